Source: an optimization exercise on an open RTL-to-GDS flow (aim: small area and a short achievable clock period). Production flows keep margins and buffers that such runs may drop.
Where RTL was checked, it was by simulation tests only, not by an equivalence proof against the original.
The runs stand in the order in which they began. Some may have run side by side, so a run need not build on the results above it, and the first need not be the original design.
The series may have gaps, and a smaller design here may also do less where the tests do not look.
Function not checked in runs 1 to 10, 13 to 15, 19, 20, 22, 24 and 31: the RTL went through the layout flow alone.
Power and IR drop assume default switching activity.

<file path="flow/run.sh">
#!/bin/bash
# synth_recipe.tcl (not shown) runs the flow's synth.tcl, then flattens the netlist and writes it again
# the make line also repeats each setting of config.mk as NAME=value (left out here)
make -C /OpenROAD-flow-scripts/flow DESIGN_CONFIG=/design/flow/config.mk WORK_HOME=/design/flow/orfs CLKGATE_MAP_FILE= SYNTH_SCRIPT=/design/flow/synth_recipe.tcl finish
</file>
<file path="flow/config.mk">
export PLATFORM = sky130hd
export DESIGN_NAME = cim_mac_tree
export DESIGN_NICKNAME = cim_mac_tree
export VERILOG_FILES = /design/flow/design.v
export SDC_FILE = /design/flow/constraint.sdc
export NUM_CORES = 4
export LEC_CHECK = 0
export CAP_MARGIN = 20
export CORE_MARGIN = 2
export CORE_UTILIZATION = 40
export SLEW_MARGIN = 20
</file>
<file path="flow/constraint.sdc">
create_clock -name core_clock -period 8.0 [get_ports {clk}]
set_input_delay 1.6000 -clock core_clock [delete_from_list [all_inputs] [get_ports {clk}]]
set_output_delay 1.6000 -clock core_clock [all_outputs]
set_load 0.01 [all_outputs]
</file>
<file path="flow/design.v">
module adder_1bit ( 
    input  a,
    input  b,
    input  cin,
    output sum,
    output cout
);
    assign sum  = a ^ b ^ cin;
    assign cout = (a & b) | (b & cin) | (a & cin);
endmodule
module adder_8bit (
    input  [7:0] a,
    input  [7:0] b,
    output [8:0] sum
);
    wire c1, c2, c3, c4, c5, c6, c7;
    adder_1bit fa0 (.a(a[0]), .b(b[0]), .cin(1'b0),   .sum(sum[0]), .cout(c1));
    adder_1bit fa1 (.a(a[1]), .b(b[1]), .cin(c1),     .sum(sum[1]), .cout(c2));
    adder_1bit fa2 (.a(a[2]), .b(b[2]), .cin(c2),     .sum(sum[2]), .cout(c3));
    adder_1bit fa3 (.a(a[3]), .b(b[3]), .cin(c3),     .sum(sum[3]), .cout(c4));
    adder_1bit fa4 (.a(a[4]), .b(b[4]), .cin(c4),     .sum(sum[4]), .cout(c5));
    adder_1bit fa5 (.a(a[5]), .b(b[5]), .cin(c5),     .sum(sum[5]), .cout(c6));
    adder_1bit fa6 (.a(a[6]), .b(b[6]), .cin(c6),     .sum(sum[6]), .cout(c7));
    adder_1bit fa7 (.a(a[7]), .b(b[7]), .cin(c7),     .sum(sum[7]), .cout(sum[8]));
endmodule
module adder_9bit (
    input  [8:0] a,
    input  [8:0] b,
    output [9:0] sum
);
    wire c1, c2, c3, c4, c5, c6, c7, c8;
    adder_1bit fa0 (.a(a[0]), .b(b[0]), .cin(1'b0),   .sum(sum[0]), .cout(c1));
    adder_1bit fa1 (.a(a[1]), .b(b[1]), .cin(c1),     .sum(sum[1]), .cout(c2));
    adder_1bit fa2 (.a(a[2]), .b(b[2]), .cin(c2),     .sum(sum[2]), .cout(c3));
    adder_1bit fa3 (.a(a[3]), .b(b[3]), .cin(c3),     .sum(sum[3]), .cout(c4));
    adder_1bit fa4 (.a(a[4]), .b(b[4]), .cin(c4),     .sum(sum[4]), .cout(c5));
    adder_1bit fa5 (.a(a[5]), .b(b[5]), .cin(c5),     .sum(sum[5]), .cout(c6));
    adder_1bit fa6 (.a(a[6]), .b(b[6]), .cin(c6),     .sum(sum[6]), .cout(c7));
    adder_1bit fa7 (.a(a[7]), .b(b[7]), .cin(c7),     .sum(sum[7]), .cout(c8));
    adder_1bit fa8 (.a(a[8]), .b(b[8]), .cin(c8),     .sum(sum[8]), .cout(sum[9]));
endmodule
module adder_10bit ( 
	input  [9:0] a,
    input  [9:0] b,
    output [10:0] sum
);
    wire c1, c2, c3, c4, c5, c6, c7, c8, c9;
    adder_1bit fa0 (.a(a[0]), .b(b[0]), .cin(1'b0),   .sum(sum[0]), .cout(c1));
    adder_1bit fa1 (.a(a[1]), .b(b[1]), .cin(c1),     .sum(sum[1]), .cout(c2));
    adder_1bit fa2 (.a(a[2]), .b(b[2]), .cin(c2),     .sum(sum[2]), .cout(c3));
    adder_1bit fa3 (.a(a[3]), .b(b[3]), .cin(c3),     .sum(sum[3]), .cout(c4));
    adder_1bit fa4 (.a(a[4]), .b(b[4]), .cin(c4),     .sum(sum[4]), .cout(c5));
    adder_1bit fa5 (.a(a[5]), .b(b[5]), .cin(c5),     .sum(sum[5]), .cout(c6));
    adder_1bit fa6 (.a(a[6]), .b(b[6]), .cin(c6),     .sum(sum[6]), .cout(c7));
    adder_1bit fa7 (.a(a[7]), .b(b[7]), .cin(c7),     .sum(sum[7]), .cout(c8));
    adder_1bit fa8 (.a(a[8]), .b(b[8]), .cin(c8),     .sum(sum[8]), .cout(c9));
    adder_1bit fa9 (.a(a[9]), .b(b[9]), .cin(c9),     .sum(sum[9]), .cout(sum[10]));
endmodule
module adder_11bit (
    input  [10:0] a,
    input  [10:0] b,
    output [11:0] sum
);
    wire c1, c2, c3, c4, c5, c6, c7, c8, c9, c10;
    adder_1bit fa0  (.a(a[0]),  .b(b[0]),  .cin(1'b0),   .sum(sum[0]),  .cout(c1));
    adder_1bit fa1  (.a(a[1]),  .b(b[1]),  .cin(c1),     .sum(sum[1]),  .cout(c2));
    adder_1bit fa2  (.a(a[2]),  .b(b[2]),  .cin(c2),     .sum(sum[2]),  .cout(c3));
    adder_1bit fa3  (.a(a[3]),  .b(b[3]),  .cin(c3),     .sum(sum[3]),  .cout(c4));
    adder_1bit fa4  (.a(a[4]),  .b(b[4]),  .cin(c4),     .sum(sum[4]),  .cout(c5));
    adder_1bit fa5  (.a(a[5]),  .b(b[5]),  .cin(c5),     .sum(sum[5]),  .cout(c6));
    adder_1bit fa6  (.a(a[6]),  .b(b[6]),  .cin(c6),     .sum(sum[6]),  .cout(c7));
    adder_1bit fa7  (.a(a[7]),  .b(b[7]),  .cin(c7),     .sum(sum[7]),  .cout(c8));
    adder_1bit fa8  (.a(a[8]),  .b(b[8]),  .cin(c8),     .sum(sum[8]),  .cout(c9));
    adder_1bit fa9  (.a(a[9]),  .b(b[9]),  .cin(c9),     .sum(sum[9]),  .cout(c10));
    adder_1bit fa10 (.a(a[10]), .b(b[10]), .cin(c10),    .sum(sum[10]), .cout(sum[11]));
endmodule
module array_adder_tree (
    input             clk,
    input             rst_n,
    input      [7:0]  bank0, bank1, bank2, bank3,
                      bank4, bank5, bank6, bank7,
                      bank8, bank9, bank10, bank11,
                      bank12, bank13, bank14, bank15,
    output reg [11:0] sum
);
    wire [8:0] s1_0, s1_1, s1_2, s1_3, s1_4, s1_5, s1_6, s1_7;
    adder_8bit l1_0 (.a(bank0),  .b(bank1),  .sum(s1_0));
    adder_8bit l1_1 (.a(bank2),  .b(bank3),  .sum(s1_1));
    adder_8bit l1_2 (.a(bank4),  .b(bank5),  .sum(s1_2));
    adder_8bit l1_3 (.a(bank6),  .b(bank7),  .sum(s1_3));
    adder_8bit l1_4 (.a(bank8),  .b(bank9),  .sum(s1_4));
    adder_8bit l1_5 (.a(bank10), .b(bank11), .sum(s1_5));
    adder_8bit l1_6 (.a(bank12), .b(bank13), .sum(s1_6));
    adder_8bit l1_7 (.a(bank14), .b(bank15), .sum(s1_7));
    wire [9:0] s2_0, s2_1, s2_2, s2_3;
    adder_9bit l2_0 (.a(s1_0), .b(s1_1), .sum(s2_0));
    adder_9bit l2_1 (.a(s1_2), .b(s1_3), .sum(s2_1));
    adder_9bit l2_2 (.a(s1_4), .b(s1_5), .sum(s2_2));
    adder_9bit l2_3 (.a(s1_6), .b(s1_7), .sum(s2_3));
    wire [10:0] s3_0, s3_1;
    adder_10bit l3_0 (.a(s2_0), .b(s2_1), .sum(s3_0));
    adder_10bit l3_1 (.a(s2_2), .b(s2_3), .sum(s3_1));
    wire [11:0] s4;
    adder_11bit l4_0 (.a(s3_0), .b(s3_1), .sum(s4));
    always @(posedge clk or negedge rst_n) begin
        if (!rst_n) begin
            sum <= 12'd0;
        end else begin
            sum <= s4;
        end
    end
endmodule
module sync_to_negedge (
    input             clk_inv,
    input             rst_n,
    input             mac_en,
    input      [7:0]  col_mux,
    input      [15:0] data_in,
    input      [7:0]  bank0,  bank1,  bank2,  bank3,
                      bank4,  bank5,  bank6,  bank7,
                      bank8,  bank9,  bank10, bank11,
                      bank12, bank13, bank14, bank15,
    output reg        mac_en_neg,
    output reg [15:0] data_in_neg,
    output reg [7:0]  col_mux_neg,
    output reg [7:0]  bank0_neg,  bank1_neg,  bank2_neg,  bank3_neg,
                      bank4_neg,  bank5_neg,  bank6_neg,  bank7_neg,
                      bank8_neg,  bank9_neg,  bank10_neg, bank11_neg,
                      bank12_neg, bank13_neg, bank14_neg, bank15_neg
);
    always @(posedge clk_inv or negedge rst_n) begin
        if (!rst_n) begin
            mac_en_neg  <= 1'b1;
            data_in_neg <= 16'b0000_0000_0000_0000;
            col_mux_neg <= 8'b0000_0000;
            bank0_neg   <= 8'b0000_0000;
            bank1_neg   <= 8'b0000_0000;
            bank2_neg   <= 8'b0000_0000;
            bank3_neg   <= 8'b0000_0000;
            bank4_neg   <= 8'b0000_0000;
            bank5_neg   <= 8'b0000_0000;
            bank6_neg   <= 8'b0000_0000;
            bank7_neg   <= 8'b0000_0000;
            bank8_neg   <= 8'b0000_0000;
            bank9_neg   <= 8'b0000_0000;
            bank10_neg  <= 8'b0000_0000;
            bank11_neg  <= 8'b0000_0000;
            bank12_neg  <= 8'b0000_0000;
            bank13_neg  <= 8'b0000_0000;
            bank14_neg  <= 8'b0000_0000;
            bank15_neg  <= 8'b0000_0000;
        end
        else begin
            mac_en_neg  <= mac_en;
            data_in_neg <= data_in;
            col_mux_neg <= col_mux;
            bank0_neg   <= bank0;
            bank1_neg   <= bank1;
            bank2_neg   <= bank2;
            bank3_neg   <= bank3;
            bank4_neg   <= bank4;
            bank5_neg   <= bank5;
            bank6_neg   <= bank6;
            bank7_neg   <= bank7;
            bank8_neg   <= bank8;
            bank9_neg   <= bank9;
            bank10_neg  <= bank10;
            bank11_neg  <= bank11;
            bank12_neg  <= bank12;
            bank13_neg  <= bank13;
            bank14_neg  <= bank14;
            bank15_neg  <= bank15;
        end
    end
endmodule
module array_logic ( 
    input         clk_inv,
    input         rst_n,
    input         mac_en,
    input  [7:0]  col_mux,
    input  [15:0] data_in,
    input  [7:0]  bank0,  bank1,  bank2,  bank3,
                  bank4,  bank5,  bank6,  bank7,
                  bank8,  bank9,  bank10, bank11,
                  bank12, bank13, bank14, bank15,
    output [7:0]  add0,  add1,  add2,  add3,
                  add4,  add5,  add6,  add7,
                  add8,  add9,  add10, add11,
                  add12, add13, add14, add15
);	
    wire        mac_en_neg;
    wire [7:0]  col_mux_neg;
    wire [15:0] data_in_neg;
    wire [7:0]  bank0_neg;
    wire [7:0]  bank1_neg;
    wire [7:0]  bank2_neg;
    wire [7:0]  bank3_neg;
    wire [7:0]  bank4_neg;
    wire [7:0]  bank5_neg;
    wire [7:0]  bank6_neg;
    wire [7:0]  bank7_neg;
    wire [7:0]  bank8_neg;
    wire [7:0]  bank9_neg;
    wire [7:0]  bank10_neg;
    wire [7:0]  bank11_neg;
    wire [7:0]  bank12_neg;
    wire [7:0]  bank13_neg;
    wire [7:0]  bank14_neg;
    wire [7:0]  bank15_neg;
    sync_to_negedge u_sync (
    .clk_inv       (clk_inv),          
    .rst_n         (rst_n),            
    .mac_en        (mac_en),           
    .col_mux       (col_mux),          
    .data_in       (data_in),         
    .bank0         (bank0),
    .bank1         (bank1),
    .bank2         (bank2),
    .bank3         (bank3),
    .bank4         (bank4),
    .bank5         (bank5),
    .bank6         (bank6),
    .bank7         (bank7),
    .bank8         (bank8),
    .bank9         (bank9),
    .bank10        (bank10),
    .bank11        (bank11),
    .bank12        (bank12),
    .bank13        (bank13),
    .bank14        (bank14),
    .bank15        (bank15),
    .mac_en_neg    (mac_en_neg),       
    .col_mux_neg   (col_mux_neg),      
    .data_in_neg   (data_in_neg),      
    .bank0_neg     (bank0_neg),
    .bank1_neg     (bank1_neg),
    .bank2_neg     (bank2_neg),
    .bank3_neg     (bank3_neg),
    .bank4_neg     (bank4_neg),
    .bank5_neg     (bank5_neg),
    .bank6_neg     (bank6_neg),
    .bank7_neg     (bank7_neg),
    .bank8_neg     (bank8_neg),
    .bank9_neg     (bank9_neg),
    .bank10_neg    (bank10_neg),
    .bank11_neg    (bank11_neg),
    .bank12_neg    (bank12_neg),
    .bank13_neg    (bank13_neg),
    .bank14_neg    (bank14_neg),
    .bank15_neg    (bank15_neg)
);
    wire [15:0] match;
    assign match[0]  = |(bank0_neg  & col_mux_neg);
    assign match[1]  = |(bank1_neg  & col_mux_neg);
    assign match[2]  = |(bank2_neg  & col_mux_neg);
    assign match[3]  = |(bank3_neg  & col_mux_neg);
    assign match[4]  = |(bank4_neg  & col_mux_neg);
    assign match[5]  = |(bank5_neg  & col_mux_neg);
    assign match[6]  = |(bank6_neg  & col_mux_neg);
    assign match[7]  = |(bank7_neg  & col_mux_neg);
    assign match[8]  = |(bank8_neg  & col_mux_neg);
    assign match[9]  = |(bank9_neg  & col_mux_neg);
    assign match[10] = |(bank10_neg & col_mux_neg);
    assign match[11] = |(bank11_neg & col_mux_neg);
    assign match[12] = |(bank12_neg & col_mux_neg);
    assign match[13] = |(bank13_neg & col_mux_neg);
    assign match[14] = |(bank14_neg & col_mux_neg);
    assign match[15] = |(bank15_neg & col_mux_neg);
    assign add0  = mac_en_neg ? (bank0_neg  & {8{data_in_neg[0]}})  : {7'd0,{match[0]}};
    assign add1  = mac_en_neg ? (bank1_neg  & {8{data_in_neg[1]}})  : {7'd0,{match[1]}};
    assign add2  = mac_en_neg ? (bank2_neg  & {8{data_in_neg[2]}})  : {7'd0,{match[2]}};
    assign add3  = mac_en_neg ? (bank3_neg  & {8{data_in_neg[3]}})  : {7'd0,{match[3]}};
    assign add4  = mac_en_neg ? (bank4_neg  & {8{data_in_neg[4]}})  : {7'd0,{match[4]}};
    assign add5  = mac_en_neg ? (bank5_neg  & {8{data_in_neg[5]}})  : {7'd0,{match[5]}};
    assign add6  = mac_en_neg ? (bank6_neg  & {8{data_in_neg[6]}})  : {7'd0,{match[6]}};
    assign add7  = mac_en_neg ? (bank7_neg  & {8{data_in_neg[7]}})  : {7'd0,{match[7]}};
    assign add8  = mac_en_neg ? (bank8_neg  & {8{data_in_neg[8]}})  : {7'd0,{match[8]}};
    assign add9  = mac_en_neg ? (bank9_neg  & {8{data_in_neg[9]}})  : {7'd0,{match[9]}};
    assign add10 = mac_en_neg ? (bank10_neg & {8{data_in_neg[10]}}) : {7'd0,{match[10]}};
    assign add11 = mac_en_neg ? (bank11_neg & {8{data_in_neg[11]}}) : {7'd0,{match[11]}};
    assign add12 = mac_en_neg ? (bank12_neg & {8{data_in_neg[12]}}) : {7'd0,{match[12]}};
    assign add13 = mac_en_neg ? (bank13_neg & {8{data_in_neg[13]}}) : {7'd0,{match[13]}};
    assign add14 = mac_en_neg ? (bank14_neg & {8{data_in_neg[14]}}) : {7'd0,{match[14]}};
    assign add15 = mac_en_neg ? (bank15_neg & {8{data_in_neg[15]}}) : {7'd0,{match[15]}};
endmodule
module cim_mac_tree (
    input         clk,
    input         rst_n,
    input         mac_en,
    input  [7:0]  col_mux,
    input  [15:0] data_in,
    input  [7:0]  bank0,  bank1,  bank2,  bank3,
                  bank4,  bank5,  bank6,  bank7,
                  bank8,  bank9,  bank10, bank11,
                  bank12, bank13, bank14, bank15,
    output [11:0] sum
);
    wire [7:0] add0,  add1,  add2,  add3,
               add4,  add5,  add6,  add7,
               add8,  add9,  add10, add11,
               add12, add13, add14, add15;
    array_logic u_logic (
        .clk_inv (clk),
        .rst_n   (rst_n),
        .mac_en  (mac_en),
        .col_mux (col_mux),
        .data_in (data_in),
        .bank0 (bank0),   .bank1 (bank1),   .bank2 (bank2),   .bank3 (bank3),
        .bank4 (bank4),   .bank5 (bank5),   .bank6 (bank6),   .bank7 (bank7),
        .bank8 (bank8),   .bank9 (bank9),   .bank10(bank10),  .bank11(bank11),
        .bank12(bank12),  .bank13(bank13),  .bank14(bank14),  .bank15(bank15),
        .add0 (add0),   .add1 (add1),   .add2 (add2),   .add3 (add3),
        .add4 (add4),   .add5 (add5),   .add6 (add6),   .add7 (add7),
        .add8 (add8),   .add9 (add9),   .add10(add10),  .add11(add11),
        .add12(add12),  .add13(add13),  .add14(add14),  .add15(add15)
    );
    array_adder_tree u_tree (
        .clk   (clk),
        .rst_n (rst_n),
        .bank0 (add0),   .bank1 (add1),   .bank2 (add2),   .bank3 (add3),
        .bank4 (add4),   .bank5 (add5),   .bank6 (add6),   .bank7 (add7),
        .bank8 (add8),   .bank9 (add9),   .bank10(add10),  .bank11(add11),
        .bank12(add12),  .bank13(add13),  .bank14(add14),  .bank15(add15),
        .sum   (sum)
    );
endmodule
</file>
==> notes.md, run 1 <==
- Run status: timing/DRC/antenna clean
- Num Clock Sinks: 165
- Post-synthesis sequential area ratio: 48.7%
- The worst path uses 95.5% of the clock period.
* Wire length reported by the detailed router: 20,800 microns
* Total clock buffers created by CTS: 17
- Synth Area per Inst: 13.4 sq um
- Tracing the worst setup path back leads to its startpoint at u_logic.u_sync.col_mux_neg[6]$_DFF_PN0_.
- Capturing instance or port of the critical path: u_tree.sum[10]$_DFF_PN0_
- Setup Crit Path Kind: register to register
* Post-synthesis cell type count: 19
* Maximum fanout encountered on the critical timing path: 16
- Max_cap viols: 0
- Power density over the cells: 262 nW/um^2
- Global routing used 19.7% of the available tracks.
* Clock insertion delay at the later pin of the skew report: 420 ps
- Across all register-to-register paths, the minimum setup slack is 360 ps.
* Crit Reg-Reg Startpoint: u_logic.u_sync.col_mux_neg[6]$_DFF_PN0_
- Hold timing on the final database bottoms out at a slack of 1100 ps.
- Data arrives at the worst endpoint at 7940 ps.
- Cells with a size suffix above 1 make up 4.69% of the layout.
- Global-route wire length before repair: 32,300 microns
- The finished layout holds 1,085 standard cells, fillers aside.
* Initial antenna violation count: 0
- The cell area that synthesis handed to floorplanning was 8480 sq um.
* Initial Util: 40.6%
- Post-CTS Resized: 0
- Detailed router's first-iteration violation count: 455
- Port buffering added 166 buffers.
- Based on the critical path, the design can be clocked at up to 131 MHz.
* Clock tree from TritonCTS: yes
- Leaving out fill and tap cells, the most frequent cell in the layout is sky130_fd_sc_hd__clkdlybuf4s50_1.
- Number of setup buffers added after CTS: 0
- Cts hold-fix bufs: 0
- Reported leakage power: 4.94 nW
- Count of mapped cells out of synthesis: 635
- The number of global-route vias before repair was 5,968.
- Number of top-level pins: 167
* Reg clk slew, reported paths: 70 ps
- Entering global routing, the biggest net connects 86 pins.
- Synthesized Nets: 921
* Worst rel slew slack: 34.9%
- Vert. Die Dim: 150 microns
- Synth Register Bits: 165
* Final critical-path required period: 7640 ps
- The net count of the finished layout is 1,083.
- For this run, the detailed router's first-pass iteration total came to 5.
- WL per Instance: 19.2 microns
* Post-place instance area: 10,300 sq um
* Worst setup SP type: register
- At the placement stage, the worst setup path has a slack of 353 ps.
- In the routed layout, each cell is associated on average with a via count of 5.00.
- Total congestion overflow after global routing: 0
- After legalization and detailed placement, the total HPWL measured 16,400 microns.
* Core footprint: 20,900 sq um
- The number of failing hold endpoints at the final stage came to 0.
- Sum of negative setup slack: 0 ps
* Transition time at the pin with the least slew margin: 972 ps
- Terminus of the critical flop-to-flop path: u_tree.sum[10]$_DFF_PN0_
* Overall power after layout: 2.87 mW
- At the worst endpoint, the required time is 8300 ps.
- The clock arrives with 9.15 ps of skew.
* ANT cells: 0
* Unrepaired setup endpoints after global routing: no
- Once detail routing completed, the nets flagged for antenna violations numbered 0.
* Routability congestion estimate from global placement: 0.851
* Max IR drop VDD: 0.000171 V
* Post-Route Utilization: 52.3%
- Total number of vias: 5,428
* Final setup margin: 356 ps
- Number of max-slew violations in the final report: 0
* Cell chosen for the clock root: sky130_fd_sc_hd__clkbuf_16
- Counting along the longest clock path gives a buffer depth of 2.
- Relative area change from synthesis to final layout: 28.8%
- HP Class: register to register
* Number of placed cells counting well taps: 1,053
- The Yosys step of the flow raised 2 warnings.
- The floorplan step set the die width to 150 microns.
- Final setup fails: 0
- Most frequent cells in the layout: sky130_fd_sc_hd__clkdlybuf4s50_1 (165), sky130_fd_sc_hd__dfrtp_1 (164), sky130_fd_sc_hd__fa_1 (116)
- Number of rows in the core area: 53
* Category of the worst setup path capture point: register
* Final Cell Area: 10,900 sq um
- Depth of the worst register-to-register path: 21
* # DRC: 0
- Maximum level of the CTS H-tree: 4
- Die Outline Area: 22,400 sq um
## state kept, by name (all words and copies together), names as in the netlist
name,count
u_logic.u_sync.data_in_neg,16
u_tree.sum,12
u_logic.u_sync.bank0_neg,8
u_logic.u_sync.bank10_neg,8
u_logic.u_sync.bank11_neg,8
u_logic.u_sync.bank12_neg,8
u_logic.u_sync.bank13_neg,8
u_logic.u_sync.bank14_neg,8
u_logic.u_sync.bank15_neg,8
u_logic.u_sync.bank1_neg,8
u_logic.u_sync.bank2_neg,8
u_logic.u_sync.bank3_neg,8
u_logic.u_sync.bank4_neg,8
u_logic.u_sync.bank5_neg,8
u_logic.u_sync.bank6_neg,8
u_logic.u_sync.bank7_neg,8
u_logic.u_sync.bank8_neg,8
u_logic.u_sync.bank9_neg,8
u_logic.u_sync.col_mux_neg,8
u_logic.u_sync.mac_en_neg,1
## Yosys cell counts
master	instances	share of area, %
sky130_fd_sc_hd__a222oi_1	16	1.9
sky130_fd_sc_hd__inv_1	87	3.8
sky130_fd_sc_hd__clkbuf_1	2	0.089
sky130_fd_sc_hd__buf_4	6	0.53
sky130_fd_sc_hd__buf_2	4	0.24
sky130_fd_sc_hd__buf_6	8	1.1
sky130_fd_sc_hd__and2_1	16	1.2
sky130_fd_sc_hd__fa_1	116	27
sky130_fd_sc_hd__dfrtp_1	164	48
sky130_fd_sc_hd__dfstp_2	1	0.31
sky130_fd_sc_hd__o21ai_1	15	0.88
sky130_fd_sc_hd__clkbuf_2	6	0.35
sky130_fd_sc_hd__clkbuf_8	1	0.16
sky130_fd_sc_hd__ha_1	15	2.2
sky130_fd_sc_hd__a22oi_1	32	2.8
sky130_fd_sc_hd__and3_1	64	4.7
sky130_fd_sc_hd__o21ai_0	17	1.0
sky130_fd_sc_hd__nor2b_2	1	0.10
sky130_fd_sc_hd__nand2_1	64	2.8
## report_power, final
part	internal (mW)	total, mW	switching [mW]
Clock	0.505	0.851	0.347
Sequential	0.924	0.976	0.0519
Combinational	0.487	1.04	0.553
Total	1.92	2.87	0.952
## worst max-delay path, cell delays in order (launching register included)
cell and delay, ps:
sky130_fd_sc_hd__dfrtp_1 960, sky130_fd_sc_hd__a222oi_1 270, sky130_fd_sc_hd__and3_1 210, sky130_fd_sc_hd__o21ai_0 180, sky130_fd_sc_hd__ha_1 180, sky130_fd_sc_hd__inv_1 50, sky130_fd_sc_hd__fa_1 380, sky130_fd_sc_hd__fa_1 400
sky130_fd_sc_hd__fa_1 390, sky130_fd_sc_hd__fa_1 410, sky130_fd_sc_hd__fa_1 390, sky130_fd_sc_hd__fa_1 420, sky130_fd_sc_hd__fa_1 500, sky130_fd_sc_hd__fa_1 520, sky130_fd_sc_hd__inv_1 50, sky130_fd_sc_hd__fa_1 430
sky130_fd_sc_hd__fa_1 400, sky130_fd_sc_hd__fa_1 490, sky130_fd_sc_hd__inv_1 50, sky130_fd_sc_hd__fa_1 380, sky130_fd_sc_hd__inv_1 70, sky130_fd_sc_hd__fa_1 400
## per-layer routing
metal  GRT usage [%]  share of wire (%)  vias to the layer above
met3            4.09                7.1                       41
li1                -                  -                     2376
met2            31.0                 48                      289
met4            6.19                1.8                        0
met1            27.7                 43                     2722
met5               0                  0                        -
## cells by family (layout without fill, tap and decap cells)
| family | Yosys count | count (layout) | share of synthesized area [%] |
|---|---|---|---|
| fa+ha+maj | 131 | 131 | 29.6 |
| simple gates | 145 | 145 | 8.83 |
| compound gates | 80 | 80 | 6.61 |
| buf+inv | 114 | 289 | 6.28 |
| flops | 165 | 165 | 48.7 |
## layout make-up
cell class / count / area [sq um]
clock buffers: 19 / 443
clock inverters: 13 / 170
fillers: 1805 / 9960
inverters: 87 / 327
multi-input cells: 356 / 3820
flip-flops and latches: 165 / 4130
well taps: 275 / 344
repair buffers: 170 / 1700
## how the worst min path moves through the flow
stage                                                      start                      end  cells past startpoint  slack (ps)
final                      u_logic.u_sync.bank3_neg[0]$_DFF_PN0_  u_tree.sum[0]$_DFF_PN0_                      6        1100
after global routing      u_logic.u_sync.bank15_neg[0]$_DFF_PN0_  u_tree.sum[0]$_DFF_PN0_                      6        1160
after CTS                 u_logic.u_sync.bank14_neg[0]$_DFF_PN0_  u_tree.sum[0]$_DFF_PN0_                      6        1110
after detailed placement   u_logic.u_sync.bank3_neg[0]$_DFF_PN0_  u_tree.sum[0]$_DFF_PN0_                      6        1080
after global placement    u_logic.u_sync.bank15_neg[0]$_DFF_PN0_  u_tree.sum[0]$_DFF_PN0_                      6        1090
after floorplan           u_logic.u_sync.bank15_neg[0]$_DFF_PN0_  u_tree.sum[0]$_DFF_PN0_                      6         900
==> run 2, diff against run 1 <==
==> flow/design.v (replaced) <==
module adder_1bit ( 
    input  a,
    input  b,
    input  cin,
    output sum,
    output cout
);
    assign sum  = a ^ b ^ cin;
    assign cout = (a & b) | (b & cin) | (a & cin);
endmodule
module cim_mac_tree (
    input         clk,
    input         rst_n,
    input         mac_en,
    input  [7:0]  col_mux,
    input  [15:0] data_in,
    input  [7:0]  bank0,  bank1,  bank2,  bank3,
                  bank4,  bank5,  bank6,  bank7,
                  bank8,  bank9,  bank10, bank11,
                  bank12, bank13, bank14, bank15,
    output reg [11:0] sum
);
    wire [15:0] en = data_in & {16{mac_en}};
    wire g0_0 = mac_en ? (bank0[0] & data_in[0]) : |(bank0 & col_mux);
    wire g0_1 = bank0[1] & en[0];
    wire g0_2 = bank0[2] & en[0];
    wire g0_3 = bank0[3] & en[0];
    wire g0_4 = bank0[4] & en[0];
    wire g0_5 = bank0[5] & en[0];
    wire g0_6 = bank0[6] & en[0];
    wire g0_7 = bank0[7] & en[0];
    wire g1_0 = mac_en ? (bank1[0] & data_in[1]) : |(bank1 & col_mux);
    wire g1_1 = bank1[1] & en[1];
    wire g1_2 = bank1[2] & en[1];
    wire g1_3 = bank1[3] & en[1];
    wire g1_4 = bank1[4] & en[1];
    wire g1_5 = bank1[5] & en[1];
    wire g1_6 = bank1[6] & en[1];
    wire g1_7 = bank1[7] & en[1];
    wire g2_0 = mac_en ? (bank2[0] & data_in[2]) : |(bank2 & col_mux);
    wire g2_1 = bank2[1] & en[2];
    wire g2_2 = bank2[2] & en[2];
    wire g2_3 = bank2[3] & en[2];
    wire g2_4 = bank2[4] & en[2];
    wire g2_5 = bank2[5] & en[2];
    wire g2_6 = bank2[6] & en[2];
    wire g2_7 = bank2[7] & en[2];
    wire g3_0 = mac_en ? (bank3[0] & data_in[3]) : |(bank3 & col_mux);
    wire g3_1 = bank3[1] & en[3];
    wire g3_2 = bank3[2] & en[3];
    wire g3_3 = bank3[3] & en[3];
    wire g3_4 = bank3[4] & en[3];
    wire g3_5 = bank3[5] & en[3];
    wire g3_6 = bank3[6] & en[3];
    wire g3_7 = bank3[7] & en[3];
    wire g4_0 = mac_en ? (bank4[0] & data_in[4]) : |(bank4 & col_mux);
    wire g4_1 = bank4[1] & en[4];
    wire g4_2 = bank4[2] & en[4];
    wire g4_3 = bank4[3] & en[4];
    wire g4_4 = bank4[4] & en[4];
    wire g4_5 = bank4[5] & en[4];
    wire g4_6 = bank4[6] & en[4];
    wire g4_7 = bank4[7] & en[4];
    wire g5_0 = mac_en ? (bank5[0] & data_in[5]) : |(bank5 & col_mux);
    wire g5_1 = bank5[1] & en[5];
    wire g5_2 = bank5[2] & en[5];
    wire g5_3 = bank5[3] & en[5];
    wire g5_4 = bank5[4] & en[5];
    wire g5_5 = bank5[5] & en[5];
    wire g5_6 = bank5[6] & en[5];
    wire g5_7 = bank5[7] & en[5];
    wire g6_0 = mac_en ? (bank6[0] & data_in[6]) : |(bank6 & col_mux);
    wire g6_1 = bank6[1] & en[6];
    wire g6_2 = bank6[2] & en[6];
    wire g6_3 = bank6[3] & en[6];
    wire g6_4 = bank6[4] & en[6];
    wire g6_5 = bank6[5] & en[6];
    wire g6_6 = bank6[6] & en[6];
    wire g6_7 = bank6[7] & en[6];
    wire g7_0 = mac_en ? (bank7[0] & data_in[7]) : |(bank7 & col_mux);
    wire g7_1 = bank7[1] & en[7];
    wire g7_2 = bank7[2] & en[7];
    wire g7_3 = bank7[3] & en[7];
    wire g7_4 = bank7[4] & en[7];
    wire g7_5 = bank7[5] & en[7];
    wire g7_6 = bank7[6] & en[7];
    wire g7_7 = bank7[7] & en[7];
    wire g8_0 = mac_en ? (bank8[0] & data_in[8]) : |(bank8 & col_mux);
    wire g8_1 = bank8[1] & en[8];
    wire g8_2 = bank8[2] & en[8];
    wire g8_3 = bank8[3] & en[8];
    wire g8_4 = bank8[4] & en[8];
    wire g8_5 = bank8[5] & en[8];
    wire g8_6 = bank8[6] & en[8];
    wire g8_7 = bank8[7] & en[8];
    wire g9_0 = mac_en ? (bank9[0] & data_in[9]) : |(bank9 & col_mux);
    wire g9_1 = bank9[1] & en[9];
    wire g9_2 = bank9[2] & en[9];
    wire g9_3 = bank9[3] & en[9];
    wire g9_4 = bank9[4] & en[9];
    wire g9_5 = bank9[5] & en[9];
    wire g9_6 = bank9[6] & en[9];
    wire g9_7 = bank9[7] & en[9];
    wire g10_0 = mac_en ? (bank10[0] & data_in[10]) : |(bank10 & col_mux);
    wire g10_1 = bank10[1] & en[10];
    wire g10_2 = bank10[2] & en[10];
    wire g10_3 = bank10[3] & en[10];
    wire g10_4 = bank10[4] & en[10];
    wire g10_5 = bank10[5] & en[10];
    wire g10_6 = bank10[6] & en[10];
    wire g10_7 = bank10[7] & en[10];
    wire g11_0 = mac_en ? (bank11[0] & data_in[11]) : |(bank11 & col_mux);
    wire g11_1 = bank11[1] & en[11];
    wire g11_2 = bank11[2] & en[11];
    wire g11_3 = bank11[3] & en[11];
    wire g11_4 = bank11[4] & en[11];
    wire g11_5 = bank11[5] & en[11];
    wire g11_6 = bank11[6] & en[11];
    wire g11_7 = bank11[7] & en[11];
    wire g12_0 = mac_en ? (bank12[0] & data_in[12]) : |(bank12 & col_mux);
    wire g12_1 = bank12[1] & en[12];
    wire g12_2 = bank12[2] & en[12];
    wire g12_3 = bank12[3] & en[12];
    wire g12_4 = bank12[4] & en[12];
    wire g12_5 = bank12[5] & en[12];
    wire g12_6 = bank12[6] & en[12];
    wire g12_7 = bank12[7] & en[12];
    wire g13_0 = mac_en ? (bank13[0] & data_in[13]) : |(bank13 & col_mux);
    wire g13_1 = bank13[1] & en[13];
    wire g13_2 = bank13[2] & en[13];
    wire g13_3 = bank13[3] & en[13];
    wire g13_4 = bank13[4] & en[13];
    wire g13_5 = bank13[5] & en[13];
    wire g13_6 = bank13[6] & en[13];
    wire g13_7 = bank13[7] & en[13];
    wire g14_0 = mac_en ? (bank14[0] & data_in[14]) : |(bank14 & col_mux);
    wire g14_1 = bank14[1] & en[14];
    wire g14_2 = bank14[2] & en[14];
    wire g14_3 = bank14[3] & en[14];
    wire g14_4 = bank14[4] & en[14];
    wire g14_5 = bank14[5] & en[14];
    wire g14_6 = bank14[6] & en[14];
    wire g14_7 = bank14[7] & en[14];
    wire g15_0 = mac_en ? (bank15[0] & data_in[15]) : |(bank15 & col_mux);
    wire g15_1 = bank15[1] & en[15];
    wire g15_2 = bank15[2] & en[15];
    wire g15_3 = bank15[3] & en[15];
    wire g15_4 = bank15[4] & en[15];
    wire g15_5 = bank15[5] & en[15];
    wire g15_6 = bank15[6] & en[15];
    wire g15_7 = bank15[7] & en[15];
    wire s1, c2;
    wire s3, c4;
    wire s5, c6;
    wire s7, c8;
    wire s9, c10;
    wire s11, c12;
    wire s13, c14;
    wire s15, c16;
    wire s17, c18;
    wire s19, c20;
    wire s21, c22;
    wire s23, c24;
    wire s25, c26;
    wire s27, c28;
    wire s29, c30;
    wire s31, c32;
    wire s33, c34;
    wire s35, c36;
    wire s37, c38;
    wire s39, c40;
    wire s41, c42;
    wire s43, c44;
    wire s45, c46;
    wire s47, c48;
    wire s49, c50;
    wire s51, c52;
    wire s53, c54;
    wire s55, c56;
    wire s57, c58;
    wire s59, c60;
    wire s61, c62;
    wire s63, c64;
    wire s65, c66;
    wire s67, c68;
    wire s69, c70;
    wire s71, c72;
    wire s73, c74;
    wire s75, c76;
    wire s77, c78;
    wire s79, c80;
    wire s81, c82;
    wire s83, c84;
    wire s85, c86;
    wire s87, c88;
    wire s89, c90;
    wire s91, c92;
    wire s93, c94;
    wire s95, c96;
    wire s97, c98;
    wire s99, c100;
    wire s101, c102;
    wire s103, c104;
    wire s105, c106;
    wire s107, c108;
    wire s109, c110;
    wire s111, c112;
    wire s113, c114;
    wire s115, c116;
    wire s117, c118;
    wire s119, c120;
    wire s121, c122;
    wire s123, c124;
    wire s125, c126;
    wire s127, c128;
    wire s129, c130;
    wire s131, c132;
    wire s133, c134;
    wire s135, c136;
    wire s137, c138;
    wire s139, c140;
    wire s141, c142;
    wire s143, c144;
    wire s145, c146;
    wire s147, c148;
    wire s149, c150;
    wire s151, c152;
    wire s153, c154;
    wire s155, c156;
    wire s157, c158;
    wire s159, c160;
    wire s161, c162;
    wire s163, c164;
    wire s165, c166;
    wire s167, c168;
    wire s169, c170;
    wire s171, c172;
    wire s173, c174;
    wire s175, c176;
    wire s177, c178;
    wire s179, c180;
    wire s181, c182;
    wire s183, c184;
    wire s185, c186;
    wire s187, c188;
    wire s189, c190;
    wire s191, c192;
    wire s193, c194;
    wire s195, c196;
    wire s197, c198;
    wire s199, c200;
    wire s201, c202;
    wire s203, c204;
    wire s205, c206;
    wire s207, c208;
    wire s209, c210;
    wire s211, c212;
    wire s213, c214;
    wire s215, c216;
    wire s217, c218;
    adder_1bit u_s1 (.a(g0_0), .b(g1_0), .cin(g2_0), .sum(s1), .cout(c2));
    adder_1bit u_s3 (.a(g3_0), .b(g4_0), .cin(g5_0), .sum(s3), .cout(c4));
    adder_1bit u_s5 (.a(g6_0), .b(g7_0), .cin(g8_0), .sum(s5), .cout(c6));
    adder_1bit u_s7 (.a(g9_0), .b(g10_0), .cin(g11_0), .sum(s7), .cout(c8));
    adder_1bit u_s9 (.a(g12_0), .b(g13_0), .cin(g14_0), .sum(s9), .cout(c10));
    adder_1bit u_s11 (.a(g0_1), .b(g1_1), .cin(g2_1), .sum(s11), .cout(c12));
    adder_1bit u_s13 (.a(g3_1), .b(g4_1), .cin(g5_1), .sum(s13), .cout(c14));
    adder_1bit u_s15 (.a(g6_1), .b(g7_1), .cin(g8_1), .sum(s15), .cout(c16));
    adder_1bit u_s17 (.a(g9_1), .b(g10_1), .cin(g11_1), .sum(s17), .cout(c18));
    adder_1bit u_s19 (.a(g12_1), .b(g13_1), .cin(g14_1), .sum(s19), .cout(c20));
    adder_1bit u_s21 (.a(g15_1), .b(s11), .cin(s13), .sum(s21), .cout(c22));
    adder_1bit u_s23 (.a(s15), .b(s17), .cin(s19), .sum(s23), .cout(c24));
    adder_1bit u_s25 (.a(g0_2), .b(g1_2), .cin(g2_2), .sum(s25), .cout(c26));
    adder_1bit u_s27 (.a(g3_2), .b(g4_2), .cin(g5_2), .sum(s27), .cout(c28));
    adder_1bit u_s29 (.a(g6_2), .b(g7_2), .cin(g8_2), .sum(s29), .cout(c30));
    adder_1bit u_s31 (.a(g9_2), .b(g10_2), .cin(g11_2), .sum(s31), .cout(c32));
    adder_1bit u_s33 (.a(g12_2), .b(g13_2), .cin(g14_2), .sum(s33), .cout(c34));
    adder_1bit u_s35 (.a(g15_2), .b(c12), .cin(c14), .sum(s35), .cout(c36));
    adder_1bit u_s37 (.a(c16), .b(c18), .cin(c20), .sum(s37), .cout(c38));
    adder_1bit u_s39 (.a(s25), .b(s27), .cin(s29), .sum(s39), .cout(c40));
    adder_1bit u_s41 (.a(g0_3), .b(g1_3), .cin(g2_3), .sum(s41), .cout(c42));
    adder_1bit u_s43 (.a(g3_3), .b(g4_3), .cin(g5_3), .sum(s43), .cout(c44));
    adder_1bit u_s45 (.a(g6_3), .b(g7_3), .cin(g8_3), .sum(s45), .cout(c46));
    adder_1bit u_s47 (.a(g9_3), .b(g10_3), .cin(g11_3), .sum(s47), .cout(c48));
    adder_1bit u_s49 (.a(g12_3), .b(g13_3), .cin(g14_3), .sum(s49), .cout(c50));
    adder_1bit u_s51 (.a(g15_3), .b(c26), .cin(c28), .sum(s51), .cout(c52));
    adder_1bit u_s53 (.a(c30), .b(c32), .cin(c34), .sum(s53), .cout(c54));
    adder_1bit u_s55 (.a(s41), .b(s43), .cin(s45), .sum(s55), .cout(c56));
    adder_1bit u_s57 (.a(g0_4), .b(g1_4), .cin(g2_4), .sum(s57), .cout(c58));
    adder_1bit u_s59 (.a(g3_4), .b(g4_4), .cin(g5_4), .sum(s59), .cout(c60));
    adder_1bit u_s61 (.a(g6_4), .b(g7_4), .cin(g8_4), .sum(s61), .cout(c62));
    adder_1bit u_s63 (.a(g9_4), .b(g10_4), .cin(g11_4), .sum(s63), .cout(c64));
    adder_1bit u_s65 (.a(g12_4), .b(g13_4), .cin(g14_4), .sum(s65), .cout(c66));
    adder_1bit u_s67 (.a(g15_4), .b(c42), .cin(c44), .sum(s67), .cout(c68));
    adder_1bit u_s69 (.a(c46), .b(c48), .cin(c50), .sum(s69), .cout(c70));
    adder_1bit u_s71 (.a(s57), .b(s59), .cin(s61), .sum(s71), .cout(c72));
    adder_1bit u_s73 (.a(g0_5), .b(g1_5), .cin(g2_5), .sum(s73), .cout(c74));
    adder_1bit u_s75 (.a(g3_5), .b(g4_5), .cin(g5_5), .sum(s75), .cout(c76));
    adder_1bit u_s77 (.a(g6_5), .b(g7_5), .cin(g8_5), .sum(s77), .cout(c78));
    adder_1bit u_s79 (.a(g9_5), .b(g10_5), .cin(g11_5), .sum(s79), .cout(c80));
    adder_1bit u_s81 (.a(g12_5), .b(g13_5), .cin(g14_5), .sum(s81), .cout(c82));
    adder_1bit u_s83 (.a(g15_5), .b(c58), .cin(c60), .sum(s83), .cout(c84));
    adder_1bit u_s85 (.a(c62), .b(c64), .cin(c66), .sum(s85), .cout(c86));
    adder_1bit u_s87 (.a(s73), .b(s75), .cin(s77), .sum(s87), .cout(c88));
    adder_1bit u_s89 (.a(g0_6), .b(g1_6), .cin(g2_6), .sum(s89), .cout(c90));
    adder_1bit u_s91 (.a(g3_6), .b(g4_6), .cin(g5_6), .sum(s91), .cout(c92));
    adder_1bit u_s93 (.a(g6_6), .b(g7_6), .cin(g8_6), .sum(s93), .cout(c94));
    adder_1bit u_s95 (.a(g9_6), .b(g10_6), .cin(g11_6), .sum(s95), .cout(c96));
    adder_1bit u_s97 (.a(g12_6), .b(g13_6), .cin(g14_6), .sum(s97), .cout(c98));
    adder_1bit u_s99 (.a(g15_6), .b(c74), .cin(c76), .sum(s99), .cout(c100));
    adder_1bit u_s101 (.a(c78), .b(c80), .cin(c82), .sum(s101), .cout(c102));
    adder_1bit u_s103 (.a(s89), .b(s91), .cin(s93), .sum(s103), .cout(c104));
    adder_1bit u_s105 (.a(g0_7), .b(g1_7), .cin(g2_7), .sum(s105), .cout(c106));
    adder_1bit u_s107 (.a(g3_7), .b(g4_7), .cin(g5_7), .sum(s107), .cout(c108));
    adder_1bit u_s109 (.a(g6_7), .b(g7_7), .cin(g8_7), .sum(s109), .cout(c110));
    adder_1bit u_s111 (.a(g9_7), .b(g10_7), .cin(g11_7), .sum(s111), .cout(c112));
    adder_1bit u_s113 (.a(g12_7), .b(g13_7), .cin(g14_7), .sum(s113), .cout(c114));
    adder_1bit u_s115 (.a(g15_7), .b(c90), .cin(c92), .sum(s115), .cout(c116));
    adder_1bit u_s117 (.a(c94), .b(c96), .cin(c98), .sum(s117), .cout(c118));
    adder_1bit u_s119 (.a(s105), .b(s107), .cin(s109), .sum(s119), .cout(c120));
    adder_1bit u_s121 (.a(c106), .b(c108), .cin(c110), .sum(s121), .cout(c122));
    reg [66:0] r1;
    wire [66:0] d1 = {c122, s121, c120, c118, c116, c114, c112, s119, s117, s115, c104, c102, c100, s113, s111, s103, s101, s99, c88, c86, c84, s97, s95, s87, s85, s83, c72, c70, c68, s81, s79, s71, s69, s67, c56, c54, c52, s65, s63, s55, s53, s51, c40, c38, c36, s49, s47, s39, s37, s35, c24, c22, s33, s31, s23, s21, c10, c8, c6, c4, c2, s9, s7, s5, s3, s1, g15_0};
    adder_1bit u_s123 (.a(r1[0]), .b(r1[1]), .cin(r1[2]), .sum(s123), .cout(c124));
    adder_1bit u_s125 (.a(r1[3]), .b(r1[4]), .cin(r1[5]), .sum(s125), .cout(c126));
    adder_1bit u_s127 (.a(r1[6]), .b(r1[7]), .cin(r1[8]), .sum(s127), .cout(c128));
    adder_1bit u_s129 (.a(r1[9]), .b(r1[10]), .cin(r1[11]), .sum(s129), .cout(c130));
    adder_1bit u_s131 (.a(r1[12]), .b(c124), .cin(c126), .sum(s131), .cout(c132));
    adder_1bit u_s133 (.a(s127), .b(s129), .cin(s131), .sum(s133), .cout(c134));
    adder_1bit u_s135 (.a(r1[13]), .b(r1[14]), .cin(r1[15]), .sum(s135), .cout(c136));
    adder_1bit u_s137 (.a(r1[16]), .b(r1[17]), .cin(r1[18]), .sum(s137), .cout(c138));
    adder_1bit u_s139 (.a(r1[19]), .b(c128), .cin(c130), .sum(s139), .cout(c140));
    adder_1bit u_s141 (.a(s135), .b(s137), .cin(c132), .sum(s141), .cout(c142));
    adder_1bit u_s143 (.a(s139), .b(c134), .cin(s141), .sum(s143), .cout(c144));
    adder_1bit u_s145 (.a(r1[20]), .b(r1[21]), .cin(r1[22]), .sum(s145), .cout(c146));
    adder_1bit u_s147 (.a(r1[23]), .b(r1[24]), .cin(r1[25]), .sum(s147), .cout(c148));
    adder_1bit u_s149 (.a(r1[26]), .b(r1[27]), .cin(c136), .sum(s149), .cout(c150));
    adder_1bit u_s151 (.a(c138), .b(s145), .cin(s147), .sum(s151), .cout(c152));
    adder_1bit u_s153 (.a(c140), .b(s149), .cin(s151), .sum(s153), .cout(c154));
    adder_1bit u_s155 (.a(c142), .b(s153), .cin(c144), .sum(s155), .cout(c156));
    adder_1bit u_s157 (.a(r1[28]), .b(r1[29]), .cin(r1[30]), .sum(s157), .cout(c158));
    adder_1bit u_s159 (.a(r1[31]), .b(r1[32]), .cin(r1[33]), .sum(s159), .cout(c160));
    adder_1bit u_s161 (.a(r1[34]), .b(r1[35]), .cin(c146), .sum(s161), .cout(c162));
    adder_1bit u_s163 (.a(c148), .b(s157), .cin(s159), .sum(s163), .cout(c164));
    adder_1bit u_s165 (.a(c150), .b(c152), .cin(s161), .sum(s165), .cout(c166));
    adder_1bit u_s167 (.a(s163), .b(c154), .cin(s165), .sum(s167), .cout(c168));
    adder_1bit u_s169 (.a(r1[36]), .b(r1[37]), .cin(r1[38]), .sum(s169), .cout(c170));
    adder_1bit u_s171 (.a(r1[39]), .b(r1[40]), .cin(r1[41]), .sum(s171), .cout(c172));
    adder_1bit u_s173 (.a(r1[42]), .b(r1[43]), .cin(c158), .sum(s173), .cout(c174));
    adder_1bit u_s175 (.a(c160), .b(s169), .cin(s171), .sum(s175), .cout(c176));
    adder_1bit u_s177 (.a(c162), .b(c164), .cin(s173), .sum(s177), .cout(c178));
    adder_1bit u_s179 (.a(s175), .b(c166), .cin(s177), .sum(s179), .cout(c180));
    adder_1bit u_s181 (.a(r1[44]), .b(r1[45]), .cin(r1[46]), .sum(s181), .cout(c182));
    adder_1bit u_s183 (.a(r1[47]), .b(r1[48]), .cin(r1[49]), .sum(s183), .cout(c184));
    adder_1bit u_s185 (.a(r1[50]), .b(r1[51]), .cin(c170), .sum(s185), .cout(c186));
    adder_1bit u_s187 (.a(c172), .b(s181), .cin(s183), .sum(s187), .cout(c188));
    adder_1bit u_s189 (.a(c174), .b(c176), .cin(s185), .sum(s189), .cout(c190));
    adder_1bit u_s191 (.a(s187), .b(c178), .cin(s189), .sum(s191), .cout(c192));
    adder_1bit u_s193 (.a(r1[52]), .b(r1[53]), .cin(r1[54]), .sum(s193), .cout(c194));
    adder_1bit u_s195 (.a(r1[55]), .b(r1[56]), .cin(r1[57]), .sum(s195), .cout(c196));
    adder_1bit u_s197 (.a(r1[58]), .b(r1[59]), .cin(c182), .sum(s197), .cout(c198));
    adder_1bit u_s199 (.a(c184), .b(s193), .cin(s195), .sum(s199), .cout(c200));
    adder_1bit u_s201 (.a(c186), .b(c188), .cin(s197), .sum(s201), .cout(c202));
    adder_1bit u_s203 (.a(s199), .b(c190), .cin(s201), .sum(s203), .cout(c204));
    adder_1bit u_s205 (.a(r1[60]), .b(r1[61]), .cin(r1[62]), .sum(s205), .cout(c206));
    adder_1bit u_s207 (.a(r1[63]), .b(r1[64]), .cin(r1[65]), .sum(s207), .cout(c208));
    adder_1bit u_s209 (.a(c194), .b(c196), .cin(s205), .sum(s209), .cout(c210));
    adder_1bit u_s211 (.a(s207), .b(c198), .cin(c200), .sum(s211), .cout(c212));
    adder_1bit u_s213 (.a(s209), .b(c202), .cin(s211), .sum(s213), .cout(c214));
    adder_1bit u_s215 (.a(r1[66]), .b(c206), .cin(c208), .sum(s215), .cout(c216));
    adder_1bit u_s217 (.a(c210), .b(s215), .cin(c212), .sum(s217), .cout(c218));
    wire [11:0] rowA = {1'b0, c216, c214, c204, c192, c180, c168, s167, s155, s143, s133, s123};
    wire [11:0] rowB = {1'b0, c218, s217, s213, s203, s191, s179, c156, 1'b0, 1'b0, 1'b0, s125};
    wire [11:0] tot = rowA + rowB;
    always @(posedge clk or negedge rst_n) begin
        if (!rst_n) begin
            r1  <= 67'd0;
            sum <= 12'd0;
        end else begin
            r1  <= d1;
            sum <= tot;
        end
    end
endmodule
==> notes.md, run 2 <==
- Run status: timing/DRC/antenna clean
- Initial antenna violation count: 0
- Fillcell total: 1,441
* Largest delay contributor family on the critical path: adder cells
- Wire length reported by the detailed router: 24,300 microns
- Number of global-route vias before repair: 6,000
- Most frequent cell on the critical path: sky130_fd_sc_hd__fa_1
- Die width: 132 microns
* Sequential Power Share: 23.0%
* Largest net degree at the start of global routing: 80
- Dominant combinational cell family by area after synthesis: adder cells
- For the pin with the worst max-slew slack, the measured transition is 885 ps.
- The library cell used most frequently in the layout, excluding fill and tap cells, is sky130_fd_sc_hd__clkdlybuf4s50_1.
- Post-detailed-placement half-perimeter wirelength: 20,300 microns
- After clock tree synthesis, the setup repair step added 0 buffers.
- Largest register FFs: 67
- Register bank with the most flops: r1
- Post-CTS Resized: 0
- Detailed router's first-iteration violation count: 462
- Via/cell ratio: 5.60
- Initial Util: 41.2%
- The worst register-to-register path has a setup slack of 3780 ps.
- For this run, the number of Yosys warnings is 1.
- The worst setup path is launched from a register.
* Synthesized-area fraction occupied by ao, oa, aoi and oai cells: 13.5%
- Delay of the slowest cell on the worst path: 510 ps
* Post-synthesis sequential area ratio: 30.1%
- Area share of xor/xnor cells in the synthesized design: 0.801%
- Share of the clock period used by the worst path after layout: 52.7%
- Data on the critical path is required at its endpoint by 8250 ps.
* Largest area contributor in the synthesized netlist: sky130_fd_sc_hd__fa_1
- Share of total power in combinational logic: 57.6%
- Post-synth EDFFs: 0
* Sum of negative setup slack: 0 ps
- In the final design database the tool counted 1,010 nets.
- For this design the top-level I/O count stands at 167.
* Final count of hold timing violations: 0
- Most numerous cell in the Yosys netlist: sky130_fd_sc_hd__fa_1
* Maximum fanout encountered on the critical timing path: 4
* Reported leakage power: 4.08 nW
- Power density over the cells: 264 nW/um^2
- Setup violations remaining at the end of the flow were counted as 0.
* WL per Instance: 25.4 microns
- Clock skew on the completed layout was measured at 7.75 ps.
- The number of antenna diodes in the final layout is 0.
- Cts hold-fix bufs: 0
- Crit path max-delay cell type: sky130_fd_sc_hd__fa_1
- Total clock buffers created by CTS: 9
- Together, buffers and inverters on the worst path number 0.
- Critical path data arrival time: 4460 ps
- Yosys attributes the largest share of cell area to sky130_fd_sc_hd__fa_1 (33%), sky130_fd_sc_hd__dfrtp_1 (30%), sky130_fd_sc_hd__a22oi_1 (7.1%).
* Relative area change from synthesis to final layout: 31.4%
- Clock tree from TritonCTS: yes
* Count of mapped cells out of synthesis: 589
- The number of different library cells used by synthesis comes to 45.
* Sw frac: 40.8%
- The count of nets left with antenna violations once routing finished came out at 0.
- The floorplan step defined a die boundary enclosing 17,500 sq um.
- Total number of vias: 5,366
* Synth Area per Inst: 11.1 sq um
- Final critical-path required period: 4220 ps
- In the layout the commonest cells are sky130_fd_sc_hd__clkdlybuf4s50_1 (164), sky130_fd_sc_hd__fa_1 (109), sky130_fd_sc_hd__inv_1 (97).
- Adder and majority cell fraction of the synthesized area: 35.0%
* Global-route wire length before repair: 36,200 microns
- STA classifies the critical path endpoint as a register.
* Share of cell area taken by muxes after synthesis: 0.305%
- Number of rows in the core area: 46
- Fmax: 237 MHz
- In the final layout, flip-flops and latches occupy 1980 sq um.
- Cell-internal power: 1.35 mW
* Share of synthesized cell area in and, or, nand and nor gates: 11.8%
- Vert. Die Dim: 132 microns
- Buffers from clock root to sink, at most: 2
- At the later pin of the worst-skew pair, clock insertion delay measures 350 ps.
* Num Clock Sinks: 79
- The worst setup path is of the register to register kind.
- Of all flip-flops after synthesis, the portion carrying an async set or reset was 100%.
- Most used standard cells in the synthesized netlist: sky130_fd_sc_hd__fa_1 (109), sky130_fd_sc_hd__inv_1 (97), sky130_fd_sc_hd__dfrtp_1 (79)
- In the final layout, the registers with the most flip-flops are r1: 67 flops, sum: 12 flops.
- In this run the power spent charging and discharging nets is 0.928 mW.
- The completed layout was analyzed and its total power is 2.27 mW.
- The worst-case IR drop observed on VDD is 0.000190 V.
- Summing all multi-input logic gate instances after layout gives 4030 sq um.
- The synthesized design devotes to its leading area cell type 33.2% of total area.
- For this run, the leading register cell type out of synthesis is sky130_fd_sc_hd__dfrtp_1.
- Setup repair after global routing left no endpoint under its margin.
- Synth Register Bits: 79
- Traced cell by cell, the critical path runs through fa_1 -> fa_1 -> fa_1 -> fa_1 -> fa_1 -> ha_1 -> nand4_1 -> a21oi_2 -> or4_1 -> o311ai_1.
* HP Class: register to register
- Cell chosen for the clock root: sky130_fd_sc_hd__clkbuf_16
* Routability congestion estimate from global placement: 1.02
- Share of final-layout standard cells stronger than drive strength 1: 5.12%
- Share of total power in the clock network: 19.4%
- # DRC: 0
- Number of iterations in the first detailed-routing pass: 5
* Max_cap viols: 0
- Total of buffers placed on input and output ports: 166
* Gr usage total: 28.6%
- After clock tree synthesis, the clock-pin slew on the worst setup and hold paths is 60 ps.
- The core region is 15,900 sq um.
- Mapped Area: 6560 sq um
- In this run the number of H-tree levels came out at 3.
- The count of final max-slew check failures is 0.
- Total congestion overflow after global routing: 0
- Counting every net in the synthesized netlist gives 862.
- Worst rel slew slack: 40.8%
[run 2: logic make-up after synthesis]
| group | count (synthesis) |
|---|---|
| compound gates | 112 |
| xor+xnor | 6 |
| fa+ha+maj | 118 |
| buf+inv | 128 |
| flops | 79 |
| mux | 2 |
| simple gates | 144 |
[run 2: through the flow]
step	cell area, sq um	hold slack, ps	setup slack, ps	instances	util, %
2_1_floorplan	6560	609	4290	589	-
3_3_place_gp	8300	660	3820	942	52.1
3_5_place_dp	8300	672	3790	942	52.1
4_1_cts	8620	687	3750	958	54.1
5_1_grt	8620	722	3640	958	54.1
6_report	8620	687	3780	958	54.1
[run 2: worst paths after layout]
path | to | start | cells past startpoint
max | sum[8]$_DFF_PN0_ | r1[1]$_DFF_PN0_ | 10
min in group asynchronous | sum[7]$_DFF_PN0_ | rst_n | 1
min reg2reg | sum[0]$_DFF_PN0_ | r1[4]$_DFF_PN0_ | 2
max reg2reg | sum[8]$_DFF_PN0_ | r1[1]$_DFF_PN0_ | 10
min | sum[0]$_DFF_PN0_ | r1[4]$_DFF_PN0_ | 2
max in group asynchronous | r1[0]$_DFF_PN0_ | rst_n | 1
[run 2: routing by layer]
metal / part of all wire [%] / routed length (microns) / vias up / track usage [%]
li1: - / - / 2290 / -
met1: 40 / 9760 / 2684 / 36.4
met2: 49 / 11800 / 335 / 48.2
met3: 7.4 / 1800 / 57 / 5.23
met4: 3.9 / 952 / 0 / 12.1
met5: 0 / 0 / - / 0
[run 2: worst reg2reg max path: stages (launching register included)]
cell and delay, ps:
sky130_fd_sc_hd__dfrtp_1 420, sky130_fd_sc_hd__fa_1 510, sky130_fd_sc_hd__fa_1 490, sky130_fd_sc_hd__fa_1 460, sky130_fd_sc_hd__fa_1 440, sky130_fd_sc_hd__fa_1 480
sky130_fd_sc_hd__ha_1 400, sky130_fd_sc_hd__nand4_1 250, sky130_fd_sc_hd__a21oi_2 130, sky130_fd_sc_hd__or4_1 420, sky130_fd_sc_hd__o311ai_1 110
[run 2: area by class of cell]
cell class / count / share of cell area, %
inverters: 98 / 4.27
clock buffers: 11 / 2.93
well taps: 216 / 3.13
clock inverters: 5 / 0.740
flip-flops and latches: 79 / 22.9
multi-input cells: 382 / 46.7
repair buffers: 167 / 19.3
[run 2: power groups by stage]
stage	Clock [mW]	Combinational, mW	Sequential (mW)
after floorplan	0	0.889	0.532
after global placement	0	1.29	0.530
after detailed placement	0	1.32	0.532
after CTS	0.447	1.33	0.524
after global routing	0.469	1.48	0.529
final	0.441	1.31	0.523
==> run 3, diff against run 2 <==
==> flow/design.v (replaced) <==
module adder_1bit ( 
    input  a,
    input  b,
    input  cin,
    output sum,
    output cout
);
    assign sum  = a ^ b ^ cin;
    assign cout = (a & b) | (b & cin) | (a & cin);
endmodule
module cim_mac_tree (
    input         clk,
    input         rst_n,
    input         mac_en,
    input  [7:0]  col_mux,
    input  [15:0] data_in,
    input  [7:0]  bank0,  bank1,  bank2,  bank3,
                  bank4,  bank5,  bank6,  bank7,
                  bank8,  bank9,  bank10, bank11,
                  bank12, bank13, bank14, bank15,
    output reg [11:0] sum
);
    wire [15:0] en = data_in & {16{mac_en}};
    wire g0_0 = mac_en ? (bank0[0] & data_in[0]) : |(bank0 & col_mux);
    wire g0_1 = bank0[1] & en[0];
    wire g0_2 = bank0[2] & en[0];
    wire g0_3 = bank0[3] & en[0];
    wire g0_4 = bank0[4] & en[0];
    wire g0_5 = bank0[5] & en[0];
    wire g0_6 = bank0[6] & en[0];
    wire g0_7 = bank0[7] & en[0];
    wire g1_0 = mac_en ? (bank1[0] & data_in[1]) : |(bank1 & col_mux);
    wire g1_1 = bank1[1] & en[1];
    wire g1_2 = bank1[2] & en[1];
    wire g1_3 = bank1[3] & en[1];
    wire g1_4 = bank1[4] & en[1];
    wire g1_5 = bank1[5] & en[1];
    wire g1_6 = bank1[6] & en[1];
    wire g1_7 = bank1[7] & en[1];
    wire g2_0 = mac_en ? (bank2[0] & data_in[2]) : |(bank2 & col_mux);
    wire g2_1 = bank2[1] & en[2];
    wire g2_2 = bank2[2] & en[2];
    wire g2_3 = bank2[3] & en[2];
    wire g2_4 = bank2[4] & en[2];
    wire g2_5 = bank2[5] & en[2];
    wire g2_6 = bank2[6] & en[2];
    wire g2_7 = bank2[7] & en[2];
    wire g3_0 = mac_en ? (bank3[0] & data_in[3]) : |(bank3 & col_mux);
    wire g3_1 = bank3[1] & en[3];
    wire g3_2 = bank3[2] & en[3];
    wire g3_3 = bank3[3] & en[3];
    wire g3_4 = bank3[4] & en[3];
    wire g3_5 = bank3[5] & en[3];
    wire g3_6 = bank3[6] & en[3];
    wire g3_7 = bank3[7] & en[3];
    wire g4_0 = mac_en ? (bank4[0] & data_in[4]) : |(bank4 & col_mux);
    wire g4_1 = bank4[1] & en[4];
    wire g4_2 = bank4[2] & en[4];
    wire g4_3 = bank4[3] & en[4];
    wire g4_4 = bank4[4] & en[4];
    wire g4_5 = bank4[5] & en[4];
    wire g4_6 = bank4[6] & en[4];
    wire g4_7 = bank4[7] & en[4];
    wire g5_0 = mac_en ? (bank5[0] & data_in[5]) : |(bank5 & col_mux);
    wire g5_1 = bank5[1] & en[5];
    wire g5_2 = bank5[2] & en[5];
    wire g5_3 = bank5[3] & en[5];
    wire g5_4 = bank5[4] & en[5];
    wire g5_5 = bank5[5] & en[5];
    wire g5_6 = bank5[6] & en[5];
    wire g5_7 = bank5[7] & en[5];
    wire g6_0 = mac_en ? (bank6[0] & data_in[6]) : |(bank6 & col_mux);
    wire g6_1 = bank6[1] & en[6];
    wire g6_2 = bank6[2] & en[6];
    wire g6_3 = bank6[3] & en[6];
    wire g6_4 = bank6[4] & en[6];
    wire g6_5 = bank6[5] & en[6];
    wire g6_6 = bank6[6] & en[6];
    wire g6_7 = bank6[7] & en[6];
    wire g7_0 = mac_en ? (bank7[0] & data_in[7]) : |(bank7 & col_mux);
    wire g7_1 = bank7[1] & en[7];
    wire g7_2 = bank7[2] & en[7];
    wire g7_3 = bank7[3] & en[7];
    wire g7_4 = bank7[4] & en[7];
    wire g7_5 = bank7[5] & en[7];
    wire g7_6 = bank7[6] & en[7];
    wire g7_7 = bank7[7] & en[7];
    wire g8_0 = mac_en ? (bank8[0] & data_in[8]) : |(bank8 & col_mux);
    wire g8_1 = bank8[1] & en[8];
    wire g8_2 = bank8[2] & en[8];
    wire g8_3 = bank8[3] & en[8];
    wire g8_4 = bank8[4] & en[8];
    wire g8_5 = bank8[5] & en[8];
    wire g8_6 = bank8[6] & en[8];
    wire g8_7 = bank8[7] & en[8];
    wire g9_0 = mac_en ? (bank9[0] & data_in[9]) : |(bank9 & col_mux);
    wire g9_1 = bank9[1] & en[9];
    wire g9_2 = bank9[2] & en[9];
    wire g9_3 = bank9[3] & en[9];
    wire g9_4 = bank9[4] & en[9];
    wire g9_5 = bank9[5] & en[9];
    wire g9_6 = bank9[6] & en[9];
    wire g9_7 = bank9[7] & en[9];
    wire g10_0 = mac_en ? (bank10[0] & data_in[10]) : |(bank10 & col_mux);
    wire g10_1 = bank10[1] & en[10];
    wire g10_2 = bank10[2] & en[10];
    wire g10_3 = bank10[3] & en[10];
    wire g10_4 = bank10[4] & en[10];
    wire g10_5 = bank10[5] & en[10];
    wire g10_6 = bank10[6] & en[10];
    wire g10_7 = bank10[7] & en[10];
    wire g11_0 = mac_en ? (bank11[0] & data_in[11]) : |(bank11 & col_mux);
    wire g11_1 = bank11[1] & en[11];
    wire g11_2 = bank11[2] & en[11];
    wire g11_3 = bank11[3] & en[11];
    wire g11_4 = bank11[4] & en[11];
    wire g11_5 = bank11[5] & en[11];
    wire g11_6 = bank11[6] & en[11];
    wire g11_7 = bank11[7] & en[11];
    wire g12_0 = mac_en ? (bank12[0] & data_in[12]) : |(bank12 & col_mux);
    wire g12_1 = bank12[1] & en[12];
    wire g12_2 = bank12[2] & en[12];
    wire g12_3 = bank12[3] & en[12];
    wire g12_4 = bank12[4] & en[12];
    wire g12_5 = bank12[5] & en[12];
    wire g12_6 = bank12[6] & en[12];
    wire g12_7 = bank12[7] & en[12];
    wire g13_0 = mac_en ? (bank13[0] & data_in[13]) : |(bank13 & col_mux);
    wire g13_1 = bank13[1] & en[13];
    wire g13_2 = bank13[2] & en[13];
    wire g13_3 = bank13[3] & en[13];
    wire g13_4 = bank13[4] & en[13];
    wire g13_5 = bank13[5] & en[13];
    wire g13_6 = bank13[6] & en[13];
    wire g13_7 = bank13[7] & en[13];
    wire g14_0 = mac_en ? (bank14[0] & data_in[14]) : |(bank14 & col_mux);
    wire g14_1 = bank14[1] & en[14];
    wire g14_2 = bank14[2] & en[14];
    wire g14_3 = bank14[3] & en[14];
    wire g14_4 = bank14[4] & en[14];
    wire g14_5 = bank14[5] & en[14];
    wire g14_6 = bank14[6] & en[14];
    wire g14_7 = bank14[7] & en[14];
    wire g15_0 = mac_en ? (bank15[0] & data_in[15]) : |(bank15 & col_mux);
    wire g15_1 = bank15[1] & en[15];
    wire g15_2 = bank15[2] & en[15];
    wire g15_3 = bank15[3] & en[15];
    wire g15_4 = bank15[4] & en[15];
    wire g15_5 = bank15[5] & en[15];
    wire g15_6 = bank15[6] & en[15];
    wire g15_7 = bank15[7] & en[15];
    wire s1, c2;
    wire s3, c4;
    wire s5, c6;
    wire s7, c8;
    wire s9, c10;
    wire s11, c12;
    wire s13, c14;
    wire s15, c16;
    wire s17, c18;
    wire s19, c20;
    wire s21, c22;
    wire s23, c24;
    wire s25, c26;
    wire s27, c28;
    wire s29, c30;
    wire s31, c32;
    wire s33, c34;
    wire s35, c36;
    wire s37, c38;
    wire s39, c40;
    wire s41, c42;
    wire s43, c44;
    wire s45, c46;
    wire s47, c48;
    wire s49, c50;
    wire s51, c52;
    wire s53, c54;
    wire s55, c56;
    wire s57, c58;
    wire s59, c60;
    wire s61, c62;
    wire s63, c64;
    wire s65, c66;
    wire s67, c68;
    wire s69, c70;
    wire s71, c72;
    wire s73, c74;
    wire s75, c76;
    wire s77, c78;
    wire s79, c80;
    wire s81, c82;
    wire s83, c84;
    wire s85, c86;
    wire s87, c88;
    wire s89, c90;
    wire s91, c92;
    wire s93, c94;
    wire s95, c96;
    wire s97, c98;
    wire s99, c100;
    wire s101, c102;
    wire s103, c104;
    wire s105, c106;
    wire s107, c108;
    wire s109, c110;
    wire s111, c112;
    wire s113, c114;
    wire s115, c116;
    wire s117, c118;
    wire s119, c120;
    wire s121, c122;
    wire s123, c124;
    wire s125, c126;
    wire s127, c128;
    wire s129, c130;
    wire s131, c132;
    wire s133, c134;
    wire s135, c136;
    wire s137, c138;
    wire s139, c140;
    wire s141, c142;
    wire s143, c144;
    wire s145, c146;
    wire s147, c148;
    wire s149, c150;
    wire s151, c152;
    wire s153, c154;
    wire s155, c156;
    wire s157, c158;
    wire s159, c160;
    wire s161, c162;
    wire s163, c164;
    wire s165, c166;
    wire s167, c168;
    wire s169, c170;
    wire s171, c172;
    wire s173, c174;
    wire s175, c176;
    wire s177, c178;
    wire s179, c180;
    wire s181, c182;
    wire s183, c184;
    wire s185, c186;
    wire s187, c188;
    wire s189, c190;
    wire s191, c192;
    wire s193, c194;
    wire s195, c196;
    wire s197, c198;
    wire s199, c200;
    wire s201, c202;
    wire s203, c204;
    wire s205, c206;
    wire s207, c208;
    wire s209, c210;
    wire s211, c212;
    wire s213, c214;
    wire s215, c216;
    wire s217, c218;
    adder_1bit u_s1 (.a(g0_0), .b(g1_0), .cin(g2_0), .sum(s1), .cout(c2));
    adder_1bit u_s3 (.a(g3_0), .b(g4_0), .cin(g5_0), .sum(s3), .cout(c4));
    adder_1bit u_s5 (.a(g6_0), .b(g7_0), .cin(g8_0), .sum(s5), .cout(c6));
    adder_1bit u_s7 (.a(g9_0), .b(g10_0), .cin(g11_0), .sum(s7), .cout(c8));
    adder_1bit u_s9 (.a(g12_0), .b(g13_0), .cin(g14_0), .sum(s9), .cout(c10));
    adder_1bit u_s11 (.a(g15_0), .b(s1), .cin(s3), .sum(s11), .cout(c12));
    adder_1bit u_s13 (.a(s5), .b(s7), .cin(s9), .sum(s13), .cout(c14));
    adder_1bit u_s15 (.a(g0_1), .b(g1_1), .cin(g2_1), .sum(s15), .cout(c16));
    adder_1bit u_s17 (.a(g3_1), .b(g4_1), .cin(g5_1), .sum(s17), .cout(c18));
    adder_1bit u_s19 (.a(g6_1), .b(g7_1), .cin(g8_1), .sum(s19), .cout(c20));
    adder_1bit u_s21 (.a(g9_1), .b(g10_1), .cin(g11_1), .sum(s21), .cout(c22));
    adder_1bit u_s23 (.a(g12_1), .b(g13_1), .cin(g14_1), .sum(s23), .cout(c24));
    adder_1bit u_s25 (.a(g15_1), .b(s15), .cin(s17), .sum(s25), .cout(c26));
    adder_1bit u_s27 (.a(s19), .b(s21), .cin(s23), .sum(s27), .cout(c28));
    adder_1bit u_s29 (.a(c2), .b(c4), .cin(c6), .sum(s29), .cout(c30));
    adder_1bit u_s31 (.a(c8), .b(c10), .cin(s25), .sum(s31), .cout(c32));
    adder_1bit u_s33 (.a(g0_2), .b(g1_2), .cin(g2_2), .sum(s33), .cout(c34));
    adder_1bit u_s35 (.a(g3_2), .b(g4_2), .cin(g5_2), .sum(s35), .cout(c36));
    adder_1bit u_s37 (.a(g6_2), .b(g7_2), .cin(g8_2), .sum(s37), .cout(c38));
    adder_1bit u_s39 (.a(g9_2), .b(g10_2), .cin(g11_2), .sum(s39), .cout(c40));
    adder_1bit u_s41 (.a(g12_2), .b(g13_2), .cin(g14_2), .sum(s41), .cout(c42));
    adder_1bit u_s43 (.a(g15_2), .b(c16), .cin(c18), .sum(s43), .cout(c44));
    adder_1bit u_s45 (.a(c20), .b(c22), .cin(c24), .sum(s45), .cout(c46));
    adder_1bit u_s47 (.a(s33), .b(s35), .cin(s37), .sum(s47), .cout(c48));
    adder_1bit u_s49 (.a(s39), .b(s41), .cin(c26), .sum(s49), .cout(c50));
    adder_1bit u_s51 (.a(c28), .b(s43), .cin(s45), .sum(s51), .cout(c52));
    adder_1bit u_s53 (.a(g0_3), .b(g1_3), .cin(g2_3), .sum(s53), .cout(c54));
    adder_1bit u_s55 (.a(g3_3), .b(g4_3), .cin(g5_3), .sum(s55), .cout(c56));
    adder_1bit u_s57 (.a(g6_3), .b(g7_3), .cin(g8_3), .sum(s57), .cout(c58));
    adder_1bit u_s59 (.a(g9_3), .b(g10_3), .cin(g11_3), .sum(s59), .cout(c60));
    adder_1bit u_s61 (.a(g12_3), .b(g13_3), .cin(g14_3), .sum(s61), .cout(c62));
    adder_1bit u_s63 (.a(g15_3), .b(c34), .cin(c36), .sum(s63), .cout(c64));
    adder_1bit u_s65 (.a(c38), .b(c40), .cin(c42), .sum(s65), .cout(c66));
    adder_1bit u_s67 (.a(s53), .b(s55), .cin(s57), .sum(s67), .cout(c68));
    adder_1bit u_s69 (.a(s59), .b(s61), .cin(c44), .sum(s69), .cout(c70));
    adder_1bit u_s71 (.a(c46), .b(c48), .cin(s63), .sum(s71), .cout(c72));
    adder_1bit u_s73 (.a(g0_4), .b(g1_4), .cin(g2_4), .sum(s73), .cout(c74));
    adder_1bit u_s75 (.a(g3_4), .b(g4_4), .cin(g5_4), .sum(s75), .cout(c76));
    adder_1bit u_s77 (.a(g6_4), .b(g7_4), .cin(g8_4), .sum(s77), .cout(c78));
    adder_1bit u_s79 (.a(g9_4), .b(g10_4), .cin(g11_4), .sum(s79), .cout(c80));
    adder_1bit u_s81 (.a(g12_4), .b(g13_4), .cin(g14_4), .sum(s81), .cout(c82));
    adder_1bit u_s83 (.a(g15_4), .b(c54), .cin(c56), .sum(s83), .cout(c84));
    adder_1bit u_s85 (.a(c58), .b(c60), .cin(c62), .sum(s85), .cout(c86));
    adder_1bit u_s87 (.a(s73), .b(s75), .cin(s77), .sum(s87), .cout(c88));
    adder_1bit u_s89 (.a(s79), .b(s81), .cin(c64), .sum(s89), .cout(c90));
    adder_1bit u_s91 (.a(c66), .b(c68), .cin(s83), .sum(s91), .cout(c92));
    adder_1bit u_s93 (.a(g0_5), .b(g1_5), .cin(g2_5), .sum(s93), .cout(c94));
    adder_1bit u_s95 (.a(g3_5), .b(g4_5), .cin(g5_5), .sum(s95), .cout(c96));
    adder_1bit u_s97 (.a(g6_5), .b(g7_5), .cin(g8_5), .sum(s97), .cout(c98));
    adder_1bit u_s99 (.a(g9_5), .b(g10_5), .cin(g11_5), .sum(s99), .cout(c100));
    adder_1bit u_s101 (.a(g12_5), .b(g13_5), .cin(g14_5), .sum(s101), .cout(c102));
    adder_1bit u_s103 (.a(g15_5), .b(c74), .cin(c76), .sum(s103), .cout(c104));
    adder_1bit u_s105 (.a(c78), .b(c80), .cin(c82), .sum(s105), .cout(c106));
    adder_1bit u_s107 (.a(s93), .b(s95), .cin(s97), .sum(s107), .cout(c108));
    adder_1bit u_s109 (.a(s99), .b(s101), .cin(c84), .sum(s109), .cout(c110));
    adder_1bit u_s111 (.a(c86), .b(c88), .cin(s103), .sum(s111), .cout(c112));
    adder_1bit u_s113 (.a(g0_6), .b(g1_6), .cin(g2_6), .sum(s113), .cout(c114));
    adder_1bit u_s115 (.a(g3_6), .b(g4_6), .cin(g5_6), .sum(s115), .cout(c116));
    adder_1bit u_s117 (.a(g6_6), .b(g7_6), .cin(g8_6), .sum(s117), .cout(c118));
    adder_1bit u_s119 (.a(g9_6), .b(g10_6), .cin(g11_6), .sum(s119), .cout(c120));
    adder_1bit u_s121 (.a(g12_6), .b(g13_6), .cin(g14_6), .sum(s121), .cout(c122));
    adder_1bit u_s123 (.a(g15_6), .b(c94), .cin(c96), .sum(s123), .cout(c124));
    adder_1bit u_s125 (.a(c98), .b(c100), .cin(c102), .sum(s125), .cout(c126));
    adder_1bit u_s127 (.a(s113), .b(s115), .cin(s117), .sum(s127), .cout(c128));
    adder_1bit u_s129 (.a(s119), .b(s121), .cin(c104), .sum(s129), .cout(c130));
    adder_1bit u_s131 (.a(c106), .b(c108), .cin(s123), .sum(s131), .cout(c132));
    adder_1bit u_s133 (.a(g0_7), .b(g1_7), .cin(g2_7), .sum(s133), .cout(c134));
    adder_1bit u_s135 (.a(g3_7), .b(g4_7), .cin(g5_7), .sum(s135), .cout(c136));
    adder_1bit u_s137 (.a(g6_7), .b(g7_7), .cin(g8_7), .sum(s137), .cout(c138));
    adder_1bit u_s139 (.a(g9_7), .b(g10_7), .cin(g11_7), .sum(s139), .cout(c140));
    adder_1bit u_s141 (.a(g12_7), .b(g13_7), .cin(g14_7), .sum(s141), .cout(c142));
    adder_1bit u_s143 (.a(g15_7), .b(c114), .cin(c116), .sum(s143), .cout(c144));
    adder_1bit u_s145 (.a(c118), .b(c120), .cin(c122), .sum(s145), .cout(c146));
    adder_1bit u_s147 (.a(s133), .b(s135), .cin(s137), .sum(s147), .cout(c148));
    adder_1bit u_s149 (.a(s139), .b(s141), .cin(c124), .sum(s149), .cout(c150));
    adder_1bit u_s151 (.a(c126), .b(c128), .cin(s143), .sum(s151), .cout(c152));
    adder_1bit u_s153 (.a(c134), .b(c136), .cin(c138), .sum(s153), .cout(c154));
    adder_1bit u_s155 (.a(c140), .b(c142), .cin(c144), .sum(s155), .cout(c156));
    adder_1bit u_s157 (.a(c146), .b(c148), .cin(s153), .sum(s157), .cout(c158));
    reg [48:0] r1;
    wire [48:0] d1 = {c158, c156, c154, s157, s155, c152, c150, s151, s149, c132, c130, s147, s145, s131, s129, c112, c110, s127, s125, s111, s109, c92, c90, s107, s105, s91, s89, c72, c70, s87, s85, s71, s69, c52, c50, s67, s65, s51, s49, c32, c30, s47, s31, s29, c14, c12, s27, s13, s11};
    adder_1bit u_s159 (.a(r1[2]), .b(r1[3]), .cin(r1[4]), .sum(s159), .cout(c160));
    adder_1bit u_s161 (.a(r1[5]), .b(r1[6]), .cin(s159), .sum(s161), .cout(c162));
    adder_1bit u_s163 (.a(r1[7]), .b(r1[8]), .cin(r1[9]), .sum(s163), .cout(c164));
    adder_1bit u_s165 (.a(r1[10]), .b(r1[11]), .cin(c160), .sum(s165), .cout(c166));
    adder_1bit u_s167 (.a(s163), .b(c162), .cin(s165), .sum(s167), .cout(c168));
    adder_1bit u_s169 (.a(r1[12]), .b(r1[13]), .cin(r1[14]), .sum(s169), .cout(c170));
    adder_1bit u_s171 (.a(r1[15]), .b(r1[16]), .cin(r1[17]), .sum(s171), .cout(c172));
    adder_1bit u_s173 (.a(c164), .b(s169), .cin(s171), .sum(s173), .cout(c174));
    adder_1bit u_s175 (.a(c166), .b(s173), .cin(c168), .sum(s175), .cout(c176));
    adder_1bit u_s177 (.a(r1[18]), .b(r1[19]), .cin(r1[20]), .sum(s177), .cout(c178));
    adder_1bit u_s179 (.a(r1[21]), .b(r1[22]), .cin(r1[23]), .sum(s179), .cout(c180));
    adder_1bit u_s181 (.a(c170), .b(c172), .cin(s177), .sum(s181), .cout(c182));
    adder_1bit u_s183 (.a(s179), .b(c174), .cin(s181), .sum(s183), .cout(c184));
    adder_1bit u_s185 (.a(r1[24]), .b(r1[25]), .cin(r1[26]), .sum(s185), .cout(c186));
    adder_1bit u_s187 (.a(r1[27]), .b(r1[28]), .cin(r1[29]), .sum(s187), .cout(c188));
    adder_1bit u_s189 (.a(c178), .b(c180), .cin(s185), .sum(s189), .cout(c190));
    adder_1bit u_s191 (.a(s187), .b(c182), .cin(s189), .sum(s191), .cout(c192));
    adder_1bit u_s193 (.a(r1[30]), .b(r1[31]), .cin(r1[32]), .sum(s193), .cout(c194));
    adder_1bit u_s195 (.a(r1[33]), .b(r1[34]), .cin(r1[35]), .sum(s195), .cout(c196));
    adder_1bit u_s197 (.a(c186), .b(c188), .cin(s193), .sum(s197), .cout(c198));
    adder_1bit u_s199 (.a(s195), .b(c190), .cin(s197), .sum(s199), .cout(c200));
    adder_1bit u_s201 (.a(r1[36]), .b(r1[37]), .cin(r1[38]), .sum(s201), .cout(c202));
    adder_1bit u_s203 (.a(r1[39]), .b(r1[40]), .cin(r1[41]), .sum(s203), .cout(c204));
    adder_1bit u_s205 (.a(c194), .b(c196), .cin(s201), .sum(s205), .cout(c206));
    adder_1bit u_s207 (.a(s203), .b(c198), .cin(s205), .sum(s207), .cout(c208));
    adder_1bit u_s209 (.a(r1[42]), .b(r1[43]), .cin(r1[44]), .sum(s209), .cout(c210));
    adder_1bit u_s211 (.a(r1[45]), .b(c202), .cin(c204), .sum(s211), .cout(c212));
    adder_1bit u_s213 (.a(s209), .b(c206), .cin(s211), .sum(s213), .cout(c214));
    adder_1bit u_s215 (.a(r1[46]), .b(r1[47]), .cin(r1[48]), .sum(s215), .cout(c216));
    adder_1bit u_s217 (.a(c210), .b(s215), .cin(c212), .sum(s217), .cout(c218));
    wire [11:0] rowA = {1'b0, c216, c214, c208, c200, c192, c184, s183, s175, s167, s161, r1[0]};
    wire [11:0] rowB = {1'b0, c218, s217, s213, s207, s199, s191, c176, 1'b0, 1'b0, 1'b0, r1[1]};
    wire [11:0] tot = rowA + rowB;
    always @(posedge clk or negedge rst_n) begin
        if (!rst_n) begin
            r1  <= 49'd0;
            sum <= 12'd0;
        end else begin
            r1  <= d1;
            sum <= tot;
        end
    end
endmodule
==> notes.md, run 3 <==
- Yosys mapped a number of flops with a built-in enable equal to 0.
* Count of cells along the worst hold path: 1
- Relative to the synthesized area, the layout overhead comes to 34.8%.
- Worst Hold Path EP: sum[0]$_DFF_PN0_
- The die covers 15,900 sq um.
* Delay of the slowest cell on the worst path: 640 ps
* Via/cell ratio: 5.69
- For this design, the sink count on the clock tree is 61.
* Transition time at the pin with the least slew margin: 909 ps
- Max IR drop VDD: 0.000245 V
- The routed design uses 9840 microns of met2 wire.
* Core footprint: 14,500 sq um
- The H-tree was split into 3 levels.
- The setup path with the least slack is of type input pin to register.
- The worst pin sits at a relative slew slack of 39.2%.
- Cell chosen for the clock root: sky130_fd_sc_hd__clkbuf_16
- Clock-pin slew was measured on the worst setup and hold paths at 50 ps.
- Maximum fanout encountered on the critical timing path: 86
- Nets: 969
* Total of warnings raised by yosys: 1
* Required arrival time at the worst endpoint: 8210 ps
- The number of failing hold endpoints at the final stage came to 0.
- Clock tree from TritonCTS: yes
- The synthesized netlist contains 36 unique library cells.
* Mapped Area: 5960 sq um
* Max_cap viols: 0
* HP Class: register to register
- The worst path in the final design needs a cycle of 4290 ps, including I/O delays and setup.
* Number of top-level pins: 167
- Number of placed cells counting well taps: 869
- Top routing layer in use: met4
- Total congestion overflow after global routing: 0
- Chain of cells forming the critical path: buf_2 -> buf_4 -> and3_1 -> fa_1 -> fa_1 -> fa_1
- Biggest area contributors in the synthesized netlist: sky130_fd_sc_hd__fa_1 (37%), sky130_fd_sc_hd__dfrtp_1 (26%), sky130_fd_sc_hd__and3_1 (8.7%)
- Setup total negative slack on the finished layout was measured at 0 ps.
- Worst Clk Skew: 5.00 ps
* Startpoint of the most critical hold path: r1[0]$_DFF_PN0_
- After the flow finishes, the layout carries non-filler instances totaling 885.
- Number of rows in the core area: 44
* Crit Reg-Reg Startpoint: r1[4]$_DFF_PN0_
- The number of global-route vias before repair is 5,553.
- Pre-CTS setup slack: 3390 ps
- In this run the critical register-to-register path is captured at sum[11]$_DFF_PN0_.
- Post-detailed-placement half-perimeter wirelength: 17,200 microns
- Synth Area per Inst: 10.8 sq um
- The largest registers in the layout are r1: 49 flops, sum: 12 flops.
- Gr usage total: 26.9%
- The run finished with no timing, DRC or antenna violations.
- Buffers from clock root to sink, at most: 2
* Largest register FFs: 49
* Die width: 126 microns
* Initial Util: 41.0%
* Total clock buffers created by CTS: 9
* Routed Antenna Nets: 0
- Based on the critical path, the design can be clocked at up to 233 MHz.
* Largest net degree at the start of global routing: 87
* Leading cell type in the layout, fill and taps excluded: sky130_fd_sc_hd__clkdlybuf4s50_1
- Met3 WL: 1520 microns
* Power density over the cells: 260 nW/um^2
- Most frequent cell on the critical path: sky130_fd_sc_hd__fa_1
- Setup slack on the critical path of the routed design comes to 3710 ps.
* Category of the worst setup path capture point: register
- Setup crit start: mac_en
- Reported leakage power: 3.87 nW
- Depth of the worst register-to-register path: 9
- Final setup fails: 0
* Post-CTS Resized: 0
- Share of the clock period used by the worst path after layout: 53.6%
* Share of the synthesized area in the top cell type: 36.6%
- Synthesized Nets: 823
- Worst setup SP type: input pin
- By instance count, the leading cell after synthesis is sky130_fd_sc_hd__fa_1.
- Unrepaired setup endpoints after global routing: no
- The first routing iteration left 330 violations.
- Number of max-slew violations in the final report: 0
* Most frequent cells in the layout: sky130_fd_sc_hd__clkdlybuf4s50_1 (164), sky130_fd_sc_hd__fa_1 (109), sky130_fd_sc_hd__inv_1 (85)
- Post-route met1 wirelength: 8410 microns
- Minimum setup slack among reg-to-reg paths: 4290 ps
* Count of mapped cells out of synthesis: 550
* Synth Register Bits: 61
- Number of setup buffers added after CTS: 0
- For the worst setup path, the data arrival time is 4490 ps.
- By count the netlist is led by sky130_fd_sc_hd__fa_1 (109), sky130_fd_sc_hd__inv_1 (85), sky130_fd_sc_hd__and3_1 (83).
- In the final routed layout, each cell accounts on average for 23.0 microns.
* Share of synthesized registers carrying an async set or reset: 100%
- 0 antenna diodes ended up in the layout.
* Total number of vias: 5,039
* Routability congestion estimate from global placement: 0.966
- Largest area contributor in the synthesized netlist: sky130_fd_sc_hd__fa_1
* Total of buffers placed on input and output ports: 166
* Vert. Die Dim: 126 microns
- Synth Flop Type: sky130_fd_sc_hd__dfrtp_1
* Crit path max-delay cell type: sky130_fd_sc_hd__buf_4
- Initial antenna violation count: 0
- Of the synthesized area, sequential elements account for 25.6%.
- The pre-antenna-repair detailed-routing pass consisted of 5 iterations.
- Cts hold-fix bufs: 0
- # DRC: 0
* Register bank with the most flops: r1
- The final layout contains routed wiring with a total length of 20,400 microns.
- The first global-routing pass estimated 31,800 microns of wire.
- Of the cells placed in the final design, the portion with a size suffix greater than 1 is 3.57%.
- The later pin in the worst-skew pair is clocked with a latency of 330 ps.
## run 3: layout make-up
class,instances,area [sq um]
Clock buffer,11,233
Clock inverter,5,75.1
Fill cell,1286,6510
Inverter,85,319
Multi-Input combinational cell,371,3980
Sequential cell,61,1530
Tap cell,184,230
Timing Repair Buffer,168,1670
## run 3: stage by stage
| step | utilization, % | cell area, sq um | total power, mW | hold WS (ps) |
|---|---|---|---|---|
| floorplan | - | 5960 | 1.29 | 443 |
| global placement | 53.1 | 7720 | 1.66 | 533 |
| detailed placement | 53.1 | 7720 | 1.70 | 529 |
| CTS | 55.2 | 8030 | 2.11 | 540 |
| global route | 55.2 | 8030 | 2.27 | 573 |
| finish | 55.2 | 8030 | 2.09 | 521 |
## run 3: kinds of logic after synthesis
| kind of cell | share of synthesized area, % |
|---|---|
| adders and majority gates | 38.5 |
| AOI/OAI and AO/OA | 14.2 |
| and+or+nand+nor | 12.8 |
| muxes | 0.189 |
| DFF | 25.6 |
| xor gates and xnor gates | 1.03 |
| buffers and inverters | 7.61 |
## run 3: metal layers
layer / global-route usage (%) / up-vias
li1: - / 2180
met1: 36.4 / 2506
met2: 44.4 / 312
met3: 4.42 / 41
met4: 9.18 / 0
met5: 0 / -
## run 3: worst max-delay path by stage
stage	slack, ps	depth (start not counted)	endpoint
after floorplan	4160	8	r1[17]$_DFF_PN0_
after global placement	3430	7	r1[4]$_DFF_PN0_
after detailed placement	3390	6	r1[6]$_DFF_PN0_
after CTS	3750	6	r1[6]$_DFF_PN0_
after global routing	3570	7	r1[45]$_DFF_PN0_
final	3710	6	r1[6]$_DFF_PN0_
## run 3: power breakdown
| group | leakage, nW | internal (mW) | switching (mW) |
|---|---|---|---|
| Combinational | 2.95 | 0.589 | 0.654 |
| Clock | 0.153 | 0.271 | 0.136 |
| Sequential | 0.768 | 0.404 | 0.0323 |
| Total | 3.87 | 1.26 | 0.822 |
## run 3: worst max-delay path, delay by kind of cell
family                     cells  cell delay, ps
adders and majority gates      3            1440
buffers and inverters          2            1150
and+or+nand+nor                1             290
## Run 4: large edit since run 3, in outline
flow/design.v: 384 -> 386 lines; modules unchanged: 1
  cim_mac_tree: edited, 374 -> 376 lines, shown in part
==> module cim_mac_tree as of run 4, first 28 of 376 lines <==
module cim_mac_tree (
    input         clk,
    input         rst_n,
    input         mac_en,
    input  [7:0]  col_mux,
    input  [15:0] data_in,
    input  [7:0]  bank0,  bank1,  bank2,  bank3,
                  bank4,  bank5,  bank6,  bank7,
                  bank8,  bank9,  bank10, bank11,
                  bank12, bank13, bank14, bank15,
    output reg [11:0] sum
);
    wire [15:0] en  = data_in & {16{mac_en}};
    wire [7:0]  col = col_mux & {8{~mac_en}};
    wire g0_0 = ~((bank0[0] & en[0]) | (|(bank0 & col)));
    wire g0_1 = ~(bank0[1] & en[0]);
    wire g0_2 = ~(bank0[2] & en[0]);
    wire g0_3 = ~(bank0[3] & en[0]);
    wire g0_4 = ~(bank0[4] & en[0]);
    wire g0_5 = ~(bank0[5] & en[0]);
    wire g0_6 = ~(bank0[6] & en[0]);
    wire g0_7 = ~(bank0[7] & en[0]);
    wire g1_0 = ~((bank1[0] & en[1]) | (|(bank1 & col)));
    wire g1_1 = ~(bank1[1] & en[1]);
    wire g1_2 = ~(bank1[2] & en[1]);
    wire g1_3 = ~(bank1[3] & en[1]);
    wire g1_4 = ~(bank1[4] & en[1]);
    wire g1_5 = ~(bank1[5] & en[1]);
--- a/flow/config.mk
+++ b/flow/config.mk
@@ -9,3 +9,4 @@
 export CORE_MARGIN = 2
 export CORE_UTILIZATION = 40
 export SLEW_MARGIN = 20
+export SYNTH_HIERARCHICAL = 1
==> notes.md, run 4 <==
- The run finished with no timing, DRC or antenna violations.
- Setup Crit Path Kind: input pin to register
* Number of rows in the core area: 42
* Routability congestion estimate from global placement: 0.941
- Setup repair after global routing left no endpoint under its margin.
- Power spread over the standard cell area amounts to 285 nW/um^2.
- Entering global routing, the biggest net connects 48 pins.
* Mapped Area: 5330 sq um
- Most frequent cells in the layout: sky130_fd_sc_hd__clkdlybuf4s50_1 (166), sky130_fd_sc_hd__nand2_1 (147), sky130_fd_sc_hd__fa_1 (109)
- Sequential cells were found to cover 24.2% of the synthesized design area.
- CP Buf/Inv Count: 1
- Clock insertion delay at the later pin of the skew report: 330 ps
* # DRC: 0
* Area of the multi-input gates: 3890 sq um
* Detailed router's first-iteration violation count: 464
- For this run, asynchronously set or reset flops after synthesis account for 21.3%.
* Post-detailed-placement half-perimeter wirelength: 17,800 microns
* Category of the worst setup path capture point: register
* Total of warnings raised by yosys: 7
- Chain of cells forming the critical path: clkdlybuf4s50_1 -> a222oi_1 -> a31oi_1 -> a21oi_1 -> fa_1 -> fa_1 -> fa_1
- Die Outline Area: 14,300 sq um
* Final critical-path required period: 4810 ps
- Maximum fanout encountered on the critical timing path: 16
- Clock tree from TritonCTS: yes
- Share of the clock period used by the worst path after layout: 60.1%
- Overall power after layout: 2.11 mW
- Wire length reported by the detailed router: 20,400 microns
* Share of the synthesized area in the top cell type: 41.0%
- Most used standard cells in the synthesized netlist: sky130_fd_sc_hd__nand2_1 (147), sky130_fd_sc_hd__fa_1 (109), sky130_fd_sc_hd__dfxtp_1 (48)
* Largest area contributor in the synthesized netlist: sky130_fd_sc_hd__fa_1
- Max IR drop VDD: 0.000185 V
* Synthesized Nets: 786
* Most numerous cell in the Yosys netlist: sky130_fd_sc_hd__nand2_1
* Final setup fails: 0
- The most numerous cell type found on the critical path is sky130_fd_sc_hd__fa_1.
* Largest register FFs: 48
* Post-synth EDFFs: 0
- Total number of vias: 4,630
* Total congestion overflow after global routing: 0
* HP Class: register to register
- Share of final-layout standard cells stronger than drive strength 1: 3.63%
* Routed Antenna Nets: 0
* Delay of the slowest cell on the worst path: 820 ps
- Leaving out fill and tap cells, the most frequent cell in the layout is sky130_fd_sc_hd__clkdlybuf4s50_1.
* Fmax: 208 MHz
- After detailed routing, the average wire length per cell comes to 24.4 microns.
- Reported leakage power: 2.52 nW
- Relative area change from synthesis to final layout: 38.6%
- The core region is 13,100 sq um.
* Sum of negative setup slack: 0 ps
- The count of final max-slew check failures is 0.
* Fin Hold WS: 617 ps
- Total of buffers placed on input and output ports: 166
- After clock tree synthesis, the setup repair step added 0 buffers.
- After detailed routing, the number of vias per cell comes to 5.53.
* Number of iterations in the first detailed-routing pass: 8
- The number of failing hold endpoints at the final stage is 0.
- Num Clock Sinks: 61
- Once the clock tree was built, the resizer swapped 0 gates to a different size.
- Synth Area per Inst: 10.4 sq um
- Gr usage total: 29.4%
* Initial antenna violation count: 0
* Fillcell total: 1,145
* Number of top-level pins: 167
- The worst pin sits at a relative slew slack of 49.7%.
- Required arrival time at the worst endpoint: 8200 ps
- Nets: 929
- Register bank with the most flops: r1
- The slowest stage of the critical path is the sky130_fd_sc_hd__a222oi_1 cell.
- Biggest area contributors in the synthesized netlist: sky130_fd_sc_hd__fa_1 (41%), sky130_fd_sc_hd__dfxtp_1 (18%), sky130_fd_sc_hd__nand2_1 (10%)
- Among cell families on the critical path, the largest total delay comes from adder cells.
- Vert. Die Dim: 119 microns
* Worst Clk Skew: 4.41 ps
- Buffers inserted to repair hold after CTS numbered 0.
* Cell chosen for the clock root: sky130_fd_sc_hd__clkbuf_16
* Post-Route Utilization: 56.2%
- Counting flops and latches in the post-synthesis netlist gives 61.
* ANT cells: 0
* Sequential Area: 1290 sq um
- Data arrives at the worst endpoint at 5020 ps.
- After synthesis, the netlist uses 35 different library cells.
- Reg clk slew, reported paths: 50 ps
- The most used flip-flop cell after synthesis is sky130_fd_sc_hd__dfxtp_1.
- At the pin with the least slew margin, the transition time is 752 ps.
- Maximum level of the CTS H-tree: 3
- Measured along the x axis, the die boundary spans 119 microns.
* Global-route wire length before repair: 30,300 microns
- Registers with the most flip-flops: r1: 48 flops, sum: 12 flops, first: 1 flops
- Max_cap viols: 0
- Buffers from clock root to sink, at most: 2
- STA classifies the critical path startpoint as an input pin.
- Synthesis produced a netlist whose cell count is 513.
- Buffers inserted during clock tree synthesis total 9.
- Initial Util: 40.5%
- The number of global-route vias before repair is 5,208.
[run 4: cell types whose count changed in the layout (fill, tap and decap cells not counted), sizes merged, moves of 12 or more]
cell,before,now
a41oi,16,0
a222oi,1,16
a22oi,62,32
and3,84,0
a21oi,8,21
inv,85,6
dfrtp,61,12
nand3,14,1
dfxtp,0,48
and2,4,16
nand2,20,147
[run 4: layer usage]
layer	vias up	wire, microns	part of all wire, %	track usage (%)
li1	2017	-	-	-
met1	2316	8020	39	36.7
met2	257	10200	50	50.7
met3	40	1550	7.6	6.13
met4	0	638	3.1	10.5
met5	-	0	0	0
[run 4: per-stage QoR]
step           instance area (sq um)  setup slack [ps]  cells
4_1_cts                         7380              3260    837
3_3_place_gp                    7080              2950    821
6_report                        7380              3190    837
3_5_place_dp                    7080              2910    821
5_1_grt                         7380              3130    837
2_1_floorplan                   5330              3980    513
[run 4: final cells by class]
cell class,instances,area share (%)
multi-input combinational,413,52.7
clock buffer,9,3.05
sequential,61,17.4
timing repair buffer,167,22.6
inverter,4,0.203
tap,176,2.98
clock inverter,7,1.00
[run 4: modules after synthesis, one instance, submodules excluded]
module        times used  cell area, sq um  cells
cim_mac_tree           1              3140    404
adder_1bit           109              20.0      1
[run 4: cell families after synthesis]
family                     synth area share (%)
and+or+nand+nor                            14.8
muxes                                     0.681
adders and majority gates                  43.1
AOI/OAI and AO/OA                          13.6
other                                    0.0704
DFF                                        24.2
buffers and inverters                      2.75
xor gates and xnor gates                  0.823
[run 4: power breakdown]
| group | switching [mW] | internal, mW | total [mW] |
|---|---|---|---|
| combinational | 0.681 | 0.616 | 1.30 |
| clock | 0.141 | 0.242 | 0.382 |
| sequential | 0.0368 | 0.391 | 0.428 |
[run 4: path summary, 6_finish.rpt]
check | slack (ps) | endpoint | start | depth (start not counted)
max in group asynchronous | 5970 | sum[1]$_DFF_PN0_ | rst_n | 1
setup / recovery | 3190 | r1[4]$_DFF_P_ | col_mux[4] | 7
hold reg to reg | 620 | sum[6]$_DFF_PN0_ | first$_DFF_PN1_ | 1
hold / removal | 620 | sum[6]$_DFF_PN0_ | first$_DFF_PN1_ | 1
min in group asynchronous | 1640 | sum[8]$_DFF_PN0_ | rst_n | 1
setup reg to reg | 4690 | sum[8]$_DFF_PN0_ | r1[23]$_DFF_P_ | 8
==> run 5, diff against run 4 <==
==> flow/flow/run.sh (new file) <==
#!/bin/bash
# The standard layout (standard.sh, unchanged synthesis), with the
# port buffers made of the smallest buffer instead of the default choice.
set -o pipefail
export BUFFER_PORTS_ARGS="-buffer_cell sky130_fd_sc_hd__buf_1"
bash standard.sh finish > standard_flow.log 2>&1
==> flow/standard.sh (new file) <==
#!/bin/bash
# synth_recipe.tcl (not shown) runs the flow's synth.tcl, then flattens the netlist and writes it again
# the make line also repeats each setting of config.mk as NAME=value (left out here)
make -C /OpenROAD-flow-scripts/flow DESIGN_CONFIG=/design/flow/config.mk WORK_HOME=/design/flow/orfs CLKGATE_MAP_FILE= SYNTH_SCRIPT=/design/flow/synth_recipe.tcl "${@:-finish}"
removed: flow/run.sh
==> notes.md, run 5 <==
- The run finished with no timing, DRC or antenna violations.
- Post-synthesis cell type count: 35
- The tree built by TritonCTS fans out to 61 sinks.
- STA classifies the critical path startpoint as an input pin.
- Total of buffers placed on input and output ports: 166
* Largest net degree at the start of global routing: 48
- Of all nets on the critical path, the largest fanout is 16.
- The count of nets left with antenna violations once routing finished came out at 0.
* Final setup margin: 3700 ps
* Fin Hold WS: 598 ps
- Yosys instantiated no cell more often than sky130_fd_sc_hd__nand2_1.
- The internal power of the cells totals 1.22 mW.
- The number of setup buffers added after CTS is 0.
- The first TritonRoute pass finished after 5 iterations.
* Core footprint: 13,100 sq um
- Reg clk slew, reported paths: 50 ps
* Number of global-route vias before repair: 5,114
- Wire length reported by the detailed router: 20,300 microns
- Routability congestion estimate from global placement: 1.04
- Post-synth EDFFs: 0
* Total congestion overflow after global routing: 0
* Synth Register Bits: 61
- Summed over all failing endpoints, the final setup total negative slack is 0 ps.
* Clock insertion delay at the later pin of the skew report: 320 ps
- In this run the vertical extent of the chip is 119 microns.
* HP Class: register to register
* Sequential Power Share: 20.7%
- Of the total power, combinational logic draws 58.9%.
* Post-CTS Resized: 0
- Hold repair after CTS inserted 0 buffers.
- Synth Flop Type: sky130_fd_sc_hd__dfxtp_1
- Max IR drop VDD: 0.000191 V
- The biggest area contributor in the post-synthesis netlist is sky130_fd_sc_hd__fa_1.
* Detailed router's first-iteration violation count: 341
- Measured against its own limit, the worst slew margin works out to 39.6%.
- Setup repair after global routing left no endpoint under its margin.
- Number of max-slew violations in the final report: 0
- The number of failing hold endpoints at the final stage came to 0.
- Cell chosen for the clock root: sky130_fd_sc_hd__clkbuf_16
- Largest register FFs: 48
- Summing over every cut layer, the via total after detailed routing is 4,622.
* Max_cap viols: 0
- The share of total power dissipated in the clock network is 20.4%.
- For this design the static power due to leakage is 2.09 nW.
- Transition time at the pin with the least slew margin: 906 ps
* Die Outline Area: 14,300 sq um
* Count of mapped cells out of synthesis: 513
* Pre-CTS setup slack: 3420 ps
* Via/cell ratio: 5.52
* ANT cells: 0
- After synthesis, the cell types taking the most area are sky130_fd_sc_hd__fa_1 (41%), sky130_fd_sc_hd__dfxtp_1 (18%), sky130_fd_sc_hd__nand2_1 (10%).
- For this run, the total global-route usage over all layers was measured as 29.1%.
- Summed over all nets, the half-perimeter wirelength after detailed placement is 17,700 microns.
* Global-route wire length before repair: 29,800 microns
- For this run, the share of the core covered by cells in the final layout is 48.5%.
- Post-synthesis sequential area ratio: 24.2%
- # DRC: 0
- Leaving out fill and tap cells, the most frequent cell in the layout is sky130_fd_sc_hd__buf_1.
- Summing every instance area after synthesis gives 5330 sq um.
* WL per Instance: 24.2 microns
* Initial Util: 40.5%
- At the worst endpoint, the required time is 8190 ps.
* Final setup fails: 0
* Power density over the cells: 322 nW/um^2
- Synthesized Nets: 786
- In this run the count of I/O pins placed on the die edge is 167.
* Fmax: 233 MHz
* Maximum level of the CTS H-tree: 3
- Total clock buffers created by CTS: 9
- In this run the mean area of a mapped cell was 10.4 sq um.
- Of the total power, the share spent switching nets is 40.6%.
- Clock tree from TritonCTS: yes
- After floorplanning, the core was divided into 42 placement rows.
- Final critical-path required period: 4300 ps
- Worst Clk Skew: 7.74 ps
- In the synthesized netlist, the cells that appear most often are sky130_fd_sc_hd__nand2_1 (147), sky130_fd_sc_hd__fa_1 (109), sky130_fd_sc_hd__dfxtp_1 (48).
- The top cell type by area accounts for 41.0% of the synthesized area.
* Setup Crit Path Kind: input pin to register
- STA classifies the critical path endpoint as a register.
- Share of the clock period used by the worst path after layout: 53.7%
- Buffers from clock root to sink, at most: 2
* Share of final-layout standard cells stronger than drive strength 1: 3.33%
- Registers with the most flip-flops: r1: 48 flops, sum: 12 flops, first: 1 flops
- Relative to the synthesized area, the layout overhead comes to 19.7%.
- Critical path data arrival time: 4480 ps
- Of all flip-flops after synthesis, the portion carrying an async set or reset was 21.3%.
- Total of warnings raised by yosys: 7
- Die width: 119 microns
* Nets: 929
* Initial antenna violation count: 0
* Reported net switching power: 0.834 mW
* Register bank with the most flops: r1
- Most frequent cells in the layout: sky130_fd_sc_hd__buf_1 (166), sky130_fd_sc_hd__nand2_1 (147), sky130_fd_sc_hd__fa_1 (109)
## run 5: Yosys stat by module, one instance, submodules excluded
module        flops+latches  cell area (sq um)  copies in the design
adder_1bit                0               20.0                   109
cim_mac_tree             61               3140                     1
## run 5: logic make-up (layout without fill, tap and decap cells)
family	Yosys count	after routing	synth area share (%)
AND/OR/NAND/NOR	187	187	14.8
multiplexers	3	3	0.681
flip-flops	61	61	24.2
AO/OA/AOI/OAI	99	99	13.6
adder cells (fa/ha/maj)	118	118	43.1
buffers and inverters	39	187	2.75
other	1	1	0.0704
XOR/XNOR	5	5	0.823
## run 5: final cells by class
cell class / instances / area, sq um
clock buffers: 13 / 260
clock inverters: 3 / 67.6
fillers: 1250 / 6770
inverters: 4 / 15.0
multi-input cells: 413 / 3890
flip-flops and latches: 61 / 1290
well taps: 176 / 220
repair buffers: 167 / 631
## run 5: power groups by stage
stage,Combinational [mW],Clock (mW),Sequential [mW]
after floorplan,0.899,0,0.436
after global placement,1.17,0,0.432
after detailed placement,1.20,0,0.433
after CTS,1.22,0.428,0.427
after global routing,1.35,0.441,0.434
final,1.21,0.419,0.426
## run 5: path summary, 6_finish.rpt
check	end	depth (start not counted)	slack, ps	from
max	r1[4]$_DFF_P_	7	3700	col_mux[4]
min	sum[0]$_DFF_PN0_	3	600	r1[1]$_DFF_P_
max reg2reg	sum[8]$_DFF_PN0_	8	4680	r1[18]$_DFF_P_
min reg2reg	sum[0]$_DFF_PN0_	3	600	r1[1]$_DFF_P_
max in group asynchronous	sum[3]$_DFF_PN0_	1	6260	rst_n
min in group asynchronous	sum[10]$_DFF_PN0_	1	1300	rst_n
## run 5: critical path, stage by stage
cell	delay, ps
sky130_fd_sc_hd__buf_1	660
sky130_fd_sc_hd__a222oi_1	340
sky130_fd_sc_hd__a31oi_1	300
sky130_fd_sc_hd__a21oi_1	100
sky130_fd_sc_hd__fa_1	570
sky130_fd_sc_hd__fa_1	460
sky130_fd_sc_hd__fa_1	440
## run 5: per-stage QoR
step,area (sq um),cells,total power [mW]
after floorplan,5330,513,1.34
after global placement,6040,821,1.60
after detailed placement,6040,821,1.64
after CTS,6370,837,2.07
after global routing,6370,837,2.22
final,6370,837,2.05
## run 5: routing by layer
metal	vias to the layer above	track usage [%]	wire (microns)
li1	2015	-	-
met1	2351	37.4	8480
met2	233	51.7	10300
met3	23	4.17	1110
met4	0	7.28	407
met5	-	0	0
==> run 6, diff against run 5 <==
--- a/flow/config.mk
+++ b/flow/config.mk
@@ -8,5 +8,6 @@
 export CAP_MARGIN = 20
 export CORE_MARGIN = 2
 export CORE_UTILIZATION = 40
+export SETUP_SLACK_MARGIN = 4.5
 export SLEW_MARGIN = 20
 export SYNTH_HIERARCHICAL = 1
==> notes.md, run 6 <==
- In this run, the clock network consumes 18.9% of the power.
* Required arrival time at the worst endpoint: 8200 ps
- Cell-internal power: 1.23 mW
- Max_cap viols: 0
- The count of final max-slew check failures is 0.
* Nets: 948
* Setup Crit Path Kind: input pin to register
- The min-delay analysis places its worst path in the category register to register.
- ANT cells: 0
* Critical path data arrival time: 4040 ps
* Sw frac: 41.2%
- In the final routed layout, each cell accounts on average for 24.2 microns.
* Number of rows in the core area: 42
- Largest area contributor in the synthesized netlist: sky130_fd_sc_hd__fa_1
- In this run, CTS created clock tree buffers numbering 9.
* Routability congestion estimate from global placement: 0.958
- Cell chosen for the clock root: sky130_fd_sc_hd__clkbuf_16
* Detailed router's first-iteration violation count: 389
- In this run the power spent charging and discharging nets is 0.862 mW.
- The total area inside the core boundary comes to 13,100 sq um.
- After layout, the worst path uses 48.1% of the clock period.
- The run finished with no timing, DRC or antenna violations.
* Maximum level of the CTS H-tree: 3
- Die width: 119 microns
* Number of top-level pins: 167
* Synthesized Nets: 786
* Global-route wire length before repair: 30,500 microns
- Largest register FFs: 48
- Clock tree from TritonCTS: yes
- r1 holds more flip-flops than any other register.
- Mapped Area: 5330 sq um
- Gr usage total: 29.6%
- In the final layout, the multi-input gates occupy 4090 sq um.
- Transition time at the pin with the least slew margin: 688 ps
- Largest net degree at the start of global routing: 24
* Sum of negative setup slack: 0 ps
- The largest registers in the layout are r1: 48 flops, sum: 12 flops, first: 1 flops.
* Synth Register Bits: 61
- Final setup fails: 0
* Total number of vias: 4,781
- Maximum fanout encountered on the critical timing path: 16
- In this run the static leakage power is 2.36 nW.
- Number of global-route vias before repair: 5,322
* Synth Flop Type: sky130_fd_sc_hd__dfxtp_1
- Total power for the finished layout comes to 2.09 mW.
* Die Outline Area: 14,300 sq um
- Fmax: 260 MHz
* Sequential Area: 1290 sq um
* Most used standard cells in the synthesized netlist: sky130_fd_sc_hd__nand2_1 (147), sky130_fd_sc_hd__fa_1 (109), sky130_fd_sc_hd__dfxtp_1 (48)
- For this configuration, the core starts out at a cell density of 40.5%.
- The later pin in the worst-skew pair is clocked with a latency of 330 ps.
- For this design the ratio of total power to cell area is 302 nW/um^2.
- Via/cell ratio: 5.59
- Yosys mapped a number of flops with a built-in enable equal to 0.
- Combinational cells account for 60.7% of the total power.
- Reg clk slew, reported paths: 50 ps
* Share of final-layout standard cells stronger than drive strength 1: 17.2%
- Sequential elements use 24.2% of the synthesized area.
* Post-detailed-placement half-perimeter wirelength: 17,500 microns
- Leading cell type in the layout, fill and taps excluded: sky130_fd_sc_hd__buf_1
- Biggest area contributors in the synthesized netlist: sky130_fd_sc_hd__fa_1 (41%), sky130_fd_sc_hd__dfxtp_1 (18%), sky130_fd_sc_hd__nand2_1 (10%)
* Total of buffers placed on input and output ports: 166
* Worst Clk Skew: 9.68 ps
* Total of warnings raised by yosys: 7
* Relative area change from synthesis to final layout: 30.1%
- After detailed routing, the number of remaining DRC violations is 0.
- Routed Antenna Nets: 0
* Buffers from clock root to sink, at most: 2
- Synth Area per Inst: 10.4 sq um
- Unrepaired setup endpoints after global routing: yes
- Total congestion overflow after global routing: 0
- Most frequent cells in the layout: sky130_fd_sc_hd__buf_1 (158), sky130_fd_sc_hd__nand2_1 (134), sky130_fd_sc_hd__fa_1 (72)
- Fillcell total: 1,224
- Fin Hold WS: 607 ps
- The worst setup path is launched from an input pin.
- Counting cells, the worst reg-to-reg path comes to 8.
* Max IR drop VDD: 0.000232 V
- Sequential cells burn 20.4% of the power.
* Cts hold-fix bufs: 0
- Synthesis produced a netlist whose cell count is 513.
- In this run the vertical extent of the chip is 119 microns.
- Final critical-path required period: 3850 ps
- Share of synthesized registers carrying an async set or reset: 21.3%
- In the post-synthesis netlist, the cell with the most instances is sky130_fd_sc_hd__nand2_1.
* Wire length reported by the detailed router: 20,700 microns
* Post-synthesis cell type count: 35
- STA classifies the critical path endpoint as a register.
- The tree built by TritonCTS fans out to 61 sinks.
* Worst rel slew slack: 54.1%
- The number of failing hold endpoints at the final stage was 0.
- Initial antenna violation count: 1
- The first detailed-routing pass took 6 iterations.
* Count of cells along the worst hold path: 3
- In this run the biggest area consumer among cell types represents 41.0% of the synthesized area.
run 6: cell families (layout without fill, tap and decap cells):
kind of cell	after synthesis	count (layout)	synth area share [%]
simple gates	187	187	14.8
flops	61	61	24.2
xor+xnor	5	5	0.823
buf+inv	39	206	2.75
other cells	1	1	0.0704
compound gates	99	99	13.6
fa+ha+maj	118	118	43.1
mux	3	3	0.681
run 6: critical path, cell delays in order:
cell and delay (ps):
sky130_fd_sc_hd__buf_12 130, sky130_fd_sc_hd__a222oi_1 600, sky130_fd_sc_hd__a31oi_1 170, sky130_fd_sc_hd__a21oi_1 210
sky130_fd_sc_hd__fa_1 480, sky130_fd_sc_hd__fa_2 390, sky130_fd_sc_hd__fa_1 460
run 6: layout make-up:
type                    count  area share (%)
multi-input cells         413            59.0
clock buffers              15            4.48
repair buffers            186            14.4
flip-flops and latches     61            18.6
clock inverters             1           0.126
inverters                   4           0.217
well taps                 176            3.18
run 6: final timing paths:
check / start / endpoint / slack, ps
min in group asynchronous: rst_n / sum[6]$_DFF_PN0_ / 1290
max in group asynchronous: rst_n / sum[2]$_DFF_PN0_ / 6270
setup reg to reg: r1[17]$_DFF_P_ / sum[8]$_DFF_PN0_ / 4720
setup / recovery: col_mux[2] / r1[4]$_DFF_P_ / 4150
hold / removal: r1[1]$_DFF_P_ / sum[0]$_DFF_PN0_ / 610
hold reg to reg: r1[1]$_DFF_P_ / sum[0]$_DFF_PN0_ / 610
run 6: timing repair:
action | 4_1_cts | 5_1_grt
setup buffers | 11 | 4
pin swaps | 20 | 7
cloned | 3 | 1
setup endpoints to repair | 37 | 11
gates resized for setup | 48 | 7
run 6: routing by layer:
metal	vias up	GRT usage [%]	wire (microns)
li1	2056	-	-
met1	2395	36.5	8100
met2	278	52.3	10300
met3	50	4.41	1410
met4	2	12.0	829
met5	-	0	11
run 6: per-module statistics from Yosys (local to each module, per instance):
| module | times used | cells | area [sq um] |
|---|---|---|---|
| cim_mac_tree | 1 | 404 | 3140 |
| adder_1bit | 109 | 1 | 20.0 |
run 6: through the flow:
step                      setup WS [ps]  util [%]  area [sq um]  instances
after floorplan                    4220         -          5610        513
after global routing               4130      52.7          6930        856
after global placement             3510      47.2          6200        821
after CTS                          4240      52.1          6840        851
after detailed placement           3470      47.2          6200        821
final                              4150      52.7          6930        856
run 6: power by group through the flow:
stage / logic, mW / clock network [mW] / registers (mW)
global route: 1.41 / 0.414 / 0.434
global placement: 1.18 / 0 / 0.431
detailed placement: 1.23 / 0 / 0.433
finish: 1.27 / 0.394 / 0.427
floorplan: 0.915 / 0 / 0.436
CTS: 1.26 / 0.399 / 0.428
==> run 7: too many edits to list; what changed since run 6 <==
flow/design.v: 386 -> 386 lines; modules unchanged: 1
  cim_mac_tree: edited, 376 -> 376 lines, shown in part
==> module cim_mac_tree as of run 7, first 27 of 376 lines <==
module cim_mac_tree (
    input         clk,
    input         rst_n,
    input         mac_en,
    input  [7:0]  col_mux,
    input  [15:0] data_in,
    input  [7:0]  bank0,  bank1,  bank2,  bank3,
                  bank4,  bank5,  bank6,  bank7,
                  bank8,  bank9,  bank10, bank11,
                  bank12, bank13, bank14, bank15,
    output reg [11:0] sum
);
    wire [15:0] en  = data_in & {16{mac_en}};
    wire [7:0]  col = col_mux & {8{~mac_en}};
    wire g0_0 = ~((bank0[0] & en[0]) | (|(bank0 & col)));
    wire g0_1 = ~(bank0[1] & en[0]);
    wire g0_2 = ~(bank0[2] & en[0]);
    wire g0_3 = ~(bank0[3] & en[0]);
    wire g0_4 = ~(bank0[4] & en[0]);
    wire g0_5 = ~(bank0[5] & en[0]);
    wire g0_6 = ~(bank0[6] & en[0]);
    wire g0_7 = ~(bank0[7] & en[0]);
    wire g1_0 = ~((bank1[0] & en[1]) | (|(bank1 & col)));
    wire g1_1 = ~(bank1[1] & en[1]);
    wire g1_2 = ~(bank1[2] & en[1]);
    wire g1_3 = ~(bank1[3] & en[1]);
    wire g1_4 = ~(bank1[4] & en[1]);
--- a/flow/config.mk
+++ b/flow/config.mk
@@ -8,6 +8,5 @@
 export CAP_MARGIN = 20
 export CORE_MARGIN = 2
 export CORE_UTILIZATION = 40
-export SETUP_SLACK_MARGIN = 4.5
 export SLEW_MARGIN = 20
 export SYNTH_HIERARCHICAL = 1
==> notes.md, run 7 <==
* Number of top-level pins: 167
- Number of rows in the core area: 43
* Share of the synthesized area in the top cell type: 38.2%
* Category of the worst setup path capture point: register
- Total congestion overflow after global routing: 0
- The number of antenna diodes in the final layout is 0.
- The critical path contains buffers and inverters numbering 0 combined.
- The synthesized design contains 0 enable-type register cells.
* Most used standard cells in the synthesized netlist: sky130_fd_sc_hd__nand2_1 (147), sky130_fd_sc_hd__fa_1 (109), sky130_fd_sc_hd__dfxtp_1 (67)
- Sw frac: 41.1%
- In this run the power spent charging and discharging nets is 0.874 mW.
* Clock tree from TritonCTS: yes
- Global-route wire length before repair: 29,700 microns
* Total number of vias: 4,669
- Once detailed placement completed, the half-perimeter wirelength came to 17,700 microns.
- Post-synthesis cell type count: 35
* Num Clock Sinks: 80
- Fmax: 261 MHz
- Final cell count without fillers: 860
* Depth of the worst register-to-register path: 9
- The die covers 15,200 sq um.
- After detailed routing, the average wire length per cell comes to 23.9 microns.
* Largest area contributor in the synthesized netlist: sky130_fd_sc_hd__fa_1
- Counting tap cells, the placed design contains a total of 844 instances.
- The analysis attributes to cell leakage a power of 2.23 nW.
- Mapped Area: 5710 sq um
* Area share of xor/xnor cells in the synthesized design: 0.768%
- Power density over the cells: 317 nW/um^2
* Delay of the slowest cell on the worst path: 550 ps
- Combinational cells account for 56.8% of the total power.
- Crit path max-delay cell type: sky130_fd_sc_hd__or4b_4
- Adder and majority cell fraction of the synthesized area: 40.2%
- Terminus of the critical flop-to-flop path: sum[9]$_DFF_PN0_
* Count of mapped cells out of synthesis: 532
* Count of cells along the worst hold path: 1
* Initial antenna violation count: 2
* Synth Flop Type: sky130_fd_sc_hd__dfxtp_1
- Dominant combinational cell family by area after synthesis: adder cells
- HP Class: register to register
* Share of cell area taken by muxes after synthesis: 0.636%
- Sequential Power Share: 24.4%
* Chain of cells forming the critical path: fa_1 -> fa_1 -> fa_1 -> fa_1 -> fa_1 -> or4b_4 -> a21oi_4 -> o31a_4 -> mux2_4
* Max IR drop VDD: 0.000197 V
- After the last flow step, the layout net total stands at 948.
* Largest net degree at the start of global routing: 48
* Synthesized-area fraction occupied by ao, oa, aoi and oai cells: 12.7%
- The initial utilization of the core area, before any placement, comes to 41.1%.
* Most numerous cell in the Yosys netlist: sky130_fd_sc_hd__nand2_1
- Final count of hold timing violations: 0
- Using the TritonRoute via totals, the vias-per-cell ratio works out to 5.43.
* Wire length reported by the detailed router: 20,600 microns
* Minimum setup slack among reg-to-reg paths: 4160 ps
- Number of setup buffers added after CTS: 0
- Broken down by cell family, the worst path's largest delay share belongs to adder cells.
* Gr usage total: 28.2%
* Post-synthesis sequential area ratio: 29.2%
- Of the total power, the clock network draws 18.8%.
- Transition time at the pin with the least slew margin: 998 ps
* Cts hold-fix bufs: 0
- Cell-internal power: 1.25 mW
- The worst setup path is launched from a register.
* Maximum level of the CTS H-tree: 3
- Total of buffers placed on input and output ports: 166
* Share of the clock period used by the worst path after layout: 48.0%
- For this run, design rule violations remaining after detail routing come to 0.
* Detailed router's first-iteration violation count: 314
- TritonCTS created 9 clock buffers.
* Number of global-route vias before repair: 5,199
- For this run, the number of Yosys warnings is 7.
- On the final layout, the worst clock skew is 7.71 ps.
- Unrepaired setup endpoints after global routing: no
* Registers with the most flip-flops: r1: 67 flops, sum: 12 flops, first: 1 flops
* Largest register FFs: 67
* Die width: 123 microns
- Pre-CTS setup slack: 4150 ps
- The synthesized netlist devotes 13.9% of its cell area to simple gates.
* Number of max-slew violations in the final report: 0
- Max-cap violations in this run came to 0.
- The total area inside the core boundary comes to 13,900 sq um.
- Register bank with the most flops: r1
- In the synthesized netlist the async set-or-reset flop fraction comes to 16.3%.
* Most frequent cells in the layout: sky130_fd_sc_hd__buf_1 (166), sky130_fd_sc_hd__nand2_1 (147), sky130_fd_sc_hd__fa_1 (109)
* Maximum fanout encountered on the critical timing path: 4
- Biggest area contributors in the synthesized netlist: sky130_fd_sc_hd__fa_1 (38%), sky130_fd_sc_hd__dfxtp_1 (24%), sky130_fd_sc_hd__nand2_1 (9.7%)
* Routability congestion estimate from global placement: 1.02
- Measured against its own limit, the worst slew margin works out to 33.5%.
* Reg clk slew, reported paths: 60 ps
* Run status: timing/DRC/antenna clean
- Synthesized Nets: 805
- Post-CTS Resized: 0
- Leading cell type in the layout, fill and taps excluded: sky130_fd_sc_hd__buf_1
- For hold timing, the worst endpoint is sum[4]$_DFF_PN0_.
* Sum of negative setup slack: 0 ps
- Synth Register Bits: 80
- The count of nets left with antenna violations once routing finished came out at 0.
* Cell chosen for the clock root: sky130_fd_sc_hd__clkbuf_16
* Most frequent cell on the critical path: sky130_fd_sc_hd__fa_1
- Counting along the longest clock path gives a buffer depth of 2.
- Share of final-layout standard cells stronger than drive strength 1: 3.53%
- Clock latency on the worst-skew pair, taken at its later pin, is 350 ps.
* Startpoint of the most critical hold path: first$_DFF_PN1_
- Number of iterations in the first detailed-routing pass: 8
- The worst register-to-register path begins at r1[2]$_DFF_P_.
- The worst path meets setup with 4160 ps of slack.
- Setup Crit Path Kind: register to register
* Synth Area per Inst: 10.7 sq um
* Final critical-path required period: 3840 ps
* Required arrival time at the worst endpoint: 8230 ps
- At the worst endpoint, the arrival time is 4070 ps.
* Vert. Die Dim: 123 microns
* Relative area change from synthesis to final layout: 17.7%
- Final setup fails: 0
[run 7: cell count changes after synthesis]
cell,delta
sky130_fd_sc_hd__dfxtp_1,+19
[run 7: area by class of cell]
| type | count | area [sq um] |
|---|---|---|
| tap | 180 | 225 |
| timing repair buffer | 167 | 631 |
| sequential | 80 | 1670 |
| inverter | 4 | 15.0 |
| clock buffer | 10 | 239 |
| multi-input combinational | 413 | 3890 |
| fill | 1365 | 7160 |
| clock inverter | 6 | 48.8 |
[run 7: kinds of logic (layout without fill, tap and decap cells)]
kind of cell,after synthesis,count (layout)
simple gates,187,187
fa+ha+maj,118,118
compound gates,99,99
flops,80,80
buf+inv,39,187
xor+xnor,5,5
mux,3,3
other cells,1,1
[run 7: how the worst max path moves through the flow]
stage	startpoint	endpoint	cells after the start	slack [ps]
6_report	r1[2]$_DFF_P_	sum[9]$_DFF_PN0_	9	4160
5_1_grt	r1[0]$_DFF_P_	sum[8]$_DFF_PN0_	10	3940
3_5_place_dp	r1[0]$_DFF_P_	sum[9]$_DFF_PN0_	9	4150
3_3_place_gp	r1[2]$_DFF_P_	sum[8]$_DFF_PN0_	9	4190
2_1_floorplan	r1[0]$_DFF_P_	sum[9]$_DFF_PN0_	9	4280
4_1_cts	r1[0]$_DFF_P_	sum[8]$_DFF_PN0_	10	4130
[run 7: routing by layer]
layer  routed length (microns)  track usage (%)  vias up
met2                     10100             47.9      256
li1                          -                -     2074
met3                      1510             6.60       53
met5                        13                0        -
met1                      8090             34.1     2284
met4                       920             12.6        2
[run 7: metrics by stage]
step / utilization, % / cell area (sq um) / hold WS (ps) / power (mW)
global route: 48.4 / 6720 / 638 / 2.33
CTS: 48.4 / 6720 / 617 / 2.15
global placement: 46.3 / 6430 / 593 / 1.72
floorplan: - / 5710 / 628 / 1.46
finish: 48.4 / 6720 / 611 / 2.13
detailed placement: 46.3 / 6430 / 600 / 1.75
[run 7: per-module statistics from Yosys (local to each module, per instance)]
module | cells inside | cell area, sq um
cim_mac_tree | 423 | 3520
adder_1bit | 1 | 20.0
[run 7: power groups by stage]
| stage | clock network [mW] | logic, mW | registers [mW] |
|---|---|---|---|
| after floorplan | 0 | 0.937 | 0.524 |
| after global placement | 0 | 1.19 | 0.528 |
| after global routing | 0.427 | 1.38 | 0.526 |
| after CTS | 0.407 | 1.22 | 0.520 |
| final | 0.399 | 1.21 | 0.519 |
| after detailed placement | 0 | 1.22 | 0.529 |
==> run 8, diff against run 7 <==
--- a/flow/config.mk
+++ b/flow/config.mk
@@ -8,5 +8,6 @@
 export CAP_MARGIN = 20
 export CORE_MARGIN = 2
 export CORE_UTILIZATION = 40
+export SETUP_SLACK_MARGIN = 4.5
 export SLEW_MARGIN = 20
 export SYNTH_HIERARCHICAL = 1
==> notes.md, run 8 <==
* Post-synth EDFFs: 0
* Met2 wire length: 9770 microns
- Reg clk slew, reported paths: 70 ps
- Critical path data arrival time: 3840 ps
- The die covers 15,200 sq um.
* Required arrival time at the worst endpoint: 8230 ps
- The floorplan has 43 rows.
- Traced cell by cell, the critical path runs through fa_2 -> fa_2 -> fa_1 -> fa_2 -> fa_2 -> or4b_4 -> a21oi_4 -> o31a_4 -> mux2_4.
* Number of global-route vias before repair: 5,050
- The worst setup path is captured at a register.
* Power density over the cells: 380 nW/um^2
* Max IR drop VDD: 0.000258 V
- Fillcell total: 1,321
* Final cell count without fillers: 867
* Final setup margin: 4380 ps
* Cts hold-fix bufs: 0
- OpenSTA, run right after detailed placement, puts the worst setup slack at 4190 ps.
* Global-route wire length before repair: 29,200 microns
* Clock tree from TritonCTS: yes
- Ranked by flip-flop count, first place goes to r1.
- Fmax: 276 MHz
- Maximum fanout encountered on the critical timing path: 4
* Final count of hold timing violations: 0
* Count of mapped cells out of synthesis: 532
- Number of top-level pins: 167
- Reported leakage power: 2.28 nW
* Buffers from clock root to sink, at most: 2
- The final layout contains routed wiring with a total length of 20,100 microns.
* Crit path max-delay cell type: sky130_fd_sc_hd__or4b_4
* Clock insertion delay at the later pin of the skew report: 340 ps
- Input and output buffers added on the ports amount to 166.
- Largest delay contributor family on the critical path: adder cells
- In the final timing run, aggregate negative setup slack is 0 ps.
- For this run, the register share of the synthesized area comes to 29.2%.
- Overall power after layout: 2.62 mW
* Largest net degree at the start of global routing: 48
- Share of the synthesized area in the top cell type: 38.2%
- In the final layout, the registers with the most flip-flops are r1: 67 flops, sum: 12 flops, first: 1 flops.
* Minimum setup slack among reg-to-reg paths: 4380 ps
- For this run, asynchronously set or reset flops after synthesis account for 16.3%.
* Initial antenna violation count: 3
* Post-Route Utilization: 49.7%
- Total congestion overflow after global routing: 0
- Worst setup SP type: register
- WL per Instance: 23.2 microns
* Number of placed cells counting well taps: 844
* Num Clock Sinks: 80
- Yosys mapped the design onto 35 distinct sky130hd cell types.
- Worst rel slew slack: 39.7%
- Synth Flop Type: sky130_fd_sc_hd__dfxtp_1
- Core footprint: 13,900 sq um
- The synthesized design contains 80 register bits.
- Most used standard cells in the synthesized netlist: sky130_fd_sc_hd__nand2_1 (147), sky130_fd_sc_hd__fa_1 (109), sky130_fd_sc_hd__dfxtp_1 (67)
- The run finished with no timing, DRC or antenna violations.
- Leaving out fill and tap cells, the most frequent cell in the layout is sky130_fd_sc_hd__buf_1.
- At the pin with the least slew margin, the transition time is 905 ps.
* Cell chosen for the clock root: sky130_fd_sc_hd__clkbuf_16
* Number of iterations in the first detailed-routing pass: 7
* Relative area change from synthesis to final layout: 20.9%
- In the layout the commonest cells are sky130_fd_sc_hd__buf_1 (166), sky130_fd_sc_hd__nand2_1 (146), sky130_fd_sc_hd__fa_1 (99).
- The register with the most flip-flops in the layout has 67 of them.
- Delay of the slowest cell on the worst path: 550 ps
- After detailed routing, the number of remaining DRC violations is 0.
- Once the floorplan was initialized, standard cells occupied 41.1% of the core.
- Max_cap viols: 0
- Vert. Die Dim: 123 microns
- Share of final-layout standard cells stronger than drive strength 1: 7.14%
- Detailed placement finished with a half-perimeter wire length of 17,400 microns.
* Die width: 123 microns
- Share of the clock period used by the worst path after layout: 45.2%
* Routed Antenna Nets: 0
- Most frequent cell on the critical path: sky130_fd_sc_hd__fa_2
- Routability congestion estimate from global placement: 1.06
- The tightest min-delay check is of the register to register type.
* Setup Crit Path Kind: register to register
- Top routing layer in use: met5
* Number of max-slew violations in the final report: 0
* Synth Area per Inst: 10.7 sq um
- Across every metal layer, demand over resource in global routing totals 26.8%.
- In this run, CTS created clock tree buffers numbering 9.
- For the final database, setup skew stands at 7.78 ps.
- Among all cell types in the netlist, the one instantiated most often is sky130_fd_sc_hd__nand2_1.
* Detailed router's first-iteration violation count: 361
* Final critical-path required period: 3620 ps
- Sorting the synthesized cells by area gives the leading types as sky130_fd_sc_hd__fa_1 (38%), sky130_fd_sc_hd__dfxtp_1 (24%), sky130_fd_sc_hd__nand2_1 (9.7%).
- Post-route met1 wirelength: 8140 microns
- The clock tree synthesis step divided the H-tree into 3 levels.
* Total number of vias: 4,755
* Mapped Area: 5710 sq um
- The biggest area contributor in the post-synthesis netlist is sky130_fd_sc_hd__fa_1.
- Together, buffers and inverters on the worst path number 0.
- During synthesis, Yosys emitted a total of 7 warnings.
- Final setup fails: 0
- Synthesized Nets: 805
- Unrepaired setup endpoints after global routing: yes
- Via/cell ratio: 5.48
- At the end of the flow, the number of nets in the layout was 954.
- Met3 WL: 1590 microns
==> run 8: cell types whose count changed in the layout (fill, tap and decap cells not counted), moves of 2 or more <==
cell,delta
sky130_fd_sc_hd__inv_8,+3
sky130_fd_sc_hd__ha_1,-3
sky130_fd_sc_hd__dfxtp_2,+2
sky130_fd_sc_hd__ha_4,+3
sky130_fd_sc_hd__buf_4,+5
sky130_fd_sc_hd__fa_2,+10
sky130_fd_sc_hd__dfxtp_1,-2
sky130_fd_sc_hd__fa_1,-10
==> run 8: path summary, 6_finish.rpt <==
| check | cells after the start | endpoint | from |
|---|---|---|---|
| setup reg to reg | 9 | sum[9]$_DFF_PN0_ | r1[0]$_DFF_P_ |
| hold reg to reg | 1 | sum[2]$_DFF_PN0_ | first$_DFF_PN1_ |
| hold / removal | 1 | sum[2]$_DFF_PN0_ | first$_DFF_PN1_ |
| max in group asynchronous | 1 | sum[0]$_DFF_PN0_ | rst_n |
| min in group asynchronous | 1 | sum[8]$_DFF_PN0_ | rst_n |
| setup / recovery | 9 | sum[9]$_DFF_PN0_ | r1[0]$_DFF_P_ |
==> run 8: per-stage QoR <==
| stage | cell area (sq um) | hold slack (ps) |
|---|---|---|
| after floorplan | 5720 | 628 |
| after detailed placement | 6440 | 609 |
| after global routing | 6890 | 648 |
| after global placement | 6440 | 597 |
| final | 6900 | 619 |
| after CTS | 6830 | 622 |
==> run 8: layout make-up <==
cell class	instances	area (sq um)	share of cell area, %
Antenna cell	1	2.50	0.0363
Clock buffer	9	225	3.27
Clock inverter	7	76.3	1.11
Inverter	4	15.0	0.218
Multi-Input combinational cell	413	4000	58.0
Sequential cell	80	1670	24.2
Tap cell	180	225	3.27
Timing Repair Buffer	173	679	9.85
==> run 8: Yosys stat by module (local to each module, per instance) <==
module / area, sq um / cells / copies in the design / flip-flops and latches
cim_mac_tree: 3520 / 423 / 1 / 80
adder_1bit: 20.0 / 1 / 109 / 0
==> run 8: where the power goes <==
part	switching, mW	internal (mW)	leakage [nW]
logic	0.827	0.861	1.40
clock network	0.190	0.223	0.150
registers	0.0427	0.478	0.724
total	1.06	1.56	2.28
==> run 8: what timing repair did <==
action	CTS	global route
buffers inserted	2	4
pin swaps	4	3
gates cloned	0	0
gates resized for setup	15	8
setup endpoints to repair	5	6
==> run 8: kinds of logic (layout without fill, tap and decap cells) <==
logic type,count (synthesis),after routing,synth area share [%]
muxes,3,3,0.636
DFF,80,80,29.2
other,1,2,0.0657
AOI/OAI and AO/OA,99,99,12.7
adders and majority gates,118,118,40.2
and+or+nand+nor,187,187,13.9
xor gates and xnor gates,5,5,0.768
buffers and inverters,39,193,2.57
==> run 8: metal layers <==
layer,global-route usage (%),up-vias
met1,34.3,2361
li1,-,2088
met3,6.37,36
met5,0,-
met4,8.03,4
met2,45.2,266
==> run 8: worst register-to-register path, stage by stage, from the launching register on <==
cell and delay, ps:
sky130_fd_sc_hd__dfxtp_2 330, sky130_fd_sc_hd__fa_2 390, sky130_fd_sc_hd__fa_2 380, sky130_fd_sc_hd__fa_1 460, sky130_fd_sc_hd__fa_2 360, sky130_fd_sc_hd__fa_2 440, sky130_fd_sc_hd__or4b_4 550, sky130_fd_sc_hd__a21oi_4 170
sky130_fd_sc_hd__o31a_4 160, sky130_fd_sc_hd__mux2_4 290
==> run 9, diff against run 8 <==
==> flow/design.v (replaced) <==
module adder_1bit ( 
    input  a,
    input  b,
    input  cin,
    output sum,
    output cout
);
    assign sum  = a ^ b ^ cin;
    assign cout = (a & b) | (b & cin) | (a & cin);
endmodule
module cim_mac_tree (
    input         clk,
    input         rst_n,
    input         mac_en,
    input  [7:0]  col_mux,
    input  [15:0] data_in,
    input  [7:0]  bank0,  bank1,  bank2,  bank3,
                  bank4,  bank5,  bank6,  bank7,
                  bank8,  bank9,  bank10, bank11,
                  bank12, bank13, bank14, bank15,
    output reg [11:0] sum
);
    wire [15:0] en  = data_in & {16{mac_en}};
    wire [7:0]  col = col_mux & {8{~mac_en}};
    wire g0_0 = ~((bank0[0] & en[0]) | (|(bank0 & col)));
    wire g0_1 = ~(bank0[1] & en[0]);
    wire g0_2 = ~(bank0[2] & en[0]);
    wire g0_3 = ~(bank0[3] & en[0]);
    wire g0_4 = ~(bank0[4] & en[0]);
    wire g0_5 = ~(bank0[5] & en[0]);
    wire g0_6 = ~(bank0[6] & en[0]);
    wire g0_7 = ~(bank0[7] & en[0]);
    wire g1_0 = ~((bank1[0] & en[1]) | (|(bank1 & col)));
    wire g1_1 = ~(bank1[1] & en[1]);
    wire g1_2 = ~(bank1[2] & en[1]);
    wire g1_3 = ~(bank1[3] & en[1]);
    wire g1_4 = ~(bank1[4] & en[1]);
    wire g1_5 = ~(bank1[5] & en[1]);
    wire g1_6 = ~(bank1[6] & en[1]);
    wire g1_7 = ~(bank1[7] & en[1]);
    wire g2_0 = ~((bank2[0] & en[2]) | (|(bank2 & col)));
    wire g2_1 = ~(bank2[1] & en[2]);
    wire g2_2 = ~(bank2[2] & en[2]);
    wire g2_3 = ~(bank2[3] & en[2]);
    wire g2_4 = ~(bank2[4] & en[2]);
    wire g2_5 = ~(bank2[5] & en[2]);
    wire g2_6 = ~(bank2[6] & en[2]);
    wire g2_7 = ~(bank2[7] & en[2]);
    wire g3_0 = ~((bank3[0] & en[3]) | (|(bank3 & col)));
    wire g3_1 = ~(bank3[1] & en[3]);
    wire g3_2 = ~(bank3[2] & en[3]);
    wire g3_3 = ~(bank3[3] & en[3]);
    wire g3_4 = ~(bank3[4] & en[3]);
    wire g3_5 = ~(bank3[5] & en[3]);
    wire g3_6 = ~(bank3[6] & en[3]);
    wire g3_7 = ~(bank3[7] & en[3]);
    wire g4_0 = ~((bank4[0] & en[4]) | (|(bank4 & col)));
    wire g4_1 = ~(bank4[1] & en[4]);
    wire g4_2 = ~(bank4[2] & en[4]);
    wire g4_3 = ~(bank4[3] & en[4]);
    wire g4_4 = ~(bank4[4] & en[4]);
    wire g4_5 = ~(bank4[5] & en[4]);
    wire g4_6 = ~(bank4[6] & en[4]);
    wire g4_7 = ~(bank4[7] & en[4]);
    wire g5_0 = ~((bank5[0] & en[5]) | (|(bank5 & col)));
    wire g5_1 = ~(bank5[1] & en[5]);
    wire g5_2 = ~(bank5[2] & en[5]);
    wire g5_3 = ~(bank5[3] & en[5]);
    wire g5_4 = ~(bank5[4] & en[5]);
    wire g5_5 = ~(bank5[5] & en[5]);
    wire g5_6 = ~(bank5[6] & en[5]);
    wire g5_7 = ~(bank5[7] & en[5]);
    wire g6_0 = ~((bank6[0] & en[6]) | (|(bank6 & col)));
    wire g6_1 = ~(bank6[1] & en[6]);
    wire g6_2 = ~(bank6[2] & en[6]);
    wire g6_3 = ~(bank6[3] & en[6]);
    wire g6_4 = ~(bank6[4] & en[6]);
    wire g6_5 = ~(bank6[5] & en[6]);
    wire g6_6 = ~(bank6[6] & en[6]);
    wire g6_7 = ~(bank6[7] & en[6]);
    wire g7_0 = ~((bank7[0] & en[7]) | (|(bank7 & col)));
    wire g7_1 = ~(bank7[1] & en[7]);
    wire g7_2 = ~(bank7[2] & en[7]);
    wire g7_3 = ~(bank7[3] & en[7]);
    wire g7_4 = ~(bank7[4] & en[7]);
    wire g7_5 = ~(bank7[5] & en[7]);
    wire g7_6 = ~(bank7[6] & en[7]);
    wire g7_7 = ~(bank7[7] & en[7]);
    wire g8_0 = ~((bank8[0] & en[8]) | (|(bank8 & col)));
    wire g8_1 = ~(bank8[1] & en[8]);
    wire g8_2 = ~(bank8[2] & en[8]);
    wire g8_3 = ~(bank8[3] & en[8]);
    wire g8_4 = ~(bank8[4] & en[8]);
    wire g8_5 = ~(bank8[5] & en[8]);
    wire g8_6 = ~(bank8[6] & en[8]);
    wire g8_7 = ~(bank8[7] & en[8]);
    wire g9_0 = ~((bank9[0] & en[9]) | (|(bank9 & col)));
    wire g9_1 = ~(bank9[1] & en[9]);
    wire g9_2 = ~(bank9[2] & en[9]);
    wire g9_3 = ~(bank9[3] & en[9]);
    wire g9_4 = ~(bank9[4] & en[9]);
    wire g9_5 = ~(bank9[5] & en[9]);
    wire g9_6 = ~(bank9[6] & en[9]);
    wire g9_7 = ~(bank9[7] & en[9]);
    wire g10_0 = ~((bank10[0] & en[10]) | (|(bank10 & col)));
    wire g10_1 = ~(bank10[1] & en[10]);
    wire g10_2 = ~(bank10[2] & en[10]);
    wire g10_3 = ~(bank10[3] & en[10]);
    wire g10_4 = ~(bank10[4] & en[10]);
    wire g10_5 = ~(bank10[5] & en[10]);
    wire g10_6 = ~(bank10[6] & en[10]);
    wire g10_7 = ~(bank10[7] & en[10]);
    wire g11_0 = ~((bank11[0] & en[11]) | (|(bank11 & col)));
    wire g11_1 = ~(bank11[1] & en[11]);
    wire g11_2 = ~(bank11[2] & en[11]);
    wire g11_3 = ~(bank11[3] & en[11]);
    wire g11_4 = ~(bank11[4] & en[11]);
    wire g11_5 = ~(bank11[5] & en[11]);
    wire g11_6 = ~(bank11[6] & en[11]);
    wire g11_7 = ~(bank11[7] & en[11]);
    wire g12_0 = ~((bank12[0] & en[12]) | (|(bank12 & col)));
    wire g12_1 = ~(bank12[1] & en[12]);
    wire g12_2 = ~(bank12[2] & en[12]);
    wire g12_3 = ~(bank12[3] & en[12]);
    wire g12_4 = ~(bank12[4] & en[12]);
    wire g12_5 = ~(bank12[5] & en[12]);
    wire g12_6 = ~(bank12[6] & en[12]);
    wire g12_7 = ~(bank12[7] & en[12]);
    wire g13_0 = ~((bank13[0] & en[13]) | (|(bank13 & col)));
    wire g13_1 = ~(bank13[1] & en[13]);
    wire g13_2 = ~(bank13[2] & en[13]);
    wire g13_3 = ~(bank13[3] & en[13]);
    wire g13_4 = ~(bank13[4] & en[13]);
    wire g13_5 = ~(bank13[5] & en[13]);
    wire g13_6 = ~(bank13[6] & en[13]);
    wire g13_7 = ~(bank13[7] & en[13]);
    wire g14_0 = ~((bank14[0] & en[14]) | (|(bank14 & col)));
    wire g14_1 = ~(bank14[1] & en[14]);
    wire g14_2 = ~(bank14[2] & en[14]);
    wire g14_3 = ~(bank14[3] & en[14]);
    wire g14_4 = ~(bank14[4] & en[14]);
    wire g14_5 = ~(bank14[5] & en[14]);
    wire g14_6 = ~(bank14[6] & en[14]);
    wire g14_7 = ~(bank14[7] & en[14]);
    wire g15_0 = ~((bank15[0] & en[15]) | (|(bank15 & col)));
    wire g15_1 = ~(bank15[1] & en[15]);
    wire g15_2 = ~(bank15[2] & en[15]);
    wire g15_3 = ~(bank15[3] & en[15]);
    wire g15_4 = ~(bank15[4] & en[15]);
    wire g15_5 = ~(bank15[5] & en[15]);
    wire g15_6 = ~(bank15[6] & en[15]);
    wire g15_7 = ~(bank15[7] & en[15]);
    wire s1, c2;
    wire s3, c4;
    wire s5, c6;
    wire s7, c8;
    wire s9, c10;
    wire s11, c12;
    wire s13, c14;
    wire s15, c16;
    wire s17, c18;
    wire s19, c20;
    wire s21, c22;
    wire s23, c24;
    wire s25, c26;
    wire s27, c28;
    wire s29, c30;
    wire s31, c32;
    wire s33, c34;
    wire s35, c36;
    wire s37, c38;
    wire s39, c40;
    wire s41, c42;
    wire s43, c44;
    wire s45, c46;
    wire s47, c48;
    wire s49, c50;
    wire s51, c52;
    wire s53, c54;
    wire s55, c56;
    wire s57, c58;
    wire s59, c60;
    wire s61, c62;
    wire s63, c64;
    wire s65, c66;
    wire s67, c68;
    wire s69, c70;
    wire s71, c72;
    wire s73, c74;
    wire s75, c76;
    wire s77, c78;
    wire s79, c80;
    wire s81, c82;
    wire s83, c84;
    wire s85, c86;
    wire s87, c88;
    wire s89, c90;
    wire s91, c92;
    wire s93, c94;
    wire s95, c96;
    wire s97, c98;
    wire s99, c100;
    wire s101, c102;
    wire s103, c104;
    wire s105, c106;
    wire s107, c108;
    wire s109, c110;
    wire s111, c112;
    wire s113, c114;
    wire s115, c116;
    wire s117, c118;
    wire s119, c120;
    wire s121, c122;
    wire s123, c124;
    wire s125, c126;
    wire s127, c128;
    wire s129, c130;
    wire s131, c132;
    wire s133, c134;
    wire s135, c136;
    wire s137, c138;
    wire s139, c140;
    wire s141, c142;
    wire s143, c144;
    wire s145, c146;
    wire s147, c148;
    wire s149, c150;
    wire s151, c152;
    wire s153, c154;
    wire s155, c156;
    wire s157, c158;
    wire s159, c160;
    wire s161, c162;
    wire s163, c164;
    wire s165, c166;
    wire s167, c168;
    wire s169, c170;
    wire s171, c172;
    wire s173, c174;
    wire s175, c176;
    wire s177, c178;
    wire s179, c180;
    wire s181, c182;
    wire s183, c184;
    wire s185, c186;
    wire s187, c188;
    wire s189, c190;
    wire s191, c192;
    wire s193, c194;
    wire s195, c196;
    wire s197, c198;
    wire s199, c200;
    wire s201, c202;
    wire s203, c204;
    wire s205, c206;
    wire s207, c208;
    wire s209, c210;
    wire s211, c212;
    wire s213, c214;
    wire s215, c216;
    wire s217, c218;
    wire s219, c220;
    adder_1bit u_s1 (.a(g0_0), .b(g1_0), .cin(g2_0), .sum(s1), .cout(c2));
    adder_1bit u_s3 (.a(g3_0), .b(g4_0), .cin(g5_0), .sum(s3), .cout(c4));
    adder_1bit u_s5 (.a(g6_0), .b(g7_0), .cin(g8_0), .sum(s5), .cout(c6));
    adder_1bit u_s7 (.a(g9_0), .b(g10_0), .cin(g11_0), .sum(s7), .cout(c8));
    adder_1bit u_s9 (.a(g12_0), .b(g13_0), .cin(g14_0), .sum(s9), .cout(c10));
    adder_1bit u_s11 (.a(g15_0), .b(s1), .cin(s3), .sum(s11), .cout(c12));
    adder_1bit u_s13 (.a(s5), .b(s7), .cin(s9), .sum(s13), .cout(c14));
    adder_1bit u_s15 (.a(g0_1), .b(g1_1), .cin(g2_1), .sum(s15), .cout(c16));
    adder_1bit u_s17 (.a(g3_1), .b(g4_1), .cin(g5_1), .sum(s17), .cout(c18));
    adder_1bit u_s19 (.a(g6_1), .b(g7_1), .cin(g8_1), .sum(s19), .cout(c20));
    adder_1bit u_s21 (.a(g9_1), .b(g10_1), .cin(g11_1), .sum(s21), .cout(c22));
    adder_1bit u_s23 (.a(g12_1), .b(g13_1), .cin(g14_1), .sum(s23), .cout(c24));
    adder_1bit u_s25 (.a(g15_1), .b(s15), .cin(s17), .sum(s25), .cout(c26));
    adder_1bit u_s27 (.a(s19), .b(s21), .cin(s23), .sum(s27), .cout(c28));
    adder_1bit u_s29 (.a(s25), .b(s27), .cin(c2), .sum(s29), .cout(c30));
    adder_1bit u_s31 (.a(c4), .b(c6), .cin(c8), .sum(s31), .cout(c32));
    adder_1bit u_s33 (.a(g0_2), .b(g1_2), .cin(g2_2), .sum(s33), .cout(c34));
    adder_1bit u_s35 (.a(g3_2), .b(g4_2), .cin(g5_2), .sum(s35), .cout(c36));
    adder_1bit u_s37 (.a(g6_2), .b(g7_2), .cin(g8_2), .sum(s37), .cout(c38));
    adder_1bit u_s39 (.a(g9_2), .b(g10_2), .cin(g11_2), .sum(s39), .cout(c40));
    adder_1bit u_s41 (.a(g12_2), .b(g13_2), .cin(g14_2), .sum(s41), .cout(c42));
    adder_1bit u_s43 (.a(g15_2), .b(c16), .cin(c18), .sum(s43), .cout(c44));
    adder_1bit u_s45 (.a(c20), .b(c22), .cin(c24), .sum(s45), .cout(c46));
    adder_1bit u_s47 (.a(s33), .b(s35), .cin(s37), .sum(s47), .cout(c48));
    adder_1bit u_s49 (.a(s39), .b(s41), .cin(c26), .sum(s49), .cout(c50));
    adder_1bit u_s51 (.a(c28), .b(s43), .cin(s45), .sum(s51), .cout(c52));
    adder_1bit u_s53 (.a(g0_3), .b(g1_3), .cin(g2_3), .sum(s53), .cout(c54));
    adder_1bit u_s55 (.a(g3_3), .b(g4_3), .cin(g5_3), .sum(s55), .cout(c56));
    adder_1bit u_s57 (.a(g6_3), .b(g7_3), .cin(g8_3), .sum(s57), .cout(c58));
    adder_1bit u_s59 (.a(g9_3), .b(g10_3), .cin(g11_3), .sum(s59), .cout(c60));
    adder_1bit u_s61 (.a(g12_3), .b(g13_3), .cin(g14_3), .sum(s61), .cout(c62));
    adder_1bit u_s63 (.a(g15_3), .b(c34), .cin(c36), .sum(s63), .cout(c64));
    adder_1bit u_s65 (.a(c38), .b(c40), .cin(c42), .sum(s65), .cout(c66));
    adder_1bit u_s67 (.a(s53), .b(s55), .cin(s57), .sum(s67), .cout(c68));
    adder_1bit u_s69 (.a(s59), .b(s61), .cin(c44), .sum(s69), .cout(c70));
    adder_1bit u_s71 (.a(c46), .b(c48), .cin(s63), .sum(s71), .cout(c72));
    adder_1bit u_s73 (.a(g0_4), .b(g1_4), .cin(g2_4), .sum(s73), .cout(c74));
    adder_1bit u_s75 (.a(g3_4), .b(g4_4), .cin(g5_4), .sum(s75), .cout(c76));
    adder_1bit u_s77 (.a(g6_4), .b(g7_4), .cin(g8_4), .sum(s77), .cout(c78));
    adder_1bit u_s79 (.a(g9_4), .b(g10_4), .cin(g11_4), .sum(s79), .cout(c80));
    adder_1bit u_s81 (.a(g12_4), .b(g13_4), .cin(g14_4), .sum(s81), .cout(c82));
    adder_1bit u_s83 (.a(g15_4), .b(c54), .cin(c56), .sum(s83), .cout(c84));
    adder_1bit u_s85 (.a(c58), .b(c60), .cin(c62), .sum(s85), .cout(c86));
    adder_1bit u_s87 (.a(s73), .b(s75), .cin(s77), .sum(s87), .cout(c88));
    adder_1bit u_s89 (.a(s79), .b(s81), .cin(c64), .sum(s89), .cout(c90));
    adder_1bit u_s91 (.a(c66), .b(c68), .cin(s83), .sum(s91), .cout(c92));
    adder_1bit u_s93 (.a(g0_5), .b(g1_5), .cin(g2_5), .sum(s93), .cout(c94));
    adder_1bit u_s95 (.a(g3_5), .b(g4_5), .cin(g5_5), .sum(s95), .cout(c96));
    adder_1bit u_s97 (.a(g6_5), .b(g7_5), .cin(g8_5), .sum(s97), .cout(c98));
    adder_1bit u_s99 (.a(g9_5), .b(g10_5), .cin(g11_5), .sum(s99), .cout(c100));
    adder_1bit u_s101 (.a(g12_5), .b(g13_5), .cin(g14_5), .sum(s101), .cout(c102));
    adder_1bit u_s103 (.a(g15_5), .b(c74), .cin(c76), .sum(s103), .cout(c104));
    adder_1bit u_s105 (.a(c78), .b(c80), .cin(c82), .sum(s105), .cout(c106));
    adder_1bit u_s107 (.a(s93), .b(s95), .cin(s97), .sum(s107), .cout(c108));
    adder_1bit u_s109 (.a(s99), .b(s101), .cin(c84), .sum(s109), .cout(c110));
    adder_1bit u_s111 (.a(c86), .b(c88), .cin(s103), .sum(s111), .cout(c112));
    adder_1bit u_s113 (.a(g0_6), .b(g1_6), .cin(g2_6), .sum(s113), .cout(c114));
    adder_1bit u_s115 (.a(g3_6), .b(g4_6), .cin(g5_6), .sum(s115), .cout(c116));
    adder_1bit u_s117 (.a(g6_6), .b(g7_6), .cin(g8_6), .sum(s117), .cout(c118));
    adder_1bit u_s119 (.a(g9_6), .b(g10_6), .cin(g11_6), .sum(s119), .cout(c120));
    adder_1bit u_s121 (.a(g12_6), .b(g13_6), .cin(g14_6), .sum(s121), .cout(c122));
    adder_1bit u_s123 (.a(g15_6), .b(c94), .cin(c96), .sum(s123), .cout(c124));
    adder_1bit u_s125 (.a(c98), .b(c100), .cin(c102), .sum(s125), .cout(c126));
    adder_1bit u_s127 (.a(s113), .b(s115), .cin(s117), .sum(s127), .cout(c128));
    adder_1bit u_s129 (.a(s119), .b(s121), .cin(c104), .sum(s129), .cout(c130));
    adder_1bit u_s131 (.a(c106), .b(c108), .cin(s123), .sum(s131), .cout(c132));
    adder_1bit u_s133 (.a(g0_7), .b(g1_7), .cin(g2_7), .sum(s133), .cout(c134));
    adder_1bit u_s135 (.a(g3_7), .b(g4_7), .cin(g5_7), .sum(s135), .cout(c136));
    adder_1bit u_s137 (.a(g6_7), .b(g7_7), .cin(g8_7), .sum(s137), .cout(c138));
    adder_1bit u_s139 (.a(g9_7), .b(g10_7), .cin(g11_7), .sum(s139), .cout(c140));
    adder_1bit u_s141 (.a(g12_7), .b(g13_7), .cin(g14_7), .sum(s141), .cout(c142));
    adder_1bit u_s143 (.a(g15_7), .b(c114), .cin(c116), .sum(s143), .cout(c144));
    adder_1bit u_s145 (.a(c118), .b(c120), .cin(c122), .sum(s145), .cout(c146));
    adder_1bit u_s147 (.a(s133), .b(s135), .cin(s137), .sum(s147), .cout(c148));
    adder_1bit u_s149 (.a(s139), .b(s141), .cin(c124), .sum(s149), .cout(c150));
    adder_1bit u_s151 (.a(c126), .b(c128), .cin(s143), .sum(s151), .cout(c152));
    adder_1bit u_s153 (.a(c134), .b(c136), .cin(c138), .sum(s153), .cout(c154));
    adder_1bit u_s155 (.a(c140), .b(c142), .cin(c144), .sum(s155), .cout(c156));
    adder_1bit u_s157 (.a(c146), .b(c148), .cin(s153), .sum(s157), .cout(c158));
    reg  [48:0] r1;
    wire [48:0] d1 = {c158, c156, c154, s157, s155, c152, c150, s151, s149, c132, c130, s147, s145, s131, s129, c112, c110, s127, s125, s111, s109, c92, c90, s107, s105, s91, s89, c72, c70, s87, s85, s71, s69, c52, c50, s67, s65, c32, c30, s51, s49, s47, s31, s29, c14, c12, c10, s13, s11};
    assign s159 = ~(r1[2] ^ r1[3]);
    assign c160 = r1[2] | r1[3];
    adder_1bit u_s161 (.a(r1[7]), .b(r1[8]), .cin(r1[9]), .sum(s161), .cout(c162));
    adder_1bit u_s163 (.a(r1[12]), .b(r1[13]), .cin(r1[14]), .sum(s163), .cout(c164));
    assign s165 = ~(r1[15] ^ r1[16]);
    assign c166 = r1[15] | r1[16];
    adder_1bit u_s167 (.a(r1[18]), .b(r1[19]), .cin(r1[20]), .sum(s167), .cout(c168));
    adder_1bit u_s169 (.a(r1[21]), .b(r1[22]), .cin(r1[23]), .sum(s169), .cout(c170));
    adder_1bit u_s171 (.a(r1[24]), .b(r1[25]), .cin(r1[26]), .sum(s171), .cout(c172));
    adder_1bit u_s173 (.a(r1[27]), .b(r1[28]), .cin(r1[29]), .sum(s173), .cout(c174));
    adder_1bit u_s175 (.a(r1[30]), .b(r1[31]), .cin(r1[32]), .sum(s175), .cout(c176));
    adder_1bit u_s177 (.a(r1[33]), .b(r1[34]), .cin(r1[35]), .sum(s177), .cout(c178));
    adder_1bit u_s179 (.a(r1[36]), .b(r1[37]), .cin(r1[38]), .sum(s179), .cout(c180));
    adder_1bit u_s181 (.a(r1[39]), .b(r1[40]), .cin(r1[41]), .sum(s181), .cout(c182));
    adder_1bit u_s183 (.a(r1[42]), .b(r1[43]), .cin(r1[44]), .sum(s183), .cout(c184));
    assign s185 = ~(r1[4] ^ r1[5]);
    assign c186 = r1[4] | r1[5];
    adder_1bit u_s187 (.a(r1[10]), .b(r1[11]), .cin(c160), .sum(s187), .cout(c188));
    adder_1bit u_s189 (.a(r1[17]), .b(c162), .cin(s163), .sum(s189), .cout(c190));
    adder_1bit u_s191 (.a(c164), .b(c166), .cin(s167), .sum(s191), .cout(c192));
    adder_1bit u_s193 (.a(c168), .b(c170), .cin(s171), .sum(s193), .cout(c194));
    adder_1bit u_s195 (.a(c172), .b(c174), .cin(s175), .sum(s195), .cout(c196));
    adder_1bit u_s197 (.a(c176), .b(c178), .cin(s179), .sum(s197), .cout(c198));
    adder_1bit u_s199 (.a(r1[45]), .b(c180), .cin(c182), .sum(s199), .cout(c200));
    adder_1bit u_s201 (.a(r1[46]), .b(r1[47]), .cin(r1[48]), .sum(s201), .cout(c202));
    assign s203 = ~(r1[6] ^ s159);
    assign c204 = r1[6] | s159;
    adder_1bit u_s205 (.a(s161), .b(c186), .cin(s187), .sum(s205), .cout(c206));
    adder_1bit u_s207 (.a(s165), .b(c188), .cin(s189), .sum(s207), .cout(c208));
    adder_1bit u_s209 (.a(s169), .b(c190), .cin(s191), .sum(s209), .cout(c210));
    adder_1bit u_s211 (.a(s173), .b(c192), .cin(s193), .sum(s211), .cout(c212));
    adder_1bit u_s213 (.a(s177), .b(c194), .cin(s195), .sum(s213), .cout(c214));
    adder_1bit u_s215 (.a(s181), .b(c196), .cin(s197), .sum(s215), .cout(c216));
    adder_1bit u_s217 (.a(s183), .b(c198), .cin(s199), .sum(s217), .cout(c218));
    adder_1bit u_s219 (.a(c184), .b(s201), .cin(c200), .sum(s219), .cout(c220));
    wire [11:0] rowA = {1'b1, c202, c218, c216, c214, c212, c210, c208, c206, c204, s185, r1[0]};
    wire [11:0] rowB = {1'b1, c220, s219, s217, s215, s213, s211, s209, s207, s205, s203, r1[1]};
    wire [11:0] tot = ~(rowA + rowB + 12'd1);
    reg first;
    always @(posedge clk or negedge rst_n) begin
        if (!rst_n) first <= 1'b1;
        else        first <= 1'b0;
    end
    always @(posedge clk) r1 <= d1;
    always @(posedge clk or negedge rst_n) begin
        if (!rst_n) sum <= 12'd0;
        else        sum <= first ? 12'd0 : tot;
    end
endmodule
==> notes.md, run 9 <==
- The worst setup path is launched from an input pin.
- Traced cell by cell, the critical path runs through buf_12 -> buf_16 -> and2_4 -> nand2_4 -> fa_1 -> fa_2 -> fa_1.
- Data on the critical path arrives at its endpoint at 3690 ps.
* Total clock buffers created by CTS: 9
- Clock tree from TritonCTS: yes
* Register bank with the most flops: r1
- The commonest cells after synthesis are sky130_fd_sc_hd__nand2_1 (115), sky130_fd_sc_hd__fa_1 (107), sky130_fd_sc_hd__dfxtp_1 (49).
* Clock insertion delay at the later pin of the skew report: 330 ps
- Share of final-layout standard cells stronger than drive strength 1: 18.0%
* Post-route met1 wirelength: 8130 microns
- Counting instances, the worst hold path has a depth of 1.
- Worst rel slew slack: 56.5%
* Vert. Die Dim: 120 microns
- Routability congestion estimate from global placement: 1.07
* Initial Util: 40.8%
* Crit path max-delay cell type: sky130_fd_sc_hd__fa_2
- The worst register-to-register path begins at r1[24]$_DFF_P_.
- Yosys mapped the design onto 37 distinct sky130hd cell types.
* Most numerous cell in the Yosys netlist: sky130_fd_sc_hd__nand2_1
- In the post-route analysis, the smallest setup slack over all paths is 4500 ps.
* Share of synthesized registers carrying an async set or reset: 21.0%
- Leaving out fill and tap cells, the most frequent cell in the layout is sky130_fd_sc_hd__buf_1.
* Minimum setup slack among reg-to-reg paths: 4520 ps
* Synth Register Bits: 62
* Pre-CTS setup slack: 3490 ps
- Fin Hold WS: 594 ps
- Sequential cells were found to cover 24.4% of the synthesized design area.
- Most frequent cells in the layout: sky130_fd_sc_hd__buf_1 (165), sky130_fd_sc_hd__nand2_1 (106), sky130_fd_sc_hd__fa_1 (83)
* Worst Hold Path EP: sum[8]$_DFF_PN0_
* Number of rows in the core area: 42
- Once detail routing completed, the nets flagged for antenna violations numbered 0.
- Relative area change from synthesis to final layout: 32.5%
- Counting flops with a built-in enable in the synthesized netlist gives 0.
* Wire length reported by the detailed router: 20,000 microns
- Final critical-path required period: 3500 ps
* Share of the synthesized area in the top cell type: 40.0%
* Share of the clock period used by the worst path after layout: 43.8%
- Initial antenna violation count: 0
- The count of final max-slew check failures was 0.
- Of all nets on the critical path, the largest fanout is 6.
* Fillcell total: 1,243
- Sequential Area: 1310 sq um
* Gr usage total: 28.7%
* Total congestion overflow after global routing: 0
* Count of mapped cells out of synthesis: 503
- The tool flagged a number of max-cap violations equal to 0.
- The worst setup path is captured at a register.
- The HPWL after detailed placement is 16,800 microns.
- In this run the power density over the cells is 313 nW/um^2.
- Setup violations remaining at the end of the flow were counted as 0.
* Overall power after layout: 2.22 mW
- For this run, design rule violations remaining after detail routing come to 0.
* Largest area contributor in the synthesized netlist: sky130_fd_sc_hd__fa_1
- Reported leakage power: 2.48 nW
- The endpoint identified for the worst register-to-register timing path is sum[10]$_DFF_PN0_.
* Maximum level of the CTS H-tree: 3
- The largest registers in the layout are r1: 49 flops, sum: 12 flops, first: 1 flops.
* Unrepaired setup endpoints after global routing: yes
- For the worst setup path, the data required time is 8190 ps.
* Number of top-level pins: 167
- The tightest min-delay check is of the register to register type.
* Number of global-route vias before repair: 5,198
- Core footprint: 13,100 sq um
- Detailed router's first-iteration violation count: 300
* Setup Crit Path Kind: input pin to register
- Global-route wire length before repair: 29,600 microns
* Sum of negative setup slack: 0 ps
- Yosys printed 7 warnings.
* Depth of the worst register-to-register path: 9
* Cts hold-fix bufs: 0
* Worst Clk Skew: 9.11 ps
* Die width: 120 microns
- Once layout is complete, the utilization of the core stands at 54.0%.
* Buffers from clock root to sink, at most: 2
* Synth Flop Type: sky130_fd_sc_hd__dfxtp_1
- Dividing the detail-routed via count by the number of cells gives 5.43.
* Die Outline Area: 14,300 sq um
- The largest single stage delay on the critical path is 630 ps.
- The pre-antenna-repair detailed-routing pass consisted of 7 iterations.
- The routed design uses 10,000 microns of met2 wire.
- The number of nets handed over by synthesis was 780.
- Largest register FFs: 49
- In this run the cell area of the synthesized design comes to 5360 sq um.
- Run status: timing/DRC/antenna clean
- The worst-case IR drop observed on VDD is 0.000181 V.
- For this design, the sink count on the clock tree is 62.
* Total of buffers placed on input and output ports: 166
- At the pin with the least slew margin, the transition time is 653 ps.
- The final layout contains 959 nets.
- The number of failing hold endpoints at the final stage came to 0.
- Sorting the synthesized cells by area gives the leading types as sky130_fd_sc_hd__fa_1 (40%), sky130_fd_sc_hd__dfxtp_1 (18%), sky130_fd_sc_hd__nand2_1 (8.1%).
* Met3 WL: 1200 microns
- Startpoint of the most critical hold path: first$_DFF_PN1_
- Based on the critical path, the design can be clocked at up to 286 MHz.
- A synthesized cell averages 10.6 sq um.
* Top routing layer in use: met4
- Largest net degree at the start of global routing: 17
- Area of the multi-input gates: 4130 sq um
- Total number of vias: 4,688
* Cell chosen for the clock root: sky130_fd_sc_hd__clkbuf_16
- In the final routed layout, each cell accounts on average for 23.2 microns.
* Reg clk slew, reported paths: 60 ps
- ANT cells: 0
- Most frequent cell on the critical path: sky130_fd_sc_hd__fa_1
[run 9: cell count changes in the layout (fill, tap and decap cells not counted), sizes merged, moves of 6 or more]
cell / before / now
nand2: 147 / 115
buf: 173 / 201
a22oi: 32 / 6
dfxtp: 67 / 49
a21oi: 21 / 5
a22o: 0 / 16
a31oi: 18 / 3
a221oi: 0 / 14
and3: 0 / 14
o21ai: 5 / 18
nor2b: 4 / 13
inv: 10 / 17
ha: 9 / 15
[run 9: kinds of logic after synthesis]
family	count (synthesis)	synth area share, %
AO/OA/AOI/OAI	87	12.5
buffers and inverters	51	3.81
XOR/XNOR	6	0.981
flip-flops	62	24.4
AND/OR/NAND/NOR	172	14.2
other	1	0.0700
adder cells (fa/ha/maj)	122	43.5
multiplexers	2	0.491
[run 9: area by class of cell]
cell class | count | share of cell area (%)
Inverter | 17 | 0.900
Timing Repair Buffer | 201 | 15.0
Tap cell | 176 | 3.10
Multi-Input combinational cell | 391 | 58.3
Sequential cell | 62 | 18.4
Clock buffer | 11 | 3.42
Clock inverter | 5 | 0.829
[run 9: critical path: cells and delay by family]
family / cells / cell delay [ps]
simple gates: 2 / 260
fa+ha+maj: 3 / 1570
buf+inv: 2 / 250
[run 9: power by group]
group | internal (mW) | total [mW] | switching [mW]
registers | 0.398 | 0.432 | 0.0343
logic | 0.658 | 1.40 | 0.744
clock network | 0.249 | 0.384 | 0.135
[run 9: worst max-delay path by stage]
stage              startpoint  slack [ps]           endpoint  cells after the start
2_1_floorplan          mac_en        4390      r1[5]$_DFF_P_                      7
3_3_place_gp           mac_en        3500      r1[1]$_DFF_P_                      8
3_5_place_dp           mac_en        3490      r1[1]$_DFF_P_                      8
4_1_cts        r1[12]$_DFF_P_        4500  sum[10]$_DFF_PN0_                      9
5_1_grt        r1[18]$_DFF_P_        4430   sum[9]$_DFF_PN0_                      9
6_report               mac_en        4500      r1[5]$_DFF_P_                      7
[run 9: stage by stage]
step                      cell area (sq um)  std cells
final                                  7090        863
after global routing                   7090        863
after CTS                              6980        856
after detailed placement               6180        814
after global placement                 6180        814
after floorplan                        5620        503
[run 9: what timing repair did]
action                                  4_1_cts  5_1_grt
pin swaps                                    17       19
buffers inserted                             22        7
endpoints found under the setup margin       38       11
resized for setup                            56       11
gates cloned                                  4        0
[run 9: per-module statistics from Yosys, one instance, submodules excluded]
module	cells inside	area, sq um	flops+latches
adder_1bit	1	20.0	0
cim_mac_tree	397	3230	62
[run 9: routing by layer]
layer,global-route usage (%),up-vias
met5,0,-
met1,35.9,2328
met4,9.04,0
met2,51.8,263
met3,3.66,47
li1,-,2050
==> run 10, diff against run 9 <==
--- a/flow/config.mk
+++ b/flow/config.mk
@@ -7,7 +7,8 @@
 export LEC_CHECK = 0
 export CAP_MARGIN = 20
 export CORE_MARGIN = 2
-export CORE_UTILIZATION = 40
+export CORE_UTILIZATION = 60
+export CTS_BUF_LIST = sky130_fd_sc_hd__clkbuf_4 sky130_fd_sc_hd__clkbuf_8
 export SETUP_SLACK_MARGIN = 4.5
 export SLEW_MARGIN = 20
 export SYNTH_HIERARCHICAL = 1
==> notes.md, run 10 <==
* Gr usage total: 40.4%
- Clock insertion delay at the later pin of the skew report: 340 ps
- The initial antenna violation count is 1.
- The library cell used most frequently in the layout, excluding fill and tap cells, is sky130_fd_sc_hd__buf_1.
* Total congestion overflow after global routing: 0
* Cts hold-fix bufs: 0
- Num Clock Sinks: 62
- In the post-synthesis netlist, the cell with the most instances is sky130_fd_sc_hd__nand2_1.
* Share of final-layout standard cells stronger than drive strength 1: 12.3%
- Wire length reported by the detailed router: 19,300 microns
* Buffers from clock root to sink, at most: 2
- Largest area contributor in the synthesized netlist: sky130_fd_sc_hd__fa_1
- In this run the count of I/O pins placed on the die edge is 167.
* Routability congestion estimate from global placement: 1.06
- Detailed router's first-iteration violation count: 480
- # DRC: 0
- Counting every net in the synthesized netlist gives 780.
* Max IR drop VDD: 0.000391 V
- The wire-length estimate of the detail-placed layout is 15,800 microns.
- Largest register FFs: 49
- Power density over the cells: 346 nW/um^2
* Sequential Area: 1310 sq um
- Most used standard cells in the synthesized netlist: sky130_fd_sc_hd__nand2_1 (115), sky130_fd_sc_hd__fa_1 (107), sky130_fd_sc_hd__dfxtp_1 (49)
- Among all flip-flop cells after synthesis, the most frequent one is sky130_fd_sc_hd__dfxtp_1.
- Final critical-path required period: 3570 ps
- Unrepaired setup endpoints after global routing: yes
- Worst setup SP type: register
- Leaving out fill and tap cells, the most frequent cells in the layout are sky130_fd_sc_hd__buf_1 (165), sky130_fd_sc_hd__nand2_1 (107), sky130_fd_sc_hd__fa_1 (88).
- Compared with the post-synthesis result, the final layout area differs by 19.4%.
* Vert. Die Dim: 98.5 microns
* Maximum level of the CTS H-tree: 3
* Register bank with the most flops: r1
- For the final database, setup skew stands at 8.41 ps.
* Fin Hold WS: 624 ps
- Static timing analysis puts the maximum clock frequency at 280 MHz.
* Total number of vias: 4,860
- Buffers inserted during clock tree synthesis total 9.
- Share of the clock period used by the worst path after layout: 44.6%
- Dividing the detail-routed wire length by the instance count gives 25.4 microns.
- The first global-routing pass estimated 29,000 microns of wire.
- Entering global routing, the biggest net connects 25 pins.
* Biggest area contributors in the synthesized netlist: sky130_fd_sc_hd__fa_1 (40%), sky130_fd_sc_hd__dfxtp_1 (18%), sky130_fd_sc_hd__nand2_1 (8.1%)
* Final count of hold timing violations: 0
* Sum of negative setup slack: 0 ps
* Run status: timing/DRC/antenna clean
- Initial Util: 61.7%
- Headroom to the max-slew limit came out at 57.4%.
- Number of iterations in the first detailed-routing pass: 7
- At the pin with the least slew margin, the transition time is 639 ps.
- In this run the static leakage power is 2.17 nW.
- The setup path with the least slack is of type register to register.
- Final cell count without fillers: 761
- The count of final max-slew check failures is 0.
- Post-synthesis sequential area ratio: 24.4%
- The tool flagged a number of max-cap violations equal to 0.
- Setup violations remaining at the end of the flow were counted as 0.
- Reg clk slew, reported paths: 70 ps
- Via/cell ratio: 6.39
- Summing all multi-input logic gate instances after layout gives 4060 sq um.
- Of the post-synthesis cell area, the dominant cell type holds 40.0%.
- Routed Antenna Nets: 0
- Clock tree from TritonCTS: yes
* Die Outline Area: 9700 sq um
* Synth Area per Inst: 10.6 sq um
- Fillcell total: 616
- Row generation in the floorplan step produced 34 rows.
- After synthesis, the netlist uses 37 different library cells.
- In this run, synthesis produced a sequential element count of 62.
- STA puts the critical path data arrival time at 3800 ps.
- Counting flops with a built-in enable in the synthesized netlist gives 0.
- For this run, the number of Yosys warnings is 7.
- Counting tap cells, the placed design contains a total of 744 instances.
* Count of mapped cells out of synthesis: 503
- The number of global-route vias before repair was 5,413.
- Share of synthesized registers carrying an async set or reset: 21.0%
* ANT cells: 0
- The largest registers in the layout are r1: 49 flops, sum: 12 flops, first: 1 flops.
- The worst setup path is captured at a register.
- The tightest min-delay check is of the register to register type.
- Required arrival time at the worst endpoint: 8230 ps
* Maximum fanout encountered on the critical timing path: 5
- Summing every instance area after synthesis gives 5360 sq um.
- Input and output buffers added on the ports amount to 166.
* Die width: 98.5 microns
- Cell chosen for the clock root: sky130_fd_sc_hd__clkbuf_8
- Nets: 925
* Core footprint: 8680 sq um
## run 10: cell counts after synthesis
Identical to the previous run, type by type.
## run 10: worst max-delay path, stage by stage, from the launching register on
cell and delay [ps]:
sky130_fd_sc_hd__dfxtp_1 320, sky130_fd_sc_hd__fa_1 560, sky130_fd_sc_hd__fa_1 430, sky130_fd_sc_hd__fa_1 550, sky130_fd_sc_hd__ha_2 350, sky130_fd_sc_hd__and3_1 250
sky130_fd_sc_hd__a221oi_4 340, sky130_fd_sc_hd__o21ai_2 140, sky130_fd_sc_hd__a31oi_2 160, sky130_fd_sc_hd__mux2_2 350
## run 10: worst paths after layout
path	start	end	slack [ps]	cells after the start
max	r1[24]$_DFF_P_	sum[10]$_DFF_PN0_	4430	9
min	first$_DFF_PN1_	sum[8]$_DFF_PN0_	620	1
max reg2reg	r1[24]$_DFF_P_	sum[10]$_DFF_PN0_	4430	9
min reg2reg	first$_DFF_PN1_	sum[8]$_DFF_PN0_	620	1
max in group asynchronous	rst_n	sum[11]$_DFF_PN0_	6340	1
min in group asynchronous	rst_n	sum[0]$_DFF_PN0_	1250	1
## run 10: kinds of logic (layout without fill, tap and decap cells)
kind of cell             count (synthesis)  count (layout)  share of synthesized area [%]
AO/OA/AOI/OAI                           87              87                           12.5
XOR/XNOR                                 6               6                          0.981
adder cells (fa/ha/maj)                122             122                           43.5
buffers and inverters                   51             201                           3.81
flip-flops                              62              62                           24.4
multiplexers                             2               2                          0.491
other                                    1               1                         0.0700
AND/OR/NAND/NOR                        172             172                           14.2
## run 10: cell type report
cell class	count	share of cell area (%)
Sequential cell	62	20.4
Tap cell	108	2.11
Timing Repair Buffer	168	10.2
Multi-Input combinational cell	390	63.5
Inverter	17	0.998
Clock buffer	9	1.94
Clock inverter	7	0.763
## run 10: through the flow
| step | worst slack [ps] | instance area, sq um | total power, mW | util (%) |
|---|---|---|---|---|
| after floorplan | 4390 | 5620 | 1.37 | - |
| after global placement | 3230 | 6080 | 1.61 | 70.0 |
| after detailed placement | 3210 | 6080 | 1.72 | 70.1 |
| after CTS | 4510 | 6360 | 2.06 | 73.3 |
| after global routing | 4360 | 6400 | 2.35 | 73.7 |
| final | 4430 | 6400 | 2.21 | 73.7 |
## run 10: layer usage
metal | vias up | part of all wire [%] | track usage [%] | wire length (microns)
met3 | 111 | 9.4 | 8.09 | 1820
li1 | 1982 | - | - | -
met1 | 2324 | 34 | 47.5 | 6630
met2 | 443 | 50 | 70.0 | 9610
met4 | 0 | 6.4 | 22.0 | 1240
met5 | - | 0 | 0 | 0
## run 10: what timing repair did
item,4_1_cts,5_1_grt
pin swaps,2,6
setup endpoints to repair,51,10
resized for setup,41,8
cloned,0,0
setup buffers,0,1
## run 10: report_power, final
| part | internal, mW | switching, mW | leakage [nW] |
|---|---|---|---|
| sequential | 0.397 | 0.0392 | 0.575 |
| clock | 0.113 | 0.129 | 0.0894 |
| combinational | 0.671 | 0.862 | 1.51 |
| total | 1.18 | 1.03 | 2.17 |
## run 10: Yosys stat by module, one instance, submodules excluded
module | flip-flops and latches | cells inside | cell area [sq um] | copies in the design
adder_1bit | 0 | 1 | 20.0 | 106
cim_mac_tree | 62 | 397 | 3230 | 1
==> run 11, diff against run 10 <==
--- a/flow/design.v
+++ b/flow/design.v
@@ -259,7 +259,6 @@
     wire s213, c214;
     wire s215, c216;
     wire s217, c218;
-    wire s219, c220;
     adder_1bit u_s1 (.a(g0_0), .b(g1_0), .cin(g2_0), .sum(s1), .cout(c2));
     adder_1bit u_s3 (.a(g3_0), .b(g4_0), .cin(g5_0), .sum(s3), .cout(c4));
     adder_1bit u_s5 (.a(g6_0), .b(g7_0), .cin(g8_0), .sum(s5), .cout(c6));
@@ -341,43 +340,38 @@
     adder_1bit u_s157 (.a(c146), .b(c148), .cin(s153), .sum(s157), .cout(c158));
     reg  [48:0] r1;
     wire [48:0] d1 = {c158, c156, c154, s157, s155, c152, c150, s151, s149, c132, c130, s147, s145, s131, s129, c112, c110, s127, s125, s111, s109, c92, c90, s107, s105, s91, s89, c72, c70, s87, s85, s71, s69, c52, c50, s67, s65, c32, c30, s51, s49, s47, s31, s29, c14, c12, c10, s13, s11};
-    assign s159 = ~(r1[2] ^ r1[3]);
-    assign c160 = r1[2] | r1[3];
-    adder_1bit u_s161 (.a(r1[7]), .b(r1[8]), .cin(r1[9]), .sum(s161), .cout(c162));
-    adder_1bit u_s163 (.a(r1[12]), .b(r1[13]), .cin(r1[14]), .sum(s163), .cout(c164));
-    assign s165 = ~(r1[15] ^ r1[16]);
-    assign c166 = r1[15] | r1[16];
-    adder_1bit u_s167 (.a(r1[18]), .b(r1[19]), .cin(r1[20]), .sum(s167), .cout(c168));
-    adder_1bit u_s169 (.a(r1[21]), .b(r1[22]), .cin(r1[23]), .sum(s169), .cout(c170));
-    adder_1bit u_s171 (.a(r1[24]), .b(r1[25]), .cin(r1[26]), .sum(s171), .cout(c172));
-    adder_1bit u_s173 (.a(r1[27]), .b(r1[28]), .cin(r1[29]), .sum(s173), .cout(c174));
-    adder_1bit u_s175 (.a(r1[30]), .b(r1[31]), .cin(r1[32]), .sum(s175), .cout(c176));
-    adder_1bit u_s177 (.a(r1[33]), .b(r1[34]), .cin(r1[35]), .sum(s177), .cout(c178));
-    adder_1bit u_s179 (.a(r1[36]), .b(r1[37]), .cin(r1[38]), .sum(s179), .cout(c180));
-    adder_1bit u_s181 (.a(r1[39]), .b(r1[40]), .cin(r1[41]), .sum(s181), .cout(c182));
-    adder_1bit u_s183 (.a(r1[42]), .b(r1[43]), .cin(r1[44]), .sum(s183), .cout(c184));
-    assign s185 = ~(r1[4] ^ r1[5]);
-    assign c186 = r1[4] | r1[5];
-    adder_1bit u_s187 (.a(r1[10]), .b(r1[11]), .cin(c160), .sum(s187), .cout(c188));
-    adder_1bit u_s189 (.a(r1[17]), .b(c162), .cin(s163), .sum(s189), .cout(c190));
-    adder_1bit u_s191 (.a(c164), .b(c166), .cin(s167), .sum(s191), .cout(c192));
-    adder_1bit u_s193 (.a(c168), .b(c170), .cin(s171), .sum(s193), .cout(c194));
-    adder_1bit u_s195 (.a(c172), .b(c174), .cin(s175), .sum(s195), .cout(c196));
-    adder_1bit u_s197 (.a(c176), .b(c178), .cin(s179), .sum(s197), .cout(c198));
-    adder_1bit u_s199 (.a(r1[45]), .b(c180), .cin(c182), .sum(s199), .cout(c200));
-    adder_1bit u_s201 (.a(r1[46]), .b(r1[47]), .cin(r1[48]), .sum(s201), .cout(c202));
-    assign s203 = ~(r1[6] ^ s159);
-    assign c204 = r1[6] | s159;
-    adder_1bit u_s205 (.a(s161), .b(c186), .cin(s187), .sum(s205), .cout(c206));
-    adder_1bit u_s207 (.a(s165), .b(c188), .cin(s189), .sum(s207), .cout(c208));
-    adder_1bit u_s209 (.a(s169), .b(c190), .cin(s191), .sum(s209), .cout(c210));
-    adder_1bit u_s211 (.a(s173), .b(c192), .cin(s193), .sum(s211), .cout(c212));
-    adder_1bit u_s213 (.a(s177), .b(c194), .cin(s195), .sum(s213), .cout(c214));
-    adder_1bit u_s215 (.a(s181), .b(c196), .cin(s197), .sum(s215), .cout(c216));
-    adder_1bit u_s217 (.a(s183), .b(c198), .cin(s199), .sum(s217), .cout(c218));
-    adder_1bit u_s219 (.a(c184), .b(s201), .cin(c200), .sum(s219), .cout(c220));
-    wire [11:0] rowA = {1'b1, c202, c218, c216, c214, c212, c210, c208, c206, c204, s185, r1[0]};
-    wire [11:0] rowB = {1'b1, c220, s219, s217, s215, s213, s211, s209, s207, s205, s203, r1[1]};
+    adder_1bit u_s159 (.a(r1[2]), .b(r1[3]), .cin(r1[4]), .sum(s159), .cout(c160));
+    adder_1bit u_s161 (.a(r1[5]), .b(r1[6]), .cin(s159), .sum(s161), .cout(c162));
+    adder_1bit u_s163 (.a(r1[7]), .b(r1[8]), .cin(r1[9]), .sum(s163), .cout(c164));
+    adder_1bit u_s165 (.a(r1[10]), .b(r1[11]), .cin(c160), .sum(s165), .cout(c166));
+    adder_1bit u_s167 (.a(s163), .b(c162), .cin(s165), .sum(s167), .cout(c168));
+    adder_1bit u_s169 (.a(r1[12]), .b(r1[13]), .cin(r1[14]), .sum(s169), .cout(c170));
+    adder_1bit u_s171 (.a(r1[15]), .b(r1[16]), .cin(r1[17]), .sum(s171), .cout(c172));
+    adder_1bit u_s173 (.a(c164), .b(s169), .cin(s171), .sum(s173), .cout(c174));
+    adder_1bit u_s175 (.a(c166), .b(s173), .cin(c168), .sum(s175), .cout(c176));
+    adder_1bit u_s177 (.a(r1[18]), .b(r1[19]), .cin(r1[20]), .sum(s177), .cout(c178));
+    adder_1bit u_s179 (.a(r1[21]), .b(r1[22]), .cin(r1[23]), .sum(s179), .cout(c180));
+    adder_1bit u_s181 (.a(c170), .b(c172), .cin(s177), .sum(s181), .cout(c182));
+    adder_1bit u_s183 (.a(s179), .b(c174), .cin(s181), .sum(s183), .cout(c184));
+    adder_1bit u_s185 (.a(r1[24]), .b(r1[25]), .cin(r1[26]), .sum(s185), .cout(c186));
+    adder_1bit u_s187 (.a(r1[27]), .b(r1[28]), .cin(r1[29]), .sum(s187), .cout(c188));
+    adder_1bit u_s189 (.a(c178), .b(c180), .cin(s185), .sum(s189), .cout(c190));
+    adder_1bit u_s191 (.a(s187), .b(c182), .cin(s189), .sum(s191), .cout(c192));
+    adder_1bit u_s193 (.a(r1[30]), .b(r1[31]), .cin(r1[32]), .sum(s193), .cout(c194));
+    adder_1bit u_s195 (.a(r1[33]), .b(r1[34]), .cin(r1[35]), .sum(s195), .cout(c196));
+    adder_1bit u_s197 (.a(c186), .b(c188), .cin(s193), .sum(s197), .cout(c198));
+    adder_1bit u_s199 (.a(s195), .b(c190), .cin(s197), .sum(s199), .cout(c200));
+    adder_1bit u_s201 (.a(r1[36]), .b(r1[37]), .cin(r1[38]), .sum(s201), .cout(c202));
+    adder_1bit u_s203 (.a(r1[39]), .b(r1[40]), .cin(r1[41]), .sum(s203), .cout(c204));
+    adder_1bit u_s205 (.a(c194), .b(c196), .cin(s201), .sum(s205), .cout(c206));
+    adder_1bit u_s207 (.a(s203), .b(c198), .cin(s205), .sum(s207), .cout(c208));
+    adder_1bit u_s209 (.a(r1[42]), .b(r1[43]), .cin(r1[44]), .sum(s209), .cout(c210));
+    adder_1bit u_s211 (.a(r1[45]), .b(c202), .cin(c204), .sum(s211), .cout(c212));
+    adder_1bit u_s213 (.a(s209), .b(c206), .cin(s211), .sum(s213), .cout(c214));
+    adder_1bit u_s215 (.a(r1[46]), .b(r1[47]), .cin(r1[48]), .sum(s215), .cout(c216));
+    adder_1bit u_s217 (.a(c210), .b(s215), .cin(c212), .sum(s217), .cout(c218));
+    wire [11:0] rowA = {1'b1, c216, c214, c208, c200, c192, c184, s183, s175, s167, s161, r1[0]};
+    wire [11:0] rowB = {1'b1, c218, s217, s213, s207, s199, s191, c176, 1'b1, 1'b1, 1'b1, r1[1]};
     wire [11:0] tot = ~(rowA + rowB + 12'd1);
     reg first;
     always @(posedge clk or negedge rst_n) begin
--- a/flow/config.mk
+++ b/flow/config.mk
@@ -7,8 +7,7 @@
 export LEC_CHECK = 0
 export CAP_MARGIN = 20
 export CORE_MARGIN = 2
-export CORE_UTILIZATION = 60
-export CTS_BUF_LIST = sky130_fd_sc_hd__clkbuf_4 sky130_fd_sc_hd__clkbuf_8
+export CORE_UTILIZATION = 40
 export SETUP_SLACK_MARGIN = 4.5
 export SLEW_MARGIN = 20
 export SYNTH_HIERARCHICAL = 1
==> notes.md, run 11 <==
- Once layout is complete, the cells apart from fillers number 855.
- At the pin with the least slew margin, the transition time is 736 ps.
- Measured on the finished design, the core utilization comes to 51.8%.
- The final layout contains 946 nets.
- Registers with the most flip-flops: r1: 49 flops, sum: 12 flops, first: 1 flops
- Required arrival time at the worst endpoint: 8200 ps
- Counting the fill cells in the layout gives 1,256.
- Number of rows in the core area: 42
- Total of warnings raised by yosys: 7
- The number of global-route vias before repair came to 5,158.
- Summing the sequential cell areas from Yosys gives 24.5% of the chip area.
- Vert. Die Dim: 120 microns
- After clock tree synthesis, the clock-pin slew on the worst setup and hold paths is 50 ps.
- Final Cell Area: 6800 sq um
* Worst Clk Skew: 9.67 ps
- The worst setup path is of the input pin to register kind.
* Fin Hold WS: 618 ps
* Area of the multi-input gates: 4030 sq um
* Total number of vias: 4,806
- Register bank with the most flops: r1
* Final critical-path required period: 3480 ps
* Synth Register Bits: 62
* Post-place instance area: 6150 sq um
- By count the netlist is led by sky130_fd_sc_hd__nand2_1 (147), sky130_fd_sc_hd__fa_1 (109), sky130_fd_sc_hd__dfxtp_1 (49).
- The worst setup path is launched from an input pin.
- After detailed placement, the design holds a cell count of 822.
- Initial antenna violation count: 2
- Of the available clock period, the critical path in the final layout requires 43.5%.
* Mapped Area: 5350 sq um
- Setup violations remaining at the end of the flow were counted as 0.
- In this run, distinct cell masters in the synthesized netlist total 35.
- Share of synthesized registers carrying an async set or reset: 21.0%
- Share of total power in the clock network: 17.3%
- Global-route wire length before repair: 30,600 microns
* Max IR drop VDD: 0.000192 V
- Setup repair after global routing could not meet its margin everywhere.
* Post-synth EDFFs: 0
- STA classifies the critical path endpoint as a register.
* Synthesized Nets: 787
* Gr usage total: 29.6%
- Biggest area contributors in the synthesized netlist: sky130_fd_sc_hd__fa_1 (41%), sky130_fd_sc_hd__dfxtp_1 (18%), sky130_fd_sc_hd__nand2_1 (10%)
- The root buffer cell chosen for the clock tree is sky130_fd_sc_hd__clkbuf_16.
- Critical path data arrival time: 3680 ps
- Net switching is 41.5% of the power.
- For this configuration, the core starts out at a cell density of 40.7%.
- Derived from the worst setup path, the maximum achievable clock frequency is 287 MHz.
* Worst rel slew slack: 51.0%
- Cell-internal power: 1.29 mW
* Reported leakage power: 2.29 nW
- Routability congestion estimate from global placement: 1.03
- Max_cap viols: 0
* Overall power after layout: 2.20 mW
- Dividing total power by cell area gives a power density of 324 nW/um^2.
* # DRC: 0
- Leading cell type in the layout, fill and taps excluded: sky130_fd_sc_hd__buf_1
- Share of total power in combinational logic: 62.9%
- In this run the worst path has a maximum fanout of 16.
- For this design, the sink count on the clock tree is 62.
* Share of the synthesized area in the top cell type: 40.8%
* Synth Area per Inst: 10.4 sq um
- Clock insertion delay at the later pin of the skew report: 330 ps
- Largest register FFs: 49
- TritonCTS created 9 clock buffers.
- After detailed routing, the number of vias per cell comes to 5.62.
- In this run the horizontal extent of the chip is 120 microns.
- Run status: timing/DRC/antenna clean
- During placement, the flow inserted port buffers numbering 166.
- Adding up every negative setup slack in the final design gives 0 ps.
* Count of mapped cells out of synthesis: 514
- Registers take 1310 sq um.
- Core footprint: 13,100 sq um
* Most frequent cells in the layout: sky130_fd_sc_hd__buf_1 (158), sky130_fd_sc_hd__nand2_1 (137), sky130_fd_sc_hd__fa_1 (86)
- The count of final max-slew check failures is 0.
* Die Outline Area: 14,300 sq um
- Relative to the synthesized area, the layout overhead comes to 27.3%.
- Clock tree from TritonCTS: yes
* Number of iterations in the first detailed-routing pass: 6
- For this block, the initial DRC count from the detailed router was 470.
- HP Class: register to register
- Final setup margin: 4520 ps
* Largest area contributor in the synthesized netlist: sky130_fd_sc_hd__fa_1
- For this run, the leading register cell type out of synthesis is sky130_fd_sc_hd__dfxtp_1.
* WL per Instance: 24.4 microns
* Wire length reported by the detailed router: 20,900 microns
- Total congestion overflow after global routing: 0
- The HPWL after detailed placement is 17,700 microns.
- In this run the power spent charging and discharging nets is 0.913 mW.
* Sequential Power Share: 19.8%
- Most numerous cell in the Yosys netlist: sky130_fd_sc_hd__nand2_1
- The number of failing hold endpoints at the final stage came to 0.
* Share of final-layout standard cells stronger than drive strength 1: 14.7%
- Largest net degree at the start of global routing: 24
- During I/O placement, the number of pins put on the boundary was 167.
- In this run the deepest clock path goes through 2 buffers.
- Prior to clock tree synthesis, the placed netlist has a worst setup slack of 3750 ps.
- Maximum level of the CTS H-tree: 3
* Routed Antenna Nets: 0
## run 11: kinds of logic (layout without fill, tap and decap cells)
family	count (synthesis)	count (layout)	share of synthesized area, %
fa+ha+maj	118	118	42.9
compound gates	99	99	13.5
buf+inv	39	203	2.74
flops	62	62	24.5
xor+xnor	5	5	0.819
simple gates	187	187	14.8
mux	3	3	0.679
other cells	1	2	0.0702
## run 11: final timing paths
path,start,cells past startpoint,slack (ps),to
max in group asynchronous,rst_n,1,6220,sum[1]$_DFF_PN0_
min in group asynchronous,rst_n,1,1310,sum[5]$_DFF_PN0_
max,col_mux[2],6,4520,r1[1]$_DFF_P_
min,first$_DFF_PN1_,1,620,sum[5]$_DFF_PN0_
max reg2reg,r1[3]$_DFF_P_,8,4530,sum[9]$_DFF_PN0_
min reg2reg,first$_DFF_PN1_,1,620,sum[5]$_DFF_PN0_
## run 11: critical path: stages
cell	delay [ps]
sky130_fd_sc_hd__buf_2	240
sky130_fd_sc_hd__a222oi_1	430
sky130_fd_sc_hd__a31oi_1	210
sky130_fd_sc_hd__a21oi_1	220
sky130_fd_sc_hd__fa_1	470
sky130_fd_sc_hd__fa_1	480
## run 11: power by group through the flow
stage | Sequential, mW | Combinational [mW] | Clock, mW
final | 0.436 | 1.38 | 0.381
after global routing | 0.442 | 1.52 | 0.402
after floorplan | 0.441 | 0.925 | 0
after detailed placement | 0.442 | 1.23 | 0
after CTS | 0.436 | 1.30 | 0.387
after global placement | 0.442 | 1.18 | 0
## run 11: modules after synthesis (local to each module, per instance)
module,flip-flops and latches,cells
cim_mac_tree,62,405
adder_1bit,0,1
## run 11: cell type report
type / instances / area share (%)
Clock buffer: 14 / 4.19
Timing Repair Buffer: 183 / 13.6
Tap cell: 176 / 3.24
Sequential cell: 62 / 19.2
Inverter: 4 / 0.221
Multi-Input combinational cell: 413 / 59.3
Antenna cell: 1 / 0.0368
Clock inverter: 2 / 0.184
## run 11: timing repair
action                     CTS  global route
pin swaps                   10            19
hold buffers                 0             0
setup endpoints to repair   38            12
gates resized for setup     56            16
cloned                       2             1
buffers inserted             2            11
## run 11: metal layers
| layer | vias up | wire length (microns) | GRT usage, % |
|---|---|---|---|
| li1 | 2058 | - | - |
| met1 | 2391 | 8120 | 37.4 |
| met2 | 304 | 10200 | 50.9 |
| met3 | 51 | 1640 | 4.85 |
| met4 | 2 | 902 | 11.8 |
| met5 | - | 12 | 0 |
==> run 12, diff against run 11 <==
--- a/flow/config.mk
+++ b/flow/config.mk
@@ -7,7 +7,8 @@
 export LEC_CHECK = 0
 export CAP_MARGIN = 20
 export CORE_MARGIN = 2
-export CORE_UTILIZATION = 40
+export CORE_UTILIZATION = 65
+export CTS_BUF_LIST = sky130_fd_sc_hd__clkbuf_4
 export SETUP_SLACK_MARGIN = 4.5
 export SLEW_MARGIN = 20
 export SYNTH_HIERARCHICAL = 1
==> notes.md, run 12 <==
- The run finished with no timing, DRC or antenna violations.
* Number of iterations in the first detailed-routing pass: 9
- Counting the fill cells in the layout gives 481.
* Buffers from clock root to sink, at most: 2
- Relative area change from synthesis to final layout: 19.6%
* Routed Antenna Nets: 0
- Largest net degree at the start of global routing: 25
- Routability congestion estimate from global placement: 0.995
- Number of max-slew violations in the final report: 0
- Via/cell ratio: 7.01
- Most frequent cells in the layout: sky130_fd_sc_hd__buf_1 (158), sky130_fd_sc_hd__nand2_1 (137), sky130_fd_sc_hd__fa_1 (84)
* Total number of vias: 5,414
- Post-detailed-placement half-perimeter wirelength: 16,800 microns
- TritonCTS built the clock tree.
- In this run, distinct cell masters in the synthesized netlist total 35.
* Max_cap viols: 0
* Worst Clk Skew: 10.3 ps
* Most frequent cell on the critical path: sky130_fd_sc_hd__fa_1
- Registers with the most flip-flops: r1: 49 flops, sum: 12 flops, first: 1 flops
* Die Outline Area: 8960 sq um
- The number of failing hold endpoints at the final stage was 0.
* Global-route wire length before repair: 31,000 microns
* Count of mapped cells out of synthesis: 514
- Number of top-level pins: 167
- Timing would allow up to 267 MHz.
- Depth of the worst register-to-register path: 8
- Required arrival time at the worst endpoint: 8290 ps
- After synthesis the netlist holds a flip-flop and latch count of 62.
- The count of buffers added on input and output ports is 166.
- Final setup margin: 4260 ps
- CP Buf/Inv Count: 1
- Largest register FFs: 49
- Worst rel slew slack: 46.3%
- Power spread over the standard cell area amounts to 356 nW/um^2.
- Of the available clock period, the critical path in the final layout requires 46.8%.
- The total overflow left after global routing is 0.
- In the post-synthesis netlist, the biggest area contributors are sky130_fd_sc_hd__fa_1 (41%), sky130_fd_sc_hd__dfxtp_1 (18%), sky130_fd_sc_hd__nand2_1 (10%).
- Setup repair after global routing could not meet its margin everywhere.
- Synth Flop Type: sky130_fd_sc_hd__dfxtp_1
- Of all cell types, the one taking the most synthesized area is sky130_fd_sc_hd__fa_1.
- Initial Util: 66.0%
- In this design, the stage delay of the slowest critical-path cell is 670 ps.
- For this run, the number of Yosys warnings is 7.
- Crit path max-delay cell type: sky130_fd_sc_hd__a22oi_1
- In this run the standard cell core region covers 8090 sq um.
- Initial antenna violation count: 1
- More flip-flops sit in one register than any other, and that register is r1.
- In the synthesized netlist the async set-or-reset flop fraction comes to 21.0%.
- Transition time at the pin with the least slew margin: 806 ps
- For this run, the register share of the synthesized area comes to 24.5%.
* WL per Instance: 29.8 microns
- Cell chosen for the clock root: sky130_fd_sc_hd__clkbuf_4
* Wire length reported by the detailed router: 23,000 microns
* Number of rows in the core area: 33
- Capturing instance or port of the critical path: r1[1]$_DFF_P_
* Terminus of the critical flop-to-flop path: sum[9]$_DFF_PN0_
* Category of the worst setup path capture point: register
- Share of final-layout standard cells stronger than drive strength 1: 13.7%
- CTS saw 62 sinks.
- The detailed router finished its first iteration with 986 violations.
* Pre-CTS setup slack: 3750 ps
- Along the worst path, the maximum fanout reaches 16.
- At the later pin of the worst-skew pair, clock insertion delay measures 410 ps.
* Critical path data arrival time: 4030 ps
* Leading cell type in the layout, fill and taps excluded: sky130_fd_sc_hd__buf_1
- Counting I/O delays and the setup requirement, the final critical path takes 3740 ps.
- The kind of cell with the highest combined delay along the critical path is compound AO/OA/AOI/OAI gates.
- HP Class: register to register
- Reported leakage power: 2.13 nW
- The synthesized design devotes to its leading area cell type 40.8% of total area.
- Max IR drop VDD: 0.000249 V
- Reg clk slew, reported paths: 110 ps
- Total clock buffers created by CTS: 9
- Measured along the y axis, the die boundary spans 94.7 microns.
* Number of global-route vias before repair: 5,611
- Setup violations remaining at the end of the flow were counted as 0.
- Most numerous cell in the Yosys netlist: sky130_fd_sc_hd__nand2_1
* Crit Reg-Reg Startpoint: r1[2]$_DFF_P_
- After detailed routing, the number of remaining DRC violations is 0.
- The number of nets handed over by synthesis was 787.
- Nets: 934
- In this run the worst setup path begins at col_mux[3].
* Chain of cells forming the critical path: clkdlybuf4s15_2 -> a22oi_1 -> a31oi_1 -> a21oi_1 -> fa_1 -> fa_1
- In the final timing run, aggregate negative setup slack is 0 ps.
- Maximum level of the CTS H-tree: 3
- Startpoint of the most critical hold path: r1[1]$_DFF_P_
* Most used standard cells in the synthesized netlist: sky130_fd_sc_hd__nand2_1 (147), sky130_fd_sc_hd__fa_1 (109), sky130_fd_sc_hd__dfxtp_1 (49)
- Die width: 94.7 microns
- The worst setup path is launched from an input pin.
* Minimum setup slack among reg-to-reg paths: 4500 ps
- Gr usage total: 49.6%
- Levels on crit path: 6
- The critical path in this run is classified as input pin to register.
- Synth Area per Inst: 10.4 sq um
- Summing every instance area after synthesis gives 5350 sq um.
- Post-synth EDFFs: 0
run 12: cells by family after synthesis:
group	after synthesis	synth area share [%]
adders and majority gates	118	42.9
DFF	62	24.5
AOI/OAI and AO/OA	99	13.5
buffers and inverters	39	2.74
muxes	3	0.679
and+or+nand+nor	187	14.8
other	1	0.0702
xor gates and xnor gates	5	0.819
run 12: area by class of cell:
cell class              count  area, sq um  share of cell area, %
diodes                      1         2.50                 0.0392
repair buffers            171          758                   11.9
multi-input cells         413         4040                   63.3
clock inverters             7         65.1                   1.02
inverters                   4         15.0                  0.235
flip-flops and latches     62         1310                   20.5
clock buffers               9         67.6                   1.06
well taps                 105          131                   2.06
run 12: what timing repair did:
item / CTS / global route
setup endpoints to repair: 35 / 22
pin swaps: 3 / 12
buffers inserted: 0 / 2
hold buffers: 0 / 0
cloned: 1 / 1
resized for setup: 31 / 29
run 12: layer usage:
| metal | GRT usage [%] | part of all wire [%] |
|---|---|---|
| met5 | 1.19 | 0.16 |
| met4 | 36.8 | 10 |
| met3 | 18.3 | 15 |
| met2 | 77.8 | 45 |
| met1 | 55.2 | 30 |
run 12: through the flow:
stage	cell area [sq um]	hold slack, ps	instances	power (mW)	utilization (%)
finish	6390	612	772	2.28	79.0
global placement	6060	567	751	1.58	74.9
floorplan	5510	559	514	1.37	-
CTS	6280	619	768	2.04	77.6
detailed placement	6060	593	751	1.74	74.9
global route	6390	649	772	2.39	79.0
run 12: worst min path at each step:
stage,cells past startpoint,to
floorplan,3,sum[0]$_DFF_PN0_
global placement,3,sum[0]$_DFF_PN0_
detailed placement,3,sum[0]$_DFF_PN0_
CTS,3,sum[0]$_DFF_PN0_
global route,3,sum[0]$_DFF_PN0_
finish,3,sum[0]$_DFF_PN0_
run 12: power breakdown:
| part | internal [mW] | switching (mW) |
|---|---|---|
| Combinational | 0.660 | 0.958 |
| Sequential | 0.396 | 0.0446 |
| Clock | 0.0931 | 0.126 |
| Total | 1.15 | 1.13 |
run 12: worst reg2reg max path, stage by stage, from the launching register on:
cell	delay, ps
sky130_fd_sc_hd__dfxtp_1	340
sky130_fd_sc_hd__fa_2	410
sky130_fd_sc_hd__fa_1	460
sky130_fd_sc_hd__fa_2	370
sky130_fd_sc_hd__fa_2	500
sky130_fd_sc_hd__or4b_4	610
sky130_fd_sc_hd__a21oi_4	220
sky130_fd_sc_hd__o31a_4	180
sky130_fd_sc_hd__mux2_4	310
run 12: modules after synthesis, one instance, submodules excluded:
module | times used | area (sq um)
adder_1bit | 109 | 20.0
cim_mac_tree | 1 | 3160
==> run 13, diff against run 12 <==
==> flow/design.v: back to that of run 9 <==
--- a/flow/config.mk
+++ b/flow/config.mk
@@ -7,8 +7,8 @@
 export LEC_CHECK = 0
 export CAP_MARGIN = 20
 export CORE_MARGIN = 2
-export CORE_UTILIZATION = 65
-export CTS_BUF_LIST = sky130_fd_sc_hd__clkbuf_4
-export SETUP_SLACK_MARGIN = 4.5
+export CORE_UTILIZATION = 60
+export CTS_BUF_LIST = sky130_fd_sc_hd__clkbuf_4 sky130_fd_sc_hd__clkbuf_8
+export SETUP_SLACK_MARGIN = 4.8
 export SLEW_MARGIN = 20
 export SYNTH_HIERARCHICAL = 1
==> notes.md, run 13 <==
- For the worst setup path, the data required time is 8240 ps.
- Total congestion overflow after global routing: 0
- Before antenna repair, the detailed router went through 9 iterations.
* Post-synth EDFFs: 0
- The number of failing hold endpoints at the final stage came to 0.
- Core footprint: 8680 sq um
- The count of final max-slew check failures was 0.
* Setup crit start: r1[24]$_DFF_P_
- Summed over all instances, the cell type with the most area after synthesis is sky130_fd_sc_hd__fa_1.
- Yosys mapped the design onto 37 distinct sky130hd cell types.
* Reported leakage power: 2.63 nW
- The cell family contributing the most delay on the critical path is adder cells.
- Setup repair after global routing could not meet its margin everywhere.
- Detailed router's first-iteration violation count: 551
- Synthesized Nets: 780
- IR analysis of the VDD net gives a maximum drop of 0.000354 V.
- After synthesis the netlist holds a flip-flop and latch count of 62.
- The critical path runs through a total of 9 cells.
- The worst register-to-register path begins at r1[24]$_DFF_P_.
- Die Outline Area: 9700 sq um
* Post-detailed-placement half-perimeter wirelength: 16,300 microns
- Initial antenna violation count: 0
* Total of buffers placed on input and output ports: 166
- Synth Flop Type: sky130_fd_sc_hd__dfxtp_1
* Routability congestion estimate from global placement: 1.10
* Most frequent cells in the layout: sky130_fd_sc_hd__buf_1 (163), sky130_fd_sc_hd__nand2_1 (78), sky130_fd_sc_hd__fa_2 (58)
- Max-cap violations in this run came to 0.
- Relative area change from synthesis to final layout: 37.4%
- Cts hold-fix bufs: 0
- Die width: 98.5 microns
- r1 holds more flip-flops than any other register.
- Counting instances, the worst hold path has a depth of 1.
- The die is 98.5 microns tall.
* Num Clock Sinks: 62
- Via/cell ratio: 6.58
- The path class of the tightest hold or removal check is register to register.
- Overall power after layout: 2.68 mW
* Clock tree from TritonCTS: yes
- Power density over the cells: 364 nW/um^2
- Measured in cells, the most critical reg-to-reg path has a length of 9.
* Minimum setup slack among reg-to-reg paths: 4540 ps
- Once detail routing completed, the nets flagged for antenna violations numbered 0.
- In this design, the stage delay of the slowest critical-path cell is 600 ps.
- During I/O placement, the number of pins put on the boundary was 167.
* Final setup fails: 0
- Final critical-path required period: 3460 ps
* Setup Crit Path Kind: register to register
- The largest registers in the layout are r1: 49 flops, sum: 12 flops, first: 1 flops.
- In the post-synthesis netlist, the biggest area contributors are sky130_fd_sc_hd__fa_1 (40%), sky130_fd_sc_hd__dfxtp_1 (18%), sky130_fd_sc_hd__nand2_1 (8.1%).
* Chain of cells forming the critical path: fa_1 -> fa_1 -> fa_1 -> ha_4 -> and3_1 -> a221oi_4 -> o21ai_2 -> a31oi_1 -> mux2_2
- In the final timing run, aggregate negative setup slack is 0 ps.
- Counting both buffers and inverters, the worst setup path holds a total of 0.
- For this design, the slowest cell found on the critical path is sky130_fd_sc_hd__fa_1.
- For this run, the total global-route usage over all layers was measured as 43.8%.
- Share of final-layout standard cells stronger than drive strength 1: 30.4%
* Global-route wire length before repair: 31,000 microns
- Critical path data arrival time: 3690 ps
* Worst setup SP type: register
- For this run, the register share of the synthesized area comes to 24.4%.
- By instance count, the cell type seen most on the critical path is sky130_fd_sc_hd__fa_1.
- Ranked by instance count, the synthesized netlist is headed by sky130_fd_sc_hd__nand2_1 (115), sky130_fd_sc_hd__fa_1 (107), sky130_fd_sc_hd__dfxtp_1 (49).
* WL per Instance: 27.6 microns
- Most numerous cell in the Yosys netlist: sky130_fd_sc_hd__nand2_1
- The endpoint identified for the worst register-to-register timing path is sum[10]$_DFF_PN0_.
- Fmax: 289 MHz
- After technology mapping, the gate count stands at 503.
* # DRC: 0
- Summed over all layers, the routed wires come to 22,100 microns.
* Clock insertion delay at the later pin of the skew report: 350 ps
- Maximum fanout encountered on the critical timing path: 5
- Clock skew on the completed layout was measured at 10.2 ps.
- The number of clock buffers added by TritonCTS is 9.
- The register with the most flip-flops in the layout has 49 of them.
* Number of global-route vias before repair: 5,601
- After synthesis, the largest area contributor takes up 40.0% of total cell area.
- Nets: 963
- In this run the number of H-tree levels came out at 3.
- Worst rel slew slack: 54.0%
* Capturing instance or port of the critical path: sum[10]$_DFF_PN0_
- Share of synthesized registers carrying an async set or reset: 21.0%
- Largest net degree at the start of global routing: 17
* Transition time at the pin with the least slew margin: 690 ps
* Reg clk slew, reported paths: 80 ps
- Leaving out fill and tap cells, the most frequent cell in the layout is sky130_fd_sc_hd__buf_1.
* ANT cells: 0
- Number of rows in the core area: 34
- Run status: timing/DRC/antenna clean
* Total number of vias: 5,255
- After synthesis, the mean cell area works out to 10.6 sq um.
* Category of the worst setup path capture point: register
- In this run the cell area of the synthesized design comes to 5360 sq um.
- For this run, the number of Yosys warnings is 7.
* Share of the clock period used by the worst path after layout: 43.2%
* Buffers from clock root to sink, at most: 2
* Cell chosen for the clock root: sky130_fd_sc_hd__clkbuf_8
* Initial Util: 61.7%
## run 13: cell count changes after synthesis, moves of 14 or more
cell and change:
sky130_fd_sc_hd__a31oi_1 -15, sky130_fd_sc_hd__a22o_1 +16, sky130_fd_sc_hd__a21oi_1 -15, sky130_fd_sc_hd__nand2_1 -32
sky130_fd_sc_hd__and3_1 +14, sky130_fd_sc_hd__a22oi_1 -26
## run 13: area by class of cell
type	count	area, sq um
multi-input combinational	391	4470
tap	108	135
fill	447	1320
clock buffer	11	151
sequential	62	1310
timing repair buffer	205	1160
clock inverter	5	63.8
inverter	17	63.8
## run 13: cells by family (layout without fill, tap and decap cells)
group / after synthesis / after routing / synth area share (%)
AO/OA/AOI/OAI: 87 / 87 / 12.5
XOR/XNOR: 6 / 6 / 0.981
other: 1 / 1 / 0.0700
buffers and inverters: 51 / 238 / 3.81
multiplexers: 2 / 2 / 0.491
AND/OR/NAND/NOR: 172 / 173 / 14.2
flip-flops: 62 / 62 / 24.4
adder cells (fa/ha/maj): 122 / 122 / 43.5
## run 13: modules after synthesis (local to each module, per instance)
module        cells inside  flops+latches  cell area [sq um]  copies in the design
cim_mac_tree           397             62               3230                     1
adder_1bit               1              0               20.0                   106
## run 13: worst min-delay path by stage
stage	endpoint	slack, ps	startpoint
after floorplan	sum[0]$_DFF_PN0_	560	r1[1]$_DFF_P_
after global placement	sum[5]$_DFF_PN0_	580	first$_DFF_PN1_
after detailed placement	sum[8]$_DFF_PN0_	590	first$_DFF_PN1_
after CTS	sum[0]$_DFF_PN0_	610	r1[1]$_DFF_P_
after global routing	sum[8]$_DFF_PN0_	670	first$_DFF_PN1_
final	sum[8]$_DFF_PN0_	640	first$_DFF_PN1_
## run 13: stage by stage
stage / setup slack (ps) / instance area [sq um] / instances / hold WS (ps) / util, %
detailed placement: 3250 / 6220 / 743 / 591 / 71.6
global placement: 3230 / 6210 / 743 / 577 / 71.6
floorplan: 4390 / 5780 / 503 / 559 / -
CTS: 4590 / 7150 / 793 / 609 / 82.4
global route: 4490 / 7360 / 799 / 666 / 84.8
finish: 4540 / 7360 / 799 / 640 / 84.8
## run 13: where the power goes
| part | internal, mW | switching [mW] |
|---|---|---|
| Sequential | 0.398 | 0.0429 |
| Combinational | 0.908 | 1.02 |
| Clock | 0.164 | 0.139 |
| Total | 1.47 | 1.21 |
## run 13: layer usage
layer	wire (microns)	share of wire [%]	GRT usage (%)
met1	7060	32	50.7
met2	10700	49	74.5
met3	2650	12	12.3
met4	1630	7.4	22.4
met5	0	0	0
## run 13: what timing repair did
action	CTS	global route
setup endpoints to repair	53	26
gates cloned	4	1
buffers inserted	30	5
hold endpoints to repair	0	0
resized for setup	97	38
pin swaps	51	40
--- run 14: outline of the changes from run 13 ---
flow/design.v: 392 -> 400 lines; modules unchanged: 1
  cim_mac_tree: edited, 382 -> 390 lines, shown in part
==> module cim_mac_tree as of run 14, first 24 of 390 lines <==
module cim_mac_tree (
    input         clk,
    input         rst_n,
    input         mac_en,
    input  [7:0]  col_mux,
    input  [15:0] data_in,
    input  [7:0]  bank0,  bank1,  bank2,  bank3,
                  bank4,  bank5,  bank6,  bank7,
                  bank8,  bank9,  bank10, bank11,
                  bank12, bank13, bank14, bank15,
    output [11:0] sum
);
    wire [15:0] en  = data_in & {16{mac_en}};
    wire [7:0]  col = col_mux & {8{~mac_en}};
    wire g0_0 = ~((bank0[0] & en[0]) | (|(bank0 & col)));
    wire g0_1 = ~(bank0[1] & en[0]);
    wire g0_2 = ~(bank0[2] & en[0]);
    wire g0_3 = ~(bank0[3] & en[0]);
    wire g0_4 = ~(bank0[4] & en[0]);
    wire g0_5 = ~(bank0[5] & en[0]);
    wire g0_6 = ~(bank0[6] & en[0]);
    wire g0_7 = ~(bank0[7] & en[0]);
    wire g1_0 = ~((bank1[0] & en[1]) | (|(bank1 & col)));
    wire g1_1 = ~(bank1[1] & en[1]);
--- a/flow/config.mk
+++ b/flow/config.mk
@@ -7,7 +7,7 @@
 export LEC_CHECK = 0
 export CAP_MARGIN = 20
 export CORE_MARGIN = 2
-export CORE_UTILIZATION = 60
+export CORE_UTILIZATION = 55
 export CTS_BUF_LIST = sky130_fd_sc_hd__clkbuf_4 sky130_fd_sc_hd__clkbuf_8
 export SETUP_SLACK_MARGIN = 4.8
 export SLEW_MARGIN = 20
==> notes.md, run 14 <==
- The run finished with no timing, DRC or antenna violations.
* Sequential Area: 1710 sq um
* Most numerous cell in the Yosys netlist: sky130_fd_sc_hd__nand2_1
- Row generation in the floorplan step produced 38 rows.
- Cell chosen for the clock root: sky130_fd_sc_hd__clkbuf_8
* Sum of negative setup slack: 0 ps
- In this run the critical register-to-register path is captured at s2[11]$_DFF_PN0_.
- Depth of the worst register-to-register path: 10
- Setup repair after global routing could not meet its margin everywhere.
- Across the routed clock network, the largest skew measured is 14.7 ps.
- Share of the synthesized area in the top cell type: 35.9%
* Count of mapped cells out of synthesis: 570
- Summing all multi-input logic gate instances after layout gives 4150 sq um.
- Gr usage total: 38.1%
- Overall power consumption after layout is estimated at 2.24 mW.
- Fin Hold WS: 665 ps
* Most frequent cells in the layout: sky130_fd_sc_hd__buf_1 (158), sky130_fd_sc_hd__nand2_1 (117), sky130_fd_sc_hd__fa_1 (92)
* Total congestion overflow after global routing: 0
- Leaving out filler cells and counting taps, the final layout contains 855.
- Category of the worst setup path capture point: register
* Setup Crit Path Kind: register to register
* Relative area change from synthesis to final layout: 17.2%
- # DRC: 0
- Num Clock Sinks: 81
- Registers with the most flip-flops: r1: 67 flops, s2: 13 flops, first: 1 flops
- The critical path starts at r1[36]$_DFF_P_.
* Number of global-route vias before repair: 5,685
* Cell-internal power: 1.30 mW
* Mapped Area: 6030 sq um
- Synth Area per Inst: 10.6 sq um
- Counting along the longest clock path gives a buffer depth of 2.
- Of all nets on the critical path, the largest fanout is 2.
- Sequential elements use 28.1% of the synthesized area.
- Worst rel slew slack: 45.5%
* Capturing instance or port of the critical path: s2[11]$_DFF_PN0_
- Number of placed cells counting well taps: 836
- Synthesis produced a netlist with a net count of 851.
- The floorplan step defined a die boundary enclosing 11,800 sq um.
- For the pin with the worst max-slew slack, the measured transition is 817 ps.
- Largest net degree at the start of global routing: 39
- In this run, synthesis inferred 0 flip-flops with an integrated enable.
- Share of final-layout standard cells stronger than drive strength 1: 12.5%
- Register bank with the most flops: r1
* Number of max-slew violations in the final report: 0
- Vert. Die Dim: 109 microns
* Biggest area contributors in the synthesized netlist: sky130_fd_sc_hd__fa_1 (36%), sky130_fd_sc_hd__dfxtp_1 (22%), sky130_fd_sc_hd__nand2_1 (7.6%)
- The worst register-to-register path begins at r1[36]$_DFF_P_.
- Sequential Power Share: 23.6%
- Reported net switching power: 0.943 mW
- After detailed routing, the average wire length per cell comes to 26.6 microns.
* Clock tree from TritonCTS: yes
- Share of total power in the clock network: 15.5%
* Nets: 990
- Clock-pin slew was measured on the worst setup and hold paths at 100 ps.
- Power density over the cells: 317 nW/um^2
* Synth Register Bits: 81
- The initial antenna violation count came to 2.
- Max IR drop VDD: 0.000372 V
* Final count of hold timing violations: 0
- Wires add up to 22,700 microns.
- After filler insertion, the fill cell instance count of the layout stands at 816.
- Setup violations remaining at the end of the flow were counted as 0.
* Most used standard cells in the synthesized netlist: sky130_fd_sc_hd__nand2_1 (122), sky130_fd_sc_hd__fa_1 (108), sky130_fd_sc_hd__dfxtp_1 (67)
- Largest register FFs: 67
- Final critical-path required period: 3490 ps
- Reported leakage power: 2.51 nW
- Number of top-level pins: 167
- Routability congestion estimate from global placement: 0.996
* Number of iterations in the first detailed-routing pass: 6
- During placement, the flow inserted port buffers numbering 166.
* Largest area contributor in the synthesized netlist: sky130_fd_sc_hd__fa_1
* HP Class: register to register
* Share of the clock period used by the worst path after layout: 43.6%
* Maximum level of the CTS H-tree: 3
- Initial Util: 56.1%
* Share of synthesized registers carrying an async set or reset: 17.3%
* Post-synthesis cell type count: 44
- The clock reaches the later pin of the worst-skew pair after 350 ps.
* Synth Flop Type: sky130_fd_sc_hd__dfxtp_1
* Minimum setup slack among reg-to-reg paths: 4510 ps
- Global-route wire length before repair: 31,500 microns
- Leaving out fill and tap cells, the most frequent cell in the layout is sky130_fd_sc_hd__buf_1.
- Max_cap viols: 0
* Via/cell ratio: 6.22
- Die width: 109 microns
- Routed Antenna Nets: 0
* Total clock buffers created by CTS: 9
- Summed over all nets, the half-perimeter wirelength after detailed placement is 18,200 microns.
- Required arrival time at the worst endpoint: 8240 ps
* Core footprint: 10,700 sq um
- Data on the critical path arrives at its endpoint at 3730 ps.
* Share of total power in combinational logic: 60.9%
* Sw frac: 42.0%
* Cts hold-fix bufs: 0
* Total number of vias: 5,316
- Detailed router's first-iteration violation count: 530
- Fmax: 287 MHz
- STA classifies the critical path startpoint as a register.
* Total of warnings raised by yosys: 7
run 14: cell type report:
| type | instances | share of cell area [%] |
|---|---|---|
| diodes | 1 | 0.0354 |
| repair buffers | 169 | 9.39 |
| multi-input cells | 410 | 58.7 |
| clock inverters | 7 | 1.51 |
| clock buffers | 9 | 1.75 |
| well taps | 140 | 2.48 |
| flip-flops and latches | 81 | 24.1 |
| inverters | 38 | 2.02 |
run 14: logic make-up after synthesis:
| kind of cell | Yosys count | synth area share (%) |
|---|---|---|
| other | 1 | 0.0622 |
| adder cells (fa/ha/maj) | 126 | 39.6 |
| AO/OA/AOI/OAI | 105 | 12.8 |
| multiplexers | 1 | 0.187 |
| AND/OR/NAND/NOR | 172 | 12.7 |
| XOR/XNOR | 5 | 0.727 |
| flip-flops | 81 | 28.1 |
| buffers and inverters | 79 | 5.90 |
run 14: worst min path at each step:
| stage | from | end | slack (ps) | cells after the start |
|---|---|---|---|---|
| 6_report | first$_DFF_PN1_ | s2[1]$_DFF_PN0_ | 660 | 1 |
| 5_1_grt | first$_DFF_PN1_ | s2[1]$_DFF_PN0_ | 690 | 1 |
| 3_3_place_gp | first$_DFF_PN1_ | s2[9]$_DFF_PN0_ | 610 | 1 |
| 3_5_place_dp | first$_DFF_PN1_ | s2[7]$_DFF_PN0_ | 640 | 1 |
| 4_1_cts | first$_DFF_PN1_ | s2[7]$_DFF_PN0_ | 670 | 1 |
| 2_1_floorplan | first$_DFF_PN1_ | s2[0]$_DFF_PN0_ | 590 | 2 |
run 14: timing repair:
action / 4_1_cts / 5_1_grt
pin swaps: 10 / 6
endpoints found under the hold margin: 0 / 0
buffers inserted: 1 / 1
resized for setup: 33 / 37
endpoints found under the setup margin: 48 / 40
run 14: critical path: stages (launching register included):
cell and delay (ps):
sky130_fd_sc_hd__dfxtp_2 340, sky130_fd_sc_hd__fa_2 390, sky130_fd_sc_hd__fa_1 530, sky130_fd_sc_hd__fa_1 430, sky130_fd_sc_hd__fa_1 490, sky130_fd_sc_hd__inv_1 50, sky130_fd_sc_hd__ha_2 180, sky130_fd_sc_hd__fa_2 340
sky130_fd_sc_hd__a21o_1 170, sky130_fd_sc_hd__a21oi_2 150, sky130_fd_sc_hd__mux2_4 310
run 14: power by group through the flow:
stage	registers, mW	logic [mW]	clock network [mW]
3_3_place_gp	0.529	1.00	0
6_report	0.529	1.37	0.347
3_5_place_dp	0.532	1.09	0
2_1_floorplan	0.514	0.815	0
5_1_grt	0.535	1.48	0.365
4_1_cts	0.525	1.21	0.348
run 14: Yosys stat by module (local to each module, per instance):
module / cell area, sq um / flip-flops and latches / times used / cells
cim_mac_tree: 3900 / 81 / 1 / 464
adder_1bit: 20.0 / 0 / 106 / 1
run 14: metal layers:
layer / share of wire [%] / up-vias / global-route usage [%]
met4: 7.2 / 0 / 24.1
met2: 48 / 481 / 63.1
met5: 0 / - / 0
met1: 34 / 2538 / 44.1
met3: 11 / 127 / 9.98
li1: - / 2170 / -
run 14: through the flow:
| step | area, sq um | utilization, % | worst slack (ps) |
|---|---|---|---|
| global route | 7060 | 65.7 | 4450 |
| detailed placement | 6650 | 61.8 | 4230 |
| floorplan | 6080 | - | 4550 |
| global placement | 6650 | 61.8 | 4230 |
| finish | 7060 | 65.7 | 4510 |
| CTS | 6990 | 65.0 | 4480 |
==> run 15: too many edits to list; what changed since run 14 <==
flow/design.v: 400 -> 399 lines; modules unchanged: 1
  cim_mac_tree: edited, 390 -> 389 lines, shown in part
==> module cim_mac_tree as of run 15, first 22 of 389 lines <==
module cim_mac_tree (
    input         clk,
    input         rst_n,
    input         mac_en,
    input  [7:0]  col_mux,
    input  [15:0] data_in,
    input  [7:0]  bank0,  bank1,  bank2,  bank3,
                  bank4,  bank5,  bank6,  bank7,
                  bank8,  bank9,  bank10, bank11,
                  bank12, bank13, bank14, bank15,
    output [11:0] sum
);
    wire [15:0] en  = data_in & {16{mac_en}};
    wire [7:0]  col = col_mux & {8{~mac_en}};
    wire g0_0 = ~((bank0[0] & en[0]) | (|(bank0 & col)));
    wire g0_1 = ~(bank0[1] & en[0]);
    wire g0_2 = ~(bank0[2] & en[0]);
    wire g0_3 = ~(bank0[3] & en[0]);
    wire g0_4 = ~(bank0[4] & en[0]);
    wire g0_5 = ~(bank0[5] & en[0]);
    wire g0_6 = ~(bank0[6] & en[0]);
    wire g0_7 = ~(bank0[7] & en[0]);
--- a/flow/config.mk
+++ b/flow/config.mk
@@ -7,8 +7,8 @@
 export LEC_CHECK = 0
 export CAP_MARGIN = 20
 export CORE_MARGIN = 2
-export CORE_UTILIZATION = 55
+export CORE_UTILIZATION = 60
 export CTS_BUF_LIST = sky130_fd_sc_hd__clkbuf_4 sky130_fd_sc_hd__clkbuf_8
-export SETUP_SLACK_MARGIN = 4.8
+export SETUP_SLACK_MARGIN = 4.5
 export SLEW_MARGIN = 20
 export SYNTH_HIERARCHICAL = 1
==> notes.md, run 15 <==
* Initial antenna violation count: 0
* Nets: 960
- The core region is 9110 sq um.
- Summing all multi-input logic gate instances after layout gives 4190 sq um.
* Fmax: 288 MHz
- Between clock sinks in the finished design, the worst skew comes to 17.6 ps.
- Buffers from clock root to sink, at most: 2
- Setup Crit Path Kind: input pin to register
- After layout, the design draws a total of 2.26 mW.
* Share of final-layout standard cells stronger than drive strength 1: 13.1%
- Number of setup buffers added after CTS: 0
- The worst path needs 3470 ps of the cycle, external delays included.
* Via/cell ratio: 6.16
* Required arrival time at the worst endpoint: 8210 ps
- The sequential cells in the finished layout cover a total of 1270 sq um.
- Initial Util: 61.1%
- Worst setup SP type: input pin
* Synthesized Nets: 813
- By area the synthesized netlist is led by sky130_fd_sc_hd__fa_1 (38%), sky130_fd_sc_hd__dfxtp_1 (22%), sky130_fd_sc_hd__nand2_1 (8.1%).
* Gr usage total: 40.4%
- After detailed routing, the total wire length is 19,400 microns.
- Cell chosen for the clock root: sky130_fd_sc_hd__clkbuf_8
- The number of hold buffers added after CTS was 0.
* Detailed router's first-iteration violation count: 419
- Power density over the cells: 343 nW/um^2
* Reg clk slew, reported paths: 80 ps
- Register bank with the most flops: r1
* Run status: timing/DRC/antenna clean
- After routing the design area is 6590 sq um.
- The count of final max-slew check failures came to 0.
- Total clock buffers created by CTS: 9
* Leading cell type in the layout, fill and taps excluded: sky130_fd_sc_hd__buf_1
- Total of warnings raised by yosys: 7
- Of all nets on the critical path, the largest fanout is 24.
- Total number of vias: 4,921
* Top routing layer in use: met4
- Largest register FFs: 49
- After detailed routing, the wire length on met1 is 6680 microns.
- The internal power of the cells totals 1.23 mW.
- Measured along the x axis, the die boundary spans 100 microns.
- The average instance in the mapped netlist occupies 10.4 sq um.
* ANT cells: 0
* Pre-CTS setup slack: 3440 ps
* Number of iterations in the first detailed-routing pass: 7
* Num Clock Sinks: 63
- Maximum level of the CTS H-tree: 3
- After filler insertion, the fill cell instance count of the layout stands at 644.
- Share of total power in the clock network: 15.7%
- WL per Instance: 24.3 microns
- Combinational logic burns 63.9% of the power.
- From synthesis to final layout, the design area changed by 18.4%.
- The count of buffers added on input and output ports is 166.
* # DRC: 0
- Sequential Power Share: 20.4%
- Post-synth EDFFs: 0
- Post-synthesis cell type count: 41
* Reported leakage power: 2.19 nW
* Vert. Die Dim: 100 microns
- Pin placement for this block handled 167 I/O pins.
- In this run the remaining antenna-violating nets after routing total 0.
- For this design the total switching power over the nets is 1.04 mW.
* Share of the synthesized area in the top cell type: 38.5%
- Max_cap viols: 0
- Post-detailed-placement half-perimeter wirelength: 16,200 microns
- The most common cell in the synthesized netlist is sky130_fd_sc_hd__nand2_1.
* Category of the worst setup path capture point: register
- Die Outline Area: 10,100 sq um
- Global routing finished with a remaining overflow of 0.
* Clock tree from TritonCTS: yes
* Sw frac: 45.8%
- Share of synthesized registers carrying an async set or reset: 3.17%
- The critical path goes through buf_6 -> and2_2 -> nand2_1 -> fa_1 -> fa_1 -> fa_1.
- The largest individual stage delay along the critical path comes from the cell sky130_fd_sc_hd__fa_1.
- Mapped Area: 5570 sq um
- Delay of the slowest cell on the worst path: 570 ps
- Number of global-route vias before repair: 5,577
- IR analysis of the VDD net gives a maximum drop of 0.000360 V.
- Unrepaired setup endpoints after global routing: yes
- At the worst endpoint, the arrival time is 3670 ps.
* Final setup fails: 0
- The synthesized design contains 63 register bits.
- Global-route wire length before repair: 29,400 microns
- Share of the clock period used by the worst path after layout: 43.3%
* Most used standard cells in the synthesized netlist: sky130_fd_sc_hd__nand2_1 (120), sky130_fd_sc_hd__fa_1 (107), sky130_fd_sc_hd__dfxtp_1 (61)
* HP Class: register to register
- Synth Flop Type: sky130_fd_sc_hd__dfxtp_1
- In this design, the critical path's most frequently occurring cell is sky130_fd_sc_hd__fa_1.
- Fin Hold WS: 441 ps
- Clock insertion delay at the later pin of the skew report: 360 ps
- Post-synthesis sequential area ratio: 22.8%
- Largest area contributor in the synthesized netlist: sky130_fd_sc_hd__fa_1
- Sum of negative setup slack: 0 ps
- Most frequent cells in the layout: sky130_fd_sc_hd__buf_1 (165), sky130_fd_sc_hd__nand2_1 (112), sky130_fd_sc_hd__fa_1 (88)
- Entering global routing, the biggest net connects 25 pins.
- Row generation in the floorplan step produced 35 rows.
* Met2 wire length: 9820 microns
- Count of mapped cells out of synthesis: 536
* Met3 WL: 1840 microns
- Across all setup checks in the final design, the least slack found is 4530 ps.
* Routability congestion estimate from global placement: 1.05
* Final count of hold timing violations: 0
* Registers with the most flip-flops: r1: 49 flops, s2: 12 flops
- After detailed placement, the total cell area comes to 6260 sq um.
run 15: changes by cell type in the layout (fill, tap and decap cells not counted), sizes merged, moves of 5 or more:
| cell | delta |
|---|---|
| a211oi | +10 |
| a21oi | -11 |
| a222oi | -5 |
| a22o | +13 |
| a22oi | -18 |
| a41oi | -9 |
| and2 | +11 |
| buf | +9 |
| clkbuf | -7 |
| dfrtp | -12 |
| dfxtp | -6 |
| inv | -20 |
| nand3 | +14 |
| o21ai | +15 |
run 15: per-stage QoR:
step	cells	utilization [%]
after floorplan	536	-
after global placement	783	68.7
after detailed placement	783	68.8
after CTS	799	72.0
after global routing	799	72.4
final	799	72.4
run 15: area by class of cell:
class / count / area share [%]
tap: 111 / 2.11
timing repair buffer: 171 / 10.1
multi-input combinational: 419 / 63.6
clock buffer: 9 / 1.88
clock inverter: 7 / 1.90
sequential: 63 / 19.3
inverter: 19 / 1.08
run 15: worst paths after layout:
kind | start | to | slack, ps | depth (start not counted)
max | mac_en | r1[9]$_DFF_P_ | 4530 | 6
min | first$_DFF_PN1_ | valid$_DFF_PN0_ | 440 | 1
max reg2reg | r1[24]$_DFF_P_ | s2[9]$_DFF_P_ | 4690 | 9
min reg2reg | first$_DFF_PN1_ | valid$_DFF_PN0_ | 440 | 1
max in group asynchronous | rst_n | first$_DFF_PN1_ | 6780 | 1
min in group asynchronous | rst_n | valid$_DFF_PN0_ | 1010 | 1
run 15: layer usage:
layer | up-vias | global-route usage, %
li1 | 2079 | -
met1 | 2386 | 44.5
met2 | 378 | 72.3
met3 | 78 | 9.19
met4 | 0 | 21.5
met5 | - | 0
run 15: kinds of logic after synthesis:
logic type	after synthesis	share of synthesized area, %
AO/OA/AOI/OAI	100	14.2
XOR/XNOR	6	0.944
adder cells (fa/ha/maj)	122	41.8
buffers and inverters	54	4.63
flip-flops	63	22.8
multiplexers	1	0.180
other	1	0.0673
AND/OR/NAND/NOR	189	15.3
run 15: critical path: cells and delay by family:
family / cells / cell delay [ps]
adder cells (fa/ha/maj): 3 / 1470
buffers and inverters: 1 / 200
AND/OR/NAND/NOR: 2 / 400
run 15: Yosys stat by module (local to each module, per instance):
module | times used | cell area (sq um) | cells
cim_mac_tree | 1 | 3450 | 430
adder_1bit | 106 | 20.0 | 1
run 15: timing repair:
item / in CTS / in global routing
resized for setup: 21 / 13
endpoints found under the setup margin: 47 / 11
gates cloned: 0 / 0
run 15: power groups by stage:
| stage | Clock, mW | Sequential, mW | Combinational (mW) |
|---|---|---|---|
| 3_5_place_dp | 0 | 0.467 | 1.37 |
| 4_1_cts | 0.358 | 0.461 | 1.40 |
| 6_report | 0.356 | 0.462 | 1.45 |
| 5_1_grt | 0.368 | 0.467 | 1.57 |
| 3_3_place_gp | 0 | 0.463 | 1.26 |
| 2_1_floorplan | 0 | 0.451 | 1.03 |
==> run 16, diff against run 15 <==
--- a/flow/design.v
+++ b/flow/design.v
@@ -259,7 +259,6 @@
     wire s213, c214;
     wire s215, c216;
     wire s217, c218;
-    wire s219, c220;
     adder_1bit u_s1 (.a(g0_0), .b(g1_0), .cin(g2_0), .sum(s1), .cout(c2));
     adder_1bit u_s3 (.a(g3_0), .b(g4_0), .cin(g5_0), .sum(s3), .cout(c4));
     adder_1bit u_s5 (.a(g6_0), .b(g7_0), .cin(g8_0), .sum(s5), .cout(c6));
@@ -341,43 +340,38 @@
     adder_1bit u_s157 (.a(c146), .b(c148), .cin(s153), .sum(s157), .cout(c158));
     reg  [48:0] r1;
     wire [48:0] d1 = {c158, c156, c154, s157, s155, c152, c150, s151, s149, c132, c130, s147, s145, s131, s129, c112, c110, s127, s125, s111, s109, c92, c90, s107, s105, s91, s89, c72, c70, s87, s85, s71, s69, c52, c50, s67, s65, c32, c30, s51, s49, s47, s31, s29, c14, c12, c10, s13, s11};
-    assign s159 = ~(r1[2] ^ r1[3]);
-    assign c160 = r1[2] | r1[3];
-    adder_1bit u_s161 (.a(r1[7]), .b(r1[8]), .cin(r1[9]), .sum(s161), .cout(c162));
-    adder_1bit u_s163 (.a(r1[12]), .b(r1[13]), .cin(r1[14]), .sum(s163), .cout(c164));
-    assign s165 = ~(r1[15] ^ r1[16]);
-    assign c166 = r1[15] | r1[16];
-    adder_1bit u_s167 (.a(r1[18]), .b(r1[19]), .cin(r1[20]), .sum(s167), .cout(c168));
-    adder_1bit u_s169 (.a(r1[21]), .b(r1[22]), .cin(r1[23]), .sum(s169), .cout(c170));
-    adder_1bit u_s171 (.a(r1[24]), .b(r1[25]), .cin(r1[26]), .sum(s171), .cout(c172));
-    adder_1bit u_s173 (.a(r1[27]), .b(r1[28]), .cin(r1[29]), .sum(s173), .cout(c174));
-    adder_1bit u_s175 (.a(r1[30]), .b(r1[31]), .cin(r1[32]), .sum(s175), .cout(c176));
-    adder_1bit u_s177 (.a(r1[33]), .b(r1[34]), .cin(r1[35]), .sum(s177), .cout(c178));
-    adder_1bit u_s179 (.a(r1[36]), .b(r1[37]), .cin(r1[38]), .sum(s179), .cout(c180));
-    adder_1bit u_s181 (.a(r1[39]), .b(r1[40]), .cin(r1[41]), .sum(s181), .cout(c182));
-    adder_1bit u_s183 (.a(r1[42]), .b(r1[43]), .cin(r1[44]), .sum(s183), .cout(c184));
-    assign s185 = ~(r1[4] ^ r1[5]);
-    assign c186 = r1[4] | r1[5];
-    adder_1bit u_s187 (.a(r1[10]), .b(r1[11]), .cin(c160), .sum(s187), .cout(c188));
-    adder_1bit u_s189 (.a(r1[17]), .b(c162), .cin(s163), .sum(s189), .cout(c190));
-    adder_1bit u_s191 (.a(c164), .b(c166), .cin(s167), .sum(s191), .cout(c192));
-    adder_1bit u_s193 (.a(c168), .b(c170), .cin(s171), .sum(s193), .cout(c194));
-    adder_1bit u_s195 (.a(c172), .b(c174), .cin(s175), .sum(s195), .cout(c196));
-    adder_1bit u_s197 (.a(c176), .b(c178), .cin(s179), .sum(s197), .cout(c198));
-    adder_1bit u_s199 (.a(r1[45]), .b(c180), .cin(c182), .sum(s199), .cout(c200));
-    adder_1bit u_s201 (.a(r1[46]), .b(r1[47]), .cin(r1[48]), .sum(s201), .cout(c202));
-    assign s203 = ~(r1[6] ^ s159);
-    assign c204 = r1[6] | s159;
-    adder_1bit u_s205 (.a(s161), .b(c186), .cin(s187), .sum(s205), .cout(c206));
-    adder_1bit u_s207 (.a(s165), .b(c188), .cin(s189), .sum(s207), .cout(c208));
-    adder_1bit u_s209 (.a(s169), .b(c190), .cin(s191), .sum(s209), .cout(c210));
-    adder_1bit u_s211 (.a(s173), .b(c192), .cin(s193), .sum(s211), .cout(c212));
-    adder_1bit u_s213 (.a(s177), .b(c194), .cin(s195), .sum(s213), .cout(c214));
-    adder_1bit u_s215 (.a(s181), .b(c196), .cin(s197), .sum(s215), .cout(c216));
-    adder_1bit u_s217 (.a(s183), .b(c198), .cin(s199), .sum(s217), .cout(c218));
-    adder_1bit u_s219 (.a(c184), .b(s201), .cin(c200), .sum(s219), .cout(c220));
-    wire [11:0] rowA = {1'b1, c202, c218, c216, c214, c212, c210, c208, c206, c204, s185, r1[0]};
-    wire [11:0] rowB = {1'b1, c220, s219, s217, s215, s213, s211, s209, s207, s205, s203, r1[1]};
+    adder_1bit u_s159 (.a(r1[2]), .b(r1[3]), .cin(r1[4]), .sum(s159), .cout(c160));
+    adder_1bit u_s161 (.a(r1[5]), .b(r1[6]), .cin(s159), .sum(s161), .cout(c162));
+    adder_1bit u_s163 (.a(r1[7]), .b(r1[8]), .cin(r1[9]), .sum(s163), .cout(c164));
+    adder_1bit u_s165 (.a(r1[10]), .b(r1[11]), .cin(c160), .sum(s165), .cout(c166));
+    adder_1bit u_s167 (.a(s163), .b(c162), .cin(s165), .sum(s167), .cout(c168));
+    adder_1bit u_s169 (.a(r1[12]), .b(r1[13]), .cin(r1[14]), .sum(s169), .cout(c170));
+    adder_1bit u_s171 (.a(r1[15]), .b(r1[16]), .cin(r1[17]), .sum(s171), .cout(c172));
+    adder_1bit u_s173 (.a(c164), .b(s169), .cin(s171), .sum(s173), .cout(c174));
+    adder_1bit u_s175 (.a(c166), .b(s173), .cin(c168), .sum(s175), .cout(c176));
+    adder_1bit u_s177 (.a(r1[18]), .b(r1[19]), .cin(r1[20]), .sum(s177), .cout(c178));
+    adder_1bit u_s179 (.a(r1[21]), .b(r1[22]), .cin(r1[23]), .sum(s179), .cout(c180));
+    adder_1bit u_s181 (.a(c170), .b(c172), .cin(s177), .sum(s181), .cout(c182));
+    adder_1bit u_s183 (.a(s179), .b(c174), .cin(s181), .sum(s183), .cout(c184));
+    adder_1bit u_s185 (.a(r1[24]), .b(r1[25]), .cin(r1[26]), .sum(s185), .cout(c186));
+    adder_1bit u_s187 (.a(r1[27]), .b(r1[28]), .cin(r1[29]), .sum(s187), .cout(c188));
+    adder_1bit u_s189 (.a(c178), .b(c180), .cin(s185), .sum(s189), .cout(c190));
+    adder_1bit u_s191 (.a(s187), .b(c182), .cin(s189), .sum(s191), .cout(c192));
+    adder_1bit u_s193 (.a(r1[30]), .b(r1[31]), .cin(r1[32]), .sum(s193), .cout(c194));
+    adder_1bit u_s195 (.a(r1[33]), .b(r1[34]), .cin(r1[35]), .sum(s195), .cout(c196));
+    adder_1bit u_s197 (.a(c186), .b(c188), .cin(s193), .sum(s197), .cout(c198));
+    adder_1bit u_s199 (.a(s195), .b(c190), .cin(s197), .sum(s199), .cout(c200));
+    adder_1bit u_s201 (.a(r1[36]), .b(r1[37]), .cin(r1[38]), .sum(s201), .cout(c202));
+    adder_1bit u_s203 (.a(r1[39]), .b(r1[40]), .cin(r1[41]), .sum(s203), .cout(c204));
+    adder_1bit u_s205 (.a(c194), .b(c196), .cin(s201), .sum(s205), .cout(c206));
+    adder_1bit u_s207 (.a(s203), .b(c198), .cin(s205), .sum(s207), .cout(c208));
+    adder_1bit u_s209 (.a(r1[42]), .b(r1[43]), .cin(r1[44]), .sum(s209), .cout(c210));
+    adder_1bit u_s211 (.a(r1[45]), .b(c202), .cin(c204), .sum(s211), .cout(c212));
+    adder_1bit u_s213 (.a(s209), .b(c206), .cin(s211), .sum(s213), .cout(c214));
+    adder_1bit u_s215 (.a(r1[46]), .b(r1[47]), .cin(r1[48]), .sum(s215), .cout(c216));
+    adder_1bit u_s217 (.a(c210), .b(s215), .cin(c212), .sum(s217), .cout(c218));
+    wire [11:0] rowA = {1'b1, c216, c214, c208, c200, c192, c184, s183, s175, s167, s161, r1[0]};
+    wire [11:0] rowB = {1'b1, c218, s217, s213, s207, s199, s191, c176, 1'b1, 1'b1, 1'b1, r1[1]};
     wire [11:0] tot = ~(rowA + rowB + 12'd1);
     reg  [11:0] s2;
     wire [11:0] s2sum = s2;
==> notes.md, run 16 <==
- Vert. Die Dim: 98.1 microns
* Largest register FFs: 49
* Largest area contributor in the synthesized netlist: sky130_fd_sc_hd__fa_1
* Chain of cells forming the critical path: fa_1 -> fa_2 -> fa_1 -> fa_2 -> or4b_4 -> a22oi_1 -> a21oi_1 -> xnor2_1
- Buffers from clock root to sink, at most: 2
* Transition time at the pin with the least slew margin: 517 ps
* Total clock buffers created by CTS: 9
- The tool flagged a number of max-cap violations equal to 0.
* Global-route wire length before repair: 28,100 microns
- Global routing finished with a remaining overflow of 0.
* # DRC: 0
* Worst Clk Skew: 8.54 ps
- The top cell types in the final layout, fill and taps aside, are sky130_fd_sc_hd__buf_1 (165), sky130_fd_sc_hd__nand2_1 (102), sky130_fd_sc_hd__fa_1 (81).
- The worst setup path is launched from a register.
- Power density over the cells: 335 nW/um^2
- Routed Antenna Nets: 0
- Minimum setup slack among reg-to-reg paths: 4540 ps
* Number of placed cells counting well taps: 747
- In the routed layout, each cell is associated on average with a via count of 6.28.
* Most numerous cell in the Yosys netlist: sky130_fd_sc_hd__nand2_1
- Routability congestion estimate from global placement: 1.04
- The core region is 8640 sq um.
* Fmax: 289 MHz
- Global routing used 39.8% of the available tracks across all layers.
* Depth of the worst register-to-register path: 8
* Startpoint of the most critical hold path: first$_DFF_PN1_
- Leading cell type in the layout, fill and taps excluded: sky130_fd_sc_hd__buf_1
* Number of iterations in the first detailed-routing pass: 5
* Cell chosen for the clock root: sky130_fd_sc_hd__clkbuf_8
- Mapped Area: 5320 sq um
* Final critical-path required period: 3460 ps
- Terminus of the critical flop-to-flop path: s2[9]$_DFF_P_
- Synth Area per Inst: 10.6 sq um
- The analysis attributes to cell leakage a power of 2.04 nW.
* Delay of the slowest cell on the worst path: 570 ps
* Number of setup buffers added after CTS: 0
- The count of final max-slew check failures was 0.
- Yosys printed 7 warnings.
- The die is 98.1 microns wide.
* Die Outline Area: 9630 sq um
* Largest net degree at the start of global routing: 25
- Dividing the detail-routed wire length by the instance count gives 24.5 microns.
- Relative area change from synthesis to final layout: 20.9%
- Crit Reg-Reg Startpoint: r1[4]$_DFF_P_
- Category of the worst setup path capture point: register
- Final count of hold timing violations: 0
- The flow ran to the end and the layout has no timing, DRC or antenna violations.
* Initial Util: 61.5%
- The initial antenna violation count is 1.
- The critical path in this run is classified as register to register.
* Count of cells along the worst hold path: 1
- For the worst-skew pair, the clock arrives at the later sink with an insertion delay of 340 ps.
- The number of global-route vias before repair was 5,367.
- Clock tree from TritonCTS: yes
* Max IR drop VDD: 0.000298 V
- After legalization and detailed placement, the total HPWL measured 15,800 microns.
- Share of synthesized registers carrying an async set or reset: 3.17%
* Maximum fanout encountered on the critical timing path: 3
- In this run the number of H-tree levels came out at 3.
- HP Class: register to register
- Unrepaired setup endpoints after global routing: yes
* Share of final-layout standard cells stronger than drive strength 1: 15.6%
- Worst rel slew slack: 65.5%
* Synth Flop Type: sky130_fd_sc_hd__dfxtp_1
* Total of buffers placed on input and output ports: 166
- Critical path data arrival time: 3690 ps
* Biggest area contributors in the synthesized netlist: sky130_fd_sc_hd__fa_1 (41%), sky130_fd_sc_hd__dfxtp_1 (23%), sky130_fd_sc_hd__nand2_1 (8.1%)
* Total number of vias: 4,788
* Post-synthesis sequential area ratio: 23.9%
- Detailed router's first-iteration violation count: 398
- Share of the synthesized area in the top cell type: 41.1%
- After synthesis the netlist holds a flip-flop and latch count of 63.
- The register with the most flip-flops in the final layout is r1.
- Nets: 923
- Count of mapped cells out of synthesis: 503
- The path with the worst hold slack has its endpoint at valid$_DFF_PN0_.
- When the netlist entered floorplanning its net count stood at 776.
* ANT cells: 0
- Required arrival time at the worst endpoint: 8230 ps
- Final cell count without fillers: 763
* Most used standard cells in the synthesized netlist: sky130_fd_sc_hd__nand2_1 (115), sky130_fd_sc_hd__fa_1 (109), sky130_fd_sc_hd__dfxtp_1 (61)
- For this design, the slowest cell found on the critical path is sky130_fd_sc_hd__or4b_4.
- Wire length reported by the detailed router: 18,700 microns
- After synthesis, the netlist uses 40 different library cells.
- After layout, the worst path uses 43.3% of the clock period.
- Post-synth EDFFs: 0
- The floorplan has 34 rows.
* Final setup fails: 0
- Reg clk slew, reported paths: 70 ps
* Registers with the most flip-flops: r1: 49 flops, s2: 12 flops
- After routing, the total negative slack on setup checks comes to 0 ps.
- CTS saw 63 sinks.
- For this design the top-level I/O count stands at 167.
run 16: where the power goes:
group          leakage (nW)  switching, mW  internal (mW)
logic                  1.42          0.806          0.623
clock network        0.0887          0.131          0.124
registers             0.531         0.0460          0.421
total                  2.04          0.983           1.17
run 16: area by class of cell:
| class | count | area [sq um] |
|---|---|---|
| multi-input combinational | 401 | 4150 |
| sequential | 63 | 1270 |
| tap | 108 | 135 |
| fill | 625 | 2210 |
| clock inverter | 5 | 33.8 |
| inverter | 5 | 18.8 |
| timing repair buffer | 170 | 669 |
| clock buffer | 11 | 145 |
run 16: Yosys stat by module, one instance, submodules excluded:
module	cell area, sq um	cells inside
adder_1bit	20.0	1
cim_mac_tree	3130	394
run 16: worst max-delay path, delay by kind of cell (launching register included):
kind	cells	cell delay, ps
xor+xnor	1	140
fa+ha+maj	4	1880
flops	1	350
simple gates	1	570
compound gates	2	420
run 16: through the flow:
| step | hold WS, ps | power (mW) | area, sq um | setup WS (ps) | util (%) |
|---|---|---|---|---|---|
| 5_1_grt | 459 | 2.26 | 6430 | 4500 | 74.4 |
| 3_3_place_gp | 412 | 1.59 | 6120 | 3300 | 70.9 |
| 2_1_floorplan | 405 | 1.36 | 5590 | 4300 | - |
| 4_1_cts | 437 | 2.04 | 6370 | 4510 | 73.7 |
| 6_report | 437 | 2.15 | 6430 | 4540 | 74.4 |
| 3_5_place_dp | 419 | 1.71 | 6130 | 3500 | 70.9 |
run 16: cell families (layout without fill, tap and decap cells):
family	count (synthesis)	in the layout	share of synthesized area, %
adders and majority gates	118	118	43.2
muxes	2	2	0.377
xor gates and xnor gates	8	8	1.32
other	1	1	0.0706
and+or+nand+nor	177	177	15.3
AOI/OAI and AO/OA	95	95	12.9
DFF	63	63	23.9
buffers and inverters	39	191	2.90
run 16: how the worst max path moves through the flow:
stage	startpoint	to	depth (start not counted)
2_1_floorplan	mac_en	r1[5]$_DFF_P_	8
3_3_place_gp	mac_en	r1[1]$_DFF_P_	6
3_5_place_dp	mac_en	r1[0]$_DFF_P_	7
4_1_cts	r1[2]$_DFF_P_	s2[10]$_DFF_P_	8
5_1_grt	r1[4]$_DFF_P_	s2[10]$_DFF_P_	8
6_report	r1[4]$_DFF_P_	s2[9]$_DFF_P_	8
run 16: what timing repair did:
action,4_1_cts,5_1_grt
pin swaps,0,5
hold buffers,0,0
resized for setup,28,15
setup endpoints to repair,50,14
run 16: layer usage:
metal  GRT usage (%)  wire [microns]  vias to the layer above
met2            70.2            9290                      371
met1            44.7            6430                     2339
met4            19.6            1120                        2
met5               0              13                        -
li1                -               -                     1980
met3            10.5            1830                       96
==> run 17, diff against run 16 <==
--- a/flow/config.mk
+++ b/flow/config.mk
@@ -9,6 +9,6 @@
 export CORE_MARGIN = 2
 export CORE_UTILIZATION = 60
 export CTS_BUF_LIST = sky130_fd_sc_hd__clkbuf_4 sky130_fd_sc_hd__clkbuf_8
-export SETUP_SLACK_MARGIN = 4.5
+export SETUP_SLACK_MARGIN = 4.3
 export SLEW_MARGIN = 20
 export SYNTH_HIERARCHICAL = 1
==> notes.md, run 17 <==
- Terminus of the critical flop-to-flop path: s2[10]$_DFF_P_
- Share of the synthesized area in the top cell type: 41.1%
* Nets: 922
- In this run the count of I/O pins placed on the die edge is 167.
* Final critical-path required period: 3640 ps
* Total of warnings raised by yosys: 7
- Counting flops with a built-in enable in the synthesized netlist gives 0.
* Registers with the most flip-flops: r1: 49 flops, s2: 12 flops
- Worst Hold Path EP: valid$_DFF_PN0_
* Number of max-slew violations in the final report: 0
- Count of mapped cells out of synthesis: 503
- The slowest stage of the critical path belongs to the cell sky130_fd_sc_hd__fa_1.
* Category of the worst setup path capture point: register
- Max_cap viols: 0
* Sum of negative setup slack: 0 ps
- In the final layout, the multi-input gates occupy 3960 sq um.
* Final count of hold timing violations: 0
- Synthesis inferred 63 register bits.
- Counting instances, the worst hold path has a depth of 1.
* Startpoint of the most critical hold path: first$_DFF_PN1_
- Row generation in the floorplan step produced 34 rows.
* Post-place instance area: 5980 sq um
- Largest net degree at the start of global routing: 25
- Required arrival time at the worst endpoint: 8240 ps
- After synthesis, the cell types taking the most area are sky130_fd_sc_hd__fa_1 (41%), sky130_fd_sc_hd__dfxtp_1 (23%), sky130_fd_sc_hd__nand2_1 (8.1%).
* Global-route wire length before repair: 27,000 microns
- For the worst-skew pair, the clock arrives at the later sink with an insertion delay of 370 ps.
- Reg clk slew, reported paths: 80 ps
- Critical path data arrival time: 3880 ps
- After global routing the overflow that remains totals 0.
- Dividing the detail-routed wire length by the instance count gives 23.6 microns.
- Delay of the slowest cell on the worst path: 580 ps
- Clock tree from TritonCTS: yes
- Buffers inserted to repair hold after CTS numbered 0.
* Initial antenna violation count: 1
- Post-synthesis sequential area ratio: 23.9%
- Counting every sink on the clock net gives 63.
- Largest delay contributor family on the critical path: adder cells
* # DRC: 0
* Routed Antenna Nets: 0
* Minimum setup slack among reg-to-reg paths: 4500 ps
- Fillcell total: 650
- CP Buf/Inv Count: 1
- The run finished with no timing, DRC or antenna violations.
* Depth of the worst register-to-register path: 8
* Chain of cells forming the critical path: buf_4 -> and2_1 -> nand2_1 -> fa_1 -> fa_1 -> fa_1
* Largest register FFs: 49
- Fmax: 275 MHz
- In this run, distinct cell masters in the synthesized netlist total 40.
- For this block, the routed nets add up to 18,000 microns of wire.
- On the final layout, the worst clock skew is 13.1 ps.
* Total of buffers placed on input and output ports: 166
* Most numerous cell in the Yosys netlist: sky130_fd_sc_hd__nand2_1
- Die Outline Area: 9630 sq um
- Largest area contributor in the synthesized netlist: sky130_fd_sc_hd__fa_1
* Setup Crit Path Kind: input pin to register
- From synthesis to final layout, the design area changed by 17.5%.
- Die width: 98.1 microns
- For this run, the total global-route usage over all layers was measured as 38.5%.
- In this run the standard cell core region covers 8640 sq um.
* Most frequent cells in the layout: sky130_fd_sc_hd__buf_1 (165), sky130_fd_sc_hd__nand2_1 (112), sky130_fd_sc_hd__fa_1 (109)
- Synth Area per Inst: 10.6 sq um
- Via/cell ratio: 6.16
* Post-detailed-placement half-perimeter wirelength: 15,200 microns
- For this configuration, the core starts out at a cell density of 61.5%.
- Routability congestion estimate from global placement: 1.07
- Unrepaired setup endpoints after global routing: no
- Number of global-route vias before repair: 5,226
- Number of setup buffers added after CTS: 0
- Reported leakage power: 2.01 nW
- Number of iterations in the first detailed-routing pass: 5
* Power density over the cells: 325 nW/um^2
- ANT cells: 0
- Leading cell type in the layout, fill and taps excluded: sky130_fd_sc_hd__buf_1
- The post-route netlist has 7.03% of its cells at a drive strength greater than 1.
- Crit Reg-Reg Startpoint: r1[3]$_DFF_P_
- Worst setup SP type: input pin
- With fillers left out, the area of the finished cells amounts to 6240 sq um.
- Buffers inserted during clock tree synthesis total 9.
- Sequential Area: 1270 sq um
- The final critical path takes up 45.5% of the cycle.
- Ranked by flip-flop count, first place goes to r1.
- VDD sags by at most 0.000212 V.
- Counting instances in the post-synthesis netlist gives the leading cell types as sky130_fd_sc_hd__nand2_1 (115), sky130_fd_sc_hd__fa_1 (109), sky130_fd_sc_hd__dfxtp_1 (61).
- When the netlist entered floorplanning its net count stood at 776.
* Most frequent cell on the critical path: sky130_fd_sc_hd__fa_1
* Vert. Die Dim: 98.1 microns
- Total number of vias: 4,694
- Synth Flop Type: sky130_fd_sc_hd__dfxtp_1
- Along the worst path, the maximum fanout reaches 24.
- Detailed router's first-iteration violation count: 433
* Final setup fails: 0
- Mapped Area: 5320 sq um
- Clock tree synthesis selected as its root buffer the cell sky130_fd_sc_hd__clkbuf_8.
- In this run the worst hold path is classified as register to register.
- Counting flops with an async set or reset pin after synthesis yields a share of 3.17%.
- The longest clock path from root to sink contains 2 buffers.
- Maximum level of the CTS H-tree: 3
run 17: cell counts after synthesis:
No cell type changed its count.
run 17: worst register-to-register path, delay by kind of cell (launching register included):
family          cells  cell delay (ps)
flops               1              420
compound gates      3              700
simple gates        1              460
fa+ha+maj           4             1840
run 17: metal layers:
metal,track usage (%),share of wire (%)
met1,44.0,35
met2,66.3,50
met3,11.2,10
met4,18.6,5.3
met5,0,0.056
run 17: power breakdown:
part           switching (mW)  internal, mW
clock network           0.142         0.157
logic                   0.711         0.555
registers              0.0433         0.421
run 17: timing repair:
item | CTS | global route
endpoints found under the setup margin | 36 | 21
pin swaps | 0 | 0
resized for setup | 12 | 11
run 17: cells by family after synthesis:
family	synth area share, %
other	0.0706
XOR/XNOR	1.32
AO/OA/AOI/OAI	12.9
flip-flops	23.9
AND/OR/NAND/NOR	15.3
adder cells (fa/ha/maj)	43.2
multiplexers	0.377
buffers and inverters	2.90
run 17: per-module statistics from Yosys (local to each module, per instance):
module,copies in the design,cell area (sq um),cells inside,flops+latches
cim_mac_tree,1,3130,394,63
adder_1bit,109,20.0,1,0
run 17: area by class of cell:
type,instances,area share [%]
tap,108,2.16
sequential,63,20.4
clock inverter,6,1.16
clock buffer,10,2.20
timing repair buffer,169,10.4
multi-input combinational,401,63.4
inverter,5,0.301
run 17: worst max path at each step:
stage | from | to | cells after the start
after global routing | mac_en | r1[1]$_DFF_P_ | 8
final | mac_en | r1[5]$_DFF_P_ | 6
after floorplan | mac_en | r1[5]$_DFF_P_ | 8
after CTS | mac_en | r1[1]$_DFF_P_ | 7
after global placement | mac_en | r1[1]$_DFF_P_ | 6
after detailed placement | mac_en | r1[5]$_DFF_P_ | 6
run 17: metrics by stage:
step	hold slack (ps)	setup WS [ps]	instances	power [mW]	utilization, %
floorplan	405	4300	503	1.36	-
global placement	413	3460	746	1.58	69.2
detailed placement	421	3520	746	1.69	69.3
CTS	441	4290	762	2.01	71.9
global route	451	4320	762	2.15	72.3
finish	436	4360	762	2.03	72.3
==> run 18, diff against run 17 <==
--- a/flow/config.mk
+++ b/flow/config.mk
@@ -9,6 +9,6 @@
 export CORE_MARGIN = 2
 export CORE_UTILIZATION = 60
 export CTS_BUF_LIST = sky130_fd_sc_hd__clkbuf_4 sky130_fd_sc_hd__clkbuf_8
-export SETUP_SLACK_MARGIN = 4.3
+export SETUP_SLACK_MARGIN = 4.7
 export SLEW_MARGIN = 20
 export SYNTH_HIERARCHICAL = 1
==> notes.md, run 18 <==
- The total overflow left after global routing is 0.
* Synth Area per Inst: 10.6 sq um
* Relative area change from synthesis to final layout: 33.2%
- For this run, design rule violations remaining after detail routing come to 0.
* Total of buffers placed on input and output ports: 166
- Fin Hold WS: 433 ps
- Required arrival time at the worst endpoint: 8210 ps
* Number of iterations in the first detailed-routing pass: 5
- Overall power after layout: 2.20 mW
* Reg clk slew, reported paths: 80 ps
- For this design the ratio of total power to cell area is 310 nW/um^2.
- The cell sitting at the root of the clock tree is a sky130_fd_sc_hd__clkbuf_8.
- The first global-routing pass estimated 29,600 microns of wire.
- Along the worst path, the maximum fanout reaches 8.
- HP Class: register to register
- Entering global routing, the biggest net connects 17 pins.
- Setup violations remaining at the end of the flow were counted as 0.
- Final Cell Area: 7080 sq um
- Clock insertion delay at the later pin of the skew report: 340 ps
* Die width: 98.1 microns
- Post-detailed-placement half-perimeter wirelength: 15,600 microns
- Unrepaired setup endpoints after global routing: yes
* Pre-CTS setup slack: 3500 ps
- Count of mapped cells out of synthesis: 503
- Largest area contributor in the synthesized netlist: sky130_fd_sc_hd__fa_1
- Number of global-route vias before repair: 5,568
* Max IR drop VDD: 0.000273 V
- TritonCTS built the clock tree.
- Setup Crit Path Kind: input pin to register
- Worst setup SP type: input pin
* Number of rows in the core area: 34
* Routability congestion estimate from global placement: 1.03
- Number of placed cells counting well taps: 749
- Static timing analysis puts the maximum clock frequency at 294 MHz.
* Synth Flop Type: sky130_fd_sc_hd__dfxtp_1
- For this configuration, the core starts out at a cell density of 61.5%.
- Post-synthesis cell type count: 40
* Critical path data arrival time: 3610 ps
- The initial antenna violation count came to 1.
- Category of the worst setup path capture point: register
- Share of synthesized registers carrying an async set or reset: 3.17%
- Post-synthesis sequential area ratio: 23.9%
- The analysis attributes to cell leakage a power of 2.36 nW.
- The number of clock buffers added by TritonCTS is 9.
- Buffers from clock root to sink, at most: 2
* Wire length reported by the detailed router: 20,800 microns
- Register bank with the most flops: r1
- Registers with the most flip-flops: r1: 49 flops, s2: 12 flops
* Post-place instance area: 6180 sq um
- Most used standard cells in the synthesized netlist: sky130_fd_sc_hd__nand2_1 (115), sky130_fd_sc_hd__fa_1 (109), sky130_fd_sc_hd__dfxtp_1 (61)
- For this run, the number of Yosys warnings is 7.
* Via/cell ratio: 6.49
- The worst path uses 42.5% of the clock period.
- Worst Clk Skew: 12.3 ps
- Num Clock Sinks: 63
- Number of max-slew violations in the final report: 0
- The core region is 8640 sq um.
* Die Outline Area: 9630 sq um
- Share of the synthesized area in the top cell type: 41.1%
- The startpoint identified for the worst hold timing path is first$_DFF_PN1_.
- Final setup margin: 4600 ps
- The detailed router finished its first iteration with 543 violations.
- Final count of hold timing violations: 0
* Synth Register Bits: 63
- Cts hold-fix bufs: 0
- The synthesized netlist occupies a cell area of 5320 sq um.
- Setup total negative slack on the finished layout was measured at 0 ps.
- Share of final-layout standard cells stronger than drive strength 1: 26.3%
* Post-Route Utilization: 82.0%
* Gr usage total: 42.0%
- Max_cap viols: 0
- Most numerous cell in the Yosys netlist: sky130_fd_sc_hd__nand2_1
- The detail route stage leaves a number of antenna-violating nets equal to 0.
- In the post-synthesis netlist, the biggest area contributors are sky130_fd_sc_hd__fa_1 (41%), sky130_fd_sc_hd__dfxtp_1 (23%), sky130_fd_sc_hd__nand2_1 (8.1%).
- The top cell types in the final layout, fill and taps aside, are sky130_fd_sc_hd__buf_1 (165), sky130_fd_sc_hd__nand2_1 (92), sky130_fd_sc_hd__fa_1 (67).
- During I/O placement, the number of pins put on the boundary was 167.
- The startpoint identified for the worst register-to-register timing path is r1[4]$_DFF_P_.
* Total number of vias: 5,212
* WL per Instance: 26.0 microns
- The repair_antennas step left the layout with diodes totalling 0.
- Largest register FFs: 49
* Nets: 963
- The synthesized design contains 0 enable-type register cells.
- For this run, the number of standard cells in the final layout without fillers is 803.
- From bottom edge to top edge, the die measures 98.1 microns.
- Fillcell total: 519
- Final critical-path required period: 3400 ps
- The library cell used most frequently in the layout, excluding fill and tap cells, is sky130_fd_sc_hd__buf_1.
- Maximum level of the CTS H-tree: 3
* Setup crit start: col_mux[2]
* Synthesized Nets: 776
- The run finished with no timing, DRC or antenna violations.
## run 18: cell count changes in the layout (fill, tap and decap cells not counted), sizes merged
cell | before | now
nor2b | 9 | 11
clkbuf | 10 | 13
bufinv | 1 | 0
buf | 169 | 206
clkinv | 0 | 3
clkinvlp | 1 | 2
inv | 9 | 5
## run 18: report_power, final
part / internal (mW) / switching [mW] / total [mW]
combinational: 0.681 / 0.800 / 1.48
sequential: 0.422 / 0.0452 / 0.467
clock: 0.124 / 0.126 / 0.250
total: 1.23 / 0.971 / 2.20
## run 18: Yosys stat by module, one instance, submodules excluded
module | flip-flops and latches | copies in the design | cell area [sq um] | cells inside
cim_mac_tree | 63 | 1 | 3130 | 394
adder_1bit | 0 | 109 | 20.0 | 1
## run 18: final timing paths
| path | endpoint | slack [ps] | cells past startpoint |
|---|---|---|---|
| min in group asynchronous | valid$_DFF_PN0_ | 1030 | 1 |
| max reg2reg | s2[7]$_DFF_P_ | 4690 | 8 |
| max | r1[1]$_DFF_P_ | 4600 | 7 |
| max in group asynchronous | first$_DFF_PN1_ | 6760 | 1 |
| min reg2reg | valid$_DFF_PN0_ | 430 | 1 |
| min | valid$_DFF_PN0_ | 430 | 1 |
## run 18: cell families after synthesis
kind of cell | Yosys count | share of synthesized area (%)
adders and majority gates | 118 | 43.2
buffers and inverters | 39 | 2.90
AOI/OAI and AO/OA | 95 | 12.9
muxes | 2 | 0.377
DFF | 63 | 23.9
xor gates and xnor gates | 8 | 1.32
other | 1 | 0.0706
and+or+nand+nor | 177 | 15.3
## run 18: critical path, cell delays in order
cell and delay (ps):
sky130_fd_sc_hd__buf_1 160, sky130_fd_sc_hd__nor2b_2 460, sky130_fd_sc_hd__a22oi_1 190, sky130_fd_sc_hd__nand3_1 150
sky130_fd_sc_hd__a211oi_2 60, sky130_fd_sc_hd__fa_1 580, sky130_fd_sc_hd__fa_1 410
## run 18: what timing repair did
action                                  4_1_cts  5_1_grt
buffers inserted                             16       14
pin swaps                                    24       55
gates cloned                                  1        7
endpoints found under the setup margin       52       17
resized for setup                            53       45
## run 18: layout make-up
type	instances	area [sq um]	share of cell area, %
timing repair buffer	208	1150	16.2
clock buffer	11	145	2.05
clock inverter	5	33.8	0.477
tap	108	135	1.91
inverter	5	18.8	0.265
sequential	63	1270	18.0
multi-input combinational	403	4330	61.1
## run 18: routing by layer
metal  GRT usage, %  vias up  part of all wire [%]
met5              0        -                 0.038
met4           24.3        2                   7.6
met3           10.2      159                    12
met2           73.8      512                    49
met1           46.2     2471                    32
li1               -     2068                     -
--- run 19: outline of the changes from run 18 ---
flow/design.v: 393 -> 393 lines; modules unchanged: 1
  cim_mac_tree: edited, 383 -> 383 lines, shown in part
==> module cim_mac_tree as of run 19, first 24 of 383 lines <==
module cim_mac_tree (
    input         clk,
    input         rst_n,
    input         mac_en,
    input  [7:0]  col_mux,
    input  [15:0] data_in,
    input  [7:0]  bank0,  bank1,  bank2,  bank3,
                  bank4,  bank5,  bank6,  bank7,
                  bank8,  bank9,  bank10, bank11,
                  bank12, bank13, bank14, bank15,
    output [11:0] sum
);
    wire [15:0] en  = data_in & {16{mac_en}};
    wire [7:0]  col = col_mux & {8{~mac_en}};
    wire g0_0 = ~((bank0[0] & en[0]) | (|(bank0 & col)));
    wire g0_1 = ~(bank0[1] & en[0]);
    wire g0_2 = ~(bank0[2] & en[0]);
    wire g0_3 = ~(bank0[3] & en[0]);
    wire g0_4 = ~(bank0[4] & en[0]);
    wire g0_5 = ~(bank0[5] & en[0]);
    wire g0_6 = ~(bank0[6] & en[0]);
    wire g0_7 = ~(bank0[7] & en[0]);
    wire g1_0 = ~((bank1[0] & en[1]) | (|(bank1 & col)));
    wire g1_1 = ~(bank1[1] & en[1]);
--- a/flow/config.mk
+++ b/flow/config.mk
@@ -9,6 +9,6 @@
 export CORE_MARGIN = 2
 export CORE_UTILIZATION = 60
 export CTS_BUF_LIST = sky130_fd_sc_hd__clkbuf_4 sky130_fd_sc_hd__clkbuf_8
-export SETUP_SLACK_MARGIN = 4.7
+export SETUP_SLACK_MARGIN = 4.6
 export SLEW_MARGIN = 20
 export SYNTH_HIERARCHICAL = 1
==> notes.md, run 19 <==
- Routed Antenna Nets: 0
* Critical path data arrival time: 3850 ps
* Reported net switching power: 1.19 mW
* Share of total power in combinational logic: 69.8%
- The startpoint identified for the worst register-to-register timing path is r1[2]$_DFF_P_.
- Final cell count without fillers: 775
- Maximum fanout encountered on the critical timing path: 3
- Leading cell type in the layout, fill and taps excluded: sky130_fd_sc_hd__buf_1
* CP Buf/Inv Count: 0
- Maximum level of the CTS H-tree: 3
* Delay of the slowest cell on the worst path: 490 ps
- Among all flip-flop cells after synthesis, the most frequent one is sky130_fd_sc_hd__dfxtp_1.
- Clock tree from TritonCTS: yes
- In the global route stage, overall resource usage came out at 42.4%.
* Register bank with the most flops: r1
- At the worst endpoint, the required time is 8240 ps.
- Transition time at the pin with the least slew margin: 782 ps
- Counting distinct cell types in the post-synthesis netlist gives 40.
* Unrepaired setup endpoints after global routing: yes
* Sequential Area: 1350 sq um
- Post-synthesis sequential area ratio: 25.1%
- The number of antenna diodes in the final layout is 0.
- Routability-driven placement finished with a final weighted congestion of 1.03.
- Via/cell ratio: 6.59
- Counting stages on the worst path, the most repeated cell is sky130_fd_sc_hd__fa_2.
* Setup Crit Path Kind: register to register
- Buffers from clock root to sink, at most: 2
* Max_cap viols: 0
- For this design the ratio of total power to cell area is 389 nW/um^2.
- In this run the clock root is driven by a sky130_fd_sc_hd__clkbuf_8.
* Mapped Area: 5400 sq um
- Most used standard cells in the synthesized netlist: sky130_fd_sc_hd__nand2_1 (115), sky130_fd_sc_hd__fa_1 (109), sky130_fd_sc_hd__dfxtp_1 (65)
- Worst Clk Skew: 12.3 ps
- In this run the tightest slew margin relative to its limit is 47.6%.
- Depth of the worst register-to-register path: 9
- Once placement finished, the instance area stood at 6260 sq um.
* Crit path max-delay cell type: sky130_fd_sc_hd__fa_1
- HP Class: register to register
- Net switching is 46.2% of the power.
- In the post-synthesis netlist, the cell with the most instances is sky130_fd_sc_hd__nand2_1.
- Cts hold-fix bufs: 0
* Fmax: 277 MHz
* Cell-internal power: 1.38 mW
- Once layout is complete, the utilization of the core stands at 75.7%.
- STA classifies the critical path startpoint as a register.
- Biggest area contributors in the synthesized netlist: sky130_fd_sc_hd__fa_1 (40%), sky130_fd_sc_hd__dfxtp_1 (24%), sky130_fd_sc_hd__nand2_1 (8.0%)
* Num Clock Sinks: 67
* Share of final-layout standard cells stronger than drive strength 1: 17.8%
* Levels on crit path: 9
- Initial Util: 61.9%
- Fillcell total: 549
* Most frequent cells in the layout: sky130_fd_sc_hd__buf_1 (165), sky130_fd_sc_hd__nand2_1 (93), sky130_fd_sc_hd__fa_1 (70)
- Registers with the most flip-flops: r1: 53 flops, s2: 12 flops
- Synthesis handed over a netlist of 507 instances.
- Share of the synthesized area in the top cell type: 40.4%
- In the final routed layout, each cell accounts on average for 26.8 microns.
- Terminus of the critical flop-to-flop path: s2[10]$_DFF_P_
* Number of placed cells counting well taps: 753
- Global routing used 69.3% of the available met2 tracks.
- Setup crit start: r1[2]$_DFF_P_
- Reported leakage power: 2.14 nW
* Vert. Die Dim: 98.8 microns
- Run status: timing/DRC/antenna clean
* Fin Hold WS: 443 ps
- Total of buffers placed on input and output ports: 166
- Die Outline Area: 9770 sq um
* Largest area contributor in the synthesized netlist: sky130_fd_sc_hd__fa_1
- The multi-input combinational cells in the finished layout cover a total of 4170 sq um.
- Setup violations remaining at the end of the flow were counted as 0.
- Detailed router's first-iteration violation count: 622
* Chain of cells forming the critical path: fa_2 -> fa_1 -> fa_2 -> fa_2 -> fa_2 -> or3b_4 -> a31oi_4 -> o41ai_1 -> a311oi_1
- In the routed design, unresolved DRC markers number 0.
* Total number of vias: 5,108
- Core footprint: 8720 sq um
- Largest register FFs: 53
- Number of rows in the core area: 34
* Reg clk slew, reported paths: 80 ps
- Global-route wire length before repair: 29,900 microns
* Largest delay contributor family on the critical path: adder cells
* Met3 track demand over resource: 12.7%
- Largest net degree at the start of global routing: 25
- Sequential Power Share: 18.9%
- Capturing instance or port of the critical path: s2[10]$_DFF_P_
- In this run, CTS created clock tree buffers numbering 9.
- The layer flagged by global routing as most heavily used is met2.
- Relative area change from synthesis to final layout: 22.3%
* Final Cell Area: 6600 sq um
- The clock network is responsible for 11.3% of the overall power.
- In this run, synthesis inferred 0 flip-flops with an integrated enable.
* Total of warnings raised by yosys: 7
- Number of max-slew violations in the final report: 0
- Total congestion overflow after global routing: 0
* Nets: 935
- The number of nets handed over by synthesis was 780.
- The initial antenna violation count is 1.
- Number of iterations in the first detailed-routing pass: 6
- Number of global-route vias before repair: 5,507
- For met1 alone, demand over resource in global routing was 50.0%.
* Share of the clock period used by the worst path after layout: 45.1%
* Synth Area per Inst: 10.6 sq um
- Detailed placement ended at an HPWL of 15,700 microns.
* Synth Register Bits: 67
- VDD sags by at most 0.000474 V.
- Counting flops with an async set or reset pin after synthesis yields a share of 2.99%.
- For this block, the routed nets add up to 20,800 microns of wire.
* Minimum setup slack among reg-to-reg paths: 4390 ps
* Number of top-level pins: 167
* Final count of hold timing violations: 0
- Measured along the x axis, the die boundary spans 98.8 microns.
- Sum of negative setup slack: 0 ps
* Clock insertion delay at the later pin of the skew report: 360 ps
* Category of the worst setup path capture point: register
* Final critical-path required period: 3610 ps
==> run 19: worst min path at each step <==
stage / startpoint / endpoint / slack, ps / depth (start not counted)
5_1_grt: first$_DFF_PN1_ / valid$_DFF_PN0_ / 450 / 1
4_1_cts: first$_DFF_PN1_ / valid$_DFF_PN0_ / 440 / 1
3_5_place_dp: first$_DFF_PN1_ / valid$_DFF_PN0_ / 420 / 1
3_3_place_gp: first$_DFF_PN1_ / valid$_DFF_PN0_ / 410 / 1
2_1_floorplan: first$_DFF_PN1_ / valid$_DFF_PN0_ / 410 / 1
6_report: first$_DFF_PN1_ / valid$_DFF_PN0_ / 440 / 1
==> run 19: layer usage <==
metal  share of wire, %  wire length [microns]
met5                  0                      0
met3                 12                   2490
met4                7.6                   1580
met1                 33                   6920
met2                 47                   9810
==> run 19: Yosys stat by module, one instance, submodules excluded <==
module	cell area [sq um]	times used
cim_mac_tree	3210	1
adder_1bit	20.0	109
==> run 19: repair_timing <==
item	4_1_cts	5_1_grt
endpoints found under the hold margin	0	0
buffers inserted	3	3
pin swaps	7	3
gates resized for setup	26	11
endpoints found under the setup margin	55	18
==> run 19: cells by family (layout without fill, tap and decap cells) <==
kind of cell | after synthesis | count (layout) | synth area share [%]
simple gates | 177 | 177 | 15.1
other cells | 1 | 1 | 0.0695
flops | 67 | 67 | 25.1
compound gates | 95 | 95 | 12.7
fa+ha+maj | 118 | 118 | 42.5
mux | 2 | 2 | 0.371
buf+inv | 39 | 199 | 2.85
xor+xnor | 8 | 8 | 1.30
==> run 19: layout make-up <==
cell class | instances | share of cell area [%]
clock buffers | 9 | 1.88
flip-flops and latches | 67 | 20.5
well taps | 108 | 2.05
inverters | 5 | 0.284
repair buffers | 178 | 10.9
clock inverters | 7 | 1.18
multi-input cells | 401 | 63.2
==> run 19: through the flow <==
step	power (mW)	worst slack [ps]
3_3_place_gp	1.66	3690
2_1_floorplan	1.43	4400
4_1_cts	2.28	4450
6_report	2.57	4390
5_1_grt	2.67	4340
3_5_place_dp	1.79	3590
==> run 19: power by group through the flow <==
stage	Clock (mW)	Combinational [mW]	Sequential (mW)
after global placement	0	1.18	0.483
final	0.290	1.79	0.486
after CTS	0.287	1.51	0.482
after detailed placement	0	1.30	0.488
after floorplan	0	0.955	0.474
after global routing	0.301	1.88	0.491
==> run 19: worst register-to-register path, cell delays in order, from the launching register on <==
cell,delay [ps]
sky130_fd_sc_hd__dfxtp_1,350
sky130_fd_sc_hd__fa_2,390
sky130_fd_sc_hd__fa_1,500
sky130_fd_sc_hd__fa_2,360
sky130_fd_sc_hd__fa_2,350
sky130_fd_sc_hd__fa_2,450
sky130_fd_sc_hd__or3b_4,460
sky130_fd_sc_hd__a31oi_4,200
sky130_fd_sc_hd__o41ai_1,120
sky130_fd_sc_hd__a311oi_1,320
==> run 20, diff against run 19 <==
--- a/flow/design.v
+++ b/flow/design.v
@@ -259,6 +259,8 @@
     wire s213, c214;
     wire s215, c216;
     wire s217, c218;
+    wire s219, c220;
+    wire s221, c222;
     adder_1bit u_s1 (.a(g0_0), .b(g1_0), .cin(g2_0), .sum(s1), .cout(c2));
     adder_1bit u_s3 (.a(g3_0), .b(g4_0), .cin(g5_0), .sum(s3), .cout(c4));
     adder_1bit u_s5 (.a(g6_0), .b(g7_0), .cin(g8_0), .sum(s5), .cout(c6));
@@ -279,102 +281,112 @@
     adder_1bit u_s35 (.a(g15_2), .b(c12), .cin(c14), .sum(s35), .cout(c36));
     adder_1bit u_s37 (.a(c16), .b(c18), .cin(c20), .sum(s37), .cout(c38));
     adder_1bit u_s39 (.a(s25), .b(s27), .cin(s29), .sum(s39), .cout(c40));
-    adder_1bit u_s41 (.a(s31), .b(s33), .cin(c22), .sum(s41), .cout(c42));
-    adder_1bit u_s43 (.a(c24), .b(s35), .cin(s37), .sum(s43), .cout(c44));
-    adder_1bit u_s45 (.a(g0_3), .b(g1_3), .cin(g2_3), .sum(s45), .cout(c46));
-    adder_1bit u_s47 (.a(g3_3), .b(g4_3), .cin(g5_3), .sum(s47), .cout(c48));
-    adder_1bit u_s49 (.a(g6_3), .b(g7_3), .cin(g8_3), .sum(s49), .cout(c50));
-    adder_1bit u_s51 (.a(g9_3), .b(g10_3), .cin(g11_3), .sum(s51), .cout(c52));
-    adder_1bit u_s53 (.a(g12_3), .b(g13_3), .cin(g14_3), .sum(s53), .cout(c54));
-    adder_1bit u_s55 (.a(g15_3), .b(c26), .cin(c28), .sum(s55), .cout(c56));
-    adder_1bit u_s57 (.a(c30), .b(c32), .cin(c34), .sum(s57), .cout(c58));
-    adder_1bit u_s59 (.a(s45), .b(s47), .cin(s49), .sum(s59), .cout(c60));
-    adder_1bit u_s61 (.a(s51), .b(s53), .cin(c36), .sum(s61), .cout(c62));
-    adder_1bit u_s63 (.a(c38), .b(c40), .cin(s55), .sum(s63), .cout(c64));
-    adder_1bit u_s65 (.a(g0_4), .b(g1_4), .cin(g2_4), .sum(s65), .cout(c66));
-    adder_1bit u_s67 (.a(g3_4), .b(g4_4), .cin(g5_4), .sum(s67), .cout(c68));
-    adder_1bit u_s69 (.a(g6_4), .b(g7_4), .cin(g8_4), .sum(s69), .cout(c70));
-    adder_1bit u_s71 (.a(g9_4), .b(g10_4), .cin(g11_4), .sum(s71), .cout(c72));
-    adder_1bit u_s73 (.a(g12_4), .b(g13_4), .cin(g14_4), .sum(s73), .cout(c74));
-    adder_1bit u_s75 (.a(g15_4), .b(c46), .cin(c48), .sum(s75), .cout(c76));
-    adder_1bit u_s77 (.a(c50), .b(c52), .cin(c54), .sum(s77), .cout(c78));
-    adder_1bit u_s79 (.a(s65), .b(s67), .cin(s69), .sum(s79), .cout(c80));
-    adder_1bit u_s81 (.a(s71), .b(s73), .cin(c56), .sum(s81), .cout(c82));
-    adder_1bit u_s83 (.a(c58), .b(c60), .cin(s75), .sum(s83), .cout(c84));
-    adder_1bit u_s85 (.a(g0_5), .b(g1_5), .cin(g2_5), .sum(s85), .cout(c86));
-    adder_1bit u_s87 (.a(g3_5), .b(g4_5), .cin(g5_5), .sum(s87), .cout(c88));
-    adder_1bit u_s89 (.a(g6_5), .b(g7_5), .cin(g8_5), .sum(s89), .cout(c90));
-    adder_1bit u_s91 (.a(g9_5), .b(g10_5), .cin(g11_5), .sum(s91), .cout(c92));
-    adder_1bit u_s93 (.a(g12_5), .b(g13_5), .cin(g14_5), .sum(s93), .cout(c94));
-    adder_1bit u_s95 (.a(g15_5), .b(c66), .cin(c68), .sum(s95), .cout(c96));
-    adder_1bit u_s97 (.a(c70), .b(c72), .cin(c74), .sum(s97), .cout(c98));
-    adder_1bit u_s99 (.a(s85), .b(s87), .cin(s89), .sum(s99), .cout(c100));
-    adder_1bit u_s101 (.a(s91), .b(s93), .cin(c76), .sum(s101), .cout(c102));
-    adder_1bit u_s103 (.a(c78), .b(c80), .cin(s95), .sum(s103), .cout(c104));
-    adder_1bit u_s105 (.a(g0_6), .b(g1_6), .cin(g2_6), .sum(s105), .cout(c106));
-    adder_1bit u_s107 (.a(g3_6), .b(g4_6), .cin(g5_6), .sum(s107), .cout(c108));
-    adder_1bit u_s109 (.a(g6_6), .b(g7_6), .cin(g8_6), .sum(s109), .cout(c110));
-    adder_1bit u_s111 (.a(g9_6), .b(g10_6), .cin(g11_6), .sum(s111), .cout(c112));
-    adder_1bit u_s113 (.a(g12_6), .b(g13_6), .cin(g14_6), .sum(s113), .cout(c114));
-    adder_1bit u_s115 (.a(g15_6), .b(c86), .cin(c88), .sum(s115), .cout(c116));
-    adder_1bit u_s117 (.a(c90), .b(c92), .cin(c94), .sum(s117), .cout(c118));
+    adder_1bit u_s41 (.a(g0_3), .b(g1_3), .cin(g2_3), .sum(s41), .cout(c42));
+    adder_1bit u_s43 (.a(g3_3), .b(g4_3), .cin(g5_3), .sum(s43), .cout(c44));
+    adder_1bit u_s45 (.a(g6_3), .b(g7_3), .cin(g8_3), .sum(s45), .cout(c46));
+    adder_1bit u_s47 (.a(g9_3), .b(g10_3), .cin(g11_3), .sum(s47), .cout(c48));
+    adder_1bit u_s49 (.a(g12_3), .b(g13_3), .cin(g14_3), .sum(s49), .cout(c50));
+    adder_1bit u_s51 (.a(g15_3), .b(c26), .cin(c28), .sum(s51), .cout(c52));
+    adder_1bit u_s53 (.a(c30), .b(c32), .cin(c34), .sum(s53), .cout(c54));
+    adder_1bit u_s55 (.a(s41), .b(s43), .cin(s45), .sum(s55), .cout(c56));
+    adder_1bit u_s57 (.a(g0_4), .b(g1_4), .cin(g2_4), .sum(s57), .cout(c58));
+    adder_1bit u_s59 (.a(g3_4), .b(g4_4), .cin(g5_4), .sum(s59), .cout(c60));
+    adder_1bit u_s61 (.a(g6_4), .b(g7_4), .cin(g8_4), .sum(s61), .cout(c62));
+    adder_1bit u_s63 (.a(g9_4), .b(g10_4), .cin(g11_4), .sum(s63), .cout(c64));
+    adder_1bit u_s65 (.a(g12_4), .b(g13_4), .cin(g14_4), .sum(s65), .cout(c66));
+    adder_1bit u_s67 (.a(g15_4), .b(c42), .cin(c44), .sum(s67), .cout(c68));
+    adder_1bit u_s69 (.a(c46), .b(c48), .cin(c50), .sum(s69), .cout(c70));
+    adder_1bit u_s71 (.a(s57), .b(s59), .cin(s61), .sum(s71), .cout(c72));
+    adder_1bit u_s73 (.a(g0_5), .b(g1_5), .cin(g2_5), .sum(s73), .cout(c74));
+    adder_1bit u_s75 (.a(g3_5), .b(g4_5), .cin(g5_5), .sum(s75), .cout(c76));
+    adder_1bit u_s77 (.a(g6_5), .b(g7_5), .cin(g8_5), .sum(s77), .cout(c78));
+    adder_1bit u_s79 (.a(g9_5), .b(g10_5), .cin(g11_5), .sum(s79), .cout(c80));
+    adder_1bit u_s81 (.a(g12_5), .b(g13_5), .cin(g14_5), .sum(s81), .cout(c82));
+    adder_1bit u_s83 (.a(g15_5), .b(c58), .cin(c60), .sum(s83), .cout(c84));
+    adder_1bit u_s85 (.a(c62), .b(c64), .cin(c66), .sum(s85), .cout(c86));
+    adder_1bit u_s87 (.a(s73), .b(s75), .cin(s77), .sum(s87), .cout(c88));
+    adder_1bit u_s89 (.a(g0_6), .b(g1_6), .cin(g2_6), .sum(s89), .cout(c90));
+    adder_1bit u_s91 (.a(g3_6), .b(g4_6), .cin(g5_6), .sum(s91), .cout(c92));
+    adder_1bit u_s93 (.a(g6_6), .b(g7_6), .cin(g8_6), .sum(s93), .cout(c94));
+    adder_1bit u_s95 (.a(g9_6), .b(g10_6), .cin(g11_6), .sum(s95), .cout(c96));
+    adder_1bit u_s97 (.a(g12_6), .b(g13_6), .cin(g14_6), .sum(s97), .cout(c98));
+    adder_1bit u_s99 (.a(g15_6), .b(c74), .cin(c76), .sum(s99), .cout(c100));
+    adder_1bit u_s101 (.a(c78), .b(c80), .cin(c82), .sum(s101), .cout(c102));
+    adder_1bit u_s103 (.a(s89), .b(s91), .cin(s93), .sum(s103), .cout(c104));
+    adder_1bit u_s105 (.a(g0_7), .b(g1_7), .cin(g2_7), .sum(s105), .cout(c106));
+    adder_1bit u_s107 (.a(g3_7), .b(g4_7), .cin(g5_7), .sum(s107), .cout(c108));
+    adder_1bit u_s109 (.a(g6_7), .b(g7_7), .cin(g8_7), .sum(s109), .cout(c110));
+    adder_1bit u_s111 (.a(g9_7), .b(g10_7), .cin(g11_7), .sum(s111), .cout(c112));
+    adder_1bit u_s113 (.a(g12_7), .b(g13_7), .cin(g14_7), .sum(s113), .cout(c114));
+    adder_1bit u_s115 (.a(g15_7), .b(c90), .cin(c92), .sum(s115), .cout(c116));
+    adder_1bit u_s117 (.a(c94), .b(c96), .cin(c98), .sum(s117), .cout(c118));
     adder_1bit u_s119 (.a(s105), .b(s107), .cin(s109), .sum(s119), .cout(c120));
-    adder_1bit u_s121 (.a(s111), .b(s113), .cin(c96), .sum(s121), .cout(c122));
-    adder_1bit u_s123 (.a(c98), .b(c100), .cin(s115), .sum(s123), .cout(c124));
-    adder_1bit u_s125 (.a(g0_7), .b(g1_7), .cin(g2_7), .sum(s125), .cout(c126));
-    adder_1bit u_s127 (.a(g3_7), .b(g4_7), .cin(g5_7), .sum(s127), .cout(c128));
-    adder_1bit u_s129 (.a(g6_7), .b(g7_7), .cin(g8_7), .sum(s129), .cout(c130));
-    adder_1bit u_s131 (.a(g9_7), .b(g10_7), .cin(g11_7), .sum(s131), .cout(c132));
-    adder_1bit u_s133 (.a(g12_7), .b(g13_7), .cin(g14_7), .sum(s133), .cout(c134));
-    adder_1bit u_s135 (.a(g15_7), .b(c106), .cin(c108), .sum(s135), .cout(c136));
-    adder_1bit u_s137 (.a(c110), .b(c112), .cin(c114), .sum(s137), .cout(c138));
-    adder_1bit u_s139 (.a(s125), .b(s127), .cin(s129), .sum(s139), .cout(c140));
-    adder_1bit u_s141 (.a(s131), .b(s133), .cin(c116), .sum(s141), .cout(c142));
-    adder_1bit u_s143 (.a(c118), .b(c120), .cin(s135), .sum(s143), .cout(c144));
-    adder_1bit u_s145 (.a(c126), .b(c128), .cin(c130), .sum(s145), .cout(c146));
-    adder_1bit u_s147 (.a(c132), .b(c134), .cin(c136), .sum(s147), .cout(c148));
-    adder_1bit u_s149 (.a(c138), .b(c140), .cin(s145), .sum(s149), .cout(c150));
-    reg  [52:0] r1;
-    wire [52:0] d1 = {c150, c148, c146, s149, s147, c144, c142, s143, s141, c124, c122, s139, s137, s123, s121, c104, c102, s119, s117, s103, s101, c84, c82, s99, s97, s83, s81, c64, c62, s79, s77, s63, s61, c44, c42, s59, s57, s43, s41, s39, c10, c8, c6, c4, c2, s23, s21, s9, s7, s5, s3, s1, g15_0};
-    adder_1bit u_s151 (.a(r1[0]), .b(r1[1]), .cin(r1[2]), .sum(s151), .cout(c152));
-    adder_1bit u_s153 (.a(r1[3]), .b(r1[4]), .cin(r1[5]), .sum(s153), .cout(c154));
-    adder_1bit u_s155 (.a(r1[6]), .b(r1[7]), .cin(r1[8]), .sum(s155), .cout(c156));
-    adder_1bit u_s157 (.a(r1[9]), .b(r1[10]), .cin(r1[11]), .sum(s157), .cout(c158));
-    adder_1bit u_s159 (.a(r1[12]), .b(c152), .cin(c154), .sum(s159), .cout(c160));
-    adder_1bit u_s161 (.a(s155), .b(s157), .cin(s159), .sum(s161), .cout(c162));
-    adder_1bit u_s163 (.a(r1[13]), .b(r1[14]), .cin(r1[15]), .sum(s163), .cout(c164));
-    adder_1bit u_s165 (.a(c156), .b(c158), .cin(s163), .sum(s165), .cout(c166));
-    adder_1bit u_s167 (.a(c160), .b(s165), .cin(c162), .sum(s167), .cout(c168));
-    adder_1bit u_s169 (.a(r1[16]), .b(r1[17]), .cin(r1[18]), .sum(s169), .cout(c170));
-    adder_1bit u_s171 (.a(r1[19]), .b(r1[20]), .cin(r1[21]), .sum(s171), .cout(c172));
-    adder_1bit u_s173 (.a(c164), .b(s169), .cin(s171), .sum(s173), .cout(c174));
-    adder_1bit u_s175 (.a(c166), .b(s173), .cin(c168), .sum(s175), .cout(c176));
-    adder_1bit u_s177 (.a(r1[22]), .b(r1[23]), .cin(r1[24]), .sum(s177), .cout(c178));
-    adder_1bit u_s179 (.a(r1[25]), .b(r1[26]), .cin(r1[27]), .sum(s179), .cout(c180));
-    adder_1bit u_s181 (.a(c170), .b(c172), .cin(s177), .sum(s181), .cout(c182));
-    adder_1bit u_s183 (.a(s179), .b(c174), .cin(s181), .sum(s183), .cout(c184));
-    adder_1bit u_s185 (.a(r1[28]), .b(r1[29]), .cin(r1[30]), .sum(s185), .cout(c186));
-    adder_1bit u_s187 (.a(r1[31]), .b(r1[32]), .cin(r1[33]), .sum(s187), .cout(c188));
-    adder_1bit u_s189 (.a(c178), .b(c180), .cin(s185), .sum(s189), .cout(c190));
-    adder_1bit u_s191 (.a(s187), .b(c182), .cin(s189), .sum(s191), .cout(c192));
-    adder_1bit u_s193 (.a(r1[34]), .b(r1[35]), .cin(r1[36]), .sum(s193), .cout(c194));
-    adder_1bit u_s195 (.a(r1[37]), .b(r1[38]), .cin(r1[39]), .sum(s195), .cout(c196));
-    adder_1bit u_s197 (.a(c186), .b(c188), .cin(s193), .sum(s197), .cout(c198));
-    adder_1bit u_s199 (.a(s195), .b(c190), .cin(s197), .sum(s199), .cout(c200));
-    adder_1bit u_s201 (.a(r1[40]), .b(r1[41]), .cin(r1[42]), .sum(s201), .cout(c202));
-    adder_1bit u_s203 (.a(r1[43]), .b(r1[44]), .cin(r1[45]), .sum(s203), .cout(c204));
-    adder_1bit u_s205 (.a(c194), .b(c196), .cin(s201), .sum(s205), .cout(c206));
-    adder_1bit u_s207 (.a(s203), .b(c198), .cin(s205), .sum(s207), .cout(c208));
-    adder_1bit u_s209 (.a(r1[46]), .b(r1[47]), .cin(r1[48]), .sum(s209), .cout(c210));
-    adder_1bit u_s211 (.a(r1[49]), .b(c202), .cin(c204), .sum(s211), .cout(c212));
-    adder_1bit u_s213 (.a(s209), .b(c206), .cin(s211), .sum(s213), .cout(c214));
-    adder_1bit u_s215 (.a(r1[50]), .b(r1[51]), .cin(r1[52]), .sum(s215), .cout(c216));
-    adder_1bit u_s217 (.a(c210), .b(s215), .cin(c212), .sum(s217), .cout(c218));
-    wire [11:0] rowA = {1'b1, c216, c214, c208, c200, c192, c184, s183, s175, s167, s161, s151};
-    wire [11:0] rowB = {1'b1, c218, s217, s213, s207, s199, s191, c176, 1'b1, 1'b1, 1'b1, s153};
-    wire [11:0] tot = ~(rowA + rowB + 12'd1);
-    reg  [11:0] s2;
-    wire [11:0] s2sum = s2;
+    adder_1bit u_s121 (.a(c106), .b(c108), .cin(c110), .sum(s121), .cout(c122));
+    reg  [66:0] r1;
+    wire [66:0] d1 = {c122, s121, c120, c118, c116, c114, c112, s119, s117, s115, c104, c102, c100, s113, s111, s103, s101, s99, c88, c86, c84, s97, s95, s87, s85, s83, c72, c70, c68, s81, s79, s71, s69, s67, c56, c54, c52, s65, s63, s55, s53, s51, c40, c38, c36, s49, s47, s39, s37, s35, c24, c22, s33, s31, c10, c8, c6, c4, c2, s23, s21, s9, s7, s5, s3, s1, g15_0};
+    assign s123 = ~(r1[6] ^ r1[7]);
+    assign c124 = r1[6] | r1[7];
+    adder_1bit u_s125 (.a(r1[13]), .b(r1[14]), .cin(r1[15]), .sum(s125), .cout(c126));
+    adder_1bit u_s127 (.a(r1[20]), .b(r1[21]), .cin(r1[22]), .sum(s127), .cout(c128));
+    assign s129 = ~(r1[23] ^ r1[24]);
+    assign c130 = r1[23] | r1[24];
+    adder_1bit u_s131 (.a(r1[28]), .b(r1[29]), .cin(r1[30]), .sum(s131), .cout(c132));
+    adder_1bit u_s133 (.a(r1[31]), .b(r1[32]), .cin(r1[33]), .sum(s133), .cout(c134));
+    adder_1bit u_s135 (.a(r1[36]), .b(r1[37]), .cin(r1[38]), .sum(s135), .cout(c136));
+    adder_1bit u_s137 (.a(r1[39]), .b(r1[40]), .cin(r1[41]), .sum(s137), .cout(c138));
+    adder_1bit u_s139 (.a(r1[44]), .b(r1[45]), .cin(r1[46]), .sum(s139), .cout(c140));
+    adder_1bit u_s141 (.a(r1[47]), .b(r1[48]), .cin(r1[49]), .sum(s141), .cout(c142));
+    adder_1bit u_s143 (.a(r1[52]), .b(r1[53]), .cin(r1[54]), .sum(s143), .cout(c144));
+    adder_1bit u_s145 (.a(r1[55]), .b(r1[56]), .cin(r1[57]), .sum(s145), .cout(c146));
+    adder_1bit u_s147 (.a(r1[60]), .b(r1[61]), .cin(r1[62]), .sum(s147), .cout(c148));
+    adder_1bit u_s149 (.a(r1[0]), .b(r1[1]), .cin(r1[2]), .sum(s149), .cout(c150));
+    adder_1bit u_s151 (.a(r1[8]), .b(r1[9]), .cin(r1[10]), .sum(s151), .cout(c152));
+    assign s153 = ~(r1[11] ^ r1[12]);
+    assign c154 = r1[11] | r1[12];
+    adder_1bit u_s155 (.a(r1[16]), .b(r1[17]), .cin(r1[18]), .sum(s155), .cout(c156));
+    adder_1bit u_s157 (.a(r1[19]), .b(c124), .cin(s125), .sum(s157), .cout(c158));
+    adder_1bit u_s159 (.a(r1[25]), .b(r1[26]), .cin(r1[27]), .sum(s159), .cout(c160));
+    adder_1bit u_s161 (.a(c126), .b(s127), .cin(s129), .sum(s161), .cout(c162));
+    adder_1bit u_s163 (.a(r1[34]), .b(r1[35]), .cin(c128), .sum(s163), .cout(c164));
+    adder_1bit u_s165 (.a(c130), .b(s131), .cin(s133), .sum(s165), .cout(c166));
+    adder_1bit u_s167 (.a(r1[42]), .b(r1[43]), .cin(c132), .sum(s167), .cout(c168));
+    adder_1bit u_s169 (.a(c134), .b(s135), .cin(s137), .sum(s169), .cout(c170));
+    adder_1bit u_s171 (.a(r1[50]), .b(r1[51]), .cin(c136), .sum(s171), .cout(c172));
+    adder_1bit u_s173 (.a(c138), .b(s139), .cin(s141), .sum(s173), .cout(c174));
+    adder_1bit u_s175 (.a(r1[58]), .b(r1[59]), .cin(c140), .sum(s175), .cout(c176));
+    adder_1bit u_s177 (.a(c142), .b(s143), .cin(s145), .sum(s177), .cout(c178));
+    adder_1bit u_s179 (.a(r1[63]), .b(r1[64]), .cin(r1[65]), .sum(s179), .cout(c180));
+    adder_1bit u_s181 (.a(c144), .b(c146), .cin(s147), .sum(s181), .cout(c182));
+    assign s183 = ~(r1[3] ^ r1[4]);
+    assign c184 = r1[3] | r1[4];
+    adder_1bit u_s185 (.a(s123), .b(c150), .cin(s151), .sum(s185), .cout(c186));
+    adder_1bit u_s187 (.a(c152), .b(c154), .cin(s155), .sum(s187), .cout(c188));
+    adder_1bit u_s189 (.a(c156), .b(s159), .cin(c158), .sum(s189), .cout(c190));
+    adder_1bit u_s191 (.a(c160), .b(c162), .cin(s163), .sum(s191), .cout(c192));
+    adder_1bit u_s193 (.a(c164), .b(c166), .cin(s167), .sum(s193), .cout(c194));
+    adder_1bit u_s195 (.a(c168), .b(c170), .cin(s171), .sum(s195), .cout(c196));
+    adder_1bit u_s197 (.a(c172), .b(c174), .cin(s175), .sum(s197), .cout(c198));
+    adder_1bit u_s199 (.a(s179), .b(c176), .cin(c178), .sum(s199), .cout(c200));
+    adder_1bit u_s201 (.a(r1[66]), .b(c148), .cin(c180), .sum(s201), .cout(c202));
+    assign s203 = ~(r1[5] ^ s149);
+    assign c204 = r1[5] | s149;
+    adder_1bit u_s205 (.a(s153), .b(c184), .cin(s185), .sum(s205), .cout(c206));
+    adder_1bit u_s207 (.a(s157), .b(c186), .cin(s187), .sum(s207), .cout(c208));
+    adder_1bit u_s209 (.a(s161), .b(c188), .cin(s189), .sum(s209), .cout(c210));
+    adder_1bit u_s211 (.a(s165), .b(c190), .cin(s191), .sum(s211), .cout(c212));
+    adder_1bit u_s213 (.a(s169), .b(c192), .cin(s193), .sum(s213), .cout(c214));
+    adder_1bit u_s215 (.a(s173), .b(c194), .cin(s195), .sum(s215), .cout(c216));
+    adder_1bit u_s217 (.a(s177), .b(c196), .cin(s197), .sum(s217), .cout(c218));
+    adder_1bit u_s219 (.a(s181), .b(c198), .cin(s199), .sum(s219), .cout(c220));
+    adder_1bit u_s221 (.a(c182), .b(s201), .cin(c200), .sum(s221), .cout(c222));
+    wire [11:0] rowA = {1'b1, c202, c220, c218, c216, c214, c212, c210, c208, c206, c204, s183};
+    wire [11:0] rowB = {1'b1, c222, s221, s219, s217, s215, s213, s211, s209, s207, s205, s203};
+    wire [11:0] xa = ~rowA, xb = ~rowB;
+    wire [6:0] lo = xa[5:0] + xb[5:0];
+    wire [5:0] hi = xa[11:6] + xb[11:6];
+    wire [12:0] tot = {hi, lo};
+    reg  [12:0] s2;    
+    wire [11:0] s2sum = {s2[12:7] + s2[6], s2[5:0]};
     reg first, valid;
     always @(posedge clk or negedge rst_n) begin
         if (!rst_n) begin
--- a/flow/config.mk
+++ b/flow/config.mk
@@ -9,6 +9,6 @@
 export CORE_MARGIN = 2
 export CORE_UTILIZATION = 60
 export CTS_BUF_LIST = sky130_fd_sc_hd__clkbuf_4 sky130_fd_sc_hd__clkbuf_8
-export SETUP_SLACK_MARGIN = 4.6
+export SETUP_SLACK_MARGIN = 4.7
 export SLEW_MARGIN = 20
 export SYNTH_HIERARCHICAL = 1
==> notes.md, run 20 <==
* Largest delay contributor family on the critical path: adder cells
- CP Buf/Inv Count: 1
- In this run the remaining antenna-violating nets after routing total 0.
* Reported net switching power: 1.06 mW
- Global-route wire length before repair: 32,000 microns
- Fmax: 292 MHz
- The number of different library cells used by synthesis comes to 29.
- Post-Route Utilization: 71.9%
- Clock tree synthesis selected as its root buffer the cell sky130_fd_sc_hd__clkbuf_8.
- The synthesized design contains 82 register bits.
- The floorplan has 36 rows.
- Total congestion overflow after global routing: 0
- The synthesized netlist devotes 13.0% of its cell area to compound gates.
- The number of global-route vias before repair is 5,680.
- The critical path is of the register to register type.
* Critical path data arrival time: 3680 ps
* Number of max-slew violations in the final report: 0
- After detailed placement, the total cell area comes to 6530 sq um.
- Total of buffers placed on input and output ports: 166
- Setup repair after global routing could not meet its margin everywhere.
- The detailed router finished its first iteration with 699 violations.
- The worst register-to-register path begins at r1[20]$_DFF_P_.
- Share of total power in combinational logic: 60.9%
- Leading cell type in the layout, fill and taps excluded: sky130_fd_sc_hd__buf_1
* Mapped Area: 5920 sq um
- Sum of negative setup slack: 0 ps
* Num Clock Sinks: 82
- Post-synth EDFFs: 0
* Share of total power in the clock network: 14.9%
- The initial antenna violation count came to 2.
- The critical path starts at r1[20]$_DFF_P_.
- The register with the most flip-flops in the layout has 67 of them.
- Ranked by total cell area, the synthesized netlist is headed by sky130_fd_sc_hd__fa_1 (37%), sky130_fd_sc_hd__dfxtp_1 (27%), sky130_fd_sc_hd__nand2_1 (7.8%).
- Final setup margin: 4580 ps
- Registers with the most flip-flops: r1: 67 flops, s2: 13 flops
- Counting the fill cells in the layout gives 647.
- In the routed layout, each cell is associated on average with a via count of 6.55.
* Sw frac: 44.8%
* Largest area contributor in the synthesized netlist: sky130_fd_sc_hd__fa_1
- Measured against the total synthesized area, the mux share comes to 0%.
- Entering global routing, the biggest net connects 39 pins.
* Count of mapped cells out of synthesis: 563
- In the final design database the tool counted 991 nets.
* Reported leakage power: 2.45 nW
- The number of placed instances, taps included, is 828.
* Maximum fanout encountered on the critical timing path: 3
- Delay of the slowest cell on the worst path: 600 ps
- Total number of vias: 5,557
* Buffers from clock root to sink, at most: 2
- STA puts the critical path data required time at 8260 ps.
- Register bank with the most flops: r1
- Reg clk slew, reported paths: 90 ps
* Number of top-level pins: 167
- Clock tree from TritonCTS: yes
* Gr usage total: 43.5%
- Vert. Die Dim: 103 microns
- Adder and majority cell fraction of the synthesized area: 40.4%
- HP Class: register to register
- Initial Util: 61.1%
* Met3 WL: 3020 microns
- For this run, the detailed router's first-pass iteration total came to 10.
- After Yosys synthesis, and, or, nand and nor cells account for 11.7% of the synthesized area.
- After layout, the worst path uses 42.8% of the clock period.
* Final setup fails: 0
- Chain of cells forming the critical path: fa_1 -> fa_2 -> fa_2 -> fa_1 -> inv_1 -> ha_1 -> o21ai_2 -> nor2_1 -> o21ai_0 -> nand2b_1
- After the flow finishes, the layout carries non-filler instances totaling 849.
- Wires add up to 24,500 microns.
- The share of the Yosys chip area taken by registers is 27.9%.
* Met2 wire length: 11,400 microns
* Share of the synthesized area in the top cell type: 36.5%
- Post-detailed-placement half-perimeter wirelength: 17,800 microns
* Pre-CTS setup slack: 4250 ps
- Counting I/O delays and the setup requirement, the final critical path takes 3420 ps.
- The startpoint identified for the worst hold timing path is first$_DFF_PN1_.
- Final Cell Area: 6960 sq um
- Sequential Power Share: 24.3%
* Run status: timing/DRC/antenna clean
- Routed signal wires occupy layers up through met4.
- The number of failing hold endpoints at the final stage came to 0.
* Maximum level of the CTS H-tree: 3
- Routability congestion estimate from global placement: 1.01
- Cts hold-fix bufs: 0
* Transition time at the pin with the least slew margin: 1030 ps
- In the final routed layout, each cell accounts on average for 28.9 microns.
- Overall power after layout: 2.36 mW
* Share of final-layout standard cells stronger than drive strength 1: 10.3%
* Worst setup SP type: register
* Most used standard cells in the synthesized netlist: sky130_fd_sc_hd__nand2_1 (123), sky130_fd_sc_hd__fa_1 (108), sky130_fd_sc_hd__dfxtp_1 (80)
* Worst Clk Skew: 11.0 ps
- Most frequent cells in the layout: sky130_fd_sc_hd__buf_1 (163), sky130_fd_sc_hd__nand2_1 (123), sky130_fd_sc_hd__fa_1 (94)
* Synth Flop Type: sky130_fd_sc_hd__dfxtp_1
* Crit path max-delay cell type: sky130_fd_sc_hd__fa_2
* Synthesized Nets: 844
- After synthesis, the largest family of logic cells by area is adder cells.
- From left edge to right edge, the die measures 103 microns.
- The later pin in the worst-skew pair is clocked with a latency of 380 ps.
* Power density over the cells: 339 nW/um^2
* Cell-internal power: 1.30 mW
- The die covers 10,700 sq um.
- After synthesis, the mean cell area works out to 10.5 sq um.
* Core footprint: 9680 sq um
- From synthesis to final layout, the design area changed by 17.7%.
- Most numerous cell in the Yosys netlist: sky130_fd_sc_hd__nand2_1
- Share of synthesized registers carrying an async set or reset: 2.44%
- In this run, CTS created clock tree buffers numbering 9.
- STA classifies the critical path endpoint as a register.
- During synthesis, Yosys emitted a total of 7 warnings.
- Area share of xor/xnor cells in the synthesized design: 1.33%
* Post-route met1 wirelength: 8110 microns
* Worst rel slew slack: 31.4%
* Max_cap viols: 0
* # DRC: 0
* Max IR drop VDD: 0.000334 V
- Hold is met by 446 ps.
-- run 20: per-module statistics from Yosys, one instance, submodules excluded --
module | copies in the design | area [sq um] | cells
cim_mac_tree | 1 | 3790 | 457
adder_1bit | 106 | 20.0 | 1
-- run 20: cells by family after synthesis --
family	after synthesis
buffers and inverters	75
other	1
adder cells (fa/ha/maj)	126
XOR/XNOR	9
flip-flops	82
AND/OR/NAND/NOR	162
AO/OA/AOI/OAI	108
-- run 20: layout make-up --
type                       count  area [sq um]  share of cell area (%)
clock buffer                  11           139                    1.99
timing repair buffer         171           672                    9.65
inverter                      40           150                    2.16
antenna                        1          2.50                  0.0359
multi-input combinational    406          4080                    58.6
clock inverter                 5          87.6                    1.26
sequential                    82          1660                    23.9
tap                          133           166                    2.39
-- run 20: timing repair --
item / in CTS / in global routing
resized for setup: 21 / 43
pin swaps: 9 / 24
setup endpoints to repair: 15 / 27
setup buffers: 2 / 2
-- run 20: path summary, 6_finish.rpt --
check / cells after the start / slack [ps] / end
setup / recovery: 10 / 4580 / s2[6]$_DFF_P_
hold / removal: 1 / 450 / valid$_DFF_PN0_
setup reg to reg: 10 / 4580 / s2[6]$_DFF_P_
hold reg to reg: 1 / 450 / valid$_DFF_PN0_
max in group asynchronous: 1 / 6790 / first$_DFF_PN1_
min in group asynchronous: 1 / 1000 / valid$_DFF_PN0_
-- run 20: worst register-to-register path, delay by kind of cell, from the launching register on --
family                   cells  cell delay (ps)
AO/OA/AOI/OAI                2              370
adder cells (fa/ha/maj)      5             2380
buffers and inverters        1               50
AND/OR/NAND/NOR              2              190
flip-flops                   1              330
-- run 20: power by group through the flow --
stage | Combinational (mW) | Clock (mW) | Sequential (mW)
4_1_cts | 1.11 | 0.344 | 0.552
6_report | 1.44 | 0.350 | 0.572
5_1_grt | 1.56 | 0.364 | 0.573
3_3_place_gp | 0.935 | 0 | 0.555
3_5_place_dp | 1.03 | 0 | 0.559
2_1_floorplan | 0.737 | 0 | 0.540
-- run 20: routing by layer --
layer,global-route usage [%],up-vias
met5,0,-
met4,28.2,0
met3,12.6,189
met2,72.3,575
met1,49.2,2643
li1,-,2150
==> run 21, diff against run 20 <==
==> flow/design.v: back to that of run 16 <==
==> flow/flow/run.sh (replaced) <==
#!/bin/bash
# The standard layout (standard.sh, unchanged synthesis), with the
# port buffers made of the smallest buffer instead of the default choice,
# and ORFS's power recovery (downsizing of non-critical cells) after global
# routing.
set -o pipefail
export BUFFER_PORTS_ARGS="-buffer_cell sky130_fd_sc_hd__buf_1"
export RECOVER_POWER=100
bash standard.sh finish > standard_flow.log 2>&1
--- a/flow/config.mk
+++ b/flow/config.mk
@@ -9,6 +9,6 @@
 export CORE_MARGIN = 2
 export CORE_UTILIZATION = 60
 export CTS_BUF_LIST = sky130_fd_sc_hd__clkbuf_4 sky130_fd_sc_hd__clkbuf_8
-export SETUP_SLACK_MARGIN = 4.7
+export SETUP_SLACK_MARGIN = 4.5
 export SLEW_MARGIN = 20
 export SYNTH_HIERARCHICAL = 1
==> notes.md, run 21 <==
- Pre-CTS setup slack: 3500 ps
- # DRC: 0
- Setup crit start: mac_en
* Post-route met1 wirelength: 6510 microns
- In the synthesized netlist the async set-or-reset flop fraction comes to 3.17%.
- Counting the fill cells in the layout gives 641.
* Largest area contributor in the synthesized netlist: sky130_fd_sc_hd__fa_1
- WL per Instance: 24.6 microns
- Total clock buffers created by CTS: 9
* Buffers from clock root to sink, at most: 2
* Transition time at the pin with the least slew margin: 1500 ps
* Max IR drop VDD: 0.000267 V
- Number of max-slew violations in the final report: 17
* Global-route wire length before repair: 28,100 microns
- The net count of the finished layout is 923.
- The congestion estimate from routability-driven global placement came to 1.04.
- The initial utilization of the core area, before any placement, comes to 61.5%.
- Most used standard cells in the synthesized netlist: sky130_fd_sc_hd__nand2_1 (115), sky130_fd_sc_hd__fa_1 (109), sky130_fd_sc_hd__dfxtp_1 (61)
- Register bank with the most flops: r1
- Yosys printed 7 warnings.
- Max_cap viols: 1
- Num Clock Sinks: 63
- The number of antenna diodes in the final layout is 0.
- Using the TritonRoute via totals, the vias-per-cell ratio works out to 6.22.
- Clock tree from TritonCTS: yes
- The number of global-route vias before repair is 5,367.
* HP Class: register to register
- Global routing finished with a remaining overflow of 0.
- Startpoint of the most critical hold path: first$_DFF_PN1_
- Cts hold-fix bufs: 0
- Largest net degree at the start of global routing: 25
- Synthesized Nets: 776
- STA puts the critical path data required time at 8210 ps.
* Reg clk slew, reported paths: 70 ps
- Reported net switching power: 0.923 mW
- Summed over all cells, the static leakage comes to 2.01 nW.
- The cell count after synthesis came out at 503.
- The worst setup path is launched from an input pin.
* Final critical-path required period: 4770 ps
- Number of iterations in the first detailed-routing pass: 7
* Delay of the slowest cell on the worst path: 1300 ps
* Detailed router's first-iteration violation count: 320
* Final count of hold timing violations: 0
- Worst Clk Skew: 8.49 ps
- Number of rows in the core area: 34
- Among all flip-flop cells after synthesis, the most frequent one is sky130_fd_sc_hd__dfxtp_1.
* Sum of negative setup slack: 0 ps
* Post-detailed-placement half-perimeter wirelength: 15,800 microns
- The library cell used most frequently in the layout, excluding fill and tap cells, is sky130_fd_sc_hd__buf_1.
* Most frequent cells in the layout: sky130_fd_sc_hd__buf_1 (165), sky130_fd_sc_hd__nand2_1 (102), sky130_fd_sc_hd__fa_1 (92)
* Chain of cells forming the critical path: clkbuf_1 -> nor2b_1 -> a22oi_1 -> and4_1 -> fa_1 -> fa_1
* Share of final-layout standard cells stronger than drive strength 1: 12.5%
- Biggest area contributors in the synthesized netlist: sky130_fd_sc_hd__fa_1 (41%), sky130_fd_sc_hd__dfxtp_1 (23%), sky130_fd_sc_hd__nand2_1 (8.1%)
* Maximum fanout encountered on the critical timing path: 24
- Relative area change from synthesis to final layout: 19.1%
* Most frequent cell on the critical path: sky130_fd_sc_hd__fa_1
- Synth Area per Inst: 10.6 sq um
* Run status: failed layout checks
- Post-synthesis sequential area ratio: 23.9%
* Power density over the cells: 320 nW/um^2
* Count of cells along the worst hold path: 1
- Net switching is 45.6% of the power.
- Dividing the final minimum period by the clock period gives 59.6%.
- The register with the most flip-flops in the layout has 49 of them.
* Share of total power in the clock network: 12.4%
- Buffers placed on the I/O ports in this run total 166.
- In this run the post-CTS setup repair buffer count came out at 0.
* Die width: 98.1 microns
- The initial antenna violation count came to 1.
* Top routing layer in use: met5
* Unrepaired setup endpoints after global routing: yes
- The tree is rooted in a sky130_fd_sc_hd__clkbuf_8.
- Final setup fails: 0
- Vert. Die Dim: 98.1 microns
* Wire length reported by the detailed router: 18,800 microns
- Number of top-level pins: 167
- Share of total power in combinational logic: 64.5%
* Fmax: 210 MHz
* Core footprint: 8640 sq um
- In the detailed route, the total length drawn on met2 is 9240 microns.
- Synthesis inferred 63 register bits.
- Clock insertion delay at the later pin of the skew report: 330 ps
* Mapped Area: 5320 sq um
- Yosys mapped a number of flops with a built-in enable equal to 0.
- For this design, the slowest cell found on the critical path is sky130_fd_sc_hd__nor2b_1.
- Met3 WL: 1830 microns
* Gr usage total: 39.8%
- Setup slack closes at 3230 ps.
- Setup Crit Path Kind: input pin to register
- The H-tree was split into 3 levels.
- In the final layout, the registers with the most flip-flops are r1: 49 flops, s2: 12 flops.
* Layout check failures: max-capacitance violations, max-slew violations
* Die Outline Area: 9630 sq um
* Sequential Power Share: 23.1%
* Share of the synthesized area in the top cell type: 41.1%
- After synthesis, the netlist uses 40 different library cells.
- Crit Reg-Reg Startpoint: r1[4]$_DFF_P_
- Headroom to the max-slew limit came out at -0.463%.
- Most numerous cell in the Yosys netlist: sky130_fd_sc_hd__nand2_1
- The worst register-to-register path has a depth of 8.
* Routed Antenna Nets: 0
- STA puts the critical path data arrival time at 4980 ps.
* Total number of vias: 4,746
- The internal portion of the total power is 1.10 mW.
* Category of the worst setup path capture point: register
run 21: cell count changes after synthesis, moves of 9 or more:
cell | before | now
sky130_fd_sc_hd__a21oi_1 | 19 | 6
sky130_fd_sc_hd__a41oi_1 | 10 | 0
sky130_fd_sc_hd__a211oi_1 | 5 | 14
sky130_fd_sc_hd__a22oi_1 | 52 | 33
sky130_fd_sc_hd__clkbuf_1 | 13 | 30
sky130_fd_sc_hd__o21ai_0 | 5 | 16
sky130_fd_sc_hd__a22o_1 | 0 | 14
sky130_fd_sc_hd__inv_1 | 40 | 5
sky130_fd_sc_hd__ha_1 | 18 | 9
sky130_fd_sc_hd__nand3_1 | 2 | 15
sky130_fd_sc_hd__dfxtp_1 | 80 | 61
sky130_fd_sc_hd__buf_2 | 14 | 2
run 21: power groups by stage:
stage	Combinational [mW]	Clock, mW	Sequential, mW
after floorplan	0.911	0	0.453
after global placement	1.13	0	0.464
after detailed placement	1.24	0	0.472
after CTS	1.32	0.253	0.465
after global routing	1.40	0.268	0.473
final	1.31	0.251	0.468
run 21: final cells by class:
cell class	instances	area [sq um]	area share, %
Sequential cell	63	1270	20.1
Clock inverter	5	33.8	0.534
Multi-Input combinational cell	401	4070	64.3
Timing Repair Buffer	170	653	10.3
Tap cell	108	135	2.14
Clock buffer	11	145	2.29
Inverter	5	18.8	0.297
run 21: cell families (layout without fill, tap and decap cells):
kind of cell	after synthesis	in the layout	synth area share (%)
buffers and inverters	39	191	2.90
xor gates and xnor gates	8	8	1.32
AOI/OAI and AO/OA	95	95	12.9
other	1	1	0.0706
muxes	2	2	0.377
DFF	63	63	23.9
adders and majority gates	118	118	43.2
and+or+nand+nor	177	177	15.3
run 21: modules after synthesis (local to each module, per instance):
module        copies in the design  flip-flops and latches
adder_1bit                     109                       0
cim_mac_tree                     1                      63
run 21: timing repair:
item,CTS,global route
setup endpoints to repair,50,14
gates resized for setup,28,15
pin swaps,0,5
run 21: metal layers:
metal,global-route usage [%],vias up
met4,19.6,2
met1,44.7,2313
li1,-,1978
met3,10.5,90
met5,0,-
met2,70.2,363
run 21: worst paths after layout:
check	end	slack, ps
setup reg to reg	s2[11]$_DFF_P_	4200
hold / removal	valid$_DFF_PN0_	440
min in group asynchronous	valid$_DFF_PN0_	1030
setup / recovery	r1[1]$_DFF_P_	3230
hold reg to reg	valid$_DFF_PN0_	440
max in group asynchronous	first$_DFF_PN1_	6760
run 21: critical path: cells and delay by family:
kind / cells / cell delay, ps
compound gates: 1 / 290
buf+inv: 1 / 440
simple gates: 2 / 1630
fa+ha+maj: 2 / 1000
run 21: stage by stage:
| step | util (%) | std cells | instance area, sq um | power [mW] | hold WS (ps) |
|---|---|---|---|---|---|
| 6_report | 73.3 | 763 | 6330 | 2.03 | 437 |
| 3_5_place_dp | 70.9 | 747 | 6130 | 1.71 | 419 |
| 3_3_place_gp | 70.9 | 747 | 6120 | 1.59 | 412 |
| 4_1_cts | 73.7 | 763 | 6370 | 2.04 | 437 |
| 2_1_floorplan | - | 503 | 5590 | 1.36 | 405 |
| 5_1_grt | 73.3 | 763 | 6330 | 2.14 | 459 |
==> run 22, diff against run 21 <==
--- a/flow/design.v
+++ b/flow/design.v
@@ -259,6 +259,7 @@
     wire s213, c214;
     wire s215, c216;
     wire s217, c218;
+    wire s219, c220;
     adder_1bit u_s1 (.a(g0_0), .b(g1_0), .cin(g2_0), .sum(s1), .cout(c2));
     adder_1bit u_s3 (.a(g3_0), .b(g4_0), .cin(g5_0), .sum(s3), .cout(c4));
     adder_1bit u_s5 (.a(g6_0), .b(g7_0), .cin(g8_0), .sum(s5), .cout(c6));
@@ -340,41 +341,49 @@
     adder_1bit u_s157 (.a(c146), .b(c148), .cin(s153), .sum(s157), .cout(c158));
     reg  [48:0] r1;
     wire [48:0] d1 = {c158, c156, c154, s157, s155, c152, c150, s151, s149, c132, c130, s147, s145, s131, s129, c112, c110, s127, s125, s111, s109, c92, c90, s107, s105, s91, s89, c72, c70, s87, s85, s71, s69, c52, c50, s67, s65, c32, c30, s51, s49, s47, s31, s29, c14, c12, c10, s13, s11};
-    adder_1bit u_s159 (.a(r1[2]), .b(r1[3]), .cin(r1[4]), .sum(s159), .cout(c160));
-    adder_1bit u_s161 (.a(r1[5]), .b(r1[6]), .cin(s159), .sum(s161), .cout(c162));
-    adder_1bit u_s163 (.a(r1[7]), .b(r1[8]), .cin(r1[9]), .sum(s163), .cout(c164));
-    adder_1bit u_s165 (.a(r1[10]), .b(r1[11]), .cin(c160), .sum(s165), .cout(c166));
-    adder_1bit u_s167 (.a(s163), .b(c162), .cin(s165), .sum(s167), .cout(c168));
-    adder_1bit u_s169 (.a(r1[12]), .b(r1[13]), .cin(r1[14]), .sum(s169), .cout(c170));
-    adder_1bit u_s171 (.a(r1[15]), .b(r1[16]), .cin(r1[17]), .sum(s171), .cout(c172));
-    adder_1bit u_s173 (.a(c164), .b(s169), .cin(s171), .sum(s173), .cout(c174));
-    adder_1bit u_s175 (.a(c166), .b(s173), .cin(c168), .sum(s175), .cout(c176));
-    adder_1bit u_s177 (.a(r1[18]), .b(r1[19]), .cin(r1[20]), .sum(s177), .cout(c178));
-    adder_1bit u_s179 (.a(r1[21]), .b(r1[22]), .cin(r1[23]), .sum(s179), .cout(c180));
-    adder_1bit u_s181 (.a(c170), .b(c172), .cin(s177), .sum(s181), .cout(c182));
-    adder_1bit u_s183 (.a(s179), .b(c174), .cin(s181), .sum(s183), .cout(c184));
-    adder_1bit u_s185 (.a(r1[24]), .b(r1[25]), .cin(r1[26]), .sum(s185), .cout(c186));
-    adder_1bit u_s187 (.a(r1[27]), .b(r1[28]), .cin(r1[29]), .sum(s187), .cout(c188));
-    adder_1bit u_s189 (.a(c178), .b(c180), .cin(s185), .sum(s189), .cout(c190));
-    adder_1bit u_s191 (.a(s187), .b(c182), .cin(s189), .sum(s191), .cout(c192));
-    adder_1bit u_s193 (.a(r1[30]), .b(r1[31]), .cin(r1[32]), .sum(s193), .cout(c194));
-    adder_1bit u_s195 (.a(r1[33]), .b(r1[34]), .cin(r1[35]), .sum(s195), .cout(c196));
-    adder_1bit u_s197 (.a(c186), .b(c188), .cin(s193), .sum(s197), .cout(c198));
-    adder_1bit u_s199 (.a(s195), .b(c190), .cin(s197), .sum(s199), .cout(c200));
-    adder_1bit u_s201 (.a(r1[36]), .b(r1[37]), .cin(r1[38]), .sum(s201), .cout(c202));
-    adder_1bit u_s203 (.a(r1[39]), .b(r1[40]), .cin(r1[41]), .sum(s203), .cout(c204));
-    adder_1bit u_s205 (.a(c194), .b(c196), .cin(s201), .sum(s205), .cout(c206));
-    adder_1bit u_s207 (.a(s203), .b(c198), .cin(s205), .sum(s207), .cout(c208));
-    adder_1bit u_s209 (.a(r1[42]), .b(r1[43]), .cin(r1[44]), .sum(s209), .cout(c210));
-    adder_1bit u_s211 (.a(r1[45]), .b(c202), .cin(c204), .sum(s211), .cout(c212));
-    adder_1bit u_s213 (.a(s209), .b(c206), .cin(s211), .sum(s213), .cout(c214));
-    adder_1bit u_s215 (.a(r1[46]), .b(r1[47]), .cin(r1[48]), .sum(s215), .cout(c216));
-    adder_1bit u_s217 (.a(c210), .b(s215), .cin(c212), .sum(s217), .cout(c218));
-    wire [11:0] rowA = {1'b1, c216, c214, c208, c200, c192, c184, s183, s175, s167, s161, r1[0]};
-    wire [11:0] rowB = {1'b1, c218, s217, s213, s207, s199, s191, c176, 1'b1, 1'b1, 1'b1, r1[1]};
-    wire [11:0] tot = ~(rowA + rowB + 12'd1);
-    reg  [11:0] s2;
-    wire [11:0] s2sum = s2;
+    assign s159 = ~(r1[2] ^ r1[3]);
+    assign c160 = r1[2] | r1[3];
+    adder_1bit u_s161 (.a(r1[7]), .b(r1[8]), .cin(r1[9]), .sum(s161), .cout(c162));
+    adder_1bit u_s163 (.a(r1[12]), .b(r1[13]), .cin(r1[14]), .sum(s163), .cout(c164));
+    assign s165 = ~(r1[15] ^ r1[16]);
+    assign c166 = r1[15] | r1[16];
+    adder_1bit u_s167 (.a(r1[18]), .b(r1[19]), .cin(r1[20]), .sum(s167), .cout(c168));
+    adder_1bit u_s169 (.a(r1[21]), .b(r1[22]), .cin(r1[23]), .sum(s169), .cout(c170));
+    adder_1bit u_s171 (.a(r1[24]), .b(r1[25]), .cin(r1[26]), .sum(s171), .cout(c172));
+    adder_1bit u_s173 (.a(r1[27]), .b(r1[28]), .cin(r1[29]), .sum(s173), .cout(c174));
+    adder_1bit u_s175 (.a(r1[30]), .b(r1[31]), .cin(r1[32]), .sum(s175), .cout(c176));
+    adder_1bit u_s177 (.a(r1[33]), .b(r1[34]), .cin(r1[35]), .sum(s177), .cout(c178));
+    adder_1bit u_s179 (.a(r1[36]), .b(r1[37]), .cin(r1[38]), .sum(s179), .cout(c180));
+    adder_1bit u_s181 (.a(r1[39]), .b(r1[40]), .cin(r1[41]), .sum(s181), .cout(c182));
+    adder_1bit u_s183 (.a(r1[42]), .b(r1[43]), .cin(r1[44]), .sum(s183), .cout(c184));
+    assign s185 = ~(r1[4] ^ r1[5]);
+    assign c186 = r1[4] | r1[5];
+    adder_1bit u_s187 (.a(r1[10]), .b(r1[11]), .cin(c160), .sum(s187), .cout(c188));
+    adder_1bit u_s189 (.a(r1[17]), .b(c162), .cin(s163), .sum(s189), .cout(c190));
+    adder_1bit u_s191 (.a(c164), .b(c166), .cin(s167), .sum(s191), .cout(c192));
+    adder_1bit u_s193 (.a(c168), .b(c170), .cin(s171), .sum(s193), .cout(c194));
+    adder_1bit u_s195 (.a(c172), .b(c174), .cin(s175), .sum(s195), .cout(c196));
+    adder_1bit u_s197 (.a(c176), .b(c178), .cin(s179), .sum(s197), .cout(c198));
+    adder_1bit u_s199 (.a(r1[45]), .b(c180), .cin(c182), .sum(s199), .cout(c200));
+    adder_1bit u_s201 (.a(r1[46]), .b(r1[47]), .cin(r1[48]), .sum(s201), .cout(c202));
+    assign s203 = ~(r1[6] ^ s159);
+    assign c204 = r1[6] | s159;
+    adder_1bit u_s205 (.a(s161), .b(c186), .cin(s187), .sum(s205), .cout(c206));
+    adder_1bit u_s207 (.a(s165), .b(c188), .cin(s189), .sum(s207), .cout(c208));
+    adder_1bit u_s209 (.a(s169), .b(c190), .cin(s191), .sum(s209), .cout(c210));
+    adder_1bit u_s211 (.a(s173), .b(c192), .cin(s193), .sum(s211), .cout(c212));
+    adder_1bit u_s213 (.a(s177), .b(c194), .cin(s195), .sum(s213), .cout(c214));
+    adder_1bit u_s215 (.a(s181), .b(c196), .cin(s197), .sum(s215), .cout(c216));
+    adder_1bit u_s217 (.a(s183), .b(c198), .cin(s199), .sum(s217), .cout(c218));
+    adder_1bit u_s219 (.a(c184), .b(s201), .cin(c200), .sum(s219), .cout(c220));
+    wire [11:0] rowA = {1'b1, c202, c218, c216, c214, c212, c210, c208, c206, c204, s185, r1[0]};
+    wire [11:0] rowB = {1'b1, c220, s219, s217, s215, s213, s211, s209, s207, s205, s203, r1[1]};
+    wire [11:0] xa = ~rowA, xb = ~rowB;
+    wire [6:0] lo = xa[5:0] + xb[5:0];
+    wire [5:0] hi = xa[11:6] + xb[11:6];
+    wire [12:0] tot = {hi, lo};
+    reg  [12:0] s2;    
+    wire [11:0] s2sum = {s2[12:7] + s2[6], s2[5:0]};
     reg first, valid;
     always @(posedge clk or negedge rst_n) begin
         if (!rst_n) begin
==> flow/flow/run.sh (replaced) <==
#!/bin/bash
# The standard layout (standard.sh, unchanged synthesis), with the
# port buffers made of the smallest buffer instead of the default choice.
set -o pipefail
export BUFFER_PORTS_ARGS="-buffer_cell sky130_fd_sc_hd__buf_1"
bash standard.sh finish > standard_flow.log 2>&1
--- a/flow/config.mk
+++ b/flow/config.mk
@@ -7,8 +7,8 @@
 export LEC_CHECK = 0
 export CAP_MARGIN = 20
 export CORE_MARGIN = 2
-export CORE_UTILIZATION = 60
+export CORE_UTILIZATION = 50
 export CTS_BUF_LIST = sky130_fd_sc_hd__clkbuf_4 sky130_fd_sc_hd__clkbuf_8
-export SETUP_SLACK_MARGIN = 4.5
+export SETUP_SLACK_MARGIN = 4.6
 export SLEW_MARGIN = 20
 export SYNTH_HIERARCHICAL = 1
==> notes.md, run 22 <==
- Die width: 109 microns
- Summing all non-filler instances in the final layout gives an area of 6900 sq um.
* Cell chosen for the clock root: sky130_fd_sc_hd__clkbuf_8
- Maximum fanout encountered on the critical timing path: 16
* Unrepaired setup endpoints after global routing: yes
- For this design the ratio of total power to cell area is 271 nW/um^2.
* Met2 wire length: 9730 microns
* Max_cap viols: 0
* Final cell count without fillers: 843
- After synthesis, the share of flip-flops with an asynchronous set or reset is 3.13%.
- Reg clk slew, reported paths: 80 ps
- Max IR drop VDD: 0.000476 V
* Total clock buffers created by CTS: 9
- After Yosys synthesis, full adders, half adders and majority gates account for 43.0% of the synthesized area.
- Maximum level of the CTS H-tree: 3
- Via/cell ratio: 5.84
- Largest delay contributor family on the critical path: compound AO/OA/AOI/OAI gates
* Vert. Die Dim: 109 microns
* Gr usage total: 35.1%
- Registers with the most flip-flops: r1: 49 flops, s2: 13 flops
* Fin Hold WS: 425 ps
* Worst setup SP type: input pin
- Chain of cells forming the critical path: buf_6 -> a222oi_1 -> a31oi_1 -> a21oi_2 -> fa_1 -> fa_1
- The number of buffers and inverters on the critical path is 1.
- Global-route wire length before repair: 29,100 microns
- Summing internal, switching and leakage power gives 1.87 mW.
* Critical path data arrival time: 3650 ps
- Num Clock Sinks: 64
- The core region is 10,800 sq um.
- The die covers 11,900 sq um.
- Crit path max-delay cell type: sky130_fd_sc_hd__a222oi_1
- In this run the remaining antenna-violating nets after routing total 0.
* Fillcell total: 927
- Largest net degree at the start of global routing: 20
- Top routing layer in use: met4
- Initial antenna violation count: 0
- Leading cell type in the layout, fill and taps excluded: sky130_fd_sc_hd__buf_1
* Number of rows in the core area: 38
- Synthesis produced a netlist whose cell count is 538.
- Post-place instance area: 6300 sq um
- Pre-CTS setup slack: 3690 ps
* Number of placed cells counting well taps: 810
* Most frequent cells in the layout: sky130_fd_sc_hd__buf_1 (156), sky130_fd_sc_hd__nand2_1 (109), sky130_fd_sc_hd__fa_1 (70)
- Most used standard cells in the synthesized netlist: sky130_fd_sc_hd__nand2_1 (123), sky130_fd_sc_hd__fa_1 (108), sky130_fd_sc_hd__dfxtp_1 (62)
* Most numerous cell in the Yosys netlist: sky130_fd_sc_hd__nand2_1
- The synthesized design devotes to its leading area cell type 39.1% of total area.
- Routability congestion estimate from global placement: 1.07
- Among all flip-flop cells after synthesis, the most frequent one is sky130_fd_sc_hd__dfxtp_1.
- By area, the combinational part of the netlist is dominated by adder cells.
- In this run, synthesis produced a sequential element count of 64.
* Post-synthesis sequential area ratio: 23.4%
* Most frequent cell on the critical path: sky130_fd_sc_hd__fa_1
* Biggest area contributors in the synthesized netlist: sky130_fd_sc_hd__fa_1 (39%), sky130_fd_sc_hd__dfxtp_1 (22%), sky130_fd_sc_hd__nand2_1 (8.4%)
* # DRC: 0
- After layout, the worst path uses 42.8% of the clock period.
- TritonCTS built the clock tree.
* Category of the worst setup path capture point: register
- Sum of negative setup slack: 0 ps
- Yosys mapped the design onto 34 distinct sky130hd cell types.
- After layout, the worst setup slack is 4570 ps.
- Post-synth EDFFs: 0
- During synthesis, Yosys emitted a total of 7 warnings.
* Largest register FFs: 49
- Setup violations remaining at the end of the flow were counted as 0.
- Post-Route Utilization: 63.9%
- Detailed router's first-iteration violation count: 437
* Share of final-layout standard cells stronger than drive strength 1: 17.1%
* Wire length reported by the detailed router: 20,300 microns
- Number of iterations in the first detailed-routing pass: 5
- Required arrival time at the worst endpoint: 8230 ps
- Register bank with the most flops: r1
- Total of buffers placed on input and output ports: 166
* Worst rel slew slack: 56.8%
- Share of cell area taken by muxes after synthesis: 0%
- Summing the areas of all xor and xnor instances in the mapped netlist gives 1.43% of the synthesized area.
- Initial Util: 51.2%
- Total number of vias: 4,923
- Clock insertion delay at the later pin of the skew report: 350 ps
- Mapped Area: 5530 sq um
- Nets: 978
- Final count of hold timing violations: 0
- The min-delay analysis places its worst path in the category register to register.
- Buffers from clock root to sink, at most: 2
- For the pin with the worst max-slew slack, the measured transition is 647 ps.
* Number of top-level pins: 167
- The count of final max-slew check failures was 0.
* Largest area contributor in the synthesized netlist: sky130_fd_sc_hd__fa_1
* Run status: timing/DRC/antenna clean
- After global routing the overflow that remains totals 0.
- Post-route met1 wirelength: 7570 microns
- After layout, the minimum clock period comes to 3430 ps.
* Synthesized-area fraction occupied by ao, oa, aoi and oai cells: 14.7%
- Between clock sinks in the finished design, the worst skew comes to 9.18 ps.
- WL per Instance: 24.1 microns
* Delay of the slowest cell on the worst path: 620 ps
- Synth Area per Inst: 10.3 sq um
- The analysis attributes to cell leakage a power of 2.48 nW.
- The critical path is of the input pin to register type.
- Fmax: 292 MHz
- Relative area change from synthesis to final layout: 24.8%
- Summing the areas of all and, or, nand and nor instances in the mapped netlist gives 12.4% of the synthesized area.
* Synthesized Nets: 818
- Post-detailed-placement half-perimeter wirelength: 16,600 microns
- The routed design uses 1850 microns of met3 wire.
- Number of global-route vias before repair: 5,299
* ANT cells: 0
[run 22: report_power, final]
group	leakage, nW	internal [mW]	switching (mW)	total (mW)
combinational	1.83	0.500	0.583	1.08
sequential	0.539	0.422	0.0444	0.466
clock	0.110	0.178	0.138	0.317
[run 22: path summary, 6_finish.rpt]
kind / startpoint / end / slack (ps) / cells past startpoint
worst max-delay path: col_mux[4] / r1[0]$_DFF_P_ / 4570 / 6
worst min-delay path: first$_DFF_PN1_ / valid$_DFF_PN0_ / 420 / 1
worst max register to register: r1[24]$_DFF_P_ / s2[11]$_DFF_P_ / 4920 / 9
worst min register to register: first$_DFF_PN1_ / valid$_DFF_PN0_ / 420 / 1
max in group asynchronous: rst_n / first$_DFF_PN1_ / 6770 / 1
min in group asynchronous: rst_n / valid$_DFF_PN0_ / 1010 / 1
[run 22: modules after synthesis (local to each module, per instance)]
| module | flops+latches | cells | times used |
|---|---|---|---|
| adder_1bit | 0 | 1 | 106 |
| cim_mac_tree | 64 | 432 | 1 |
[run 22: timing repair]
action	in CTS	in global routing
buffers inserted	6	7
gates cloned	2	2
endpoints found under the hold margin	0	0
gates resized for setup	70	20
hold buffers	0	0
pin swaps	8	11
endpoints found under the setup margin	46	10
[run 22: layout make-up]
| class | count | area, sq um | share of cell area (%) |
|---|---|---|---|
| Tap cell | 140 | 175 | 2.54 |
| Sequential cell | 64 | 1290 | 18.7 |
| Clock buffer | 9 | 124 | 1.80 |
| Clock inverter | 7 | 103 | 1.49 |
| Inverter | 31 | 116 | 1.69 |
| Multi-Input combinational cell | 408 | 4170 | 60.4 |
| Timing Repair Buffer | 184 | 921 | 13.3 |
[run 22: per-layer routing]
| metal | vias to the layer above | GRT usage [%] |
|---|---|---|
| met3 | 75 | 6.46 |
| li1 | 2116 | - |
| met2 | 358 | 59.8 |
| met1 | 2374 | 42.2 |
| met5 | - | 0 |
| met4 | 0 | 18.2 |
[run 22: cell families after synthesis]
| kind of cell | Yosys count |
|---|---|
| buffers and inverters | 66 |
| AOI/OAI and AO/OA | 113 |
| other | 1 |
| xor gates and xnor gates | 9 |
| adders and majority gates | 125 |
| and+or+nand+nor | 160 |
| DFF | 64 |
==> run 23, diff against run 22 <==
==> flow/design.v: back to that of run 16 <==
--- a/flow/config.mk
+++ b/flow/config.mk
@@ -9,6 +9,6 @@
 export CORE_MARGIN = 2
 export CORE_UTILIZATION = 50
 export CTS_BUF_LIST = sky130_fd_sc_hd__clkbuf_4 sky130_fd_sc_hd__clkbuf_8
-export SETUP_SLACK_MARGIN = 4.6
+export SETUP_SLACK_MARGIN = 4.5
 export SLEW_MARGIN = 20
 export SYNTH_HIERARCHICAL = 1
==> notes.md, run 23 <==
- Number of rows in the core area: 37
- Startpoint of the most critical hold path: first$_DFF_PN1_
* Share of total power in combinational logic: 64.7%
- The tool flagged a number of max-cap violations equal to 0.
- The critical path goes through buf_8 -> and2_2 -> nand2_1 -> fa_1 -> fa_2 -> fa_1.
- Largest register FFs: 49
- sky130_fd_sc_hd__fa_1 takes more of the synthesized area than any other cell.
- Unrepaired setup endpoints after global routing: yes
* Count of cells along the worst hold path: 1
- Synth Register Bits: 63
- Wire length reported by the detailed router: 18,700 microns
- Final critical-path required period: 3460 ps
* WL per Instance: 23.5 microns
- Largest net degree at the start of global routing: 25
- The floorplan step set the die height to 107 microns.
- The critical path is of the input pin to register type.
- Measured along the x axis, the die boundary spans 107 microns.
- Number of iterations in the first detailed-routing pass: 6
* Post-synthesis sequential area ratio: 23.9%
- Total clock buffers created by CTS: 9
- Detailed router's first-iteration violation count: 325
* Gr usage total: 34.3%
* Minimum setup slack among reg-to-reg paths: 4630 ps
- Among all flip-flop cells after synthesis, the most frequent one is sky130_fd_sc_hd__dfxtp_1.
- In this design, the stage delay of the slowest critical-path cell is 600 ps.
- Fmax: 289 MHz
- Share of total power in the clock network: 12.6%
* Most frequent cells in the layout: sky130_fd_sc_hd__buf_1 (165), sky130_fd_sc_hd__nand2_1 (102), sky130_fd_sc_hd__fa_1 (84)
* Number of max-slew violations in the final report: 0
* Mapped Area: 5320 sq um
- The floorplan step defined a die boundary enclosing 11,500 sq um.
- Leading cell type in the layout, fill and taps excluded: sky130_fd_sc_hd__buf_1
- Category of the worst setup path capture point: register
* Terminus of the critical flop-to-flop path: s2[11]$_DFF_P_
* Max IR drop VDD: 0.000391 V
- The tree is rooted in a sky130_fd_sc_hd__clkbuf_8.
- In this run the count of I/O pins placed on the die edge is 167.
- Initial Util: 51.5%
- 0 antenna diodes ended up in the layout.
- At the worst endpoint, the required time is 8210 ps.
- Once placement finished, the instance area stood at 6170 sq um.
- Maximum level of the CTS H-tree: 3
- Registers with the most flip-flops: r1: 49 flops, s2: 12 flops
* Critical path data arrival time: 3670 ps
- Final setup fails: 0
- Post-detailed-placement half-perimeter wirelength: 16,100 microns
- Total congestion overflow after global routing: 0
* Core footprint: 10,300 sq um
- Maximum fanout encountered on the critical timing path: 24
- Ranked by total cell area, the synthesized netlist is headed by sky130_fd_sc_hd__fa_1 (41%), sky130_fd_sc_hd__dfxtp_1 (23%), sky130_fd_sc_hd__nand2_1 (8.1%).
- Worst setup SP type: input pin
- Post-synthesis cell type count: 40
- Number of global-route vias before repair: 5,043
- Power density over the cells: 312 nW/um^2
- Depth of the worst register-to-register path: 8
- Reported net switching power: 0.884 mW
- The run finished with no timing, DRC or antenna violations.
- After clock tree synthesis, the clock-pin slew on the worst setup and hold paths is 80 ps.
* Cts hold-fix bufs: 0
- TritonCTS built the clock tree.
- Share of the synthesized area in the top cell type: 41.1%
- Sum of negative setup slack: 0 ps
- Total number of vias: 4,626
* Share of the clock period used by the worst path after layout: 43.3%
- Via/cell ratio: 5.83
* Post-synth EDFFs: 0
- The initial antenna violation count came to 1.
* Buffers from clock root to sink, at most: 2
* Overall power after layout: 2.01 mW
- By instance count, the leading cell after synthesis is sky130_fd_sc_hd__nand2_1.
* Register bank with the most flops: r1
- Most used standard cells in the synthesized netlist: sky130_fd_sc_hd__nand2_1 (115), sky130_fd_sc_hd__fa_1 (109), sky130_fd_sc_hd__dfxtp_1 (61)
- HP Class: register to register
- Worst Clk Skew: 11.5 ps
- Synthesized Nets: 776
- Cells with a size suffix above 1 make up 14.9% of the layout.
- At the end of the flow the core is filled with cells to 62.5%.
- Summed over all cells, the static leakage comes to 2.05 nW.
- The congestion estimate from routability-driven global placement came to 1.03.
- Most frequent cell on the critical path: sky130_fd_sc_hd__fa_1
- Averaged over all synthesized cells, the footprint is 10.6 sq um.
- The first global-routing pass estimated 28,000 microns of wire.
- Num Clock Sinks: 63
- For this run, the post-layout net count is 926.
* Cell-internal power: 1.13 mW
- Crit path max-delay cell type: sky130_fd_sc_hd__fa_2
- Final count of hold timing violations: 0
* Share of synthesized registers carrying an async set or reset: 3.17%
- Yosys printed 7 warnings.
- Final Cell Area: 6450 sq um
- The count of buffers added on input and output ports is 166.
- Routed Antenna Nets: 0
* # DRC: 0
- Crit Reg-Reg Startpoint: r1[2]$_DFF_P_
- Sw frac: 44.0%
- Clock insertion delay at the later pin of the skew report: 340 ps
* Relative area change from synthesis to final layout: 21.4%
- Worst Hold Path EP: valid$_DFF_PN0_
- Sequential Power Share: 22.7%
* Count of mapped cells out of synthesis: 503
==> run 23: routing by layer <==
metal | vias up | share of wire [%] | track usage (%)
met4 | 2 | 4.9 | 14.7
met5 | - | 0.059 | 0
met2 | 294 | 49 | 59.2
met3 | 61 | 7.6 | 6.08
li1 | 1987 | - | -
met1 | 2282 | 39 | 42.1
==> run 23: layout make-up <==
type / count / area (sq um)
flip-flops and latches: 63 / 1270
clock buffers: 10 / 138
fillers: 875 / 3870
well taps: 136 / 170
inverters: 5 / 18.8
clock inverters: 6 / 43.8
repair buffers: 173 / 687
multi-input cells: 401 / 4120
==> run 23: repair_timing <==
action	4_1_cts	5_1_grt
pin swaps	0	2
resized for setup	18	20
cloned	0	0
setup buffers	0	1
setup endpoints to repair	47	18
==> run 23: per-stage QoR <==
stage | instances | hold WS [ps] | setup slack (ps)
floorplan | 503 | 405 | 4300
global placement | 777 | 412 | 3540
detailed placement | 777 | 415 | 3490
CTS | 793 | 435 | 4470
global route | 794 | 453 | 4450
finish | 794 | 433 | 4540
==> run 23: cells by family after synthesis <==
kind of cell	share of synthesized area (%)
simple gates	15.3
fa+ha+maj	43.2
compound gates	12.9
flops	23.9
buf+inv	2.90
xor+xnor	1.32
mux	0.377
other cells	0.0706
==> run 23: critical path: cells and delay by family <==
kind	cells	cell delay (ps)
adder cells (fa/ha/maj)	3	1510
buffers and inverters	1	170
AND/OR/NAND/NOR	2	370
==> run 23: worst max-delay path by stage <==
stage,start,end,slack [ps],cells past startpoint
6_report,mac_en,r1[9]$_DFF_P_,4540,6
5_1_grt,mac_en,r1[1]$_DFF_P_,4450,8
3_5_place_dp,mac_en,r1[1]$_DFF_P_,3490,7
4_1_cts,mac_en,r1[1]$_DFF_P_,4470,7
3_3_place_gp,mac_en,r1[1]$_DFF_P_,3540,7
2_1_floorplan,mac_en,r1[5]$_DFF_P_,4300,8
==> run 23: modules after synthesis, one instance, submodules excluded <==
module / cells inside / cell area, sq um
cim_mac_tree: 394 / 3130
adder_1bit: 1 / 20.0
==> run 23: power groups by stage <==
| stage | Sequential (mW) | Clock, mW | Combinational (mW) |
|---|---|---|---|
| 2_1_floorplan | 0.453 | 0 | 0.911 |
| 3_3_place_gp | 0.463 | 0 | 1.15 |
| 3_5_place_dp | 0.465 | 0 | 1.22 |
| 4_1_cts | 0.458 | 0.259 | 1.23 |
| 5_1_grt | 0.466 | 0.271 | 1.44 |
| 6_report | 0.457 | 0.253 | 1.30 |
==> run 24, diff against run 23 <==
--- a/flow/design.v
+++ b/flow/design.v
@@ -271,107 +271,107 @@
     adder_1bit u_s19 (.a(g6_1), .b(g7_1), .cin(g8_1), .sum(s19), .cout(c20));
     adder_1bit u_s21 (.a(g9_1), .b(g10_1), .cin(g11_1), .sum(s21), .cout(c22));
     adder_1bit u_s23 (.a(g12_1), .b(g13_1), .cin(g14_1), .sum(s23), .cout(c24));
-    adder_1bit u_s25 (.a(g15_1), .b(s15), .cin(s17), .sum(s25), .cout(c26));
-    adder_1bit u_s27 (.a(s19), .b(s21), .cin(s23), .sum(s27), .cout(c28));
-    adder_1bit u_s29 (.a(s25), .b(s27), .cin(c2), .sum(s29), .cout(c30));
-    adder_1bit u_s31 (.a(c4), .b(c6), .cin(c8), .sum(s31), .cout(c32));
-    adder_1bit u_s33 (.a(g0_2), .b(g1_2), .cin(g2_2), .sum(s33), .cout(c34));
-    adder_1bit u_s35 (.a(g3_2), .b(g4_2), .cin(g5_2), .sum(s35), .cout(c36));
-    adder_1bit u_s37 (.a(g6_2), .b(g7_2), .cin(g8_2), .sum(s37), .cout(c38));
-    adder_1bit u_s39 (.a(g9_2), .b(g10_2), .cin(g11_2), .sum(s39), .cout(c40));
-    adder_1bit u_s41 (.a(g12_2), .b(g13_2), .cin(g14_2), .sum(s41), .cout(c42));
-    adder_1bit u_s43 (.a(g15_2), .b(c16), .cin(c18), .sum(s43), .cout(c44));
-    adder_1bit u_s45 (.a(c20), .b(c22), .cin(c24), .sum(s45), .cout(c46));
-    adder_1bit u_s47 (.a(s33), .b(s35), .cin(s37), .sum(s47), .cout(c48));
-    adder_1bit u_s49 (.a(s39), .b(s41), .cin(c26), .sum(s49), .cout(c50));
-    adder_1bit u_s51 (.a(c28), .b(s43), .cin(s45), .sum(s51), .cout(c52));
-    adder_1bit u_s53 (.a(g0_3), .b(g1_3), .cin(g2_3), .sum(s53), .cout(c54));
-    adder_1bit u_s55 (.a(g3_3), .b(g4_3), .cin(g5_3), .sum(s55), .cout(c56));
-    adder_1bit u_s57 (.a(g6_3), .b(g7_3), .cin(g8_3), .sum(s57), .cout(c58));
-    adder_1bit u_s59 (.a(g9_3), .b(g10_3), .cin(g11_3), .sum(s59), .cout(c60));
-    adder_1bit u_s61 (.a(g12_3), .b(g13_3), .cin(g14_3), .sum(s61), .cout(c62));
-    adder_1bit u_s63 (.a(g15_3), .b(c34), .cin(c36), .sum(s63), .cout(c64));
-    adder_1bit u_s65 (.a(c38), .b(c40), .cin(c42), .sum(s65), .cout(c66));
-    adder_1bit u_s67 (.a(s53), .b(s55), .cin(s57), .sum(s67), .cout(c68));
-    adder_1bit u_s69 (.a(s59), .b(s61), .cin(c44), .sum(s69), .cout(c70));
-    adder_1bit u_s71 (.a(c46), .b(c48), .cin(s63), .sum(s71), .cout(c72));
-    adder_1bit u_s73 (.a(g0_4), .b(g1_4), .cin(g2_4), .sum(s73), .cout(c74));
-    adder_1bit u_s75 (.a(g3_4), .b(g4_4), .cin(g5_4), .sum(s75), .cout(c76));
-    adder_1bit u_s77 (.a(g6_4), .b(g7_4), .cin(g8_4), .sum(s77), .cout(c78));
-    adder_1bit u_s79 (.a(g9_4), .b(g10_4), .cin(g11_4), .sum(s79), .cout(c80));
-    adder_1bit u_s81 (.a(g12_4), .b(g13_4), .cin(g14_4), .sum(s81), .cout(c82));
-    adder_1bit u_s83 (.a(g15_4), .b(c54), .cin(c56), .sum(s83), .cout(c84));
-    adder_1bit u_s85 (.a(c58), .b(c60), .cin(c62), .sum(s85), .cout(c86));
-    adder_1bit u_s87 (.a(s73), .b(s75), .cin(s77), .sum(s87), .cout(c88));
-    adder_1bit u_s89 (.a(s79), .b(s81), .cin(c64), .sum(s89), .cout(c90));
-    adder_1bit u_s91 (.a(c66), .b(c68), .cin(s83), .sum(s91), .cout(c92));
-    adder_1bit u_s93 (.a(g0_5), .b(g1_5), .cin(g2_5), .sum(s93), .cout(c94));
-    adder_1bit u_s95 (.a(g3_5), .b(g4_5), .cin(g5_5), .sum(s95), .cout(c96));
-    adder_1bit u_s97 (.a(g6_5), .b(g7_5), .cin(g8_5), .sum(s97), .cout(c98));
-    adder_1bit u_s99 (.a(g9_5), .b(g10_5), .cin(g11_5), .sum(s99), .cout(c100));
-    adder_1bit u_s101 (.a(g12_5), .b(g13_5), .cin(g14_5), .sum(s101), .cout(c102));
-    adder_1bit u_s103 (.a(g15_5), .b(c74), .cin(c76), .sum(s103), .cout(c104));
-    adder_1bit u_s105 (.a(c78), .b(c80), .cin(c82), .sum(s105), .cout(c106));
-    adder_1bit u_s107 (.a(s93), .b(s95), .cin(s97), .sum(s107), .cout(c108));
-    adder_1bit u_s109 (.a(s99), .b(s101), .cin(c84), .sum(s109), .cout(c110));
-    adder_1bit u_s111 (.a(c86), .b(c88), .cin(s103), .sum(s111), .cout(c112));
-    adder_1bit u_s113 (.a(g0_6), .b(g1_6), .cin(g2_6), .sum(s113), .cout(c114));
-    adder_1bit u_s115 (.a(g3_6), .b(g4_6), .cin(g5_6), .sum(s115), .cout(c116));
-    adder_1bit u_s117 (.a(g6_6), .b(g7_6), .cin(g8_6), .sum(s117), .cout(c118));
-    adder_1bit u_s119 (.a(g9_6), .b(g10_6), .cin(g11_6), .sum(s119), .cout(c120));
-    adder_1bit u_s121 (.a(g12_6), .b(g13_6), .cin(g14_6), .sum(s121), .cout(c122));
-    adder_1bit u_s123 (.a(g15_6), .b(c94), .cin(c96), .sum(s123), .cout(c124));
-    adder_1bit u_s125 (.a(c98), .b(c100), .cin(c102), .sum(s125), .cout(c126));
-    adder_1bit u_s127 (.a(s113), .b(s115), .cin(s117), .sum(s127), .cout(c128));
-    adder_1bit u_s129 (.a(s119), .b(s121), .cin(c104), .sum(s129), .cout(c130));
-    adder_1bit u_s131 (.a(c106), .b(c108), .cin(s123), .sum(s131), .cout(c132));
-    adder_1bit u_s133 (.a(g0_7), .b(g1_7), .cin(g2_7), .sum(s133), .cout(c134));
-    adder_1bit u_s135 (.a(g3_7), .b(g4_7), .cin(g5_7), .sum(s135), .cout(c136));
-    adder_1bit u_s137 (.a(g6_7), .b(g7_7), .cin(g8_7), .sum(s137), .cout(c138));
-    adder_1bit u_s139 (.a(g9_7), .b(g10_7), .cin(g11_7), .sum(s139), .cout(c140));
-    adder_1bit u_s141 (.a(g12_7), .b(g13_7), .cin(g14_7), .sum(s141), .cout(c142));
-    adder_1bit u_s143 (.a(g15_7), .b(c114), .cin(c116), .sum(s143), .cout(c144));
-    adder_1bit u_s145 (.a(c118), .b(c120), .cin(c122), .sum(s145), .cout(c146));
-    adder_1bit u_s147 (.a(s133), .b(s135), .cin(s137), .sum(s147), .cout(c148));
-    adder_1bit u_s149 (.a(s139), .b(s141), .cin(c124), .sum(s149), .cout(c150));
-    adder_1bit u_s151 (.a(c126), .b(c128), .cin(s143), .sum(s151), .cout(c152));
-    adder_1bit u_s153 (.a(c134), .b(c136), .cin(c138), .sum(s153), .cout(c154));
-    adder_1bit u_s155 (.a(c140), .b(c142), .cin(c144), .sum(s155), .cout(c156));
-    adder_1bit u_s157 (.a(c146), .b(c148), .cin(s153), .sum(s157), .cout(c158));
-    reg  [48:0] r1;
-    wire [48:0] d1 = {c158, c156, c154, s157, s155, c152, c150, s151, s149, c132, c130, s147, s145, s131, s129, c112, c110, s127, s125, s111, s109, c92, c90, s107, s105, s91, s89, c72, c70, s87, s85, s71, s69, c52, c50, s67, s65, c32, c30, s51, s49, s47, s31, s29, c14, c12, c10, s13, s11};
-    adder_1bit u_s159 (.a(r1[2]), .b(r1[3]), .cin(r1[4]), .sum(s159), .cout(c160));
-    adder_1bit u_s161 (.a(r1[5]), .b(r1[6]), .cin(s159), .sum(s161), .cout(c162));
-    adder_1bit u_s163 (.a(r1[7]), .b(r1[8]), .cin(r1[9]), .sum(s163), .cout(c164));
-    adder_1bit u_s165 (.a(r1[10]), .b(r1[11]), .cin(c160), .sum(s165), .cout(c166));
-    adder_1bit u_s167 (.a(s163), .b(c162), .cin(s165), .sum(s167), .cout(c168));
-    adder_1bit u_s169 (.a(r1[12]), .b(r1[13]), .cin(r1[14]), .sum(s169), .cout(c170));
-    adder_1bit u_s171 (.a(r1[15]), .b(r1[16]), .cin(r1[17]), .sum(s171), .cout(c172));
-    adder_1bit u_s173 (.a(c164), .b(s169), .cin(s171), .sum(s173), .cout(c174));
-    adder_1bit u_s175 (.a(c166), .b(s173), .cin(c168), .sum(s175), .cout(c176));
-    adder_1bit u_s177 (.a(r1[18]), .b(r1[19]), .cin(r1[20]), .sum(s177), .cout(c178));
-    adder_1bit u_s179 (.a(r1[21]), .b(r1[22]), .cin(r1[23]), .sum(s179), .cout(c180));
+    adder_1bit u_s25 (.a(g15_1), .b(c2), .cin(c4), .sum(s25), .cout(c26));
+    adder_1bit u_s27 (.a(c6), .b(c8), .cin(c10), .sum(s27), .cout(c28));
+    adder_1bit u_s29 (.a(s15), .b(s17), .cin(s19), .sum(s29), .cout(c30));
+    adder_1bit u_s31 (.a(s21), .b(s23), .cin(c12), .sum(s31), .cout(c32));
+    adder_1bit u_s33 (.a(c14), .b(s25), .cin(s27), .sum(s33), .cout(c34));
+    adder_1bit u_s35 (.a(g0_2), .b(g1_2), .cin(g2_2), .sum(s35), .cout(c36));
+    adder_1bit u_s37 (.a(g3_2), .b(g4_2), .cin(g5_2), .sum(s37), .cout(c38));
+    adder_1bit u_s39 (.a(g6_2), .b(g7_2), .cin(g8_2), .sum(s39), .cout(c40));
+    adder_1bit u_s41 (.a(g9_2), .b(g10_2), .cin(g11_2), .sum(s41), .cout(c42));
+    adder_1bit u_s43 (.a(g12_2), .b(g13_2), .cin(g14_2), .sum(s43), .cout(c44));
+    adder_1bit u_s45 (.a(g15_2), .b(c16), .cin(c18), .sum(s45), .cout(c46));
+    adder_1bit u_s47 (.a(c20), .b(c22), .cin(c24), .sum(s47), .cout(c48));
+    adder_1bit u_s49 (.a(s35), .b(s37), .cin(s39), .sum(s49), .cout(c50));
+    adder_1bit u_s51 (.a(s41), .b(s43), .cin(c26), .sum(s51), .cout(c52));
+    adder_1bit u_s53 (.a(c28), .b(c30), .cin(s45), .sum(s53), .cout(c54));
+    adder_1bit u_s55 (.a(g0_3), .b(g1_3), .cin(g2_3), .sum(s55), .cout(c56));
+    adder_1bit u_s57 (.a(g3_3), .b(g4_3), .cin(g5_3), .sum(s57), .cout(c58));
+    adder_1bit u_s59 (.a(g6_3), .b(g7_3), .cin(g8_3), .sum(s59), .cout(c60));
+    adder_1bit u_s61 (.a(g9_3), .b(g10_3), .cin(g11_3), .sum(s61), .cout(c62));
+    adder_1bit u_s63 (.a(g12_3), .b(g13_3), .cin(g14_3), .sum(s63), .cout(c64));
+    adder_1bit u_s65 (.a(g15_3), .b(c36), .cin(c38), .sum(s65), .cout(c66));
+    adder_1bit u_s67 (.a(c40), .b(c42), .cin(c44), .sum(s67), .cout(c68));
+    adder_1bit u_s69 (.a(s55), .b(s57), .cin(s59), .sum(s69), .cout(c70));
+    adder_1bit u_s71 (.a(s61), .b(s63), .cin(c46), .sum(s71), .cout(c72));
+    adder_1bit u_s73 (.a(c48), .b(c50), .cin(s65), .sum(s73), .cout(c74));
+    adder_1bit u_s75 (.a(g0_4), .b(g1_4), .cin(g2_4), .sum(s75), .cout(c76));
+    adder_1bit u_s77 (.a(g3_4), .b(g4_4), .cin(g5_4), .sum(s77), .cout(c78));
+    adder_1bit u_s79 (.a(g6_4), .b(g7_4), .cin(g8_4), .sum(s79), .cout(c80));
+    adder_1bit u_s81 (.a(g9_4), .b(g10_4), .cin(g11_4), .sum(s81), .cout(c82));
+    adder_1bit u_s83 (.a(g12_4), .b(g13_4), .cin(g14_4), .sum(s83), .cout(c84));
+    adder_1bit u_s85 (.a(g15_4), .b(c56), .cin(c58), .sum(s85), .cout(c86));
+    adder_1bit u_s87 (.a(c60), .b(c62), .cin(c64), .sum(s87), .cout(c88));
+    adder_1bit u_s89 (.a(s75), .b(s77), .cin(s79), .sum(s89), .cout(c90));
+    adder_1bit u_s91 (.a(s81), .b(s83), .cin(c66), .sum(s91), .cout(c92));
+    adder_1bit u_s93 (.a(c68), .b(c70), .cin(s85), .sum(s93), .cout(c94));
+    adder_1bit u_s95 (.a(g0_5), .b(g1_5), .cin(g2_5), .sum(s95), .cout(c96));
+    adder_1bit u_s97 (.a(g3_5), .b(g4_5), .cin(g5_5), .sum(s97), .cout(c98));
+    adder_1bit u_s99 (.a(g6_5), .b(g7_5), .cin(g8_5), .sum(s99), .cout(c100));
+    adder_1bit u_s101 (.a(g9_5), .b(g10_5), .cin(g11_5), .sum(s101), .cout(c102));
+    adder_1bit u_s103 (.a(g12_5), .b(g13_5), .cin(g14_5), .sum(s103), .cout(c104));
+    adder_1bit u_s105 (.a(g15_5), .b(c76), .cin(c78), .sum(s105), .cout(c106));
+    adder_1bit u_s107 (.a(c80), .b(c82), .cin(c84), .sum(s107), .cout(c108));
+    adder_1bit u_s109 (.a(s95), .b(s97), .cin(s99), .sum(s109), .cout(c110));
+    adder_1bit u_s111 (.a(s101), .b(s103), .cin(c86), .sum(s111), .cout(c112));
+    adder_1bit u_s113 (.a(c88), .b(c90), .cin(s105), .sum(s113), .cout(c114));
+    adder_1bit u_s115 (.a(g0_6), .b(g1_6), .cin(g2_6), .sum(s115), .cout(c116));
+    adder_1bit u_s117 (.a(g3_6), .b(g4_6), .cin(g5_6), .sum(s117), .cout(c118));
+    adder_1bit u_s119 (.a(g6_6), .b(g7_6), .cin(g8_6), .sum(s119), .cout(c120));
+    adder_1bit u_s121 (.a(g9_6), .b(g10_6), .cin(g11_6), .sum(s121), .cout(c122));
+    adder_1bit u_s123 (.a(g12_6), .b(g13_6), .cin(g14_6), .sum(s123), .cout(c124));
+    adder_1bit u_s125 (.a(g15_6), .b(c96), .cin(c98), .sum(s125), .cout(c126));
+    adder_1bit u_s127 (.a(c100), .b(c102), .cin(c104), .sum(s127), .cout(c128));
+    adder_1bit u_s129 (.a(s115), .b(s117), .cin(s119), .sum(s129), .cout(c130));
+    adder_1bit u_s131 (.a(s121), .b(s123), .cin(c106), .sum(s131), .cout(c132));
+    adder_1bit u_s133 (.a(c108), .b(c110), .cin(s125), .sum(s133), .cout(c134));
+    adder_1bit u_s135 (.a(g0_7), .b(g1_7), .cin(g2_7), .sum(s135), .cout(c136));
+    adder_1bit u_s137 (.a(g3_7), .b(g4_7), .cin(g5_7), .sum(s137), .cout(c138));
+    adder_1bit u_s139 (.a(g6_7), .b(g7_7), .cin(g8_7), .sum(s139), .cout(c140));
+    adder_1bit u_s141 (.a(g9_7), .b(g10_7), .cin(g11_7), .sum(s141), .cout(c142));
+    adder_1bit u_s143 (.a(g12_7), .b(g13_7), .cin(g14_7), .sum(s143), .cout(c144));
+    adder_1bit u_s145 (.a(g15_7), .b(c116), .cin(c118), .sum(s145), .cout(c146));
+    adder_1bit u_s147 (.a(c120), .b(c122), .cin(c124), .sum(s147), .cout(c148));
+    adder_1bit u_s149 (.a(s135), .b(s137), .cin(s139), .sum(s149), .cout(c150));
+    adder_1bit u_s151 (.a(s141), .b(s143), .cin(c126), .sum(s151), .cout(c152));
+    adder_1bit u_s153 (.a(c128), .b(c130), .cin(s145), .sum(s153), .cout(c154));
+    adder_1bit u_s155 (.a(c136), .b(c138), .cin(c140), .sum(s155), .cout(c156));
+    adder_1bit u_s157 (.a(c142), .b(c144), .cin(c146), .sum(s157), .cout(c158));
+    adder_1bit u_s159 (.a(c148), .b(c150), .cin(s155), .sum(s159), .cout(c160));
+    reg  [47:0] r1;
+    wire [47:0] d1 = {c160, c158, c156, s159, s157, c154, c152, s153, s151, c134, c132, s149, s147, s133, s131, c114, c112, s129, s127, s113, s111, c94, c92, s109, s107, s93, s91, c74, c72, s89, s87, s73, s71, c54, c52, s69, s67, s53, s51, c34, c32, s49, s47, s33, s31, s29, s13, s11};
+    adder_1bit u_s161 (.a(r1[2]), .b(r1[3]), .cin(r1[4]), .sum(s161), .cout(c162));
+    adder_1bit u_s163 (.a(r1[5]), .b(r1[6]), .cin(r1[7]), .sum(s163), .cout(c164));
+    adder_1bit u_s165 (.a(r1[8]), .b(r1[9]), .cin(r1[10]), .sum(s165), .cout(c166));
+    adder_1bit u_s167 (.a(c162), .b(s163), .cin(s165), .sum(s167), .cout(c168));
+    adder_1bit u_s169 (.a(r1[11]), .b(r1[12]), .cin(r1[13]), .sum(s169), .cout(c170));
+    adder_1bit u_s171 (.a(r1[14]), .b(r1[15]), .cin(r1[16]), .sum(s171), .cout(c172));
+    adder_1bit u_s173 (.a(c164), .b(c166), .cin(s169), .sum(s173), .cout(c174));
+    adder_1bit u_s175 (.a(s171), .b(c168), .cin(s173), .sum(s175), .cout(c176));
+    adder_1bit u_s177 (.a(r1[17]), .b(r1[18]), .cin(r1[19]), .sum(s177), .cout(c178));
+    adder_1bit u_s179 (.a(r1[20]), .b(r1[21]), .cin(r1[22]), .sum(s179), .cout(c180));
     adder_1bit u_s181 (.a(c170), .b(c172), .cin(s177), .sum(s181), .cout(c182));
     adder_1bit u_s183 (.a(s179), .b(c174), .cin(s181), .sum(s183), .cout(c184));
-    adder_1bit u_s185 (.a(r1[24]), .b(r1[25]), .cin(r1[26]), .sum(s185), .cout(c186));
-    adder_1bit u_s187 (.a(r1[27]), .b(r1[28]), .cin(r1[29]), .sum(s187), .cout(c188));
+    adder_1bit u_s185 (.a(r1[23]), .b(r1[24]), .cin(r1[25]), .sum(s185), .cout(c186));
+    adder_1bit u_s187 (.a(r1[26]), .b(r1[27]), .cin(r1[28]), .sum(s187), .cout(c188));
     adder_1bit u_s189 (.a(c178), .b(c180), .cin(s185), .sum(s189), .cout(c190));
     adder_1bit u_s191 (.a(s187), .b(c182), .cin(s189), .sum(s191), .cout(c192));
-    adder_1bit u_s193 (.a(r1[30]), .b(r1[31]), .cin(r1[32]), .sum(s193), .cout(c194));
-    adder_1bit u_s195 (.a(r1[33]), .b(r1[34]), .cin(r1[35]), .sum(s195), .cout(c196));
+    adder_1bit u_s193 (.a(r1[29]), .b(r1[30]), .cin(r1[31]), .sum(s193), .cout(c194));
+    adder_1bit u_s195 (.a(r1[32]), .b(r1[33]), .cin(r1[34]), .sum(s195), .cout(c196));
     adder_1bit u_s197 (.a(c186), .b(c188), .cin(s193), .sum(s197), .cout(c198));
     adder_1bit u_s199 (.a(s195), .b(c190), .cin(s197), .sum(s199), .cout(c200));
-    adder_1bit u_s201 (.a(r1[36]), .b(r1[37]), .cin(r1[38]), .sum(s201), .cout(c202));
-    adder_1bit u_s203 (.a(r1[39]), .b(r1[40]), .cin(r1[41]), .sum(s203), .cout(c204));
+    adder_1bit u_s201 (.a(r1[35]), .b(r1[36]), .cin(r1[37]), .sum(s201), .cout(c202));
+    adder_1bit u_s203 (.a(r1[38]), .b(r1[39]), .cin(r1[40]), .sum(s203), .cout(c204));
     adder_1bit u_s205 (.a(c194), .b(c196), .cin(s201), .sum(s205), .cout(c206));
     adder_1bit u_s207 (.a(s203), .b(c198), .cin(s205), .sum(s207), .cout(c208));
-    adder_1bit u_s209 (.a(r1[42]), .b(r1[43]), .cin(r1[44]), .sum(s209), .cout(c210));
-    adder_1bit u_s211 (.a(r1[45]), .b(c202), .cin(c204), .sum(s211), .cout(c212));
+    adder_1bit u_s209 (.a(r1[41]), .b(r1[42]), .cin(r1[43]), .sum(s209), .cout(c210));
+    adder_1bit u_s211 (.a(r1[44]), .b(c202), .cin(c204), .sum(s211), .cout(c212));
     adder_1bit u_s213 (.a(s209), .b(c206), .cin(s211), .sum(s213), .cout(c214));
-    adder_1bit u_s215 (.a(r1[46]), .b(r1[47]), .cin(r1[48]), .sum(s215), .cout(c216));
+    adder_1bit u_s215 (.a(r1[45]), .b(r1[46]), .cin(r1[47]), .sum(s215), .cout(c216));
     adder_1bit u_s217 (.a(c210), .b(s215), .cin(c212), .sum(s217), .cout(c218));
-    wire [11:0] rowA = {1'b1, c216, c214, c208, c200, c192, c184, s183, s175, s167, s161, r1[0]};
-    wire [11:0] rowB = {1'b1, c218, s217, s213, s207, s199, s191, c176, 1'b1, 1'b1, 1'b1, r1[1]};
+    wire [11:0] rowA = {1'b1, c216, c214, c208, c200, c192, c184, c176, s175, s167, s161, r1[0]};
+    wire [11:0] rowB = {1'b1, c218, s217, s213, s207, s199, s191, s183, 1'b1, 1'b1, 1'b1, r1[1]};
     wire [11:0] tot = ~(rowA + rowB + 12'd1);
     reg  [11:0] s2;
     wire [11:0] s2sum = s2;
--- a/flow/config.mk
+++ b/flow/config.mk
@@ -7,7 +7,7 @@
 export LEC_CHECK = 0
 export CAP_MARGIN = 20
 export CORE_MARGIN = 2
-export CORE_UTILIZATION = 50
+export CORE_UTILIZATION = 60
 export CTS_BUF_LIST = sky130_fd_sc_hd__clkbuf_4 sky130_fd_sc_hd__clkbuf_8
 export SETUP_SLACK_MARGIN = 4.5
 export SLEW_MARGIN = 20
==> notes.md, run 24 <==
* Die Outline Area: 9590 sq um
* ANT cells: 0
- The flow ran to the end and the layout has no timing, DRC or antenna violations.
- In this run the register-to-register setup slack is 4900 ps.
- Counting flops with a built-in enable in the synthesized netlist gives 0.
* Clock tree from TritonCTS: yes
- Worst Clk Skew: 15.3 ps
- In this design, the critical path's most frequently occurring cell is sky130_fd_sc_hd__fa_2.
- In this run the static leakage power is 2.19 nW.
- A synthesized cell averages 10.5 sq um.
- The tightest hold path in the finished design has a slack of 436 ps.
* Die width: 97.9 microns
* Register bank with the most flops: r1
- The net count of the finished layout is 936.
- Net switching is 42.9% of the power.
- Cell-internal power: 1.22 mW
- WL per Instance: 24.8 microns
- Clock insertion delay at the later pin of the skew report: 350 ps
* Cell chosen for the clock root: sky130_fd_sc_hd__clkbuf_8
- Via/cell ratio: 6.31
- IR analysis of the VDD net gives a maximum drop of 0.000221 V.
* Most used standard cells in the synthesized netlist: sky130_fd_sc_hd__nand2_1 (115), sky130_fd_sc_hd__fa_1 (109), sky130_fd_sc_hd__dfxtp_1 (60)
- Fmax: 270 MHz
* Final cell count without fillers: 776
- In the routed design, unresolved DRC markers number 0.
- Measured on the finished design, the core utilization comes to 78.3%.
- HP Class: register to register
- Share of final-layout standard cells stronger than drive strength 1: 20.5%
- Count of mapped cells out of synthesis: 502
- The tree built by TritonCTS fans out to 62 sinks.
- Data on the critical path is required at its endpoint by 8220 ps.
* Number of global-route vias before repair: 5,527
- In the synthesized netlist the async set-or-reset flop fraction comes to 3.23%.
- The largest registers in the layout are r1: 48 flops, s2: 12 flops.
- Reg clk slew, reported paths: 80 ps
* Setup Crit Path Kind: input pin to register
- Initial antenna violation count: 0
- Largest delay contributor family on the critical path: adder cells
- Share of total power in the clock network: 15.9%
- In this run, synthesis produced a sequential element count of 62.
- Worst Hold Path EP: valid$_DFF_PN0_
- Depth of the worst register-to-register path: 8
- The signal on the critical path passes through buf_1 -> nor2b_4 -> buf_8 -> a22oi_2 -> nand3_1 -> a211oi_2 -> fa_2 -> fa_2 -> fa_1.
* Maximum fanout encountered on the critical timing path: 8
* Critical path data arrival time: 3930 ps
- Routability congestion estimate from global placement: 0.960
- Leading cell type in the layout, fill and taps excluded: sky130_fd_sc_hd__buf_1
- Total number of vias: 4,898
- Wire length reported by the detailed router: 19,200 microns
- Delay of the slowest cell on the worst path: 490 ps
- For this run the aggregate overflow at the end of global routing stands at 0.
- Summing every instance area after synthesis gives 5300 sq um.
* Total of buffers placed on input and output ports: 166
* Detailed router's first-iteration violation count: 442
- The final critical path takes up 46.4% of the cycle.
- Unrepaired setup endpoints after global routing: yes
- Post-place instance area: 6110 sq um
* Reported net switching power: 0.920 mW
- Levels on crit path: 9
- Detailed placement finished with a half-perimeter wire length of 15,300 microns.
* Share of total power in combinational logic: 62.8%
- Crit Reg-Reg Startpoint: r1[29]$_DFF_P_
- The first global-routing pass estimated 29,400 microns of wire.
- Total clock buffers created by CTS: 9
- Initial Util: 61.3%
- STA classifies the critical path startpoint as an input pin.
- The count of final max-slew check failures was 0.
- From bottom edge to top edge, the die measures 97.9 microns.
- After routing, the total negative slack on setup checks comes to 0 ps.
- Number of rows in the core area: 34
- Routed Antenna Nets: 0
- Gr usage total: 41.8%
- The worst setup path is captured at a register.
- Buffers from clock root to sink, at most: 2
- Among all stages on the critical path, the largest delay is contributed by sky130_fd_sc_hd__fa_2.
- Sequential Power Share: 21.3%
* Maximum level of the CTS H-tree: 3
- Setup violations remaining at the end of the flow were counted as 0.
- Largest net degree at the start of global routing: 17
* Startpoint of the most critical hold path: first$_DFF_PN1_
* Number of top-level pins: 167
* Final critical-path required period: 3710 ps
- The synthesized netlist contains 40 unique library cells.
* Number of placed cells counting well taps: 747
- Power spread over the standard cell area amounts to 317 nW/um^2.
- The number of failing hold endpoints at the final stage is 0.
* Total of warnings raised by yosys: 7
- Most numerous cell in the Yosys netlist: sky130_fd_sc_hd__nand2_1
- Among all flip-flop cells after synthesis, the most frequent one is sky130_fd_sc_hd__dfxtp_1.
* Synthesized Nets: 775
- Core footprint: 8640 sq um
- Max-cap violations in this run came to 0.
- The synthesized design devotes to its leading area cell type 41.2% of total area.
- Counting instances, the worst hold path has a depth of 1.
- Terminus of the critical flop-to-flop path: s2[11]$_DFF_P_
* Post-synthesis sequential area ratio: 23.7%
- Cts hold-fix bufs: 0
- Counting both buffers and inverters, the worst setup path holds a total of 2.
* Relative area change from synthesis to final layout: 27.7%
- Biggest area contributors in the synthesized netlist: sky130_fd_sc_hd__fa_1 (41%), sky130_fd_sc_hd__dfxtp_1 (23%), sky130_fd_sc_hd__nand2_1 (8.2%)
* Largest area contributor in the synthesized netlist: sky130_fd_sc_hd__fa_1
* Largest register FFs: 48
- The top cell types in the final layout, fill and taps aside, are sky130_fd_sc_hd__buf_1 (165), sky130_fd_sc_hd__nand2_1 (102), sky130_fd_sc_hd__fa_1 (75).
* Number of iterations in the first detailed-routing pass: 7
- Final Cell Area: 6760 sq um
==> run 24: worst max-delay path by stage <==
stage                          start       endpoint  slack (ps)
final                     col_mux[5]  r1[3]$_DFF_P_        4290
after global routing      col_mux[5]  r1[4]$_DFF_P_        4280
after CTS                 col_mux[5]  r1[3]$_DFF_P_        4370
after detailed placement      mac_en  r1[4]$_DFF_P_        3090
after global placement        mac_en  r1[4]$_DFF_P_        3160
after floorplan               mac_en  r1[4]$_DFF_P_        4100
==> run 24: kinds of logic (layout without fill, tap and decap cells) <==
group,Yosys count,in the layout,synth area share (%)
AO/OA/AOI/OAI,95,95,13.0
XOR/XNOR,8,8,1.32
adder cells (fa/ha/maj),118,118,43.3
buffers and inverters,39,205,2.91
flip-flops,62,62,23.7
multiplexers,2,2,0.378
other,1,1,0.0708
AND/OR/NAND/NOR,177,177,15.4
==> run 24: modules after synthesis, one instance, submodules excluded <==
module | flip-flops and latches | cell area [sq um]
adder_1bit | 0 | 20.0
cim_mac_tree | 62 | 3110
==> run 24: through the flow <==
stage	power (mW)	setup slack (ps)
after floorplan	1.39	4100
after global placement	1.63	3160
after detailed placement	1.75	3090
after CTS	2.11	4370
after global routing	2.26	4280
final	2.14	4290
==> run 24: area by class of cell <==
type / count / area, sq um
Clock buffer: 10 / 131
Clock inverter: 6 / 109
Fill cell: 602 / 1880
Inverter: 5 / 18.8
Multi-Input combinational cell: 401 / 4240
Sequential cell: 62 / 1250
Tap cell: 108 / 135
Timing Repair Buffer: 184 / 878
==> run 24: power groups by stage <==
stage / clock network [mW] / registers (mW) / logic, mW
finish: 0.340 / 0.457 / 1.34
floorplan: 0 / 0.450 / 0.940
detailed placement: 0 / 0.464 / 1.28
CTS: 0.342 / 0.457 / 1.31
global route: 0.356 / 0.464 / 1.44
global placement: 0 / 0.460 / 1.17
==> run 24: timing repair <==
| action | in CTS | in global routing |
|---|---|---|
| gates resized for setup | 69 | 14 |
| buffers inserted | 9 | 0 |
| setup endpoints to repair | 46 | 7 |
| pin swaps | 31 | 15 |
| gates cloned | 4 | 0 |
==> run 24: per-layer routing <==
| layer | wire (microns) | track usage, % |
|---|---|---|
| met1 | 6350 | 46.6 |
| met2 | 9220 | 69.8 |
| met3 | 2200 | 12.2 |
| met4 | 1470 | 27.7 |
| met5 | 0 | 0 |
==> run 25, diff against run 24 <==
==> flow/design.v: back to that of run 16 <==
--- a/flow/config.mk
+++ b/flow/config.mk
@@ -7,8 +7,8 @@
 export LEC_CHECK = 0
 export CAP_MARGIN = 20
 export CORE_MARGIN = 2
-export CORE_UTILIZATION = 60
+export CORE_UTILIZATION = 55
 export CTS_BUF_LIST = sky130_fd_sc_hd__clkbuf_4 sky130_fd_sc_hd__clkbuf_8
-export SETUP_SLACK_MARGIN = 4.5
+export SETUP_SLACK_MARGIN = 4.55
 export SLEW_MARGIN = 20
 export SYNTH_HIERARCHICAL = 1
==> notes.md, run 25 <==
* Run status: timing/DRC/antenna clean
- Die width: 102 microns
- Total clock buffers created by CTS: 9
- The worst setup path is launched from a register.
* Crit path max-delay cell type: sky130_fd_sc_hd__or4b_4
- Routability congestion estimate from global placement: 1.07
- Summing internal, switching and leakage power gives 2.08 mW.
- Fillcell total: 724
- Num Clock Sinks: 63
- The H-tree was split into 3 levels.
- Synthesized Nets: 776
- Post-synthesis sequential area ratio: 23.9%
* Die Outline Area: 10,500 sq um
- Critical path data arrival time: 3730 ps
- Most frequent cell on the critical path: sky130_fd_sc_hd__fa_1
* Final setup fails: 0
- Sum of negative setup slack: 0 ps
- In the final layout, the registers with the most flip-flops are r1: 49 flops, s2: 12 flops.
- Total of warnings raised by yosys: 7
- Chain of cells forming the critical path: fa_1 -> fa_2 -> fa_1 -> fa_1 -> or4b_4 -> a221oi_4 -> o21ai_1 -> a21oi_1
* Largest area contributor in the synthesized netlist: sky130_fd_sc_hd__fa_1
- The critical path is of the register to register type.
- The longest clock path from root to sink contains 2 buffers.
- The first global-routing pass estimated 29,100 microns of wire.
- At the later pin of the worst-skew pair, clock insertion delay measures 350 ps.
- Of the cells placed in the final design, the portion with a size suffix greater than 1 is 16.4%.
- Cell chosen for the clock root: sky130_fd_sc_hd__clkbuf_8
* Vert. Die Dim: 102 microns
- Power spread over the standard cell area amounts to 322 nW/um^2.
- Once the floorplan was initialized, standard cells occupied 57.0% of the core.
- Ranked by instance count, the synthesized netlist is headed by sky130_fd_sc_hd__nand2_1 (115), sky130_fd_sc_hd__fa_1 (109), sky130_fd_sc_hd__dfxtp_1 (61).
- The register with the most flip-flops in the final layout is r1.
- STA classifies the critical path endpoint as a register.
* Core footprint: 9330 sq um
- Once detailed placement completed, the half-perimeter wirelength came to 16,300 microns.
- The detail route stage leaves a number of antenna-violating nets equal to 0.
- In this run the cell area of the synthesized design comes to 5320 sq um.
- The total overflow left after global routing is 0.
- Required arrival time at the worst endpoint: 8280 ps
* Synth Register Bits: 63
- Of the available clock period, the critical path in the final layout requires 43.1%.
* Number of rows in the core area: 35
* Via/cell ratio: 6.18
- After detailed routing, the average wire length per cell comes to 25.0 microns.
- CP Buf/Inv Count: 0
- Gr usage total: 39.6%
- Max IR drop VDD: 0.000338 V
- Synth Flop Type: sky130_fd_sc_hd__dfxtp_1
- On the worst path, the slowest cell contributes a delay of 570 ps.
* Clock tree from TritonCTS: yes
- ANT cells: 0
* Number of top-level pins: 167
* Area of the multi-input gates: 4150 sq um
* Relative area change from synthesis to final layout: 21.8%
- The number of failing hold endpoints at the final stage came to 0.
* Largest net degree at the start of global routing: 25
* Sequential Area: 1270 sq um
- The first TritonRoute pass finished after 5 iterations.
- # DRC: 0
- Max_cap viols: 0
- Wire length reported by the detailed router: 19,700 microns
- Fmax: 290 MHz
- HP Class: register to register
- Across the routed clock network, the largest skew measured is 12.6 ps.
- Total number of vias: 4,854
- Most numerous cell in the Yosys netlist: sky130_fd_sc_hd__nand2_1
* Most frequent cells in the layout: sky130_fd_sc_hd__buf_1 (165), sky130_fd_sc_hd__nand2_1 (102), sky130_fd_sc_hd__fa_1 (77)
- Reported leakage power: 2.04 nW
- Hold is met by 438 ps.
- Nets: 925
* Leading cell type in the layout, fill and taps excluded: sky130_fd_sc_hd__buf_1
- Ranked by total cell area, the synthesized netlist is headed by sky130_fd_sc_hd__fa_1 (41%), sky130_fd_sc_hd__dfxtp_1 (23%), sky130_fd_sc_hd__nand2_1 (8.1%).
- Share of synthesized registers carrying an async set or reset: 3.17%
* Number of max-slew violations in the final report: 0
- After synthesis, the largest area contributor takes up 41.1% of total cell area.
- Post-synth EDFFs: 0
- Maximum fanout encountered on the critical timing path: 3
- Unrepaired setup endpoints after global routing: yes
- For this block, the initial DRC count from the detailed router was 419.
* Total of buffers placed on input and output ports: 166
- Post-synthesis cell type count: 40
- Clock-pin slew was measured on the worst setup and hold paths at 80 ps.
- The cell family contributing the most delay on the critical path is adder cells.
- Synth Area per Inst: 10.6 sq um
- The register with the most flip-flops in the layout has 49 of them.
- The number of global-route vias before repair was 5,433.
* Count of mapped cells out of synthesis: 503
- Number of setup buffers added after CTS: 0
* Initial antenna violation count: 0
* Final critical-path required period: 3450 ps
[run 25: report_power, final]
| part | internal, mW | switching (mW) |
|---|---|---|
| clock network | 0.122 | 0.138 |
| logic | 0.599 | 0.755 |
| registers | 0.421 | 0.0483 |
[run 25: logic make-up (layout without fill, tap and decap cells)]
group / after synthesis / in the layout / share of synthesized area (%)
muxes: 2 / 2 / 0.377
buffers and inverters: 39 / 193 / 2.90
DFF: 63 / 63 / 23.9
AOI/OAI and AO/OA: 95 / 95 / 12.9
xor gates and xnor gates: 8 / 8 / 1.32
adders and majority gates: 118 / 118 / 43.2
other: 1 / 1 / 0.0706
and+or+nand+nor: 177 / 177 / 15.3
[run 25: final timing paths]
check | startpoint | end | slack [ps] | depth (start not counted)
hold / removal | first$_DFF_PN1_ | valid$_DFF_PN0_ | 440 | 1
setup / recovery | r1[3]$_DFF_P_ | s2[11]$_DFF_P_ | 4550 | 8
setup reg to reg | r1[3]$_DFF_P_ | s2[11]$_DFF_P_ | 4550 | 8
min in group asynchronous | rst_n | valid$_DFF_PN0_ | 1020 | 1
hold reg to reg | first$_DFF_PN1_ | valid$_DFF_PN0_ | 440 | 1
max in group asynchronous | rst_n | first$_DFF_PN1_ | 6780 | 1
[run 25: per-layer routing]
| metal | share of wire, % | GRT usage (%) |
|---|---|---|
| met1 | 34 | 43.8 |
| met5 | 0 | 0 |
| met2 | 48 | 68.0 |
| met4 | 6.1 | 22.3 |
| met3 | 11 | 12.0 |
[run 25: final cells by class]
cell class	instances	share of cell area [%]
clock buffers	10	2.13
clock inverters	6	0.657
inverters	5	0.290
multi-input cells	401	64.1
flip-flops and latches	63	19.7
well taps	129	2.49
repair buffers	172	10.7
[run 25: repair_timing]
item | 4_1_cts | 5_1_grt
cloned | 0 | 0
pin swaps | 0 | 5
setup endpoints to repair | 50 | 13
hold buffers | 0 | 0
resized for setup | 28 | 13
[run 25: stage by stage]
step / instances / setup WS (ps) / instance area (sq um) / utilization, %
after CTS: 786 / 4560 / 6430 / 69.0
after global routing: 786 / 4530 / 6470 / 69.4
after detailed placement: 770 / 3520 / 6180 / 66.3
after floorplan: 503 / 4300 / 5620 / -
final: 786 / 4550 / 6470 / 69.4
after global placement: 770 / 3600 / 6180 / 66.3
[run 25: modules after synthesis (local to each module, per instance)]
module / cell area, sq um / times used / flops+latches
cim_mac_tree: 3130 / 1 / 63
adder_1bit: 20.0 / 109 / 0
==> run 26, diff against run 25 <==
--- a/flow/config.mk
+++ b/flow/config.mk
@@ -7,8 +7,10 @@
 export LEC_CHECK = 0
 export CAP_MARGIN = 20
 export CORE_MARGIN = 2
-export CORE_UTILIZATION = 55
+export CORE_UTILIZATION = 60
 export CTS_BUF_LIST = sky130_fd_sc_hd__clkbuf_4 sky130_fd_sc_hd__clkbuf_8
-export SETUP_SLACK_MARGIN = 4.55
+export CTS_CLUSTER_DIAMETER = 80
+export CTS_CLUSTER_SIZE = 30
+export SETUP_SLACK_MARGIN = 4.5
 export SLEW_MARGIN = 20
 export SYNTH_HIERARCHICAL = 1
==> notes.md, run 26 <==
- After synthesis the netlist holds a flip-flop and latch count of 63.
- The library cell used most frequently in the layout, excluding fill and tap cells, is sky130_fd_sc_hd__buf_1.
* Number of max-slew violations in the final report: 0
- Synthesized Nets: 776
- After clock tree synthesis, the clock-pin slew on the worst setup and hold paths is 70 ps.
- Largest delay contributor family on the critical path: adder cells
- Count of mapped cells out of synthesis: 503
* Buffers from clock root to sink, at most: 2
* Number of placed cells counting well taps: 747
* Critical path data arrival time: 3690 ps
- The largest registers in the layout are r1: 49 flops, s2: 12 flops.
- Reported leakage power: 2.04 nW
- By instance count, the leading cell after synthesis is sky130_fd_sc_hd__nand2_1.
* Share of the clock period used by the worst path after layout: 43.3%
- Before antenna repair, the detailed router went through 5 iterations.
- In the final routed layout, each cell accounts on average for 24.5 microns.
* Total clock buffers created by CTS: 9
* Worst Clk Skew: 8.54 ps
- Synth Flop Type: sky130_fd_sc_hd__dfxtp_1
- The congestion estimate from routability-driven global placement came to 1.04.
* Total of buffers placed on input and output ports: 166
- The worst path in the final design needs a cycle of 3460 ps, including I/O delays and setup.
- Routed Antenna Nets: 0
- Initial Util: 61.5%
* Final cell count without fillers: 763
- Category of the worst setup path capture point: register
- Clock insertion delay at the later pin of the skew report: 340 ps
* Die width: 98.1 microns
* Post-synth EDFFs: 0
- Setup Crit Path Kind: register to register
- Summed over all failing endpoints, the final setup total negative slack is 0 ps.
- The H-tree was split into 3 levels.
* Fillcell total: 625
- For this design, the slowest cell found on the critical path is sky130_fd_sc_hd__or4b_4.
- Maximum fanout encountered on the critical timing path: 3
- After synthesis, the cell types taking the most area are sky130_fd_sc_hd__fa_1 (41%), sky130_fd_sc_hd__dfxtp_1 (23%), sky130_fd_sc_hd__nand2_1 (8.1%).
- The number of global-route vias before repair was 5,367.
- The floorplan step set the die height to 98.1 microns.
- Levels on crit path: 8
- The floorplan has 34 rows.
* Setup crit start: r1[4]$_DFF_P_
* Post-synthesis cell type count: 40
- Final setup fails: 0
- Summed over all layers, the global routing overflow is 0.
- Total of warnings raised by yosys: 7
* Depth of the worst register-to-register path: 8
- Setup repair after global routing could not meet its margin everywhere.
- Gr usage total: 39.8%
* Post-synthesis sequential area ratio: 23.9%
- Entering global routing, the biggest net connects 25 pins.
- For this design the ratio of total power to cell area is 335 nW/um^2.
* Largest area contributor in the synthesized netlist: sky130_fd_sc_hd__fa_1
- Fmax: 289 MHz
- Of the cells placed in the final design, the portion with a size suffix greater than 1 is 15.6%.
- The startpoint identified for the worst hold timing path is first$_DFF_PN1_.
* Most used standard cells in the synthesized netlist: sky130_fd_sc_hd__nand2_1 (115), sky130_fd_sc_hd__fa_1 (109), sky130_fd_sc_hd__dfxtp_1 (61)
- Share of synthesized registers carrying an async set or reset: 3.17%
* Cell chosen for the clock root: sky130_fd_sc_hd__clkbuf_8
- Crit Reg-Reg Startpoint: r1[4]$_DFF_P_
- Across the VDD grid, the largest voltage drop is 0.000298 V.
* Post-detailed-placement half-perimeter wirelength: 15,800 microns
* Clock tree from TritonCTS: yes
- Relative area change from synthesis to final layout: 20.9%
- The run finished with no timing, DRC or antenna violations.
- Largest register FFs: 49
- Delay of the slowest cell on the worst path: 570 ps
* Detailed router's first-iteration violation count: 398
- The initial antenna violation count was 1.
* HP Class: register to register
* Transition time at the pin with the least slew margin: 517 ps
- Worst rel slew slack: 65.5%
- CP Buf/Inv Count: 0
* Via/cell ratio: 6.28
- In this run the mean area of a mapped cell was 10.6 sq um.
- Register bank with the most flops: r1
- Wire length reported by the detailed router: 18,700 microns
- Die Outline Area: 9630 sq um
- ANT cells: 0
* Most frequent cells in the layout: sky130_fd_sc_hd__buf_1 (165), sky130_fd_sc_hd__nand2_1 (102), sky130_fd_sc_hd__fa_1 (81)
- Worst setup SP type: register
- After synthesis the cells add up to 5320 sq um.
* Total number of vias: 4,788
- Share of the synthesized area in the top cell type: 41.1%
- After detailed routing, the number of remaining DRC violations is 0.
- Core footprint: 8640 sq um
- Hold repair after CTS inserted 0 buffers.
* Number of top-level pins: 167
* Global-route wire length before repair: 28,100 microns
- In the final design database the tool counted 923 nets.
- Chain of cells forming the critical path: fa_1 -> fa_2 -> fa_1 -> fa_2 -> or4b_4 -> a22oi_1 -> a21oi_1 -> xnor2_1
- The number of failing hold endpoints at the final stage was 0.
* Count of cells along the worst hold path: 1
- Required arrival time at the worst endpoint: 8230 ps
- Num Clock Sinks: 63
- Post-CTS timing repair inserted 0 buffers for setup.
* Max_cap viols: 0
==> run 26: cell count changes in the layout (fill, tap and decap cells not counted), moves of 4 or more <==
cell / delta
sky130_fd_sc_hd__and2_2: -4
sky130_fd_sc_hd__and2_4: +4
sky130_fd_sc_hd__buf_6: -4
sky130_fd_sc_hd__fa_1: +4
sky130_fd_sc_hd__fa_2: -4
sky130_fd_sc_hd__o21ai_0: +5
sky130_fd_sc_hd__o21ai_1: -4
==> run 26: report_power, final <==
| group | internal, mW | leakage [nW] | switching, mW | total [mW] |
|---|---|---|---|---|
| Clock | 0.124 | 0.0887 | 0.131 | 0.254 |
| Combinational | 0.623 | 1.42 | 0.806 | 1.43 |
| Sequential | 0.421 | 0.531 | 0.0460 | 0.468 |
==> run 26: per-layer routing <==
metal	wire, microns	GRT usage [%]
met5	13	0
met4	1120	19.6
met3	1830	10.5
met2	9290	70.2
met1	6430	44.7
==> run 26: path summary, 6_finish.rpt <==
check | endpoint | slack [ps]
worst max-delay path | s2[9]$_DFF_P_ | 4540
max in group asynchronous | first$_DFF_PN1_ | 6770
worst max register to register | s2[9]$_DFF_P_ | 4540
worst min register to register | valid$_DFF_PN0_ | 440
min in group asynchronous | valid$_DFF_PN0_ | 1020
worst min-delay path | valid$_DFF_PN0_ | 440
==> run 26: metrics by stage <==
step           cell area (sq um)  utilization (%)  setup slack [ps]  hold slack (ps)  total power [mW]
3_3_place_gp                6120             70.9              3300              412              1.59
5_1_grt                     6430             74.4              4500              459              2.26
3_5_place_dp                6130             70.9              3500              419              1.71
6_report                    6430             74.4              4540              437              2.15
2_1_floorplan               5590                -              4300              405              1.36
4_1_cts                     6370             73.7              4510              437              2.04
==> run 26: per-module statistics from Yosys, one instance, submodules excluded <==
| module | cells | area, sq um | flip-flops and latches | times used |
|---|---|---|---|---|
| cim_mac_tree | 394 | 3130 | 63 | 1 |
| adder_1bit | 1 | 20.0 | 0 | 109 |
==> run 26: final cells by class <==
| class | count | area (sq um) | share of cell area [%] |
|---|---|---|---|
| repair buffers | 170 | 669 | 10.4 |
| multi-input cells | 401 | 4150 | 64.6 |
| well taps | 108 | 135 | 2.10 |
| inverters | 5 | 18.8 | 0.292 |
| clock inverters | 5 | 33.8 | 0.526 |
| flip-flops and latches | 63 | 1270 | 19.8 |
| clock buffers | 11 | 145 | 2.26 |
==> run 26: repair_timing <==
| item | 4_1_cts | 5_1_grt |
|---|---|---|
| resized for setup | 28 | 15 |
| setup endpoints to repair | 50 | 14 |
| pin swaps | 0 | 5 |
==> run 26: worst reg2reg max path, stage by stage (launching register included) <==
cell and delay (ps):
sky130_fd_sc_hd__dfxtp_1 350, sky130_fd_sc_hd__fa_1 560, sky130_fd_sc_hd__fa_2 400, sky130_fd_sc_hd__fa_1 440, sky130_fd_sc_hd__fa_2 480, sky130_fd_sc_hd__or4b_4 570, sky130_fd_sc_hd__a22oi_1 290, sky130_fd_sc_hd__a21oi_1 130
sky130_fd_sc_hd__xnor2_1 140
==> run 26: logic make-up after synthesis <==
| kind of cell | count (synthesis) | synth area share [%] |
|---|---|---|
| multiplexers | 2 | 0.377 |
| buffers and inverters | 39 | 2.90 |
| flip-flops | 63 | 23.9 |
| AND/OR/NAND/NOR | 177 | 15.3 |
| AO/OA/AOI/OAI | 95 | 12.9 |
| other | 1 | 0.0706 |
| adder cells (fa/ha/maj) | 118 | 43.2 |
| XOR/XNOR | 8 | 1.32 |
==> run 27, diff against run 26 <==
--- a/flow/config.mk
+++ b/flow/config.mk
@@ -9,8 +9,7 @@
 export CORE_MARGIN = 2
 export CORE_UTILIZATION = 60
 export CTS_BUF_LIST = sky130_fd_sc_hd__clkbuf_4 sky130_fd_sc_hd__clkbuf_8
-export CTS_CLUSTER_DIAMETER = 80
-export CTS_CLUSTER_SIZE = 30
+export PLACE_DENSITY = 0.75
 export SETUP_SLACK_MARGIN = 4.5
 export SLEW_MARGIN = 20
 export SYNTH_HIERARCHICAL = 1
==> notes.md, run 27 <==
* Buffers from clock root to sink, at most: 2
- Die Outline Area: 9630 sq um
* Die width: 98.1 microns
- Number of rows in the core area: 34
* Number of iterations in the first detailed-routing pass: 13
* Post-place instance area: 6130 sq um
- Post-synthesis sequential area ratio: 23.9%
- Routed Antenna Nets: 0
- Reported leakage power: 2.05 nW
* Mapped Area: 5320 sq um
- Global-route wire length before repair: 28,300 microns
* Most frequent cell on the critical path: sky130_fd_sc_hd__fa_1
* Sequential Area: 1270 sq um
- Fillcell total: 593
- The later pin in the worst-skew pair is clocked with a latency of 360 ps.
* Share of the synthesized area in the top cell type: 41.1%
- Across all setup checks in the final design, the least slack found is 4510 ps.
* Minimum setup slack among reg-to-reg paths: 4590 ps
* Synth Area per Inst: 10.6 sq um
- Share of synthesized registers carrying an async set or reset: 3.17%
- The startpoint identified for the worst register-to-register timing path is r1[2]$_DFF_P_.
- For this block, the via count after detailed routing is 4,845.
* Final Cell Area: 6410 sq um
- Leaving out fill and tap cells, the most frequent cell in the layout is sky130_fd_sc_hd__buf_1.
* Total congestion overflow after global routing: 0
- Power density over the cells: 321 nW/um^2
- Required arrival time at the worst endpoint: 8240 ps
- The count of final max-slew check failures is 0.
* Cell chosen for the clock root: sky130_fd_sc_hd__clkbuf_8
- Share of total power in combinational logic: 65.3%
* Number of top-level pins: 167
* Setup crit start: mac_en
* Delay of the slowest cell on the worst path: 470 ps
* Reported net switching power: 0.903 mW
* Initial Util: 61.5%
- The count of buffers added on input and output ports is 166.
* Maximum level of the CTS H-tree: 3
- Synthesized Nets: 776
- Most frequent cells in the layout: sky130_fd_sc_hd__buf_1 (165), sky130_fd_sc_hd__nand2_1 (102), sky130_fd_sc_hd__fa_1 (81)
- ANT cells: 0
- Yosys mapped a number of flops with a built-in enable equal to 0.
- Category of the worst setup path capture point: register
- Sequential Power Share: 22.5%
* Crit path max-delay cell type: sky130_fd_sc_hd__fa_1
* Worst setup SP type: input pin
- Vert. Die Dim: 98.1 microns
- Synth Flop Type: sky130_fd_sc_hd__dfxtp_1
- Pre-CTS setup slack: 3490 ps
- The number of hold buffers added after CTS was 0.
- Count of cells along the worst hold path: 1
- The most common cell in the synthesized netlist is sky130_fd_sc_hd__nand2_1.
- Final setup fails: 0
* Largest net degree at the start of global routing: 25
- The number of cells on the worst reg-to-reg path is 8.
- Relative area change from synthesis to final layout: 20.6%
* Share of the clock period used by the worst path after layout: 43.6%
- After layout, the design draws a total of 2.06 mW.
- Number of placed cells counting well taps: 747
- # DRC: 0
- Number of global-route vias before repair: 5,345
- After routing, the total negative slack on setup checks comes to 0 ps.
- Synth Register Bits: 63
- Num Clock Sinks: 63
- Chain of cells forming the critical path: buf_12 -> nor2b_1 -> buf_4 -> a222oi_1 -> and4_1 -> fa_1 -> fa_1
* Final count of hold timing violations: 0
* Total clock buffers created by CTS: 9
- Of all cell types, the one taking the most synthesized area is sky130_fd_sc_hd__fa_1.
- Biggest area contributors in the synthesized netlist: sky130_fd_sc_hd__fa_1 (41%), sky130_fd_sc_hd__dfxtp_1 (23%), sky130_fd_sc_hd__nand2_1 (8.1%)
- The initial antenna violation count was 0.
* Register bank with the most flops: r1
* Share of final-layout standard cells stronger than drive strength 1: 15.1%
* Terminus of the critical flop-to-flop path: s2[11]$_DFF_P_
* Final critical-path required period: 3490 ps
- After detailed routing, the number of vias per cell comes to 6.34.
* HP Class: register to register
- Largest register FFs: 49
- In this run, the number of DRC markers left after iteration 0 of detailed routing was 398.
* Registers with the most flip-flops: r1: 49 flops, s2: 12 flops
- After synthesis, the netlist uses 40 different library cells.
- After clock tree synthesis, the clock-pin slew on the worst setup and hold paths is 70 ps.
- Nets: 924
* Max_cap viols: 0
* WL per Instance: 24.9 microns
- Maximum fanout encountered on the critical timing path: 24
* Final cell count without fillers: 764
- Share of total power in the clock network: 12.2%
* Routability congestion estimate from global placement: 1.13
- TritonCTS built the clock tree.
* Core footprint: 8640 sq um
* Wire length reported by the detailed router: 19,000 microns
- Gr usage total: 40.6%
- Area of the multi-input gates: 4130 sq um
* Startpoint of the most critical hold path: first$_DFF_PN1_
- In this run switching power makes up 43.9% of total power.
- Setup repair after global routing left no endpoint under its margin.
* Run status: timing/DRC/antenna clean
- Detailed placement finished with a half-perimeter wire length of 15,700 microns.
- Most used standard cells in the synthesized netlist: sky130_fd_sc_hd__nand2_1 (115), sky130_fd_sc_hd__fa_1 (109), sky130_fd_sc_hd__dfxtp_1 (61)
- Total of warnings raised by yosys: 7
- Cell-internal power: 1.16 mW
- Setup Crit Path Kind: input pin to register
- Count of mapped cells out of synthesis: 503
* Worst Clk Skew: 11.5 ps
- Across the VDD grid, the largest voltage drop is 0.000304 V.
* Worst Hold Path EP: valid$_DFF_PN0_
- For this run, the top clock speed supported by timing is 286 MHz.
- Critical path data arrival time: 3730 ps
run 27: cell counts after synthesis:
No cell type changed its count.
run 27: timing repair:
item                       CTS  global route
setup endpoints to repair   47             7
gates resized for setup     29            10
buffers inserted             0             1
pin swaps                    2             5
run 27: layer usage:
metal / global-route usage, % / part of all wire [%] / routed length [microns]
met1: 46.1 / 33 / 6280
met2: 67.8 / 48 / 9100
met3: 10.5 / 12 / 2210
met4: 26.4 / 7.6 / 1450
met5: 0 / 0 / 0
run 27: worst max path at each step:
stage / end
after floorplan: r1[5]$_DFF_P_
after global routing: s2[11]$_DFF_P_
after global placement: r1[0]$_DFF_P_
final: r1[1]$_DFF_P_
after CTS: r1[1]$_DFF_P_
after detailed placement: r1[5]$_DFF_P_
run 27: final cells by class:
class | instances | share of cell area, %
multi-input combinational | 401 | 64.4
clock inverter | 4 | 0.351
timing repair buffer | 171 | 10.6
clock buffer | 12 | 2.38
tap | 108 | 2.11
inverter | 5 | 0.293
sequential | 63 | 19.9
run 27: kinds of logic (layout without fill, tap and decap cells):
| logic type | after synthesis | count (layout) | synth area share, % |
|---|---|---|---|
| XOR/XNOR | 8 | 8 | 1.32 |
| flip-flops | 63 | 63 | 23.9 |
| adder cells (fa/ha/maj) | 118 | 118 | 43.2 |
| other | 1 | 1 | 0.0706 |
| multiplexers | 2 | 2 | 0.377 |
| AO/OA/AOI/OAI | 95 | 95 | 12.9 |
| AND/OR/NAND/NOR | 177 | 177 | 15.3 |
| buffers and inverters | 39 | 192 | 2.90 |
run 27: metrics by stage:
step | hold slack [ps] | util (%)
global route | 465 | 74.2
global placement | 412 | 70.9
finish | 436 | 74.2
CTS | 440 | 73.6
floorplan | 405 | -
detailed placement | 422 | 70.9
run 27: worst max-delay path, delay by kind of cell:
kind	cells	cell delay, ps
adders and majority gates	2	940
AOI/OAI and AO/OA	1	420
and+or+nand+nor	2	380
buffers and inverters	2	370
run 27: per-module statistics from Yosys (local to each module, per instance):
| module | flops+latches | times used |
|---|---|---|
| cim_mac_tree | 63 | 1 |
| adder_1bit | 0 | 109 |
run 27: power by group through the flow:
stage / logic (mW) / clock network [mW] / registers, mW
after global routing: 1.47 / 0.267 / 0.469
after CTS: 1.25 / 0.252 / 0.462
after detailed placement: 1.21 / 0 / 0.469
after global placement: 1.12 / 0 / 0.464
final: 1.34 / 0.251 / 0.462
after floorplan: 0.911 / 0 / 0.453
==> run 28, diff against run 27 <==
--- a/flow/config.mk
+++ b/flow/config.mk
@@ -5,11 +5,11 @@
 export SDC_FILE = /design/flow/constraint.sdc
 export NUM_CORES = 4
 export LEC_CHECK = 0
+export ABC_AREA = 1
 export CAP_MARGIN = 20
 export CORE_MARGIN = 2
 export CORE_UTILIZATION = 60
 export CTS_BUF_LIST = sky130_fd_sc_hd__clkbuf_4 sky130_fd_sc_hd__clkbuf_8
-export PLACE_DENSITY = 0.75
 export SETUP_SLACK_MARGIN = 4.5
 export SLEW_MARGIN = 20
 export SYNTH_HIERARCHICAL = 1
==> notes.md, run 28 <==
- The run finished with no timing, DRC or antenna violations.
- The worst setup path is launched from an input pin.
- Yosys mapped a number of flops with a built-in enable equal to 0.
- In this run the number of H-tree levels came out at 3.
* Most numerous cell in the Yosys netlist: sky130_fd_sc_hd__nand2_1
* Number of top-level pins: 167
- Register bank with the most flops: r1
- The min-delay analysis places its worst path in the category register to register.
* Synth Flop Type: sky130_fd_sc_hd__dfxtp_1
- Row generation in the floorplan step produced 35 rows.
- The initial antenna violation count is 0.
- Die width: 100 microns
- Maximum fanout encountered on the critical timing path: 8
* Relative area change from synthesis to final layout: 21.4%
- In this run, placement finished with an instance count of 916.
- Synth Area per Inst: 8.60 sq um
* Number of global-route vias before repair: 5,747
- Share of the clock period used by the worst path after layout: 43.4%
* WL per Instance: 20.9 microns
* Mapped Area: 5580 sq um
- Detailed router's first-iteration violation count: 449
- The clock network is responsible for 11.9% of the overall power.
* Category of the worst setup path capture point: register
- Die Outline Area: 10,100 sq um
- Number of iterations in the first detailed-routing pass: 8
- The finished cells cover 6770 sq um.
- Setup Crit Path Kind: input pin to register
* Required arrival time at the worst endpoint: 8230 ps
* Via/cell ratio: 5.75
- For this run, the register share of the synthesized area comes to 22.8%.
- In this run the static leakage power is 2.59 nW.
- Biggest area contributors in the synthesized netlist: sky130_fd_sc_hd__fa_1 (39%), sky130_fd_sc_hd__dfxtp_1 (22%), sky130_fd_sc_hd__nand2_1 (20%)
- ANT cells: 0
- Clock insertion delay at the later pin of the skew report: 350 ps
* Share of synthesized registers carrying an async set or reset: 3.17%
* Count of mapped cells out of synthesis: 648
- Yosys printed 7 warnings.
* Largest area contributor in the synthesized netlist: sky130_fd_sc_hd__fa_1
- Max_cap viols: 0
- Routed Antenna Nets: 0
- In the final timing run, aggregate negative setup slack is 0 ps.
* Largest net degree at the start of global routing: 17
* Number of max-slew violations in the final report: 0
- Total clock buffers created by CTS: 9
- Cts hold-fix bufs: 0
* Post-detailed-placement half-perimeter wirelength: 16,300 microns
- For this design, the sink count on the clock tree is 63.
- Reg clk slew, reported paths: 80 ps
* Post-place instance area: 6350 sq um
* Clock tree from TritonCTS: yes
* Reported net switching power: 1.07 mW
- Fillcell total: 676
- Sequential Power Share: 21.8%
* Critical path data arrival time: 3700 ps
- The clock arrives with 12.0 ps of skew.
* Share of final-layout standard cells stronger than drive strength 1: 11.9%
* Cell-internal power: 1.07 mW
- Subtracting the final worst setup slack from the clock period gives 3480 ps.
- After global routing the overflow that remains totals 0.
- The congestion estimate from routability-driven global placement came to 1.06.
- Overall power consumption after layout is estimated at 2.14 mW.
- The floorplan step set the die height to 100 microns.
* Most used standard cells in the synthesized netlist: sky130_fd_sc_hd__nand2_1 (302), sky130_fd_sc_hd__fa_1 (109), sky130_fd_sc_hd__dfxtp_1 (61)
- Summed over its instances, the top area cell type makes up 39.1% of the synthesized netlist area.
* Post-synthesis cell type count: 24
* Share of total power in combinational logic: 66.3%
- Buffers from clock root to sink, at most: 2
* Final count of hold timing violations: 0
* Nets: 1,098
* Synth Register Bits: 63
- Most frequent cells in the layout: sky130_fd_sc_hd__nand2_1 (290), sky130_fd_sc_hd__buf_1 (165), sky130_fd_sc_hd__fa_1 (88)
* Synthesized Nets: 921
* Global-route wire length before repair: 30,100 microns
- Total number of vias: 5,414
* Largest register FFs: 49
- Final cell count without fillers: 941
- Leaving out fill and tap cells, the most frequent cell in the layout is sky130_fd_sc_hd__nand2_1.
* Unrepaired setup endpoints after global routing: no
- Registers with the most flip-flops: r1: 49 flops, s2: 12 flops
- The total area inside the core boundary comes to 9110 sq um.
- Max IR drop VDD: 0.000225 V
- CTS placed an instance of sky130_fd_sc_hd__clkbuf_8 at the clock tree root.
- Total of buffers placed on input and output ports: 166
- For this run, the total global-route usage over all layers was measured as 40.9%.
* Fin Hold WS: 430 ps
- Timing would allow up to 288 MHz.
* Final setup fails: 0
* Power density over the cells: 315 nW/um^2
* Sw frac: 50.1%
- Initial Util: 61.2%
- Wire length reported by the detailed router: 19,700 microns
* # DRC: 0
==> run 28: cell count changes in the layout (fill, tap and decap cells not counted), sizes merged, moves of 3 or more <==
cell,previous run,this run
nand2,115,302
inv,5,53
nor2b,9,0
nor2,1,16
a211oi,14,0
nor3,1,17
a22oi,33,0
buf,171,175
a21o,3,0
nand3,15,39
a22o,14,0
xnor2,5,2
and2,28,0
==> run 28: per-module statistics from Yosys, one instance, submodules excluded <==
module	flip-flops and latches	cells	area (sq um)	times used
cim_mac_tree	63	539	3390	1
adder_1bit	0	1	20.0	109
==> run 28: final timing paths <==
path | cells after the start | end | slack, ps | startpoint
max | 8 | r1[5]$_DFF_P_ | 4520 | mac_en
min | 1 | valid$_DFF_PN0_ | 430 | first$_DFF_PN1_
max reg2reg | 13 | s2[8]$_DFF_P_ | 4720 | r1[4]$_DFF_P_
min reg2reg | 1 | valid$_DFF_PN0_ | 430 | first$_DFF_PN1_
max in group asynchronous | 1 | first$_DFF_PN1_ | 6780 | rst_n
min in group asynchronous | 1 | valid$_DFF_PN0_ | 1010 | rst_n
==> run 28: kinds of logic after synthesis <==
family | after synthesis | synth area share, %
compound gates | 22 | 2.02
xor+xnor | 5 | 0.786
buf+inv | 64 | 5.09
fa+ha+maj | 118 | 41.2
other cells | 1 | 0.0673
simple gates | 375 | 28.1
flops | 63 | 22.8
==> run 28: cell type report <==
class | count | area [sq um] | share of cell area [%]
clock buffer | 11 | 139 | 2.05
inverter | 53 | 234 | 3.46
clock inverter | 5 | 35.0 | 0.518
timing repair buffer | 177 | 801 | 11.8
tap | 111 | 139 | 2.05
multi-input combinational | 521 | 4150 | 61.3
sequential | 63 | 1270 | 18.8
==> run 28: through the flow <==
stage	worst slack (ps)	utilization, %
after global placement	3420	69.5
after floorplan	4430	-
after global routing	4500	74.3
after CTS	4510	72.8
final	4520	74.3
after detailed placement	3690	69.7
==> run 28: timing repair <==
item	4_1_cts	5_1_grt
cloned	1	2
resized for setup	22	22
pin swaps	2	6
buffers inserted	4	2
endpoints found under the setup margin	28	20
==> run 28: layer usage <==
layer	up-vias	track usage, %	part of all wire (%)
li1	2332	-	-
met1	2605	50.9	37
met2	389	70.9	49
met3	88	6.96	8.5
met4	0	16.5	5.0
met5	-	0	0
==> run 28: critical path, stage by stage <==
cell                        delay, ps
sky130_fd_sc_hd__buf_6            130
sky130_fd_sc_hd__clkbuf_16        160
sky130_fd_sc_hd__nand2_1           90
sky130_fd_sc_hd__inv_4            110
sky130_fd_sc_hd__nand2_2           70
sky130_fd_sc_hd__fa_1             500
sky130_fd_sc_hd__fa_2             610
sky130_fd_sc_hd__fa_1             430
==> run 28: power groups by stage <==
stage | clock network (mW) | registers [mW] | logic [mW]
CTS | 0.255 | 0.466 | 1.35
global route | 0.267 | 0.472 | 1.52
detailed placement | 0 | 0.473 | 1.31
finish | 0.254 | 0.466 | 1.42
floorplan | 0 | 0.454 | 0.921
global placement | 0 | 0.467 | 1.15
==> run 29, diff against run 28 <==
==> flow/config.mk (replaced) <==
export PLATFORM = sky130hd
export DESIGN_NAME = cim_mac_tree
export DESIGN_NICKNAME = cim_mac_tree
export VERILOG_FILES = /design/flow/design.v
export SDC_FILE = /design/flow/constraint.sdc
export NUM_CORES = 4
export LEC_CHECK = 0
export CAP_MARGIN = 20
export CORE_MARGIN = 2
export CORE_UTILIZATION = 60
export CTS_BUF_LIST = sky130_fd_sc_hd__clkbuf_4
export SETUP_SLACK_MARGIN = 4.5
export SLEW_MARGIN = 20
export SYNTH_HIERARCHICAL = 1
==> notes.md, run 29 <==
* Final Cell Area: 6330 sq um
* Total of warnings raised by yosys: 7
- The synthesized design spends more area on one cell type than any other, namely sky130_fd_sc_hd__fa_1.
* Max_cap viols: 0
- Vert. Die Dim: 98.1 microns
* Clock tree from TritonCTS: yes
- Global routing consumed, on the met1 layer, 44.3% of the routing resources.
* Initial Util: 61.5%
* Chain of cells forming the critical path: buf_6 -> and2_2 -> nand2_1 -> fa_1 -> fa_1 -> fa_1
- The worst register-to-register path ends at s2[7]$_DFF_P_.
* Worst Hold Path EP: valid$_DFF_PN0_
- The number of failing hold endpoints at the final stage came to 0.
- Share of the clock period used by the worst path after layout: 43.4%
- Mapped Area: 5320 sq um
- Buffers from clock root to sink, at most: 2
- In the global route stage, met2 resource usage came out at 69.5%.
- In this run the worst path has a maximum fanout of 24.
- Total of buffers placed on input and output ports: 166
- Run status: timing/DRC/antenna clean
- In this run the remaining antenna-violating nets after routing total 0.
* ANT cells: 0
* Leading cell type in the layout, fill and taps excluded: sky130_fd_sc_hd__buf_1
- The most used flip-flop cell after synthesis is sky130_fd_sc_hd__dfxtp_1.
* Share of synthesized registers carrying an async set or reset: 3.17%
* Detailed router's first-iteration violation count: 350
* Met3 track demand over resource: 10.8%
- Final critical-path required period: 3480 ps
* Post-place instance area: 6130 sq um
* Global-route wire length before repair: 27,800 microns
* Worst rel slew slack: 56.1%
* Most used standard cells in the synthesized netlist: sky130_fd_sc_hd__nand2_1 (115), sky130_fd_sc_hd__fa_1 (109), sky130_fd_sc_hd__dfxtp_1 (61)
- Post-detailed-placement half-perimeter wirelength: 15,800 microns
- Number of top-level pins: 167
- Across the routed clock network, the largest skew measured is 18.4 ps.
* Most frequent cell on the critical path: sky130_fd_sc_hd__fa_1
* Synth Area per Inst: 10.6 sq um
- Measured along the x axis, the die boundary spans 98.1 microns.
* Crit Reg-Reg Startpoint: r1[2]$_DFF_P_
* Maximum level of the CTS H-tree: 3
- Number of global-route vias before repair: 5,273
- Power density over the cells: 331 nW/um^2
* Cts hold-fix bufs: 0
* Reported leakage power: 2.00 nW
- The floorplan has 34 rows.
- Count of mapped cells out of synthesis: 503
- In this run the worst hold path is classified as register to register.
* Number of iterations in the first detailed-routing pass: 8
* Synthesized Nets: 776
- Registers with the most flip-flops: r1: 49 flops, s2: 12 flops
- Setup violations remaining at the end of the flow were counted as 0.
- In the final timing run, aggregate negative setup slack is 0 ps.
* Most frequent cells in the layout: sky130_fd_sc_hd__buf_1 (165), sky130_fd_sc_hd__nand2_1 (102), sky130_fd_sc_hd__fa_1 (82)
- In the routed design, unresolved DRC markers number 0.
- Entering global routing, the biggest net connects 25 pins.
* Routability congestion estimate from global placement: 1.04
* Share of the synthesized area in the top cell type: 41.1%
- Fillcell total: 634
- Most numerous cell in the Yosys netlist: sky130_fd_sc_hd__nand2_1
- Total clock buffers created by CTS: 9
- Share of final-layout standard cells stronger than drive strength 1: 14.9%
- Post-synth EDFFs: 0
- Compared with the post-synthesis result, the final layout area differs by 19.1%.
* Setup Crit Path Kind: input pin to register
- Reg clk slew, reported paths: 120 ps
- Sorting the synthesized cells by area gives the leading types as sky130_fd_sc_hd__fa_1 (41%), sky130_fd_sc_hd__dfxtp_1 (23%), sky130_fd_sc_hd__nand2_1 (8.1%).
- Register bank with the most flops: r1
* Largest delay contributor family on the critical path: adder cells
- The count of final max-slew check failures was 0.
- Counting distinct cell types in the post-synthesis netlist gives 40.
* GR peak layer: met2
- Setup repair after global routing left no endpoint under its margin.
- Cell chosen for the clock root: sky130_fd_sc_hd__clkbuf_4
- Based on the critical path, the design can be clocked at up to 288 MHz.
- Count of cells along the worst hold path: 1
* Synth Register Bits: 63
- The worst setup path is captured at a register.
- The setup check on the worst reg-to-reg path leaves a slack of 4540 ps.
* Depth of the worst register-to-register path: 8
- The floorplan step defined a die boundary enclosing 9630 sq um.
- Worst setup SP type: input pin
- After detailed routing, the average wire length per cell comes to 24.5 microns.
- Crit path max-delay cell type: sky130_fd_sc_hd__fa_1
- The clock drives 63 sinks.
* Post-Route Utilization: 73.3%
* Clock insertion delay at the later pin of the skew report: 410 ps
- The multi-input combinational cells in the finished layout cover a total of 4120 sq um.
- Across every metal layer, demand over resource in global routing totals 39.4%.
- The worst-case IR drop observed on VDD is 0.000278 V.
* Sequential Area: 1270 sq um
* Core footprint: 8640 sq um
* CP Buf/Inv Count: 1
* Via/cell ratio: 6.37
- For the pin with the worst max-slew slack, the measured transition is 656 ps.
- Total number of vias: 4,866
- Wire length reported by the detailed router: 18,700 microns
* Largest register FFs: 49
- Sequential elements use 23.9% of the synthesized area.
* Nets: 924
- The total overflow left after global routing is 0.
- Delay of the slowest cell on the worst path: 580 ps
- Required arrival time at the worst endpoint: 8360 ps
* Initial antenna violation count: 0
* Critical path data arrival time: 3830 ps
- The startpoint identified for the worst hold timing path is first$_DFF_PN1_.
-- run 29: changes by cell type after synthesis, sizes merged, moves of 16 or more --
cell / before / now
and2: 0 / 28
a22oi: 0 / 33
nand3: 39 / 15
nor3: 17 / 1
clkbuf: 1 / 31
inv: 53 / 5
nand2: 302 / 115
-- run 29: cell type report --
type                       count  share of cell area (%)
multi-input combinational    401                    65.1
tap                          108                    2.13
clock buffer                  10                    1.19
clock inverter                 6                   0.593
timing repair buffer         171                    10.6
sequential                    63                    20.1
inverter                       5                   0.296
-- run 29: report_power, final --
part	switching [mW]	total, mW	internal, mW
logic	0.798	1.44	0.639
registers	0.0455	0.466	0.421
clock network	0.124	0.190	0.0657
-- run 29: how the worst max path moves through the flow --
stage	from	end	slack, ps	cells past startpoint
final	mac_en	r1[5]$_DFF_P_	4520	6
after global routing	mac_en	r1[5]$_DFF_P_	4500	6
after CTS	r1[2]$_DFF_P_	s2[11]$_DFF_P_	4520	8
after detailed placement	mac_en	r1[0]$_DFF_P_	3500	7
after global placement	mac_en	r1[1]$_DFF_P_	3300	6
after floorplan	mac_en	r1[5]$_DFF_P_	4300	8
-- run 29: timing repair --
action | 4_1_cts | 5_1_grt
buffers inserted | 0 | 1
pin swaps | 0 | 2
gates resized for setup | 23 | 7
setup endpoints to repair | 44 | 16
-- run 29: per-stage QoR --
| step | cells | setup WS [ps] | hold WS, ps | power [mW] |
|---|---|---|---|---|
| after floorplan | 503 | 4300 | 405 | 1.36 |
| after global placement | 747 | 3300 | 412 | 1.59 |
| after detailed placement | 747 | 3500 | 419 | 1.71 |
| after CTS | 763 | 4520 | 446 | 2.00 |
| after global routing | 764 | 4500 | 469 | 2.19 |
| final | 764 | 4520 | 447 | 2.09 |
-- run 29: layer usage --
metal / share of wire, % / routed length (microns)
met4: 5.2 / 969
met1: 34 / 6390
met5: 0 / 0
met3: 11 / 1980
met2: 50 / 9370
-- run 29: cells by family after synthesis --
family | share of synthesized area, %
xor+xnor | 1.32
other cells | 0.0706
compound gates | 12.9
simple gates | 15.3
fa+ha+maj | 43.2
mux | 0.377
buf+inv | 2.90
flops | 23.9
-- run 29: Yosys stat by module (local to each module, per instance) --
module	times used	cell area, sq um	flops+latches
adder_1bit	109	20.0	0
cim_mac_tree	1	3130	63
==> run 30, diff against run 29 <==
--- a/flow/config.mk
+++ b/flow/config.mk
@@ -8,7 +8,7 @@
 export CAP_MARGIN = 20
 export CORE_MARGIN = 2
 export CORE_UTILIZATION = 60
-export CTS_BUF_LIST = sky130_fd_sc_hd__clkbuf_4
+export CTS_BUF_LIST = sky130_fd_sc_hd__clkbuf_2 sky130_fd_sc_hd__clkbuf_4
 export SETUP_SLACK_MARGIN = 4.5
 export SLEW_MARGIN = 20
 export SYNTH_HIERARCHICAL = 1
==> notes.md, run 30 <==
* Share of final-layout standard cells stronger than drive strength 1: 14.9%
* Final critical-path required period: 3480 ps
* Routability congestion estimate from global placement: 1.04
* GR Util met2: 69.5%
- For this run, the number of Yosys warnings is 7.
* Share of the clock period used by the worst path after layout: 43.4%
- Counting flops and latches in the post-synthesis netlist gives 63.
- Sum of negative setup slack: 0 ps
- After global routing, the most crowded layer is met2.
* Final count of hold timing violations: 0
- Power density over the cells: 331 nW/um^2
- Synth Flop Type: sky130_fd_sc_hd__dfxtp_1
- The worst pin sits at a relative slew slack of 56.1%.
* Fillcell total: 634
- Internal power comes to 1.13 mW.
- ANT cells: 0
* Final setup fails: 0
- The worst setup path is launched from an input pin.
- The setup path with the least slack is of type input pin to register.
- For this configuration, the core starts out at a cell density of 61.5%.
* Global-route wire length before repair: 27,800 microns
- The largest total area in the synthesized netlist belongs to sky130_fd_sc_hd__fa_1.
- Reported net switching power: 0.968 mW
- The largest registers in the layout are r1: 49 flops, s2: 12 flops.
- TritonCTS built the clock tree.
- Met3 track demand over resource: 10.8%
- Run status: timing/DRC/antenna clean
* Number of global-route vias before repair: 5,273
- Number of iterations in the first detailed-routing pass: 8
* Routed Antenna Nets: 0
- Synth Area per Inst: 10.6 sq um
- Sequential Power Share: 22.3%
- Largest net degree at the start of global routing: 25
- For this run, design rule violations remaining after detail routing come to 0.
- The tightest min-delay check is of the register to register type.
- Relative area change from synthesis to final layout: 19.1%
- Total number of vias: 4,866
- In this run the deepest clock path goes through 2 buffers.
- Transition time at the pin with the least slew margin: 656 ps
* Fin Hold WS: 447 ps
- Clock insertion delay at the later pin of the skew report: 410 ps
- Maximum level of the CTS H-tree: 3
* Share of the synthesized area in the top cell type: 41.1%
- Number of max-slew violations in the final report: 0
- Counting flops with an async set or reset pin after synthesis yields a share of 3.17%.
* Gr usage total: 39.4%
- Largest register FFs: 49
- Count of mapped cells out of synthesis: 503
* Leading cell type in the layout, fill and taps excluded: sky130_fd_sc_hd__buf_1
- The mapped netlist covers 5320 sq um.
- Number of rows in the core area: 34
- In the final design database the tool counted 924 nets.
- Total congestion overflow after global routing: 0
- Required arrival time at the worst endpoint: 8360 ps
* Overall power after layout: 2.09 mW
* Share of total power in the clock network: 9.1%
* WL per Instance: 24.5 microns
- Reported leakage power: 2.00 nW
- The clock net in this run drives a total of 63 sinks.
- Ranked by flip-flop count, first place goes to r1.
- Post-synthesis cell type count: 40
* Biggest area contributors in the synthesized netlist: sky130_fd_sc_hd__fa_1 (41%), sky130_fd_sc_hd__dfxtp_1 (23%), sky130_fd_sc_hd__nand2_1 (8.1%)
- After clock tree synthesis, the clock-pin slew on the worst setup and hold paths is 120 ps.
* Unrepaired setup endpoints after global routing: no
- The first routing iteration left 350 violations.
- Clock skew on the completed layout was measured at 18.4 ps.
- Most frequent cells in the layout: sky130_fd_sc_hd__buf_1 (165), sky130_fd_sc_hd__nand2_1 (102), sky130_fd_sc_hd__fa_1 (82)
* Critical path data arrival time: 3830 ps
- Global routing consumed, on the met1 layer, 44.3% of the routing resources.
- Die Outline Area: 9630 sq um
- Input and output buffers added on the ports amount to 166.
- Total clock buffers created by CTS: 9
- 167 I/O pins were placed.
* Die width: 98.1 microns
- Summed over all layers, the routed wires come to 18,700 microns.
- Counting flops with a built-in enable in the synthesized netlist gives 0.
* Maximum fanout encountered on the critical timing path: 24
- After clock tree synthesis, the flow added hold-fix buffers numbering 0.
- Max-cap violations in this run came to 0.
- The core region is 8640 sq um.
- Most numerous cell in the Yosys netlist: sky130_fd_sc_hd__nand2_1
- STA classifies the critical path endpoint as a register.
- The number of nets in the synthesized netlist is 776.
- Share of total power in combinational logic: 68.6%
- Timing would allow up to 288 MHz.
* Post-synthesis sequential area ratio: 23.9%
- The tree is rooted in a sky130_fd_sc_hd__clkbuf_4.
* Via/cell ratio: 6.37
* Sw frac: 46.2%
- Detailed placement ended at an HPWL of 15,800 microns.
* Initial antenna violation count: 0
- Vert. Die Dim: 98.1 microns
- VDD sags by at most 0.000278 V.
- The commonest cells after synthesis are sky130_fd_sc_hd__nand2_1 (115), sky130_fd_sc_hd__fa_1 (109), sky130_fd_sc_hd__dfxtp_1 (61).
## run 30: cell counts after synthesis
No cell type changed its count.
## run 30: final timing paths
check / cells after the start / slack (ps) / startpoint / endpoint
setup / recovery: 6 / 4520 / mac_en / r1[5]$_DFF_P_
hold / removal: 1 / 450 / first$_DFF_PN1_ / valid$_DFF_PN0_
setup reg to reg: 8 / 4540 / r1[2]$_DFF_P_ / s2[7]$_DFF_P_
hold reg to reg: 1 / 450 / first$_DFF_PN1_ / valid$_DFF_PN0_
max in group asynchronous: 1 / 6840 / rst_n / first$_DFF_PN1_
min in group asynchronous: 1 / 950 / rst_n / valid$_DFF_PN0_
## run 30: per-module statistics from Yosys, one instance, submodules excluded
module | cells | cell area, sq um | flip-flops and latches | times used
adder_1bit | 1 | 20.0 | 0 | 109
cim_mac_tree | 394 | 3130 | 63 | 1
## run 30: cell type report
class | count | area [sq um] | area share [%]
clock inverter | 6 | 37.5 | 0.593
timing repair buffer | 171 | 668 | 10.6
clock buffer | 10 | 75.1 | 1.19
sequential | 63 | 1270 | 20.1
tap | 108 | 135 | 2.13
inverter | 5 | 18.8 | 0.296
multi-input combinational | 401 | 4120 | 65.1
## run 30: logic make-up (layout without fill, tap and decap cells)
group / count (synthesis) / in the layout / synth area share, %
simple gates: 177 / 177 / 15.3
fa+ha+maj: 118 / 118 / 43.2
compound gates: 95 / 95 / 12.9
flops: 63 / 63 / 23.9
buf+inv: 39 / 192 / 2.90
xor+xnor: 8 / 8 / 1.32
mux: 2 / 2 / 0.377
other cells: 1 / 1 / 0.0706
## run 30: metrics by stage
stage | cells | cell area (sq um) | util [%] | setup slack (ps)
3_5_place_dp | 747 | 6130 | 70.9 | 3500
5_1_grt | 764 | 6330 | 73.3 | 4500
4_1_cts | 763 | 6300 | 72.9 | 4520
6_report | 764 | 6330 | 73.3 | 4520
3_3_place_gp | 747 | 6120 | 70.9 | 3300
2_1_floorplan | 503 | 5590 | - | 4300
## run 30: power groups by stage
stage | Clock (mW) | Combinational, mW | Sequential, mW
CTS | 0.190 | 1.34 | 0.465
detailed placement | 0 | 1.24 | 0.472
global placement | 0 | 1.13 | 0.464
floorplan | 0 | 0.911 | 0.453
global route | 0.204 | 1.51 | 0.472
finish | 0.190 | 1.44 | 0.466
## run 30: repair_timing
item	4_1_cts	5_1_grt
resized for setup	23	7
buffers inserted	0	1
setup endpoints to repair	44	16
pin swaps	0	2
cloned	0	0
## run 30: metal layers
metal,vias up,part of all wire (%)
li1,1982,-
met5,-,0
met1,2402,34
met3,83,11
met4,0,5.2
met2,399,50
## run 30: critical path, stage by stage
cell and delay, ps:
sky130_fd_sc_hd__buf_6 190, sky130_fd_sc_hd__and2_2 300, sky130_fd_sc_hd__nand2_1 100, sky130_fd_sc_hd__fa_1 490, sky130_fd_sc_hd__fa_1 580, sky130_fd_sc_hd__fa_1 560
==> run 31, diff against run 30 <==
--- a/flow/design.v
+++ b/flow/design.v
@@ -22,134 +22,134 @@
 );
     wire [15:0] en  = data_in & {16{mac_en}};
     wire [7:0]  col = col_mux & {8{~mac_en}};
-    wire g0_0 = ~((bank0[0] & en[0]) | (|(bank0 & col)));
-    wire g0_1 = ~(bank0[1] & en[0]);
-    wire g0_2 = ~(bank0[2] & en[0]);
-    wire g0_3 = ~(bank0[3] & en[0]);
-    wire g0_4 = ~(bank0[4] & en[0]);
-    wire g0_5 = ~(bank0[5] & en[0]);
-    wire g0_6 = ~(bank0[6] & en[0]);
-    wire g0_7 = ~(bank0[7] & en[0]);
-    wire g1_0 = ~((bank1[0] & en[1]) | (|(bank1 & col)));
-    wire g1_1 = ~(bank1[1] & en[1]);
-    wire g1_2 = ~(bank1[2] & en[1]);
-    wire g1_3 = ~(bank1[3] & en[1]);
-    wire g1_4 = ~(bank1[4] & en[1]);
-    wire g1_5 = ~(bank1[5] & en[1]);
-    wire g1_6 = ~(bank1[6] & en[1]);
-    wire g1_7 = ~(bank1[7] & en[1]);
-    wire g2_0 = ~((bank2[0] & en[2]) | (|(bank2 & col)));
-    wire g2_1 = ~(bank2[1] & en[2]);
-    wire g2_2 = ~(bank2[2] & en[2]);
-    wire g2_3 = ~(bank2[3] & en[2]);
-    wire g2_4 = ~(bank2[4] & en[2]);
-    wire g2_5 = ~(bank2[5] & en[2]);
-    wire g2_6 = ~(bank2[6] & en[2]);
-    wire g2_7 = ~(bank2[7] & en[2]);
-    wire g3_0 = ~((bank3[0] & en[3]) | (|(bank3 & col)));
-    wire g3_1 = ~(bank3[1] & en[3]);
-    wire g3_2 = ~(bank3[2] & en[3]);
-    wire g3_3 = ~(bank3[3] & en[3]);
-    wire g3_4 = ~(bank3[4] & en[3]);
-    wire g3_5 = ~(bank3[5] & en[3]);
-    wire g3_6 = ~(bank3[6] & en[3]);
-    wire g3_7 = ~(bank3[7] & en[3]);
-    wire g4_0 = ~((bank4[0] & en[4]) | (|(bank4 & col)));
-    wire g4_1 = ~(bank4[1] & en[4]);
-    wire g4_2 = ~(bank4[2] & en[4]);
-    wire g4_3 = ~(bank4[3] & en[4]);
-    wire g4_4 = ~(bank4[4] & en[4]);
-    wire g4_5 = ~(bank4[5] & en[4]);
-    wire g4_6 = ~(bank4[6] & en[4]);
-    wire g4_7 = ~(bank4[7] & en[4]);
-    wire g5_0 = ~((bank5[0] & en[5]) | (|(bank5 & col)));
-    wire g5_1 = ~(bank5[1] & en[5]);
-    wire g5_2 = ~(bank5[2] & en[5]);
-    wire g5_3 = ~(bank5[3] & en[5]);
-    wire g5_4 = ~(bank5[4] & en[5]);
-    wire g5_5 = ~(bank5[5] & en[5]);
-    wire g5_6 = ~(bank5[6] & en[5]);
-    wire g5_7 = ~(bank5[7] & en[5]);
-    wire g6_0 = ~((bank6[0] & en[6]) | (|(bank6 & col)));
-    wire g6_1 = ~(bank6[1] & en[6]);
-    wire g6_2 = ~(bank6[2] & en[6]);
-    wire g6_3 = ~(bank6[3] & en[6]);
-    wire g6_4 = ~(bank6[4] & en[6]);
-    wire g6_5 = ~(bank6[5] & en[6]);
-    wire g6_6 = ~(bank6[6] & en[6]);
-    wire g6_7 = ~(bank6[7] & en[6]);
-    wire g7_0 = ~((bank7[0] & en[7]) | (|(bank7 & col)));
-    wire g7_1 = ~(bank7[1] & en[7]);
-    wire g7_2 = ~(bank7[2] & en[7]);
-    wire g7_3 = ~(bank7[3] & en[7]);
-    wire g7_4 = ~(bank7[4] & en[7]);
-    wire g7_5 = ~(bank7[5] & en[7]);
-    wire g7_6 = ~(bank7[6] & en[7]);
-    wire g7_7 = ~(bank7[7] & en[7]);
-    wire g8_0 = ~((bank8[0] & en[8]) | (|(bank8 & col)));
-    wire g8_1 = ~(bank8[1] & en[8]);
-    wire g8_2 = ~(bank8[2] & en[8]);
-    wire g8_3 = ~(bank8[3] & en[8]);
-    wire g8_4 = ~(bank8[4] & en[8]);
-    wire g8_5 = ~(bank8[5] & en[8]);
-    wire g8_6 = ~(bank8[6] & en[8]);
-    wire g8_7 = ~(bank8[7] & en[8]);
-    wire g9_0 = ~((bank9[0] & en[9]) | (|(bank9 & col)));
-    wire g9_1 = ~(bank9[1] & en[9]);
-    wire g9_2 = ~(bank9[2] & en[9]);
-    wire g9_3 = ~(bank9[3] & en[9]);
-    wire g9_4 = ~(bank9[4] & en[9]);
-    wire g9_5 = ~(bank9[5] & en[9]);
-    wire g9_6 = ~(bank9[6] & en[9]);
-    wire g9_7 = ~(bank9[7] & en[9]);
-    wire g10_0 = ~((bank10[0] & en[10]) | (|(bank10 & col)));
-    wire g10_1 = ~(bank10[1] & en[10]);
-    wire g10_2 = ~(bank10[2] & en[10]);
-    wire g10_3 = ~(bank10[3] & en[10]);
-    wire g10_4 = ~(bank10[4] & en[10]);
-    wire g10_5 = ~(bank10[5] & en[10]);
-    wire g10_6 = ~(bank10[6] & en[10]);
-    wire g10_7 = ~(bank10[7] & en[10]);
-    wire g11_0 = ~((bank11[0] & en[11]) | (|(bank11 & col)));
-    wire g11_1 = ~(bank11[1] & en[11]);
-    wire g11_2 = ~(bank11[2] & en[11]);
-    wire g11_3 = ~(bank11[3] & en[11]);
-    wire g11_4 = ~(bank11[4] & en[11]);
-    wire g11_5 = ~(bank11[5] & en[11]);
-    wire g11_6 = ~(bank11[6] & en[11]);
-    wire g11_7 = ~(bank11[7] & en[11]);
-    wire g12_0 = ~((bank12[0] & en[12]) | (|(bank12 & col)));
-    wire g12_1 = ~(bank12[1] & en[12]);
-    wire g12_2 = ~(bank12[2] & en[12]);
-    wire g12_3 = ~(bank12[3] & en[12]);
-    wire g12_4 = ~(bank12[4] & en[12]);
-    wire g12_5 = ~(bank12[5] & en[12]);
-    wire g12_6 = ~(bank12[6] & en[12]);
-    wire g12_7 = ~(bank12[7] & en[12]);
-    wire g13_0 = ~((bank13[0] & en[13]) | (|(bank13 & col)));
-    wire g13_1 = ~(bank13[1] & en[13]);
-    wire g13_2 = ~(bank13[2] & en[13]);
-    wire g13_3 = ~(bank13[3] & en[13]);
-    wire g13_4 = ~(bank13[4] & en[13]);
-    wire g13_5 = ~(bank13[5] & en[13]);
-    wire g13_6 = ~(bank13[6] & en[13]);
-    wire g13_7 = ~(bank13[7] & en[13]);
-    wire g14_0 = ~((bank14[0] & en[14]) | (|(bank14 & col)));
-    wire g14_1 = ~(bank14[1] & en[14]);
-    wire g14_2 = ~(bank14[2] & en[14]);
-    wire g14_3 = ~(bank14[3] & en[14]);
-    wire g14_4 = ~(bank14[4] & en[14]);
-    wire g14_5 = ~(bank14[5] & en[14]);
-    wire g14_6 = ~(bank14[6] & en[14]);
-    wire g14_7 = ~(bank14[7] & en[14]);
-    wire g15_0 = ~((bank15[0] & en[15]) | (|(bank15 & col)));
-    wire g15_1 = ~(bank15[1] & en[15]);
-    wire g15_2 = ~(bank15[2] & en[15]);
-    wire g15_3 = ~(bank15[3] & en[15]);
-    wire g15_4 = ~(bank15[4] & en[15]);
-    wire g15_5 = ~(bank15[5] & en[15]);
-    wire g15_6 = ~(bank15[6] & en[15]);
-    wire g15_7 = ~(bank15[7] & en[15]);
+    wire g0_0 = ((bank0[0] & en[0]) | (|(bank0 & col)));
+    wire g0_1 = (bank0[1] & en[0]);
+    wire g0_2 = (bank0[2] & en[0]);
+    wire g0_3 = (bank0[3] & en[0]);
+    wire g0_4 = (bank0[4] & en[0]);
+    wire g0_5 = (bank0[5] & en[0]);
+    wire g0_6 = (bank0[6] & en[0]);
+    wire g0_7 = (bank0[7] & en[0]);
+    wire g1_0 = ((bank1[0] & en[1]) | (|(bank1 & col)));
+    wire g1_1 = (bank1[1] & en[1]);
+    wire g1_2 = (bank1[2] & en[1]);
+    wire g1_3 = (bank1[3] & en[1]);
+    wire g1_4 = (bank1[4] & en[1]);
+    wire g1_5 = (bank1[5] & en[1]);
+    wire g1_6 = (bank1[6] & en[1]);
+    wire g1_7 = (bank1[7] & en[1]);
+    wire g2_0 = ((bank2[0] & en[2]) | (|(bank2 & col)));
+    wire g2_1 = (bank2[1] & en[2]);
+    wire g2_2 = (bank2[2] & en[2]);
+    wire g2_3 = (bank2[3] & en[2]);
+    wire g2_4 = (bank2[4] & en[2]);
+    wire g2_5 = (bank2[5] & en[2]);
+    wire g2_6 = (bank2[6] & en[2]);
+    wire g2_7 = (bank2[7] & en[2]);
+    wire g3_0 = ((bank3[0] & en[3]) | (|(bank3 & col)));
+    wire g3_1 = (bank3[1] & en[3]);
+    wire g3_2 = (bank3[2] & en[3]);
+    wire g3_3 = (bank3[3] & en[3]);
+    wire g3_4 = (bank3[4] & en[3]);
+    wire g3_5 = (bank3[5] & en[3]);
+    wire g3_6 = (bank3[6] & en[3]);
+    wire g3_7 = (bank3[7] & en[3]);
+    wire g4_0 = ((bank4[0] & en[4]) | (|(bank4 & col)));
+    wire g4_1 = (bank4[1] & en[4]);
+    wire g4_2 = (bank4[2] & en[4]);
+    wire g4_3 = (bank4[3] & en[4]);
+    wire g4_4 = (bank4[4] & en[4]);
+    wire g4_5 = (bank4[5] & en[4]);
+    wire g4_6 = (bank4[6] & en[4]);
+    wire g4_7 = (bank4[7] & en[4]);
+    wire g5_0 = ((bank5[0] & en[5]) | (|(bank5 & col)));
+    wire g5_1 = (bank5[1] & en[5]);
+    wire g5_2 = (bank5[2] & en[5]);
+    wire g5_3 = (bank5[3] & en[5]);
+    wire g5_4 = (bank5[4] & en[5]);
+    wire g5_5 = (bank5[5] & en[5]);
+    wire g5_6 = (bank5[6] & en[5]);
+    wire g5_7 = (bank5[7] & en[5]);
+    wire g6_0 = ((bank6[0] & en[6]) | (|(bank6 & col)));
+    wire g6_1 = (bank6[1] & en[6]);
+    wire g6_2 = (bank6[2] & en[6]);
+    wire g6_3 = (bank6[3] & en[6]);
+    wire g6_4 = (bank6[4] & en[6]);
+    wire g6_5 = (bank6[5] & en[6]);
+    wire g6_6 = (bank6[6] & en[6]);
+    wire g6_7 = (bank6[7] & en[6]);
+    wire g7_0 = ((bank7[0] & en[7]) | (|(bank7 & col)));
+    wire g7_1 = (bank7[1] & en[7]);
+    wire g7_2 = (bank7[2] & en[7]);
+    wire g7_3 = (bank7[3] & en[7]);
+    wire g7_4 = (bank7[4] & en[7]);
+    wire g7_5 = (bank7[5] & en[7]);
+    wire g7_6 = (bank7[6] & en[7]);
+    wire g7_7 = (bank7[7] & en[7]);
+    wire g8_0 = ((bank8[0] & en[8]) | (|(bank8 & col)));
+    wire g8_1 = (bank8[1] & en[8]);
+    wire g8_2 = (bank8[2] & en[8]);
+    wire g8_3 = (bank8[3] & en[8]);
+    wire g8_4 = (bank8[4] & en[8]);
+    wire g8_5 = (bank8[5] & en[8]);
+    wire g8_6 = (bank8[6] & en[8]);
+    wire g8_7 = (bank8[7] & en[8]);
+    wire g9_0 = ((bank9[0] & en[9]) | (|(bank9 & col)));
+    wire g9_1 = (bank9[1] & en[9]);
+    wire g9_2 = (bank9[2] & en[9]);
+    wire g9_3 = (bank9[3] & en[9]);
+    wire g9_4 = (bank9[4] & en[9]);
+    wire g9_5 = (bank9[5] & en[9]);
+    wire g9_6 = (bank9[6] & en[9]);
+    wire g9_7 = (bank9[7] & en[9]);
+    wire g10_0 = ((bank10[0] & en[10]) | (|(bank10 & col)));
+    wire g10_1 = (bank10[1] & en[10]);
+    wire g10_2 = (bank10[2] & en[10]);
+    wire g10_3 = (bank10[3] & en[10]);
+    wire g10_4 = (bank10[4] & en[10]);
+    wire g10_5 = (bank10[5] & en[10]);
+    wire g10_6 = (bank10[6] & en[10]);
+    wire g10_7 = (bank10[7] & en[10]);
+    wire g11_0 = ((bank11[0] & en[11]) | (|(bank11 & col)));
+    wire g11_1 = (bank11[1] & en[11]);
+    wire g11_2 = (bank11[2] & en[11]);
+    wire g11_3 = (bank11[3] & en[11]);
+    wire g11_4 = (bank11[4] & en[11]);
+    wire g11_5 = (bank11[5] & en[11]);
+    wire g11_6 = (bank11[6] & en[11]);
+    wire g11_7 = (bank11[7] & en[11]);
+    wire g12_0 = ((bank12[0] & en[12]) | (|(bank12 & col)));
+    wire g12_1 = (bank12[1] & en[12]);
+    wire g12_2 = (bank12[2] & en[12]);
+    wire g12_3 = (bank12[3] & en[12]);
+    wire g12_4 = (bank12[4] & en[12]);
+    wire g12_5 = (bank12[5] & en[12]);
+    wire g12_6 = (bank12[6] & en[12]);
+    wire g12_7 = (bank12[7] & en[12]);
+    wire g13_0 = ((bank13[0] & en[13]) | (|(bank13 & col)));
+    wire g13_1 = (bank13[1] & en[13]);
+    wire g13_2 = (bank13[2] & en[13]);
+    wire g13_3 = (bank13[3] & en[13]);
+    wire g13_4 = (bank13[4] & en[13]);
+    wire g13_5 = (bank13[5] & en[13]);
+    wire g13_6 = (bank13[6] & en[13]);
+    wire g13_7 = (bank13[7] & en[13]);
+    wire g14_0 = ((bank14[0] & en[14]) | (|(bank14 & col)));
+    wire g14_1 = (bank14[1] & en[14]);
+    wire g14_2 = (bank14[2] & en[14]);
+    wire g14_3 = (bank14[3] & en[14]);
+    wire g14_4 = (bank14[4] & en[14]);
+    wire g14_5 = (bank14[5] & en[14]);
+    wire g14_6 = (bank14[6] & en[14]);
+    wire g14_7 = (bank14[7] & en[14]);
+    wire g15_0 = ((bank15[0] & en[15]) | (|(bank15 & col)));
+    wire g15_1 = (bank15[1] & en[15]);
+    wire g15_2 = (bank15[2] & en[15]);
+    wire g15_3 = (bank15[3] & en[15]);
+    wire g15_4 = (bank15[4] & en[15]);
+    wire g15_5 = (bank15[5] & en[15]);
+    wire g15_6 = (bank15[6] & en[15]);
+    wire g15_7 = (bank15[7] & en[15]);
     wire s1, c2;
     wire s3, c4;
     wire s5, c6;
@@ -370,9 +370,9 @@
     adder_1bit u_s213 (.a(s209), .b(c206), .cin(s211), .sum(s213), .cout(c214));
     adder_1bit u_s215 (.a(r1[46]), .b(r1[47]), .cin(r1[48]), .sum(s215), .cout(c216));
     adder_1bit u_s217 (.a(c210), .b(s215), .cin(c212), .sum(s217), .cout(c218));
-    wire [11:0] rowA = {1'b1, c216, c214, c208, c200, c192, c184, s183, s175, s167, s161, r1[0]};
-    wire [11:0] rowB = {1'b1, c218, s217, s213, s207, s199, s191, c176, 1'b1, 1'b1, 1'b1, r1[1]};
-    wire [11:0] tot = ~(rowA + rowB + 12'd1);
+    wire [11:0] rowA = {1'b0, c216, c214, c208, c200, c192, c184, s183, s175, s167, s161, r1[0]};
+    wire [11:0] rowB = {1'b0, c218, s217, s213, s207, s199, s191, c176, 1'b0, 1'b0, 1'b0, r1[1]};
+    wire [11:0] tot = rowA + rowB;
     reg  [11:0] s2;
     wire [11:0] s2sum = s2;
     reg first, valid;
--- a/flow/config.mk
+++ b/flow/config.mk
@@ -8,7 +8,7 @@
 export CAP_MARGIN = 20
 export CORE_MARGIN = 2
 export CORE_UTILIZATION = 60
-export CTS_BUF_LIST = sky130_fd_sc_hd__clkbuf_2 sky130_fd_sc_hd__clkbuf_4
+export CTS_BUF_LIST = sky130_fd_sc_hd__clkbuf_4 sky130_fd_sc_hd__clkbuf_8
 export SETUP_SLACK_MARGIN = 4.5
 export SLEW_MARGIN = 20
 export SYNTH_HIERARCHICAL = 1
==> notes.md, run 31 <==
- Num Clock Sinks: 63
- Buffers from clock root to sink, at most: 2
* Final cell count without fillers: 750
- Max IR drop VDD: 0.000193 V
- The number of antenna diodes in the final layout is 0.
- The analysis attributes to cell leakage a power of 3.03 nW.
- Total congestion overflow after global routing: 0
- Synthesis inferred 63 register bits.
- Dividing the detail-routed via count by the number of cells gives 6.71.
- In the synthesized netlist the async set-or-reset flop fraction comes to 3.17%.
* Terminus of the critical flop-to-flop path: s2[8]$_DFF_P_
- Largest area contributor in the synthesized netlist: sky130_fd_sc_hd__fa_1
- After detailed routing, the number of remaining DRC violations is 0.
- Number of setup buffers added after CTS: 0
- Routability congestion estimate from global placement: 1.02
- STA classifies the critical path endpoint as a register.
* Power density over the cells: 289 nW/um^2
- Total number of vias: 5,031
- Die Outline Area: 10,100 sq um
- STA classifies the critical path startpoint as an input pin.
- Dividing the final minimum period by the clock period gives 43.2%.
- The initial utilization of the core area, before any placement, comes to 61.1%.
- Cells with a size suffix above 1 make up 11.9% of the layout.
- Startpoint of the most critical hold path: first$_DFF_PN1_
- Die width: 101 microns
- Clock insertion delay at the later pin of the skew report: 340 ps
- On the final layout, the worst clock skew is 10.3 ps.
* Number of max-slew violations in the final report: 0
- Overall power after layout: 1.92 mW
- Final count of hold timing violations: 0
- Share of the synthesized area in the top cell type: 39.0%
- Number of placed cells counting well taps: 732
- Post-detailed-placement half-perimeter wirelength: 15,200 microns
- Summing all non-filler instances in the final layout gives an area of 6640 sq um.
- At the worst endpoint, the required time is 8210 ps.
- Synth Area per Inst: 11.5 sq um
- Post-Route Utilization: 72.5%
* Final critical-path required period: 3460 ps
* Synth Flop Type: sky130_fd_sc_hd__dfxtp_1
- The worst hold path belongs to the class register to register.
* Count of mapped cells out of synthesis: 487
* Vert. Die Dim: 101 microns
- Run status: timing/DRC/antenna clean
- Counting flops per register, the top entry is r1.
- Post-synthesis sequential area ratio: 22.8%
- Pre-CTS setup slack: 3250 ps
- In the final layout, the registers with the most flip-flops are r1: 49 flops, s2: 12 flops.
* Most numerous cell in the Yosys netlist: sky130_fd_sc_hd__and3_1
- Number of top-level pins: 167
- Final setup fails: 0
- Clock-pin slew was measured on the worst setup and hold paths at 80 ps.
- Total clock buffers created by CTS: 9
* Post-synth EDFFs: 0
- Along the worst hold path, the cell count comes to 1.
- The register with the most flip-flops in the layout has 49 of them.
* Most frequent cells in the layout: sky130_fd_sc_hd__buf_1 (157), sky130_fd_sc_hd__and3_1 (107), sky130_fd_sc_hd__fa_1 (84)
- Setup crit start: mac_en
* Nets: 907
* Post-place instance area: 6270 sq um
- Biggest area contributors in the synthesized netlist: sky130_fd_sc_hd__fa_1 (39%), sky130_fd_sc_hd__dfxtp_1 (22%), sky130_fd_sc_hd__and3_1 (13%)
- Maximum level of the CTS H-tree: 3
- TritonCTS built the clock tree.
- After synthesis, the netlist uses 39 different library cells.
- The worst setup path is of the input pin to register kind.
- The routed design has 18,900 microns of wire.
- Buffers placed on the I/O ports in this run total 166.
- Routed Antenna Nets: 0
* Depth of the worst register-to-register path: 9
- When the netlist entered floorplanning its net count stood at 760.
- Fillcell total: 671
* Leading cell type in the layout, fill and taps excluded: sky130_fd_sc_hd__buf_1
- Detailed router's first-iteration violation count: 464
- Mapped Area: 5590 sq um
- Largest net degree at the start of global routing: 75
* Most used standard cells in the synthesized netlist: sky130_fd_sc_hd__and3_1 (112), sky130_fd_sc_hd__fa_1 (109), sky130_fd_sc_hd__a22oi_1 (64)
- In this run the core area contains 35 standard-cell rows.
- After clock tree synthesis, the flow added hold-fix buffers numbering 0.
- For this run, the total global-route usage over all layers was measured as 38.7%.
- Worst Hold Path EP: valid$_DFF_PN0_
- Initial antenna violation count: 0
* Number of global-route vias before repair: 5,233
- The first global-routing pass estimated 28,300 microns of wire.
- Fmax: 289 MHz
- Max_cap viols: 0
* Fin Hold WS: 445 ps
* Core footprint: 9150 sq um
- Along the worst path, the maximum fanout reaches 37.
- Compared with the post-synthesis result, the final layout area differs by 18.7%.
- Sum of negative setup slack: 0 ps
- Minimum setup slack among reg-to-reg paths: 4720 ps
* WL per Instance: 25.3 microns
* Unrepaired setup endpoints after global routing: yes
* Total of warnings raised by yosys: 7
* Critical path data arrival time: 3670 ps
- The startpoint identified for the worst register-to-register timing path is r1[2]$_DFF_P_.
* Number of iterations in the first detailed-routing pass: 7
- Clock tree synthesis selected as its root buffer the cell sky130_fd_sc_hd__clkbuf_8.
- Final setup margin: 4540 ps
run 31: what timing repair did:
action / CTS / global route
pin swaps: 0 / 0
gates cloned: 1 / 1
resized for setup: 38 / 10
hold endpoints to repair: 0 / 0
endpoints found under the setup margin: 46 / 13
run 31: worst max-delay path by stage:
| stage | end | slack [ps] | cells past startpoint |
|---|---|---|---|
| 6_report | r1[45]$_DFF_P_ | 4540 | 6 |
| 5_1_grt | s2[8]$_DFF_P_ | 4410 | 9 |
| 4_1_cts | r1[23]$_DFF_P_ | 4500 | 6 |
| 3_5_place_dp | r1[5]$_DFF_P_ | 3250 | 6 |
| 3_3_place_gp | r1[5]$_DFF_P_ | 3330 | 6 |
| 2_1_floorplan | r1[5]$_DFF_P_ | 4320 | 7 |
run 31: per-layer routing:
| layer | global-route usage, % | vias to the layer above | share of wire [%] |
|---|---|---|---|
| li1 | - | 2097 | - |
| met1 | 49.9 | 2426 | 36 |
| met2 | 63.6 | 434 | 47 |
| met3 | 7.98 | 74 | 11 |
| met4 | 17.3 | 0 | 5.0 |
| met5 | 0 | - | 0 |
run 31: kinds of logic after synthesis:
logic type / Yosys count / synth area share (%)
adder cells (fa/ha/maj): 118 / 41.0
other: 1 / 0.0670
AO/OA/AOI/OAI: 112 / 15.6
XOR/XNOR: 6 / 0.940
flip-flops: 63 / 22.8
multiplexers: 2 / 0.358
buffers and inverters: 36 / 3.20
AND/OR/NAND/NOR: 149 / 16.0
run 31: critical path, stage by stage:
cell and delay [ps]:
sky130_fd_sc_hd__buf_16 150, sky130_fd_sc_hd__bufbuf_16 320, sky130_fd_sc_hd__and3_1 170, sky130_fd_sc_hd__fa_1 410
sky130_fd_sc_hd__fa_1 570, sky130_fd_sc_hd__fa_1 450
run 31: where the power goes:
part | switching, mW | internal [mW]
clock | 0.120 | 0.192
sequential | 0.0391 | 0.413
combinational | 0.646 | 0.508
total | 0.805 | 1.11
run 31: final cells by class:
| cell class | instances | area (sq um) | share of cell area [%] |
|---|---|---|---|
| clock buffers | 11 | 151 | 2.28 |
| repair buffers | 169 | 742 | 11.2 |
| inverters | 3 | 11.3 | 0.170 |
| multi-input cells | 388 | 4240 | 63.9 |
| clock inverters | 5 | 80.1 | 1.21 |
| flip-flops and latches | 63 | 1270 | 19.2 |
| well taps | 111 | 139 | 2.09 |
run 31: per-module statistics from Yosys, one instance, submodules excluded:
module        copies in the design  area (sq um)
cim_mac_tree                     1          3410
adder_1bit                     109          20.0
==> run 32, diff against run 31 <==
==> flow/design.v: back to that of run 16 <==
--- a/flow/config.mk
+++ b/flow/config.mk
@@ -9,6 +9,7 @@
 export CORE_MARGIN = 2
 export CORE_UTILIZATION = 60
 export CTS_BUF_LIST = sky130_fd_sc_hd__clkbuf_4 sky130_fd_sc_hd__clkbuf_8
+export GPL_ROUTABILITY_DRIVEN = 0
 export SETUP_SLACK_MARGIN = 4.5
 export SLEW_MARGIN = 20
 export SYNTH_HIERARCHICAL = 1
==> notes.md, run 32 <==
- Number of rows in the core area: 34
- Mapped Area: 5320 sq um
- The initial utilization of the core area, before any placement, comes to 61.5%.
* HP Class: register to register
* Core footprint: 8640 sq um
- Largest register FFs: 49
* Post-synth EDFFs: 0
- Share of synthesized registers carrying an async set or reset: 3.17%
* Crit Reg-Reg Startpoint: r1[3]$_DFF_P_
- The initial antenna violation count was 0.
- In the routed design, unresolved DRC markers number 0.
* Synth Register Bits: 63
* Post-synthesis cell type count: 40
- Max_cap viols: 0
* Cell chosen for the clock root: sky130_fd_sc_hd__clkbuf_8
- By area the synthesized netlist is led by sky130_fd_sc_hd__fa_1 (41%), sky130_fd_sc_hd__dfxtp_1 (23%), sky130_fd_sc_hd__nand2_1 (8.1%).
- A synthesized cell averages 10.6 sq um.
- Max IR drop VDD: 0.000199 V
- Vert. Die Dim: 98.1 microns
- Routed Antenna Nets: 0
- Worst Hold Path EP: valid$_DFF_PN0_
- Summed over its instances, the top area cell type makes up 41.1% of the synthesized netlist area.
* Registers with the most flip-flops: r1: 49 flops, s2: 12 flops
- The number of global-route vias before repair came to 5,099.
* Power density over the cells: 296 nW/um^2
* Run status: timing/DRC/antenna clean
* Category of the worst setup path capture point: register
- The clock period could shrink to 3450 ps.
* Via/cell ratio: 6.17
- In the final routed layout, each cell accounts on average for 22.3 microns.
* Reported leakage power: 2.04 nW
- STA puts the critical path data required time at 8220 ps.
- Global routing used 42.8% of the available met1 tracks.
- Setup repair after global routing left no endpoint under its margin.
* Total number of vias: 4,698
- For this run the aggregate overflow at the end of global routing stands at 0.
* Clock insertion delay at the later pin of the skew report: 350 ps
- Maximum level of the CTS H-tree: 3
* Overall power after layout: 1.89 mW
- Reg clk slew, reported paths: 70 ps
* Final setup fails: 0
- Number of top-level pins: 167
- Synthesized Nets: 776
* Cts hold-fix bufs: 0
* Total clock buffers created by CTS: 9
- Fmax: 290 MHz
- Sum of negative setup slack: 0 ps
* Most frequent cells in the layout: sky130_fd_sc_hd__buf_1 (165), sky130_fd_sc_hd__nand2_1 (102), sky130_fd_sc_hd__fa_1 (84)
- For this run, the post-layout net count is 921.
- Entering global routing, the biggest net connects 25 pins.
- The longest clock path from root to sink contains 2 buffers.
- The wire-length estimate of the detail-placed layout is 14,400 microns.
- More flip-flops sit in one register than any other, and that register is r1.
- Post-synthesis sequential area ratio: 23.9%
- Most numerous cell in the Yosys netlist: sky130_fd_sc_hd__nand2_1
- Depth of the worst register-to-register path: 8
- Counting instances, the worst hold path has a depth of 1.
- The Yosys step of the flow raised 7 warnings.
- Maximum fanout encountered on the critical timing path: 24
- Startpoint of the most critical hold path: first$_DFF_PN1_
- Global routing consumed, over all layers together, 36.8% of the routing resources.
* Minimum setup slack among reg-to-reg paths: 4560 ps
- In this run the critical register-to-register path is captured at s2[11]$_DFF_P_.
- The worst path uses 43.2% of the clock period.
- Die Outline Area: 9630 sq um
- Critical path data arrival time: 3670 ps
- The detailed router finished its first iteration with 442 violations.
* Relative area change from synthesis to final layout: 19.8%
- For this design, the sink count on the clock tree is 63.
* Largest area contributor in the synthesized netlist: sky130_fd_sc_hd__fa_1
- Wire length reported by the detailed router: 16,900 microns
- Leading cell type in the layout, fill and taps excluded: sky130_fd_sc_hd__buf_1
- Number of max-slew violations in the final report: 0
* Count of mapped cells out of synthesis: 503
- The first detailed-routing pass took 6 iterations.
- From left edge to right edge, the die measures 98.1 microns.
- The setup path with the least slack is of type input pin to register.
- The clock arrives with 8.61 ps of skew.
- Worst setup SP type: input pin
* GR Util met2: 61.4%
- Total of buffers placed on input and output ports: 166
- In the synthesized netlist the dominant register cell turns out to be sky130_fd_sc_hd__dfxtp_1.
- Of the cells placed in the final design, the portion with a size suffix greater than 1 is 14.2%.
* Final count of hold timing violations: 0
- Clock tree from TritonCTS: yes
- Most used standard cells in the synthesized netlist: sky130_fd_sc_hd__nand2_1 (115), sky130_fd_sc_hd__fa_1 (109), sky130_fd_sc_hd__dfxtp_1 (61)
* ANT cells: 0
- The first global-routing pass estimated 26,000 microns of wire.
- Met3 track demand over resource: 11.0%
- Fill cells in the final layout number 643.
- Number of setup buffers added after CTS: 0
* GR peak layer: met2
## run 32: cell count changes in the layout (fill, tap and decap cells not counted), moves of 8 or more
| cell | previous run | this run |
|---|---|---|
| sky130_fd_sc_hd__a22oi_1 | 62 | 33 |
| sky130_fd_sc_hd__a31o_2 | 12 | 1 |
| sky130_fd_sc_hd__o21ai_0 | 3 | 15 |
| sky130_fd_sc_hd__nand3_1 | 4 | 15 |
| sky130_fd_sc_hd__and2_4 | 0 | 9 |
| sky130_fd_sc_hd__nand2_1 | 4 | 102 |
| sky130_fd_sc_hd__a211oi_2 | 0 | 10 |
| sky130_fd_sc_hd__buf_1 | 157 | 165 |
| sky130_fd_sc_hd__nand2_2 | 0 | 12 |
| sky130_fd_sc_hd__a41oi_1 | 16 | 0 |
| sky130_fd_sc_hd__and3_1 | 107 | 1 |
| sky130_fd_sc_hd__a22o_1 | 0 | 14 |
| sky130_fd_sc_hd__buf_2 | 8 | 0 |
## run 32: worst max path at each step
stage | from | endpoint | slack, ps | depth (start not counted)
after floorplan | mac_en | r1[5]$_DFF_P_ | 4300 | 8
after global placement | mac_en | r1[1]$_DFF_P_ | 3470 | 6
after detailed placement | mac_en | r1[1]$_DFF_P_ | 3380 | 6
after CTS | mac_en | r1[1]$_DFF_P_ | 4520 | 7
after global routing | r1[3]$_DFF_P_ | s2[11]$_DFF_P_ | 4500 | 8
final | mac_en | r1[5]$_DFF_P_ | 4550 | 6
## run 32: Yosys stat by module (local to each module, per instance)
| module | cell area (sq um) | flops+latches | cells | copies in the design |
|---|---|---|---|---|
| cim_mac_tree | 3130 | 63 | 394 | 1 |
| adder_1bit | 20.0 | 0 | 1 | 109 |
## run 32: final cells by class
cell class / instances / area (sq um) / share of cell area (%)
repair buffers: 168 / 654 / 10.3
clock buffers: 11 / 139 / 2.18
well taps: 108 / 135 / 2.12
clock inverters: 5 / 35.0 / 0.550
multi-input cells: 401 / 4110 / 64.6
inverters: 5 / 18.8 / 0.295
flip-flops and latches: 63 / 1270 / 20.0
## run 32: cells by family after synthesis
kind of cell	count (synthesis)	synth area share (%)
other	1	0.0706
AO/OA/AOI/OAI	95	12.9
AND/OR/NAND/NOR	177	15.3
multiplexers	2	0.377
flip-flops	63	23.9
adder cells (fa/ha/maj)	118	43.2
XOR/XNOR	8	1.32
buffers and inverters	39	2.90
## run 32: per-stage QoR
step / instances / hold WS, ps / utilization (%) / area [sq um] / setup slack, ps
after CTS: 761 / 444 / 73.5 / 6340 / 4520
after floorplan: 503 / 405 / - / 5590 / 4300
final: 761 / 436 / 73.7 / 6370 / 4550
after global routing: 761 / 460 / 73.7 / 6370 / 4500
after global placement: 745 / 412 / 70.7 / 6110 / 3470
after detailed placement: 745 / 425 / 70.8 / 6110 / 3380
## run 32: power breakdown
part           internal, mW  leakage [nW]  switching (mW)
registers             0.421         0.530          0.0397
clock network         0.119        0.0901           0.128
logic                 0.547          1.42           0.633
## run 32: repair_timing
item | CTS | global route
pin swaps | 0 | 2
endpoints found under the setup margin | 48 | 8
resized for setup | 33 | 5
endpoints found under the hold margin | 0 | 0
gates cloned | 0 | 0
## run 32: layer usage
metal | part of all wire, % | up-vias | wire (microns)
li1 | - | 1975 | -
met1 | 34 | 2197 | 5700
met2 | 47 | 412 | 7950
met3 | 12 | 114 | 2020
met4 | 7.6 | 0 | 1280
met5 | 0 | - | 0
## run 32: worst max-delay path: stages
cell	delay, ps
sky130_fd_sc_hd__buf_12	150
sky130_fd_sc_hd__and2_2	280
sky130_fd_sc_hd__nand2_1	110
sky130_fd_sc_hd__fa_1	500
sky130_fd_sc_hd__fa_1	580
sky130_fd_sc_hd__fa_1	440
==> run 33, diff against run 32 <==
--- a/flow/config.mk
+++ b/flow/config.mk
@@ -10,6 +10,6 @@
 export CORE_UTILIZATION = 60
 export CTS_BUF_LIST = sky130_fd_sc_hd__clkbuf_4 sky130_fd_sc_hd__clkbuf_8
 export GPL_ROUTABILITY_DRIVEN = 0
-export SETUP_SLACK_MARGIN = 4.5
+export SETUP_SLACK_MARGIN = 4.6
 export SLEW_MARGIN = 20
 export SYNTH_HIERARCHICAL = 1
==> notes.md, run 33 <==
- Dividing the detail-routed wire length by the instance count gives 22.2 microns.
- HP Class: register to register
- Share of final-layout standard cells stronger than drive strength 1: 17.6%
- Relative area change from synthesis to final layout: 22.9%
- Count of mapped cells out of synthesis: 503
- In this run, the number of DRC markers left after iteration 0 of detailed routing was 393.
* Pre-CTS setup slack: 3310 ps
- STA classifies the critical path endpoint as a register.
- Total number of vias: 4,612
* Count of cells along the worst hold path: 1
- Number of global-route vias before repair: 5,039
- Buffers inserted during clock tree synthesis total 9.
* Die Outline Area: 9630 sq um
* Post-detailed-placement half-perimeter wirelength: 14,400 microns
- The number of different library cells used by synthesis comes to 40.
- For this run, design rule violations remaining after detail routing come to 0.
* Largest area contributor in the synthesized netlist: sky130_fd_sc_hd__fa_1
- The H-tree generated during clock tree synthesis spans 3 levels.
* Worst Hold Path EP: valid$_DFF_PN0_
- Reg clk slew, reported paths: 80 ps
- In this run the clock root is driven by a sky130_fd_sc_hd__clkbuf_8.
- 167 I/O pins were placed.
* Number of placed cells counting well taps: 744
* Most numerous cell in the Yosys netlist: sky130_fd_sc_hd__nand2_1
- Maximum fanout encountered on the critical timing path: 16
- The die is 98.1 microns wide.
* Chain of cells forming the critical path: clkbuf_16 -> nor2b_4 -> a22oi_1 -> and4_1 -> fa_1 -> fa_1
- Terminus of the critical flop-to-flop path: s2[11]$_DFF_P_
* Final setup margin: 4630 ps
- Initial Util: 61.5%
- Routed Antenna Nets: 0
- The flow ran to the end and the layout has no timing, DRC or antenna violations.
- In this run the critical register-to-register path is launched from r1[3]$_DFF_P_.
* Unrepaired setup endpoints after global routing: yes
- Biggest area contributors in the synthesized netlist: sky130_fd_sc_hd__fa_1 (41%), sky130_fd_sc_hd__dfxtp_1 (23%), sky130_fd_sc_hd__nand2_1 (8.1%)
- The count of final max-slew check failures was 0.
- Post-Route Utilization: 75.6%
- Fillcell total: 635
- The top cell types in the final layout, fill and taps aside, are sky130_fd_sc_hd__buf_1 (165), sky130_fd_sc_hd__nand2_1 (97), sky130_fd_sc_hd__fa_1 (73).
* Number of iterations in the first detailed-routing pass: 7
- The clock passes through at most 2 buffers.
- Overall power consumption after layout is estimated at 2.05 mW.
- Post-synth EDFFs: 0
- Dividing the detail-routed via count by the number of cells gives 6.05.
- Number of rows in the core area: 34
- Synth Area per Inst: 10.6 sq um
- In this run the register-to-register setup slack is 4690 ps.
* Clock insertion delay at the later pin of the skew report: 340 ps
- Final count of hold timing violations: 0
* Fmax: 297 MHz
- Worst Clk Skew: 11.4 ps
- CP Buf/Inv Count: 1
* Reported leakage power: 2.10 nW
- Core footprint: 8640 sq um
- The initial antenna violation count is 0.
- Share of synthesized registers carrying an async set or reset: 3.17%
- Post-synthesis sequential area ratio: 23.9%
* Total of warnings raised by yosys: 7
* ANT cells: 0
- Synth Register Bits: 63
- Final Cell Area: 6530 sq um
- Global routing consumed, over all layers together, 37.1% of the routing resources.
- Final hold analysis gives a worst-case slack of 436 ps.
- The commonest cells after synthesis are sky130_fd_sc_hd__nand2_1 (115), sky130_fd_sc_hd__fa_1 (109), sky130_fd_sc_hd__dfxtp_1 (61).
* Required arrival time at the worst endpoint: 8220 ps
* Max IR drop VDD: 0.000213 V
* Delay of the slowest cell on the worst path: 510 ps
* Sum of negative setup slack: 0 ps
* Crit path max-delay cell type: sky130_fd_sc_hd__fa_1
* Registers with the most flip-flops: r1: 49 flops, s2: 12 flops
* Vert. Die Dim: 98.1 microns
- Summed over its instances, the top area cell type makes up 41.1% of the synthesized netlist area.
- Setup Crit Path Kind: input pin to register
- After layout, the worst path uses 42.1% of the clock period.
- Largest delay contributor family on the critical path: adder cells
- The routed design could run at a clock period as short as 3370 ps.
* Mapped Area: 5320 sq um
- Most frequent cell on the critical path: sky130_fd_sc_hd__fa_1
- Final setup fails: 0
* Leading cell type in the layout, fill and taps excluded: sky130_fd_sc_hd__buf_1
- CTS saw 63 sinks.
- Max_cap viols: 0
* Worst setup SP type: input pin
- Total congestion overflow after global routing: 0
- Wire length reported by the detailed router: 16,900 microns
- Final cell count without fillers: 762
- In this run the most critical hold path is launched from first$_DFF_PN1_.
- Largest net degree at the start of global routing: 25
- Data on the critical path arrives at its endpoint at 3600 ps.
- The first global-routing pass estimated 26,200 microns of wire.
* Total of buffers placed on input and output ports: 166
* Post-place instance area: 6150 sq um
* Synth Flop Type: sky130_fd_sc_hd__dfxtp_1
- TritonCTS built the clock tree.
* Nets: 922
* Largest register FFs: 49
* Setup crit start: mac_en
- Depth of the worst register-to-register path: 8
- Power density over the cells: 314 nW/um^2
- Register bank with the most flops: r1
- Cts hold-fix bufs: 0
- Counting every net in the synthesized netlist gives 776.
[run 33: how the worst max path moves through the flow]
stage,to,slack [ps],cells past startpoint
after floorplan,r1[5]$_DFF_P_,4300,8
after global placement,r1[1]$_DFF_P_,3380,7
after detailed placement,r1[0]$_DFF_P_,3310,7
after CTS,r1[0]$_DFF_P_,4620,7
after global routing,r1[1]$_DFF_P_,4580,6
final,r1[1]$_DFF_P_,4630,6
[run 33: cell families after synthesis]
kind of cell / after synthesis / share of synthesized area [%]
xor gates and xnor gates: 8 / 1.32
other: 1 / 0.0706
AOI/OAI and AO/OA: 95 / 12.9
buffers and inverters: 39 / 2.90
muxes: 2 / 0.377
DFF: 63 / 23.9
adders and majority gates: 118 / 43.2
and+or+nand+nor: 177 / 15.3
[run 33: modules after synthesis, one instance, submodules excluded]
module / flops+latches / copies in the design / cell area (sq um)
adder_1bit: 0 / 109 / 20.0
cim_mac_tree: 63 / 1 / 3130
[run 33: where the power goes]
part	total, mW	switching, mW	leakage, nW	internal (mW)
sequential	0.460	0.0395	0.530	0.421
clock	0.310	0.132	0.114	0.178
combinational	1.28	0.691	1.46	0.589
total	2.05	0.862	2.10	1.19
[run 33: repair_timing]
item | in CTS | in global routing
hold endpoints to repair | 0 | 0
setup buffers | 0 | 1
pin swaps | 3 | 7
setup endpoints to repair | 48 | 12
gates resized for setup | 47 | 6
cloned | 0 | 1
[run 33: layout make-up]
class                      instances  area [sq um]  area share [%]
inverter                           5          18.8           0.287
tap                              108           135            2.07
clock inverter                     6          83.8            1.28
timing repair buffer             169           691            10.6
clock buffer                      10           131            2.01
sequential                        63          1270            19.5
multi-input combinational        401          4200            64.3
[run 33: layer usage]
metal  GRT usage, %  wire (microns)  vias up
li1               -               -     1979
met1           44.0            5860     2175
met2           64.9            8300      361
met3           8.88            1880       97
met4           15.3             909        0
met5              0               0        -
==> run 34, diff against run 33 <==
--- a/flow/config.mk
+++ b/flow/config.mk
@@ -10,6 +10,7 @@
 export CORE_UTILIZATION = 60
 export CTS_BUF_LIST = sky130_fd_sc_hd__clkbuf_4 sky130_fd_sc_hd__clkbuf_8
 export GPL_ROUTABILITY_DRIVEN = 0
-export SETUP_SLACK_MARGIN = 4.6
+export GPL_TIMING_DRIVEN = 0
+export SETUP_SLACK_MARGIN = 4.5
 export SLEW_MARGIN = 20
 export SYNTH_HIERARCHICAL = 1
==> notes.md, run 34 <==
- The run finished with no timing, DRC or antenna violations.
- Initial antenna violation count: 1
- Counting flops with an async set or reset pin after synthesis yields a share of 3.17%.
- Crit path max-delay cell type: sky130_fd_sc_hd__fa_1
- Final setup margin: 4390 ps
- Unrepaired setup endpoints after global routing: yes
- Required arrival time at the worst endpoint: 8210 ps
* Number of rows in the core area: 34
- The detailed router finished its first iteration with 494 violations.
- Yosys printed 7 warnings.
- The clock tree synthesis step divided the H-tree into 3 levels.
- Leading cell type in the layout, fill and taps excluded: sky130_fd_sc_hd__buf_1
- Fmax: 277 MHz
* Buffers from clock root to sink, at most: 2
- Final setup fails: 0
- Adding up every negative setup slack in the final design gives 0 ps.
* ANT cells: 0
- Most used standard cells in the synthesized netlist: sky130_fd_sc_hd__nand2_1 (115), sky130_fd_sc_hd__fa_1 (109), sky130_fd_sc_hd__dfxtp_1 (61)
- Sorting the synthesized cells by area gives the leading types as sky130_fd_sc_hd__fa_1 (41%), sky130_fd_sc_hd__dfxtp_1 (23%), sky130_fd_sc_hd__nand2_1 (8.1%).
* # DRC: 0
- Summing all flip-flop and latch instances after layout gives 1270 sq um.
* Total clock buffers created by CTS: 9
* Wire length reported by the detailed router: 18,100 microns
- Final count of hold timing violations: 0
- Counting every net in the synthesized netlist gives 776.
- Number of top-level pins: 167
- Share of final-layout standard cells stronger than drive strength 1: 26.4%
- Max IR drop VDD: 0.000275 V
- Delay of the slowest cell on the worst path: 590 ps
* Share of the synthesized area in the top cell type: 41.1%
* Count of mapped cells out of synthesis: 503
- For the worst-skew pair, the clock arrives at the later sink with an insertion delay of 330 ps.
- Number of max-slew violations in the final report: 0
- Across every metal layer, demand over resource in global routing totals 38.1%.
- Global-route wire length before repair: 27,000 microns
- Traced cell by cell, the critical path runs through buf_8 -> bufbuf_16 -> and2_4 -> buf_8 -> nand2_2 -> fa_1 -> fa_2 -> fa_1.
* Area of the multi-input gates: 4300 sq um
- Fillcell total: 502
* Largest net degree at the start of global routing: 13
- Setup Crit Path Kind: input pin to register
- After clock tree synthesis, the clock-pin slew on the worst setup and hold paths is 80 ps.
* Via/cell ratio: 6.19
- Crit Reg-Reg Startpoint: r1[2]$_DFF_P_
- The tree is rooted in a sky130_fd_sc_hd__clkbuf_8.
- Dividing the synthesized area by the synthesized cell count gives 10.6 sq um.
- Summed over all cells, the static leakage comes to 2.42 nW.
- Share of the clock period used by the worst path after layout: 45.2%
- Category of the worst setup path capture point: register
- Number of global-route vias before repair: 5,256
- The most used flip-flop cell after synthesis is sky130_fd_sc_hd__dfxtp_1.
- The clock arrives with 11.0 ps of skew.
- Data arrives at the worst endpoint at 3830 ps.
* Total congestion overflow after global routing: 0
* WL per Instance: 22.3 microns
* Post-detailed-placement half-perimeter wirelength: 14,600 microns
- The library cells used most frequently in the layout, excluding fill and tap cells, are sky130_fd_sc_hd__buf_1 (165), sky130_fd_sc_hd__nand2_1 (82), sky130_fd_sc_hd__fa_1 (70).
* Post-synthesis sequential area ratio: 23.9%
* Post-synthesis cell type count: 40
- Power spread over the standard cell area amounts to 283 nW/um^2.
* Core footprint: 8640 sq um
- Of all nets on the critical path, the largest fanout is 5.
- The synthesized design spends more area on one cell type than any other, namely sky130_fd_sc_hd__fa_1.
* Pre-CTS setup slack: 3660 ps
- At the end of the flow, the number of nets in the layout was 972.
- Total number of vias: 5,023
* Num Clock Sinks: 63
- Number of iterations in the first detailed-routing pass: 6
- After synthesis the cells add up to 5320 sq um.
- Routed Antenna Nets: 0
* Startpoint of the most critical hold path: first$_DFF_PN1_
* Registers with the most flip-flops: r1: 49 flops, s2: 12 flops
* Worst setup SP type: input pin
- Most numerous cell in the Yosys netlist: sky130_fd_sc_hd__nand2_1
- The worst hold path belongs to the class register to register.
- In this run the worst setup path begins at mac_en.
* Relative area change from synthesis to final layout: 35.3%
* Max_cap viols: 0
- Die Outline Area: 9630 sq um
- In this run the vertical extent of the chip is 98.1 microns.
* Clock tree from TritonCTS: yes
- r1 holds more flip-flops than any other register.
- The floorplan step set the die width to 98.1 microns.
* Largest register FFs: 49
- Final critical-path required period: 3610 ps
* Initial Util: 61.5%
- Post-synth EDFFs: 0
- The synthesized design contains 63 register bits.
* Total of buffers placed on input and output ports: 166
[run 34: cell counts after synthesis]
No cell type changed its count.
[run 34: what timing repair did]
item,4_1_cts,5_1_grt
endpoints found under the setup margin,36,22
hold buffers,0,0
setup buffers,7,10
pin swaps,26,35
gates resized for setup,88,64
cloned,2,0
[run 34: Yosys stat by module (local to each module, per instance)]
module / flops+latches / copies in the design
adder_1bit: 0 / 109
cim_mac_tree: 63 / 1
[run 34: area by class of cell]
type | count | share of cell area, %
buffer | 34 | 5.67
clock buffer | 10 | 1.91
sequential | 63 | 17.7
timing repair buffer | 185 | 11.8
inverter | 5 | 0.261
clock inverter | 6 | 0.939
tap | 108 | 1.88
multi-input combinational | 401 | 59.8
[run 34: cell families after synthesis]
group	after synthesis	share of synthesized area [%]
xor gates and xnor gates	8	1.32
AOI/OAI and AO/OA	95	12.9
and+or+nand+nor	177	15.3
buffers and inverters	39	2.90
adders and majority gates	118	43.2
DFF	63	23.9
other	1	0.0706
muxes	2	0.377
[run 34: where the power goes]
| part | internal (mW) | switching [mW] |
|---|---|---|
| Clock | 0.153 | 0.132 |
| Sequential | 0.420 | 0.0333 |
| Combinational | 0.604 | 0.688 |
[run 34: path summary, 6_finish.rpt]
check / endpoint / slack [ps] / cells after the start
max: r1[5]$_DFF_P_ / 4390 / 8
min: valid$_DFF_PN0_ / 440 / 1
max reg2reg: s2[11]$_DFF_P_ / 4650 / 8
min reg2reg: valid$_DFF_PN0_ / 440 / 1
max in group asynchronous: first$_DFF_PN1_ / 6760 / 1
min in group asynchronous: valid$_DFF_PN0_ / 1040 / 1
[run 34: per-layer routing]
layer | GRT usage [%] | vias to the layer above | wire length, microns
met5 | 0 | - | 13
met4 | 20.8 | 2 | 1330
met3 | 11.5 | 132 | 2430
met2 | 63.9 | 476 | 8540
met1 | 43.9 | 2331 | 5780
li1 | - | 2082 | -
[run 34: through the flow]
step           area, sq um  power, mW  cells  hold WS, ps  utilization, %
2_1_floorplan         5590       1.36    503          405               -
6_report              7190       2.03    812          439            83.3
4_1_cts               6950       1.98    802          445            80.5
3_3_place_gp          6340       1.61    777          413            73.5
3_5_place_dp          6340       1.67    777          419            73.5
5_1_grt               7190       2.21    812          450            83.3
[run 34: critical path: cells and delay by family]
kind / cells / cell delay, ps
adder cells (fa/ha/maj): 3 / 1590
AND/OR/NAND/NOR: 2 / 200
buffers and inverters: 3 / 440
==> run 35, diff against run 34 <==
==> flow/config.mk (replaced) <==
export PLATFORM = sky130hd
export DESIGN_NAME = cim_mac_tree
export DESIGN_NICKNAME = cim_mac_tree
export VERILOG_FILES = /design/flow/design.v
export SDC_FILE = /design/flow/constraint.sdc
export NUM_CORES = 4
export LEC_CHECK = 0
export CAP_MARGIN = 0
export CORE_MARGIN = 2
export CORE_UTILIZATION = 60
export CTS_BUF_LIST = sky130_fd_sc_hd__clkbuf_4 sky130_fd_sc_hd__clkbuf_8
export GPL_ROUTABILITY_DRIVEN = 0
export SETUP_SLACK_MARGIN = 4.5
export SLEW_MARGIN = 0
export SYNTH_HIERARCHICAL = 1
==> notes.md, run 35 <==
- Run status: timing/DRC/antenna clean
* CP Buf/Inv Count: 1
- Ranked by total cell area, the synthesized netlist is headed by sky130_fd_sc_hd__fa_1 (41%), sky130_fd_sc_hd__dfxtp_1 (23%), sky130_fd_sc_hd__nand2_1 (8.1%).
- Of the synthesized area, sequential elements account for 23.9%.
* Number of rows in the core area: 34
* Chain of cells forming the critical path: buf_12 -> and2_2 -> nand2_1 -> fa_1 -> fa_1 -> fa_1
- Via/cell ratio: 6.18
* # DRC: 0
- The first routing iteration left 428 violations.
* Reported leakage power: 2.04 nW
- The synthesized netlist devotes 12.9% of its cell area to compound gates.
- In this run, distinct cell masters in the synthesized netlist total 40.
- The initial utilization of the core area, before any placement, comes to 61.5%.
- On the final layout, the worst hold slack is 436 ps.
- On the final layout, the worst clock skew is 15.2 ps.
- The worst path uses 43.0% of the clock period.
* Setup crit start: mac_en
* Number of iterations in the first detailed-routing pass: 7
* Adder and majority cell fraction of the synthesized area: 43.2%
- In this design, the critical path's most frequently occurring cell is sky130_fd_sc_hd__fa_1.
* Total number of vias: 4,704
* Max IR drop VDD: 0.000217 V
- Unrepaired setup endpoints after global routing: no
- Final Cell Area: 6380 sq um
* Largest delay contributor family on the critical path: adder cells
* Clock insertion delay at the later pin of the skew report: 350 ps
* Depth of the worst register-to-register path: 8
* Share of cell area taken by muxes after synthesis: 0.377%
- Summed over all instances, the cell type with the most area after synthesis is sky130_fd_sc_hd__fa_1.
* Clock tree from TritonCTS: yes
- ANT cells: 0
* Critical path data arrival time: 3660 ps
- Most used standard cells in the synthesized netlist: sky130_fd_sc_hd__nand2_1 (115), sky130_fd_sc_hd__fa_1 (109), sky130_fd_sc_hd__dfxtp_1 (61)
* Count of mapped cells out of synthesis: 503
- Wire length reported by the detailed router: 16,900 microns
- Minimum setup slack among reg-to-reg paths: 4610 ps
- In this run the worst hold path is classified as register to register.
* Synth Register Bits: 63
* Final count of hold timing violations: 0
- For this run, the number of Yosys warnings is 7.
- WL per Instance: 22.3 microns
- Reg clk slew, reported paths: 80 ps
- Die Outline Area: 9630 sq um
* Delay of the slowest cell on the worst path: 570 ps
- The critical path ends at r1[5]$_DFF_P_.
- sky130_fd_sc_hd__nand2_1 is the most common cell in the netlist.
* Share of final-layout standard cells stronger than drive strength 1: 14.2%
- Number of global-route vias before repair: 5,107
- In this run the cell area measured after placement is 6110 sq um.
- Counting buffers and inverters, the worst setup path is 6 cells deep.
- Synth Flop Type: sky130_fd_sc_hd__dfxtp_1
- Post-CTS timing repair inserted 0 buffers for setup.
* Cell chosen for the clock root: sky130_fd_sc_hd__clkbuf_8
* Final setup fails: 0
- Final critical-path required period: 3440 ps
- Post-Route Utilization: 73.8%
* Register bank with the most flops: r1
- Nets: 921
- On the critical path, the stage with the largest delay is an instance of sky130_fd_sc_hd__fa_1.
- Gr usage total: 37.0%
- Total of buffers placed on input and output ports: 166
* Global-route wire length before repair: 26,100 microns
* Post-detailed-placement half-perimeter wirelength: 14,400 microns
* Required arrival time at the worst endpoint: 8220 ps
- Number of top-level pins: 167
- Most frequent cells in the layout: sky130_fd_sc_hd__buf_1 (165), sky130_fd_sc_hd__nand2_1 (102), sky130_fd_sc_hd__fa_1 (84)
* Vert. Die Dim: 98.1 microns
- Synthesized Nets: 776
* Share of synthesized cell area in and, or, nand and nor gates: 15.3%
* Largest register FFs: 49
- After Yosys synthesis, XOR and XNOR cells account for 1.32% of the synthesized area.
- Die width: 98.1 microns
- Share of synthesized registers carrying an async set or reset: 3.17%
- Core footprint: 8640 sq um
- Sum of negative setup slack: 0 ps
- Synth Area per Inst: 10.6 sq um
* Registers with the most flip-flops: r1: 49 flops, s2: 12 flops
- In this run the critical register-to-register path is launched from r1[3]$_DFF_P_.
- Startpoint of the most critical hold path: first$_DFF_PN1_
* Initial antenna violation count: 0
* Post-synth EDFFs: 0
- Fmax: 291 MHz
* Worst setup SP type: input pin
* Num Clock Sinks: 63
- Power density over the cells: 301 nW/um^2
* Category of the worst setup path capture point: register
- Total congestion overflow after global routing: 0
- Setup Crit Path Kind: input pin to register
- Max-cap violations in this run came to 0.
- Entering global routing, the biggest net connects 25 pins.
- Routed Antenna Nets: 0
* Number of max-slew violations in the final report: 0
* Buffers from clock root to sink, at most: 2
- The H-tree was split into 3 levels.
* Mapped Area: 5320 sq um
* Leading cell type in the layout, fill and taps excluded: sky130_fd_sc_hd__buf_1
- Final cell count without fillers: 761
* Terminus of the critical flop-to-flop path: s2[11]$_DFF_P_
* Relative area change from synthesis to final layout: 20.0%
* Cts hold-fix bufs: 0
- The number of placed instances, taps included, is 745.
- After synthesis, the largest area contributor takes up 41.1% of total cell area.
* Total clock buffers created by CTS: 9
- By area, the combinational part of the netlist is dominated by adder cells.
- Maximum fanout encountered on the critical timing path: 24
run 35: cell counts after synthesis:
Identical to the previous run, type by type.
run 35: timing repair:
item,4_1_cts,5_1_grt
hold endpoints to repair,0,0
endpoints found under the setup margin,43,7
pin swaps,0,2
gates resized for setup,30,6
run 35: metal layers:
layer / wire, microns / vias to the layer above / GRT usage [%] / part of all wire (%)
met1: 5870 / 2250 / 44.5 / 35
met4: 1090 / 0 / 20.6 / 6.4
met2: 8130 / 377 / 61.7 / 48
met3: 1860 / 97 / 8.38 / 11
li1: - / 1980 / - / -
met5: 0 / - / 0 / 0
run 35: stage by stage:
stage	total power, mW	setup slack [ps]
3_3_place_gp	1.60	3470
2_1_floorplan	1.36	4300
3_5_place_dp	1.63	3340
6_report	1.92	4560
4_1_cts	1.88	4540
5_1_grt	2.09	4510
run 35: kinds of logic (layout without fill, tap and decap cells):
| logic type | Yosys count | count (layout) |
|---|---|---|
| simple gates | 177 | 177 |
| compound gates | 95 | 95 |
| xor+xnor | 8 | 8 |
| flops | 63 | 63 |
| other cells | 1 | 1 |
| mux | 2 | 2 |
| fa+ha+maj | 118 | 118 |
| buf+inv | 39 | 189 |
run 35: worst reg2reg max path, stage by stage, from the launching register on:
cell and delay (ps):
sky130_fd_sc_hd__dfxtp_1 400, sky130_fd_sc_hd__fa_1 460, sky130_fd_sc_hd__fa_1 420, sky130_fd_sc_hd__fa_1 420, sky130_fd_sc_hd__fa_1 500, sky130_fd_sc_hd__or4b_4 580
sky130_fd_sc_hd__a221oi_4 290, sky130_fd_sc_hd__o21ai_1 110, sky130_fd_sc_hd__a21oi_1 150
run 35: power breakdown:
| group | total, mW | switching [mW] | internal [mW] |
|---|---|---|---|
| clock network | 0.246 | 0.127 | 0.119 |
| registers | 0.461 | 0.0399 | 0.421 |
| logic | 1.21 | 0.648 | 0.564 |
| total | 1.92 | 0.815 | 1.10 |
run 35: worst min path at each step:
stage                      end  slack, ps  depth (start not counted)
5_1_grt        valid$_DFF_PN0_        470                          1
6_report       valid$_DFF_PN0_        440                          1
3_5_place_dp   valid$_DFF_PN0_        420                          1
2_1_floorplan  valid$_DFF_PN0_        410                          1
3_3_place_gp   valid$_DFF_PN0_        410                          1
4_1_cts        valid$_DFF_PN0_        440                          1
run 35: area by class of cell:
cell class,instances,area [sq um]
multi-input combinational,401,4120
fill,666,2260
sequential,63,1270
timing repair buffer,168,654
clock buffer,11,139
tap,108,135
clock inverter,5,35.0
inverter,5,18.8
run 35: per-module statistics from Yosys, one instance, submodules excluded:
module	cell area, sq um	cells inside
cim_mac_tree	3130	394
adder_1bit	20.0	1
==> run 36, diff against run 35 <==
==> flow/config.mk (replaced) <==
export PLATFORM = sky130hd
export DESIGN_NAME = cim_mac_tree
export DESIGN_NICKNAME = cim_mac_tree
export VERILOG_FILES = /design/flow/design.v
export SDC_FILE = /design/flow/constraint.sdc
export NUM_CORES = 4
export LEC_CHECK = 0
export CAP_MARGIN = 10
export CORE_MARGIN = 2
export CORE_UTILIZATION = 60
export CTS_BUF_LIST = sky130_fd_sc_hd__clkbuf_4 sky130_fd_sc_hd__clkbuf_8
export GPL_ROUTABILITY_DRIVEN = 0
export SETUP_SLACK_MARGIN = 4.55
export SLEW_MARGIN = 10
export SYNTH_HIERARCHICAL = 1
==> notes.md, run 36 <==
- Run status: timing/DRC/antenna clean
* Number of rows in the core area: 34
* Setup Crit Path Kind: input pin to register
* Core footprint: 8640 sq um
* Fmax: 293 MHz
- Setup repair after global routing left no endpoint under its margin.
- Across all layers, the routed design uses 4,596 vias.
- The register with the most flip-flops in the layout has 49 of them.
- Required arrival time at the worst endpoint: 8210 ps
- Setup slack on the worst reg-to-reg path comes out at 4670 ps.
- The number of nets in the synthesized netlist is 776.
* Max IR drop VDD: 0.000222 V
- Sw frac: 42.5%
- Pin placement for this block handled 167 I/O pins.
- After routing, the total negative slack on setup checks comes to 0 ps.
- Clock tree synthesis inserted a total of 9 buffers.
- Gr usage total: 37.1%
- Final critical-path required period: 3420 ps
- Relative area change from synthesis to final layout: 22.5%
- Number of iterations in the first detailed-routing pass: 6
- Clock insertion delay at the later pin of the skew report: 330 ps
- Leaving out fill and tap cells, the most frequent cell in the layout is sky130_fd_sc_hd__buf_1.
- Final hold analysis gives a worst-case slack of 435 ps.
- Of the cells placed in the final design, the portion with a size suffix greater than 1 is 16.0%.
- For this run, design rule violations remaining after detail routing come to 0.
* Total of buffers placed on input and output ports: 166
- The clock passes through at most 2 buffers.
- Largest net degree at the start of global routing: 25
- Power density over the cells: 309 nW/um^2
- STA classifies the critical path endpoint as a register.
- The number of different library cells used by synthesis comes to 40.
- Registers are responsible for 22.8% of the overall power.
- Reg clk slew, reported paths: 80 ps
* Cell-internal power: 1.16 mW
* Reported net switching power: 0.854 mW
- Final setup fails: 0
- The clock network is responsible for 14.9% of the overall power.
* Registers with the most flip-flops: r1: 49 flops, s2: 12 flops
- Post-detailed-placement half-perimeter wirelength: 14,200 microns
* Clock tree from TritonCTS: yes
- Count of mapped cells out of synthesis: 503
* HP Class: register to register
- r1 holds more flip-flops than any other register.
- The library cells used most frequently in the layout, excluding fill and tap cells, are sky130_fd_sc_hd__buf_1 (165), sky130_fd_sc_hd__nand2_1 (102), sky130_fd_sc_hd__fa_1 (78).
* Final Cell Area: 6510 sq um
- For this block, the initial DRC count from the detailed router was 393.
- Wire length reported by the detailed router: 16,900 microns
- Of all flip-flops after synthesis, the portion carrying an async set or reset was 3.17%.
* Initial Util: 61.5%
- Share of the synthesized area in the top cell type: 41.1%
- The synthesized design spends more area on one cell type than any other, namely sky130_fd_sc_hd__fa_1.
- Number of global-route vias before repair: 5,130
* Sequential Area: 1270 sq um
- Total congestion overflow after global routing: 0
- The die covers 9630 sq um.
* Reported leakage power: 2.09 nW
* Most used standard cells in the synthesized netlist: sky130_fd_sc_hd__nand2_1 (115), sky130_fd_sc_hd__fa_1 (109), sky130_fd_sc_hd__dfxtp_1 (61)
- Initial antenna violation count: 0
- Die width: 98.1 microns
* Total of warnings raised by yosys: 7
- Number of max-slew violations in the final report: 0
- Across the run, the number of max-cap violations was 0.
* Via/cell ratio: 6.02
* Mapped Area: 5320 sq um
- Sequential elements use 23.9% of the synthesized area.
- Synth Register Bits: 63
- Synth Area per Inst: 10.6 sq um
- Biggest area contributors in the synthesized netlist: sky130_fd_sc_hd__fa_1 (41%), sky130_fd_sc_hd__dfxtp_1 (23%), sky130_fd_sc_hd__nand2_1 (8.1%)
- ANT cells: 0
* Num Clock Sinks: 63
- The root buffer cell chosen for the clock tree is sky130_fd_sc_hd__clkbuf_8.
* Cts hold-fix bufs: 0
* Final count of hold timing violations: 0
- Fillcell total: 628
- Worst Clk Skew: 9.82 ps
- The count of nets left with antenna violations once routing finished came out at 0.
* Area of the multi-input gates: 4170 sq um
- In this run, synthesis inferred 0 flip-flops with an integrated enable.
* Global-route wire length before repair: 26,400 microns
- Vert. Die Dim: 98.1 microns
- Maximum level of the CTS H-tree: 3
- Dividing the detail-routed wire length by the instance count gives 22.1 microns.
* Worst setup SP type: input pin
* Critical path data arrival time: 3630 ps
- Once placement finished, the instance area stood at 6120 sq um.
- Synth Flop Type: sky130_fd_sc_hd__dfxtp_1
- Most numerous cell in the Yosys netlist: sky130_fd_sc_hd__nand2_1
* Maximum fanout encountered on the critical timing path: 24
- After the last flow step, the layout net total stands at 923.
- After layout, the worst path uses 42.7% of the clock period.
- In this run, the combinational gates consume 62.3% of the power.
==> run 36: cell counts after synthesis <==
Identical to the previous run, type by type.
==> run 36: per-module statistics from Yosys, one instance, submodules excluded <==
module | flops+latches | cells inside | copies in the design | area (sq um)
adder_1bit | 0 | 1 | 109 | 20.0
cim_mac_tree | 63 | 394 | 1 | 3130
==> run 36: repair_timing <==
item	CTS	global route
endpoints found under the setup margin	48	10
pin swaps	1	6
gates resized for setup	43	10
endpoints found under the hold margin	0	0
buffers inserted	0	3
cloned	0	0
==> run 36: cell type report <==
class	instances	area share (%)
clock buffers	11	2.33
clock inverters	5	0.961
multi-input cells	401	64.1
repair buffers	170	10.7
inverters	5	0.288
flip-flops and latches	63	19.6
well taps	108	2.08
==> run 36: power by group through the flow <==
stage	clock network (mW)	logic, mW	registers [mW]
detailed placement	0	1.20	0.466
finish	0.300	1.25	0.459
floorplan	0	0.913	0.453
global route	0.321	1.38	0.467
CTS	0.305	1.21	0.459
global placement	0	1.14	0.464
==> run 36: cell families after synthesis <==
kind of cell             Yosys count  share of synthesized area [%]
other                              1                         0.0706
adder cells (fa/ha/maj)          118                           43.2
AND/OR/NAND/NOR                  177                           15.3
multiplexers                       2                          0.377
flip-flops                        63                           23.9
AO/OA/AOI/OAI                     95                           12.9
XOR/XNOR                           8                           1.32
buffers and inverters             39                           2.90
==> run 36: through the flow <==
step           worst slack (ps)  util [%]  instances  power (mW)
4_1_cts                    4550      74.3        760        1.98
5_1_grt                    4560      75.4        763        2.17
6_report                   4580      75.4        763        2.01
3_3_place_gp               3370      70.8        744        1.60
2_1_floorplan              4300         -        503        1.37
3_5_place_dp               3240      70.8        744        1.66
==> run 36: final timing paths <==
| kind | startpoint | to | depth (start not counted) |
|---|---|---|---|
| max in group asynchronous | rst_n | first$_DFF_PN1_ | 1 |
| hold / removal | first$_DFF_PN1_ | valid$_DFF_PN0_ | 1 |
| hold reg to reg | first$_DFF_PN1_ | valid$_DFF_PN0_ | 1 |
| setup / recovery | mac_en | r1[5]$_DFF_P_ | 6 |
| min in group asynchronous | rst_n | valid$_DFF_PN0_ | 1 |
| setup reg to reg | r1[2]$_DFF_P_ | s2[11]$_DFF_P_ | 8 |
==> run 36: critical path, cell delays in order <==
cell and delay (ps):
sky130_fd_sc_hd__buf_12 170, sky130_fd_sc_hd__and2_4 230, sky130_fd_sc_hd__nand2_4 60, sky130_fd_sc_hd__fa_1 510
sky130_fd_sc_hd__fa_1 620, sky130_fd_sc_hd__fa_1 420
==> run 36: layer usage <==
layer | global-route usage (%) | wire length (microns) | vias to the layer above | part of all wire [%]
li1 | - | - | 1981 | -
met1 | 44.0 | 5810 | 2181 | 34
met2 | 64.9 | 8370 | 350 | 50
met3 | 7.59 | 1770 | 84 | 10
met4 | 17.6 | 940 | 0 | 5.6
met5 | 0 | 0 | - | 0
==> run 37, diff against run 36 <==
--- a/flow/config.mk
+++ b/flow/config.mk
@@ -10,6 +10,6 @@
 export CORE_UTILIZATION = 60
 export CTS_BUF_LIST = sky130_fd_sc_hd__clkbuf_4 sky130_fd_sc_hd__clkbuf_8
 export GPL_ROUTABILITY_DRIVEN = 0
-export SETUP_SLACK_MARGIN = 4.55
+export SETUP_SLACK_MARGIN = 4.5
 export SLEW_MARGIN = 10
 export SYNTH_HIERARCHICAL = 1
==> notes.md, run 37 <==
* Number of global-route vias before repair: 5,107
- Count of mapped cells out of synthesis: 503
- The later pin in the worst-skew pair is clocked with a latency of 350 ps.
* Share of the synthesized area in the top cell type: 41.1%
- Worst setup SP type: input pin
- Fillcell total: 666
- Wire length reported by the detailed router: 16,900 microns
- Worst Hold Path EP: valid$_DFF_PN0_
- Post-place instance area: 6110 sq um
- Post-synthesis cell type count: 40
* Vert. Die Dim: 98.1 microns
- Reg clk slew, reported paths: 80 ps
- Synthesis inferred 63 register bits.
- The worst register-to-register path ends at s2[11]$_DFF_P_.
- Leaving out fill and tap cells, the most frequent cell in the layout is sky130_fd_sc_hd__buf_1.
- The number of antenna diodes in the final layout is 0.
- Post-synth EDFFs: 0
- Using the TritonRoute via totals, the vias-per-cell ratio works out to 6.18.
- Fmax: 291 MHz
* Total of warnings raised by yosys: 7
* Post-synthesis sequential area ratio: 23.9%
* Buffers from clock root to sink, at most: 2
- Final critical-path required period: 3440 ps
* HP Class: register to register
- Maximum level of the CTS H-tree: 3
* Sum of negative setup slack: 0 ps
* Biggest area contributors in the synthesized netlist: sky130_fd_sc_hd__fa_1 (41%), sky130_fd_sc_hd__dfxtp_1 (23%), sky130_fd_sc_hd__nand2_1 (8.1%)
- Met1 Track Usage GR: 44.5%
* Reported leakage power: 2.04 nW
- In this run, CTS created clock tree buffers numbering 9.
* Gr usage total: 37.0%
- Cell chosen for the clock root: sky130_fd_sc_hd__clkbuf_8
- The flow ran to the end and the layout has no timing, DRC or antenna violations.
* Startpoint of the most critical hold path: first$_DFF_PN1_
- Dividing the detail-routed wire length by the instance count gives 22.3 microns.
* Total number of vias: 4,704
- Along the worst hold path, the cell count comes to 1.
* Worst Clk Skew: 15.2 ps
* Synthesized Nets: 776
- Num Clock Sinks: 63
- For the worst setup path, the data arrival time is 3660 ps.
- GR peak layer: met2
* GR Util met2: 61.7%
* Detailed router's first-iteration violation count: 428
* Number of rows in the core area: 34
* Number of max-slew violations in the final report: 0
- In the final layout, the share of cells above drive strength 1 is 14.2%.
* Final Cell Area: 6380 sq um
- The floorplan step defined a die boundary enclosing 9630 sq um.
* Registers with the most flip-flops: r1: 49 flops, s2: 12 flops
- The register with the most flip-flops in the final layout is r1.
- Setup violations remaining at the end of the flow were counted as 0.
- Most frequent cells in the layout: sky130_fd_sc_hd__buf_1 (165), sky130_fd_sc_hd__nand2_1 (102), sky130_fd_sc_hd__fa_1 (84)
* Setup crit start: mac_en
- Setup Crit Path Kind: input pin to register
- Most used standard cells in the synthesized netlist: sky130_fd_sc_hd__nand2_1 (115), sky130_fd_sc_hd__fa_1 (109), sky130_fd_sc_hd__dfxtp_1 (61)
- In the final design database the tool counted 921 nets.
- The register with the most flip-flops in the layout has 49 of them.
- The die is 98.1 microns wide.
- Unrepaired setup endpoints after global routing: no
* Largest net degree at the start of global routing: 25
* Share of synthesized registers carrying an async set or reset: 3.17%
- Met3 track demand over resource: 8.38%
- For the worst setup path, the data required time is 8220 ps.
* Mapped Area: 5320 sq um
- For this configuration, the core starts out at a cell density of 61.5%.
- The pre-antenna-repair detailed-routing pass consisted of 7 iterations.
- # DRC: 0
* Overall power after layout: 1.92 mW
- In the synthesized netlist the dominant register cell turns out to be sky130_fd_sc_hd__dfxtp_1.
- TritonCTS built the clock tree.
- Core footprint: 8640 sq um
- Crit Reg-Reg Startpoint: r1[3]$_DFF_P_
- Power density over the cells: 301 nW/um^2
- From synthesis to final layout, the design area changed by 20.0%.
- VDD sags by at most 0.000217 V.
* Max_cap viols: 0
- For this design the top-level I/O count stands at 167.
- Averaged over all synthesized cells, the footprint is 10.6 sq um.
* Total of buffers placed on input and output ports: 166
- Global-route wire length before repair: 26,100 microns
- For flop-to-flop paths, the worst setup slack is 4610 ps.
* Total congestion overflow after global routing: 0
- Depth of the worst register-to-register path: 8
* Largest area contributor in the synthesized netlist: sky130_fd_sc_hd__fa_1
- Maximum fanout encountered on the critical timing path: 24
* Post-detailed-placement half-perimeter wirelength: 14,400 microns
* Number of placed cells counting well taps: 745
- Final count of hold timing violations: 0
- Share of the clock period used by the worst path after layout: 43.0%
- Most numerous cell in the Yosys netlist: sky130_fd_sc_hd__nand2_1
* Category of the worst setup path capture point: register
- Final cell count without fillers: 761
* Routed Antenna Nets: 0
* Initial antenna violation count: 0
[run 37: cell counts after synthesis]
No cell type changed its count.
[run 37: through the flow]
step | setup slack (ps) | hold slack [ps] | utilization [%]
2_1_floorplan | 4300 | 405 | -
3_3_place_gp | 3470 | 412 | 70.7
3_5_place_dp | 3340 | 422 | 70.7
4_1_cts | 4540 | 441 | 73.4
5_1_grt | 4510 | 467 | 73.8
6_report | 4560 | 436 | 73.8
[run 37: final cells by class]
class | instances | area, sq um | area share, %
Inverter | 5 | 18.8 | 0.294
Tap cell | 108 | 135 | 2.12
Clock inverter | 5 | 35.0 | 0.549
Timing Repair Buffer | 168 | 654 | 10.3
Sequential cell | 63 | 1270 | 20.0
Clock buffer | 11 | 139 | 2.18
Multi-Input combinational cell | 401 | 4120 | 64.6
[run 37: power by group]
group	internal (mW)	leakage (nW)	switching (mW)
clock network	0.119	0.0901	0.127
logic	0.564	1.42	0.648
registers	0.421	0.530	0.0399
total	1.10	2.04	0.815
[run 37: worst max-delay path by stage]
stage	to	cells after the start
floorplan	r1[5]$_DFF_P_	8
global placement	r1[1]$_DFF_P_	6
detailed placement	r1[0]$_DFF_P_	7
CTS	r1[5]$_DFF_P_	6
global route	r1[1]$_DFF_P_	7
finish	r1[5]$_DFF_P_	6
[run 37: kinds of logic after synthesis]
group,share of synthesized area [%]
adders and majority gates,43.2
DFF,23.9
AOI/OAI and AO/OA,12.9
other,0.0706
xor gates and xnor gates,1.32
muxes,0.377
buffers and inverters,2.90
and+or+nand+nor,15.3
[run 37: critical path: stages]
cell,delay (ps)
sky130_fd_sc_hd__buf_12,150
sky130_fd_sc_hd__and2_2,290
sky130_fd_sc_hd__nand2_1,110
sky130_fd_sc_hd__fa_1,490
sky130_fd_sc_hd__fa_1,570
sky130_fd_sc_hd__fa_1,440
[run 37: routing by layer]
| layer | routed length [microns] | up-vias | share of wire, % |
|---|---|---|---|
| li1 | - | 1980 | - |
| met1 | 5870 | 2250 | 35 |
| met2 | 8130 | 377 | 48 |
| met3 | 1860 | 97 | 11 |
| met4 | 1090 | 0 | 6.4 |
| met5 | 0 | - | 0 |
[run 37: per-module statistics from Yosys (local to each module, per instance)]
module	cells	cell area (sq um)
adder_1bit	1	20.0
cim_mac_tree	394	3130
[run 37: timing repair]
item                                    4_1_cts  5_1_grt
hold buffers                                  0        0
endpoints found under the hold margin         0        0
resized for setup                            30        6
pin swaps                                     0        2
buffers inserted                              0        0
endpoints found under the setup margin       43        7

## what the ideal ports hide
In the flow no input, the clock included, has a driving cell. The finished layouts below were timed again as built, in two steps.
Step 1 (the two cells are an assumption about what drives the block):
set clk [get_ports {clk}]
set_driving_cell -lib_cell sky130_fd_sc_hd__clkbuf_16 $clk
set_driving_cell -lib_cell sky130_fd_sc_hd__buf_2 [delete_from_list [all_inputs] $clk]
Step 2 also shifts input and output timing later by t, the mid clock arrival at the registers, as if the neighbouring blocks saw the same clock.
Slacks: ideal ports / drivers / drivers and shift; pairs: ideal ports / drivers.
run	t, ns	setup slack, ns	hold WS [ns]	worst register clock-pin slew, ns
run 1	0.460	0.356 / 0.356 / 0.356	1.102 / 1.102 / 1.102	0.07 / 0.07
run 2	0.390	3.782 / 3.782 / 3.782	0.687 / 0.687 / 0.687	0.07 / 0.07
run 3	0.369	3.711 / 3.722 / 3.353	0.521 / 0.521 / 0.521	0.05 / 0.05
run 4	0.361	3.189 / 3.198 / 2.837	0.617 / 0.617 / 0.617	0.05 / 0.05
run 5	0.353	3.705 / 3.707 / 3.354	0.598 / 0.598 / 0.598	0.05 / 0.05
run 6	0.359	4.153 / 4.114 / 3.755	0.607 / 0.607 / 0.607	0.06 / 0.06
run 7	0.385	4.161 / 4.161 / 4.145	0.611 / 0.611 / 0.611	0.06 / 0.06
run 8	0.367	4.382 / 4.382 / 4.237	0.619 / 0.619 / 0.619	0.07 / 0.07
run 9	0.358	4.500 / 4.471 / 4.113	0.594 / 0.594 / 0.594	0.06 / 0.06
run 10	0.372	4.433 / 4.433 / 4.132	0.624 / 0.624 / 0.624	0.07 / 0.07
run 11	0.359	4.516 / 4.527 / 4.167	0.618 / 0.618 / 0.618	0.06 / 0.06
run 12	0.437	4.258 / 4.259 / 3.822	0.612 / 0.612 / 0.612	0.12 / 0.12
run 13	0.376	4.543 / 4.320 / 3.945	0.640 / 0.640 / 0.640	0.08 / 0.08
run 14	0.376	4.512 / 4.512 / 4.436	0.665 / 0.665 / 0.665	0.10 / 0.10
run 15	0.380	4.533 / 4.529 / 4.149	0.441 / 0.441 / 0.441	0.09 / 0.09
run 16	0.376	4.537 / 4.537 / 4.187	0.437 / 0.437 / 0.437	0.07 / 0.07
run 17	0.403	4.358 / 4.373 / 3.970	0.436 / 0.436 / 0.436	0.08 / 0.08
run 18	0.367	4.603 / 4.418 / 4.051	0.433 / 0.433 / 0.433	0.08 / 0.08
run 19	0.399	4.392 / 4.392 / 4.241	0.443 / 0.443 / 0.443	0.08 / 0.08
run 20	0.408	4.576 / 4.576 / 4.337	0.446 / 0.446 / 0.446	0.09 / 0.09
run 21	0.366	3.235 / 3.253 / 2.886	0.437 / 0.437 / 0.437	0.07 / 0.07
run 22	0.387	4.574 / 4.584 / 4.197	0.425 / 0.425 / 0.425	0.08 / 0.08
run 23	0.368	4.536 / 4.517 / 4.149	0.433 / 0.433 / 0.433	0.08 / 0.08
run 24	0.380	4.292 / 4.231 / 3.852	0.436 / 0.436 / 0.436	0.08 / 0.08
run 25	0.382	4.550 / 4.550 / 4.180	0.438 / 0.438 / 0.438	0.08 / 0.08
run 26	0.376	4.537 / 4.537 / 4.187	0.437 / 0.437 / 0.437	0.07 / 0.07
run 27	0.388	4.509 / 4.483 / 4.095	0.436 / 0.436 / 0.436	0.07 / 0.07
run 28	0.379	4.524 / 4.519 / 4.140	0.430 / 0.430 / 0.430	0.08 / 0.08
run 29	0.432	4.525 / 4.520 / 4.088	0.447 / 0.447 / 0.447	0.12 / 0.12
run 30	0.432	4.525 / 4.520 / 4.088	0.447 / 0.447 / 0.447	0.12 / 0.12
run 31	0.367	4.541 / 4.433 / 4.065	0.445 / 0.445 / 0.445	0.08 / 0.08
run 32	0.380	4.547 / 4.519 / 4.140	0.436 / 0.436 / 0.436	0.08 / 0.08
run 33	0.374	4.628 / 4.574 / 4.200	0.436 / 0.436 / 0.436	0.08 / 0.08
run 34	0.365	4.386 / 4.371 / 4.006	0.439 / 0.439 / 0.439	0.08 / 0.08
run 35	0.377	4.558 / 4.532 / 4.155	0.436 / 0.436 / 0.436	0.08 / 0.08
run 36	0.367	4.583 / 4.558 / 4.191	0.435 / 0.435 / 0.435	0.08 / 0.08
run 37	0.377	4.558 / 4.532 / 4.155	0.436 / 0.436 / 0.436	0.08 / 0.08
For run 13, which loses most, drivers alone change the setup slack by -0.223 ns; drivers and shift together by -0.598 ns.
